This is an optimization exercise on Yosys and OpenROAD, whose aim is small area, a short achievable clock period and few clock cycles, not a production implementation. RTL that was checked went through simulation tests only; none was proved equivalent to the original. Order is by start time. A run may have started before the one above it ended, and the first run may already hold edits. Some runs may be left out. An edit can pass the tests and still lose a function that they never use. For runs 2 to 4, 6 and 8 to 10, only the layout was checked, not whether the RTL still works. Power and IR drop assume default switching activity.

<file path="design/flow/design.v">
module mux
#(parameter width)
(
    input  [width-1:0] in1,
    input  [width-1:0] in2,
    input sel,
    output reg [width-1:0] mux_out
);
always @(*) begin
    case(sel)
    1'b0: mux_out = in1;
    1'b1: mux_out = in2;
    endcase
end
endmodule 
module Adder (
  input      [31:0]  IN_A,
  input      [31:0]  IN_B,
  output reg [31:0] ADD_out
);
always @(*) begin
    ADD_out = IN_A + IN_B; 
end
endmodule 
module shift 
(
    input  [31:0] IN,
    output reg [31:0] OUT
);
always @(*) begin
    OUT = IN <<2;
end
endmodule 
module shif_wid(
    input [25:0] IN,
    output reg [27:0] OUT
);
always @(*) begin
    OUT= {IN,2'b00};
end
endmodule 
module Sign_Ext (
    input      [15:0] sign_in,
    output reg [31:0] sign_out 
);
always @(*) begin
    if (sign_in[15]==1'b0)
      begin 
          sign_out = {16'h0000,sign_in};
      end
    else 
     begin 
        sign_out = {16'hFFFF,sign_in}; 
     end 
end
endmodule 
module PC_plus4(
    input        [31:0] PC_plus4_in,
    output reg   [31:0] PC_plus4_out 
);
always @(*) begin
    PC_plus4_out = PC_plus4_in +32'd4;  
end
endmodule 
module PC (
input        [31:0] PC_in,
input               clk,
input               rst,
output reg   [31:0] PC_out
);
always @(posedge clk , negedge rst) begin
     if (!rst)
      begin
       PC_out <= 32'b0;
      end 
     else
      begin 
          PC_out <= PC_in;
      end
end
endmodule
module reg_file(
    input [4:0] A1,
    input [4:0] A2,
    input [4:0] A3,
    input [31:0] WD3,
    input     clk,
    input     rst,
    input     WE3,
    output wire [31:0] RD1,
    output wire [31:0] RD2   
);
reg [31:0] REG  [31:0];
integer i;
always @(posedge clk , negedge rst) begin
    if (!rst) 
    begin 
        for(i=0; i<32; i=i+1)
        begin
            REG [i] <= { (32) {1'b0} };
        end
    end
    else if (WE3)
    begin
        REG[A3] <= WD3;
    end 
end
assign RD1 = REG[A1];
assign RD2 = REG[A2];
endmodule
module alu(
    input  [31:0] srcA,
    input  [31:0] srcB,
    input  [2:0]  alu_control,
    output reg       zero_flag,
    output reg [31:0] alu_out   
);
always @(*) 
begin
    case(alu_control)
    3'b000: alu_out = srcA & srcB;
    3'b001: alu_out = srcA | srcB;
    3'b010: alu_out = srcA + srcB;
    3'b100: alu_out = srcA - srcB;
    3'b101: alu_out = srcA * srcB;
    3'b110: 
      begin
        if (srcA < srcB) alu_out = 32'hFFFFFFFF;
        else  alu_out =32'b0;
      end
    default: alu_out = 32'b0;  
    endcase
end
always @(*) 
 begin
     if (alu_out == 32'b0 )
     begin
         zero_flag = 1'b1;
     end
     else 
     begin
         zero_flag = 1'b0;
     end  
 end
 endmodule
module DATA(
    input wire clkd,
    input wire rstd,
    input   [31:0] instrd,
    input   [31:0] ReadDatad,
    input   [2:0]  Alucontd,
    input          jumpd,
    input          PCsrcd,
    input          MemtoRegd,
    input          Alusrcd,
    input          RegDstd,
    input          RegWrited, 
    output         zerod,
    output  [31:0] PCd,
    output  [31:0] AluOutd,
    output  [31:0] WriteDatad
);
wire [31:0] mux_out1;
wire [31:0] PCplus4;
wire [31:0] PCbranch;
wire [31:0] PCjump;
wire [31:0] mux_out2;
wire [27:0] shif_out1;
wire [31:0] signlmm;
wire [31:0] shif_out2;
wire [4:0]  WriteReg;
wire [31:0] result;
wire [31:0] Alu1;
wire [31:0] Alu2;
assign PCjump = {PCplus4[31:28],shif_out1};
mux #(.width(32)) mux1 (
    .sel(PCsrcd),
    .in1(PCplus4),
    .in2(PCbranch),
    .mux_out(mux_out1)
);
mux #(.width(32)) mux2 (
    .sel(jumpd),
    .in1(mux_out1),
    .in2(PCjump),
    .mux_out(mux_out2)
);
PC PC_d (
  .PC_in(mux_out2),
  .clk(clkd),
  .rst(rstd),
  .PC_out(PCd)
);
PC_plus4 PC_plus4d (
   .PC_plus4_in(PCd),
   .PC_plus4_out(PCplus4) 
);
shif_wid shif_wid_d (
    .IN(instrd[25:0]),
    .OUT(shif_out1)
);
Sign_Ext  Sign_Ext_d (
    .sign_in(instrd[15:0]),
    .sign_out(signlmm) 
);
shift shiftd (
    .IN(signlmm),
    .OUT(shif_out2)
);
Adder Adderd (
    .IN_A(shif_out2),
    .IN_B(PCplus4),
    .ADD_out(PCbranch)
);
mux #(.width(5)) mux3 (
    .in1(instrd[20:16]),
    .in2(instrd[15:11]),
    .sel(RegDstd),
    .mux_out(WriteReg)
);
reg_file reg_file_d (
    .A1(instrd[25:21]),
    .A2(instrd[20:16]),
    .A3(WriteReg),
    .WD3(result),
    .clk(clkd),
    .rst(rstd),
    .WE3(RegWrited),
    .RD1(Alu1),
    .RD2(WriteDatad)   
);
mux #(.width(32)) mux4 (
    .in1(WriteDatad),
    .in2(signlmm),
    .sel(Alusrcd),
    .mux_out(Alu2)
);
alu alud (
    .srcA(Alu1),
    .srcB(Alu2),
    .alu_control(Alucontd),
    .zero_flag(zerod),
    .alu_out(AluOutd)
);
mux #(.width(32)) mux5 (
    .in1(AluOutd),
    .in2(ReadDatad),
    .sel(MemtoRegd),
    .mux_out(result)
);
endmodule
module control_unit(
    input  [5:0]  opcode,
    input  [5:0]  funct,
    output  reg jump,
    output  reg mem_to_reg,
    output  reg mem_wrt,
    output  reg branch,
    output  reg ALUsrc,
    output  reg reg_des,
    output  reg reg_wrt,
    output  reg  [2:0]  ALU_control   
);
reg  [1:0]  ALUout;
 always @(*) begin
     case(opcode)
      6'b10_0011: begin
          jump = 1'b0;
          ALUout = 2'b00;
          mem_wrt = 1'b0;
          reg_wrt = 1'b1;
          reg_des = 1'b0;
          ALUsrc = 1'b1;
          mem_to_reg = 1'b1;
          branch = 1'b0;
      end 
      6'b10_1011: begin
          jump = 1'b0;
          ALUout = 2'b00;
          mem_wrt = 1'b1;
          reg_wrt = 1'b0;
          reg_des = 1'b0;
          ALUsrc = 1'b1;
          mem_to_reg = 1'b1;
          branch = 1'b0;
      end
      6'b00_0000: begin
          jump = 1'b0;
          ALUout = 2'b10;
          mem_wrt = 1'b0;
          reg_wrt = 1'b1;
          reg_des = 1'b1;
          ALUsrc = 1'b0;
          mem_to_reg = 1'b0;
          branch = 1'b0; 
      end
      6'b00_1000: begin
          jump = 1'b0;
          ALUout = 2'b00;
          mem_wrt = 1'b0;
          reg_wrt = 1'b1;
          reg_des = 1'b0;
          ALUsrc = 1'b1;
          mem_to_reg = 1'b0;
          branch = 1'b0;
      end
      6'b00_0100: begin
          jump = 1'b0;
          ALUout = 2'b01;
          mem_wrt = 1'b0;
          reg_wrt = 1'b0;
          reg_des = 1'b0;
          ALUsrc = 1'b0;
          mem_to_reg = 1'b0;
          branch = 1'b1;
      end
      6'b00_0010: begin
          jump = 1'b1;
          ALUout = 2'b00;
          mem_wrt = 1'b0;
          reg_wrt = 1'b0;
          reg_des = 1'b0;
          ALUsrc = 1'b0;
          mem_to_reg = 1'b0;
          branch = 1'b0;
      end
      default: begin
         jump = 1'b0;
          ALUout = 2'b00;
          mem_wrt = 1'b0;
          reg_wrt = 1'b0;
          reg_des = 1'b0;
          ALUsrc = 1'b0;
          mem_to_reg = 1'b0;
          branch = 1'b0; 
      end 
     endcase
 end
always @(*) begin
    case(ALUout)
    2'b00: ALU_control = 3'b010;
    2'b01: ALU_control = 3'b100;
    2'b10: begin
        case (funct)
        6'b10_0000: ALU_control = 3'b010;
        6'b10_0010: ALU_control = 3'b100;
        6'b10_1010: ALU_control = 3'b110;
        6'b01_1100: ALU_control = 3'b101;
        default:    ALU_control = 3'b010;
        endcase
    end 
    default: ALU_control = 3'b010;  
    endcase
end
endmodule 
module mips_core(
    input         clk,
    input         rst_n,
    output [31:0] imem_addr,
    input  [31:0] imem_data,
    output [31:0] dmem_addr,
    output [31:0] dmem_wdata,
    output        dmem_we,
    input  [31:0] dmem_rdata
);
wire [31:0] PC_top;
wire [31:0] instr;
wire [31:0] ReadData_top;
wire [31:0] AluOut_top;
wire [31:0] WriteData_top;
wire        MemWrite_top;
wire        RegWrite_top;
wire        RegDst_top;
wire        AluSrc_top;
wire        MemtoReg_top;
wire        Branch_top;
wire        jump_top;
wire    [2:0]    Alucont_top;
wire        PCsrc_top;
wire        zero_top;
assign PCsrc_top = zero_top & Branch_top;
assign imem_addr = PC_top;
assign instr     = imem_data;
assign dmem_addr    = AluOut_top;
assign dmem_wdata   = WriteData_top;
assign dmem_we      = MemWrite_top;
assign ReadData_top = dmem_rdata;
DATA DATA_top (
    .clkd(clk),
    .rstd(rst_n),
    .instrd(instr),
    .ReadDatad(ReadData_top),
    .Alucontd(Alucont_top),
    .jumpd(jump_top),
    .PCsrcd(PCsrc_top),
    .MemtoRegd(MemtoReg_top),
    .Alusrcd(AluSrc_top),
    .RegDstd(RegDst_top),
    .RegWrited(RegWrite_top),
    .zerod(zero_top),
    .PCd(PC_top),
    .AluOutd(AluOut_top),
    .WriteDatad(WriteData_top)
);
control_unit control_unit_top (
    .opcode(instr[31:26]),
    .funct(instr[5:0]),
    .jump(jump_top),
    .mem_to_reg(MemtoReg_top),
    .mem_wrt(MemWrite_top),
    .branch(Branch_top),
    .ALUsrc(AluSrc_top),
    .reg_des(RegDst_top),
    .reg_wrt(RegWrite_top),
    .ALU_control(Alucont_top)
);
endmodule
</file>
<file path="design/flow/run.sh">
#!/bin/bash
# synth_recipe.tcl (not shown) runs the flow's synth.tcl, then flattens the netlist and writes it again
# the make line also repeats each setting of config.mk as NAME=value (left out here)
make -C /OpenROAD-flow-scripts/flow DESIGN_CONFIG=/design/flow/config.mk WORK_HOME=/design/flow/orfs CLKGATE_MAP_FILE= SYNTH_SCRIPT=/design/flow/synth_recipe.tcl finish
</file>
<file path="design/flow/config.mk">
export PLATFORM = sky130hd
export DESIGN_NAME = mips_core
export DESIGN_NICKNAME = mips_core
export VERILOG_FILES = /design/flow/design.v
export SDC_FILE = /design/flow/constraint.sdc
export NUM_CORES = 4
export LEC_CHECK = 0
export CAP_MARGIN = 20
export CORE_MARGIN = 2
export CORE_UTILIZATION = 35
export SETUP_SLACK_MARGIN = 0.3
export SLEW_MARGIN = 20
</file>
<file path="design/flow/constraint.sdc">
create_clock -name core_clock -period 19.0 [get_ports {clk}]
set_input_delay 3.8000 -clock core_clock [delete_from_list [all_inputs] [get_ports {clk}]]
set_output_delay 3.8000 -clock core_clock [all_outputs]
set_load 0.01 [all_outputs]
</file>
==> results of run 1 <==
[worst reg2reg max path: cells and delay by family, from the launching register on]
family | cells | cell delay [ns]
adder cells (fa/ha/maj) | 10 | 3.79
AO/OA/AOI/OAI | 9 | 2.26
flip-flops | 1 | 0.49
AND/OR/NAND/NOR | 8 | 2.94
multiplexers | 1 | 0.38
buffers and inverters | 12 | 2.05
XOR/XNOR | 1 | 0.16
[flip-flops by register name, summed over array words and instances, names as in the netlist]
register	flops
DATA_top.PC_d.PC_out	30
DATA_top.reg_file_d.REG	1024
[metal layers]
metal / GRT usage / share of wire / vias up
met5: 0.0127 / 0.0015 / -
met4: 0.254 / 0.085 / 52
met3: 0.175 / 0.16 / 1963
met2: 0.522 / 0.39 / 6915
met1: 0.491 / 0.37 / 38500
li1: - / - / 31500
[final cells by class]
class | count | area, um2
fillers | 21000 | 124000
multi-input cells | 6498 | 44200
flip-flops and latches | 1054 | 26400
repair buffers | 840 | 7370
well taps | 2821 | 3530
clock buffers | 157 | 3310
inverters | 637 | 2390
clock inverters | 57 | 883
diodes | 42 | 105
[per-stage QoR]
step	instance area [um2]	util
2_1_floorplan	75000	-
3_3_place_gp	83600	0.393
3_5_place_dp	83600	0.393
4_1_cts	87800	0.413
5_1_grt	88100	0.414
6_report	88100	0.415
[what timing repair did]
action,in CTS,in global routing
setup endpoints to repair,1,8
setup buffers,0,9
pin swaps,0,0
gates resized for setup,1,8
[final timing paths]
| path | startpoint | to | depth (start not counted) |
|---|---|---|---|
| worst max-delay path | imem_data[19] | dmem_addr[30] | 40 |
| worst min-delay path | DATA_top.reg_file_d.REG[16][26] | DATA_top.reg_file_d.REG[16][26] | 2 |
| worst max register to register | DATA_top.reg_file_d.REG[22][5] | DATA_top.PC_d.PC_out[30] | 41 |
| worst min register to register | DATA_top.reg_file_d.REG[16][26] | DATA_top.reg_file_d.REG[16][26] | 2 |
| max in group asynchronous | rst_n | DATA_top.PC_d.PC_out[10] | 5 |
| min in group asynchronous | rst_n | DATA_top.reg_file_d.REG[30][9] | 1 |
[cell families (layout without fill, tap and decap cells)]
kind of cell             count (synthesis)  in the layout  synth area share
AND/OR/NAND/NOR                       3247           3247             0.196
AO/OA/AOI/OAI                         2383           2383             0.201
buffers and inverters                 1350           1691            0.0721
flip-flops                            1054           1054             0.352
adder cells (fa/ha/maj)                662            662             0.152
XOR/XNOR                               144            144            0.0186
multiplexers                            60             60           0.00824
other                                    1             44         0.0000500
[cells in the final DEF, fill, tap and decap left out, types with 105 or more instances in the layout]
cell type / count
buf_4: 625
nor2_1: 532
nand3_1: 465
and3_1: 141
fa_1: 411
a21oi_1: 177
nand2_1: 1463
xnor2_1: 105
nand4_1: 227
dfrtp_1: 1054
ha_1: 251
a22oi_1: 568
clkdlybuf4s50_1: 149
inv_1: 619
o21ai_0: 1089
clkbuf_16: 118
[power breakdown]
| group | leakage [nW] | total [W] | switching [W] | internal, W |
|---|---|---|---|---|
| clock network | 2.05 | 0.00254 | 0.00106 | 0.00148 |
| registers | 14.6 | 0.00235 | 0.0000588 | 0.00229 |
| logic | 22.8 | 0.000925 | 0.000619 | 0.000306 |
==> metrics.csv, run 1 <==
metric,value,unit
initial_core_util,0.353,
leakage,39.5,nW
fin_crit,18.50,ns
row_count,169,
htreeDepth,3,
fmax,54.1,MHz
netlist_instances,8901,
num_vias,78900,
clk_pin_slew_worst_paths,0.06,ns
overflow,0,
grt_usage,0.387,
die_w,467,um
clock-sinks,1054,
crit_family,adder cells,
slew_headroom,0.137,
layout-drive-gt1-share,0.122,
wl,432,mm
pin_count,163,
synthTopCellsByCount,"1,497 x nand2_1, 1,095 x o21ai_0, 1,054 x dfrtp_1",
io_buffers,160,
powerDensity,66.0,nW/um2
drt_first_pass_iters,12,
antenna_found_initial,49,
synthDistinctLibCells,110,
dieArea,218000,um2
cts_buffers,116,
area_delta_synth_final,17.6,%
synthFlopType,dfrtp_1,
hpwl,306,mm
cp.required,15.20,ns
synth_edf_count,0,
final_cell_count_no_fill,12100,
core_area,213000,um2
ys_ff_latch,1054,
yosysMostFrequentCell,nand2_1,
wl_per_cell,35.7,um
r2r_slack,6.80,ns
grt_pass1_vias,74900,
yosys_warnings,12,
grt_pass1_wl,594,mm
clk-insertion-delay-late,0.84,ns
ys_seq_area_frac,0.352,
yosysTopAreaCellShare,0.352,
cpPeakStageDelay,0.78,ns
rsz0062_at_grt,true,
crit_type,input port to output port,
hold_violations,0,
syn_avg_cell_area,8.42,um2
hp-class,register to register,
crit_path_frequent_cell,fa_1,
cts_tree,done,
tightest_slew,1.29,ns
drt_iter0_markers,13800,
slowest_stage,a2111oi_1,
drv_slew,0,
cp.arrival,14.70,ns
synth-async-reset-ratio,1.00,
gp_congestion,1.12,
clockBufferDepth,3,
synth.area.top_cells,"dfrtp_1 35%, fa_1 11%, nand2_1 7.5%, o21ai_0 7.3%, a22oi_1 5.7%",
cts_root_buf,clkbuf_16,
vdd_drop_max,77.8,uV
drc,0,
p_total,0.00582,W
nNetsFinal,9875,
finalWorstSetupSlack,0.502,ns
status,timing/DRC/antenna clean,
postRouteAntennaNets,0,
period_share,0.974,
hold_buffers,0,
holdWs,0.506,ns
die_y,467,um
setup_viol,0,
crit_fanout,20,
yosys.area.top_type,dfrtp_1,
skew,0.0965,ns
vias_per_cell,6.52,
dp.cells,11800,
start_kind,input port,
end_kind,output port,
tns,0,ns
netlist_area,75000,um2
drv_cap,0,
path_buf_inv,14,
grt_max_degree,182,
pre_cts_ws,0.297,ns
Testbench counts, summed over its fixed seeds: cycles 101,209.
==> run 2, diff against run 1 <==
==> design/flow/design.v (replaced) <==
module reg_file(
    input         clk,
    input         rst_n,
    input  [31:0] sa,
    input  [31:0] sb,
    input         we,
    input  [4:0]  wa,
    input  [31:0] wd,
    output reg [31:0] da,
    output reg [31:0] db
);
reg [31:0] REG [0:31];
reg [31:0] valid;
integer i;
always @(posedge clk or negedge rst_n) begin
    if (!rst_n)
        valid <= 32'b0;
    else if (we)
        valid[wa] <= 1'b1;
end
always @(posedge clk) begin
    if (we)
        REG[wa] <= wd;
end
wire [31:0] ea = sa & valid;
wire [31:0] eb = sb & valid;
always @(*) begin
    da = 32'b0;
    db = 32'b0;
    for (i = 0; i < 32; i = i + 1) begin
        da = da | ({32{ea[i]}} & REG[i]);
        db = db | ({32{eb[i]}} & REG[i]);
    end
end
endmodule
module mul32lo (
  input  [31:0] a,
  input  [31:0] b,
  output [31:0] s,
  output [31:0] c
);
  wire neg0 = b[1];
  wire one0 = b[0] ^ 1'b0;
  wire two0 = (b[1] & ~b[0] & ~1'b0) | (~b[1] & b[0] & 1'b0);
  wire p0_0 = ((one0 & a[0]) | (two0 & 1'b0)) ^ neg0;
  wire p0_1 = ((one0 & a[1]) | (two0 & a[0])) ^ neg0;
  wire p0_2 = ((one0 & a[2]) | (two0 & a[1])) ^ neg0;
  wire p0_3 = ((one0 & a[3]) | (two0 & a[2])) ^ neg0;
  wire p0_4 = ((one0 & a[4]) | (two0 & a[3])) ^ neg0;
  wire p0_5 = ((one0 & a[5]) | (two0 & a[4])) ^ neg0;
  wire p0_6 = ((one0 & a[6]) | (two0 & a[5])) ^ neg0;
  wire p0_7 = ((one0 & a[7]) | (two0 & a[6])) ^ neg0;
  wire p0_8 = ((one0 & a[8]) | (two0 & a[7])) ^ neg0;
  wire p0_9 = ((one0 & a[9]) | (two0 & a[8])) ^ neg0;
  wire p0_10 = ((one0 & a[10]) | (two0 & a[9])) ^ neg0;
  wire p0_11 = ((one0 & a[11]) | (two0 & a[10])) ^ neg0;
  wire p0_12 = ((one0 & a[12]) | (two0 & a[11])) ^ neg0;
  wire p0_13 = ((one0 & a[13]) | (two0 & a[12])) ^ neg0;
  wire p0_14 = ((one0 & a[14]) | (two0 & a[13])) ^ neg0;
  wire p0_15 = ((one0 & a[15]) | (two0 & a[14])) ^ neg0;
  wire p0_16 = ((one0 & a[16]) | (two0 & a[15])) ^ neg0;
  wire p0_17 = ((one0 & a[17]) | (two0 & a[16])) ^ neg0;
  wire p0_18 = ((one0 & a[18]) | (two0 & a[17])) ^ neg0;
  wire p0_19 = ((one0 & a[19]) | (two0 & a[18])) ^ neg0;
  wire p0_20 = ((one0 & a[20]) | (two0 & a[19])) ^ neg0;
  wire p0_21 = ((one0 & a[21]) | (two0 & a[20])) ^ neg0;
  wire p0_22 = ((one0 & a[22]) | (two0 & a[21])) ^ neg0;
  wire p0_23 = ((one0 & a[23]) | (two0 & a[22])) ^ neg0;
  wire p0_24 = ((one0 & a[24]) | (two0 & a[23])) ^ neg0;
  wire p0_25 = ((one0 & a[25]) | (two0 & a[24])) ^ neg0;
  wire p0_26 = ((one0 & a[26]) | (two0 & a[25])) ^ neg0;
  wire p0_27 = ((one0 & a[27]) | (two0 & a[26])) ^ neg0;
  wire p0_28 = ((one0 & a[28]) | (two0 & a[27])) ^ neg0;
  wire p0_29 = ((one0 & a[29]) | (two0 & a[28])) ^ neg0;
  wire p0_30 = ((one0 & a[30]) | (two0 & a[29])) ^ neg0;
  wire p0_31 = ((one0 & a[31]) | (two0 & a[30])) ^ neg0;
  wire neg1 = b[3];
  wire one1 = b[2] ^ b[1];
  wire two1 = (b[3] & ~b[2] & ~b[1]) | (~b[3] & b[2] & b[1]);
  wire p1_0 = ((one1 & a[0]) | (two1 & 1'b0)) ^ neg1;
  wire p1_1 = ((one1 & a[1]) | (two1 & a[0])) ^ neg1;
  wire p1_2 = ((one1 & a[2]) | (two1 & a[1])) ^ neg1;
  wire p1_3 = ((one1 & a[3]) | (two1 & a[2])) ^ neg1;
  wire p1_4 = ((one1 & a[4]) | (two1 & a[3])) ^ neg1;
  wire p1_5 = ((one1 & a[5]) | (two1 & a[4])) ^ neg1;
  wire p1_6 = ((one1 & a[6]) | (two1 & a[5])) ^ neg1;
  wire p1_7 = ((one1 & a[7]) | (two1 & a[6])) ^ neg1;
  wire p1_8 = ((one1 & a[8]) | (two1 & a[7])) ^ neg1;
  wire p1_9 = ((one1 & a[9]) | (two1 & a[8])) ^ neg1;
  wire p1_10 = ((one1 & a[10]) | (two1 & a[9])) ^ neg1;
  wire p1_11 = ((one1 & a[11]) | (two1 & a[10])) ^ neg1;
  wire p1_12 = ((one1 & a[12]) | (two1 & a[11])) ^ neg1;
  wire p1_13 = ((one1 & a[13]) | (two1 & a[12])) ^ neg1;
  wire p1_14 = ((one1 & a[14]) | (two1 & a[13])) ^ neg1;
  wire p1_15 = ((one1 & a[15]) | (two1 & a[14])) ^ neg1;
  wire p1_16 = ((one1 & a[16]) | (two1 & a[15])) ^ neg1;
  wire p1_17 = ((one1 & a[17]) | (two1 & a[16])) ^ neg1;
  wire p1_18 = ((one1 & a[18]) | (two1 & a[17])) ^ neg1;
  wire p1_19 = ((one1 & a[19]) | (two1 & a[18])) ^ neg1;
  wire p1_20 = ((one1 & a[20]) | (two1 & a[19])) ^ neg1;
  wire p1_21 = ((one1 & a[21]) | (two1 & a[20])) ^ neg1;
  wire p1_22 = ((one1 & a[22]) | (two1 & a[21])) ^ neg1;
  wire p1_23 = ((one1 & a[23]) | (two1 & a[22])) ^ neg1;
  wire p1_24 = ((one1 & a[24]) | (two1 & a[23])) ^ neg1;
  wire p1_25 = ((one1 & a[25]) | (two1 & a[24])) ^ neg1;
  wire p1_26 = ((one1 & a[26]) | (two1 & a[25])) ^ neg1;
  wire p1_27 = ((one1 & a[27]) | (two1 & a[26])) ^ neg1;
  wire p1_28 = ((one1 & a[28]) | (two1 & a[27])) ^ neg1;
  wire p1_29 = ((one1 & a[29]) | (two1 & a[28])) ^ neg1;
  wire neg2 = b[5];
  wire one2 = b[4] ^ b[3];
  wire two2 = (b[5] & ~b[4] & ~b[3]) | (~b[5] & b[4] & b[3]);
  wire p2_0 = ((one2 & a[0]) | (two2 & 1'b0)) ^ neg2;
  wire p2_1 = ((one2 & a[1]) | (two2 & a[0])) ^ neg2;
  wire p2_2 = ((one2 & a[2]) | (two2 & a[1])) ^ neg2;
  wire p2_3 = ((one2 & a[3]) | (two2 & a[2])) ^ neg2;
  wire p2_4 = ((one2 & a[4]) | (two2 & a[3])) ^ neg2;
  wire p2_5 = ((one2 & a[5]) | (two2 & a[4])) ^ neg2;
  wire p2_6 = ((one2 & a[6]) | (two2 & a[5])) ^ neg2;
  wire p2_7 = ((one2 & a[7]) | (two2 & a[6])) ^ neg2;
  wire p2_8 = ((one2 & a[8]) | (two2 & a[7])) ^ neg2;
  wire p2_9 = ((one2 & a[9]) | (two2 & a[8])) ^ neg2;
  wire p2_10 = ((one2 & a[10]) | (two2 & a[9])) ^ neg2;
  wire p2_11 = ((one2 & a[11]) | (two2 & a[10])) ^ neg2;
  wire p2_12 = ((one2 & a[12]) | (two2 & a[11])) ^ neg2;
  wire p2_13 = ((one2 & a[13]) | (two2 & a[12])) ^ neg2;
  wire p2_14 = ((one2 & a[14]) | (two2 & a[13])) ^ neg2;
  wire p2_15 = ((one2 & a[15]) | (two2 & a[14])) ^ neg2;
  wire p2_16 = ((one2 & a[16]) | (two2 & a[15])) ^ neg2;
  wire p2_17 = ((one2 & a[17]) | (two2 & a[16])) ^ neg2;
  wire p2_18 = ((one2 & a[18]) | (two2 & a[17])) ^ neg2;
  wire p2_19 = ((one2 & a[19]) | (two2 & a[18])) ^ neg2;
  wire p2_20 = ((one2 & a[20]) | (two2 & a[19])) ^ neg2;
  wire p2_21 = ((one2 & a[21]) | (two2 & a[20])) ^ neg2;
  wire p2_22 = ((one2 & a[22]) | (two2 & a[21])) ^ neg2;
  wire p2_23 = ((one2 & a[23]) | (two2 & a[22])) ^ neg2;
  wire p2_24 = ((one2 & a[24]) | (two2 & a[23])) ^ neg2;
  wire p2_25 = ((one2 & a[25]) | (two2 & a[24])) ^ neg2;
  wire p2_26 = ((one2 & a[26]) | (two2 & a[25])) ^ neg2;
  wire p2_27 = ((one2 & a[27]) | (two2 & a[26])) ^ neg2;
  wire neg3 = b[7];
  wire one3 = b[6] ^ b[5];
  wire two3 = (b[7] & ~b[6] & ~b[5]) | (~b[7] & b[6] & b[5]);
  wire p3_0 = ((one3 & a[0]) | (two3 & 1'b0)) ^ neg3;
  wire p3_1 = ((one3 & a[1]) | (two3 & a[0])) ^ neg3;
  wire p3_2 = ((one3 & a[2]) | (two3 & a[1])) ^ neg3;
  wire p3_3 = ((one3 & a[3]) | (two3 & a[2])) ^ neg3;
  wire p3_4 = ((one3 & a[4]) | (two3 & a[3])) ^ neg3;
  wire p3_5 = ((one3 & a[5]) | (two3 & a[4])) ^ neg3;
  wire p3_6 = ((one3 & a[6]) | (two3 & a[5])) ^ neg3;
  wire p3_7 = ((one3 & a[7]) | (two3 & a[6])) ^ neg3;
  wire p3_8 = ((one3 & a[8]) | (two3 & a[7])) ^ neg3;
  wire p3_9 = ((one3 & a[9]) | (two3 & a[8])) ^ neg3;
  wire p3_10 = ((one3 & a[10]) | (two3 & a[9])) ^ neg3;
  wire p3_11 = ((one3 & a[11]) | (two3 & a[10])) ^ neg3;
  wire p3_12 = ((one3 & a[12]) | (two3 & a[11])) ^ neg3;
  wire p3_13 = ((one3 & a[13]) | (two3 & a[12])) ^ neg3;
  wire p3_14 = ((one3 & a[14]) | (two3 & a[13])) ^ neg3;
  wire p3_15 = ((one3 & a[15]) | (two3 & a[14])) ^ neg3;
  wire p3_16 = ((one3 & a[16]) | (two3 & a[15])) ^ neg3;
  wire p3_17 = ((one3 & a[17]) | (two3 & a[16])) ^ neg3;
  wire p3_18 = ((one3 & a[18]) | (two3 & a[17])) ^ neg3;
  wire p3_19 = ((one3 & a[19]) | (two3 & a[18])) ^ neg3;
  wire p3_20 = ((one3 & a[20]) | (two3 & a[19])) ^ neg3;
  wire p3_21 = ((one3 & a[21]) | (two3 & a[20])) ^ neg3;
  wire p3_22 = ((one3 & a[22]) | (two3 & a[21])) ^ neg3;
  wire p3_23 = ((one3 & a[23]) | (two3 & a[22])) ^ neg3;
  wire p3_24 = ((one3 & a[24]) | (two3 & a[23])) ^ neg3;
  wire p3_25 = ((one3 & a[25]) | (two3 & a[24])) ^ neg3;
  wire neg4 = b[9];
  wire one4 = b[8] ^ b[7];
  wire two4 = (b[9] & ~b[8] & ~b[7]) | (~b[9] & b[8] & b[7]);
  wire p4_0 = ((one4 & a[0]) | (two4 & 1'b0)) ^ neg4;
  wire p4_1 = ((one4 & a[1]) | (two4 & a[0])) ^ neg4;
  wire p4_2 = ((one4 & a[2]) | (two4 & a[1])) ^ neg4;
  wire p4_3 = ((one4 & a[3]) | (two4 & a[2])) ^ neg4;
  wire p4_4 = ((one4 & a[4]) | (two4 & a[3])) ^ neg4;
  wire p4_5 = ((one4 & a[5]) | (two4 & a[4])) ^ neg4;
  wire p4_6 = ((one4 & a[6]) | (two4 & a[5])) ^ neg4;
  wire p4_7 = ((one4 & a[7]) | (two4 & a[6])) ^ neg4;
  wire p4_8 = ((one4 & a[8]) | (two4 & a[7])) ^ neg4;
  wire p4_9 = ((one4 & a[9]) | (two4 & a[8])) ^ neg4;
  wire p4_10 = ((one4 & a[10]) | (two4 & a[9])) ^ neg4;
  wire p4_11 = ((one4 & a[11]) | (two4 & a[10])) ^ neg4;
  wire p4_12 = ((one4 & a[12]) | (two4 & a[11])) ^ neg4;
  wire p4_13 = ((one4 & a[13]) | (two4 & a[12])) ^ neg4;
  wire p4_14 = ((one4 & a[14]) | (two4 & a[13])) ^ neg4;
  wire p4_15 = ((one4 & a[15]) | (two4 & a[14])) ^ neg4;
  wire p4_16 = ((one4 & a[16]) | (two4 & a[15])) ^ neg4;
  wire p4_17 = ((one4 & a[17]) | (two4 & a[16])) ^ neg4;
  wire p4_18 = ((one4 & a[18]) | (two4 & a[17])) ^ neg4;
  wire p4_19 = ((one4 & a[19]) | (two4 & a[18])) ^ neg4;
  wire p4_20 = ((one4 & a[20]) | (two4 & a[19])) ^ neg4;
  wire p4_21 = ((one4 & a[21]) | (two4 & a[20])) ^ neg4;
  wire p4_22 = ((one4 & a[22]) | (two4 & a[21])) ^ neg4;
  wire p4_23 = ((one4 & a[23]) | (two4 & a[22])) ^ neg4;
  wire neg5 = b[11];
  wire one5 = b[10] ^ b[9];
  wire two5 = (b[11] & ~b[10] & ~b[9]) | (~b[11] & b[10] & b[9]);
  wire p5_0 = ((one5 & a[0]) | (two5 & 1'b0)) ^ neg5;
  wire p5_1 = ((one5 & a[1]) | (two5 & a[0])) ^ neg5;
  wire p5_2 = ((one5 & a[2]) | (two5 & a[1])) ^ neg5;
  wire p5_3 = ((one5 & a[3]) | (two5 & a[2])) ^ neg5;
  wire p5_4 = ((one5 & a[4]) | (two5 & a[3])) ^ neg5;
  wire p5_5 = ((one5 & a[5]) | (two5 & a[4])) ^ neg5;
  wire p5_6 = ((one5 & a[6]) | (two5 & a[5])) ^ neg5;
  wire p5_7 = ((one5 & a[7]) | (two5 & a[6])) ^ neg5;
  wire p5_8 = ((one5 & a[8]) | (two5 & a[7])) ^ neg5;
  wire p5_9 = ((one5 & a[9]) | (two5 & a[8])) ^ neg5;
  wire p5_10 = ((one5 & a[10]) | (two5 & a[9])) ^ neg5;
  wire p5_11 = ((one5 & a[11]) | (two5 & a[10])) ^ neg5;
  wire p5_12 = ((one5 & a[12]) | (two5 & a[11])) ^ neg5;
  wire p5_13 = ((one5 & a[13]) | (two5 & a[12])) ^ neg5;
  wire p5_14 = ((one5 & a[14]) | (two5 & a[13])) ^ neg5;
  wire p5_15 = ((one5 & a[15]) | (two5 & a[14])) ^ neg5;
  wire p5_16 = ((one5 & a[16]) | (two5 & a[15])) ^ neg5;
  wire p5_17 = ((one5 & a[17]) | (two5 & a[16])) ^ neg5;
  wire p5_18 = ((one5 & a[18]) | (two5 & a[17])) ^ neg5;
  wire p5_19 = ((one5 & a[19]) | (two5 & a[18])) ^ neg5;
  wire p5_20 = ((one5 & a[20]) | (two5 & a[19])) ^ neg5;
  wire p5_21 = ((one5 & a[21]) | (two5 & a[20])) ^ neg5;
  wire neg6 = b[13];
  wire one6 = b[12] ^ b[11];
  wire two6 = (b[13] & ~b[12] & ~b[11]) | (~b[13] & b[12] & b[11]);
  wire p6_0 = ((one6 & a[0]) | (two6 & 1'b0)) ^ neg6;
  wire p6_1 = ((one6 & a[1]) | (two6 & a[0])) ^ neg6;
  wire p6_2 = ((one6 & a[2]) | (two6 & a[1])) ^ neg6;
  wire p6_3 = ((one6 & a[3]) | (two6 & a[2])) ^ neg6;
  wire p6_4 = ((one6 & a[4]) | (two6 & a[3])) ^ neg6;
  wire p6_5 = ((one6 & a[5]) | (two6 & a[4])) ^ neg6;
  wire p6_6 = ((one6 & a[6]) | (two6 & a[5])) ^ neg6;
  wire p6_7 = ((one6 & a[7]) | (two6 & a[6])) ^ neg6;
  wire p6_8 = ((one6 & a[8]) | (two6 & a[7])) ^ neg6;
  wire p6_9 = ((one6 & a[9]) | (two6 & a[8])) ^ neg6;
  wire p6_10 = ((one6 & a[10]) | (two6 & a[9])) ^ neg6;
  wire p6_11 = ((one6 & a[11]) | (two6 & a[10])) ^ neg6;
  wire p6_12 = ((one6 & a[12]) | (two6 & a[11])) ^ neg6;
  wire p6_13 = ((one6 & a[13]) | (two6 & a[12])) ^ neg6;
  wire p6_14 = ((one6 & a[14]) | (two6 & a[13])) ^ neg6;
  wire p6_15 = ((one6 & a[15]) | (two6 & a[14])) ^ neg6;
  wire p6_16 = ((one6 & a[16]) | (two6 & a[15])) ^ neg6;
  wire p6_17 = ((one6 & a[17]) | (two6 & a[16])) ^ neg6;
  wire p6_18 = ((one6 & a[18]) | (two6 & a[17])) ^ neg6;
  wire p6_19 = ((one6 & a[19]) | (two6 & a[18])) ^ neg6;
  wire neg7 = b[15];
  wire one7 = b[14] ^ b[13];
  wire two7 = (b[15] & ~b[14] & ~b[13]) | (~b[15] & b[14] & b[13]);
  wire p7_0 = ((one7 & a[0]) | (two7 & 1'b0)) ^ neg7;
  wire p7_1 = ((one7 & a[1]) | (two7 & a[0])) ^ neg7;
  wire p7_2 = ((one7 & a[2]) | (two7 & a[1])) ^ neg7;
  wire p7_3 = ((one7 & a[3]) | (two7 & a[2])) ^ neg7;
  wire p7_4 = ((one7 & a[4]) | (two7 & a[3])) ^ neg7;
  wire p7_5 = ((one7 & a[5]) | (two7 & a[4])) ^ neg7;
  wire p7_6 = ((one7 & a[6]) | (two7 & a[5])) ^ neg7;
  wire p7_7 = ((one7 & a[7]) | (two7 & a[6])) ^ neg7;
  wire p7_8 = ((one7 & a[8]) | (two7 & a[7])) ^ neg7;
  wire p7_9 = ((one7 & a[9]) | (two7 & a[8])) ^ neg7;
  wire p7_10 = ((one7 & a[10]) | (two7 & a[9])) ^ neg7;
  wire p7_11 = ((one7 & a[11]) | (two7 & a[10])) ^ neg7;
  wire p7_12 = ((one7 & a[12]) | (two7 & a[11])) ^ neg7;
  wire p7_13 = ((one7 & a[13]) | (two7 & a[12])) ^ neg7;
  wire p7_14 = ((one7 & a[14]) | (two7 & a[13])) ^ neg7;
  wire p7_15 = ((one7 & a[15]) | (two7 & a[14])) ^ neg7;
  wire p7_16 = ((one7 & a[16]) | (two7 & a[15])) ^ neg7;
  wire p7_17 = ((one7 & a[17]) | (two7 & a[16])) ^ neg7;
  wire neg8 = b[17];
  wire one8 = b[16] ^ b[15];
  wire two8 = (b[17] & ~b[16] & ~b[15]) | (~b[17] & b[16] & b[15]);
  wire p8_0 = ((one8 & a[0]) | (two8 & 1'b0)) ^ neg8;
  wire p8_1 = ((one8 & a[1]) | (two8 & a[0])) ^ neg8;
  wire p8_2 = ((one8 & a[2]) | (two8 & a[1])) ^ neg8;
  wire p8_3 = ((one8 & a[3]) | (two8 & a[2])) ^ neg8;
  wire p8_4 = ((one8 & a[4]) | (two8 & a[3])) ^ neg8;
  wire p8_5 = ((one8 & a[5]) | (two8 & a[4])) ^ neg8;
  wire p8_6 = ((one8 & a[6]) | (two8 & a[5])) ^ neg8;
  wire p8_7 = ((one8 & a[7]) | (two8 & a[6])) ^ neg8;
  wire p8_8 = ((one8 & a[8]) | (two8 & a[7])) ^ neg8;
  wire p8_9 = ((one8 & a[9]) | (two8 & a[8])) ^ neg8;
  wire p8_10 = ((one8 & a[10]) | (two8 & a[9])) ^ neg8;
  wire p8_11 = ((one8 & a[11]) | (two8 & a[10])) ^ neg8;
  wire p8_12 = ((one8 & a[12]) | (two8 & a[11])) ^ neg8;
  wire p8_13 = ((one8 & a[13]) | (two8 & a[12])) ^ neg8;
  wire p8_14 = ((one8 & a[14]) | (two8 & a[13])) ^ neg8;
  wire p8_15 = ((one8 & a[15]) | (two8 & a[14])) ^ neg8;
  wire neg9 = b[19];
  wire one9 = b[18] ^ b[17];
  wire two9 = (b[19] & ~b[18] & ~b[17]) | (~b[19] & b[18] & b[17]);
  wire p9_0 = ((one9 & a[0]) | (two9 & 1'b0)) ^ neg9;
  wire p9_1 = ((one9 & a[1]) | (two9 & a[0])) ^ neg9;
  wire p9_2 = ((one9 & a[2]) | (two9 & a[1])) ^ neg9;
  wire p9_3 = ((one9 & a[3]) | (two9 & a[2])) ^ neg9;
  wire p9_4 = ((one9 & a[4]) | (two9 & a[3])) ^ neg9;
  wire p9_5 = ((one9 & a[5]) | (two9 & a[4])) ^ neg9;
  wire p9_6 = ((one9 & a[6]) | (two9 & a[5])) ^ neg9;
  wire p9_7 = ((one9 & a[7]) | (two9 & a[6])) ^ neg9;
  wire p9_8 = ((one9 & a[8]) | (two9 & a[7])) ^ neg9;
  wire p9_9 = ((one9 & a[9]) | (two9 & a[8])) ^ neg9;
  wire p9_10 = ((one9 & a[10]) | (two9 & a[9])) ^ neg9;
  wire p9_11 = ((one9 & a[11]) | (two9 & a[10])) ^ neg9;
  wire p9_12 = ((one9 & a[12]) | (two9 & a[11])) ^ neg9;
  wire p9_13 = ((one9 & a[13]) | (two9 & a[12])) ^ neg9;
  wire neg10 = b[21];
  wire one10 = b[20] ^ b[19];
  wire two10 = (b[21] & ~b[20] & ~b[19]) | (~b[21] & b[20] & b[19]);
  wire p10_0 = ((one10 & a[0]) | (two10 & 1'b0)) ^ neg10;
  wire p10_1 = ((one10 & a[1]) | (two10 & a[0])) ^ neg10;
  wire p10_2 = ((one10 & a[2]) | (two10 & a[1])) ^ neg10;
  wire p10_3 = ((one10 & a[3]) | (two10 & a[2])) ^ neg10;
  wire p10_4 = ((one10 & a[4]) | (two10 & a[3])) ^ neg10;
  wire p10_5 = ((one10 & a[5]) | (two10 & a[4])) ^ neg10;
  wire p10_6 = ((one10 & a[6]) | (two10 & a[5])) ^ neg10;
  wire p10_7 = ((one10 & a[7]) | (two10 & a[6])) ^ neg10;
  wire p10_8 = ((one10 & a[8]) | (two10 & a[7])) ^ neg10;
  wire p10_9 = ((one10 & a[9]) | (two10 & a[8])) ^ neg10;
  wire p10_10 = ((one10 & a[10]) | (two10 & a[9])) ^ neg10;
  wire p10_11 = ((one10 & a[11]) | (two10 & a[10])) ^ neg10;
  wire neg11 = b[23];
  wire one11 = b[22] ^ b[21];
  wire two11 = (b[23] & ~b[22] & ~b[21]) | (~b[23] & b[22] & b[21]);
  wire p11_0 = ((one11 & a[0]) | (two11 & 1'b0)) ^ neg11;
  wire p11_1 = ((one11 & a[1]) | (two11 & a[0])) ^ neg11;
  wire p11_2 = ((one11 & a[2]) | (two11 & a[1])) ^ neg11;
  wire p11_3 = ((one11 & a[3]) | (two11 & a[2])) ^ neg11;
  wire p11_4 = ((one11 & a[4]) | (two11 & a[3])) ^ neg11;
  wire p11_5 = ((one11 & a[5]) | (two11 & a[4])) ^ neg11;
  wire p11_6 = ((one11 & a[6]) | (two11 & a[5])) ^ neg11;
  wire p11_7 = ((one11 & a[7]) | (two11 & a[6])) ^ neg11;
  wire p11_8 = ((one11 & a[8]) | (two11 & a[7])) ^ neg11;
  wire p11_9 = ((one11 & a[9]) | (two11 & a[8])) ^ neg11;
  wire neg12 = b[25];
  wire one12 = b[24] ^ b[23];
  wire two12 = (b[25] & ~b[24] & ~b[23]) | (~b[25] & b[24] & b[23]);
  wire p12_0 = ((one12 & a[0]) | (two12 & 1'b0)) ^ neg12;
  wire p12_1 = ((one12 & a[1]) | (two12 & a[0])) ^ neg12;
  wire p12_2 = ((one12 & a[2]) | (two12 & a[1])) ^ neg12;
  wire p12_3 = ((one12 & a[3]) | (two12 & a[2])) ^ neg12;
  wire p12_4 = ((one12 & a[4]) | (two12 & a[3])) ^ neg12;
  wire p12_5 = ((one12 & a[5]) | (two12 & a[4])) ^ neg12;
  wire p12_6 = ((one12 & a[6]) | (two12 & a[5])) ^ neg12;
  wire p12_7 = ((one12 & a[7]) | (two12 & a[6])) ^ neg12;
  wire neg13 = b[27];
  wire one13 = b[26] ^ b[25];
  wire two13 = (b[27] & ~b[26] & ~b[25]) | (~b[27] & b[26] & b[25]);
  wire p13_0 = ((one13 & a[0]) | (two13 & 1'b0)) ^ neg13;
  wire p13_1 = ((one13 & a[1]) | (two13 & a[0])) ^ neg13;
  wire p13_2 = ((one13 & a[2]) | (two13 & a[1])) ^ neg13;
  wire p13_3 = ((one13 & a[3]) | (two13 & a[2])) ^ neg13;
  wire p13_4 = ((one13 & a[4]) | (two13 & a[3])) ^ neg13;
  wire p13_5 = ((one13 & a[5]) | (two13 & a[4])) ^ neg13;
  wire neg14 = b[29];
  wire one14 = b[28] ^ b[27];
  wire two14 = (b[29] & ~b[28] & ~b[27]) | (~b[29] & b[28] & b[27]);
  wire p14_0 = ((one14 & a[0]) | (two14 & 1'b0)) ^ neg14;
  wire p14_1 = ((one14 & a[1]) | (two14 & a[0])) ^ neg14;
  wire p14_2 = ((one14 & a[2]) | (two14 & a[1])) ^ neg14;
  wire p14_3 = ((one14 & a[3]) | (two14 & a[2])) ^ neg14;
  wire neg15 = b[31];
  wire one15 = b[30] ^ b[29];
  wire two15 = (b[31] & ~b[30] & ~b[29]) | (~b[31] & b[30] & b[29]);
  wire p15_0 = ((one15 & a[0]) | (two15 & 1'b0)) ^ neg15;
  wire p15_1 = ((one15 & a[1]) | (two15 & a[0])) ^ neg15;
  wire s0 = p0_24 ^ p1_22;
  wire c0 = p0_24 & p1_22;
  wire s1 = p0_25 ^ p1_23;
  wire c1 = p0_25 & p1_23;
  wire s2 = p0_26 ^ p1_24 ^ p2_22;
  wire c2 = (p0_26 & p1_24) | (p0_26 & p2_22) | (p1_24 & p2_22);
  wire s3 = p3_20 ^ p4_18;
  wire c3 = p3_20 & p4_18;
  wire s4 = p0_27 ^ p1_25 ^ p2_23;
  wire c4 = (p0_27 & p1_25) | (p0_27 & p2_23) | (p1_25 & p2_23);
  wire s5 = p3_21 ^ p4_19;
  wire c5 = p3_21 & p4_19;
  wire s6 = p0_28 ^ p1_26 ^ p2_24;
  wire c6 = (p0_28 & p1_26) | (p0_28 & p2_24) | (p1_26 & p2_24);
  wire s7 = p3_22 ^ p4_20 ^ p5_18;
  wire c7 = (p3_22 & p4_20) | (p3_22 & p5_18) | (p4_20 & p5_18);
  wire s8 = p6_16 ^ p7_14;
  wire c8 = p6_16 & p7_14;
  wire s9 = p0_29 ^ p1_27 ^ p2_25;
  wire c9 = (p0_29 & p1_27) | (p0_29 & p2_25) | (p1_27 & p2_25);
  wire s10 = p3_23 ^ p4_21 ^ p5_19;
  wire c10 = (p3_23 & p4_21) | (p3_23 & p5_19) | (p4_21 & p5_19);
  wire s11 = p6_17 ^ p7_15;
  wire c11 = p6_17 & p7_15;
  wire s12 = p0_30 ^ p1_28 ^ p2_26;
  wire c12 = (p0_30 & p1_28) | (p0_30 & p2_26) | (p1_28 & p2_26);
  wire s13 = p3_24 ^ p4_22 ^ p5_20;
  wire c13 = (p3_24 & p4_22) | (p3_24 & p5_20) | (p4_22 & p5_20);
  wire s14 = p6_18 ^ p7_16 ^ p8_14;
  wire c14 = (p6_18 & p7_16) | (p6_18 & p8_14) | (p7_16 & p8_14);
  wire s15 = p9_12 ^ p10_10;
  wire c15 = p9_12 & p10_10;
  wire s16 = p0_31 ^ p1_29 ^ p2_27;
  wire s17 = p3_25 ^ p4_23 ^ p5_21;
  wire s18 = p6_19 ^ p7_17 ^ p8_15;
  wire s19 = p9_13 ^ p10_11;
  wire s20 = p0_16 ^ p1_14;
  wire c20 = p0_16 & p1_14;
  wire s21 = p0_17 ^ p1_15;
  wire c21 = p0_17 & p1_15;
  wire s22 = p0_18 ^ p1_16 ^ p2_14;
  wire c22 = (p0_18 & p1_16) | (p0_18 & p2_14) | (p1_16 & p2_14);
  wire s23 = p3_12 ^ p4_10;
  wire c23 = p3_12 & p4_10;
  wire s24 = p0_19 ^ p1_17 ^ p2_15;
  wire c24 = (p0_19 & p1_17) | (p0_19 & p2_15) | (p1_17 & p2_15);
  wire s25 = p3_13 ^ p4_11;
  wire c25 = p3_13 & p4_11;
  wire s26 = p0_20 ^ p1_18 ^ p2_16;
  wire c26 = (p0_20 & p1_18) | (p0_20 & p2_16) | (p1_18 & p2_16);
  wire s27 = p3_14 ^ p4_12 ^ p5_10;
  wire c27 = (p3_14 & p4_12) | (p3_14 & p5_10) | (p4_12 & p5_10);
  wire s28 = p6_8 ^ p7_6;
  wire c28 = p6_8 & p7_6;
  wire s29 = p0_21 ^ p1_19 ^ p2_17;
  wire c29 = (p0_21 & p1_19) | (p0_21 & p2_17) | (p1_19 & p2_17);
  wire s30 = p3_15 ^ p4_13 ^ p5_11;
  wire c30 = (p3_15 & p4_13) | (p3_15 & p5_11) | (p4_13 & p5_11);
  wire s31 = p6_9 ^ p7_7;
  wire c31 = p6_9 & p7_7;
  wire s32 = p0_22 ^ p1_20 ^ p2_18;
  wire c32 = (p0_22 & p1_20) | (p0_22 & p2_18) | (p1_20 & p2_18);
  wire s33 = p3_16 ^ p4_14 ^ p5_12;
  wire c33 = (p3_16 & p4_14) | (p3_16 & p5_12) | (p4_14 & p5_12);
  wire s34 = p6_10 ^ p7_8 ^ p8_6;
  wire c34 = (p6_10 & p7_8) | (p6_10 & p8_6) | (p7_8 & p8_6);
  wire s35 = p9_4 ^ p10_2;
  wire c35 = p9_4 & p10_2;
  wire s36 = p0_23 ^ p1_21 ^ p2_19;
  wire c36 = (p0_23 & p1_21) | (p0_23 & p2_19) | (p1_21 & p2_19);
  wire s37 = p3_17 ^ p4_15 ^ p5_13;
  wire c37 = (p3_17 & p4_15) | (p3_17 & p5_13) | (p4_15 & p5_13);
  wire s38 = p6_11 ^ p7_9 ^ p8_7;
  wire c38 = (p6_11 & p7_9) | (p6_11 & p8_7) | (p7_9 & p8_7);
  wire s39 = p9_5 ^ p10_3;
  wire c39 = p9_5 & p10_3;
  wire s40 = p2_20 ^ p3_18 ^ p4_16;
  wire c40 = (p2_20 & p3_18) | (p2_20 & p4_16) | (p3_18 & p4_16);
  wire s41 = p5_14 ^ p6_12 ^ p7_10;
  wire c41 = (p5_14 & p6_12) | (p5_14 & p7_10) | (p6_12 & p7_10);
  wire s42 = p8_8 ^ p9_6 ^ p10_4;
  wire c42 = (p8_8 & p9_6) | (p8_8 & p10_4) | (p9_6 & p10_4);
  wire s43 = p11_2 ^ p12_0 ^ neg12;
  wire c43 = (p11_2 & p12_0) | (p11_2 & neg12) | (p12_0 & neg12);
  wire s44 = p2_21 ^ p3_19 ^ p4_17;
  wire c44 = (p2_21 & p3_19) | (p2_21 & p4_17) | (p3_19 & p4_17);
  wire s45 = p5_15 ^ p6_13 ^ p7_11;
  wire c45 = (p5_15 & p6_13) | (p5_15 & p7_11) | (p6_13 & p7_11);
  wire s46 = p8_9 ^ p9_7 ^ p10_5;
  wire c46 = (p8_9 & p9_7) | (p8_9 & p10_5) | (p9_7 & p10_5);
  wire s47 = p11_3 ^ p12_1 ^ c0;
  wire c47 = (p11_3 & p12_1) | (p11_3 & c0) | (p12_1 & c0);
  wire s48 = p5_16 ^ p6_14 ^ p7_12;
  wire c48 = (p5_16 & p6_14) | (p5_16 & p7_12) | (p6_14 & p7_12);
  wire s49 = p8_10 ^ p9_8 ^ p10_6;
  wire c49 = (p8_10 & p9_8) | (p8_10 & p10_6) | (p9_8 & p10_6);
  wire s50 = p11_4 ^ p12_2 ^ p13_0;
  wire c50 = (p11_4 & p12_2) | (p11_4 & p13_0) | (p12_2 & p13_0);
  wire s51 = neg13 ^ c1 ^ s2;
  wire c51 = (neg13 & c1) | (neg13 & s2) | (c1 & s2);
  wire s52 = p5_17 ^ p6_15 ^ p7_13;
  wire c52 = (p5_17 & p6_15) | (p5_17 & p7_13) | (p6_15 & p7_13);
  wire s53 = p8_11 ^ p9_9 ^ p10_7;
  wire c53 = (p8_11 & p9_9) | (p8_11 & p10_7) | (p9_9 & p10_7);
  wire s54 = p11_5 ^ p12_3 ^ p13_1;
  wire c54 = (p11_5 & p12_3) | (p11_5 & p13_1) | (p12_3 & p13_1);
  wire s55 = c2 ^ c3 ^ s4;
  wire c55 = (c2 & c3) | (c2 & s4) | (c3 & s4);
  wire s56 = p8_12 ^ p9_10 ^ p10_8;
  wire c56 = (p8_12 & p9_10) | (p8_12 & p10_8) | (p9_10 & p10_8);
  wire s57 = p11_6 ^ p12_4 ^ p13_2;
  wire c57 = (p11_6 & p12_4) | (p11_6 & p13_2) | (p12_4 & p13_2);
  wire s58 = p14_0 ^ neg14 ^ c4;
  wire c58 = (p14_0 & neg14) | (p14_0 & c4) | (neg14 & c4);
  wire s59 = c5 ^ s6 ^ s7;
  wire c59 = (c5 & s6) | (c5 & s7) | (s6 & s7);
  wire s60 = p8_13 ^ p9_11 ^ p10_9;
  wire c60 = (p8_13 & p9_11) | (p8_13 & p10_9) | (p9_11 & p10_9);
  wire s61 = p11_7 ^ p12_5 ^ p13_3;
  wire c61 = (p11_7 & p12_5) | (p11_7 & p13_3) | (p12_5 & p13_3);
  wire s62 = p14_1 ^ c6 ^ c7;
  wire c62 = (p14_1 & c6) | (p14_1 & c7) | (c6 & c7);
  wire s63 = c8 ^ s9 ^ s10;
  wire c63 = (c8 & s9) | (c8 & s10) | (s9 & s10);
  wire s64 = p11_8 ^ p12_6 ^ p13_4;
  wire c64 = (p11_8 & p12_6) | (p11_8 & p13_4) | (p12_6 & p13_4);
  wire s65 = p14_2 ^ p15_0 ^ neg15;
  wire c65 = (p14_2 & p15_0) | (p14_2 & neg15) | (p15_0 & neg15);
  wire s66 = c9 ^ c10 ^ c11;
  wire c66 = (c9 & c10) | (c9 & c11) | (c10 & c11);
  wire s67 = s12 ^ s13 ^ s14;
  wire c67 = (s12 & s13) | (s12 & s14) | (s13 & s14);
  wire s68 = p11_9 ^ p12_7 ^ p13_5;
  wire s69 = p14_3 ^ p15_1 ^ c12;
  wire s70 = c13 ^ c14 ^ c15;
  wire s71 = s16 ^ s17 ^ s18;
  wire s72 = p0_10 ^ p1_8;
  wire c72 = p0_10 & p1_8;
  wire s73 = p0_11 ^ p1_9;
  wire c73 = p0_11 & p1_9;
  wire s74 = p0_12 ^ p1_10 ^ p2_8;
  wire c74 = (p0_12 & p1_10) | (p0_12 & p2_8) | (p1_10 & p2_8);
  wire s75 = p3_6 ^ p4_4;
  wire c75 = p3_6 & p4_4;
  wire s76 = p0_13 ^ p1_11 ^ p2_9;
  wire c76 = (p0_13 & p1_11) | (p0_13 & p2_9) | (p1_11 & p2_9);
  wire s77 = p3_7 ^ p4_5;
  wire c77 = p3_7 & p4_5;
  wire s78 = p0_14 ^ p1_12 ^ p2_10;
  wire c78 = (p0_14 & p1_12) | (p0_14 & p2_10) | (p1_12 & p2_10);
  wire s79 = p3_8 ^ p4_6 ^ p5_4;
  wire c79 = (p3_8 & p4_6) | (p3_8 & p5_4) | (p4_6 & p5_4);
  wire s80 = p6_2 ^ p7_0;
  wire c80 = p6_2 & p7_0;
  wire s81 = p0_15 ^ p1_13 ^ p2_11;
  wire c81 = (p0_15 & p1_13) | (p0_15 & p2_11) | (p1_13 & p2_11);
  wire s82 = p3_9 ^ p4_7 ^ p5_5;
  wire c82 = (p3_9 & p4_7) | (p3_9 & p5_5) | (p4_7 & p5_5);
  wire s83 = p6_3 ^ p7_1;
  wire c83 = p6_3 & p7_1;
  wire s84 = p2_12 ^ p3_10 ^ p4_8;
  wire c84 = (p2_12 & p3_10) | (p2_12 & p4_8) | (p3_10 & p4_8);
  wire s85 = p5_6 ^ p6_4 ^ p7_2;
  wire c85 = (p5_6 & p6_4) | (p5_6 & p7_2) | (p6_4 & p7_2);
  wire s86 = p8_0 ^ neg8 ^ s20;
  wire c86 = (p8_0 & neg8) | (p8_0 & s20) | (neg8 & s20);
  wire s87 = p2_13 ^ p3_11 ^ p4_9;
  wire c87 = (p2_13 & p3_11) | (p2_13 & p4_9) | (p3_11 & p4_9);
  wire s88 = p5_7 ^ p6_5 ^ p7_3;
  wire c88 = (p5_7 & p6_5) | (p5_7 & p7_3) | (p6_5 & p7_3);
  wire s89 = p8_1 ^ c20 ^ s21;
  wire c89 = (p8_1 & c20) | (p8_1 & s21) | (c20 & s21);
  wire s90 = p5_8 ^ p6_6 ^ p7_4;
  wire c90 = (p5_8 & p6_6) | (p5_8 & p7_4) | (p6_6 & p7_4);
  wire s91 = p8_2 ^ p9_0 ^ neg9;
  wire c91 = (p8_2 & p9_0) | (p8_2 & neg9) | (p9_0 & neg9);
  wire s92 = c21 ^ s22 ^ s23;
  wire c92 = (c21 & s22) | (c21 & s23) | (s22 & s23);
  wire s93 = p5_9 ^ p6_7 ^ p7_5;
  wire c93 = (p5_9 & p6_7) | (p5_9 & p7_5) | (p6_7 & p7_5);
  wire s94 = p8_3 ^ p9_1 ^ c22;
  wire c94 = (p8_3 & p9_1) | (p8_3 & c22) | (p9_1 & c22);
  wire s95 = c23 ^ s24 ^ s25;
  wire c95 = (c23 & s24) | (c23 & s25) | (s24 & s25);
  wire s96 = p8_4 ^ p9_2 ^ p10_0;
  wire c96 = (p8_4 & p9_2) | (p8_4 & p10_0) | (p9_2 & p10_0);
  wire s97 = neg10 ^ c24 ^ c25;
  wire c97 = (neg10 & c24) | (neg10 & c25) | (c24 & c25);
  wire s98 = s26 ^ s27 ^ s28;
  wire c98 = (s26 & s27) | (s26 & s28) | (s27 & s28);
  wire s99 = p8_5 ^ p9_3 ^ p10_1;
  wire c99 = (p8_5 & p9_3) | (p8_5 & p10_1) | (p9_3 & p10_1);
  wire s100 = c26 ^ c27 ^ c28;
  wire c100 = (c26 & c27) | (c26 & c28) | (c27 & c28);
  wire s101 = s29 ^ s30 ^ s31;
  wire c101 = (s29 & s30) | (s29 & s31) | (s30 & s31);
  wire s102 = p11_0 ^ neg11 ^ c29;
  wire c102 = (p11_0 & neg11) | (p11_0 & c29) | (neg11 & c29);
  wire s103 = c30 ^ c31 ^ s32;
  wire c103 = (c30 & c31) | (c30 & s32) | (c31 & s32);
  wire s104 = s33 ^ s34 ^ s35;
  wire c104 = (s33 & s34) | (s33 & s35) | (s34 & s35);
  wire s105 = p11_1 ^ c32 ^ c33;
  wire c105 = (p11_1 & c32) | (p11_1 & c33) | (c32 & c33);
  wire s106 = c34 ^ c35 ^ s36;
  wire c106 = (c34 & c35) | (c34 & s36) | (c35 & s36);
  wire s107 = s37 ^ s38 ^ s39;
  wire c107 = (s37 & s38) | (s37 & s39) | (s38 & s39);
  wire s108 = s0 ^ c36 ^ c37;
  wire c108 = (s0 & c36) | (s0 & c37) | (c36 & c37);
  wire s109 = c38 ^ c39 ^ s40;
  wire c109 = (c38 & c39) | (c38 & s40) | (c39 & s40);
  wire s110 = s41 ^ s42 ^ s43;
  wire c110 = (s41 & s42) | (s41 & s43) | (s42 & s43);
  wire s111 = s1 ^ c40 ^ c41;
  wire c111 = (s1 & c40) | (s1 & c41) | (c40 & c41);
  wire s112 = c42 ^ c43 ^ s44;
  wire c112 = (c42 & c43) | (c42 & s44) | (c43 & s44);
  wire s113 = s45 ^ s46 ^ s47;
  wire c113 = (s45 & s46) | (s45 & s47) | (s46 & s47);
  wire s114 = s3 ^ c44 ^ c45;
  wire c114 = (s3 & c44) | (s3 & c45) | (c44 & c45);
  wire s115 = c46 ^ c47 ^ s48;
  wire c115 = (c46 & c47) | (c46 & s48) | (c47 & s48);
  wire s116 = s49 ^ s50 ^ s51;
  wire c116 = (s49 & s50) | (s49 & s51) | (s50 & s51);
  wire s117 = s5 ^ c48 ^ c49;
  wire c117 = (s5 & c48) | (s5 & c49) | (c48 & c49);
  wire s118 = c50 ^ c51 ^ s52;
  wire c118 = (c50 & c51) | (c50 & s52) | (c51 & s52);
  wire s119 = s53 ^ s54 ^ s55;
  wire c119 = (s53 & s54) | (s53 & s55) | (s54 & s55);
  wire s120 = s8 ^ c52 ^ c53;
  wire c120 = (s8 & c52) | (s8 & c53) | (c52 & c53);
  wire s121 = c54 ^ c55 ^ s56;
  wire c121 = (c54 & c55) | (c54 & s56) | (c55 & s56);
  wire s122 = s57 ^ s58 ^ s59;
  wire c122 = (s57 & s58) | (s57 & s59) | (s58 & s59);
  wire s123 = s11 ^ c56 ^ c57;
  wire c123 = (s11 & c56) | (s11 & c57) | (c56 & c57);
  wire s124 = c58 ^ c59 ^ s60;
  wire c124 = (c58 & c59) | (c58 & s60) | (c59 & s60);
  wire s125 = s61 ^ s62 ^ s63;
  wire c125 = (s61 & s62) | (s61 & s63) | (s62 & s63);
  wire s126 = s15 ^ c60 ^ c61;
  wire c126 = (s15 & c60) | (s15 & c61) | (c60 & c61);
  wire s127 = c62 ^ c63 ^ s64;
  wire c127 = (c62 & c63) | (c62 & s64) | (c63 & s64);
  wire s128 = s65 ^ s66 ^ s67;
  wire c128 = (s65 & s66) | (s65 & s67) | (s66 & s67);
  wire s129 = s19 ^ c64 ^ c65;
  wire s130 = c66 ^ c67 ^ s68;
  wire s131 = s69 ^ s70 ^ s71;
  wire s132 = p0_6 ^ p1_4;
  wire c132 = p0_6 & p1_4;
  wire s133 = p0_7 ^ p1_5;
  wire c133 = p0_7 & p1_5;
  wire s134 = p0_8 ^ p1_6 ^ p2_4;
  wire c134 = (p0_8 & p1_6) | (p0_8 & p2_4) | (p1_6 & p2_4);
  wire s135 = p3_2 ^ p4_0;
  wire c135 = p3_2 & p4_0;
  wire s136 = p0_9 ^ p1_7 ^ p2_5;
  wire c136 = (p0_9 & p1_7) | (p0_9 & p2_5) | (p1_7 & p2_5);
  wire s137 = p3_3 ^ p4_1;
  wire c137 = p3_3 & p4_1;
  wire s138 = p2_6 ^ p3_4 ^ p4_2;
  wire c138 = (p2_6 & p3_4) | (p2_6 & p4_2) | (p3_4 & p4_2);
  wire s139 = p5_0 ^ neg5 ^ s72;
  wire c139 = (p5_0 & neg5) | (p5_0 & s72) | (neg5 & s72);
  wire s140 = p2_7 ^ p3_5 ^ p4_3;
  wire c140 = (p2_7 & p3_5) | (p2_7 & p4_3) | (p3_5 & p4_3);
  wire s141 = p5_1 ^ c72 ^ s73;
  wire c141 = (p5_1 & c72) | (p5_1 & s73) | (c72 & s73);
  wire s142 = p5_2 ^ p6_0 ^ neg6;
  wire c142 = (p5_2 & p6_0) | (p5_2 & neg6) | (p6_0 & neg6);
  wire s143 = c73 ^ s74 ^ s75;
  wire c143 = (c73 & s74) | (c73 & s75) | (s74 & s75);
  wire s144 = p5_3 ^ p6_1 ^ c74;
  wire c144 = (p5_3 & p6_1) | (p5_3 & c74) | (p6_1 & c74);
  wire s145 = c75 ^ s76 ^ s77;
  wire c145 = (c75 & s76) | (c75 & s77) | (s76 & s77);
  wire s146 = neg7 ^ c76 ^ c77;
  wire c146 = (neg7 & c76) | (neg7 & c77) | (c76 & c77);
  wire s147 = s78 ^ s79 ^ s80;
  wire c147 = (s78 & s79) | (s78 & s80) | (s79 & s80);
  wire s148 = c78 ^ c79 ^ c80;
  wire c148 = (c78 & c79) | (c78 & c80) | (c79 & c80);
  wire s149 = s81 ^ s82 ^ s83;
  wire c149 = (s81 & s82) | (s81 & s83) | (s82 & s83);
  wire s150 = c81 ^ c82 ^ c83;
  wire c150 = (c81 & c82) | (c81 & c83) | (c82 & c83);
  wire s151 = s84 ^ s85 ^ s86;
  wire c151 = (s84 & s85) | (s84 & s86) | (s85 & s86);
  wire s152 = c84 ^ c85 ^ c86;
  wire c152 = (c84 & c85) | (c84 & c86) | (c85 & c86);
  wire s153 = s87 ^ s88 ^ s89;
  wire c153 = (s87 & s88) | (s87 & s89) | (s88 & s89);
  wire s154 = c87 ^ c88 ^ c89;
  wire c154 = (c87 & c88) | (c87 & c89) | (c88 & c89);
  wire s155 = s90 ^ s91 ^ s92;
  wire c155 = (s90 & s91) | (s90 & s92) | (s91 & s92);
  wire s156 = c90 ^ c91 ^ c92;
  wire c156 = (c90 & c91) | (c90 & c92) | (c91 & c92);
  wire s157 = s93 ^ s94 ^ s95;
  wire c157 = (s93 & s94) | (s93 & s95) | (s94 & s95);
  wire s158 = c93 ^ c94 ^ c95;
  wire c158 = (c93 & c94) | (c93 & c95) | (c94 & c95);
  wire s159 = s96 ^ s97 ^ s98;
  wire c159 = (s96 & s97) | (s96 & s98) | (s97 & s98);
  wire s160 = c96 ^ c97 ^ c98;
  wire c160 = (c96 & c97) | (c96 & c98) | (c97 & c98);
  wire s161 = s99 ^ s100 ^ s101;
  wire c161 = (s99 & s100) | (s99 & s101) | (s100 & s101);
  wire s162 = c99 ^ c100 ^ c101;
  wire c162 = (c99 & c100) | (c99 & c101) | (c100 & c101);
  wire s163 = s102 ^ s103 ^ s104;
  wire c163 = (s102 & s103) | (s102 & s104) | (s103 & s104);
  wire s164 = c102 ^ c103 ^ c104;
  wire c164 = (c102 & c103) | (c102 & c104) | (c103 & c104);
  wire s165 = s105 ^ s106 ^ s107;
  wire c165 = (s105 & s106) | (s105 & s107) | (s106 & s107);
  wire s166 = c105 ^ c106 ^ c107;
  wire c166 = (c105 & c106) | (c105 & c107) | (c106 & c107);
  wire s167 = s108 ^ s109 ^ s110;
  wire c167 = (s108 & s109) | (s108 & s110) | (s109 & s110);
  wire s168 = c108 ^ c109 ^ c110;
  wire c168 = (c108 & c109) | (c108 & c110) | (c109 & c110);
  wire s169 = s111 ^ s112 ^ s113;
  wire c169 = (s111 & s112) | (s111 & s113) | (s112 & s113);
  wire s170 = c111 ^ c112 ^ c113;
  wire c170 = (c111 & c112) | (c111 & c113) | (c112 & c113);
  wire s171 = s114 ^ s115 ^ s116;
  wire c171 = (s114 & s115) | (s114 & s116) | (s115 & s116);
  wire s172 = c114 ^ c115 ^ c116;
  wire c172 = (c114 & c115) | (c114 & c116) | (c115 & c116);
  wire s173 = s117 ^ s118 ^ s119;
  wire c173 = (s117 & s118) | (s117 & s119) | (s118 & s119);
  wire s174 = c117 ^ c118 ^ c119;
  wire c174 = (c117 & c118) | (c117 & c119) | (c118 & c119);
  wire s175 = s120 ^ s121 ^ s122;
  wire c175 = (s120 & s121) | (s120 & s122) | (s121 & s122);
  wire s176 = c120 ^ c121 ^ c122;
  wire c176 = (c120 & c121) | (c120 & c122) | (c121 & c122);
  wire s177 = s123 ^ s124 ^ s125;
  wire c177 = (s123 & s124) | (s123 & s125) | (s124 & s125);
  wire s178 = c123 ^ c124 ^ c125;
  wire c178 = (c123 & c124) | (c123 & c125) | (c124 & c125);
  wire s179 = s126 ^ s127 ^ s128;
  wire c179 = (s126 & s127) | (s126 & s128) | (s127 & s128);
  wire s180 = c126 ^ c127 ^ c128;
  wire s181 = s129 ^ s130 ^ s131;
  wire s182 = p0_4 ^ p1_2;
  wire c182 = p0_4 & p1_2;
  wire s183 = p0_5 ^ p1_3;
  wire c183 = p0_5 & p1_3;
  wire s184 = p2_2 ^ p3_0 ^ neg3;
  wire c184 = (p2_2 & p3_0) | (p2_2 & neg3) | (p3_0 & neg3);
  wire s185 = p2_3 ^ p3_1 ^ c132;
  wire c185 = (p2_3 & p3_1) | (p2_3 & c132) | (p3_1 & c132);
  wire s186 = neg4 ^ c133 ^ s134;
  wire c186 = (neg4 & c133) | (neg4 & s134) | (c133 & s134);
  wire s187 = c134 ^ c135 ^ s136;
  wire c187 = (c134 & c135) | (c134 & s136) | (c135 & s136);
  wire s188 = c136 ^ c137 ^ s138;
  wire c188 = (c136 & c137) | (c136 & s138) | (c137 & s138);
  wire s189 = c138 ^ c139 ^ s140;
  wire c189 = (c138 & c139) | (c138 & s140) | (c139 & s140);
  wire s190 = c140 ^ c141 ^ s142;
  wire c190 = (c140 & c141) | (c140 & s142) | (c141 & s142);
  wire s191 = c142 ^ c143 ^ s144;
  wire c191 = (c142 & c143) | (c142 & s144) | (c143 & s144);
  wire s192 = c144 ^ c145 ^ s146;
  wire c192 = (c144 & c145) | (c144 & s146) | (c145 & s146);
  wire s193 = c146 ^ c147 ^ s148;
  wire c193 = (c146 & c147) | (c146 & s148) | (c147 & s148);
  wire s194 = c148 ^ c149 ^ s150;
  wire c194 = (c148 & c149) | (c148 & s150) | (c149 & s150);
  wire s195 = c150 ^ c151 ^ s152;
  wire c195 = (c150 & c151) | (c150 & s152) | (c151 & s152);
  wire s196 = c152 ^ c153 ^ s154;
  wire c196 = (c152 & c153) | (c152 & s154) | (c153 & s154);
  wire s197 = c154 ^ c155 ^ s156;
  wire c197 = (c154 & c155) | (c154 & s156) | (c155 & s156);
  wire s198 = c156 ^ c157 ^ s158;
  wire c198 = (c156 & c157) | (c156 & s158) | (c157 & s158);
  wire s199 = c158 ^ c159 ^ s160;
  wire c199 = (c158 & c159) | (c158 & s160) | (c159 & s160);
  wire s200 = c160 ^ c161 ^ s162;
  wire c200 = (c160 & c161) | (c160 & s162) | (c161 & s162);
  wire s201 = c162 ^ c163 ^ s164;
  wire c201 = (c162 & c163) | (c162 & s164) | (c163 & s164);
  wire s202 = c164 ^ c165 ^ s166;
  wire c202 = (c164 & c165) | (c164 & s166) | (c165 & s166);
  wire s203 = c166 ^ c167 ^ s168;
  wire c203 = (c166 & c167) | (c166 & s168) | (c167 & s168);
  wire s204 = c168 ^ c169 ^ s170;
  wire c204 = (c168 & c169) | (c168 & s170) | (c169 & s170);
  wire s205 = c170 ^ c171 ^ s172;
  wire c205 = (c170 & c171) | (c170 & s172) | (c171 & s172);
  wire s206 = c172 ^ c173 ^ s174;
  wire c206 = (c172 & c173) | (c172 & s174) | (c173 & s174);
  wire s207 = c174 ^ c175 ^ s176;
  wire c207 = (c174 & c175) | (c174 & s176) | (c175 & s176);
  wire s208 = c176 ^ c177 ^ s178;
  wire c208 = (c176 & c177) | (c176 & s178) | (c177 & s178);
  wire s209 = c178 ^ c179 ^ s180;
  wire s210 = p0_2 ^ p1_0;
  wire c210 = p0_2 & p1_0;
  wire s211 = p0_3 ^ p1_1;
  wire c211 = p0_3 & p1_1;
  wire s212 = p2_0 ^ neg2 ^ s182;
  wire c212 = (p2_0 & neg2) | (p2_0 & s182) | (neg2 & s182);
  wire s213 = p2_1 ^ c182 ^ s183;
  wire c213 = (p2_1 & c182) | (p2_1 & s183) | (c182 & s183);
  wire s214 = s132 ^ c183 ^ s184;
  wire c214 = (s132 & c183) | (s132 & s184) | (c183 & s184);
  wire s215 = s133 ^ c184 ^ s185;
  wire c215 = (s133 & c184) | (s133 & s185) | (c184 & s185);
  wire s216 = s135 ^ c185 ^ s186;
  wire c216 = (s135 & c185) | (s135 & s186) | (c185 & s186);
  wire s217 = s137 ^ c186 ^ s187;
  wire c217 = (s137 & c186) | (s137 & s187) | (c186 & s187);
  wire s218 = s139 ^ c187 ^ s188;
  wire c218 = (s139 & c187) | (s139 & s188) | (c187 & s188);
  wire s219 = s141 ^ c188 ^ s189;
  wire c219 = (s141 & c188) | (s141 & s189) | (c188 & s189);
  wire s220 = s143 ^ c189 ^ s190;
  wire c220 = (s143 & c189) | (s143 & s190) | (c189 & s190);
  wire s221 = s145 ^ c190 ^ s191;
  wire c221 = (s145 & c190) | (s145 & s191) | (c190 & s191);
  wire s222 = s147 ^ c191 ^ s192;
  wire c222 = (s147 & c191) | (s147 & s192) | (c191 & s192);
  wire s223 = s149 ^ c192 ^ s193;
  wire c223 = (s149 & c192) | (s149 & s193) | (c192 & s193);
  wire s224 = s151 ^ c193 ^ s194;
  wire c224 = (s151 & c193) | (s151 & s194) | (c193 & s194);
  wire s225 = s153 ^ c194 ^ s195;
  wire c225 = (s153 & c194) | (s153 & s195) | (c194 & s195);
  wire s226 = s155 ^ c195 ^ s196;
  wire c226 = (s155 & c195) | (s155 & s196) | (c195 & s196);
  wire s227 = s157 ^ c196 ^ s197;
  wire c227 = (s157 & c196) | (s157 & s197) | (c196 & s197);
  wire s228 = s159 ^ c197 ^ s198;
  wire c228 = (s159 & c197) | (s159 & s198) | (c197 & s198);
  wire s229 = s161 ^ c198 ^ s199;
  wire c229 = (s161 & c198) | (s161 & s199) | (c198 & s199);
  wire s230 = s163 ^ c199 ^ s200;
  wire c230 = (s163 & c199) | (s163 & s200) | (c199 & s200);
  wire s231 = s165 ^ c200 ^ s201;
  wire c231 = (s165 & c200) | (s165 & s201) | (c200 & s201);
  wire s232 = s167 ^ c201 ^ s202;
  wire c232 = (s167 & c201) | (s167 & s202) | (c201 & s202);
  wire s233 = s169 ^ c202 ^ s203;
  wire c233 = (s169 & c202) | (s169 & s203) | (c202 & s203);
  wire s234 = s171 ^ c203 ^ s204;
  wire c234 = (s171 & c203) | (s171 & s204) | (c203 & s204);
  wire s235 = s173 ^ c204 ^ s205;
  wire c235 = (s173 & c204) | (s173 & s205) | (c204 & s205);
  wire s236 = s175 ^ c205 ^ s206;
  wire c236 = (s175 & c205) | (s175 & s206) | (c205 & s206);
  wire s237 = s177 ^ c206 ^ s207;
  wire c237 = (s177 & c206) | (s177 & s207) | (c206 & s207);
  wire s238 = s179 ^ c207 ^ s208;
  wire c238 = (s179 & c207) | (s179 & s208) | (c207 & s208);
  wire s239 = s181 ^ c208 ^ s209;
  assign s[0] = p0_0;
  assign c[0] = neg0;
  assign s[1] = p0_1;
  assign c[1] = 1'b0;
  assign s[2] = neg1;
  assign c[2] = s210;
  assign s[3] = c210;
  assign c[3] = s211;
  assign s[4] = c211;
  assign c[4] = s212;
  assign s[5] = c212;
  assign c[5] = s213;
  assign s[6] = c213;
  assign c[6] = s214;
  assign s[7] = c214;
  assign c[7] = s215;
  assign s[8] = c215;
  assign c[8] = s216;
  assign s[9] = c216;
  assign c[9] = s217;
  assign s[10] = c217;
  assign c[10] = s218;
  assign s[11] = c218;
  assign c[11] = s219;
  assign s[12] = c219;
  assign c[12] = s220;
  assign s[13] = c220;
  assign c[13] = s221;
  assign s[14] = c221;
  assign c[14] = s222;
  assign s[15] = c222;
  assign c[15] = s223;
  assign s[16] = c223;
  assign c[16] = s224;
  assign s[17] = c224;
  assign c[17] = s225;
  assign s[18] = c225;
  assign c[18] = s226;
  assign s[19] = c226;
  assign c[19] = s227;
  assign s[20] = c227;
  assign c[20] = s228;
  assign s[21] = c228;
  assign c[21] = s229;
  assign s[22] = c229;
  assign c[22] = s230;
  assign s[23] = c230;
  assign c[23] = s231;
  assign s[24] = c231;
  assign c[24] = s232;
  assign s[25] = c232;
  assign c[25] = s233;
  assign s[26] = c233;
  assign c[26] = s234;
  assign s[27] = c234;
  assign c[27] = s235;
  assign s[28] = c235;
  assign c[28] = s236;
  assign s[29] = c236;
  assign c[29] = s237;
  assign s[30] = c237;
  assign c[30] = s238;
  assign s[31] = c238;
  assign c[31] = s239;
endmodule
module mips_core(
    input         clk,
    input         rst_n,
    output [31:0] imem_addr,
    input  [31:0] imem_data,
    output [31:0] dmem_addr,
    output [31:0] dmem_wdata,
    output        dmem_we,
    input  [31:0] dmem_rdata
);
reg  [9:0]  pc;           
reg  [31:0] ir;           
reg         v2;           
reg  [9:0]  pc2n;         
reg  [31:0] sel_a;        
reg  [31:0] sel_b;        
reg  [31:0] x3;           
reg  [31:0] y3;           
reg  [4:0]  rd3;
reg         wr3, st3, ld3, mul3;
reg  [31:0] ws4, wc4;     
reg  [4:0]  rd4;
reg         wr4;
assign imem_addr  = {20'b0, pc, 2'b00};
assign dmem_addr  = x3;
assign dmem_wdata = y3;
assign dmem_we    = st3;
wire [31:0] w4 = ws4 + wc4;
wire [5:0] op = ir[31:26];
wire [5:0] fn = ir[5:0];
wire [4:0] rs = ir[25:21];
wire [4:0] rt = ir[20:16];
wire [4:0] rd = ir[15:11];
wire is_r    = (op == 6'h00);
wire is_lw   = (op == 6'h23);
wire is_sw   = (op == 6'h2B);
wire is_addi = (op == 6'h08);
wire is_beq  = (op == 6'h04);
wire use_rs  = is_r | is_lw | is_sw | is_addi | is_beq;
wire use_rt  = is_r | is_sw | is_beq;
wire f_sub   = (fn == 6'h22);
wire f_slt   = (fn == 6'h2A);
wire f_mul   = (fn == 6'h1C);
wire [31:0] rf_a, rf_b;
reg_file rf (
    .clk(clk), .rst_n(rst_n),
    .sa(sel_a), .sb(sel_b),
    .we(wr4), .wa(rd4), .wd(w4),
    .da(rf_a), .db(rf_b)
);
wire hit3a = wr3 & (rd3 == rs);
wire hit3b = wr3 & (rd3 == rt);
wire hit4a = wr4 & (rd4 == rs);
wire hit4b = wr4 & (rd4 == rt);
wire [31:0] a = hit3a ? x3 : hit4a ? w4 : rf_a;
wire [31:0] b = hit3b ? x3 : hit4b ? w4 : rf_b;
wire stall = v2 & (ld3 | mul3) & ((use_rs & hit3a) | (use_rt & hit3b));
wire [31:0] imm  = {{16{ir[15]}}, ir[15:0]};
wire        sub  = is_r & (f_sub | f_slt);
wire [31:0] bop  = is_r ? b : imm;
wire [33:0] sum  = {1'b0, a, 1'b1} + {1'b0, bop ^ {32{sub}}, sub};
wire        ltu  = ~sum[33];
wire [31:0] res  = (is_r & f_mul) ? a :
                   (is_r & f_slt) ? {32{ltu}} : sum[32:1];
wire       taken    = v2 & is_beq & (a == b);
wire       redirect = taken & ~stall & (ir[9:0] != 10'd0);
wire [9:0] btgt     = pc2n + ir[9:0];
wire [9:0] pc1 = pc + 10'd1;
wire       f_j = (imem_data[31:26] == 6'h02);
always @(posedge clk or negedge rst_n) begin
    if (!rst_n) begin
        pc <= 10'd0;
        v2 <= 1'b0;
    end else if (!stall) begin
        if (redirect) begin
            pc <= btgt;
            v2 <= 1'b0;
        end else begin
            pc <= f_j ? imem_data[9:0] : pc1;
            v2 <= 1'b1;
        end
    end
end
always @(posedge clk) begin
    if (!stall) begin
        ir    <= imem_data;
        pc2n  <= pc1;
        sel_a <= 32'd1 << imem_data[25:21];
        sel_b <= 32'd1 << imem_data[20:16];
    end
end
always @(posedge clk or negedge rst_n) begin
    if (!rst_n) begin
        wr3 <= 1'b0;
        st3 <= 1'b0;
    end else begin
        wr3 <= v2 & ~stall & (is_r | is_lw | is_addi);
        st3 <= v2 & ~stall & is_sw;
    end
end
always @(posedge clk) begin
    x3   <= res;
    y3   <= b;
    rd3  <= is_r ? rd : rt;
    ld3  <= is_lw;
    mul3 <= is_r & f_mul;
end
wire [31:0] ms, mc;
mul32lo mul (.a(x3), .b(y3), .s(ms), .c(mc));
always @(posedge clk or negedge rst_n) begin
    if (!rst_n)
        wr4 <= 1'b0;
    else
        wr4 <= wr3;
end
always @(posedge clk) begin
    ws4 <= ld3 ? dmem_rdata : mul3 ? ms : x3;
    wc4 <= (mul3 & ~ld3) ? mc : 32'b0;
    rd4 <= rd3;
end
endmodule
==> design/flow/flow/run.sh (new file) <==
#!/bin/bash
set -euo pipefail
MARGIN=$(cat flow/margin.txt)
bash standard.sh SETUP_SLACK_MARGIN="$MARGIN" finish > make_finish.log 2>&1
==> design/flow/flow/margin.txt (new file) <==
13.7
==> design/flow/standard.sh (new file) <==
#!/bin/bash
# synth_recipe.tcl (not shown) runs the flow's synth.tcl, then flattens the netlist and writes it again
# the make line also repeats each setting of config.mk as NAME=value (left out here)
make -C /OpenROAD-flow-scripts/flow DESIGN_CONFIG=/design/flow/config.mk WORK_HOME=/design/flow/orfs CLKGATE_MAP_FILE= SYNTH_SCRIPT=/design/flow/synth_recipe.tcl "${@:-finish}"
--- a/design/flow/config.mk
+++ b/design/flow/config.mk
@@ -8,5 +8,4 @@
 export CAP_MARGIN = 20
 export CORE_MARGIN = 2
-export CORE_UTILIZATION = 35
-export SETUP_SLACK_MARGIN = 0.3
+export CORE_UTILIZATION = 45
 export SLEW_MARGIN = 20
removed: design/flow/run.sh
==> run 2 against run 1 <==
Net effect:
- register-to-register slack gained 6.2 ns
- sequential cell count grew 261
- cell count shrank 25%
- core utilization grew 13 points
- total power grew 34%
- die area shrank 25%
- design area shrank 0.40%
- via count shrank 12%
- non-clock buffer count shrank 115
- worst setup slack gained 12 ns
- first-iteration DRC count grew 21%
- critical path type is now register to register
- largest power group is now registers
==> metrics.csv, run 2 <==
metric,value,unit
drv_slew,0,
yosys.area.top_type,edfxtp_1,
regToRegEndpoint,x3[23],
clockBufferDepth,3,
clock-sinks,1315,
dieArea,164000,um2
drt_first_pass_iters,14,
largest-register,rf.REG,
largest_reg_flops,1024,
hold_buffers,0,
combPwrFrac,0.199,
ys_ff_latch,1315,
holdWs,0.383,ns
cts_root_buf,clkbuf_16,
p_seq_frac,0.432,
wl,391,mm
reg2reg_from,sel_a[11],
regArea,38100,um2
io_buffers,140,
final_common_cell,edfxtp_1,
overflow,0,
n_fill_cell,13500,
start_kind,register,
synthTopCellsByCount,"1,130 x edfxtp_1, 696 x a22oi_1, 545 x nand2_1",
die_y,405,um
layout-drive-gt1-share,0.195,
setup_viol,0,
power_switching,0.00232,W
wl_met1,125,mm
drv_cap,0,
clk_pin_slew_worst_paths,0.06,ns
cp.arrival,6.71,ns
crit_type,register to register,
drt_iter0_markers,16700,
yosysTopAreaCellShare,0.469,
rsz0062_at_grt,true,
synth-async-reset-ratio,0.0350,
status,timing/DRC/antenna clean,
synthDistinctLibCells,93,
clk-insertion-delay-late,0.83,ns
hold_start,rd3[2],
fin_crit,6.00,ns
initial_core_util,0.452,
period_share,0.316,
hold_violations,0,
yosysMostFrequentCell,edfxtp_1,
antenna_found_initial,38,
core_area,160000,um2
wl_per_cell,43.1,um
vdd_drop_max,105,uV
synth.area.top_cells,"edfxtp_1 47%, a22oi_1 7.2%, fa_1 5.2%, dfxtp_1 3.8%, a221oi_1 3.2%",
crit_fanout,28,
switching_share,0.298,
postRouteAntennaNets,0,
min_to,rd4[2],
htreeDepth,4,
pwr-share-clk,0.370,
grt_pass1_wl,521,mm
area_delta_synth_final,21.5,%
nNetsFinal,7178,
cts_buffers,143,
route.met2.wl,153,mm
drc,0,
hp-class,register to register,
cp.required,19.71,ns
grt_max_degree,79,
die_w,405,um
yosys_warnings,2,
tns,0,ns
netlist_instances,6498,
skew,0.0560,ns
fmax,167,MHz
final_cell_mix,"1,130 x edfxtp_1, 679 x a22oi_1, 539 x nand2_1",
tightest_slew,1.30,ns
multiInputGateArea,33400,um2
pin_count,163,
grt_usage,0.462,
grt_pass1_vias,63200,
ff2ff_path_depth,26,
hold_depth,0,
met3WireLength,69.7,mm
vias_per_cell,7.66,
r2r_slack,13.00,ns
end_kind,register,
synth_edf_count,1130,
synthFlopType,edfxtp_1,
cts_tree,done,
num_vias,69400,
syn_avg_cell_area,11.1,um2
netlist_area,72300,um2
gp_congestion,1.00,
ys_seq_area_frac,0.524,
top_layer,met5,
slew_headroom,0.129,
powerDensity,88.8,nW/um2
row_count,147,
leakage,32.0,nW
hpwl,215,mm
intPower,0.00548,W
[run 2: cell count changes in the layout (fill, tap and decap cells not counted), moves of 317 or more]
cell      delta
dfrtp_1   -1028
edfxtp_1  +1130
inv_1      -411
nand2_1    -924
nand3_1    -317
o21ai_0    -807
[run 2: power by group through the flow]
stage / clock network, W / registers, W / logic [W]
finish: 0.00288 / 0.00336 / 0.00155
floorplan: 0 / 0.00340 / 0.000790
detailed placement: 0 / 0.00344 / 0.00125
global placement: 0 / 0.00344 / 0.00125
global route: 0.00296 / 0.00336 / 0.00162
CTS: 0.00285 / 0.00336 / 0.00145
[run 2: timing repair]
item | 4_1_cts | 5_1_grt
buffers inserted | 272 | 52
resized for setup | 800 | 174
gates cloned | 43 | 6
endpoints found under the setup margin | 134 | 61
pin swaps | 92 | 96
[run 2: kinds of logic after synthesis]
family	share of synthesized area
AO/OA/AOI/OAI	0.210
XOR/XNOR	0.0325
adder cells (fa/ha/maj)	0.0717
buffers and inverters	0.0455
flip-flops	0.524
multiplexers	0.00819
other	0.0000519
AND/OR/NAND/NOR	0.108
[run 2: worst max path at each step]
stage,start,end,slack [ns],cells after the start
2_1_floorplan,ws4[5],x3[22],13.69,24
3_3_place_gp,wc4[2],x3[4],12.31,25
3_5_place_dp,ws4[2],x3[5],12.19,25
4_1_cts,sel_b[11],x3[16],13.36,27
5_1_grt,rf.valid[25],x3[23],13.04,27
6_report,sel_a[11],x3[23],13.00,26
[run 2: cell type report]
cell class / count / share of cell area
Clock buffer: 169 / 0.0434
Multi-Input combinational cell: 4419 / 0.381
Clock inverter: 93 / 0.0104
Timing Repair Buffer: 725 / 0.0917
Inverter: 214 / 0.00921
Antenna cell: 34 / 0.000969
Sequential cell: 1315 / 0.434
Tap cell: 2086 / 0.0297
[run 2: per-layer routing]
metal  global-route usage  vias to the layer above
li1                     -                    25600
met2                0.634                     7875
met1                0.537                    33200
met5               0.0294                        -
met3                0.244                     2616
met4                0.361                       48
[run 2: stage by stage]
| step | instances | util | instance area [um2] | setup WS [ns] | power [W] |
|---|---|---|---|---|---|
| 3_3_place_gp | 8384 | 0.476 | 76200 | 12.31 | 0.00470 |
| 6_report | 9055 | 0.549 | 87800 | 13.00 | 0.00779 |
| 4_1_cts | 8961 | 0.541 | 86500 | 13.36 | 0.00766 |
| 2_1_floorplan | 6519 | - | 72600 | 13.69 | 0.00419 |
| 5_1_grt | 9033 | 0.548 | 87700 | 13.04 | 0.00794 |
| 3_5_place_dp | 8384 | 0.477 | 76300 | 12.19 | 0.00470 |
[run 2: critical path, cell delays in order, from the launching register on]
cell and delay, ns:
edfxtp_1 0.58, and2_2 0.30, buf_8 0.25, a221oi_1 0.35, nand4_1 0.19, nor3_2 0.24, nand4_1 0.41, o21ai_2 0.22
o21ai_0 0.16, ha_1 0.37, o21a_1 0.12, o21a_1 0.19, o211a_1 0.24, o21a_1 0.20, o21ai_2 0.17, o311ai_4 0.15
a21o_1 0.23, nand4_1 0.11, nand3_2 0.12, o211a_1 0.23, o21a_1 0.22, o31ai_4 0.18, buf_6 0.16, buf_12 0.13
buf_16 0.14, a21oi_1 0.05, nor2_1 0.13
==> run 3, diff against run 2 <==
--- a/design/flow/design.v
+++ b/design/flow/design.v
@@ -955,8 +955,10 @@
                    (is_r & f_slt) ? {32{ltu}} : sum[32:1];
 wire       taken    = v2 & is_beq & (a == b);
-wire       redirect = taken & ~stall & (ir[9:0] != 10'd0);
+wire       redirect = taken & ~stall & (rs != rt) & (ir[9:0] != 10'd0);
 wire [9:0] btgt     = pc2n + ir[9:0];
 wire [9:0] pc1 = pc + 10'd1;
 wire       f_j = (imem_data[31:26] == 6'h02);
+wire       f_b = (imem_data[31:26] == 6'h04) & (imem_data[25:21] == imem_data[20:16]);
+wire [9:0] f_btgt = pc1 + imem_data[9:0];
 always @(posedge clk or negedge rst_n) begin
     if (!rst_n) begin
@@ -968,5 +970,5 @@
             v2 <= 1'b0;
         end else begin
-            pc <= f_j ? imem_data[9:0] : pc1;
+            pc <= f_j ? imem_data[9:0] : f_b ? f_btgt : pc1;
             v2 <= 1'b1;
         end
--- a/design/flow/config.mk
+++ b/design/flow/config.mk
@@ -6,4 +6,5 @@
 export NUM_CORES = 4
 export LEC_CHECK = 0
+export ABC_CLOCK_PERIOD_IN_PS = 5000
 export CAP_MARGIN = 20
 export CORE_MARGIN = 2
==> run 3 against run 2 <==
Net effect:
- still clean
- synthesized cell count up 3.3%
- worst hold slack better by 0.0029 ns
- worst setup slack better by 0.087 ns
- first-iteration DRC count down 0.96%
- clock power up 4%
- clock-buffer cell count up 13
- core utilization up 0.79 points
- critical path type unchanged
==> metrics.csv, run 3 <==
metric,value,unit
pin_count,163,
hold_violations,0,
yosysTopAreaCellShare,0.466,
nNetsFinal,7452,
ys_seq_area_frac,0.520,
vdd_drop_max,108,uV
row_count,147,
ys_ff_latch,1315,
dieArea,165000,um2
grt_pass1_vias,64600,
vias_per_cell,7.56,
synthDistinctLibCells,92,
die_y,406,um
tightest_slew,1.29,ns
crit_family,compound AO/OA/AOI/OAI gates,
wl,416,mm
synth-async-reset-ratio,0.0350,
cts_tree,done,
slew_headroom,0.132,
synthFlopType,edfxtp_1,
hold_buffers,0,
clk_pin_slew_worst_paths,0.06,ns
drc,0,
cp.required,19.70,ns
core_area,161000,um2
pre_cts_ws,11.82,ns
yosysMostFrequentCell,edfxtp_1,
grt_usage,0.489,
final_area,89500,um2
fmax,169,MHz
cts_buffers,146,
postRouteAntennaNets,0,
syn_avg_cell_area,10.9,um2
drv_cap,0,
grt_max_degree,69,
htreeDepth,4,
leakage,33.1,nW
grt_pass1_wl,548,mm
crit_fanout,8,
crit_chain,and2_4 -> buf_12 -> buf_4 -> clkbuf_16 -> a221oi_1 -> nand4_1 -> nor4_4 -> a211oi_2 -> a21oi_2 -> inv_1 -> ha_4 -> a21o_1 -> a21o_1 -> a21oi_2 -> o22ai_2 -> a311o_1 -> nand2_2 -> nor3b_2 -> o31a_1 -> nand4_1 -> buf_6 -> a31o_4 -> a21oi_2 -> a21oi_1,
cts_root_buf,clkbuf_16,
clockBufferDepth,3,
crit_type,register to register,
cp.arrival,6.61,ns
powerDensity,91.3,nW/um2
initial_core_util,0.453,
place_area,77400,um2
final_cell_count_no_fill,9395,
power_switching,0.00250,W
final_common_cell,edfxtp_1,
combPwrFrac,0.222,
finalWorstSetupSlack,13.08,ns
fin_util,0.557,
final_cell_mix,"1,130 x edfxtp_1, 594 x a22oi_1, 578 x nand2_1",
period_share,0.311,
skew,0.0751,ns
setup_viol,0,
yosys_warnings,2,
yosys.area.top_type,edfxtp_1,
start_kind,register,
tns,0,ns
rsz0062_at_grt,true,
wl_per_cell,44.2,um
drv_slew,0,
area_delta_synth_final,22.8,%
cpPeakStageDelay,1.06,ns
crit_path_frequent_cell,a21oi_2,
largest_reg_flops,1024,
hp-class,register to register,
intPower,0.00567,W
path_buf_inv,5,
clk-insertion-delay-late,0.85,ns
io_buffers,140,
fin_crit,5.92,ns
hpwl,239,mm
overflow,0,
die_w,406,um
switching_share,0.306,
largest-register,rf.REG,
synth_edf_count,1130,
drt_first_pass_iters,17,
netlist_area,72900,um2
pwr-share-clk,0.367,
slowest_stage,nor4_4,
status,timing/DRC/antenna clean,
clock-sinks,1315,
p_seq_frac,0.412,
synth.area.top_cells,"edfxtp_1 47%, a22oi_1 6.2%, fa_1 5.2%, dfxtp_1 3.8%, a221oi_1 3.2%",
dp.cells,8688,
netlist_instances,6713,
layout-drive-gt1-share,0.205,
num_vias,71000,
synthTopCellsByCount,"1,130 x edfxtp_1, 600 x a22oi_1, 590 x nand2_1",
drt_iter0_markers,16500,
antenna_found_initial,49,
end_kind,register,
gp_congestion,1.01,
[run 3: cell types whose count changed in the layout (fill, tap and decap cells not counted), moves of 20 or more]
cell | before | now
a22oi_1 | 679 | 594
clkdlybuf4s50_1 | 64 | 44
buf_4 | 379 | 484
nor2_1 | 351 | 318
a21oi_2 | 20 | 46
a21oi_1 | 264 | 289
o22ai_1 | 33 | 8
nand3_1 | 148 | 352
nand2_1 | 539 | 578
buf_6 | 70 | 44
nand4_1 | 187 | 221
[run 3: routing by layer]
metal | vias to the layer above | wire length [um] | GRT usage
met4 | 52 | 43400 | 0.372
li1 | 26400 | - | -
met5 | - | 513 | 0.000595
met2 | 7857 | 160000 | 0.654
met1 | 34200 | 138000 | 0.598
met3 | 2518 | 74400 | 0.242
[run 3: cells by family (layout without fill, tap and decap cells)]
kind of cell | count (synthesis) | after routing | synth area share
AO/OA/AOI/OAI | 2012 | 2015 | 0.196
AND/OR/NAND/NOR | 1914 | 1915 | 0.126
buffers and inverters | 831 | 1295 | 0.0446
flip-flops | 1315 | 1315 | 0.520
multiplexers | 56 | 56 | 0.00778
XOR/XNOR | 280 | 282 | 0.0337
adder cells (fa/ha/maj) | 304 | 304 | 0.0717
other | 1 | 53 | 0.0000515
[run 3: worst reg2reg max path, cell delays in order, from the launching register on]
cell       delay [ns]
edfxtp_1         0.48
and2_4           0.28
buf_12           0.17
buf_4            0.17
clkbuf_16        0.17
a221oi_1         0.30
nand4_1          0.24
nor4_4           1.06
a211oi_2         0.12
a21oi_2          0.27
inv_1            0.11
ha_4             0.25
a21o_1           0.16
a21o_1           0.19
a21oi_2          0.18
o22ai_2          0.09
a311o_1          0.34
nand2_2          0.08
nor3b_2          0.05
o31a_1           0.32
nand4_1          0.14
buf_6            0.14
a31o_4           0.29
a21oi_2          0.05
a21oi_1          0.15
[run 3: per-stage QoR]
step                total power (W)  hold slack, ns
floorplan                   0.00427           0.374
global placement            0.00485           0.395
detailed placement          0.00487           0.393
CTS                         0.00802           0.396
global route                0.00832           0.401
finish                      0.00817           0.386
[run 3: area by class of cell]
cell class              instances  area [um2]
flip-flops and latches       1315       38100
diodes                         31        77.6
repair buffers                803        8560
inverters                     222         841
multi-input cells            4594       34200
clock buffers                 182        3890
well taps                    2160        2700
clock inverters                88        1050
fillers                     13700       71300
[run 3: repair_timing]
action | 4_1_cts | 5_1_grt
setup endpoints to repair | 144 | 55
gates cloned | 41 | 7
pin swaps | 117 | 87
gates resized for setup | 920 | 148
buffers inserted | 291 | 65
[run 3: path summary, 6_finish.rpt]
path                       startpoint           end  slack, ns  cells past startpoint
setup / recovery            sel_a[26]        x3[28]      13.08                     24
hold / removal                 rd3[0]        rd4[0]       0.39                      0
setup reg to reg            sel_a[26]        x3[28]      13.08                     24
hold reg to reg                rd3[0]        rd4[0]       0.39                      0
max in group asynchronous       rst_n  rf.valid[18]      15.04                      2
min in group asynchronous       rst_n  rf.valid[21]       2.81                      1
[run 3: power by group through the flow]
stage / sequential [W] / combinational [W] / clock (W)
after global placement: 0.00344 / 0.00141 / 0
after CTS: 0.00336 / 0.00169 / 0.00297
final: 0.00336 / 0.00181 / 0.00299
after floorplan: 0.00340 / 0.000872 / 0
after global routing: 0.00336 / 0.00187 / 0.00308
after detailed placement: 0.00344 / 0.00142 / 0
==> run 4, diff against run 3 <==
--- a/design/flow/design.v
+++ b/design/flow/design.v
@@ -2,15 +2,16 @@
     input         clk,
     input         rst_n,
-    input  [31:0] sa,
-    input  [31:0] sb,
+    input  [4:0]  ra,
+    input  [4:0]  rb,
     input         we,
     input  [4:0]  wa,
     input  [31:0] wd,
-    output reg [31:0] da,
-    output reg [31:0] db
+    output [31:0] qa,
+    output [31:0] qb,
+    output        va,
+    output        vb
 );
 reg [31:0] REG [0:31];
 reg [31:0] valid;
-integer i;
 always @(posedge clk or negedge rst_n) begin
     if (!rst_n)
@@ -23,14 +24,8 @@
         REG[wa] <= wd;
 end
-wire [31:0] ea = sa & valid;
-wire [31:0] eb = sb & valid;
-always @(*) begin
-    da = 32'b0;
-    db = 32'b0;
-    for (i = 0; i < 32; i = i + 1) begin
-        da = da | ({32{ea[i]}} & REG[i]);
-        db = db | ({32{eb[i]}} & REG[i]);
-    end
-end
+assign va = valid[ra];
+assign vb = valid[rb];
+assign qa = REG[ra];
+assign qb = REG[rb];
 endmodule
 module mul32lo (
@@ -903,11 +898,11 @@
 reg  [31:0] ir;           
 reg         v2;           
-reg  [9:0]  pc2n;         
-reg  [31:0] sel_a;        
-reg  [31:0] sel_b;        
+reg  [9:0]  pc2;          
 reg  [31:0] x3;           
 reg  [31:0] y3;           
+reg  [31:0] ma3, mb3;     
 reg  [4:0]  rd3;
 reg         wr3, st3, ld3, mul3;
+reg         slt3, lt3;    
 reg  [31:0] ws4, wc4;     
 reg  [4:0]  rd4;
@@ -934,9 +929,10 @@
 wire f_mul   = (fn == 6'h1C);
 wire [31:0] rf_a, rf_b;
+wire        rf_va, rf_vb;
 reg_file rf (
     .clk(clk), .rst_n(rst_n),
-    .sa(sel_a), .sb(sel_b),
+    .ra(rs), .rb(rt),
     .we(wr4), .wa(rd4), .wd(w4),
-    .da(rf_a), .db(rf_b)
+    .qa(rf_a), .qb(rf_b), .va(rf_va), .vb(rf_vb)
 );
 wire hit3a = wr3 & (rd3 == rs);
@@ -944,6 +940,13 @@
 wire hit4a = wr4 & (rd4 == rs);
 wire hit4b = wr4 & (rd4 == rt);
-wire [31:0] a = hit3a ? x3 : hit4a ? w4 : rf_a;
-wire [31:0] b = hit3b ? x3 : hit4b ? w4 : rf_b;
+wire [31:0] r3 = slt3 ? {32{lt3}} : x3;     
+wire        sa3 = hit3a;
+wire        sa4 = ~hit3a & hit4a;
+wire        saf = ~hit3a & ~hit4a & rf_va;
+wire        sb3 = hit3b;
+wire        sb4 = ~hit3b & hit4b;
+wire        sbf = ~hit3b & ~hit4b & rf_vb;
+wire [31:0] a = ({32{sa3}} & r3) | ({32{sa4}} & w4) | ({32{saf}} & rf_a);
+wire [31:0] b = ({32{sb3}} & r3) | ({32{sb4}} & w4) | ({32{sbf}} & rf_b);
 wire stall = v2 & (ld3 | mul3) & ((use_rs & hit3a) | (use_rt & hit3b));
 wire [31:0] imm  = {{16{ir[15]}}, ir[15:0]};
@@ -952,9 +955,9 @@
 wire [33:0] sum  = {1'b0, a, 1'b1} + {1'b0, bop ^ {32{sub}}, sub};
 wire        ltu  = ~sum[33];
-wire [31:0] res  = (is_r & f_mul) ? a :
-                   (is_r & f_slt) ? {32{ltu}} : sum[32:1];
+wire [31:0] res  = sum[32:1];
 wire       taken    = v2 & is_beq & (a == b);
 wire       redirect = taken & ~stall & (rs != rt) & (ir[9:0] != 10'd0);
-wire [9:0] btgt     = pc2n + ir[9:0];
+wire [10:0] btgt2   = {pc2, 1'b1} + {ir[9:0], 1'b1};    
+wire [9:0] btgt     = btgt2[10:1];
 wire [9:0] pc1 = pc + 10'd1;
 wire       f_j = (imem_data[31:26] == 6'h02);
@@ -965,5 +968,8 @@
         pc <= 10'd0;
         v2 <= 1'b0;
-    end else if (!stall) begin
+    end else if (stall) begin
+        pc <= pc2;
+        v2 <= 1'b0;
+    end else begin
         if (redirect) begin
             pc <= btgt;
@@ -976,10 +982,6 @@
 end
 always @(posedge clk) begin
-    if (!stall) begin
-        ir    <= imem_data;
-        pc2n  <= pc1;
-        sel_a <= 32'd1 << imem_data[25:21];
-        sel_b <= 32'd1 << imem_data[20:16];
-    end
+    ir    <= imem_data;
+    pc2   <= pc;
 end
 always @(posedge clk or negedge rst_n) begin
@@ -995,10 +997,14 @@
     x3   <= res;
     y3   <= b;
+    ma3  <= a;
+    mb3  <= b & {32{is_r & f_mul}};
     rd3  <= is_r ? rd : rt;
     ld3  <= is_lw;
     mul3 <= is_r & f_mul;
+    slt3 <= is_r & f_slt;
+    lt3  <= ltu;
 end
 wire [31:0] ms, mc;
-mul32lo mul (.a(x3), .b(y3), .s(ms), .c(mc));
+mul32lo mul (.a(ma3), .b(mb3), .s(ms), .c(mc));
 always @(posedge clk or negedge rst_n) begin
     if (!rst_n)
@@ -1008,5 +1014,5 @@
 end
 always @(posedge clk) begin
-    ws4 <= ld3 ? dmem_rdata : mul3 ? ms : x3;
+    ws4 <= ld3 ? dmem_rdata : mul3 ? ms : r3;
     wc4 <= (mul3 & ~ld3) ? mc : 32'b0;
     rd4 <= rd3;
==> design/flow/flow/margin.txt (replaced) <==
13.75
--- a/design/flow/config.mk
+++ b/design/flow/config.mk
@@ -6,5 +6,4 @@
 export NUM_CORES = 4
 export LEC_CHECK = 0
-export ABC_CLOCK_PERIOD_IN_PS = 5000
 export CAP_MARGIN = 20
 export CORE_MARGIN = 2
==> run 4 against run 3 <==
Net effect:
- combinational power decreased by 22%
- global-route usage decreased by 16 points
- first-iteration DRC count decreased by 51%
- non-clock buffer count decreased by 244
- synthesized area increased by 8.8%
- design area increased by 3.8%
- critical path depth decreased by 3
- register-to-register slack improved by 0.27 ns
- via count decreased by 16%
- die area increased by 8.7%
- worst setup slack improved by 0.27 ns
- critical endpoint is now lt3
- highest routed layer unchanged
==> metrics.csv, run 4 <==
metric,value,unit
netlist_instances,6536,
final_cell_mix,"1,024 x edfxtp_1, 715 x nand2_1, 535 x mux4_2",
antenna_found_initial,15,
htreeDepth,4,
tns,0,ns
grt_max_degree,84,
cp.required,19.72,ns
crit_fanout,35,
largest-register,rf.REG,
die_y,424,um
num_vias,59900,
slew_headroom,0.240,
cts_buffers,138,
row_count,154,
crit_type,register to register,
hp-class,register to register,
powerDensity,80.9,nW/um2
period_share,0.297,
final_common_cell,edfxtp_1,
synthDistinctLibCells,89,
synthFlopType,edfxtp_1,
drt_first_pass_iters,9,
wl,297,mm
initial_core_util,0.452,
cp.arrival,6.36,ns
synth_edf_count,1024,
p_total,0.00751,W
final_area,92900,um2
clockBufferDepth,3,
fin_crit,5.64,ns
yosys.area.top_type,edfxtp_1,
hpwl,174,mm
die_w,424,um
yosysTopAreaCellShare,0.388,
pin_count,163,
cts_tree,done,
layout-drive-gt1-share,0.242,
leakage,32.8,nW
clk-insertion-delay-late,0.80,ns
ys_seq_area_frac,0.465,
rsz0062_at_grt,true,
area_delta_synth_final,17.1,%
synth-async-reset-ratio,0.0349,
skew,0.0368,ns
overflow,0,
fmax,177,MHz
yosys_warnings,2,
cts_root_buf,clkbuf_16,
postRouteAntennaNets,0,
tightest_slew,1.14,ns
grt_pass1_wl,420,mm
gp_congestion,0.965,
crit_chain,buf_12 -> bufbuf_16 -> mux4_2 -> mux4_2 -> mux2i_1 -> o21ai_0 -> ha_1 -> o21ai_1 -> nand2b_1 -> a21oi_1 -> a21o_1 -> nor2_2 -> nand3_2 -> o21ai_2 -> o41ai_4 -> buf_4 -> o31ai_4 -> a221o_1 -> or4b_4 -> a31o_4 -> a21oi_1,
dieArea,180000,um2
status,timing/DRC/antenna clean,
netlist_area,79300,um2
nNetsFinal,7033,
syn_avg_cell_area,12.1,um2
largest_reg_flops,1024,
setup_viol,0,
path_buf_inv,3,
vdd_drop_max,76.6,uV
cpPeakStageDelay,0.51,ns
wl_per_cell,32.5,um
slowest_stage,or4b_4,
dp.cells,8599,
grt_usage,0.326,
end_kind,register,
ys_ff_latch,1317,
yosysMostFrequentCell,edfxtp_1,
clk_pin_slew_worst_paths,0.06,ns
clock-sinks,1317,
drv_slew,0,
drt_iter0_markers,8039,
grt_pass1_vias,57000,
synthTopCellsByCount,"1,024 x edfxtp_1, 735 x nand2_1, 531 x mux4_2",
drc,0,
drv_cap,0,
io_buffers,140,
crit_family,compound AO/OA/AOI/OAI gates,
place_area,83000,um2
final_cell_count_no_fill,9113,
start_kind,register,
hold_violations,0,
core_area,176000,um2
vias_per_cell,6.57,
synth.area.top_cells,"edfxtp_1 39%, mux4_2 15%, dfxtp_1 6.2%, fa_1 4.7%, nand2_1 3.5%",
## run 4: kinds of logic (layout without fill, tap and decap cells)
| family | after synthesis | after routing | synth area share |
|---|---|---|---|
| other cells | 1 | 25 | 0.0000473 |
| mux | 799 | 799 | 0.187 |
| fa+ha+maj | 408 | 408 | 0.0789 |
| compound gates | 1429 | 1430 | 0.114 |
| xor+xnor | 235 | 242 | 0.0260 |
| flops | 1317 | 1317 | 0.465 |
| simple gates | 1497 | 1501 | 0.0834 |
| buf+inv | 850 | 1051 | 0.0463 |
## run 4: per-stage QoR
step                      hold slack (ns)   util  setup slack, ns
after floorplan                     0.373      -            13.11
after CTS                           0.396  0.524            13.43
final                               0.411  0.529            13.36
after global placement              0.401  0.473            11.14
after global routing                0.412  0.529            13.23
after detailed placement            0.386  0.473            11.08
## run 4: timing repair
action | 4_1_cts | 5_1_grt
endpoints found under the setup margin | 146 | 37
hold buffers | 0 | 0
gates resized for setup | 711 | 116
setup buffers | 165 | 43
pin swaps | 119 | 64
gates cloned | 54 | 2
## run 4: path summary, 6_finish.rpt
check / slack [ns] / depth (start not counted) / startpoint / to
setup / recovery: 13.36 / 21 / ir[22] / lt3
hold / removal: 0.41 / 0 / rd3[0] / rd4[0]
setup reg to reg: 13.36 / 21 / ir[22] / lt3
hold reg to reg: 0.41 / 0 / rd3[0] / rd4[0]
max in group asynchronous: 15.48 / 1 / rst_n / pc[2]
min in group asynchronous: 3.03 / 1 / rst_n / rf.valid[6]
## run 4: metal layers
| layer | GRT usage | wire (um) | vias to the layer above |
|---|---|---|---|
| li1 | - | - | 24900 |
| met1 | 0.419 | 108000 | 30400 |
| met2 | 0.519 | 139000 | 3792 |
| met3 | 0.0640 | 30300 | 796 |
| met4 | 0.178 | 19200 | 10 |
| met5 | 0 | 70 | - |
## run 4: layout make-up
cell class / instances / area [um2]
flip-flops and latches: 1317 / 37100
multi-input cells: 4402 / 41100
clock buffers: 176 / 3770
well taps: 2340 / 2930
inverters: 246 / 957
fillers: 14500 / 82700
clock inverters: 70 / 627
repair buffers: 559 / 6440
diodes: 3 / 7.51
## run 4: power breakdown
part | internal (W) | total (W) | switching [W]
Sequential | 0.00330 | 0.00340 | 0.0000931
Clock | 0.00153 | 0.00270 | 0.00118
Combinational | 0.000565 | 0.00141 | 0.000846
==> run 5, diff against run 4 <==
==> design/flow/design.v (replaced) <==
module reg_file(
    input         clk,
    input         rst_n,
    input  [4:0]  ra,
    input  [4:0]  rb,
    input         we,
    input  [4:0]  wa,
    input  [31:0] wd,
    output [31:0] da,
    output [31:0] db
);
reg [31:0] REG [0:31];
reg [31:0] valid;
always @(posedge clk or negedge rst_n) begin
    if (!rst_n)
        valid <= 32'b0;
    else if (we)
        valid[wa] <= 1'b1;
end
always @(posedge clk) begin
    if (we)
        REG[wa] <= wd;
end
assign da = valid[ra] ? REG[ra] : 32'b0;
assign db = valid[rb] ? REG[rb] : 32'b0;
endmodule
module mul32lo (
  input  [31:0] a,
  input  [31:0] b,
  output [31:0] s,
  output [31:0] c
);
  wire pp0_0 = a[0] & b[0];
  wire pp0_1 = a[1] & b[0];
  wire pp1_0 = a[0] & b[1];
  wire pp0_2 = a[2] & b[0];
  wire pp1_1 = a[1] & b[1];
  wire pp2_0 = a[0] & b[2];
  wire pp0_3 = a[3] & b[0];
  wire pp1_2 = a[2] & b[1];
  wire pp2_1 = a[1] & b[2];
  wire pp3_0 = a[0] & b[3];
  wire pp0_4 = a[4] & b[0];
  wire pp1_3 = a[3] & b[1];
  wire pp2_2 = a[2] & b[2];
  wire pp3_1 = a[1] & b[3];
  wire pp4_0 = a[0] & b[4];
  wire pp0_5 = a[5] & b[0];
  wire pp1_4 = a[4] & b[1];
  wire pp2_3 = a[3] & b[2];
  wire pp3_2 = a[2] & b[3];
  wire pp4_1 = a[1] & b[4];
  wire pp5_0 = a[0] & b[5];
  wire pp0_6 = a[6] & b[0];
  wire pp1_5 = a[5] & b[1];
  wire pp2_4 = a[4] & b[2];
  wire pp3_3 = a[3] & b[3];
  wire pp4_2 = a[2] & b[4];
  wire pp5_1 = a[1] & b[5];
  wire pp6_0 = a[0] & b[6];
  wire pp0_7 = a[7] & b[0];
  wire pp1_6 = a[6] & b[1];
  wire pp2_5 = a[5] & b[2];
  wire pp3_4 = a[4] & b[3];
  wire pp4_3 = a[3] & b[4];
  wire pp5_2 = a[2] & b[5];
  wire pp6_1 = a[1] & b[6];
  wire pp7_0 = a[0] & b[7];
  wire pp0_8 = a[8] & b[0];
  wire pp1_7 = a[7] & b[1];
  wire pp2_6 = a[6] & b[2];
  wire pp3_5 = a[5] & b[3];
  wire pp4_4 = a[4] & b[4];
  wire pp5_3 = a[3] & b[5];
  wire pp6_2 = a[2] & b[6];
  wire pp7_1 = a[1] & b[7];
  wire pp8_0 = a[0] & b[8];
  wire pp0_9 = a[9] & b[0];
  wire pp1_8 = a[8] & b[1];
  wire pp2_7 = a[7] & b[2];
  wire pp3_6 = a[6] & b[3];
  wire pp4_5 = a[5] & b[4];
  wire pp5_4 = a[4] & b[5];
  wire pp6_3 = a[3] & b[6];
  wire pp7_2 = a[2] & b[7];
  wire pp8_1 = a[1] & b[8];
  wire pp9_0 = a[0] & b[9];
  wire pp0_10 = a[10] & b[0];
  wire pp1_9 = a[9] & b[1];
  wire pp2_8 = a[8] & b[2];
  wire pp3_7 = a[7] & b[3];
  wire pp4_6 = a[6] & b[4];
  wire pp5_5 = a[5] & b[5];
  wire pp6_4 = a[4] & b[6];
  wire pp7_3 = a[3] & b[7];
  wire pp8_2 = a[2] & b[8];
  wire pp9_1 = a[1] & b[9];
  wire pp10_0 = a[0] & b[10];
  wire pp0_11 = a[11] & b[0];
  wire pp1_10 = a[10] & b[1];
  wire pp2_9 = a[9] & b[2];
  wire pp3_8 = a[8] & b[3];
  wire pp4_7 = a[7] & b[4];
  wire pp5_6 = a[6] & b[5];
  wire pp6_5 = a[5] & b[6];
  wire pp7_4 = a[4] & b[7];
  wire pp8_3 = a[3] & b[8];
  wire pp9_2 = a[2] & b[9];
  wire pp10_1 = a[1] & b[10];
  wire pp11_0 = a[0] & b[11];
  wire pp0_12 = a[12] & b[0];
  wire pp1_11 = a[11] & b[1];
  wire pp2_10 = a[10] & b[2];
  wire pp3_9 = a[9] & b[3];
  wire pp4_8 = a[8] & b[4];
  wire pp5_7 = a[7] & b[5];
  wire pp6_6 = a[6] & b[6];
  wire pp7_5 = a[5] & b[7];
  wire pp8_4 = a[4] & b[8];
  wire pp9_3 = a[3] & b[9];
  wire pp10_2 = a[2] & b[10];
  wire pp11_1 = a[1] & b[11];
  wire pp12_0 = a[0] & b[12];
  wire pp0_13 = a[13] & b[0];
  wire pp1_12 = a[12] & b[1];
  wire pp2_11 = a[11] & b[2];
  wire pp3_10 = a[10] & b[3];
  wire pp4_9 = a[9] & b[4];
  wire pp5_8 = a[8] & b[5];
  wire pp6_7 = a[7] & b[6];
  wire pp7_6 = a[6] & b[7];
  wire pp8_5 = a[5] & b[8];
  wire pp9_4 = a[4] & b[9];
  wire pp10_3 = a[3] & b[10];
  wire pp11_2 = a[2] & b[11];
  wire pp12_1 = a[1] & b[12];
  wire pp13_0 = a[0] & b[13];
  wire pp0_14 = a[14] & b[0];
  wire pp1_13 = a[13] & b[1];
  wire pp2_12 = a[12] & b[2];
  wire pp3_11 = a[11] & b[3];
  wire pp4_10 = a[10] & b[4];
  wire pp5_9 = a[9] & b[5];
  wire pp6_8 = a[8] & b[6];
  wire pp7_7 = a[7] & b[7];
  wire pp8_6 = a[6] & b[8];
  wire pp9_5 = a[5] & b[9];
  wire pp10_4 = a[4] & b[10];
  wire pp11_3 = a[3] & b[11];
  wire pp12_2 = a[2] & b[12];
  wire pp13_1 = a[1] & b[13];
  wire pp14_0 = a[0] & b[14];
  wire pp0_15 = a[15] & b[0];
  wire pp1_14 = a[14] & b[1];
  wire pp2_13 = a[13] & b[2];
  wire pp3_12 = a[12] & b[3];
  wire pp4_11 = a[11] & b[4];
  wire pp5_10 = a[10] & b[5];
  wire pp6_9 = a[9] & b[6];
  wire pp7_8 = a[8] & b[7];
  wire pp8_7 = a[7] & b[8];
  wire pp9_6 = a[6] & b[9];
  wire pp10_5 = a[5] & b[10];
  wire pp11_4 = a[4] & b[11];
  wire pp12_3 = a[3] & b[12];
  wire pp13_2 = a[2] & b[13];
  wire pp14_1 = a[1] & b[14];
  wire pp15_0 = a[0] & b[15];
  wire pp0_16 = a[16] & b[0];
  wire pp1_15 = a[15] & b[1];
  wire pp2_14 = a[14] & b[2];
  wire pp3_13 = a[13] & b[3];
  wire pp4_12 = a[12] & b[4];
  wire pp5_11 = a[11] & b[5];
  wire pp6_10 = a[10] & b[6];
  wire pp7_9 = a[9] & b[7];
  wire pp8_8 = a[8] & b[8];
  wire pp9_7 = a[7] & b[9];
  wire pp10_6 = a[6] & b[10];
  wire pp11_5 = a[5] & b[11];
  wire pp12_4 = a[4] & b[12];
  wire pp13_3 = a[3] & b[13];
  wire pp14_2 = a[2] & b[14];
  wire pp15_1 = a[1] & b[15];
  wire pp16_0 = a[0] & b[16];
  wire pp0_17 = a[17] & b[0];
  wire pp1_16 = a[16] & b[1];
  wire pp2_15 = a[15] & b[2];
  wire pp3_14 = a[14] & b[3];
  wire pp4_13 = a[13] & b[4];
  wire pp5_12 = a[12] & b[5];
  wire pp6_11 = a[11] & b[6];
  wire pp7_10 = a[10] & b[7];
  wire pp8_9 = a[9] & b[8];
  wire pp9_8 = a[8] & b[9];
  wire pp10_7 = a[7] & b[10];
  wire pp11_6 = a[6] & b[11];
  wire pp12_5 = a[5] & b[12];
  wire pp13_4 = a[4] & b[13];
  wire pp14_3 = a[3] & b[14];
  wire pp15_2 = a[2] & b[15];
  wire pp16_1 = a[1] & b[16];
  wire pp17_0 = a[0] & b[17];
  wire pp0_18 = a[18] & b[0];
  wire pp1_17 = a[17] & b[1];
  wire pp2_16 = a[16] & b[2];
  wire pp3_15 = a[15] & b[3];
  wire pp4_14 = a[14] & b[4];
  wire pp5_13 = a[13] & b[5];
  wire pp6_12 = a[12] & b[6];
  wire pp7_11 = a[11] & b[7];
  wire pp8_10 = a[10] & b[8];
  wire pp9_9 = a[9] & b[9];
  wire pp10_8 = a[8] & b[10];
  wire pp11_7 = a[7] & b[11];
  wire pp12_6 = a[6] & b[12];
  wire pp13_5 = a[5] & b[13];
  wire pp14_4 = a[4] & b[14];
  wire pp15_3 = a[3] & b[15];
  wire pp16_2 = a[2] & b[16];
  wire pp17_1 = a[1] & b[17];
  wire pp18_0 = a[0] & b[18];
  wire pp0_19 = a[19] & b[0];
  wire pp1_18 = a[18] & b[1];
  wire pp2_17 = a[17] & b[2];
  wire pp3_16 = a[16] & b[3];
  wire pp4_15 = a[15] & b[4];
  wire pp5_14 = a[14] & b[5];
  wire pp6_13 = a[13] & b[6];
  wire pp7_12 = a[12] & b[7];
  wire pp8_11 = a[11] & b[8];
  wire pp9_10 = a[10] & b[9];
  wire pp10_9 = a[9] & b[10];
  wire pp11_8 = a[8] & b[11];
  wire pp12_7 = a[7] & b[12];
  wire pp13_6 = a[6] & b[13];
  wire pp14_5 = a[5] & b[14];
  wire pp15_4 = a[4] & b[15];
  wire pp16_3 = a[3] & b[16];
  wire pp17_2 = a[2] & b[17];
  wire pp18_1 = a[1] & b[18];
  wire pp19_0 = a[0] & b[19];
  wire pp0_20 = a[20] & b[0];
  wire pp1_19 = a[19] & b[1];
  wire pp2_18 = a[18] & b[2];
  wire pp3_17 = a[17] & b[3];
  wire pp4_16 = a[16] & b[4];
  wire pp5_15 = a[15] & b[5];
  wire pp6_14 = a[14] & b[6];
  wire pp7_13 = a[13] & b[7];
  wire pp8_12 = a[12] & b[8];
  wire pp9_11 = a[11] & b[9];
  wire pp10_10 = a[10] & b[10];
  wire pp11_9 = a[9] & b[11];
  wire pp12_8 = a[8] & b[12];
  wire pp13_7 = a[7] & b[13];
  wire pp14_6 = a[6] & b[14];
  wire pp15_5 = a[5] & b[15];
  wire pp16_4 = a[4] & b[16];
  wire pp17_3 = a[3] & b[17];
  wire pp18_2 = a[2] & b[18];
  wire pp19_1 = a[1] & b[19];
  wire pp20_0 = a[0] & b[20];
  wire pp0_21 = a[21] & b[0];
  wire pp1_20 = a[20] & b[1];
  wire pp2_19 = a[19] & b[2];
  wire pp3_18 = a[18] & b[3];
  wire pp4_17 = a[17] & b[4];
  wire pp5_16 = a[16] & b[5];
  wire pp6_15 = a[15] & b[6];
  wire pp7_14 = a[14] & b[7];
  wire pp8_13 = a[13] & b[8];
  wire pp9_12 = a[12] & b[9];
  wire pp10_11 = a[11] & b[10];
  wire pp11_10 = a[10] & b[11];
  wire pp12_9 = a[9] & b[12];
  wire pp13_8 = a[8] & b[13];
  wire pp14_7 = a[7] & b[14];
  wire pp15_6 = a[6] & b[15];
  wire pp16_5 = a[5] & b[16];
  wire pp17_4 = a[4] & b[17];
  wire pp18_3 = a[3] & b[18];
  wire pp19_2 = a[2] & b[19];
  wire pp20_1 = a[1] & b[20];
  wire pp21_0 = a[0] & b[21];
  wire pp0_22 = a[22] & b[0];
  wire pp1_21 = a[21] & b[1];
  wire pp2_20 = a[20] & b[2];
  wire pp3_19 = a[19] & b[3];
  wire pp4_18 = a[18] & b[4];
  wire pp5_17 = a[17] & b[5];
  wire pp6_16 = a[16] & b[6];
  wire pp7_15 = a[15] & b[7];
  wire pp8_14 = a[14] & b[8];
  wire pp9_13 = a[13] & b[9];
  wire pp10_12 = a[12] & b[10];
  wire pp11_11 = a[11] & b[11];
  wire pp12_10 = a[10] & b[12];
  wire pp13_9 = a[9] & b[13];
  wire pp14_8 = a[8] & b[14];
  wire pp15_7 = a[7] & b[15];
  wire pp16_6 = a[6] & b[16];
  wire pp17_5 = a[5] & b[17];
  wire pp18_4 = a[4] & b[18];
  wire pp19_3 = a[3] & b[19];
  wire pp20_2 = a[2] & b[20];
  wire pp21_1 = a[1] & b[21];
  wire pp22_0 = a[0] & b[22];
  wire pp0_23 = a[23] & b[0];
  wire pp1_22 = a[22] & b[1];
  wire pp2_21 = a[21] & b[2];
  wire pp3_20 = a[20] & b[3];
  wire pp4_19 = a[19] & b[4];
  wire pp5_18 = a[18] & b[5];
  wire pp6_17 = a[17] & b[6];
  wire pp7_16 = a[16] & b[7];
  wire pp8_15 = a[15] & b[8];
  wire pp9_14 = a[14] & b[9];
  wire pp10_13 = a[13] & b[10];
  wire pp11_12 = a[12] & b[11];
  wire pp12_11 = a[11] & b[12];
  wire pp13_10 = a[10] & b[13];
  wire pp14_9 = a[9] & b[14];
  wire pp15_8 = a[8] & b[15];
  wire pp16_7 = a[7] & b[16];
  wire pp17_6 = a[6] & b[17];
  wire pp18_5 = a[5] & b[18];
  wire pp19_4 = a[4] & b[19];
  wire pp20_3 = a[3] & b[20];
  wire pp21_2 = a[2] & b[21];
  wire pp22_1 = a[1] & b[22];
  wire pp23_0 = a[0] & b[23];
  wire pp0_24 = a[24] & b[0];
  wire pp1_23 = a[23] & b[1];
  wire pp2_22 = a[22] & b[2];
  wire pp3_21 = a[21] & b[3];
  wire pp4_20 = a[20] & b[4];
  wire pp5_19 = a[19] & b[5];
  wire pp6_18 = a[18] & b[6];
  wire pp7_17 = a[17] & b[7];
  wire pp8_16 = a[16] & b[8];
  wire pp9_15 = a[15] & b[9];
  wire pp10_14 = a[14] & b[10];
  wire pp11_13 = a[13] & b[11];
  wire pp12_12 = a[12] & b[12];
  wire pp13_11 = a[11] & b[13];
  wire pp14_10 = a[10] & b[14];
  wire pp15_9 = a[9] & b[15];
  wire pp16_8 = a[8] & b[16];
  wire pp17_7 = a[7] & b[17];
  wire pp18_6 = a[6] & b[18];
  wire pp19_5 = a[5] & b[19];
  wire pp20_4 = a[4] & b[20];
  wire pp21_3 = a[3] & b[21];
  wire pp22_2 = a[2] & b[22];
  wire pp23_1 = a[1] & b[23];
  wire pp24_0 = a[0] & b[24];
  wire pp0_25 = a[25] & b[0];
  wire pp1_24 = a[24] & b[1];
  wire pp2_23 = a[23] & b[2];
  wire pp3_22 = a[22] & b[3];
  wire pp4_21 = a[21] & b[4];
  wire pp5_20 = a[20] & b[5];
  wire pp6_19 = a[19] & b[6];
  wire pp7_18 = a[18] & b[7];
  wire pp8_17 = a[17] & b[8];
  wire pp9_16 = a[16] & b[9];
  wire pp10_15 = a[15] & b[10];
  wire pp11_14 = a[14] & b[11];
  wire pp12_13 = a[13] & b[12];
  wire pp13_12 = a[12] & b[13];
  wire pp14_11 = a[11] & b[14];
  wire pp15_10 = a[10] & b[15];
  wire pp16_9 = a[9] & b[16];
  wire pp17_8 = a[8] & b[17];
  wire pp18_7 = a[7] & b[18];
  wire pp19_6 = a[6] & b[19];
  wire pp20_5 = a[5] & b[20];
  wire pp21_4 = a[4] & b[21];
  wire pp22_3 = a[3] & b[22];
  wire pp23_2 = a[2] & b[23];
  wire pp24_1 = a[1] & b[24];
  wire pp25_0 = a[0] & b[25];
  wire pp0_26 = a[26] & b[0];
  wire pp1_25 = a[25] & b[1];
  wire pp2_24 = a[24] & b[2];
  wire pp3_23 = a[23] & b[3];
  wire pp4_22 = a[22] & b[4];
  wire pp5_21 = a[21] & b[5];
  wire pp6_20 = a[20] & b[6];
  wire pp7_19 = a[19] & b[7];
  wire pp8_18 = a[18] & b[8];
  wire pp9_17 = a[17] & b[9];
  wire pp10_16 = a[16] & b[10];
  wire pp11_15 = a[15] & b[11];
  wire pp12_14 = a[14] & b[12];
  wire pp13_13 = a[13] & b[13];
  wire pp14_12 = a[12] & b[14];
  wire pp15_11 = a[11] & b[15];
  wire pp16_10 = a[10] & b[16];
  wire pp17_9 = a[9] & b[17];
  wire pp18_8 = a[8] & b[18];
  wire pp19_7 = a[7] & b[19];
  wire pp20_6 = a[6] & b[20];
  wire pp21_5 = a[5] & b[21];
  wire pp22_4 = a[4] & b[22];
  wire pp23_3 = a[3] & b[23];
  wire pp24_2 = a[2] & b[24];
  wire pp25_1 = a[1] & b[25];
  wire pp26_0 = a[0] & b[26];
  wire pp0_27 = a[27] & b[0];
  wire pp1_26 = a[26] & b[1];
  wire pp2_25 = a[25] & b[2];
  wire pp3_24 = a[24] & b[3];
  wire pp4_23 = a[23] & b[4];
  wire pp5_22 = a[22] & b[5];
  wire pp6_21 = a[21] & b[6];
  wire pp7_20 = a[20] & b[7];
  wire pp8_19 = a[19] & b[8];
  wire pp9_18 = a[18] & b[9];
  wire pp10_17 = a[17] & b[10];
  wire pp11_16 = a[16] & b[11];
  wire pp12_15 = a[15] & b[12];
  wire pp13_14 = a[14] & b[13];
  wire pp14_13 = a[13] & b[14];
  wire pp15_12 = a[12] & b[15];
  wire pp16_11 = a[11] & b[16];
  wire pp17_10 = a[10] & b[17];
  wire pp18_9 = a[9] & b[18];
  wire pp19_8 = a[8] & b[19];
  wire pp20_7 = a[7] & b[20];
  wire pp21_6 = a[6] & b[21];
  wire pp22_5 = a[5] & b[22];
  wire pp23_4 = a[4] & b[23];
  wire pp24_3 = a[3] & b[24];
  wire pp25_2 = a[2] & b[25];
  wire pp26_1 = a[1] & b[26];
  wire pp27_0 = a[0] & b[27];
  wire pp0_28 = a[28] & b[0];
  wire pp1_27 = a[27] & b[1];
  wire pp2_26 = a[26] & b[2];
  wire pp3_25 = a[25] & b[3];
  wire pp4_24 = a[24] & b[4];
  wire pp5_23 = a[23] & b[5];
  wire pp6_22 = a[22] & b[6];
  wire pp7_21 = a[21] & b[7];
  wire pp8_20 = a[20] & b[8];
  wire pp9_19 = a[19] & b[9];
  wire pp10_18 = a[18] & b[10];
  wire pp11_17 = a[17] & b[11];
  wire pp12_16 = a[16] & b[12];
  wire pp13_15 = a[15] & b[13];
  wire pp14_14 = a[14] & b[14];
  wire pp15_13 = a[13] & b[15];
  wire pp16_12 = a[12] & b[16];
  wire pp17_11 = a[11] & b[17];
  wire pp18_10 = a[10] & b[18];
  wire pp19_9 = a[9] & b[19];
  wire pp20_8 = a[8] & b[20];
  wire pp21_7 = a[7] & b[21];
  wire pp22_6 = a[6] & b[22];
  wire pp23_5 = a[5] & b[23];
  wire pp24_4 = a[4] & b[24];
  wire pp25_3 = a[3] & b[25];
  wire pp26_2 = a[2] & b[26];
  wire pp27_1 = a[1] & b[27];
  wire pp28_0 = a[0] & b[28];
  wire pp0_29 = a[29] & b[0];
  wire pp1_28 = a[28] & b[1];
  wire pp2_27 = a[27] & b[2];
  wire pp3_26 = a[26] & b[3];
  wire pp4_25 = a[25] & b[4];
  wire pp5_24 = a[24] & b[5];
  wire pp6_23 = a[23] & b[6];
  wire pp7_22 = a[22] & b[7];
  wire pp8_21 = a[21] & b[8];
  wire pp9_20 = a[20] & b[9];
  wire pp10_19 = a[19] & b[10];
  wire pp11_18 = a[18] & b[11];
  wire pp12_17 = a[17] & b[12];
  wire pp13_16 = a[16] & b[13];
  wire pp14_15 = a[15] & b[14];
  wire pp15_14 = a[14] & b[15];
  wire pp16_13 = a[13] & b[16];
  wire pp17_12 = a[12] & b[17];
  wire pp18_11 = a[11] & b[18];
  wire pp19_10 = a[10] & b[19];
  wire pp20_9 = a[9] & b[20];
  wire pp21_8 = a[8] & b[21];
  wire pp22_7 = a[7] & b[22];
  wire pp23_6 = a[6] & b[23];
  wire pp24_5 = a[5] & b[24];
  wire pp25_4 = a[4] & b[25];
  wire pp26_3 = a[3] & b[26];
  wire pp27_2 = a[2] & b[27];
  wire pp28_1 = a[1] & b[28];
  wire pp29_0 = a[0] & b[29];
  wire pp0_30 = a[30] & b[0];
  wire pp1_29 = a[29] & b[1];
  wire pp2_28 = a[28] & b[2];
  wire pp3_27 = a[27] & b[3];
  wire pp4_26 = a[26] & b[4];
  wire pp5_25 = a[25] & b[5];
  wire pp6_24 = a[24] & b[6];
  wire pp7_23 = a[23] & b[7];
  wire pp8_22 = a[22] & b[8];
  wire pp9_21 = a[21] & b[9];
  wire pp10_20 = a[20] & b[10];
  wire pp11_19 = a[19] & b[11];
  wire pp12_18 = a[18] & b[12];
  wire pp13_17 = a[17] & b[13];
  wire pp14_16 = a[16] & b[14];
  wire pp15_15 = a[15] & b[15];
  wire pp16_14 = a[14] & b[16];
  wire pp17_13 = a[13] & b[17];
  wire pp18_12 = a[12] & b[18];
  wire pp19_11 = a[11] & b[19];
  wire pp20_10 = a[10] & b[20];
  wire pp21_9 = a[9] & b[21];
  wire pp22_8 = a[8] & b[22];
  wire pp23_7 = a[7] & b[23];
  wire pp24_6 = a[6] & b[24];
  wire pp25_5 = a[5] & b[25];
  wire pp26_4 = a[4] & b[26];
  wire pp27_3 = a[3] & b[27];
  wire pp28_2 = a[2] & b[28];
  wire pp29_1 = a[1] & b[29];
  wire pp30_0 = a[0] & b[30];
  wire pp0_31 = a[31] & b[0];
  wire pp1_30 = a[30] & b[1];
  wire pp2_29 = a[29] & b[2];
  wire pp3_28 = a[28] & b[3];
  wire pp4_27 = a[27] & b[4];
  wire pp5_26 = a[26] & b[5];
  wire pp6_25 = a[25] & b[6];
  wire pp7_24 = a[24] & b[7];
  wire pp8_23 = a[23] & b[8];
  wire pp9_22 = a[22] & b[9];
  wire pp10_21 = a[21] & b[10];
  wire pp11_20 = a[20] & b[11];
  wire pp12_19 = a[19] & b[12];
  wire pp13_18 = a[18] & b[13];
  wire pp14_17 = a[17] & b[14];
  wire pp15_16 = a[16] & b[15];
  wire pp16_15 = a[15] & b[16];
  wire pp17_14 = a[14] & b[17];
  wire pp18_13 = a[13] & b[18];
  wire pp19_12 = a[12] & b[19];
  wire pp20_11 = a[11] & b[20];
  wire pp21_10 = a[10] & b[21];
  wire pp22_9 = a[9] & b[22];
  wire pp23_8 = a[8] & b[23];
  wire pp24_7 = a[7] & b[24];
  wire pp25_6 = a[6] & b[25];
  wire pp26_5 = a[5] & b[26];
  wire pp27_4 = a[4] & b[27];
  wire pp28_3 = a[3] & b[28];
  wire pp29_2 = a[2] & b[29];
  wire pp30_1 = a[1] & b[30];
  wire pp31_0 = a[0] & b[31];
  wire s0 = pp0_28 ^ pp1_27;
  wire c0 = pp0_28 & pp1_27;
  wire s1 = pp0_29 ^ pp1_28 ^ pp2_27;
  wire c1 = (pp0_29 & pp1_28) | (pp0_29 & pp2_27) | (pp1_28 & pp2_27);
  wire s2 = pp3_26 ^ pp4_25;
  wire c2 = pp3_26 & pp4_25;
  wire s3 = pp0_30 ^ pp1_29 ^ pp2_28;
  wire c3 = (pp0_30 & pp1_29) | (pp0_30 & pp2_28) | (pp1_29 & pp2_28);
  wire s4 = pp3_27 ^ pp4_26 ^ pp5_25;
  wire c4 = (pp3_27 & pp4_26) | (pp3_27 & pp5_25) | (pp4_26 & pp5_25);
  wire s5 = pp6_24 ^ pp7_23;
  wire c5 = pp6_24 & pp7_23;
  wire s6 = pp0_31 ^ pp1_30 ^ pp2_29;
  wire s7 = pp3_28 ^ pp4_27 ^ pp5_26;
  wire s8 = pp6_25 ^ pp7_24 ^ pp8_23;
  wire s9 = pp9_22 ^ pp10_21;
  wire s10 = pp0_19 ^ pp1_18;
  wire c10 = pp0_19 & pp1_18;
  wire s11 = pp0_20 ^ pp1_19 ^ pp2_18;
  wire c11 = (pp0_20 & pp1_19) | (pp0_20 & pp2_18) | (pp1_19 & pp2_18);
  wire s12 = pp3_17 ^ pp4_16;
  wire c12 = pp3_17 & pp4_16;
  wire s13 = pp0_21 ^ pp1_20 ^ pp2_19;
  wire c13 = (pp0_21 & pp1_20) | (pp0_21 & pp2_19) | (pp1_20 & pp2_19);
  wire s14 = pp3_18 ^ pp4_17 ^ pp5_16;
  wire c14 = (pp3_18 & pp4_17) | (pp3_18 & pp5_16) | (pp4_17 & pp5_16);
  wire s15 = pp6_15 ^ pp7_14;
  wire c15 = pp6_15 & pp7_14;
  wire s16 = pp0_22 ^ pp1_21 ^ pp2_20;
  wire c16 = (pp0_22 & pp1_21) | (pp0_22 & pp2_20) | (pp1_21 & pp2_20);
  wire s17 = pp3_19 ^ pp4_18 ^ pp5_17;
  wire c17 = (pp3_19 & pp4_18) | (pp3_19 & pp5_17) | (pp4_18 & pp5_17);
  wire s18 = pp6_16 ^ pp7_15 ^ pp8_14;
  wire c18 = (pp6_16 & pp7_15) | (pp6_16 & pp8_14) | (pp7_15 & pp8_14);
  wire s19 = pp9_13 ^ pp10_12;
  wire c19 = pp9_13 & pp10_12;
  wire s20 = pp0_23 ^ pp1_22 ^ pp2_21;
  wire c20 = (pp0_23 & pp1_22) | (pp0_23 & pp2_21) | (pp1_22 & pp2_21);
  wire s21 = pp3_20 ^ pp4_19 ^ pp5_18;
  wire c21 = (pp3_20 & pp4_19) | (pp3_20 & pp5_18) | (pp4_19 & pp5_18);
  wire s22 = pp6_17 ^ pp7_16 ^ pp8_15;
  wire c22 = (pp6_17 & pp7_16) | (pp6_17 & pp8_15) | (pp7_16 & pp8_15);
  wire s23 = pp9_14 ^ pp10_13 ^ pp11_12;
  wire c23 = (pp9_14 & pp10_13) | (pp9_14 & pp11_12) | (pp10_13 & pp11_12);
  wire s24 = pp12_11 ^ pp13_10;
  wire c24 = pp12_11 & pp13_10;
  wire s25 = pp0_24 ^ pp1_23 ^ pp2_22;
  wire c25 = (pp0_24 & pp1_23) | (pp0_24 & pp2_22) | (pp1_23 & pp2_22);
  wire s26 = pp3_21 ^ pp4_20 ^ pp5_19;
  wire c26 = (pp3_21 & pp4_20) | (pp3_21 & pp5_19) | (pp4_20 & pp5_19);
  wire s27 = pp6_18 ^ pp7_17 ^ pp8_16;
  wire c27 = (pp6_18 & pp7_17) | (pp6_18 & pp8_16) | (pp7_17 & pp8_16);
  wire s28 = pp9_15 ^ pp10_14 ^ pp11_13;
  wire c28 = (pp9_15 & pp10_14) | (pp9_15 & pp11_13) | (pp10_14 & pp11_13);
  wire s29 = pp12_12 ^ pp13_11 ^ pp14_10;
  wire c29 = (pp12_12 & pp13_11) | (pp12_12 & pp14_10) | (pp13_11 & pp14_10);
  wire s30 = pp15_9 ^ pp16_8;
  wire c30 = pp15_9 & pp16_8;
  wire s31 = pp0_25 ^ pp1_24 ^ pp2_23;
  wire c31 = (pp0_25 & pp1_24) | (pp0_25 & pp2_23) | (pp1_24 & pp2_23);
  wire s32 = pp3_22 ^ pp4_21 ^ pp5_20;
  wire c32 = (pp3_22 & pp4_21) | (pp3_22 & pp5_20) | (pp4_21 & pp5_20);
  wire s33 = pp6_19 ^ pp7_18 ^ pp8_17;
  wire c33 = (pp6_19 & pp7_18) | (pp6_19 & pp8_17) | (pp7_18 & pp8_17);
  wire s34 = pp9_16 ^ pp10_15 ^ pp11_14;
  wire c34 = (pp9_16 & pp10_15) | (pp9_16 & pp11_14) | (pp10_15 & pp11_14);
  wire s35 = pp12_13 ^ pp13_12 ^ pp14_11;
  wire c35 = (pp12_13 & pp13_12) | (pp12_13 & pp14_11) | (pp13_12 & pp14_11);
  wire s36 = pp15_10 ^ pp16_9 ^ pp17_8;
  wire c36 = (pp15_10 & pp16_9) | (pp15_10 & pp17_8) | (pp16_9 & pp17_8);
  wire s37 = pp18_7 ^ pp19_6;
  wire c37 = pp18_7 & pp19_6;
  wire s38 = pp0_26 ^ pp1_25 ^ pp2_24;
  wire c38 = (pp0_26 & pp1_25) | (pp0_26 & pp2_24) | (pp1_25 & pp2_24);
  wire s39 = pp3_23 ^ pp4_22 ^ pp5_21;
  wire c39 = (pp3_23 & pp4_22) | (pp3_23 & pp5_21) | (pp4_22 & pp5_21);
  wire s40 = pp6_20 ^ pp7_19 ^ pp8_18;
  wire c40 = (pp6_20 & pp7_19) | (pp6_20 & pp8_18) | (pp7_19 & pp8_18);
  wire s41 = pp9_17 ^ pp10_16 ^ pp11_15;
  wire c41 = (pp9_17 & pp10_16) | (pp9_17 & pp11_15) | (pp10_16 & pp11_15);
  wire s42 = pp12_14 ^ pp13_13 ^ pp14_12;
  wire c42 = (pp12_14 & pp13_13) | (pp12_14 & pp14_12) | (pp13_13 & pp14_12);
  wire s43 = pp15_11 ^ pp16_10 ^ pp17_9;
  wire c43 = (pp15_11 & pp16_10) | (pp15_11 & pp17_9) | (pp16_10 & pp17_9);
  wire s44 = pp18_8 ^ pp19_7 ^ pp20_6;
  wire c44 = (pp18_8 & pp19_7) | (pp18_8 & pp20_6) | (pp19_7 & pp20_6);
  wire s45 = pp21_5 ^ pp22_4;
  wire c45 = pp21_5 & pp22_4;
  wire s46 = pp0_27 ^ pp1_26 ^ pp2_25;
  wire c46 = (pp0_27 & pp1_26) | (pp0_27 & pp2_25) | (pp1_26 & pp2_25);
  wire s47 = pp3_24 ^ pp4_23 ^ pp5_22;
  wire c47 = (pp3_24 & pp4_23) | (pp3_24 & pp5_22) | (pp4_23 & pp5_22);
  wire s48 = pp6_21 ^ pp7_20 ^ pp8_19;
  wire c48 = (pp6_21 & pp7_20) | (pp6_21 & pp8_19) | (pp7_20 & pp8_19);
  wire s49 = pp9_18 ^ pp10_17 ^ pp11_16;
  wire c49 = (pp9_18 & pp10_17) | (pp9_18 & pp11_16) | (pp10_17 & pp11_16);
  wire s50 = pp12_15 ^ pp13_14 ^ pp14_13;
  wire c50 = (pp12_15 & pp13_14) | (pp12_15 & pp14_13) | (pp13_14 & pp14_13);
  wire s51 = pp15_12 ^ pp16_11 ^ pp17_10;
  wire c51 = (pp15_12 & pp16_11) | (pp15_12 & pp17_10) | (pp16_11 & pp17_10);
  wire s52 = pp18_9 ^ pp19_8 ^ pp20_7;
  wire c52 = (pp18_9 & pp19_8) | (pp18_9 & pp20_7) | (pp19_8 & pp20_7);
  wire s53 = pp21_6 ^ pp22_5 ^ pp23_4;
  wire c53 = (pp21_6 & pp22_5) | (pp21_6 & pp23_4) | (pp22_5 & pp23_4);
  wire s54 = pp24_3 ^ pp25_2;
  wire c54 = pp24_3 & pp25_2;
  wire s55 = pp2_26 ^ pp3_25 ^ pp4_24;
  wire c55 = (pp2_26 & pp3_25) | (pp2_26 & pp4_24) | (pp3_25 & pp4_24);
  wire s56 = pp5_23 ^ pp6_22 ^ pp7_21;
  wire c56 = (pp5_23 & pp6_22) | (pp5_23 & pp7_21) | (pp6_22 & pp7_21);
  wire s57 = pp8_20 ^ pp9_19 ^ pp10_18;
  wire c57 = (pp8_20 & pp9_19) | (pp8_20 & pp10_18) | (pp9_19 & pp10_18);
  wire s58 = pp11_17 ^ pp12_16 ^ pp13_15;
  wire c58 = (pp11_17 & pp12_16) | (pp11_17 & pp13_15) | (pp12_16 & pp13_15);
  wire s59 = pp14_14 ^ pp15_13 ^ pp16_12;
  wire c59 = (pp14_14 & pp15_13) | (pp14_14 & pp16_12) | (pp15_13 & pp16_12);
  wire s60 = pp17_11 ^ pp18_10 ^ pp19_9;
  wire c60 = (pp17_11 & pp18_10) | (pp17_11 & pp19_9) | (pp18_10 & pp19_9);
  wire s61 = pp20_8 ^ pp21_7 ^ pp22_6;
  wire c61 = (pp20_8 & pp21_7) | (pp20_8 & pp22_6) | (pp21_7 & pp22_6);
  wire s62 = pp23_5 ^ pp24_4 ^ pp25_3;
  wire c62 = (pp23_5 & pp24_4) | (pp23_5 & pp25_3) | (pp24_4 & pp25_3);
  wire s63 = pp26_2 ^ pp27_1 ^ pp28_0;
  wire c63 = (pp26_2 & pp27_1) | (pp26_2 & pp28_0) | (pp27_1 & pp28_0);
  wire s64 = pp5_24 ^ pp6_23 ^ pp7_22;
  wire c64 = (pp5_24 & pp6_23) | (pp5_24 & pp7_22) | (pp6_23 & pp7_22);
  wire s65 = pp8_21 ^ pp9_20 ^ pp10_19;
  wire c65 = (pp8_21 & pp9_20) | (pp8_21 & pp10_19) | (pp9_20 & pp10_19);
  wire s66 = pp11_18 ^ pp12_17 ^ pp13_16;
  wire c66 = (pp11_18 & pp12_17) | (pp11_18 & pp13_16) | (pp12_17 & pp13_16);
  wire s67 = pp14_15 ^ pp15_14 ^ pp16_13;
  wire c67 = (pp14_15 & pp15_14) | (pp14_15 & pp16_13) | (pp15_14 & pp16_13);
  wire s68 = pp17_12 ^ pp18_11 ^ pp19_10;
  wire c68 = (pp17_12 & pp18_11) | (pp17_12 & pp19_10) | (pp18_11 & pp19_10);
  wire s69 = pp20_9 ^ pp21_8 ^ pp22_7;
  wire c69 = (pp20_9 & pp21_8) | (pp20_9 & pp22_7) | (pp21_8 & pp22_7);
  wire s70 = pp23_6 ^ pp24_5 ^ pp25_4;
  wire c70 = (pp23_6 & pp24_5) | (pp23_6 & pp25_4) | (pp24_5 & pp25_4);
  wire s71 = pp26_3 ^ pp27_2 ^ pp28_1;
  wire c71 = (pp26_3 & pp27_2) | (pp26_3 & pp28_1) | (pp27_2 & pp28_1);
  wire s72 = pp29_0 ^ c0 ^ s1;
  wire c72 = (pp29_0 & c0) | (pp29_0 & s1) | (c0 & s1);
  wire s73 = pp8_22 ^ pp9_21 ^ pp10_20;
  wire c73 = (pp8_22 & pp9_21) | (pp8_22 & pp10_20) | (pp9_21 & pp10_20);
  wire s74 = pp11_19 ^ pp12_18 ^ pp13_17;
  wire c74 = (pp11_19 & pp12_18) | (pp11_19 & pp13_17) | (pp12_18 & pp13_17);
  wire s75 = pp14_16 ^ pp15_15 ^ pp16_14;
  wire c75 = (pp14_16 & pp15_15) | (pp14_16 & pp16_14) | (pp15_15 & pp16_14);
  wire s76 = pp17_13 ^ pp18_12 ^ pp19_11;
  wire c76 = (pp17_13 & pp18_12) | (pp17_13 & pp19_11) | (pp18_12 & pp19_11);
  wire s77 = pp20_10 ^ pp21_9 ^ pp22_8;
  wire c77 = (pp20_10 & pp21_9) | (pp20_10 & pp22_8) | (pp21_9 & pp22_8);
  wire s78 = pp23_7 ^ pp24_6 ^ pp25_5;
  wire c78 = (pp23_7 & pp24_6) | (pp23_7 & pp25_5) | (pp24_6 & pp25_5);
  wire s79 = pp26_4 ^ pp27_3 ^ pp28_2;
  wire c79 = (pp26_4 & pp27_3) | (pp26_4 & pp28_2) | (pp27_3 & pp28_2);
  wire s80 = pp29_1 ^ pp30_0 ^ c1;
  wire c80 = (pp29_1 & pp30_0) | (pp29_1 & c1) | (pp30_0 & c1);
  wire s81 = c2 ^ s3 ^ s4;
  wire c81 = (c2 & s3) | (c2 & s4) | (s3 & s4);
  wire s82 = pp11_20 ^ pp12_19 ^ pp13_18;
  wire s83 = pp14_17 ^ pp15_16 ^ pp16_15;
  wire s84 = pp17_14 ^ pp18_13 ^ pp19_12;
  wire s85 = pp20_11 ^ pp21_10 ^ pp22_9;
  wire s86 = pp23_8 ^ pp24_7 ^ pp25_6;
  wire s87 = pp26_5 ^ pp27_4 ^ pp28_3;
  wire s88 = pp29_2 ^ pp30_1 ^ pp31_0;
  wire s89 = c3 ^ c4 ^ c5;
  wire s90 = s6 ^ s7 ^ s8;
  wire s91 = pp0_13 ^ pp1_12;
  wire c91 = pp0_13 & pp1_12;
  wire s92 = pp0_14 ^ pp1_13 ^ pp2_12;
  wire c92 = (pp0_14 & pp1_13) | (pp0_14 & pp2_12) | (pp1_13 & pp2_12);
  wire s93 = pp3_11 ^ pp4_10;
  wire c93 = pp3_11 & pp4_10;
  wire s94 = pp0_15 ^ pp1_14 ^ pp2_13;
  wire c94 = (pp0_15 & pp1_14) | (pp0_15 & pp2_13) | (pp1_14 & pp2_13);
  wire s95 = pp3_12 ^ pp4_11 ^ pp5_10;
  wire c95 = (pp3_12 & pp4_11) | (pp3_12 & pp5_10) | (pp4_11 & pp5_10);
  wire s96 = pp6_9 ^ pp7_8;
  wire c96 = pp6_9 & pp7_8;
  wire s97 = pp0_16 ^ pp1_15 ^ pp2_14;
  wire c97 = (pp0_16 & pp1_15) | (pp0_16 & pp2_14) | (pp1_15 & pp2_14);
  wire s98 = pp3_13 ^ pp4_12 ^ pp5_11;
  wire c98 = (pp3_13 & pp4_12) | (pp3_13 & pp5_11) | (pp4_12 & pp5_11);
  wire s99 = pp6_10 ^ pp7_9 ^ pp8_8;
  wire c99 = (pp6_10 & pp7_9) | (pp6_10 & pp8_8) | (pp7_9 & pp8_8);
  wire s100 = pp9_7 ^ pp10_6;
  wire c100 = pp9_7 & pp10_6;
  wire s101 = pp0_17 ^ pp1_16 ^ pp2_15;
  wire c101 = (pp0_17 & pp1_16) | (pp0_17 & pp2_15) | (pp1_16 & pp2_15);
  wire s102 = pp3_14 ^ pp4_13 ^ pp5_12;
  wire c102 = (pp3_14 & pp4_13) | (pp3_14 & pp5_12) | (pp4_13 & pp5_12);
  wire s103 = pp6_11 ^ pp7_10 ^ pp8_9;
  wire c103 = (pp6_11 & pp7_10) | (pp6_11 & pp8_9) | (pp7_10 & pp8_9);
  wire s104 = pp9_8 ^ pp10_7 ^ pp11_6;
  wire c104 = (pp9_8 & pp10_7) | (pp9_8 & pp11_6) | (pp10_7 & pp11_6);
  wire s105 = pp12_5 ^ pp13_4;
  wire c105 = pp12_5 & pp13_4;
  wire s106 = pp0_18 ^ pp1_17 ^ pp2_16;
  wire c106 = (pp0_18 & pp1_17) | (pp0_18 & pp2_16) | (pp1_17 & pp2_16);
  wire s107 = pp3_15 ^ pp4_14 ^ pp5_13;
  wire c107 = (pp3_15 & pp4_14) | (pp3_15 & pp5_13) | (pp4_14 & pp5_13);
  wire s108 = pp6_12 ^ pp7_11 ^ pp8_10;
  wire c108 = (pp6_12 & pp7_11) | (pp6_12 & pp8_10) | (pp7_11 & pp8_10);
  wire s109 = pp9_9 ^ pp10_8 ^ pp11_7;
  wire c109 = (pp9_9 & pp10_8) | (pp9_9 & pp11_7) | (pp10_8 & pp11_7);
  wire s110 = pp12_6 ^ pp13_5 ^ pp14_4;
  wire c110 = (pp12_6 & pp13_5) | (pp12_6 & pp14_4) | (pp13_5 & pp14_4);
  wire s111 = pp15_3 ^ pp16_2;
  wire c111 = pp15_3 & pp16_2;
  wire s112 = pp2_17 ^ pp3_16 ^ pp4_15;
  wire c112 = (pp2_17 & pp3_16) | (pp2_17 & pp4_15) | (pp3_16 & pp4_15);
  wire s113 = pp5_14 ^ pp6_13 ^ pp7_12;
  wire c113 = (pp5_14 & pp6_13) | (pp5_14 & pp7_12) | (pp6_13 & pp7_12);
  wire s114 = pp8_11 ^ pp9_10 ^ pp10_9;
  wire c114 = (pp8_11 & pp9_10) | (pp8_11 & pp10_9) | (pp9_10 & pp10_9);
  wire s115 = pp11_8 ^ pp12_7 ^ pp13_6;
  wire c115 = (pp11_8 & pp12_7) | (pp11_8 & pp13_6) | (pp12_7 & pp13_6);
  wire s116 = pp14_5 ^ pp15_4 ^ pp16_3;
  wire c116 = (pp14_5 & pp15_4) | (pp14_5 & pp16_3) | (pp15_4 & pp16_3);
  wire s117 = pp17_2 ^ pp18_1 ^ pp19_0;
  wire c117 = (pp17_2 & pp18_1) | (pp17_2 & pp19_0) | (pp18_1 & pp19_0);
  wire s118 = pp5_15 ^ pp6_14 ^ pp7_13;
  wire c118 = (pp5_15 & pp6_14) | (pp5_15 & pp7_13) | (pp6_14 & pp7_13);
  wire s119 = pp8_12 ^ pp9_11 ^ pp10_10;
  wire c119 = (pp8_12 & pp9_11) | (pp8_12 & pp10_10) | (pp9_11 & pp10_10);
  wire s120 = pp11_9 ^ pp12_8 ^ pp13_7;
  wire c120 = (pp11_9 & pp12_8) | (pp11_9 & pp13_7) | (pp12_8 & pp13_7);
  wire s121 = pp14_6 ^ pp15_5 ^ pp16_4;
  wire c121 = (pp14_6 & pp15_5) | (pp14_6 & pp16_4) | (pp15_5 & pp16_4);
  wire s122 = pp17_3 ^ pp18_2 ^ pp19_1;
  wire c122 = (pp17_3 & pp18_2) | (pp17_3 & pp19_1) | (pp18_2 & pp19_1);
  wire s123 = pp20_0 ^ c10 ^ s11;
  wire c123 = (pp20_0 & c10) | (pp20_0 & s11) | (c10 & s11);
  wire s124 = pp8_13 ^ pp9_12 ^ pp10_11;
  wire c124 = (pp8_13 & pp9_12) | (pp8_13 & pp10_11) | (pp9_12 & pp10_11);
  wire s125 = pp11_10 ^ pp12_9 ^ pp13_8;
  wire c125 = (pp11_10 & pp12_9) | (pp11_10 & pp13_8) | (pp12_9 & pp13_8);
  wire s126 = pp14_7 ^ pp15_6 ^ pp16_5;
  wire c126 = (pp14_7 & pp15_6) | (pp14_7 & pp16_5) | (pp15_6 & pp16_5);
  wire s127 = pp17_4 ^ pp18_3 ^ pp19_2;
  wire c127 = (pp17_4 & pp18_3) | (pp17_4 & pp19_2) | (pp18_3 & pp19_2);
  wire s128 = pp20_1 ^ pp21_0 ^ c11;
  wire c128 = (pp20_1 & pp21_0) | (pp20_1 & c11) | (pp21_0 & c11);
  wire s129 = c12 ^ s13 ^ s14;
  wire c129 = (c12 & s13) | (c12 & s14) | (s13 & s14);
  wire s130 = pp11_11 ^ pp12_10 ^ pp13_9;
  wire c130 = (pp11_11 & pp12_10) | (pp11_11 & pp13_9) | (pp12_10 & pp13_9);
  wire s131 = pp14_8 ^ pp15_7 ^ pp16_6;
  wire c131 = (pp14_8 & pp15_7) | (pp14_8 & pp16_6) | (pp15_7 & pp16_6);
  wire s132 = pp17_5 ^ pp18_4 ^ pp19_3;
  wire c132 = (pp17_5 & pp18_4) | (pp17_5 & pp19_3) | (pp18_4 & pp19_3);
  wire s133 = pp20_2 ^ pp21_1 ^ pp22_0;
  wire c133 = (pp20_2 & pp21_1) | (pp20_2 & pp22_0) | (pp21_1 & pp22_0);
  wire s134 = c13 ^ c14 ^ c15;
  wire c134 = (c13 & c14) | (c13 & c15) | (c14 & c15);
  wire s135 = s16 ^ s17 ^ s18;
  wire c135 = (s16 & s17) | (s16 & s18) | (s17 & s18);
  wire s136 = pp14_9 ^ pp15_8 ^ pp16_7;
  wire c136 = (pp14_9 & pp15_8) | (pp14_9 & pp16_7) | (pp15_8 & pp16_7);
  wire s137 = pp17_6 ^ pp18_5 ^ pp19_4;
  wire c137 = (pp17_6 & pp18_5) | (pp17_6 & pp19_4) | (pp18_5 & pp19_4);
  wire s138 = pp20_3 ^ pp21_2 ^ pp22_1;
  wire c138 = (pp20_3 & pp21_2) | (pp20_3 & pp22_1) | (pp21_2 & pp22_1);
  wire s139 = pp23_0 ^ c16 ^ c17;
  wire c139 = (pp23_0 & c16) | (pp23_0 & c17) | (c16 & c17);
  wire s140 = c18 ^ c19 ^ s20;
  wire c140 = (c18 & c19) | (c18 & s20) | (c19 & s20);
  wire s141 = s21 ^ s22 ^ s23;
  wire c141 = (s21 & s22) | (s21 & s23) | (s22 & s23);
  wire s142 = pp17_7 ^ pp18_6 ^ pp19_5;
  wire c142 = (pp17_7 & pp18_6) | (pp17_7 & pp19_5) | (pp18_6 & pp19_5);
  wire s143 = pp20_4 ^ pp21_3 ^ pp22_2;
  wire c143 = (pp20_4 & pp21_3) | (pp20_4 & pp22_2) | (pp21_3 & pp22_2);
  wire s144 = pp23_1 ^ pp24_0 ^ c20;
  wire c144 = (pp23_1 & pp24_0) | (pp23_1 & c20) | (pp24_0 & c20);
  wire s145 = c21 ^ c22 ^ c23;
  wire c145 = (c21 & c22) | (c21 & c23) | (c22 & c23);
  wire s146 = c24 ^ s25 ^ s26;
  wire c146 = (c24 & s25) | (c24 & s26) | (s25 & s26);
  wire s147 = s27 ^ s28 ^ s29;
  wire c147 = (s27 & s28) | (s27 & s29) | (s28 & s29);
  wire s148 = pp20_5 ^ pp21_4 ^ pp22_3;
  wire c148 = (pp20_5 & pp21_4) | (pp20_5 & pp22_3) | (pp21_4 & pp22_3);
  wire s149 = pp23_2 ^ pp24_1 ^ pp25_0;
  wire c149 = (pp23_2 & pp24_1) | (pp23_2 & pp25_0) | (pp24_1 & pp25_0);
  wire s150 = c25 ^ c26 ^ c27;
  wire c150 = (c25 & c26) | (c25 & c27) | (c26 & c27);
  wire s151 = c28 ^ c29 ^ c30;
  wire c151 = (c28 & c29) | (c28 & c30) | (c29 & c30);
  wire s152 = s31 ^ s32 ^ s33;
  wire c152 = (s31 & s32) | (s31 & s33) | (s32 & s33);
  wire s153 = s34 ^ s35 ^ s36;
  wire c153 = (s34 & s35) | (s34 & s36) | (s35 & s36);
  wire s154 = pp23_3 ^ pp24_2 ^ pp25_1;
  wire c154 = (pp23_3 & pp24_2) | (pp23_3 & pp25_1) | (pp24_2 & pp25_1);
  wire s155 = pp26_0 ^ c31 ^ c32;
  wire c155 = (pp26_0 & c31) | (pp26_0 & c32) | (c31 & c32);
  wire s156 = c33 ^ c34 ^ c35;
  wire c156 = (c33 & c34) | (c33 & c35) | (c34 & c35);
  wire s157 = c36 ^ c37 ^ s38;
  wire c157 = (c36 & c37) | (c36 & s38) | (c37 & s38);
  wire s158 = s39 ^ s40 ^ s41;
  wire c158 = (s39 & s40) | (s39 & s41) | (s40 & s41);
  wire s159 = s42 ^ s43 ^ s44;
  wire c159 = (s42 & s43) | (s42 & s44) | (s43 & s44);
  wire s160 = pp26_1 ^ pp27_0 ^ c38;
  wire c160 = (pp26_1 & pp27_0) | (pp26_1 & c38) | (pp27_0 & c38);
  wire s161 = c39 ^ c40 ^ c41;
  wire c161 = (c39 & c40) | (c39 & c41) | (c40 & c41);
  wire s162 = c42 ^ c43 ^ c44;
  wire c162 = (c42 & c43) | (c42 & c44) | (c43 & c44);
  wire s163 = c45 ^ s46 ^ s47;
  wire c163 = (c45 & s46) | (c45 & s47) | (s46 & s47);
  wire s164 = s48 ^ s49 ^ s50;
  wire c164 = (s48 & s49) | (s48 & s50) | (s49 & s50);
  wire s165 = s51 ^ s52 ^ s53;
  wire c165 = (s51 & s52) | (s51 & s53) | (s52 & s53);
  wire s166 = s0 ^ c46 ^ c47;
  wire c166 = (s0 & c46) | (s0 & c47) | (c46 & c47);
  wire s167 = c48 ^ c49 ^ c50;
  wire c167 = (c48 & c49) | (c48 & c50) | (c49 & c50);
  wire s168 = c51 ^ c52 ^ c53;
  wire c168 = (c51 & c52) | (c51 & c53) | (c52 & c53);
  wire s169 = c54 ^ s55 ^ s56;
  wire c169 = (c54 & s55) | (c54 & s56) | (s55 & s56);
  wire s170 = s57 ^ s58 ^ s59;
  wire c170 = (s57 & s58) | (s57 & s59) | (s58 & s59);
  wire s171 = s60 ^ s61 ^ s62;
  wire c171 = (s60 & s61) | (s60 & s62) | (s61 & s62);
  wire s172 = s2 ^ c55 ^ c56;
  wire c172 = (s2 & c55) | (s2 & c56) | (c55 & c56);
  wire s173 = c57 ^ c58 ^ c59;
  wire c173 = (c57 & c58) | (c57 & c59) | (c58 & c59);
  wire s174 = c60 ^ c61 ^ c62;
  wire c174 = (c60 & c61) | (c60 & c62) | (c61 & c62);
  wire s175 = c63 ^ s64 ^ s65;
  wire c175 = (c63 & s64) | (c63 & s65) | (s64 & s65);
  wire s176 = s66 ^ s67 ^ s68;
  wire c176 = (s66 & s67) | (s66 & s68) | (s67 & s68);
  wire s177 = s69 ^ s70 ^ s71;
  wire c177 = (s69 & s70) | (s69 & s71) | (s70 & s71);
  wire s178 = s5 ^ c64 ^ c65;
  wire c178 = (s5 & c64) | (s5 & c65) | (c64 & c65);
  wire s179 = c66 ^ c67 ^ c68;
  wire c179 = (c66 & c67) | (c66 & c68) | (c67 & c68);
  wire s180 = c69 ^ c70 ^ c71;
  wire c180 = (c69 & c70) | (c69 & c71) | (c70 & c71);
  wire s181 = c72 ^ s73 ^ s74;
  wire c181 = (c72 & s73) | (c72 & s74) | (s73 & s74);
  wire s182 = s75 ^ s76 ^ s77;
  wire c182 = (s75 & s76) | (s75 & s77) | (s76 & s77);
  wire s183 = s78 ^ s79 ^ s80;
  wire c183 = (s78 & s79) | (s78 & s80) | (s79 & s80);
  wire s184 = s9 ^ c73 ^ c74;
  wire s185 = c75 ^ c76 ^ c77;
  wire s186 = c78 ^ c79 ^ c80;
  wire s187 = c81 ^ s82 ^ s83;
  wire s188 = s84 ^ s85 ^ s86;
  wire s189 = s87 ^ s88 ^ s89;
  wire s190 = pp0_9 ^ pp1_8;
  wire c190 = pp0_9 & pp1_8;
  wire s191 = pp0_10 ^ pp1_9 ^ pp2_8;
  wire c191 = (pp0_10 & pp1_9) | (pp0_10 & pp2_8) | (pp1_9 & pp2_8);
  wire s192 = pp3_7 ^ pp4_6;
  wire c192 = pp3_7 & pp4_6;
  wire s193 = pp0_11 ^ pp1_10 ^ pp2_9;
  wire c193 = (pp0_11 & pp1_10) | (pp0_11 & pp2_9) | (pp1_10 & pp2_9);
  wire s194 = pp3_8 ^ pp4_7 ^ pp5_6;
  wire c194 = (pp3_8 & pp4_7) | (pp3_8 & pp5_6) | (pp4_7 & pp5_6);
  wire s195 = pp6_5 ^ pp7_4;
  wire c195 = pp6_5 & pp7_4;
  wire s196 = pp0_12 ^ pp1_11 ^ pp2_10;
  wire c196 = (pp0_12 & pp1_11) | (pp0_12 & pp2_10) | (pp1_11 & pp2_10);
  wire s197 = pp3_9 ^ pp4_8 ^ pp5_7;
  wire c197 = (pp3_9 & pp4_8) | (pp3_9 & pp5_7) | (pp4_8 & pp5_7);
  wire s198 = pp6_6 ^ pp7_5 ^ pp8_4;
  wire c198 = (pp6_6 & pp7_5) | (pp6_6 & pp8_4) | (pp7_5 & pp8_4);
  wire s199 = pp9_3 ^ pp10_2;
  wire c199 = pp9_3 & pp10_2;
  wire s200 = pp2_11 ^ pp3_10 ^ pp4_9;
  wire c200 = (pp2_11 & pp3_10) | (pp2_11 & pp4_9) | (pp3_10 & pp4_9);
  wire s201 = pp5_8 ^ pp6_7 ^ pp7_6;
  wire c201 = (pp5_8 & pp6_7) | (pp5_8 & pp7_6) | (pp6_7 & pp7_6);
  wire s202 = pp8_5 ^ pp9_4 ^ pp10_3;
  wire c202 = (pp8_5 & pp9_4) | (pp8_5 & pp10_3) | (pp9_4 & pp10_3);
  wire s203 = pp11_2 ^ pp12_1 ^ pp13_0;
  wire c203 = (pp11_2 & pp12_1) | (pp11_2 & pp13_0) | (pp12_1 & pp13_0);
  wire s204 = pp5_9 ^ pp6_8 ^ pp7_7;
  wire c204 = (pp5_9 & pp6_8) | (pp5_9 & pp7_7) | (pp6_8 & pp7_7);
  wire s205 = pp8_6 ^ pp9_5 ^ pp10_4;
  wire c205 = (pp8_6 & pp9_5) | (pp8_6 & pp10_4) | (pp9_5 & pp10_4);
  wire s206 = pp11_3 ^ pp12_2 ^ pp13_1;
  wire c206 = (pp11_3 & pp12_2) | (pp11_3 & pp13_1) | (pp12_2 & pp13_1);
  wire s207 = pp14_0 ^ c91 ^ s92;
  wire c207 = (pp14_0 & c91) | (pp14_0 & s92) | (c91 & s92);
  wire s208 = pp8_7 ^ pp9_6 ^ pp10_5;
  wire c208 = (pp8_7 & pp9_6) | (pp8_7 & pp10_5) | (pp9_6 & pp10_5);
  wire s209 = pp11_4 ^ pp12_3 ^ pp13_2;
  wire c209 = (pp11_4 & pp12_3) | (pp11_4 & pp13_2) | (pp12_3 & pp13_2);
  wire s210 = pp14_1 ^ pp15_0 ^ c92;
  wire c210 = (pp14_1 & pp15_0) | (pp14_1 & c92) | (pp15_0 & c92);
  wire s211 = c93 ^ s94 ^ s95;
  wire c211 = (c93 & s94) | (c93 & s95) | (s94 & s95);
  wire s212 = pp11_5 ^ pp12_4 ^ pp13_3;
  wire c212 = (pp11_5 & pp12_4) | (pp11_5 & pp13_3) | (pp12_4 & pp13_3);
  wire s213 = pp14_2 ^ pp15_1 ^ pp16_0;
  wire c213 = (pp14_2 & pp15_1) | (pp14_2 & pp16_0) | (pp15_1 & pp16_0);
  wire s214 = c94 ^ c95 ^ c96;
  wire c214 = (c94 & c95) | (c94 & c96) | (c95 & c96);
  wire s215 = s97 ^ s98 ^ s99;
  wire c215 = (s97 & s98) | (s97 & s99) | (s98 & s99);
  wire s216 = pp14_3 ^ pp15_2 ^ pp16_1;
  wire c216 = (pp14_3 & pp15_2) | (pp14_3 & pp16_1) | (pp15_2 & pp16_1);
  wire s217 = pp17_0 ^ c97 ^ c98;
  wire c217 = (pp17_0 & c97) | (pp17_0 & c98) | (c97 & c98);
  wire s218 = c99 ^ c100 ^ s101;
  wire c218 = (c99 & c100) | (c99 & s101) | (c100 & s101);
  wire s219 = s102 ^ s103 ^ s104;
  wire c219 = (s102 & s103) | (s102 & s104) | (s103 & s104);
  wire s220 = pp17_1 ^ pp18_0 ^ c101;
  wire c220 = (pp17_1 & pp18_0) | (pp17_1 & c101) | (pp18_0 & c101);
  wire s221 = c102 ^ c103 ^ c104;
  wire c221 = (c102 & c103) | (c102 & c104) | (c103 & c104);
  wire s222 = c105 ^ s106 ^ s107;
  wire c222 = (c105 & s106) | (c105 & s107) | (s106 & s107);
  wire s223 = s108 ^ s109 ^ s110;
  wire c223 = (s108 & s109) | (s108 & s110) | (s109 & s110);
  wire s224 = s10 ^ c106 ^ c107;
  wire c224 = (s10 & c106) | (s10 & c107) | (c106 & c107);
  wire s225 = c108 ^ c109 ^ c110;
  wire c225 = (c108 & c109) | (c108 & c110) | (c109 & c110);
  wire s226 = c111 ^ s112 ^ s113;
  wire c226 = (c111 & s112) | (c111 & s113) | (s112 & s113);
  wire s227 = s114 ^ s115 ^ s116;
  wire c227 = (s114 & s115) | (s114 & s116) | (s115 & s116);
  wire s228 = s12 ^ c112 ^ c113;
  wire c228 = (s12 & c112) | (s12 & c113) | (c112 & c113);
  wire s229 = c114 ^ c115 ^ c116;
  wire c229 = (c114 & c115) | (c114 & c116) | (c115 & c116);
  wire s230 = c117 ^ s118 ^ s119;
  wire c230 = (c117 & s118) | (c117 & s119) | (s118 & s119);
  wire s231 = s120 ^ s121 ^ s122;
  wire c231 = (s120 & s121) | (s120 & s122) | (s121 & s122);
  wire s232 = s15 ^ c118 ^ c119;
  wire c232 = (s15 & c118) | (s15 & c119) | (c118 & c119);
  wire s233 = c120 ^ c121 ^ c122;
  wire c233 = (c120 & c121) | (c120 & c122) | (c121 & c122);
  wire s234 = c123 ^ s124 ^ s125;
  wire c234 = (c123 & s124) | (c123 & s125) | (s124 & s125);
  wire s235 = s126 ^ s127 ^ s128;
  wire c235 = (s126 & s127) | (s126 & s128) | (s127 & s128);
  wire s236 = s19 ^ c124 ^ c125;
  wire c236 = (s19 & c124) | (s19 & c125) | (c124 & c125);
  wire s237 = c126 ^ c127 ^ c128;
  wire c237 = (c126 & c127) | (c126 & c128) | (c127 & c128);
  wire s238 = c129 ^ s130 ^ s131;
  wire c238 = (c129 & s130) | (c129 & s131) | (s130 & s131);
  wire s239 = s132 ^ s133 ^ s134;
  wire c239 = (s132 & s133) | (s132 & s134) | (s133 & s134);
  wire s240 = s24 ^ c130 ^ c131;
  wire c240 = (s24 & c130) | (s24 & c131) | (c130 & c131);
  wire s241 = c132 ^ c133 ^ c134;
  wire c241 = (c132 & c133) | (c132 & c134) | (c133 & c134);
  wire s242 = c135 ^ s136 ^ s137;
  wire c242 = (c135 & s136) | (c135 & s137) | (s136 & s137);
  wire s243 = s138 ^ s139 ^ s140;
  wire c243 = (s138 & s139) | (s138 & s140) | (s139 & s140);
  wire s244 = s30 ^ c136 ^ c137;
  wire c244 = (s30 & c136) | (s30 & c137) | (c136 & c137);
  wire s245 = c138 ^ c139 ^ c140;
  wire c245 = (c138 & c139) | (c138 & c140) | (c139 & c140);
  wire s246 = c141 ^ s142 ^ s143;
  wire c246 = (c141 & s142) | (c141 & s143) | (s142 & s143);
  wire s247 = s144 ^ s145 ^ s146;
  wire c247 = (s144 & s145) | (s144 & s146) | (s145 & s146);
  wire s248 = s37 ^ c142 ^ c143;
  wire c248 = (s37 & c142) | (s37 & c143) | (c142 & c143);
  wire s249 = c144 ^ c145 ^ c146;
  wire c249 = (c144 & c145) | (c144 & c146) | (c145 & c146);
  wire s250 = c147 ^ s148 ^ s149;
  wire c250 = (c147 & s148) | (c147 & s149) | (s148 & s149);
  wire s251 = s150 ^ s151 ^ s152;
  wire c251 = (s150 & s151) | (s150 & s152) | (s151 & s152);
  wire s252 = s45 ^ c148 ^ c149;
  wire c252 = (s45 & c148) | (s45 & c149) | (c148 & c149);
  wire s253 = c150 ^ c151 ^ c152;
  wire c253 = (c150 & c151) | (c150 & c152) | (c151 & c152);
  wire s254 = c153 ^ s154 ^ s155;
  wire c254 = (c153 & s154) | (c153 & s155) | (s154 & s155);
  wire s255 = s156 ^ s157 ^ s158;
  wire c255 = (s156 & s157) | (s156 & s158) | (s157 & s158);
  wire s256 = s54 ^ c154 ^ c155;
  wire c256 = (s54 & c154) | (s54 & c155) | (c154 & c155);
  wire s257 = c156 ^ c157 ^ c158;
  wire c257 = (c156 & c157) | (c156 & c158) | (c157 & c158);
  wire s258 = c159 ^ s160 ^ s161;
  wire c258 = (c159 & s160) | (c159 & s161) | (s160 & s161);
  wire s259 = s162 ^ s163 ^ s164;
  wire c259 = (s162 & s163) | (s162 & s164) | (s163 & s164);
  wire s260 = s63 ^ c160 ^ c161;
  wire c260 = (s63 & c160) | (s63 & c161) | (c160 & c161);
  wire s261 = c162 ^ c163 ^ c164;
  wire c261 = (c162 & c163) | (c162 & c164) | (c163 & c164);
  wire s262 = c165 ^ s166 ^ s167;
  wire c262 = (c165 & s166) | (c165 & s167) | (s166 & s167);
  wire s263 = s168 ^ s169 ^ s170;
  wire c263 = (s168 & s169) | (s168 & s170) | (s169 & s170);
  wire s264 = s72 ^ c166 ^ c167;
  wire c264 = (s72 & c166) | (s72 & c167) | (c166 & c167);
  wire s265 = c168 ^ c169 ^ c170;
  wire c265 = (c168 & c169) | (c168 & c170) | (c169 & c170);
  wire s266 = c171 ^ s172 ^ s173;
  wire c266 = (c171 & s172) | (c171 & s173) | (s172 & s173);
  wire s267 = s174 ^ s175 ^ s176;
  wire c267 = (s174 & s175) | (s174 & s176) | (s175 & s176);
  wire s268 = s81 ^ c172 ^ c173;
  wire c268 = (s81 & c172) | (s81 & c173) | (c172 & c173);
  wire s269 = c174 ^ c175 ^ c176;
  wire c269 = (c174 & c175) | (c174 & c176) | (c175 & c176);
  wire s270 = c177 ^ s178 ^ s179;
  wire c270 = (c177 & s178) | (c177 & s179) | (s178 & s179);
  wire s271 = s180 ^ s181 ^ s182;
  wire c271 = (s180 & s181) | (s180 & s182) | (s181 & s182);
  wire s272 = s90 ^ c178 ^ c179;
  wire s273 = c180 ^ c181 ^ c182;
  wire s274 = c183 ^ s184 ^ s185;
  wire s275 = s186 ^ s187 ^ s188;
  wire s276 = pp0_6 ^ pp1_5;
  wire c276 = pp0_6 & pp1_5;
  wire s277 = pp0_7 ^ pp1_6 ^ pp2_5;
  wire c277 = (pp0_7 & pp1_6) | (pp0_7 & pp2_5) | (pp1_6 & pp2_5);
  wire s278 = pp3_4 ^ pp4_3;
  wire c278 = pp3_4 & pp4_3;
  wire s279 = pp0_8 ^ pp1_7 ^ pp2_6;
  wire c279 = (pp0_8 & pp1_7) | (pp0_8 & pp2_6) | (pp1_7 & pp2_6);
  wire s280 = pp3_5 ^ pp4_4 ^ pp5_3;
  wire c280 = (pp3_5 & pp4_4) | (pp3_5 & pp5_3) | (pp4_4 & pp5_3);
  wire s281 = pp6_2 ^ pp7_1;
  wire c281 = pp6_2 & pp7_1;
  wire s282 = pp2_7 ^ pp3_6 ^ pp4_5;
  wire c282 = (pp2_7 & pp3_6) | (pp2_7 & pp4_5) | (pp3_6 & pp4_5);
  wire s283 = pp5_4 ^ pp6_3 ^ pp7_2;
  wire c283 = (pp5_4 & pp6_3) | (pp5_4 & pp7_2) | (pp6_3 & pp7_2);
  wire s284 = pp8_1 ^ pp9_0 ^ s190;
  wire c284 = (pp8_1 & pp9_0) | (pp8_1 & s190) | (pp9_0 & s190);
  wire s285 = pp5_5 ^ pp6_4 ^ pp7_3;
  wire c285 = (pp5_5 & pp6_4) | (pp5_5 & pp7_3) | (pp6_4 & pp7_3);
  wire s286 = pp8_2 ^ pp9_1 ^ pp10_0;
  wire c286 = (pp8_2 & pp9_1) | (pp8_2 & pp10_0) | (pp9_1 & pp10_0);
  wire s287 = c190 ^ s191 ^ s192;
  wire c287 = (c190 & s191) | (c190 & s192) | (s191 & s192);
  wire s288 = pp8_3 ^ pp9_2 ^ pp10_1;
  wire c288 = (pp8_3 & pp9_2) | (pp8_3 & pp10_1) | (pp9_2 & pp10_1);
  wire s289 = pp11_0 ^ c191 ^ c192;
  wire c289 = (pp11_0 & c191) | (pp11_0 & c192) | (c191 & c192);
  wire s290 = s193 ^ s194 ^ s195;
  wire c290 = (s193 & s194) | (s193 & s195) | (s194 & s195);
  wire s291 = pp11_1 ^ pp12_0 ^ c193;
  wire c291 = (pp11_1 & pp12_0) | (pp11_1 & c193) | (pp12_0 & c193);
  wire s292 = c194 ^ c195 ^ s196;
  wire c292 = (c194 & c195) | (c194 & s196) | (c195 & s196);
  wire s293 = s197 ^ s198 ^ s199;
  wire c293 = (s197 & s198) | (s197 & s199) | (s198 & s199);
  wire s294 = s91 ^ c196 ^ c197;
  wire c294 = (s91 & c196) | (s91 & c197) | (c196 & c197);
  wire s295 = c198 ^ c199 ^ s200;
  wire c295 = (c198 & c199) | (c198 & s200) | (c199 & s200);
  wire s296 = s201 ^ s202 ^ s203;
  wire c296 = (s201 & s202) | (s201 & s203) | (s202 & s203);
  wire s297 = s93 ^ c200 ^ c201;
  wire c297 = (s93 & c200) | (s93 & c201) | (c200 & c201);
  wire s298 = c202 ^ c203 ^ s204;
  wire c298 = (c202 & c203) | (c202 & s204) | (c203 & s204);
  wire s299 = s205 ^ s206 ^ s207;
  wire c299 = (s205 & s206) | (s205 & s207) | (s206 & s207);
  wire s300 = s96 ^ c204 ^ c205;
  wire c300 = (s96 & c204) | (s96 & c205) | (c204 & c205);
  wire s301 = c206 ^ c207 ^ s208;
  wire c301 = (c206 & c207) | (c206 & s208) | (c207 & s208);
  wire s302 = s209 ^ s210 ^ s211;
  wire c302 = (s209 & s210) | (s209 & s211) | (s210 & s211);
  wire s303 = s100 ^ c208 ^ c209;
  wire c303 = (s100 & c208) | (s100 & c209) | (c208 & c209);
  wire s304 = c210 ^ c211 ^ s212;
  wire c304 = (c210 & c211) | (c210 & s212) | (c211 & s212);
  wire s305 = s213 ^ s214 ^ s215;
  wire c305 = (s213 & s214) | (s213 & s215) | (s214 & s215);
  wire s306 = s105 ^ c212 ^ c213;
  wire c306 = (s105 & c212) | (s105 & c213) | (c212 & c213);
  wire s307 = c214 ^ c215 ^ s216;
  wire c307 = (c214 & c215) | (c214 & s216) | (c215 & s216);
  wire s308 = s217 ^ s218 ^ s219;
  wire c308 = (s217 & s218) | (s217 & s219) | (s218 & s219);
  wire s309 = s111 ^ c216 ^ c217;
  wire c309 = (s111 & c216) | (s111 & c217) | (c216 & c217);
  wire s310 = c218 ^ c219 ^ s220;
  wire c310 = (c218 & c219) | (c218 & s220) | (c219 & s220);
  wire s311 = s221 ^ s222 ^ s223;
  wire c311 = (s221 & s222) | (s221 & s223) | (s222 & s223);
  wire s312 = s117 ^ c220 ^ c221;
  wire c312 = (s117 & c220) | (s117 & c221) | (c220 & c221);
  wire s313 = c222 ^ c223 ^ s224;
  wire c313 = (c222 & c223) | (c222 & s224) | (c223 & s224);
  wire s314 = s225 ^ s226 ^ s227;
  wire c314 = (s225 & s226) | (s225 & s227) | (s226 & s227);
  wire s315 = s123 ^ c224 ^ c225;
  wire c315 = (s123 & c224) | (s123 & c225) | (c224 & c225);
  wire s316 = c226 ^ c227 ^ s228;
  wire c316 = (c226 & c227) | (c226 & s228) | (c227 & s228);
  wire s317 = s229 ^ s230 ^ s231;
  wire c317 = (s229 & s230) | (s229 & s231) | (s230 & s231);
  wire s318 = s129 ^ c228 ^ c229;
  wire c318 = (s129 & c228) | (s129 & c229) | (c228 & c229);
  wire s319 = c230 ^ c231 ^ s232;
  wire c319 = (c230 & c231) | (c230 & s232) | (c231 & s232);
  wire s320 = s233 ^ s234 ^ s235;
  wire c320 = (s233 & s234) | (s233 & s235) | (s234 & s235);
  wire s321 = s135 ^ c232 ^ c233;
  wire c321 = (s135 & c232) | (s135 & c233) | (c232 & c233);
  wire s322 = c234 ^ c235 ^ s236;
  wire c322 = (c234 & c235) | (c234 & s236) | (c235 & s236);
  wire s323 = s237 ^ s238 ^ s239;
  wire c323 = (s237 & s238) | (s237 & s239) | (s238 & s239);
  wire s324 = s141 ^ c236 ^ c237;
  wire c324 = (s141 & c236) | (s141 & c237) | (c236 & c237);
  wire s325 = c238 ^ c239 ^ s240;
  wire c325 = (c238 & c239) | (c238 & s240) | (c239 & s240);
  wire s326 = s241 ^ s242 ^ s243;
  wire c326 = (s241 & s242) | (s241 & s243) | (s242 & s243);
  wire s327 = s147 ^ c240 ^ c241;
  wire c327 = (s147 & c240) | (s147 & c241) | (c240 & c241);
  wire s328 = c242 ^ c243 ^ s244;
  wire c328 = (c242 & c243) | (c242 & s244) | (c243 & s244);
  wire s329 = s245 ^ s246 ^ s247;
  wire c329 = (s245 & s246) | (s245 & s247) | (s246 & s247);
  wire s330 = s153 ^ c244 ^ c245;
  wire c330 = (s153 & c244) | (s153 & c245) | (c244 & c245);
  wire s331 = c246 ^ c247 ^ s248;
  wire c331 = (c246 & c247) | (c246 & s248) | (c247 & s248);
  wire s332 = s249 ^ s250 ^ s251;
  wire c332 = (s249 & s250) | (s249 & s251) | (s250 & s251);
  wire s333 = s159 ^ c248 ^ c249;
  wire c333 = (s159 & c248) | (s159 & c249) | (c248 & c249);
  wire s334 = c250 ^ c251 ^ s252;
  wire c334 = (c250 & c251) | (c250 & s252) | (c251 & s252);
  wire s335 = s253 ^ s254 ^ s255;
  wire c335 = (s253 & s254) | (s253 & s255) | (s254 & s255);
  wire s336 = s165 ^ c252 ^ c253;
  wire c336 = (s165 & c252) | (s165 & c253) | (c252 & c253);
  wire s337 = c254 ^ c255 ^ s256;
  wire c337 = (c254 & c255) | (c254 & s256) | (c255 & s256);
  wire s338 = s257 ^ s258 ^ s259;
  wire c338 = (s257 & s258) | (s257 & s259) | (s258 & s259);
  wire s339 = s171 ^ c256 ^ c257;
  wire c339 = (s171 & c256) | (s171 & c257) | (c256 & c257);
  wire s340 = c258 ^ c259 ^ s260;
  wire c340 = (c258 & c259) | (c258 & s260) | (c259 & s260);
  wire s341 = s261 ^ s262 ^ s263;
  wire c341 = (s261 & s262) | (s261 & s263) | (s262 & s263);
  wire s342 = s177 ^ c260 ^ c261;
  wire c342 = (s177 & c260) | (s177 & c261) | (c260 & c261);
  wire s343 = c262 ^ c263 ^ s264;
  wire c343 = (c262 & c263) | (c262 & s264) | (c263 & s264);
  wire s344 = s265 ^ s266 ^ s267;
  wire c344 = (s265 & s266) | (s265 & s267) | (s266 & s267);
  wire s345 = s183 ^ c264 ^ c265;
  wire c345 = (s183 & c264) | (s183 & c265) | (c264 & c265);
  wire s346 = c266 ^ c267 ^ s268;
  wire c346 = (c266 & c267) | (c266 & s268) | (c267 & s268);
  wire s347 = s269 ^ s270 ^ s271;
  wire c347 = (s269 & s270) | (s269 & s271) | (s270 & s271);
  wire s348 = s189 ^ c268 ^ c269;
  wire s349 = c270 ^ c271 ^ s272;
  wire s350 = s273 ^ s274 ^ s275;
  wire s351 = pp0_4 ^ pp1_3;
  wire c351 = pp0_4 & pp1_3;
  wire s352 = pp0_5 ^ pp1_4 ^ pp2_3;
  wire c352 = (pp0_5 & pp1_4) | (pp0_5 & pp2_3) | (pp1_4 & pp2_3);
  wire s353 = pp3_2 ^ pp4_1;
  wire c353 = pp3_2 & pp4_1;
  wire s354 = pp2_4 ^ pp3_3 ^ pp4_2;
  wire c354 = (pp2_4 & pp3_3) | (pp2_4 & pp4_2) | (pp3_3 & pp4_2);
  wire s355 = pp5_1 ^ pp6_0 ^ s276;
  wire c355 = (pp5_1 & pp6_0) | (pp5_1 & s276) | (pp6_0 & s276);
  wire s356 = pp5_2 ^ pp6_1 ^ pp7_0;
  wire c356 = (pp5_2 & pp6_1) | (pp5_2 & pp7_0) | (pp6_1 & pp7_0);
  wire s357 = c276 ^ s277 ^ s278;
  wire c357 = (c276 & s277) | (c276 & s278) | (s277 & s278);
  wire s358 = pp8_0 ^ c277 ^ c278;
  wire c358 = (pp8_0 & c277) | (pp8_0 & c278) | (c277 & c278);
  wire s359 = s279 ^ s280 ^ s281;
  wire c359 = (s279 & s280) | (s279 & s281) | (s280 & s281);
  wire s360 = c279 ^ c280 ^ c281;
  wire c360 = (c279 & c280) | (c279 & c281) | (c280 & c281);
  wire s361 = s282 ^ s283 ^ s284;
  wire c361 = (s282 & s283) | (s282 & s284) | (s283 & s284);
  wire s362 = c282 ^ c283 ^ c284;
  wire c362 = (c282 & c283) | (c282 & c284) | (c283 & c284);
  wire s363 = s285 ^ s286 ^ s287;
  wire c363 = (s285 & s286) | (s285 & s287) | (s286 & s287);
  wire s364 = c285 ^ c286 ^ c287;
  wire c364 = (c285 & c286) | (c285 & c287) | (c286 & c287);
  wire s365 = s288 ^ s289 ^ s290;
  wire c365 = (s288 & s289) | (s288 & s290) | (s289 & s290);
  wire s366 = c288 ^ c289 ^ c290;
  wire c366 = (c288 & c289) | (c288 & c290) | (c289 & c290);
  wire s367 = s291 ^ s292 ^ s293;
  wire c367 = (s291 & s292) | (s291 & s293) | (s292 & s293);
  wire s368 = c291 ^ c292 ^ c293;
  wire c368 = (c291 & c292) | (c291 & c293) | (c292 & c293);
  wire s369 = s294 ^ s295 ^ s296;
  wire c369 = (s294 & s295) | (s294 & s296) | (s295 & s296);
  wire s370 = c294 ^ c295 ^ c296;
  wire c370 = (c294 & c295) | (c294 & c296) | (c295 & c296);
  wire s371 = s297 ^ s298 ^ s299;
  wire c371 = (s297 & s298) | (s297 & s299) | (s298 & s299);
  wire s372 = c297 ^ c298 ^ c299;
  wire c372 = (c297 & c298) | (c297 & c299) | (c298 & c299);
  wire s373 = s300 ^ s301 ^ s302;
  wire c373 = (s300 & s301) | (s300 & s302) | (s301 & s302);
  wire s374 = c300 ^ c301 ^ c302;
  wire c374 = (c300 & c301) | (c300 & c302) | (c301 & c302);
  wire s375 = s303 ^ s304 ^ s305;
  wire c375 = (s303 & s304) | (s303 & s305) | (s304 & s305);
  wire s376 = c303 ^ c304 ^ c305;
  wire c376 = (c303 & c304) | (c303 & c305) | (c304 & c305);
  wire s377 = s306 ^ s307 ^ s308;
  wire c377 = (s306 & s307) | (s306 & s308) | (s307 & s308);
  wire s378 = c306 ^ c307 ^ c308;
  wire c378 = (c306 & c307) | (c306 & c308) | (c307 & c308);
  wire s379 = s309 ^ s310 ^ s311;
  wire c379 = (s309 & s310) | (s309 & s311) | (s310 & s311);
  wire s380 = c309 ^ c310 ^ c311;
  wire c380 = (c309 & c310) | (c309 & c311) | (c310 & c311);
  wire s381 = s312 ^ s313 ^ s314;
  wire c381 = (s312 & s313) | (s312 & s314) | (s313 & s314);
  wire s382 = c312 ^ c313 ^ c314;
  wire c382 = (c312 & c313) | (c312 & c314) | (c313 & c314);
  wire s383 = s315 ^ s316 ^ s317;
  wire c383 = (s315 & s316) | (s315 & s317) | (s316 & s317);
  wire s384 = c315 ^ c316 ^ c317;
  wire c384 = (c315 & c316) | (c315 & c317) | (c316 & c317);
  wire s385 = s318 ^ s319 ^ s320;
  wire c385 = (s318 & s319) | (s318 & s320) | (s319 & s320);
  wire s386 = c318 ^ c319 ^ c320;
  wire c386 = (c318 & c319) | (c318 & c320) | (c319 & c320);
  wire s387 = s321 ^ s322 ^ s323;
  wire c387 = (s321 & s322) | (s321 & s323) | (s322 & s323);
  wire s388 = c321 ^ c322 ^ c323;
  wire c388 = (c321 & c322) | (c321 & c323) | (c322 & c323);
  wire s389 = s324 ^ s325 ^ s326;
  wire c389 = (s324 & s325) | (s324 & s326) | (s325 & s326);
  wire s390 = c324 ^ c325 ^ c326;
  wire c390 = (c324 & c325) | (c324 & c326) | (c325 & c326);
  wire s391 = s327 ^ s328 ^ s329;
  wire c391 = (s327 & s328) | (s327 & s329) | (s328 & s329);
  wire s392 = c327 ^ c328 ^ c329;
  wire c392 = (c327 & c328) | (c327 & c329) | (c328 & c329);
  wire s393 = s330 ^ s331 ^ s332;
  wire c393 = (s330 & s331) | (s330 & s332) | (s331 & s332);
  wire s394 = c330 ^ c331 ^ c332;
  wire c394 = (c330 & c331) | (c330 & c332) | (c331 & c332);
  wire s395 = s333 ^ s334 ^ s335;
  wire c395 = (s333 & s334) | (s333 & s335) | (s334 & s335);
  wire s396 = c333 ^ c334 ^ c335;
  wire c396 = (c333 & c334) | (c333 & c335) | (c334 & c335);
  wire s397 = s336 ^ s337 ^ s338;
  wire c397 = (s336 & s337) | (s336 & s338) | (s337 & s338);
  wire s398 = c336 ^ c337 ^ c338;
  wire c398 = (c336 & c337) | (c336 & c338) | (c337 & c338);
  wire s399 = s339 ^ s340 ^ s341;
  wire c399 = (s339 & s340) | (s339 & s341) | (s340 & s341);
  wire s400 = c339 ^ c340 ^ c341;
  wire c400 = (c339 & c340) | (c339 & c341) | (c340 & c341);
  wire s401 = s342 ^ s343 ^ s344;
  wire c401 = (s342 & s343) | (s342 & s344) | (s343 & s344);
  wire s402 = c342 ^ c343 ^ c344;
  wire c402 = (c342 & c343) | (c342 & c344) | (c343 & c344);
  wire s403 = s345 ^ s346 ^ s347;
  wire c403 = (s345 & s346) | (s345 & s347) | (s346 & s347);
  wire s404 = c345 ^ c346 ^ c347;
  wire s405 = s348 ^ s349 ^ s350;
  wire s406 = pp0_3 ^ pp1_2;
  wire c406 = pp0_3 & pp1_2;
  wire s407 = pp2_2 ^ pp3_1 ^ pp4_0;
  wire c407 = (pp2_2 & pp3_1) | (pp2_2 & pp4_0) | (pp3_1 & pp4_0);
  wire s408 = pp5_0 ^ c351 ^ s352;
  wire c408 = (pp5_0 & c351) | (pp5_0 & s352) | (c351 & s352);
  wire s409 = c352 ^ c353 ^ s354;
  wire c409 = (c352 & c353) | (c352 & s354) | (c353 & s354);
  wire s410 = c354 ^ c355 ^ s356;
  wire c410 = (c354 & c355) | (c354 & s356) | (c355 & s356);
  wire s411 = c356 ^ c357 ^ s358;
  wire c411 = (c356 & c357) | (c356 & s358) | (c357 & s358);
  wire s412 = c358 ^ c359 ^ s360;
  wire c412 = (c358 & c359) | (c358 & s360) | (c359 & s360);
  wire s413 = c360 ^ c361 ^ s362;
  wire c413 = (c360 & c361) | (c360 & s362) | (c361 & s362);
  wire s414 = c362 ^ c363 ^ s364;
  wire c414 = (c362 & c363) | (c362 & s364) | (c363 & s364);
  wire s415 = c364 ^ c365 ^ s366;
  wire c415 = (c364 & c365) | (c364 & s366) | (c365 & s366);
  wire s416 = c366 ^ c367 ^ s368;
  wire c416 = (c366 & c367) | (c366 & s368) | (c367 & s368);
  wire s417 = c368 ^ c369 ^ s370;
  wire c417 = (c368 & c369) | (c368 & s370) | (c369 & s370);
  wire s418 = c370 ^ c371 ^ s372;
  wire c418 = (c370 & c371) | (c370 & s372) | (c371 & s372);
  wire s419 = c372 ^ c373 ^ s374;
  wire c419 = (c372 & c373) | (c372 & s374) | (c373 & s374);
  wire s420 = c374 ^ c375 ^ s376;
  wire c420 = (c374 & c375) | (c374 & s376) | (c375 & s376);
  wire s421 = c376 ^ c377 ^ s378;
  wire c421 = (c376 & c377) | (c376 & s378) | (c377 & s378);
  wire s422 = c378 ^ c379 ^ s380;
  wire c422 = (c378 & c379) | (c378 & s380) | (c379 & s380);
  wire s423 = c380 ^ c381 ^ s382;
  wire c423 = (c380 & c381) | (c380 & s382) | (c381 & s382);
  wire s424 = c382 ^ c383 ^ s384;
  wire c424 = (c382 & c383) | (c382 & s384) | (c383 & s384);
  wire s425 = c384 ^ c385 ^ s386;
  wire c425 = (c384 & c385) | (c384 & s386) | (c385 & s386);
  wire s426 = c386 ^ c387 ^ s388;
  wire c426 = (c386 & c387) | (c386 & s388) | (c387 & s388);
  wire s427 = c388 ^ c389 ^ s390;
  wire c427 = (c388 & c389) | (c388 & s390) | (c389 & s390);
  wire s428 = c390 ^ c391 ^ s392;
  wire c428 = (c390 & c391) | (c390 & s392) | (c391 & s392);
  wire s429 = c392 ^ c393 ^ s394;
  wire c429 = (c392 & c393) | (c392 & s394) | (c393 & s394);
  wire s430 = c394 ^ c395 ^ s396;
  wire c430 = (c394 & c395) | (c394 & s396) | (c395 & s396);
  wire s431 = c396 ^ c397 ^ s398;
  wire c431 = (c396 & c397) | (c396 & s398) | (c397 & s398);
  wire s432 = c398 ^ c399 ^ s400;
  wire c432 = (c398 & c399) | (c398 & s400) | (c399 & s400);
  wire s433 = c400 ^ c401 ^ s402;
  wire c433 = (c400 & c401) | (c400 & s402) | (c401 & s402);
  wire s434 = c402 ^ c403 ^ s404;
  wire s435 = pp0_2 ^ pp1_1;
  wire c435 = pp0_2 & pp1_1;
  wire s436 = pp2_1 ^ pp3_0 ^ s406;
  wire c436 = (pp2_1 & pp3_0) | (pp2_1 & s406) | (pp3_0 & s406);
  wire s437 = s351 ^ c406 ^ s407;
  wire c437 = (s351 & c406) | (s351 & s407) | (c406 & s407);
  wire s438 = s353 ^ c407 ^ s408;
  wire c438 = (s353 & c407) | (s353 & s408) | (c407 & s408);
  wire s439 = s355 ^ c408 ^ s409;
  wire c439 = (s355 & c408) | (s355 & s409) | (c408 & s409);
  wire s440 = s357 ^ c409 ^ s410;
  wire c440 = (s357 & c409) | (s357 & s410) | (c409 & s410);
  wire s441 = s359 ^ c410 ^ s411;
  wire c441 = (s359 & c410) | (s359 & s411) | (c410 & s411);
  wire s442 = s361 ^ c411 ^ s412;
  wire c442 = (s361 & c411) | (s361 & s412) | (c411 & s412);
  wire s443 = s363 ^ c412 ^ s413;
  wire c443 = (s363 & c412) | (s363 & s413) | (c412 & s413);
  wire s444 = s365 ^ c413 ^ s414;
  wire c444 = (s365 & c413) | (s365 & s414) | (c413 & s414);
  wire s445 = s367 ^ c414 ^ s415;
  wire c445 = (s367 & c414) | (s367 & s415) | (c414 & s415);
  wire s446 = s369 ^ c415 ^ s416;
  wire c446 = (s369 & c415) | (s369 & s416) | (c415 & s416);
  wire s447 = s371 ^ c416 ^ s417;
  wire c447 = (s371 & c416) | (s371 & s417) | (c416 & s417);
  wire s448 = s373 ^ c417 ^ s418;
  wire c448 = (s373 & c417) | (s373 & s418) | (c417 & s418);
  wire s449 = s375 ^ c418 ^ s419;
  wire c449 = (s375 & c418) | (s375 & s419) | (c418 & s419);
  wire s450 = s377 ^ c419 ^ s420;
  wire c450 = (s377 & c419) | (s377 & s420) | (c419 & s420);
  wire s451 = s379 ^ c420 ^ s421;
  wire c451 = (s379 & c420) | (s379 & s421) | (c420 & s421);
  wire s452 = s381 ^ c421 ^ s422;
  wire c452 = (s381 & c421) | (s381 & s422) | (c421 & s422);
  wire s453 = s383 ^ c422 ^ s423;
  wire c453 = (s383 & c422) | (s383 & s423) | (c422 & s423);
  wire s454 = s385 ^ c423 ^ s424;
  wire c454 = (s385 & c423) | (s385 & s424) | (c423 & s424);
  wire s455 = s387 ^ c424 ^ s425;
  wire c455 = (s387 & c424) | (s387 & s425) | (c424 & s425);
  wire s456 = s389 ^ c425 ^ s426;
  wire c456 = (s389 & c425) | (s389 & s426) | (c425 & s426);
  wire s457 = s391 ^ c426 ^ s427;
  wire c457 = (s391 & c426) | (s391 & s427) | (c426 & s427);
  wire s458 = s393 ^ c427 ^ s428;
  wire c458 = (s393 & c427) | (s393 & s428) | (c427 & s428);
  wire s459 = s395 ^ c428 ^ s429;
  wire c459 = (s395 & c428) | (s395 & s429) | (c428 & s429);
  wire s460 = s397 ^ c429 ^ s430;
  wire c460 = (s397 & c429) | (s397 & s430) | (c429 & s430);
  wire s461 = s399 ^ c430 ^ s431;
  wire c461 = (s399 & c430) | (s399 & s431) | (c430 & s431);
  wire s462 = s401 ^ c431 ^ s432;
  wire c462 = (s401 & c431) | (s401 & s432) | (c431 & s432);
  wire s463 = s403 ^ c432 ^ s433;
  wire c463 = (s403 & c432) | (s403 & s433) | (c432 & s433);
  wire s464 = s405 ^ c433 ^ s434;
  assign s[0] = pp0_0;
  assign c[0] = 1'b0;
  assign s[1] = pp0_1;
  assign c[1] = pp1_0;
  assign s[2] = pp2_0;
  assign c[2] = s435;
  assign s[3] = c435;
  assign c[3] = s436;
  assign s[4] = c436;
  assign c[4] = s437;
  assign s[5] = c437;
  assign c[5] = s438;
  assign s[6] = c438;
  assign c[6] = s439;
  assign s[7] = c439;
  assign c[7] = s440;
  assign s[8] = c440;
  assign c[8] = s441;
  assign s[9] = c441;
  assign c[9] = s442;
  assign s[10] = c442;
  assign c[10] = s443;
  assign s[11] = c443;
  assign c[11] = s444;
  assign s[12] = c444;
  assign c[12] = s445;
  assign s[13] = c445;
  assign c[13] = s446;
  assign s[14] = c446;
  assign c[14] = s447;
  assign s[15] = c447;
  assign c[15] = s448;
  assign s[16] = c448;
  assign c[16] = s449;
  assign s[17] = c449;
  assign c[17] = s450;
  assign s[18] = c450;
  assign c[18] = s451;
  assign s[19] = c451;
  assign c[19] = s452;
  assign s[20] = c452;
  assign c[20] = s453;
  assign s[21] = c453;
  assign c[21] = s454;
  assign s[22] = c454;
  assign c[22] = s455;
  assign s[23] = c455;
  assign c[23] = s456;
  assign s[24] = c456;
  assign c[24] = s457;
  assign s[25] = c457;
  assign c[25] = s458;
  assign s[26] = c458;
  assign c[26] = s459;
  assign s[27] = c459;
  assign c[27] = s460;
  assign s[28] = c460;
  assign c[28] = s461;
  assign s[29] = c461;
  assign c[29] = s462;
  assign s[30] = c462;
  assign c[30] = s463;
  assign s[31] = c463;
  assign c[31] = s464;
endmodule
module mips_core(
    input         clk,
    input         rst_n,
    output [31:0] imem_addr,
    input  [31:0] imem_data,
    output [31:0] dmem_addr,
    output [31:0] dmem_wdata,
    output        dmem_we,
    input  [31:0] dmem_rdata
);
reg  [9:0]  pc;           
reg  [31:0] ir;           
reg         v2;           
reg  [9:0]  pc2n;         
reg  [31:0] x3;           
reg  [31:0] y3;           
reg  [4:0]  rd3;
reg         wr3, st3, ld3, mul3;
reg  [31:0] ws4, wc4;     
reg  [4:0]  rd4;
reg         wr4;
assign imem_addr  = {20'b0, pc, 2'b00};
assign dmem_addr  = x3;
assign dmem_wdata = y3;
assign dmem_we    = st3;
wire [31:0] w4 = ws4 + wc4;
wire [5:0] op = ir[31:26];
wire [5:0] fn = ir[5:0];
wire [4:0] rs = ir[25:21];
wire [4:0] rt = ir[20:16];
wire [4:0] rd = ir[15:11];
wire is_r    = (op == 6'h00);
wire is_lw   = (op == 6'h23);
wire is_sw   = (op == 6'h2B);
wire is_addi = (op == 6'h08);
wire is_beq  = (op == 6'h04);
wire use_rs  = is_r | is_lw | is_sw | is_addi | is_beq;
wire use_rt  = is_r | is_sw | is_beq;
wire f_sub   = (fn == 6'h22);
wire f_slt   = (fn == 6'h2A);
wire f_mul   = (fn == 6'h1C);
wire [31:0] rf_a, rf_b;
reg_file rf (
    .clk(clk), .rst_n(rst_n),
    .ra(rs), .rb(rt),
    .we(wr4), .wa(rd4), .wd(w4),
    .da(rf_a), .db(rf_b)
);
wire hit3a = wr3 & (rd3 == rs);
wire hit3b = wr3 & (rd3 == rt);
wire hit4a = wr4 & (rd4 == rs);
wire hit4b = wr4 & (rd4 == rt);
wire [31:0] a = hit3a ? x3 : hit4a ? w4 : rf_a;
wire [31:0] b = hit3b ? x3 : hit4b ? w4 : rf_b;
wire stall = v2 & (ld3 | mul3) & ((use_rs & hit3a) | (use_rt & hit3b));
wire [31:0] imm  = {{16{ir[15]}}, ir[15:0]};
wire        sub  = is_r & (f_sub | f_slt);
wire [31:0] bop  = is_r ? b : imm;
wire [33:0] sum  = {1'b0, a, 1'b1} + {1'b0, bop ^ {32{sub}}, sub};
wire        ltu  = ~sum[33];
wire [31:0] res  = (is_r & f_mul) ? a :
                   (is_r & f_slt) ? {32{ltu}} : sum[32:1];
wire       taken    = v2 & is_beq & (a == b);
wire       redirect = taken & ~stall & (ir[9:0] != 10'd0);
wire [9:0] btgt     = pc2n + ir[9:0];
wire [9:0] pc1 = pc + 10'd1;
wire       f_j = (imem_data[31:26] == 6'h02);
always @(posedge clk or negedge rst_n) begin
    if (!rst_n) begin
        pc <= 10'd0;
        v2 <= 1'b0;
    end else if (!stall) begin
        if (redirect) begin
            pc <= btgt;
            v2 <= 1'b0;
        end else begin
            pc <= f_j ? imem_data[9:0] : pc1;
            v2 <= 1'b1;
        end
    end
end
always @(posedge clk) begin
    if (!stall) begin
        ir   <= imem_data;
        pc2n <= pc1;
    end
end
always @(posedge clk or negedge rst_n) begin
    if (!rst_n) begin
        wr3 <= 1'b0;
        st3 <= 1'b0;
    end else begin
        wr3 <= v2 & ~stall & (is_r | is_lw | is_addi);
        st3 <= v2 & ~stall & is_sw;
    end
end
always @(posedge clk) begin
    x3   <= res;
    y3   <= b;
    rd3  <= is_r ? rd : rt;
    ld3  <= is_lw;
    mul3 <= is_r & f_mul;
end
wire [31:0] ms, mc;
mul32lo mul (.a(x3), .b(y3), .s(ms), .c(mc));
always @(posedge clk or negedge rst_n) begin
    if (!rst_n)
        wr4 <= 1'b0;
    else
        wr4 <= wr3;
end
always @(posedge clk) begin
    ws4 <= ld3 ? dmem_rdata : mul3 ? ms : x3;
    wc4 <= (mul3 & ~ld3) ? mc : 32'b0;
    rd4 <= rd3;
end
endmodule
==> design/flow/flow/margin.txt (replaced) <==
13.7
==> run 5 against run 4 <==
Net effect:
- clock-buffer cell count increased by 5
- critical path type unchanged
- worst hold slack lost 0.020 ns
- sequential share of layout area shrank 0.72 points
- wire length increased by 4.4%
- critical path depth grew 5
- combinational power increased by 120%
- non-clock buffer count rose by 170
- synthesized area is 3.4% lower
- worst setup slack better by 0.31 ns
- global-route usage up 2.6 points
- critical endpoint is now x3[15]
- register-to-register slack better by 0.31 ns
- die area shrank 3.4%
==> metrics.csv, run 5 <==
metric,value,unit
status,timing/DRC/antenna clean,
yosys.area.top_type,edfxtp_1,
crit_path_frequent_cell,a21o_1,
cts_root_buf,clkbuf_16,
num_vias,56400,
drt_iter0_markers,7569,
rsz0062_at_grt,true,
postRouteAntennaNets,0,
layout-drive-gt1-share,0.244,
wl_per_cell,35.6,um
crit_family,compound AO/OA/AOI/OAI gates,
tns,0,ns
pin_count,163,
grt_pass1_vias,55800,
crit_type,register to register,
cp.arrival,6.04,ns
largest-register,rf.REG,
hp-class,register to register,
grt_max_degree,67,
yosys_warnings,2,
cpPeakStageDelay,0.51,ns
start_kind,register,
gp_congestion,0.933,
synthTopCellsByCount,"1,066 x edfxtp_1, 461 x mux2i_1, 448 x inv_1",
tightest_slew,1.10,ns
area_delta_synth_final,21.2,%
overflow,0,
setup_viol,0,
synth_edf_count,1066,
skew,0.0749,ns
vdd_drop_max,98.0,uV
dieArea,174000,um2
core_area,169000,um2
die_y,417,um
n_fill_cell,13900,
synth.area.top_cells,"edfxtp_1 42%, fa_1 11%, mux4_2 10%, mux2i_1 6.0%, dfxtp_1 3.9%",
drt_first_pass_iters,6,
synthDistinctLibCells,88,
drc,0,
netlist_area,76600,um2
hold_buffers,0,
clockBufferDepth,3,
path_buf_inv,6,
ys_ff_latch,1261,
netlist_instances,5867,
initial_core_util,0.452,
synthFlopType,edfxtp_1,
wl,310,mm
hold_violations,0,
clock-sinks,1261,
final_common_cell,edfxtp_1,
ys_seq_area_frac,0.472,
cts_tree,done,
clk_pin_slew_worst_paths,0.06,ns
clk-insertion-delay-late,0.83,ns
final_cell_mix,"1,066 x edfxtp_1, 454 x mux2i_1, 446 x inv_1",
cts_buffers,141,
syn_avg_cell_area,13.1,um2
fin_crit,5.33,ns
row_count,151,
powerDensity,98.4,nW/um2
period_share,0.281,
yosysMostFrequentCell,edfxtp_1,
htreeDepth,4,
drv_cap,0,
p_total,0.00913,W
hpwl,175,mm
synth-async-reset-ratio,0.0365,
nNetsFinal,6947,
grt_usage,0.351,
antenna_found_initial,26,
end_kind,register,
grt_pass1_wl,427,mm
leakage,35.9,nW
largest_reg_flops,1024,
cp.required,19.71,ns
drv_slew,0,
crit_fanout,14,
slowest_stage,mux4_2,
yosysTopAreaCellShare,0.418,
slew_headroom,0.249,
die_w,417,um
fmax,187,MHz
io_buffers,140,
vias_per_cell,6.47,
run 5: cell types whose count changed in the layout (fill, tap and decap cells not counted), moves of 104 or more:
cell and delta:
mux2i_1 +217, o21ai_0 -264, a21oi_1 -156, fa_1 +223
maj3_1 -105, and2_1 +356, nand2_1 -309, inv_1 +213
nor2_1 -176, mux4_2 -180, buf_4 +104
run 5: timing repair:
item,CTS,global route
setup endpoints to repair,123,43
pin swaps,33,90
buffers inserted,218,113
gates resized for setup,721,213
gates cloned,48,10
run 5: kinds of logic (layout without fill, tap and decap cells):
kind of cell	Yosys count	in the layout	share of synthesized area
AOI/OAI and AO/OA	851	851	0.0750
and+or+nand+nor	1347	1347	0.0885
xor gates and xnor gates	212	214	0.0242
other	1	31	0.0000490
adders and majority gates	513	513	0.124
muxes	837	837	0.168
DFF	1261	1261	0.472
buffers and inverters	845	1439	0.0487
run 5: report_power, final:
part,switching [W],internal [W],leakage (nW)
logic,0.00182,0.00121,22.2
clock network,0.00120,0.00157,2.24
registers,0.0000850,0.00324,11.5
run 5: layout make-up:
class | count | area (um2) | area share
Multi-Input combinational cell | 3784 | 38700 | 0.417
Sequential cell | 1261 | 36400 | 0.392
Timing Repair Buffer | 729 | 8600 | 0.0927
Clock buffer | 181 | 3730 | 0.0402
Tap cell | 2218 | 2780 | 0.0299
Inverter | 451 | 1700 | 0.0183
Clock inverter | 78 | 918 | 0.00989
Antenna cell | 9 | 22.5 | 0.000243
run 5: final timing paths:
kind | cells after the start | startpoint | slack, ns | end
max | 26 | register | 13.67 | x3[15]
min | 0 | rd3[4] | 0.39 | rd4[4]
max reg2reg | 26 | register | 13.67 | x3[15]
min reg2reg | 0 | rd3[4] | 0.39 | rd4[4]
max in group asynchronous | 1 | rst_n | 15.47 | pc[6]
min in group asynchronous | 1 | rst_n | 3.01 | rf.valid[2]
run 5: per-layer routing:
metal	share of wire	wire length (um)	vias to the layer above	global-route usage
met3	0.12	36900	1011	0.102
met1	0.35	108000	29000	0.431
li1	-	-	22400	-
met2	0.45	141000	3946	0.544
met4	0.076	23600	10	0.226
met5	0.00020	62	-	0
run 5: through the flow:
stage	util	worst slack, ns	instance area [um2]	hold WS, ns	instances
floorplan	-	13.71	76800	0.373	5888
global placement	0.478	10.86	81000	0.392	8052
detailed placement	0.479	10.78	81000	0.389	8054
CTS	0.537	13.67	90800	0.390	8579
global route	0.548	13.52	92800	0.402	8702
finish	0.548	13.67	92800	0.391	8711
run 5: worst register-to-register path, stage by stage (launching register included):
cell	delay (ns)
dfxtp_4	0.42
buf_16	0.19
buf_16	0.20
buf_16	0.21
mux4_2	0.52
o211ai_1	0.19
o211ai_1	0.13
nor2_2	0.25
o21ai_0	0.25
o22ai_2	0.22
xnor2_1	0.14
a21oi_1	0.09
ha_1	0.24
a21o_1	0.20
a21o_1	0.18
a21o_1	0.20
a21o_1	0.21
a21oi_4	0.16
o32ai_4	0.13
o41ai_4	0.21
buf_4	0.18
o41ai_4	0.07
buf_6	0.17
clkbuf_16	0.17
nand2_1	0.07
nor2_1	0.04
nor3b_1	0.19
Testbench counts for the RTL of run 5, summed over its fixed seeds: cycles 104,643.
==> run 6, diff against run 5 <==
==> design/flow/design.v (replaced) <==
module reg_file(
    input         clk,
    input         rst_n,
    input  [4:0]  ra,
    input  [4:0]  rb,
    input         we,
    input  [4:0]  wa,
    input  [31:0] wd,
    output [31:0] qa,
    output [31:0] qb,
    output        va,
    output        vb
);
reg [31:0] REG [0:31];
reg [31:0] valid;
always @(posedge clk or negedge rst_n) begin
    if (!rst_n)
        valid <= 32'b0;
    else if (we)
        valid[wa] <= 1'b1;
end
always @(posedge clk) begin
    if (we)
        REG[wa] <= wd;
end
assign va = valid[ra];
assign vb = valid[rb];
assign qa = REG[ra];
assign qb = REG[rb];
endmodule
module mul32lo (
  input  [31:0] a,
  input  [31:0] b,
  output [31:0] s,
  output [31:0] c
);
  wire neg0 = b[1];
  wire one0 = b[0] ^ 1'b0;
  wire two0 = (b[1] & ~b[0] & ~1'b0) | (~b[1] & b[0] & 1'b0);
  wire p0_0 = ((one0 & a[0]) | (two0 & 1'b0)) ^ neg0;
  wire p0_1 = ((one0 & a[1]) | (two0 & a[0])) ^ neg0;
  wire p0_2 = ((one0 & a[2]) | (two0 & a[1])) ^ neg0;
  wire p0_3 = ((one0 & a[3]) | (two0 & a[2])) ^ neg0;
  wire p0_4 = ((one0 & a[4]) | (two0 & a[3])) ^ neg0;
  wire p0_5 = ((one0 & a[5]) | (two0 & a[4])) ^ neg0;
  wire p0_6 = ((one0 & a[6]) | (two0 & a[5])) ^ neg0;
  wire p0_7 = ((one0 & a[7]) | (two0 & a[6])) ^ neg0;
  wire p0_8 = ((one0 & a[8]) | (two0 & a[7])) ^ neg0;
  wire p0_9 = ((one0 & a[9]) | (two0 & a[8])) ^ neg0;
  wire p0_10 = ((one0 & a[10]) | (two0 & a[9])) ^ neg0;
  wire p0_11 = ((one0 & a[11]) | (two0 & a[10])) ^ neg0;
  wire p0_12 = ((one0 & a[12]) | (two0 & a[11])) ^ neg0;
  wire p0_13 = ((one0 & a[13]) | (two0 & a[12])) ^ neg0;
  wire p0_14 = ((one0 & a[14]) | (two0 & a[13])) ^ neg0;
  wire p0_15 = ((one0 & a[15]) | (two0 & a[14])) ^ neg0;
  wire p0_16 = ((one0 & a[16]) | (two0 & a[15])) ^ neg0;
  wire p0_17 = ((one0 & a[17]) | (two0 & a[16])) ^ neg0;
  wire p0_18 = ((one0 & a[18]) | (two0 & a[17])) ^ neg0;
  wire p0_19 = ((one0 & a[19]) | (two0 & a[18])) ^ neg0;
  wire p0_20 = ((one0 & a[20]) | (two0 & a[19])) ^ neg0;
  wire p0_21 = ((one0 & a[21]) | (two0 & a[20])) ^ neg0;
  wire p0_22 = ((one0 & a[22]) | (two0 & a[21])) ^ neg0;
  wire p0_23 = ((one0 & a[23]) | (two0 & a[22])) ^ neg0;
  wire p0_24 = ((one0 & a[24]) | (two0 & a[23])) ^ neg0;
  wire p0_25 = ((one0 & a[25]) | (two0 & a[24])) ^ neg0;
  wire p0_26 = ((one0 & a[26]) | (two0 & a[25])) ^ neg0;
  wire p0_27 = ((one0 & a[27]) | (two0 & a[26])) ^ neg0;
  wire p0_28 = ((one0 & a[28]) | (two0 & a[27])) ^ neg0;
  wire p0_29 = ((one0 & a[29]) | (two0 & a[28])) ^ neg0;
  wire p0_30 = ((one0 & a[30]) | (two0 & a[29])) ^ neg0;
  wire p0_31 = ((one0 & a[31]) | (two0 & a[30])) ^ neg0;
  wire neg1 = b[3];
  wire one1 = b[2] ^ b[1];
  wire two1 = (b[3] & ~b[2] & ~b[1]) | (~b[3] & b[2] & b[1]);
  wire p1_0 = ((one1 & a[0]) | (two1 & 1'b0)) ^ neg1;
  wire p1_1 = ((one1 & a[1]) | (two1 & a[0])) ^ neg1;
  wire p1_2 = ((one1 & a[2]) | (two1 & a[1])) ^ neg1;
  wire p1_3 = ((one1 & a[3]) | (two1 & a[2])) ^ neg1;
  wire p1_4 = ((one1 & a[4]) | (two1 & a[3])) ^ neg1;
  wire p1_5 = ((one1 & a[5]) | (two1 & a[4])) ^ neg1;
  wire p1_6 = ((one1 & a[6]) | (two1 & a[5])) ^ neg1;
  wire p1_7 = ((one1 & a[7]) | (two1 & a[6])) ^ neg1;
  wire p1_8 = ((one1 & a[8]) | (two1 & a[7])) ^ neg1;
  wire p1_9 = ((one1 & a[9]) | (two1 & a[8])) ^ neg1;
  wire p1_10 = ((one1 & a[10]) | (two1 & a[9])) ^ neg1;
  wire p1_11 = ((one1 & a[11]) | (two1 & a[10])) ^ neg1;
  wire p1_12 = ((one1 & a[12]) | (two1 & a[11])) ^ neg1;
  wire p1_13 = ((one1 & a[13]) | (two1 & a[12])) ^ neg1;
  wire p1_14 = ((one1 & a[14]) | (two1 & a[13])) ^ neg1;
  wire p1_15 = ((one1 & a[15]) | (two1 & a[14])) ^ neg1;
  wire p1_16 = ((one1 & a[16]) | (two1 & a[15])) ^ neg1;
  wire p1_17 = ((one1 & a[17]) | (two1 & a[16])) ^ neg1;
  wire p1_18 = ((one1 & a[18]) | (two1 & a[17])) ^ neg1;
  wire p1_19 = ((one1 & a[19]) | (two1 & a[18])) ^ neg1;
  wire p1_20 = ((one1 & a[20]) | (two1 & a[19])) ^ neg1;
  wire p1_21 = ((one1 & a[21]) | (two1 & a[20])) ^ neg1;
  wire p1_22 = ((one1 & a[22]) | (two1 & a[21])) ^ neg1;
  wire p1_23 = ((one1 & a[23]) | (two1 & a[22])) ^ neg1;
  wire p1_24 = ((one1 & a[24]) | (two1 & a[23])) ^ neg1;
  wire p1_25 = ((one1 & a[25]) | (two1 & a[24])) ^ neg1;
  wire p1_26 = ((one1 & a[26]) | (two1 & a[25])) ^ neg1;
  wire p1_27 = ((one1 & a[27]) | (two1 & a[26])) ^ neg1;
  wire p1_28 = ((one1 & a[28]) | (two1 & a[27])) ^ neg1;
  wire p1_29 = ((one1 & a[29]) | (two1 & a[28])) ^ neg1;
  wire neg2 = b[5];
  wire one2 = b[4] ^ b[3];
  wire two2 = (b[5] & ~b[4] & ~b[3]) | (~b[5] & b[4] & b[3]);
  wire p2_0 = ((one2 & a[0]) | (two2 & 1'b0)) ^ neg2;
  wire p2_1 = ((one2 & a[1]) | (two2 & a[0])) ^ neg2;
  wire p2_2 = ((one2 & a[2]) | (two2 & a[1])) ^ neg2;
  wire p2_3 = ((one2 & a[3]) | (two2 & a[2])) ^ neg2;
  wire p2_4 = ((one2 & a[4]) | (two2 & a[3])) ^ neg2;
  wire p2_5 = ((one2 & a[5]) | (two2 & a[4])) ^ neg2;
  wire p2_6 = ((one2 & a[6]) | (two2 & a[5])) ^ neg2;
  wire p2_7 = ((one2 & a[7]) | (two2 & a[6])) ^ neg2;
  wire p2_8 = ((one2 & a[8]) | (two2 & a[7])) ^ neg2;
  wire p2_9 = ((one2 & a[9]) | (two2 & a[8])) ^ neg2;
  wire p2_10 = ((one2 & a[10]) | (two2 & a[9])) ^ neg2;
  wire p2_11 = ((one2 & a[11]) | (two2 & a[10])) ^ neg2;
  wire p2_12 = ((one2 & a[12]) | (two2 & a[11])) ^ neg2;
  wire p2_13 = ((one2 & a[13]) | (two2 & a[12])) ^ neg2;
  wire p2_14 = ((one2 & a[14]) | (two2 & a[13])) ^ neg2;
  wire p2_15 = ((one2 & a[15]) | (two2 & a[14])) ^ neg2;
  wire p2_16 = ((one2 & a[16]) | (two2 & a[15])) ^ neg2;
  wire p2_17 = ((one2 & a[17]) | (two2 & a[16])) ^ neg2;
  wire p2_18 = ((one2 & a[18]) | (two2 & a[17])) ^ neg2;
  wire p2_19 = ((one2 & a[19]) | (two2 & a[18])) ^ neg2;
  wire p2_20 = ((one2 & a[20]) | (two2 & a[19])) ^ neg2;
  wire p2_21 = ((one2 & a[21]) | (two2 & a[20])) ^ neg2;
  wire p2_22 = ((one2 & a[22]) | (two2 & a[21])) ^ neg2;
  wire p2_23 = ((one2 & a[23]) | (two2 & a[22])) ^ neg2;
  wire p2_24 = ((one2 & a[24]) | (two2 & a[23])) ^ neg2;
  wire p2_25 = ((one2 & a[25]) | (two2 & a[24])) ^ neg2;
  wire p2_26 = ((one2 & a[26]) | (two2 & a[25])) ^ neg2;
  wire p2_27 = ((one2 & a[27]) | (two2 & a[26])) ^ neg2;
  wire neg3 = b[7];
  wire one3 = b[6] ^ b[5];
  wire two3 = (b[7] & ~b[6] & ~b[5]) | (~b[7] & b[6] & b[5]);
  wire p3_0 = ((one3 & a[0]) | (two3 & 1'b0)) ^ neg3;
  wire p3_1 = ((one3 & a[1]) | (two3 & a[0])) ^ neg3;
  wire p3_2 = ((one3 & a[2]) | (two3 & a[1])) ^ neg3;
  wire p3_3 = ((one3 & a[3]) | (two3 & a[2])) ^ neg3;
  wire p3_4 = ((one3 & a[4]) | (two3 & a[3])) ^ neg3;
  wire p3_5 = ((one3 & a[5]) | (two3 & a[4])) ^ neg3;
  wire p3_6 = ((one3 & a[6]) | (two3 & a[5])) ^ neg3;
  wire p3_7 = ((one3 & a[7]) | (two3 & a[6])) ^ neg3;
  wire p3_8 = ((one3 & a[8]) | (two3 & a[7])) ^ neg3;
  wire p3_9 = ((one3 & a[9]) | (two3 & a[8])) ^ neg3;
  wire p3_10 = ((one3 & a[10]) | (two3 & a[9])) ^ neg3;
  wire p3_11 = ((one3 & a[11]) | (two3 & a[10])) ^ neg3;
  wire p3_12 = ((one3 & a[12]) | (two3 & a[11])) ^ neg3;
  wire p3_13 = ((one3 & a[13]) | (two3 & a[12])) ^ neg3;
  wire p3_14 = ((one3 & a[14]) | (two3 & a[13])) ^ neg3;
  wire p3_15 = ((one3 & a[15]) | (two3 & a[14])) ^ neg3;
  wire p3_16 = ((one3 & a[16]) | (two3 & a[15])) ^ neg3;
  wire p3_17 = ((one3 & a[17]) | (two3 & a[16])) ^ neg3;
  wire p3_18 = ((one3 & a[18]) | (two3 & a[17])) ^ neg3;
  wire p3_19 = ((one3 & a[19]) | (two3 & a[18])) ^ neg3;
  wire p3_20 = ((one3 & a[20]) | (two3 & a[19])) ^ neg3;
  wire p3_21 = ((one3 & a[21]) | (two3 & a[20])) ^ neg3;
  wire p3_22 = ((one3 & a[22]) | (two3 & a[21])) ^ neg3;
  wire p3_23 = ((one3 & a[23]) | (two3 & a[22])) ^ neg3;
  wire p3_24 = ((one3 & a[24]) | (two3 & a[23])) ^ neg3;
  wire p3_25 = ((one3 & a[25]) | (two3 & a[24])) ^ neg3;
  wire neg4 = b[9];
  wire one4 = b[8] ^ b[7];
  wire two4 = (b[9] & ~b[8] & ~b[7]) | (~b[9] & b[8] & b[7]);
  wire p4_0 = ((one4 & a[0]) | (two4 & 1'b0)) ^ neg4;
  wire p4_1 = ((one4 & a[1]) | (two4 & a[0])) ^ neg4;
  wire p4_2 = ((one4 & a[2]) | (two4 & a[1])) ^ neg4;
  wire p4_3 = ((one4 & a[3]) | (two4 & a[2])) ^ neg4;
  wire p4_4 = ((one4 & a[4]) | (two4 & a[3])) ^ neg4;
  wire p4_5 = ((one4 & a[5]) | (two4 & a[4])) ^ neg4;
  wire p4_6 = ((one4 & a[6]) | (two4 & a[5])) ^ neg4;
  wire p4_7 = ((one4 & a[7]) | (two4 & a[6])) ^ neg4;
  wire p4_8 = ((one4 & a[8]) | (two4 & a[7])) ^ neg4;
  wire p4_9 = ((one4 & a[9]) | (two4 & a[8])) ^ neg4;
  wire p4_10 = ((one4 & a[10]) | (two4 & a[9])) ^ neg4;
  wire p4_11 = ((one4 & a[11]) | (two4 & a[10])) ^ neg4;
  wire p4_12 = ((one4 & a[12]) | (two4 & a[11])) ^ neg4;
  wire p4_13 = ((one4 & a[13]) | (two4 & a[12])) ^ neg4;
  wire p4_14 = ((one4 & a[14]) | (two4 & a[13])) ^ neg4;
  wire p4_15 = ((one4 & a[15]) | (two4 & a[14])) ^ neg4;
  wire p4_16 = ((one4 & a[16]) | (two4 & a[15])) ^ neg4;
  wire p4_17 = ((one4 & a[17]) | (two4 & a[16])) ^ neg4;
  wire p4_18 = ((one4 & a[18]) | (two4 & a[17])) ^ neg4;
  wire p4_19 = ((one4 & a[19]) | (two4 & a[18])) ^ neg4;
  wire p4_20 = ((one4 & a[20]) | (two4 & a[19])) ^ neg4;
  wire p4_21 = ((one4 & a[21]) | (two4 & a[20])) ^ neg4;
  wire p4_22 = ((one4 & a[22]) | (two4 & a[21])) ^ neg4;
  wire p4_23 = ((one4 & a[23]) | (two4 & a[22])) ^ neg4;
  wire neg5 = b[11];
  wire one5 = b[10] ^ b[9];
  wire two5 = (b[11] & ~b[10] & ~b[9]) | (~b[11] & b[10] & b[9]);
  wire p5_0 = ((one5 & a[0]) | (two5 & 1'b0)) ^ neg5;
  wire p5_1 = ((one5 & a[1]) | (two5 & a[0])) ^ neg5;
  wire p5_2 = ((one5 & a[2]) | (two5 & a[1])) ^ neg5;
  wire p5_3 = ((one5 & a[3]) | (two5 & a[2])) ^ neg5;
  wire p5_4 = ((one5 & a[4]) | (two5 & a[3])) ^ neg5;
  wire p5_5 = ((one5 & a[5]) | (two5 & a[4])) ^ neg5;
  wire p5_6 = ((one5 & a[6]) | (two5 & a[5])) ^ neg5;
  wire p5_7 = ((one5 & a[7]) | (two5 & a[6])) ^ neg5;
  wire p5_8 = ((one5 & a[8]) | (two5 & a[7])) ^ neg5;
  wire p5_9 = ((one5 & a[9]) | (two5 & a[8])) ^ neg5;
  wire p5_10 = ((one5 & a[10]) | (two5 & a[9])) ^ neg5;
  wire p5_11 = ((one5 & a[11]) | (two5 & a[10])) ^ neg5;
  wire p5_12 = ((one5 & a[12]) | (two5 & a[11])) ^ neg5;
  wire p5_13 = ((one5 & a[13]) | (two5 & a[12])) ^ neg5;
  wire p5_14 = ((one5 & a[14]) | (two5 & a[13])) ^ neg5;
  wire p5_15 = ((one5 & a[15]) | (two5 & a[14])) ^ neg5;
  wire p5_16 = ((one5 & a[16]) | (two5 & a[15])) ^ neg5;
  wire p5_17 = ((one5 & a[17]) | (two5 & a[16])) ^ neg5;
  wire p5_18 = ((one5 & a[18]) | (two5 & a[17])) ^ neg5;
  wire p5_19 = ((one5 & a[19]) | (two5 & a[18])) ^ neg5;
  wire p5_20 = ((one5 & a[20]) | (two5 & a[19])) ^ neg5;
  wire p5_21 = ((one5 & a[21]) | (two5 & a[20])) ^ neg5;
  wire neg6 = b[13];
  wire one6 = b[12] ^ b[11];
  wire two6 = (b[13] & ~b[12] & ~b[11]) | (~b[13] & b[12] & b[11]);
  wire p6_0 = ((one6 & a[0]) | (two6 & 1'b0)) ^ neg6;
  wire p6_1 = ((one6 & a[1]) | (two6 & a[0])) ^ neg6;
  wire p6_2 = ((one6 & a[2]) | (two6 & a[1])) ^ neg6;
  wire p6_3 = ((one6 & a[3]) | (two6 & a[2])) ^ neg6;
  wire p6_4 = ((one6 & a[4]) | (two6 & a[3])) ^ neg6;
  wire p6_5 = ((one6 & a[5]) | (two6 & a[4])) ^ neg6;
  wire p6_6 = ((one6 & a[6]) | (two6 & a[5])) ^ neg6;
  wire p6_7 = ((one6 & a[7]) | (two6 & a[6])) ^ neg6;
  wire p6_8 = ((one6 & a[8]) | (two6 & a[7])) ^ neg6;
  wire p6_9 = ((one6 & a[9]) | (two6 & a[8])) ^ neg6;
  wire p6_10 = ((one6 & a[10]) | (two6 & a[9])) ^ neg6;
  wire p6_11 = ((one6 & a[11]) | (two6 & a[10])) ^ neg6;
  wire p6_12 = ((one6 & a[12]) | (two6 & a[11])) ^ neg6;
  wire p6_13 = ((one6 & a[13]) | (two6 & a[12])) ^ neg6;
  wire p6_14 = ((one6 & a[14]) | (two6 & a[13])) ^ neg6;
  wire p6_15 = ((one6 & a[15]) | (two6 & a[14])) ^ neg6;
  wire p6_16 = ((one6 & a[16]) | (two6 & a[15])) ^ neg6;
  wire p6_17 = ((one6 & a[17]) | (two6 & a[16])) ^ neg6;
  wire p6_18 = ((one6 & a[18]) | (two6 & a[17])) ^ neg6;
  wire p6_19 = ((one6 & a[19]) | (two6 & a[18])) ^ neg6;
  wire neg7 = b[15];
  wire one7 = b[14] ^ b[13];
  wire two7 = (b[15] & ~b[14] & ~b[13]) | (~b[15] & b[14] & b[13]);
  wire p7_0 = ((one7 & a[0]) | (two7 & 1'b0)) ^ neg7;
  wire p7_1 = ((one7 & a[1]) | (two7 & a[0])) ^ neg7;
  wire p7_2 = ((one7 & a[2]) | (two7 & a[1])) ^ neg7;
  wire p7_3 = ((one7 & a[3]) | (two7 & a[2])) ^ neg7;
  wire p7_4 = ((one7 & a[4]) | (two7 & a[3])) ^ neg7;
  wire p7_5 = ((one7 & a[5]) | (two7 & a[4])) ^ neg7;
  wire p7_6 = ((one7 & a[6]) | (two7 & a[5])) ^ neg7;
  wire p7_7 = ((one7 & a[7]) | (two7 & a[6])) ^ neg7;
  wire p7_8 = ((one7 & a[8]) | (two7 & a[7])) ^ neg7;
  wire p7_9 = ((one7 & a[9]) | (two7 & a[8])) ^ neg7;
  wire p7_10 = ((one7 & a[10]) | (two7 & a[9])) ^ neg7;
  wire p7_11 = ((one7 & a[11]) | (two7 & a[10])) ^ neg7;
  wire p7_12 = ((one7 & a[12]) | (two7 & a[11])) ^ neg7;
  wire p7_13 = ((one7 & a[13]) | (two7 & a[12])) ^ neg7;
  wire p7_14 = ((one7 & a[14]) | (two7 & a[13])) ^ neg7;
  wire p7_15 = ((one7 & a[15]) | (two7 & a[14])) ^ neg7;
  wire p7_16 = ((one7 & a[16]) | (two7 & a[15])) ^ neg7;
  wire p7_17 = ((one7 & a[17]) | (two7 & a[16])) ^ neg7;
  wire neg8 = b[17];
  wire one8 = b[16] ^ b[15];
  wire two8 = (b[17] & ~b[16] & ~b[15]) | (~b[17] & b[16] & b[15]);
  wire p8_0 = ((one8 & a[0]) | (two8 & 1'b0)) ^ neg8;
  wire p8_1 = ((one8 & a[1]) | (two8 & a[0])) ^ neg8;
  wire p8_2 = ((one8 & a[2]) | (two8 & a[1])) ^ neg8;
  wire p8_3 = ((one8 & a[3]) | (two8 & a[2])) ^ neg8;
  wire p8_4 = ((one8 & a[4]) | (two8 & a[3])) ^ neg8;
  wire p8_5 = ((one8 & a[5]) | (two8 & a[4])) ^ neg8;
  wire p8_6 = ((one8 & a[6]) | (two8 & a[5])) ^ neg8;
  wire p8_7 = ((one8 & a[7]) | (two8 & a[6])) ^ neg8;
  wire p8_8 = ((one8 & a[8]) | (two8 & a[7])) ^ neg8;
  wire p8_9 = ((one8 & a[9]) | (two8 & a[8])) ^ neg8;
  wire p8_10 = ((one8 & a[10]) | (two8 & a[9])) ^ neg8;
  wire p8_11 = ((one8 & a[11]) | (two8 & a[10])) ^ neg8;
  wire p8_12 = ((one8 & a[12]) | (two8 & a[11])) ^ neg8;
  wire p8_13 = ((one8 & a[13]) | (two8 & a[12])) ^ neg8;
  wire p8_14 = ((one8 & a[14]) | (two8 & a[13])) ^ neg8;
  wire p8_15 = ((one8 & a[15]) | (two8 & a[14])) ^ neg8;
  wire neg9 = b[19];
  wire one9 = b[18] ^ b[17];
  wire two9 = (b[19] & ~b[18] & ~b[17]) | (~b[19] & b[18] & b[17]);
  wire p9_0 = ((one9 & a[0]) | (two9 & 1'b0)) ^ neg9;
  wire p9_1 = ((one9 & a[1]) | (two9 & a[0])) ^ neg9;
  wire p9_2 = ((one9 & a[2]) | (two9 & a[1])) ^ neg9;
  wire p9_3 = ((one9 & a[3]) | (two9 & a[2])) ^ neg9;
  wire p9_4 = ((one9 & a[4]) | (two9 & a[3])) ^ neg9;
  wire p9_5 = ((one9 & a[5]) | (two9 & a[4])) ^ neg9;
  wire p9_6 = ((one9 & a[6]) | (two9 & a[5])) ^ neg9;
  wire p9_7 = ((one9 & a[7]) | (two9 & a[6])) ^ neg9;
  wire p9_8 = ((one9 & a[8]) | (two9 & a[7])) ^ neg9;
  wire p9_9 = ((one9 & a[9]) | (two9 & a[8])) ^ neg9;
  wire p9_10 = ((one9 & a[10]) | (two9 & a[9])) ^ neg9;
  wire p9_11 = ((one9 & a[11]) | (two9 & a[10])) ^ neg9;
  wire p9_12 = ((one9 & a[12]) | (two9 & a[11])) ^ neg9;
  wire p9_13 = ((one9 & a[13]) | (two9 & a[12])) ^ neg9;
  wire neg10 = b[21];
  wire one10 = b[20] ^ b[19];
  wire two10 = (b[21] & ~b[20] & ~b[19]) | (~b[21] & b[20] & b[19]);
  wire p10_0 = ((one10 & a[0]) | (two10 & 1'b0)) ^ neg10;
  wire p10_1 = ((one10 & a[1]) | (two10 & a[0])) ^ neg10;
  wire p10_2 = ((one10 & a[2]) | (two10 & a[1])) ^ neg10;
  wire p10_3 = ((one10 & a[3]) | (two10 & a[2])) ^ neg10;
  wire p10_4 = ((one10 & a[4]) | (two10 & a[3])) ^ neg10;
  wire p10_5 = ((one10 & a[5]) | (two10 & a[4])) ^ neg10;
  wire p10_6 = ((one10 & a[6]) | (two10 & a[5])) ^ neg10;
  wire p10_7 = ((one10 & a[7]) | (two10 & a[6])) ^ neg10;
  wire p10_8 = ((one10 & a[8]) | (two10 & a[7])) ^ neg10;
  wire p10_9 = ((one10 & a[9]) | (two10 & a[8])) ^ neg10;
  wire p10_10 = ((one10 & a[10]) | (two10 & a[9])) ^ neg10;
  wire p10_11 = ((one10 & a[11]) | (two10 & a[10])) ^ neg10;
  wire neg11 = b[23];
  wire one11 = b[22] ^ b[21];
  wire two11 = (b[23] & ~b[22] & ~b[21]) | (~b[23] & b[22] & b[21]);
  wire p11_0 = ((one11 & a[0]) | (two11 & 1'b0)) ^ neg11;
  wire p11_1 = ((one11 & a[1]) | (two11 & a[0])) ^ neg11;
  wire p11_2 = ((one11 & a[2]) | (two11 & a[1])) ^ neg11;
  wire p11_3 = ((one11 & a[3]) | (two11 & a[2])) ^ neg11;
  wire p11_4 = ((one11 & a[4]) | (two11 & a[3])) ^ neg11;
  wire p11_5 = ((one11 & a[5]) | (two11 & a[4])) ^ neg11;
  wire p11_6 = ((one11 & a[6]) | (two11 & a[5])) ^ neg11;
  wire p11_7 = ((one11 & a[7]) | (two11 & a[6])) ^ neg11;
  wire p11_8 = ((one11 & a[8]) | (two11 & a[7])) ^ neg11;
  wire p11_9 = ((one11 & a[9]) | (two11 & a[8])) ^ neg11;
  wire neg12 = b[25];
  wire one12 = b[24] ^ b[23];
  wire two12 = (b[25] & ~b[24] & ~b[23]) | (~b[25] & b[24] & b[23]);
  wire p12_0 = ((one12 & a[0]) | (two12 & 1'b0)) ^ neg12;
  wire p12_1 = ((one12 & a[1]) | (two12 & a[0])) ^ neg12;
  wire p12_2 = ((one12 & a[2]) | (two12 & a[1])) ^ neg12;
  wire p12_3 = ((one12 & a[3]) | (two12 & a[2])) ^ neg12;
  wire p12_4 = ((one12 & a[4]) | (two12 & a[3])) ^ neg12;
  wire p12_5 = ((one12 & a[5]) | (two12 & a[4])) ^ neg12;
  wire p12_6 = ((one12 & a[6]) | (two12 & a[5])) ^ neg12;
  wire p12_7 = ((one12 & a[7]) | (two12 & a[6])) ^ neg12;
  wire neg13 = b[27];
  wire one13 = b[26] ^ b[25];
  wire two13 = (b[27] & ~b[26] & ~b[25]) | (~b[27] & b[26] & b[25]);
  wire p13_0 = ((one13 & a[0]) | (two13 & 1'b0)) ^ neg13;
  wire p13_1 = ((one13 & a[1]) | (two13 & a[0])) ^ neg13;
  wire p13_2 = ((one13 & a[2]) | (two13 & a[1])) ^ neg13;
  wire p13_3 = ((one13 & a[3]) | (two13 & a[2])) ^ neg13;
  wire p13_4 = ((one13 & a[4]) | (two13 & a[3])) ^ neg13;
  wire p13_5 = ((one13 & a[5]) | (two13 & a[4])) ^ neg13;
  wire neg14 = b[29];
  wire one14 = b[28] ^ b[27];
  wire two14 = (b[29] & ~b[28] & ~b[27]) | (~b[29] & b[28] & b[27]);
  wire p14_0 = ((one14 & a[0]) | (two14 & 1'b0)) ^ neg14;
  wire p14_1 = ((one14 & a[1]) | (two14 & a[0])) ^ neg14;
  wire p14_2 = ((one14 & a[2]) | (two14 & a[1])) ^ neg14;
  wire p14_3 = ((one14 & a[3]) | (two14 & a[2])) ^ neg14;
  wire neg15 = b[31];
  wire one15 = b[30] ^ b[29];
  wire two15 = (b[31] & ~b[30] & ~b[29]) | (~b[31] & b[30] & b[29]);
  wire p15_0 = ((one15 & a[0]) | (two15 & 1'b0)) ^ neg15;
  wire p15_1 = ((one15 & a[1]) | (two15 & a[0])) ^ neg15;
  wire s0 = p0_24 ^ p1_22;
  wire c0 = p0_24 & p1_22;
  wire s1 = p0_25 ^ p1_23;
  wire c1 = p0_25 & p1_23;
  wire s2 = p0_26 ^ p1_24 ^ p2_22;
  wire c2 = (p0_26 & p1_24) | (p0_26 & p2_22) | (p1_24 & p2_22);
  wire s3 = p3_20 ^ p4_18;
  wire c3 = p3_20 & p4_18;
  wire s4 = p0_27 ^ p1_25 ^ p2_23;
  wire c4 = (p0_27 & p1_25) | (p0_27 & p2_23) | (p1_25 & p2_23);
  wire s5 = p3_21 ^ p4_19;
  wire c5 = p3_21 & p4_19;
  wire s6 = p0_28 ^ p1_26 ^ p2_24;
  wire c6 = (p0_28 & p1_26) | (p0_28 & p2_24) | (p1_26 & p2_24);
  wire s7 = p3_22 ^ p4_20 ^ p5_18;
  wire c7 = (p3_22 & p4_20) | (p3_22 & p5_18) | (p4_20 & p5_18);
  wire s8 = p6_16 ^ p7_14;
  wire c8 = p6_16 & p7_14;
  wire s9 = p0_29 ^ p1_27 ^ p2_25;
  wire c9 = (p0_29 & p1_27) | (p0_29 & p2_25) | (p1_27 & p2_25);
  wire s10 = p3_23 ^ p4_21 ^ p5_19;
  wire c10 = (p3_23 & p4_21) | (p3_23 & p5_19) | (p4_21 & p5_19);
  wire s11 = p6_17 ^ p7_15;
  wire c11 = p6_17 & p7_15;
  wire s12 = p0_30 ^ p1_28 ^ p2_26;
  wire c12 = (p0_30 & p1_28) | (p0_30 & p2_26) | (p1_28 & p2_26);
  wire s13 = p3_24 ^ p4_22 ^ p5_20;
  wire c13 = (p3_24 & p4_22) | (p3_24 & p5_20) | (p4_22 & p5_20);
  wire s14 = p6_18 ^ p7_16 ^ p8_14;
  wire c14 = (p6_18 & p7_16) | (p6_18 & p8_14) | (p7_16 & p8_14);
  wire s15 = p9_12 ^ p10_10;
  wire c15 = p9_12 & p10_10;
  wire s16 = p0_31 ^ p1_29 ^ p2_27;
  wire s17 = p3_25 ^ p4_23 ^ p5_21;
  wire s18 = p6_19 ^ p7_17 ^ p8_15;
  wire s19 = p9_13 ^ p10_11;
  wire s20 = p0_16 ^ p1_14;
  wire c20 = p0_16 & p1_14;
  wire s21 = p0_17 ^ p1_15;
  wire c21 = p0_17 & p1_15;
  wire s22 = p0_18 ^ p1_16 ^ p2_14;
  wire c22 = (p0_18 & p1_16) | (p0_18 & p2_14) | (p1_16 & p2_14);
  wire s23 = p3_12 ^ p4_10;
  wire c23 = p3_12 & p4_10;
  wire s24 = p0_19 ^ p1_17 ^ p2_15;
  wire c24 = (p0_19 & p1_17) | (p0_19 & p2_15) | (p1_17 & p2_15);
  wire s25 = p3_13 ^ p4_11;
  wire c25 = p3_13 & p4_11;
  wire s26 = p0_20 ^ p1_18 ^ p2_16;
  wire c26 = (p0_20 & p1_18) | (p0_20 & p2_16) | (p1_18 & p2_16);
  wire s27 = p3_14 ^ p4_12 ^ p5_10;
  wire c27 = (p3_14 & p4_12) | (p3_14 & p5_10) | (p4_12 & p5_10);
  wire s28 = p6_8 ^ p7_6;
  wire c28 = p6_8 & p7_6;
  wire s29 = p0_21 ^ p1_19 ^ p2_17;
  wire c29 = (p0_21 & p1_19) | (p0_21 & p2_17) | (p1_19 & p2_17);
  wire s30 = p3_15 ^ p4_13 ^ p5_11;
  wire c30 = (p3_15 & p4_13) | (p3_15 & p5_11) | (p4_13 & p5_11);
  wire s31 = p6_9 ^ p7_7;
  wire c31 = p6_9 & p7_7;
  wire s32 = p0_22 ^ p1_20 ^ p2_18;
  wire c32 = (p0_22 & p1_20) | (p0_22 & p2_18) | (p1_20 & p2_18);
  wire s33 = p3_16 ^ p4_14 ^ p5_12;
  wire c33 = (p3_16 & p4_14) | (p3_16 & p5_12) | (p4_14 & p5_12);
  wire s34 = p6_10 ^ p7_8 ^ p8_6;
  wire c34 = (p6_10 & p7_8) | (p6_10 & p8_6) | (p7_8 & p8_6);
  wire s35 = p9_4 ^ p10_2;
  wire c35 = p9_4 & p10_2;
  wire s36 = p0_23 ^ p1_21 ^ p2_19;
  wire c36 = (p0_23 & p1_21) | (p0_23 & p2_19) | (p1_21 & p2_19);
  wire s37 = p3_17 ^ p4_15 ^ p5_13;
  wire c37 = (p3_17 & p4_15) | (p3_17 & p5_13) | (p4_15 & p5_13);
  wire s38 = p6_11 ^ p7_9 ^ p8_7;
  wire c38 = (p6_11 & p7_9) | (p6_11 & p8_7) | (p7_9 & p8_7);
  wire s39 = p9_5 ^ p10_3;
  wire c39 = p9_5 & p10_3;
  wire s40 = p2_20 ^ p3_18 ^ p4_16;
  wire c40 = (p2_20 & p3_18) | (p2_20 & p4_16) | (p3_18 & p4_16);
  wire s41 = p5_14 ^ p6_12 ^ p7_10;
  wire c41 = (p5_14 & p6_12) | (p5_14 & p7_10) | (p6_12 & p7_10);
  wire s42 = p8_8 ^ p9_6 ^ p10_4;
  wire c42 = (p8_8 & p9_6) | (p8_8 & p10_4) | (p9_6 & p10_4);
  wire s43 = p11_2 ^ p12_0 ^ neg12;
  wire c43 = (p11_2 & p12_0) | (p11_2 & neg12) | (p12_0 & neg12);
  wire s44 = p2_21 ^ p3_19 ^ p4_17;
  wire c44 = (p2_21 & p3_19) | (p2_21 & p4_17) | (p3_19 & p4_17);
  wire s45 = p5_15 ^ p6_13 ^ p7_11;
  wire c45 = (p5_15 & p6_13) | (p5_15 & p7_11) | (p6_13 & p7_11);
  wire s46 = p8_9 ^ p9_7 ^ p10_5;
  wire c46 = (p8_9 & p9_7) | (p8_9 & p10_5) | (p9_7 & p10_5);
  wire s47 = p11_3 ^ p12_1 ^ c0;
  wire c47 = (p11_3 & p12_1) | (p11_3 & c0) | (p12_1 & c0);
  wire s48 = p5_16 ^ p6_14 ^ p7_12;
  wire c48 = (p5_16 & p6_14) | (p5_16 & p7_12) | (p6_14 & p7_12);
  wire s49 = p8_10 ^ p9_8 ^ p10_6;
  wire c49 = (p8_10 & p9_8) | (p8_10 & p10_6) | (p9_8 & p10_6);
  wire s50 = p11_4 ^ p12_2 ^ p13_0;
  wire c50 = (p11_4 & p12_2) | (p11_4 & p13_0) | (p12_2 & p13_0);
  wire s51 = neg13 ^ c1 ^ s2;
  wire c51 = (neg13 & c1) | (neg13 & s2) | (c1 & s2);
  wire s52 = p5_17 ^ p6_15 ^ p7_13;
  wire c52 = (p5_17 & p6_15) | (p5_17 & p7_13) | (p6_15 & p7_13);
  wire s53 = p8_11 ^ p9_9 ^ p10_7;
  wire c53 = (p8_11 & p9_9) | (p8_11 & p10_7) | (p9_9 & p10_7);
  wire s54 = p11_5 ^ p12_3 ^ p13_1;
  wire c54 = (p11_5 & p12_3) | (p11_5 & p13_1) | (p12_3 & p13_1);
  wire s55 = c2 ^ c3 ^ s4;
  wire c55 = (c2 & c3) | (c2 & s4) | (c3 & s4);
  wire s56 = p8_12 ^ p9_10 ^ p10_8;
  wire c56 = (p8_12 & p9_10) | (p8_12 & p10_8) | (p9_10 & p10_8);
  wire s57 = p11_6 ^ p12_4 ^ p13_2;
  wire c57 = (p11_6 & p12_4) | (p11_6 & p13_2) | (p12_4 & p13_2);
  wire s58 = p14_0 ^ neg14 ^ c4;
  wire c58 = (p14_0 & neg14) | (p14_0 & c4) | (neg14 & c4);
  wire s59 = c5 ^ s6 ^ s7;
  wire c59 = (c5 & s6) | (c5 & s7) | (s6 & s7);
  wire s60 = p8_13 ^ p9_11 ^ p10_9;
  wire c60 = (p8_13 & p9_11) | (p8_13 & p10_9) | (p9_11 & p10_9);
  wire s61 = p11_7 ^ p12_5 ^ p13_3;
  wire c61 = (p11_7 & p12_5) | (p11_7 & p13_3) | (p12_5 & p13_3);
  wire s62 = p14_1 ^ c6 ^ c7;
  wire c62 = (p14_1 & c6) | (p14_1 & c7) | (c6 & c7);
  wire s63 = c8 ^ s9 ^ s10;
  wire c63 = (c8 & s9) | (c8 & s10) | (s9 & s10);
  wire s64 = p11_8 ^ p12_6 ^ p13_4;
  wire c64 = (p11_8 & p12_6) | (p11_8 & p13_4) | (p12_6 & p13_4);
  wire s65 = p14_2 ^ p15_0 ^ neg15;
  wire c65 = (p14_2 & p15_0) | (p14_2 & neg15) | (p15_0 & neg15);
  wire s66 = c9 ^ c10 ^ c11;
  wire c66 = (c9 & c10) | (c9 & c11) | (c10 & c11);
  wire s67 = s12 ^ s13 ^ s14;
  wire c67 = (s12 & s13) | (s12 & s14) | (s13 & s14);
  wire s68 = p11_9 ^ p12_7 ^ p13_5;
  wire s69 = p14_3 ^ p15_1 ^ c12;
  wire s70 = c13 ^ c14 ^ c15;
  wire s71 = s16 ^ s17 ^ s18;
  wire s72 = p0_10 ^ p1_8;
  wire c72 = p0_10 & p1_8;
  wire s73 = p0_11 ^ p1_9;
  wire c73 = p0_11 & p1_9;
  wire s74 = p0_12 ^ p1_10 ^ p2_8;
  wire c74 = (p0_12 & p1_10) | (p0_12 & p2_8) | (p1_10 & p2_8);
  wire s75 = p3_6 ^ p4_4;
  wire c75 = p3_6 & p4_4;
  wire s76 = p0_13 ^ p1_11 ^ p2_9;
  wire c76 = (p0_13 & p1_11) | (p0_13 & p2_9) | (p1_11 & p2_9);
  wire s77 = p3_7 ^ p4_5;
  wire c77 = p3_7 & p4_5;
  wire s78 = p0_14 ^ p1_12 ^ p2_10;
  wire c78 = (p0_14 & p1_12) | (p0_14 & p2_10) | (p1_12 & p2_10);
  wire s79 = p3_8 ^ p4_6 ^ p5_4;
  wire c79 = (p3_8 & p4_6) | (p3_8 & p5_4) | (p4_6 & p5_4);
  wire s80 = p6_2 ^ p7_0;
  wire c80 = p6_2 & p7_0;
  wire s81 = p0_15 ^ p1_13 ^ p2_11;
  wire c81 = (p0_15 & p1_13) | (p0_15 & p2_11) | (p1_13 & p2_11);
  wire s82 = p3_9 ^ p4_7 ^ p5_5;
  wire c82 = (p3_9 & p4_7) | (p3_9 & p5_5) | (p4_7 & p5_5);
  wire s83 = p6_3 ^ p7_1;
  wire c83 = p6_3 & p7_1;
  wire s84 = p2_12 ^ p3_10 ^ p4_8;
  wire c84 = (p2_12 & p3_10) | (p2_12 & p4_8) | (p3_10 & p4_8);
  wire s85 = p5_6 ^ p6_4 ^ p7_2;
  wire c85 = (p5_6 & p6_4) | (p5_6 & p7_2) | (p6_4 & p7_2);
  wire s86 = p8_0 ^ neg8 ^ s20;
  wire c86 = (p8_0 & neg8) | (p8_0 & s20) | (neg8 & s20);
  wire s87 = p2_13 ^ p3_11 ^ p4_9;
  wire c87 = (p2_13 & p3_11) | (p2_13 & p4_9) | (p3_11 & p4_9);
  wire s88 = p5_7 ^ p6_5 ^ p7_3;
  wire c88 = (p5_7 & p6_5) | (p5_7 & p7_3) | (p6_5 & p7_3);
  wire s89 = p8_1 ^ c20 ^ s21;
  wire c89 = (p8_1 & c20) | (p8_1 & s21) | (c20 & s21);
  wire s90 = p5_8 ^ p6_6 ^ p7_4;
  wire c90 = (p5_8 & p6_6) | (p5_8 & p7_4) | (p6_6 & p7_4);
  wire s91 = p8_2 ^ p9_0 ^ neg9;
  wire c91 = (p8_2 & p9_0) | (p8_2 & neg9) | (p9_0 & neg9);
  wire s92 = c21 ^ s22 ^ s23;
  wire c92 = (c21 & s22) | (c21 & s23) | (s22 & s23);
  wire s93 = p5_9 ^ p6_7 ^ p7_5;
  wire c93 = (p5_9 & p6_7) | (p5_9 & p7_5) | (p6_7 & p7_5);
  wire s94 = p8_3 ^ p9_1 ^ c22;
  wire c94 = (p8_3 & p9_1) | (p8_3 & c22) | (p9_1 & c22);
  wire s95 = c23 ^ s24 ^ s25;
  wire c95 = (c23 & s24) | (c23 & s25) | (s24 & s25);
  wire s96 = p8_4 ^ p9_2 ^ p10_0;
  wire c96 = (p8_4 & p9_2) | (p8_4 & p10_0) | (p9_2 & p10_0);
  wire s97 = neg10 ^ c24 ^ c25;
  wire c97 = (neg10 & c24) | (neg10 & c25) | (c24 & c25);
  wire s98 = s26 ^ s27 ^ s28;
  wire c98 = (s26 & s27) | (s26 & s28) | (s27 & s28);
  wire s99 = p8_5 ^ p9_3 ^ p10_1;
  wire c99 = (p8_5 & p9_3) | (p8_5 & p10_1) | (p9_3 & p10_1);
  wire s100 = c26 ^ c27 ^ c28;
  wire c100 = (c26 & c27) | (c26 & c28) | (c27 & c28);
  wire s101 = s29 ^ s30 ^ s31;
  wire c101 = (s29 & s30) | (s29 & s31) | (s30 & s31);
  wire s102 = p11_0 ^ neg11 ^ c29;
  wire c102 = (p11_0 & neg11) | (p11_0 & c29) | (neg11 & c29);
  wire s103 = c30 ^ c31 ^ s32;
  wire c103 = (c30 & c31) | (c30 & s32) | (c31 & s32);
  wire s104 = s33 ^ s34 ^ s35;
  wire c104 = (s33 & s34) | (s33 & s35) | (s34 & s35);
  wire s105 = p11_1 ^ c32 ^ c33;
  wire c105 = (p11_1 & c32) | (p11_1 & c33) | (c32 & c33);
  wire s106 = c34 ^ c35 ^ s36;
  wire c106 = (c34 & c35) | (c34 & s36) | (c35 & s36);
  wire s107 = s37 ^ s38 ^ s39;
  wire c107 = (s37 & s38) | (s37 & s39) | (s38 & s39);
  wire s108 = s0 ^ c36 ^ c37;
  wire c108 = (s0 & c36) | (s0 & c37) | (c36 & c37);
  wire s109 = c38 ^ c39 ^ s40;
  wire c109 = (c38 & c39) | (c38 & s40) | (c39 & s40);
  wire s110 = s41 ^ s42 ^ s43;
  wire c110 = (s41 & s42) | (s41 & s43) | (s42 & s43);
  wire s111 = s1 ^ c40 ^ c41;
  wire c111 = (s1 & c40) | (s1 & c41) | (c40 & c41);
  wire s112 = c42 ^ c43 ^ s44;
  wire c112 = (c42 & c43) | (c42 & s44) | (c43 & s44);
  wire s113 = s45 ^ s46 ^ s47;
  wire c113 = (s45 & s46) | (s45 & s47) | (s46 & s47);
  wire s114 = s3 ^ c44 ^ c45;
  wire c114 = (s3 & c44) | (s3 & c45) | (c44 & c45);
  wire s115 = c46 ^ c47 ^ s48;
  wire c115 = (c46 & c47) | (c46 & s48) | (c47 & s48);
  wire s116 = s49 ^ s50 ^ s51;
  wire c116 = (s49 & s50) | (s49 & s51) | (s50 & s51);
  wire s117 = s5 ^ c48 ^ c49;
  wire c117 = (s5 & c48) | (s5 & c49) | (c48 & c49);
  wire s118 = c50 ^ c51 ^ s52;
  wire c118 = (c50 & c51) | (c50 & s52) | (c51 & s52);
  wire s119 = s53 ^ s54 ^ s55;
  wire c119 = (s53 & s54) | (s53 & s55) | (s54 & s55);
  wire s120 = s8 ^ c52 ^ c53;
  wire c120 = (s8 & c52) | (s8 & c53) | (c52 & c53);
  wire s121 = c54 ^ c55 ^ s56;
  wire c121 = (c54 & c55) | (c54 & s56) | (c55 & s56);
  wire s122 = s57 ^ s58 ^ s59;
  wire c122 = (s57 & s58) | (s57 & s59) | (s58 & s59);
  wire s123 = s11 ^ c56 ^ c57;
  wire c123 = (s11 & c56) | (s11 & c57) | (c56 & c57);
  wire s124 = c58 ^ c59 ^ s60;
  wire c124 = (c58 & c59) | (c58 & s60) | (c59 & s60);
  wire s125 = s61 ^ s62 ^ s63;
  wire c125 = (s61 & s62) | (s61 & s63) | (s62 & s63);
  wire s126 = s15 ^ c60 ^ c61;
  wire c126 = (s15 & c60) | (s15 & c61) | (c60 & c61);
  wire s127 = c62 ^ c63 ^ s64;
  wire c127 = (c62 & c63) | (c62 & s64) | (c63 & s64);
  wire s128 = s65 ^ s66 ^ s67;
  wire c128 = (s65 & s66) | (s65 & s67) | (s66 & s67);
  wire s129 = s19 ^ c64 ^ c65;
  wire s130 = c66 ^ c67 ^ s68;
  wire s131 = s69 ^ s70 ^ s71;
  wire s132 = p0_6 ^ p1_4;
  wire c132 = p0_6 & p1_4;
  wire s133 = p0_7 ^ p1_5;
  wire c133 = p0_7 & p1_5;
  wire s134 = p0_8 ^ p1_6 ^ p2_4;
  wire c134 = (p0_8 & p1_6) | (p0_8 & p2_4) | (p1_6 & p2_4);
  wire s135 = p3_2 ^ p4_0;
  wire c135 = p3_2 & p4_0;
  wire s136 = p0_9 ^ p1_7 ^ p2_5;
  wire c136 = (p0_9 & p1_7) | (p0_9 & p2_5) | (p1_7 & p2_5);
  wire s137 = p3_3 ^ p4_1;
  wire c137 = p3_3 & p4_1;
  wire s138 = p2_6 ^ p3_4 ^ p4_2;
  wire c138 = (p2_6 & p3_4) | (p2_6 & p4_2) | (p3_4 & p4_2);
  wire s139 = p5_0 ^ neg5 ^ s72;
  wire c139 = (p5_0 & neg5) | (p5_0 & s72) | (neg5 & s72);
  wire s140 = p2_7 ^ p3_5 ^ p4_3;
  wire c140 = (p2_7 & p3_5) | (p2_7 & p4_3) | (p3_5 & p4_3);
  wire s141 = p5_1 ^ c72 ^ s73;
  wire c141 = (p5_1 & c72) | (p5_1 & s73) | (c72 & s73);
  wire s142 = p5_2 ^ p6_0 ^ neg6;
  wire c142 = (p5_2 & p6_0) | (p5_2 & neg6) | (p6_0 & neg6);
  wire s143 = c73 ^ s74 ^ s75;
  wire c143 = (c73 & s74) | (c73 & s75) | (s74 & s75);
  wire s144 = p5_3 ^ p6_1 ^ c74;
  wire c144 = (p5_3 & p6_1) | (p5_3 & c74) | (p6_1 & c74);
  wire s145 = c75 ^ s76 ^ s77;
  wire c145 = (c75 & s76) | (c75 & s77) | (s76 & s77);
  wire s146 = neg7 ^ c76 ^ c77;
  wire c146 = (neg7 & c76) | (neg7 & c77) | (c76 & c77);
  wire s147 = s78 ^ s79 ^ s80;
  wire c147 = (s78 & s79) | (s78 & s80) | (s79 & s80);
  wire s148 = c78 ^ c79 ^ c80;
  wire c148 = (c78 & c79) | (c78 & c80) | (c79 & c80);
  wire s149 = s81 ^ s82 ^ s83;
  wire c149 = (s81 & s82) | (s81 & s83) | (s82 & s83);
  wire s150 = c81 ^ c82 ^ c83;
  wire c150 = (c81 & c82) | (c81 & c83) | (c82 & c83);
  wire s151 = s84 ^ s85 ^ s86;
  wire c151 = (s84 & s85) | (s84 & s86) | (s85 & s86);
  wire s152 = c84 ^ c85 ^ c86;
  wire c152 = (c84 & c85) | (c84 & c86) | (c85 & c86);
  wire s153 = s87 ^ s88 ^ s89;
  wire c153 = (s87 & s88) | (s87 & s89) | (s88 & s89);
  wire s154 = c87 ^ c88 ^ c89;
  wire c154 = (c87 & c88) | (c87 & c89) | (c88 & c89);
  wire s155 = s90 ^ s91 ^ s92;
  wire c155 = (s90 & s91) | (s90 & s92) | (s91 & s92);
  wire s156 = c90 ^ c91 ^ c92;
  wire c156 = (c90 & c91) | (c90 & c92) | (c91 & c92);
  wire s157 = s93 ^ s94 ^ s95;
  wire c157 = (s93 & s94) | (s93 & s95) | (s94 & s95);
  wire s158 = c93 ^ c94 ^ c95;
  wire c158 = (c93 & c94) | (c93 & c95) | (c94 & c95);
  wire s159 = s96 ^ s97 ^ s98;
  wire c159 = (s96 & s97) | (s96 & s98) | (s97 & s98);
  wire s160 = c96 ^ c97 ^ c98;
  wire c160 = (c96 & c97) | (c96 & c98) | (c97 & c98);
  wire s161 = s99 ^ s100 ^ s101;
  wire c161 = (s99 & s100) | (s99 & s101) | (s100 & s101);
  wire s162 = c99 ^ c100 ^ c101;
  wire c162 = (c99 & c100) | (c99 & c101) | (c100 & c101);
  wire s163 = s102 ^ s103 ^ s104;
  wire c163 = (s102 & s103) | (s102 & s104) | (s103 & s104);
  wire s164 = c102 ^ c103 ^ c104;
  wire c164 = (c102 & c103) | (c102 & c104) | (c103 & c104);
  wire s165 = s105 ^ s106 ^ s107;
  wire c165 = (s105 & s106) | (s105 & s107) | (s106 & s107);
  wire s166 = c105 ^ c106 ^ c107;
  wire c166 = (c105 & c106) | (c105 & c107) | (c106 & c107);
  wire s167 = s108 ^ s109 ^ s110;
  wire c167 = (s108 & s109) | (s108 & s110) | (s109 & s110);
  wire s168 = c108 ^ c109 ^ c110;
  wire c168 = (c108 & c109) | (c108 & c110) | (c109 & c110);
  wire s169 = s111 ^ s112 ^ s113;
  wire c169 = (s111 & s112) | (s111 & s113) | (s112 & s113);
  wire s170 = c111 ^ c112 ^ c113;
  wire c170 = (c111 & c112) | (c111 & c113) | (c112 & c113);
  wire s171 = s114 ^ s115 ^ s116;
  wire c171 = (s114 & s115) | (s114 & s116) | (s115 & s116);
  wire s172 = c114 ^ c115 ^ c116;
  wire c172 = (c114 & c115) | (c114 & c116) | (c115 & c116);
  wire s173 = s117 ^ s118 ^ s119;
  wire c173 = (s117 & s118) | (s117 & s119) | (s118 & s119);
  wire s174 = c117 ^ c118 ^ c119;
  wire c174 = (c117 & c118) | (c117 & c119) | (c118 & c119);
  wire s175 = s120 ^ s121 ^ s122;
  wire c175 = (s120 & s121) | (s120 & s122) | (s121 & s122);
  wire s176 = c120 ^ c121 ^ c122;
  wire c176 = (c120 & c121) | (c120 & c122) | (c121 & c122);
  wire s177 = s123 ^ s124 ^ s125;
  wire c177 = (s123 & s124) | (s123 & s125) | (s124 & s125);
  wire s178 = c123 ^ c124 ^ c125;
  wire c178 = (c123 & c124) | (c123 & c125) | (c124 & c125);
  wire s179 = s126 ^ s127 ^ s128;
  wire c179 = (s126 & s127) | (s126 & s128) | (s127 & s128);
  wire s180 = c126 ^ c127 ^ c128;
  wire s181 = s129 ^ s130 ^ s131;
  wire s182 = p0_4 ^ p1_2;
  wire c182 = p0_4 & p1_2;
  wire s183 = p0_5 ^ p1_3;
  wire c183 = p0_5 & p1_3;
  wire s184 = p2_2 ^ p3_0 ^ neg3;
  wire c184 = (p2_2 & p3_0) | (p2_2 & neg3) | (p3_0 & neg3);
  wire s185 = p2_3 ^ p3_1 ^ c132;
  wire c185 = (p2_3 & p3_1) | (p2_3 & c132) | (p3_1 & c132);
  wire s186 = neg4 ^ c133 ^ s134;
  wire c186 = (neg4 & c133) | (neg4 & s134) | (c133 & s134);
  wire s187 = c134 ^ c135 ^ s136;
  wire c187 = (c134 & c135) | (c134 & s136) | (c135 & s136);
  wire s188 = c136 ^ c137 ^ s138;
  wire c188 = (c136 & c137) | (c136 & s138) | (c137 & s138);
  wire s189 = c138 ^ c139 ^ s140;
  wire c189 = (c138 & c139) | (c138 & s140) | (c139 & s140);
  wire s190 = c140 ^ c141 ^ s142;
  wire c190 = (c140 & c141) | (c140 & s142) | (c141 & s142);
  wire s191 = c142 ^ c143 ^ s144;
  wire c191 = (c142 & c143) | (c142 & s144) | (c143 & s144);
  wire s192 = c144 ^ c145 ^ s146;
  wire c192 = (c144 & c145) | (c144 & s146) | (c145 & s146);
  wire s193 = c146 ^ c147 ^ s148;
  wire c193 = (c146 & c147) | (c146 & s148) | (c147 & s148);
  wire s194 = c148 ^ c149 ^ s150;
  wire c194 = (c148 & c149) | (c148 & s150) | (c149 & s150);
  wire s195 = c150 ^ c151 ^ s152;
  wire c195 = (c150 & c151) | (c150 & s152) | (c151 & s152);
  wire s196 = c152 ^ c153 ^ s154;
  wire c196 = (c152 & c153) | (c152 & s154) | (c153 & s154);
  wire s197 = c154 ^ c155 ^ s156;
  wire c197 = (c154 & c155) | (c154 & s156) | (c155 & s156);
  wire s198 = c156 ^ c157 ^ s158;
  wire c198 = (c156 & c157) | (c156 & s158) | (c157 & s158);
  wire s199 = c158 ^ c159 ^ s160;
  wire c199 = (c158 & c159) | (c158 & s160) | (c159 & s160);
  wire s200 = c160 ^ c161 ^ s162;
  wire c200 = (c160 & c161) | (c160 & s162) | (c161 & s162);
  wire s201 = c162 ^ c163 ^ s164;
  wire c201 = (c162 & c163) | (c162 & s164) | (c163 & s164);
  wire s202 = c164 ^ c165 ^ s166;
  wire c202 = (c164 & c165) | (c164 & s166) | (c165 & s166);
  wire s203 = c166 ^ c167 ^ s168;
  wire c203 = (c166 & c167) | (c166 & s168) | (c167 & s168);
  wire s204 = c168 ^ c169 ^ s170;
  wire c204 = (c168 & c169) | (c168 & s170) | (c169 & s170);
  wire s205 = c170 ^ c171 ^ s172;
  wire c205 = (c170 & c171) | (c170 & s172) | (c171 & s172);
  wire s206 = c172 ^ c173 ^ s174;
  wire c206 = (c172 & c173) | (c172 & s174) | (c173 & s174);
  wire s207 = c174 ^ c175 ^ s176;
  wire c207 = (c174 & c175) | (c174 & s176) | (c175 & s176);
  wire s208 = c176 ^ c177 ^ s178;
  wire c208 = (c176 & c177) | (c176 & s178) | (c177 & s178);
  wire s209 = c178 ^ c179 ^ s180;
  wire s210 = p0_2 ^ p1_0;
  wire c210 = p0_2 & p1_0;
  wire s211 = p0_3 ^ p1_1;
  wire c211 = p0_3 & p1_1;
  wire s212 = p2_0 ^ neg2 ^ s182;
  wire c212 = (p2_0 & neg2) | (p2_0 & s182) | (neg2 & s182);
  wire s213 = p2_1 ^ c182 ^ s183;
  wire c213 = (p2_1 & c182) | (p2_1 & s183) | (c182 & s183);
  wire s214 = s132 ^ c183 ^ s184;
  wire c214 = (s132 & c183) | (s132 & s184) | (c183 & s184);
  wire s215 = s133 ^ c184 ^ s185;
  wire c215 = (s133 & c184) | (s133 & s185) | (c184 & s185);
  wire s216 = s135 ^ c185 ^ s186;
  wire c216 = (s135 & c185) | (s135 & s186) | (c185 & s186);
  wire s217 = s137 ^ c186 ^ s187;
  wire c217 = (s137 & c186) | (s137 & s187) | (c186 & s187);
  wire s218 = s139 ^ c187 ^ s188;
  wire c218 = (s139 & c187) | (s139 & s188) | (c187 & s188);
  wire s219 = s141 ^ c188 ^ s189;
  wire c219 = (s141 & c188) | (s141 & s189) | (c188 & s189);
  wire s220 = s143 ^ c189 ^ s190;
  wire c220 = (s143 & c189) | (s143 & s190) | (c189 & s190);
  wire s221 = s145 ^ c190 ^ s191;
  wire c221 = (s145 & c190) | (s145 & s191) | (c190 & s191);
  wire s222 = s147 ^ c191 ^ s192;
  wire c222 = (s147 & c191) | (s147 & s192) | (c191 & s192);
  wire s223 = s149 ^ c192 ^ s193;
  wire c223 = (s149 & c192) | (s149 & s193) | (c192 & s193);
  wire s224 = s151 ^ c193 ^ s194;
  wire c224 = (s151 & c193) | (s151 & s194) | (c193 & s194);
  wire s225 = s153 ^ c194 ^ s195;
  wire c225 = (s153 & c194) | (s153 & s195) | (c194 & s195);
  wire s226 = s155 ^ c195 ^ s196;
  wire c226 = (s155 & c195) | (s155 & s196) | (c195 & s196);
  wire s227 = s157 ^ c196 ^ s197;
  wire c227 = (s157 & c196) | (s157 & s197) | (c196 & s197);
  wire s228 = s159 ^ c197 ^ s198;
  wire c228 = (s159 & c197) | (s159 & s198) | (c197 & s198);
  wire s229 = s161 ^ c198 ^ s199;
  wire c229 = (s161 & c198) | (s161 & s199) | (c198 & s199);
  wire s230 = s163 ^ c199 ^ s200;
  wire c230 = (s163 & c199) | (s163 & s200) | (c199 & s200);
  wire s231 = s165 ^ c200 ^ s201;
  wire c231 = (s165 & c200) | (s165 & s201) | (c200 & s201);
  wire s232 = s167 ^ c201 ^ s202;
  wire c232 = (s167 & c201) | (s167 & s202) | (c201 & s202);
  wire s233 = s169 ^ c202 ^ s203;
  wire c233 = (s169 & c202) | (s169 & s203) | (c202 & s203);
  wire s234 = s171 ^ c203 ^ s204;
  wire c234 = (s171 & c203) | (s171 & s204) | (c203 & s204);
  wire s235 = s173 ^ c204 ^ s205;
  wire c235 = (s173 & c204) | (s173 & s205) | (c204 & s205);
  wire s236 = s175 ^ c205 ^ s206;
  wire c236 = (s175 & c205) | (s175 & s206) | (c205 & s206);
  wire s237 = s177 ^ c206 ^ s207;
  wire c237 = (s177 & c206) | (s177 & s207) | (c206 & s207);
  wire s238 = s179 ^ c207 ^ s208;
  wire c238 = (s179 & c207) | (s179 & s208) | (c207 & s208);
  wire s239 = s181 ^ c208 ^ s209;
  assign s[0] = p0_0;
  assign c[0] = neg0;
  assign s[1] = p0_1;
  assign c[1] = 1'b0;
  assign s[2] = neg1;
  assign c[2] = s210;
  assign s[3] = c210;
  assign c[3] = s211;
  assign s[4] = c211;
  assign c[4] = s212;
  assign s[5] = c212;
  assign c[5] = s213;
  assign s[6] = c213;
  assign c[6] = s214;
  assign s[7] = c214;
  assign c[7] = s215;
  assign s[8] = c215;
  assign c[8] = s216;
  assign s[9] = c216;
  assign c[9] = s217;
  assign s[10] = c217;
  assign c[10] = s218;
  assign s[11] = c218;
  assign c[11] = s219;
  assign s[12] = c219;
  assign c[12] = s220;
  assign s[13] = c220;
  assign c[13] = s221;
  assign s[14] = c221;
  assign c[14] = s222;
  assign s[15] = c222;
  assign c[15] = s223;
  assign s[16] = c223;
  assign c[16] = s224;
  assign s[17] = c224;
  assign c[17] = s225;
  assign s[18] = c225;
  assign c[18] = s226;
  assign s[19] = c226;
  assign c[19] = s227;
  assign s[20] = c227;
  assign c[20] = s228;
  assign s[21] = c228;
  assign c[21] = s229;
  assign s[22] = c229;
  assign c[22] = s230;
  assign s[23] = c230;
  assign c[23] = s231;
  assign s[24] = c231;
  assign c[24] = s232;
  assign s[25] = c232;
  assign c[25] = s233;
  assign s[26] = c233;
  assign c[26] = s234;
  assign s[27] = c234;
  assign c[27] = s235;
  assign s[28] = c235;
  assign c[28] = s236;
  assign s[29] = c236;
  assign c[29] = s237;
  assign s[30] = c237;
  assign c[30] = s238;
  assign s[31] = c238;
  assign c[31] = s239;
endmodule
module mips_core(
    input         clk,
    input         rst_n,
    output [31:0] imem_addr,
    input  [31:0] imem_data,
    output [31:0] dmem_addr,
    output [31:0] dmem_wdata,
    output        dmem_we,
    input  [31:0] dmem_rdata
);
reg  [9:0]  pc;           
reg  [31:0] ir;           
reg  [31:0] qa2, qb2;     
reg         va2, vb2;     
reg         v2;           
reg  [9:0]  pc2;          
reg  [31:0] x3;           
reg  [31:0] y3;           
reg  [31:0] ma3, mb3;     
reg  [4:0]  rd3;
reg         wr3, st3, ld3, mul3;
reg         slt3, lt3;    
reg  [31:0] ws4, wc4;     
reg  [4:0]  rd4;
reg         wr4;
reg  [31:0] w5;           
reg  [4:0]  rd5;
reg         wr5;
assign imem_addr  = {20'b0, pc, 2'b00};
assign dmem_addr  = x3;
assign dmem_wdata = y3;
assign dmem_we    = st3;
wire [31:0] w4 = ws4 + wc4;
wire [5:0] op = ir[31:26];
wire [5:0] fn = ir[5:0];
wire [4:0] rs = ir[25:21];
wire [4:0] rt = ir[20:16];
wire [4:0] rd = ir[15:11];
wire is_r    = (op == 6'h00);
wire is_lw   = (op == 6'h23);
wire is_sw   = (op == 6'h2B);
wire is_addi = (op == 6'h08);
wire is_beq  = (op == 6'h04);
wire use_rs  = is_r | is_lw | is_sw | is_addi | is_beq;
wire use_rt  = is_r | is_sw | is_beq;
wire f_sub   = (fn == 6'h22);
wire f_slt   = (fn == 6'h2A);
wire f_mul   = (fn == 6'h1C);
wire [31:0] rf_a, rf_b;
wire        rf_va, rf_vb;
reg_file rf (
    .clk(clk), .rst_n(rst_n),
    .ra(imem_data[25:21]), .rb(imem_data[20:16]),
    .we(wr4), .wa(rd4), .wd(w4),
    .qa(rf_a), .qb(rf_b), .va(rf_va), .vb(rf_vb)
);
wire hit3a = wr3 & (rd3 == rs);
wire hit3b = wr3 & (rd3 == rt);
wire hit4a = wr4 & (rd4 == rs);
wire hit4b = wr4 & (rd4 == rt);
wire hit5a = wr5 & (rd5 == rs);
wire hit5b = wr5 & (rd5 == rt);
wire [31:0] r3 = slt3 ? {32{lt3}} : x3;     
wire        sa3 = hit3a;
wire        sa4 = ~hit3a & hit4a;
wire        sa5 = ~hit3a & ~hit4a & hit5a;
wire        saf = ~hit3a & ~hit4a & ~hit5a & va2;
wire        sb3 = hit3b;
wire        sb4 = ~hit3b & hit4b;
wire        sb5 = ~hit3b & ~hit4b & hit5b;
wire        sbf = ~hit3b & ~hit4b & ~hit5b & vb2;
wire [31:0] a = ({32{sa3}} & r3) | ({32{sa4}} & w4) | ({32{sa5}} & w5) | ({32{saf}} & qa2);
wire [31:0] b = ({32{sb3}} & r3) | ({32{sb4}} & w4) | ({32{sb5}} & w5) | ({32{sbf}} & qb2);
wire stall = v2 & (ld3 | mul3) & ((use_rs & hit3a) | (use_rt & hit3b));
wire [31:0] imm  = {{16{ir[15]}}, ir[15:0]};
wire        sub  = is_r & (f_sub | f_slt);
wire [31:0] bop  = is_r ? b : imm;
wire [33:0] sum  = {1'b0, a, 1'b1} + {1'b0, bop ^ {32{sub}}, sub};
wire        ltu  = ~sum[33];
wire [31:0] res  = sum[32:1];
wire       taken    = v2 & is_beq & (a == b);
wire       redirect = taken & ~stall & (rs != rt) & (ir[9:0] != 10'd0);
wire [10:0] btgt2   = {pc2, 1'b1} + {ir[9:0], 1'b1};    
wire [9:0] btgt     = btgt2[10:1];
wire [9:0] pc1 = pc + 10'd1;
wire       f_j = (imem_data[31:26] == 6'h02);
wire       f_b = (imem_data[31:26] == 6'h04) & (imem_data[25:21] == imem_data[20:16]);
wire [9:0] f_btgt = pc1 + imem_data[9:0];
always @(posedge clk or negedge rst_n) begin
    if (!rst_n) begin
        pc <= 10'd0;
        v2 <= 1'b0;
    end else if (stall) begin
        pc <= pc2;
        v2 <= 1'b0;
    end else begin
        if (redirect) begin
            pc <= btgt;
            v2 <= 1'b0;
        end else begin
            pc <= f_j ? imem_data[9:0] : f_b ? f_btgt : pc1;
            v2 <= 1'b1;
        end
    end
end
always @(posedge clk) begin
    ir    <= imem_data;
    qa2   <= rf_a;
    qb2   <= rf_b;
    va2   <= rf_va;
    vb2   <= rf_vb;
    pc2   <= pc;
end
always @(posedge clk or negedge rst_n) begin
    if (!rst_n) begin
        wr3 <= 1'b0;
        st3 <= 1'b0;
    end else begin
        wr3 <= v2 & ~stall & (is_r | is_lw | is_addi);
        st3 <= v2 & ~stall & is_sw;
    end
end
always @(posedge clk) begin
    x3   <= res;
    y3   <= b;
    ma3  <= a;
    mb3  <= b & {32{is_r & f_mul}};
    rd3  <= is_r ? rd : rt;
    ld3  <= is_lw;
    mul3 <= is_r & f_mul;
    slt3 <= is_r & f_slt;
    lt3  <= ltu;
end
wire [31:0] ms, mc;
mul32lo mul (.a(ma3), .b(mb3), .s(ms), .c(mc));
always @(posedge clk or negedge rst_n) begin
    if (!rst_n) begin
        wr4 <= 1'b0;
        wr5 <= 1'b0;
    end else begin
        wr4 <= wr3;
        wr5 <= wr4;
    end
end
always @(posedge clk) begin
    w5  <= w4;
    rd5 <= rd4;
end
always @(posedge clk) begin
    ws4 <= ld3 ? dmem_rdata : mul3 ? ms : r3;
    wc4 <= (mul3 & ~ld3) ? mc : 32'b0;
    rd4 <= rd3;
end
endmodule
==> design/flow/flow/margin.txt (replaced) <==
13.8
==> run 6 against run 5 <==
Net effect:
- still clean
- register-to-register slack gained 0.19 ns
- critical path depth shrank 22
- via count grew 4.8%
- first-iteration DRC count grew 6.1%
- wire length shrank 6.8%
- clock power grew 6%
- maximum frequency grew 2.5%
- clock-buffer cell count grew 2
- core utilization shrank 2.7 points
- sequential share of layout area grew 2.3 points
- cell count grew 3.3%
- sequential power grew 9.6%
- largest power group unchanged
==> metrics.csv, run 6 <==
metric,value,unit
status,timing/DRC/antenna clean,
yosysMostFrequentCell,edfxtp_1,
wl_per_cell,32.1,um
largest_reg_flops,1024,
vias_per_cell,6.56,
nNetsFinal,6875,
synth_top_family_by_area,multiplexers,
start_kind,input port,
synth_compound_area_frac,0.101,
initial_core_util,0.452,
largest-register,rf.REG,
synth.area.top_cells,"edfxtp_1 38%, mux4_2 18%, dfxtp_1 8.6%, fa_1 4.6%, nand2_1 2.9%",
vdd_drop_max,77.4,uV
hp-class,register to register,
synthMuxAreaShare,0.200,
overflow,0,
clockBufferDepth,3,
row_count,156,
fin_util,0.522,
holdWs,0.394,ns
slowest_stage,buf_4,
fin_crit,5.20,ns
pre_cts_ws,10.39,ns
p_total,0.00784,W
ys_seq_area_frac,0.477,
crit_family,buffers and inverters,
cts_root_buf,clkbuf_16,
pin_count,163,
crit_chain,buf_6 -> buf_4 -> mux4_2 -> mux2_2,
drc,0,
final_cell_mix,"1,024 x edfxtp_1, 660 x mux4_2, 623 x nand2_1",
fmax,192,MHz
ys_ff_latch,1421,
synth_xor_area_frac,0.0303,
crit_fanout,37,
cp.required,19.70,ns
final_common_cell,edfxtp_1,
syn_avg_cell_area,12.7,um2
synthDistinctLibCells,98,
wl,289,mm
synth-async-reset-ratio,0.0331,
synth_fa_ha_area_frac,0.0757,
synth-simple-area-share,0.0755,
end_kind,register,
tns,0,ns
drt_iter0_markers,8031,
yosysTopAreaCellShare,0.377,
path_buf_inv,2,
netlist_instances,6451,
crit_type,input port to register,
hpwl,174,mm
drv_slew,0,
yosys.area.top_type,edfxtp_1,
clock-sinks,1421,
cts_buffers,144,
io_buffers,140,
area_delta_synth_final,15.4,%
finalWorstSetupSlack,13.80,ns
die_y,430,um
setup_viol,0,
tightest_slew,1.14,ns
postRouteAntennaNets,0,
antenna_found_initial,9,
yosys_warnings,2,
core_area,181000,um2
grt_usage,0.306,
rsz0062_at_grt,true,
powerDensity,83.2,nW/um2
drv_cap,0,
grt_pass1_wl,408,mm
gp_congestion,1.01,
cp.arrival,5.90,ns
slew_headroom,0.239,
htreeDepth,4,
cts_tree,done,
leakage,32.6,nW
dieArea,185000,um2
synthTopCellsByCount,"1,024 x edfxtp_1, 660 x mux4_2, 629 x nand2_1",
cpPeakStageDelay,0.76,ns
synthFlopType,edfxtp_1,
num_vias,59100,
r2r_slack,13.86,ns
grt_max_degree,101,
layout-drive-gt1-share,0.256,
drt_first_pass_iters,7,
netlist_area,81600,um2
clk-insertion-delay-late,0.84,ns
die_w,430,um
synth_edf_count,1024,
skew,0.0398,ns
period_share,0.274,
clk_pin_slew_worst_paths,0.07,ns
hold_violations,0,
grt_pass1_vias,56100,
[run 6: cell count changes after synthesis, moves of 200 or more]
cell,before,now
fa_1,408,188
mux4_2,355,660
o21ai_0,141,397
and2_1,434,65
mux2i_1,461,54
clkbuf_1,185,421
dfxtp_1,149,350
nand2_1,414,629
inv_1,448,248
[run 6: path summary, 6_finish.rpt]
kind	from	end	cells past startpoint
min	rd3[3]	rd4[3]	0
max	imem_data[24]	qa2[0]	4
max reg2reg	ws4[0]	lt3	25
max in group asynchronous	rst_n	pc[7]	1
min reg2reg	rd3[3]	rd4[3]	0
min in group asynchronous	rst_n	rf.valid[23]	1
[run 6: timing repair]
item	4_1_cts	5_1_grt
endpoints found under the setup margin	194	62
pin swaps	47	67
gates cloned	35	8
gates resized for setup	545	146
hold buffers	0	0
setup buffers	80	49
[run 6: power by group]
part	total [W]	internal [W]	switching, W	leakage (nW)
clock network	0.00294	0.00166	0.00128	2.35
registers	0.00364	0.00352	0.000121	12.7
logic	0.00126	0.000529	0.000730	17.5
[run 6: routing by layer]
metal | part of all wire | GRT usage | vias up | wire [um]
met5 | 0.000080 | 0 | - | 23
met4 | 0.060 | 0.151 | 4 | 17200
met3 | 0.11 | 0.0685 | 719 | 31300
met2 | 0.45 | 0.467 | 3612 | 130000
met1 | 0.38 | 0.415 | 30200 | 110000
li1 | - | - | 24500 | -
[run 6: logic make-up (layout without fill, tap and decap cells)]
group	count (synthesis)	count (layout)
AOI/OAI and AO/OA	1322	1322
and+or+nand+nor	1387	1389
other	1	24
muxes	793	793
buffers and inverters	844	996
DFF	1421	1421
xor gates and xnor gates	282	283
adders and majority gates	401	401
[run 6: metrics by stage]
| stage | cell area, um2 | std cells |
|---|---|---|
| final | 94200 | 8999 |
| after CTS | 93100 | 8940 |
| after floorplan | 83000 | 6472 |
| after global placement | 85600 | 8558 |
| after global routing | 94200 | 8997 |
| after detailed placement | 85600 | 8558 |
[run 6: worst register-to-register path, delay by kind of cell (launching register included)]
kind / cells / cell delay [ns]
XOR/XNOR: 2 / 0.27
AO/OA/AOI/OAI: 16 / 3.32
AND/OR/NAND/NOR: 2 / 0.18
adder cells (fa/ha/maj): 3 / 0.60
flip-flops: 1 / 0.34
buffers and inverters: 2 / 0.35
[run 6: cell type report]
type | count | area (um2)
repair inverters | 2 | 10.0
fillers | 15000 | 86300
clock buffers | 183 | 3950
repair buffers | 478 | 5320
well taps | 2370 | 2970
flip-flops and latches | 1421 | 39100
multi-input cells | 4210 | 41000
inverters | 249 | 942
diodes | 2 | 5.00
clock inverters | 84 | 906
==> run 7, diff against run 6 <==
--- a/design/flow/design.v
+++ b/design/flow/design.v
@@ -2,11 +2,11 @@
     input         clk,
     input         rst_n,
-    input  [4:0]  ra,
-    input  [4:0]  rb,
+    input  [31:0] sa,
+    input  [31:0] sb,
     input         we,
     input  [4:0]  wa,
     input  [31:0] wd,
-    output [31:0] qa,
-    output [31:0] qb,
+    output reg [31:0] qa,
+    output reg [31:0] qb,
     output        va,
     output        vb
@@ -14,4 +14,5 @@
 reg [31:0] REG [0:31];
 reg [31:0] valid;
+integer i;
 always @(posedge clk or negedge rst_n) begin
     if (!rst_n)
@@ -24,8 +25,14 @@
         REG[wa] <= wd;
 end
-assign va = valid[ra];
-assign vb = valid[rb];
-assign qa = REG[ra];
-assign qb = REG[rb];
+assign va = |(sa & valid);
+assign vb = |(sb & valid);
+always @(*) begin
+    qa = 32'b0;
+    qb = 32'b0;
+    for (i = 0; i < 32; i = i + 1) begin
+        qa = qa | ({32{sa[i]}} & REG[i]);
+        qb = qb | ({32{sb[i]}} & REG[i]);
+    end
+end
 endmodule
 module mul32lo (
@@ -897,8 +904,8 @@
 reg  [9:0]  pc;           
 reg  [31:0] ir;           
-reg  [31:0] qa2, qb2;     
-reg         va2, vb2;     
 reg         v2;           
 reg  [9:0]  pc2;          
+reg  [31:0] sel_a;        
+reg  [31:0] sel_b;        
 reg  [31:0] x3;           
 reg  [31:0] y3;           
@@ -910,7 +917,4 @@
 reg  [4:0]  rd4;
 reg         wr4;
-reg  [31:0] w5;           
-reg  [4:0]  rd5;
-reg         wr5;
 assign imem_addr  = {20'b0, pc, 2'b00};
 assign dmem_addr  = x3;
@@ -937,5 +941,5 @@
 reg_file rf (
     .clk(clk), .rst_n(rst_n),
-    .ra(imem_data[25:21]), .rb(imem_data[20:16]),
+    .sa(sel_a), .sb(sel_b),
     .we(wr4), .wa(rd4), .wd(w4),
     .qa(rf_a), .qb(rf_b), .va(rf_va), .vb(rf_vb)
@@ -945,17 +949,13 @@
 wire hit4a = wr4 & (rd4 == rs);
 wire hit4b = wr4 & (rd4 == rt);
-wire hit5a = wr5 & (rd5 == rs);
-wire hit5b = wr5 & (rd5 == rt);
 wire [31:0] r3 = slt3 ? {32{lt3}} : x3;     
 wire        sa3 = hit3a;
 wire        sa4 = ~hit3a & hit4a;
-wire        sa5 = ~hit3a & ~hit4a & hit5a;
-wire        saf = ~hit3a & ~hit4a & ~hit5a & va2;
+wire        saf = ~hit3a & ~hit4a & rf_va;
 wire        sb3 = hit3b;
 wire        sb4 = ~hit3b & hit4b;
-wire        sb5 = ~hit3b & ~hit4b & hit5b;
-wire        sbf = ~hit3b & ~hit4b & ~hit5b & vb2;
-wire [31:0] a = ({32{sa3}} & r3) | ({32{sa4}} & w4) | ({32{sa5}} & w5) | ({32{saf}} & qa2);
-wire [31:0] b = ({32{sb3}} & r3) | ({32{sb4}} & w4) | ({32{sb5}} & w5) | ({32{sbf}} & qb2);
+wire        sbf = ~hit3b & ~hit4b & rf_vb;
+wire [31:0] a = ({32{sa3}} & r3) | ({32{sa4}} & w4) | ({32{saf}} & rf_a);
+wire [31:0] b = ({32{sb3}} & r3) | ({32{sb4}} & w4) | ({32{sbf}} & rf_b);
 wire stall = v2 & (ld3 | mul3) & ((use_rs & hit3a) | (use_rt & hit3b));
 wire [31:0] imm  = {{16{ir[15]}}, ir[15:0]};
@@ -992,9 +992,7 @@
 always @(posedge clk) begin
     ir    <= imem_data;
-    qa2   <= rf_a;
-    qb2   <= rf_b;
-    va2   <= rf_va;
-    vb2   <= rf_vb;
     pc2   <= pc;
+    sel_a <= 32'd1 << imem_data[25:21];
+    sel_b <= 32'd1 << imem_data[20:16];
 end
 always @(posedge clk or negedge rst_n) begin
@@ -1021,15 +1019,8 @@
 mul32lo mul (.a(ma3), .b(mb3), .s(ms), .c(mc));
 always @(posedge clk or negedge rst_n) begin
-    if (!rst_n) begin
+    if (!rst_n)
         wr4 <= 1'b0;
-        wr5 <= 1'b0;
-    end else begin
+    else
         wr4 <= wr3;
-        wr5 <= wr4;
-    end
-end
-always @(posedge clk) begin
-    w5  <= w4;
-    rd5 <= rd4;
 end
 always @(posedge clk) begin
==> design/flow/flow/margin.txt (replaced) <==
13.75
==> run 7 against run 6 <==
Net effect:
- still clean
- sequential power down 4%
- worst hold slack worse by 0.0023 ns
- worst setup slack worse by 0.17 ns
- global-route usage up 11 points
- clock power up 4%
- critical endpoint is now pc[7]
- largest cell class is now sequential cells
- largest power group unchanged
- highest routed layer unchanged
==> metrics.csv, run 7 <==
metric,value,unit
overflow,0,
clk_pin_slew_worst_paths,0.06,ns
core_area,165000,um2
grt_usage,0.413,
die_w,411,um
switching_share,0.275,
fin_crit,5.38,ns
cts_tree,done,
leakage,29.8,nW
initial_core_util,0.452,
final_cell_mix,"1,024 x edfxtp_1, 970 x a22oi_1, 606 x nand2_1",
grt_max_degree,96,
synth.area.top_cells,"edfxtp_1 41%, a22oi_1 9.8%, dfxtp_1 8.4%, fa_1 5.1%, nand2_1 3.1%",
start_kind,register,
synthTopCellsByCount,"1,024 x edfxtp_1, 974 x a22oi_1, 615 x nand2_1",
netlist_instances,6944,
powerDensity,87.8,nW/um2
slowest_stage,nor4_4,
dieArea,169000,um2
crit_type,register to register,
largest-register,rf.REG,
cp.required,19.74,ns
htreeDepth,4,
drv_slew,0,
postRouteAntennaNets,0,
drt_first_pass_iters,11,
ys_ff_latch,1381,
p_seq_frac,0.461,
synth-async-reset-ratio,0.0333,
vias_per_cell,7.26,
netlist_area,74500,um2
status,timing/DRC/antenna clean,
pre_cts_ws,12.37,ns
synthFlopType,edfxtp_1,
final_area,86200,um2
finalWorstSetupSlack,13.62,ns
n_fill_cell,14300,
grt_pass1_wl,490,mm
yosys_warnings,2,
layout-drive-gt1-share,0.145,
drv_cap,0,
cts_root_buf,clkbuf_16,
crit_chain,buf_4 -> buf_4 -> a22oi_1 -> nand4_1 -> nor4_4 -> nor4_1 -> a221o_1 -> xnor2_1 -> or4b_1 -> nor4_2 -> nand4_1 -> nor4_4 -> nand2_4 -> or3_1 -> nand3_1,
combPwrFrac,0.133,
syn_avg_cell_area,10.7,um2
hp-class,register to register,
drt_iter0_markers,13300,
yosysTopAreaCellShare,0.413,
wl,362,mm
clock-sinks,1381,
setup_viol,0,
end_kind,register,
synth_edf_count,1024,
tns,0,ns
io_buffers,140,
yosysMostFrequentCell,edfxtp_1,
power_switching,0.00208,W
tightest_slew,1.20,ns
final_common_cell,edfxtp_1,
place_area,78600,um2
yosys.area.top_type,edfxtp_1,
clockBufferDepth,3,
vdd_drop_max,105,uV
rsz0062_at_grt,true,
largest_reg_flops,1024,
ys_seq_area_frac,0.512,
path_buf_inv,2,
hpwl,215,mm
skew,0.0803,ns
cpPeakStageDelay,0.72,ns
cp.arrival,6.12,ns
intPower,0.00549,W
slew_headroom,0.200,
area_delta_synth_final,15.8,%
crit_family,simple AND/OR/NAND/NOR gates,
nNetsFinal,7328,
clk-insertion-delay-late,0.85,ns
die_y,411,um
gp_congestion,0.984,
period_share,0.283,
pin_count,163,
grt_pass1_vias,61900,
num_vias,67400,
drc,0,
wl_per_cell,38.9,um
row_count,149,
cts_buffers,151,
fmax,186,MHz
synthDistinctLibCells,88,
pwr-share-clk,0.406,
antenna_found_initial,18,
hold_violations,0,
crit_fanout,19,
==> run 7: cell count changes in the layout (fill, tap and decap cells not counted), moves of 75 or more <==
cell      previous run  this run
a22oi_1             88       970
nand4_1             27       208
a221oi_1            40       115
mux4_2             660         0
mux2_2              78         3
a22o_1              10        88
dfxtp_1            277       168
==> run 7: cells by family (layout without fill, tap and decap cells) <==
family	after synthesis	after routing	synth area share
mux	57	57	0.00773
compound gates	2319	2319	0.216
simple gates	1641	1642	0.104
other cells	1	35	0.0000504
fa+ha+maj	400	400	0.0829
flops	1381	1381	0.512
xor+xnor	270	271	0.0318
buf+inv	875	992	0.0455
==> run 7: what timing repair did <==
action                                  in CTS  in global routing
buffers inserted                            43                 51
gates cloned                                 6                  3
resized for setup                          517                216
endpoints found under the hold margin        0                  0
hold buffers                                 0                  0
pin swaps                                   38                 53
endpoints found under the setup margin     123                 49
==> run 7: worst reg2reg max path, stage by stage (launching register included) <==
cell and delay, ns:
dfxtp_2 0.31, buf_4 0.29, buf_4 0.40, a22oi_1 0.25, nand4_1 0.18, nor4_4 0.72
nor4_1 0.17, a221o_1 0.41, xnor2_1 0.17, or4b_1 0.56, nor4_2 0.40, nand4_1 0.37
nor4_4 0.35, nand2_4 0.22, or3_1 0.40, nand3_1 0.10
==> run 7: path summary, 6_finish.rpt <==
| check | to | slack, ns | from | depth (start not counted) |
|---|---|---|---|---|
| setup / recovery | pc[7] | 13.62 | sel_a[27] | 15 |
| hold / removal | rd4[3] | 0.39 | rd3[3] | 0 |
| setup reg to reg | pc[7] | 13.62 | sel_a[27] | 15 |
| hold reg to reg | rd4[3] | 0.39 | rd3[3] | 0 |
| max in group asynchronous | pc[0] | 15.27 | rst_n | 2 |
| min in group asynchronous | rf.valid[23] | 3.13 | rst_n | 2 |
==> run 7: final cells by class <==
cell class	count	area (um2)	share of cell area
well taps	2189	2740	0.0318
inverters	257	968	0.0112
flip-flops and latches	1381	38500	0.446
diodes	13	32.5	0.000377
clock inverters	86	1070	0.0125
clock buffers	192	4050	0.0469
repair buffers	457	4250	0.0492
multi-input cells	4711	34700	0.402
==> run 7: routing by layer <==
metal / part of all wire / global-route usage
met1: 0.33 / 0.488
met2: 0.41 / 0.602
met3: 0.16 / 0.188
met4: 0.093 / 0.277
met5: 0.0016 / 0.0119
==> run 7: metrics by stage <==
stage                     total power (W)   util  hold WS [ns]  instances
after detailed placement          0.00440  0.477         0.385       8891
after floorplan                   0.00400      -         0.366       6965
after CTS                         0.00745  0.516         0.388       9218
after global placement            0.00440  0.477         0.382       8890
after global routing              0.00772  0.524         0.390       9275
final                             0.00757  0.524         0.392       9286
==> run 7: power by group through the flow <==
stage	Sequential, W	Combinational, W	Clock (W)
after floorplan	0.00350	0.000507	0
after global placement	0.00355	0.000851	0
after detailed placement	0.00355	0.000856	0
after CTS	0.00348	0.000917	0.00306
after global routing	0.00348	0.00106	0.00318
final	0.00349	0.00101	0.00307
Testbench counts for the RTL of run 7, summed over its fixed seeds: cycles 103,356.
==> run 8, diff against run 7 <==
--- a/design/flow/design.v
+++ b/design/flow/design.v
@@ -904,8 +904,8 @@
 reg  [9:0]  pc;           
 reg  [31:0] ir;           
+reg  [31:0] qa2, qb2;     
+reg         va2, vb2;     
 reg         v2;           
 reg  [9:0]  pc2;          
-reg  [31:0] sel_a;        
-reg  [31:0] sel_b;        
 reg  [31:0] x3;           
 reg  [31:0] y3;           
@@ -917,4 +917,7 @@
 reg  [4:0]  rd4;
 reg         wr4;
+reg  [31:0] w5;           
+reg  [4:0]  rd5;
+reg         wr5;
 assign imem_addr  = {20'b0, pc, 2'b00};
 assign dmem_addr  = x3;
@@ -941,5 +944,5 @@
 reg_file rf (
     .clk(clk), .rst_n(rst_n),
-    .sa(sel_a), .sb(sel_b),
+    .sa(32'd1 << imem_data[25:21]), .sb(32'd1 << imem_data[20:16]),
     .we(wr4), .wa(rd4), .wd(w4),
     .qa(rf_a), .qb(rf_b), .va(rf_va), .vb(rf_vb)
@@ -949,13 +952,17 @@
 wire hit4a = wr4 & (rd4 == rs);
 wire hit4b = wr4 & (rd4 == rt);
+wire hit5a = wr5 & (rd5 == rs);
+wire hit5b = wr5 & (rd5 == rt);
 wire [31:0] r3 = slt3 ? {32{lt3}} : x3;     
 wire        sa3 = hit3a;
 wire        sa4 = ~hit3a & hit4a;
-wire        saf = ~hit3a & ~hit4a & rf_va;
+wire        sa5 = ~hit3a & ~hit4a & hit5a;
+wire        saf = ~hit3a & ~hit4a & ~hit5a & va2;
 wire        sb3 = hit3b;
 wire        sb4 = ~hit3b & hit4b;
-wire        sbf = ~hit3b & ~hit4b & rf_vb;
-wire [31:0] a = ({32{sa3}} & r3) | ({32{sa4}} & w4) | ({32{saf}} & rf_a);
-wire [31:0] b = ({32{sb3}} & r3) | ({32{sb4}} & w4) | ({32{sbf}} & rf_b);
+wire        sb5 = ~hit3b & ~hit4b & hit5b;
+wire        sbf = ~hit3b & ~hit4b & ~hit5b & vb2;
+wire [31:0] a = ({32{sa3}} & r3) | ({32{sa4}} & w4) | ({32{sa5}} & w5) | ({32{saf}} & qa2);
+wire [31:0] b = ({32{sb3}} & r3) | ({32{sb4}} & w4) | ({32{sb5}} & w5) | ({32{sbf}} & qb2);
 wire stall = v2 & (ld3 | mul3) & ((use_rs & hit3a) | (use_rt & hit3b));
 wire [31:0] imm  = {{16{ir[15]}}, ir[15:0]};
@@ -992,7 +999,9 @@
 always @(posedge clk) begin
     ir    <= imem_data;
+    qa2   <= rf_a;
+    qb2   <= rf_b;
+    va2   <= rf_va;
+    vb2   <= rf_vb;
     pc2   <= pc;
-    sel_a <= 32'd1 << imem_data[25:21];
-    sel_b <= 32'd1 << imem_data[20:16];
 end
 always @(posedge clk or negedge rst_n) begin
@@ -1019,8 +1028,15 @@
 mul32lo mul (.a(ma3), .b(mb3), .s(ms), .c(mc));
 always @(posedge clk or negedge rst_n) begin
-    if (!rst_n)
+    if (!rst_n) begin
         wr4 <= 1'b0;
-    else
+        wr5 <= 1'b0;
+    end else begin
         wr4 <= wr3;
+        wr5 <= wr4;
+    end
+end
+always @(posedge clk) begin
+    w5  <= w4;
+    rd5 <= rd4;
 end
 always @(posedge clk) begin
==> design/flow/flow/margin.txt (replaced) <==
13.8
==> run 8 against run 7 <==
Net effect:
- via count increased by 4.1%
- core utilization rose by 1.2 points
- maximum frequency rose by 1.5%
- total power rose by 2.6%
- sequential power is 4% higher
==> metrics.csv, run 8 <==
metric,value,unit
status,timing/DRC/antenna clean,
grt_pass1_wl,503,mm
netlist_area,76900,um2
netlist_instances,7225,
skew,0.0719,ns
area_delta_synth_final,18.2,%
tns,0,ns
cts_root_buf,clkbuf_16,
leakage,31.6,nW
period_share,0.279,
htreeDepth,4,
largest-register,rf.REG,
final_cell_mix,"1,024 x edfxtp_1, 666 x a22oi_1, 649 x nand2_1",
setup_viol,0,
grt_pass1_vias,64300,
holdWs,0.384,ns
clk_pin_slew_worst_paths,0.06,ns
r2r_slack,13.71,ns
synthTopCellsByCount,"1,024 x edfxtp_1, 770 x a22oi_1, 660 x nand2_1",
hp-class,register to register,
die_w,417,um
antenna_found_initial,20,
slew_headroom,0.218,
synth_edf_count,1024,
n_fill_cell,14400,
fmax,189,MHz
fin_crit,5.30,ns
synth.area.top_cells,"edfxtp_1 40%, dfxtp_1 9.1%, a22oi_1 7.5%, fa_1 4.9%, nand2_1 3.2%",
yosysTopAreaCellShare,0.400,
hold_violations,0,
initial_core_util,0.454,
wl_per_cell,38.4,um
yosysMostFrequentCell,edfxtp_1,
drc,0,
drt_first_pass_iters,10,
crit_type,input port to register,
dieArea,174000,um2
largest_reg_flops,1024,
fin_util,0.536,
final_common_cell,edfxtp_1,
start_kind,input port,
vias_per_cell,7.28,
ys_ff_latch,1421,
grt_usage,0.411,
grt_max_degree,84,
ys_seq_area_frac,0.506,
hpwl,208,mm
powerDensity,85.4,nW/um2
pin_count,163,
cts_tree,done,
drv_slew,0,
io_buffers,140,
clk-insertion-delay-late,0.87,ns
end_kind,register,
tightest_slew,1.17,ns
synth-async-reset-ratio,0.0331,
syn_avg_cell_area,10.6,um2
die_y,417,um
yosys.area.top_type,edfxtp_1,
rsz0062_at_grt,true,
yosys_warnings,2,
vdd_drop_max,108,uV
row_count,151,
core_area,169000,um2
cp.arrival,6.01,ns
synthFlopType,edfxtp_1,
gp_congestion,0.974,
crit_fanout,2,
drv_cap,0,
postRouteAntennaNets,0,
num_vias,70200,
clockBufferDepth,3,
nNetsFinal,7648,
drt_iter0_markers,13500,
wl,370,mm
layout-drive-gt1-share,0.172,
synthDistinctLibCells,90,
overflow,0,
cp.required,19.71,ns
clock-sinks,1421,
cts_buffers,150,
run 8: cells by family after synthesis:
kind of cell | Yosys count | synth area share
other | 1 | 0.0000488
xor gates and xnor gates | 275 | 0.0313
DFF | 1421 | 0.506
buffers and inverters | 885 | 0.0450
adders and majority gates | 400 | 0.0803
AOI/OAI and AO/OA | 2391 | 0.219
and+or+nand+nor | 1795 | 0.110
muxes | 57 | 0.00760
run 8: power breakdown:
part | total [W] | switching [W] | internal (W)
clock network | 0.00313 | 0.00134 | 0.00179
registers | 0.00362 | 0.000147 | 0.00348
logic | 0.00101 | 0.000613 | 0.000394
run 8: worst paths after layout:
path | from | endpoint | depth (start not counted)
worst max-delay path | imem_data[0] | pc[8] | 16
worst min-delay path | rd3[0] | rd4[0] | 0
worst min register to register | rd3[0] | rd4[0] | 0
min in group asynchronous | rst_n | rf.valid[7] | 2
max in group asynchronous | rst_n | pc[5] | 2
worst max register to register | mb3[5] | wc4[31] | 21
run 8: final cells by class:
cell class | instances | area (um2) | share of cell area
clock inverters | 81 | 1110 | 0.0122
clock buffers | 198 | 4100 | 0.0451
multi-input cells | 4943 | 37700 | 0.414
diodes | 17 | 42.5 | 0.000468
repair buffers | 524 | 5220 | 0.0574
well taps | 2218 | 2780 | 0.0305
flip-flops and latches | 1421 | 39100 | 0.430
inverters | 239 | 903 | 0.00994
run 8: per-stage QoR:
| step | setup slack (ns) | instances | instance area (um2) | total power [W] |
|---|---|---|---|---|
| 2_1_floorplan | 13.10 | 7246 | 79600 | 0.00412 |
| 5_1_grt | 13.58 | 9624 | 90900 | 0.00794 |
| 4_1_cts | 13.54 | 9571 | 89800 | 0.00767 |
| 3_5_place_dp | 11.90 | 9170 | 82500 | 0.00450 |
| 6_report | 13.70 | 9641 | 90900 | 0.00776 |
| 3_3_place_gp | 11.91 | 9170 | 82500 | 0.00448 |
run 8: worst max-delay path: stages:
cell,delay [ns]
buf_8,0.10
ha_4,0.16
fa_2,0.35
a21oi_2,0.15
nor2_1,0.06
nor2_1,0.15
o21bai_1,0.10
a21oi_2,0.15
nor2b_1,0.06
o21ai_1,0.13
nand2b_1,0.09
xnor2_1,0.19
nand2_1,0.08
o21ai_2,0.07
a2111oi_2,0.08
a211o_1,0.28
run 8: timing repair:
item | CTS | global route
pin swaps | 55 | 72
cloned | 11 | 4
hold buffers | 0 | 0
buffers inserted | 111 | 47
endpoints found under the setup margin | 192 | 110
gates resized for setup | 543 | 226
run 8: metal layers:
metal | track usage | up-vias | wire length (um)
li1 | - | 27600 | -
met1 | 0.504 | 34100 | 128000
met2 | 0.590 | 6589 | 152000
met3 | 0.165 | 1948 | 55800
met4 | 0.282 | 22 | 33800
met5 | 0.00611 | - | 209
==> run 9, diff against run 8 <==
--- a/design/flow/design.v
+++ b/design/flow/design.v
@@ -2,11 +2,11 @@
     input         clk,
     input         rst_n,
-    input  [31:0] sa,
-    input  [31:0] sb,
+    input  [4:0]  ra,
+    input  [4:0]  rb,
     input         we,
     input  [4:0]  wa,
     input  [31:0] wd,
-    output reg [31:0] qa,
-    output reg [31:0] qb,
+    output [31:0] qa,
+    output [31:0] qb,
     output        va,
     output        vb
@@ -14,5 +14,4 @@
 reg [31:0] REG [0:31];
 reg [31:0] valid;
-integer i;
 always @(posedge clk or negedge rst_n) begin
     if (!rst_n)
@@ -25,14 +24,8 @@
         REG[wa] <= wd;
 end
-assign va = |(sa & valid);
-assign vb = |(sb & valid);
-always @(*) begin
-    qa = 32'b0;
-    qb = 32'b0;
-    for (i = 0; i < 32; i = i + 1) begin
-        qa = qa | ({32{sa[i]}} & REG[i]);
-        qb = qb | ({32{sb[i]}} & REG[i]);
-    end
-end
+assign va = valid[ra];
+assign vb = valid[rb];
+assign qa = REG[ra];
+assign qb = REG[rb];
 endmodule
 module mul32lo (
@@ -944,5 +937,5 @@
 reg_file rf (
     .clk(clk), .rst_n(rst_n),
-    .sa(32'd1 << imem_data[25:21]), .sb(32'd1 << imem_data[20:16]),
+    .ra(imem_data[25:21]), .rb(imem_data[20:16]),
     .we(wr4), .wa(rd4), .wd(w4),
     .qa(rf_a), .qb(rf_b), .va(rf_va), .vb(rf_vb)
--- a/design/flow/config.mk
+++ b/design/flow/config.mk
@@ -9,3 +9,5 @@
 export CORE_MARGIN = 2
 export CORE_UTILIZATION = 45
+export CTS_CLUSTER_DIAMETER = 120
+export CTS_CLUSTER_SIZE = 24
 export SLEW_MARGIN = 20
==> run 9 against run 8 <==
Net effect:
- register-to-register slack improved by 0.13 ns
- sequential cell count did not move
- clock power fell by 44%
- total power fell by 14%
- clock skew fell by 0.019 ns
- sequential share of layout area fell by 0.54 points
- die area rose by 6.1%
- clock-buffer cell count fell by 83
- critical endpoint is now qa2[0]
- largest cell class is now multi-input combinational cells
- highest routed layer unchanged
- design area rose by 1.3%
- maximum frequency rose by 0.89%
==> metrics.csv, run 9 <==
metric,value,unit
leakage,31.6,nW
hold_violations,0,
hpwl,174,mm
wl_per_cell,32.3,um
ys_seq_area_frac,0.477,
overflow,0,
wl,287,mm
pin_count,163,
hold_buffers,0,
finalWorstSetupSlack,13.75,ns
powerDensity,72.5,nW/um2
cpPeakStageDelay,0.75,ns
skew,0.0528,ns
clk-insertion-delay-late,0.73,ns
vdd_drop_max,63.7,uV
netlist_area,81600,um2
fin_crit,5.25,ns
io_buffers,140,
clock-sinks,1421,
synthDistinctLibCells,98,
syn_avg_cell_area,12.7,um2
crit_fanout,37,
layout-drive-gt1-share,0.241,
row_count,156,
crit_chain,buf_6 -> buf_4 -> mux4_2 -> mux2_2,
cp.required,19.62,ns
status,timing/DRC/antenna clean,
postRouteAntennaNets,0,
grt_usage,0.304,
crit_family,buffers and inverters,
antenna_found_initial,21,
slew_headroom,0.240,
synth-async-reset-ratio,0.0331,
setup_viol,0,
dieArea,185000,um2
path_buf_inv,2,
yosysMostFrequentCell,edfxtp_1,
drv_slew,0,
n_fill_cell,15200,
clk_pin_slew_worst_paths,0.10,ns
yosys.area.top_type,edfxtp_1,
drc,0,
cp.arrival,5.87,ns
pre_cts_ws,10.39,ns
die_w,430,um
fmax,190,MHz
cts_tree,done,
clockBufferDepth,3,
grt_pass1_vias,55100,
crit_type,input port to register,
htreeDepth,3,
tns,0,ns
gp_congestion,1.01,
drv_cap,0,
cts_buffers,71,
hp-class,register to register,
yosysTopAreaCellShare,0.377,
largest-register,rf.REG,
synthTopCellsByCount,"1,024 x edfxtp_1, 660 x mux4_2, 629 x nand2_1",
core_area,181000,um2
yosys_warnings,2,
tightest_slew,1.14,ns
holdWs,0.385,ns
drt_first_pass_iters,8,
drt_iter0_markers,8081,
rsz0062_at_grt,true,
cts_root_buf,clkbuf_16,
vias_per_cell,6.61,
synth.area.top_cells,"edfxtp_1 38%, mux4_2 18%, dfxtp_1 8.6%, fa_1 4.6%, nand2_1 2.9%",
grt_max_degree,101,
final_cell_mix,"1,024 x edfxtp_1, 660 x mux4_2, 622 x nand2_1",
nNetsFinal,6823,
die_y,430,um
ys_ff_latch,1421,
period_share,0.276,
initial_core_util,0.452,
final_common_cell,edfxtp_1,
netlist_instances,6451,
start_kind,input port,
slowest_stage,buf_4,
largest_reg_flops,1024,
end_kind,register,
synthFlopType,edfxtp_1,
synth_edf_count,1024,
num_vias,58700,
grt_pass1_wl,405,mm
area_delta_synth_final,12.7,%
## run 9: cell types whose count changed in the layout (fill, tap and decap cells not counted), sizes merged, moves of 36 or more
cell,previous run,this run
a221oi,239,45
or3,42,6
nand4,182,27
nor2,432,383
clkbuf,212,138
clkinv,47,10
buf,431,346
mux4,0,660
a22oi,771,92
a22o,210,10
nand3,135,59
mux2,11,79
## run 9: final timing paths
kind	start	endpoint	slack (ns)	depth (start not counted)
worst min register to register	rd3[3]	rd4[3]	0.39	0
min in group asynchronous	rst_n	rf.valid[21]	3.09	1
worst max-delay path	imem_data[24]	qa2[0]	13.75	4
worst max register to register	ir[19]	x3[24]	13.84	26
max in group asynchronous	rst_n	pc[2]	15.42	1
worst min-delay path	rd3[3]	rd4[3]	0.39	0
## run 9: logic make-up after synthesis
family / share of synthesized area
buffers and inverters: 0.0408
AND/OR/NAND/NOR: 0.0755
AO/OA/AOI/OAI: 0.101
other: 0.0000459
multiplexers: 0.200
flip-flops: 0.477
adder cells (fa/ha/maj): 0.0757
XOR/XNOR: 0.0303
## run 9: per-layer routing
layer	track usage	routed length (um)	part of all wire
met1	0.419	111000	0.39
met2	0.462	129000	0.45
met3	0.0600	30300	0.11
met4	0.148	17500	0.061
met5	0	48	0.00017
## run 9: cell type report
type	instances	area (um2)	share of cell area
multi-input combinational	4211	41100	0.447
sequential	1421	39100	0.425
timing repair buffer	498	5740	0.0624
tap	2370	2970	0.0322
clock buffer	115	1940	0.0211
timing repair inverter	2	10.0	0.000109
clock inverter	11	181	0.00197
antenna	10	25.0	0.000272
inverter	249	942	0.0102
## run 9: power breakdown
group	internal (W)	switching (W)	total, W
combinational	0.000538	0.000732	0.00127
sequential	0.00352	0.000121	0.00364
clock	0.000727	0.00104	0.00176
total	0.00478	0.00189	0.00667
## run 9: timing repair
action	in CTS	in global routing
setup buffers	91	51
pin swaps	51	85
cloned	39	10
setup endpoints to repair	194	61
gates resized for setup	442	191
## run 9: metrics by stage
stage           util  total power, W  instance area, um2  std cells
3_3_place_gp   0.474         0.00479               85600       8558
5_1_grt        0.510         0.00688               92000       8877
4_1_cts        0.502         0.00660               90700       8814
3_5_place_dp   0.474         0.00481               85600       8558
6_report       0.510         0.00667               92000       8887
2_1_floorplan      -         0.00441               83000       6472
==> run 10, diff against run 9 <==
--- a/design/flow/config.mk
+++ b/design/flow/config.mk
@@ -9,5 +9,4 @@
 export CORE_MARGIN = 2
 export CORE_UTILIZATION = 45
-export CTS_CLUSTER_DIAMETER = 120
-export CTS_CLUSTER_SIZE = 24
 export SLEW_MARGIN = 20
+export TNS_END_PERCENT = 20
==> run 10 against run 9 <==
Net effect:
- register-to-register slack about the same
- sequential power about the same
- non-clock buffer count decreased by 25
- synthesized cell count unchanged
- sequential share of layout area decreased by 0.97 points
- maximum frequency decreased by 1.1%
- total power increased by 19%
- synthesized area unchanged
- highest routed layer unchanged
- clock-buffer cell count increased by 88
- worst setup slack got worse by 0.059 ns
- still clean on timing, DRC and antenna
==> metrics.csv, run 10 <==
metric,value,unit
ff2ff_path_depth,19,
crit_type,input port to register,
end_kind,register,
hold_depth,0,
grt_max_degree,104,
hold_start,rd3[4],
synthFlopType,edfxtp_1,
cts_buffers,147,
synth_edf_count,1024,
synthDistinctLibCells,98,
p_total,0.00796,W
io_buffers,140,
wl_per_cell,31.9,um
overflow,0,
fin_crit,5.31,ns
clk-insertion-delay-late,0.82,ns
wl,287,mm
leakage,32.7,nW
grt_pass1_vias,56900,
netlist_instances,6451,
cp.required,19.69,ns
cts_tree,done,
status,timing/DRC/antenna clean,
grt_pass1_wl,406,mm
synth.area.top_cells,"edfxtp_1 38%, mux4_2 18%, dfxtp_1 8.6%, fa_1 4.6%, nand2_1 2.9%",
die_y,430,um
r2r_slack,13.85,ns
final_cell_mix,"1,024 x edfxtp_1, 660 x mux4_2, 623 x nand2_1",
synth-async-reset-ratio,0.0331,
tightest_slew,1.16,ns
yosysMostFrequentCell,edfxtp_1,
crit_fanout,103,
drt_iter0_markers,8040,
largest-register,rf.REG,
start_kind,input port,
slew_headroom,0.224,
tns,0,ns
crit_chain,buf_16 -> buf_16 -> mux4_2 -> mux4_2 -> mux2_2,
drt_first_pass_iters,7,
yosysTopAreaCellShare,0.377,
layout-drive-gt1-share,0.250,
hp-class,register to register,
grt_usage,0.304,
drc,0,
slowest_stage,mux4_2,
hold_violations,0,
gp_congestion,0.999,
fmax,188,MHz
clock-sinks,1421,
synthTopCellsByCount,"1,024 x edfxtp_1, 660 x mux4_2, 629 x nand2_1",
antenna_found_initial,24,
skew,0.0357,ns
dieArea,185000,um2
die_w,430,um
area_delta_synth_final,15.3,%
final_common_cell,edfxtp_1,
vdd_drop_max,76.1,uV
yosys.area.top_type,edfxtp_1,
core_area,181000,um2
htreeDepth,4,
period_share,0.280,
regToRegEndpoint,x3[30],
postRouteAntennaNets,0,
largest_reg_flops,1024,
setup_viol,0,
yosys_warnings,2,
ys_ff_latch,1421,
ys_seq_area_frac,0.477,
clk_pin_slew_worst_paths,0.06,ns
rsz0062_at_grt,true,
syn_avg_cell_area,12.7,um2
clockBufferDepth,3,
netlist_area,81600,um2
powerDensity,84.5,nW/um2
hpwl,176,mm
min_to,rd4[4],
cts_root_buf,clkbuf_16,
pin_count,163,
cp.arrival,6.00,ns
reg2reg_from,rd4[0],
nNetsFinal,6875,
row_count,156,
num_vias,58800,
cpPeakStageDelay,0.52,ns
drv_cap,0,
vias_per_cell,6.53,
drv_slew,0,
initial_core_util,0.452,
==> run 10: final cells by class <==
type | count | area [um2]
Clock buffer | 203 | 4150
Timing Repair inverter | 2 | 10.0
Fill cell | 15000 | 86400
Timing Repair Buffer | 473 | 5040
Inverter | 249 | 942
Antenna cell | 9 | 22.5
Tap cell | 2370 | 2970
Clock inverter | 72 | 897
Sequential cell | 1421 | 39000
Multi-Input combinational cell | 4212 | 41000
==> run 10: cell families (layout without fill, tap and decap cells) <==
kind of cell | Yosys count | in the layout | share of synthesized area
xor gates and xnor gates | 282 | 283 | 0.0303
other | 1 | 31 | 0.0000459
adders and majority gates | 401 | 401 | 0.0757
AOI/OAI and AO/OA | 1322 | 1322 | 0.101
DFF | 1421 | 1421 | 0.477
buffers and inverters | 844 | 999 | 0.0408
muxes | 793 | 793 | 0.200
and+or+nand+nor | 1387 | 1391 | 0.0755
==> run 10: timing repair <==
action | in CTS | in global routing
buffers inserted | 61 | 72
resized for setup | 420 | 153
cloned | 28 | 4
hold buffers | 0 | 0
setup endpoints to repair | 190 | 131
pin swaps | 53 | 80
==> run 10: routing by layer <==
metal / vias up / GRT usage / part of all wire
met1: 30000 / 0.404 / 0.38
met2: 3530 / 0.463 / 0.45
li1: 24500 / - / -
met5: - / 0 / 0.0011
met3: 745 / 0.0698 / 0.11
met4: 18 / 0.171 / 0.064
==> run 10: critical path, delay by kind of cell <==
family | cells | cell delay, ns
buffers and inverters | 2 | 0.75
multiplexers | 3 | 1.18
==> run 10: worst max-delay path by stage <==
stage / start / to / slack [ns] / depth (start not counted)
finish: imem_data[22] / qa2[2] / 13.69 / 5
global route: rd4[0] / x3[30] / 13.67 / 21
CTS: x3[23] / dmem_addr[23] / 13.71 / 1
detailed placement: imem_data[21] / qa2[20] / 11.28 / 6
global placement: imem_data[21] / qa2[25] / 11.32 / 6
floorplan: imem_data[0] / pc[8] / 13.17 / 13
==> run 10: metrics by stage <==
stage          hold WS (ns)   util  std cells  instance area, um2  setup slack [ns]
4_1_cts               0.384  0.514       8925               92800             13.71
3_3_place_gp          0.392  0.474       8561               85600             11.32
3_5_place_dp          0.390  0.474       8561               85600             11.28
6_report              0.385  0.521       9011               94100             13.69
2_1_floorplan         0.369      -       6472               82400             13.17
5_1_grt               0.391  0.521       9007               94100             13.67
==> run 10: power breakdown <==
group / leakage, nW / switching, W / total, W / internal [W]
combinational: 17.5 / 0.000747 / 0.00129 / 0.000544
sequential: 12.7 / 0.000124 / 0.00365 / 0.00352
clock: 2.43 / 0.00130 / 0.00302 / 0.00172
==> run 11, diff against run 10 <==
==> design/flow/design.v: back to that of run 7 <==
==> design/flow/flow/margin.txt (replaced) <==
13.75
--- a/design/flow/config.mk
+++ b/design/flow/config.mk
@@ -9,4 +9,5 @@
 export CORE_MARGIN = 2
 export CORE_UTILIZATION = 45
+export CTS_CLUSTER_DIAMETER = 110
+export CTS_CLUSTER_SIZE = 22
 export SLEW_MARGIN = 20
-export TNS_END_PERCENT = 20
==> run 11 against run 10 <==
Net effect:
- clock-buffer cell count fell by 88
- register-to-register slack got worse by 0.32 ns
- non-clock buffer count fell by 1
- design area fell by 11%
- critical path type is now register to register
- largest cell class is now sequential cells
==> metrics.csv, run 11 <==
metric,value,unit
dieArea,169000,um2
yosysMostFrequentCell,edfxtp_1,
largest-register,rf.REG,
ys_seq_area_frac,0.512,
leakage,28.6,nW
netlist_area,74500,um2
grt_pass1_wl,485,mm
die_w,411,um
synth_edf_count,1024,
yosys_warnings,2,
synthDistinctLibCells,88,
clockBufferDepth,3,
cp.arrival,6.13,ns
cts_buffers,75,
clk_pin_slew_worst_paths,0.10,ns
ys_ff_latch,1381,
final_area,83600,um2
largest_reg_flops,1024,
status,timing/DRC/antenna clean,
cp.required,19.67,ns
initial_core_util,0.452,
area_delta_synth_final,12.3,%
place_area,78600,um2
drt_first_pass_iters,14,
row_count,149,
final_cell_mix,"1,024 x edfxtp_1, 968 x a22oi_1, 606 x nand2_1",
hpwl,215,mm
syn_avg_cell_area,10.7,um2
clk-insertion-delay-late,0.78,ns
start_kind,register,
yosysTopAreaCellShare,0.413,
grt_pass1_vias,61000,
vias_per_cell,7.30,
pwr-share-clk,0.291,
clock-sinks,1381,
synthTopCellsByCount,"1,024 x edfxtp_1, 974 x a22oi_1, 615 x nand2_1",
core_area,165000,um2
antenna_found_initial,19,
yosys.area.top_type,edfxtp_1,
final_common_cell,edfxtp_1,
cts_tree,done,
layout-drive-gt1-share,0.126,
pin_count,163,
crit_fanout,27,
hp-class,register to register,
tns,0,ns
p_seq_frac,0.548,
synthFlopType,edfxtp_1,
intPower,0.00452,W
drv_cap,0,
powerDensity,76.0,nW/um2
combPwrFrac,0.161,
drv_slew,0,
io_buffers,140,
wl,359,mm
end_kind,register,
rsz0062_at_grt,true,
fin_util,0.508,
num_vias,66900,
vdd_drop_max,86.7,uV
switching_share,0.289,
period_share,0.288,
netlist_instances,6944,
crit_type,register to register,
synth.area.top_cells,"edfxtp_1 41%, a22oi_1 9.8%, dfxtp_1 8.4%, fa_1 5.1%, nand2_1 3.1%",
postRouteAntennaNets,0,
die_y,411,um
hold_buffers,0,
gp_congestion,0.984,
overflow,0,
drc,0,
wl_per_cell,39.3,um
fmax,183,MHz
fin_crit,5.47,ns
tightest_slew,1.38,ns
drt_iter0_markers,13300,
hold_violations,0,
grt_max_degree,96,
synth-async-reset-ratio,0.0333,
slew_headroom,0.0720,
grt_usage,0.409,
setup_viol,0,
cts_root_buf,clkbuf_16,
htreeDepth,3,
nNetsFinal,7267,
skew,0.0917,ns
power_switching,0.00184,W
run 11: path summary, 6_finish.rpt:
kind / from / end / slack [ns] / depth (start not counted)
min in group asynchronous: rst_n / rf.valid[23] / 3.19 / 2
min: rd3[4] / rd4[4] / 0.38 / 0
min reg2reg: rd3[4] / rd4[4] / 0.38 / 0
max reg2reg: sel_a[10] / pc[7] / 13.53 / 12
max: sel_a[10] / pc[7] / 13.53 / 12
max in group asynchronous: rst_n / pc[8] / 15.21 / 2
run 11: per-stage QoR:
stage                     total power (W)  hold slack, ns  std cells  setup slack [ns]
after detailed placement          0.00440           0.385       8891             12.37
after global routing              0.00648           0.388       9142             13.60
after floorplan                   0.00400           0.366       6965             13.18
after CTS                         0.00623           0.394       9069             13.48
final                             0.00635           0.383       9156             13.53
after global placement            0.00440           0.382       8890             12.34
run 11: cells by family (layout without fill, tap and decap cells):
family,Yosys count,after routing,synth area share
other cells,1,39,0.0000504
mux,57,57,0.00773
fa+ha+maj,400,400,0.0829
flops,1381,1381,0.512
xor+xnor,270,271,0.0318
compound gates,2319,2319,0.216
simple gates,1641,1642,0.104
buf+inv,875,858,0.0455
run 11: timing repair:
item / 4_1_cts / 5_1_grt
buffers inserted: 45 / 64
hold endpoints to repair: 0 / 0
setup endpoints to repair: 124 / 36
gates resized for setup: 459 / 241
pin swaps: 43 / 67
cloned: 4 / 5
run 11: critical path, stage by stage, from the launching register on:
cell      delay, ns
dfxtp_2        0.45
buf_4          0.44
a221oi_1       0.41
nand3_1        0.15
o41ai_2        1.16
o311ai_1       0.53
xor2_1         0.30
nor4_2         0.47
nand4_1        0.36
nor4_4         0.35
nand2_4        0.21
or3_1          0.40
nand3_1        0.10
run 11: metal layers:
metal / global-route usage / vias to the layer above / wire length, um
met5: 0.00254 / - / 497
met4: 0.271 / 24 / 33100
met3: 0.177 / 1866 / 57300
met2: 0.597 / 6407 / 149000
met1: 0.488 / 32400 / 120000
li1: - / 26200 / -
run 11: layout make-up:
cell class              instances  area [um2]
diodes                         17        42.5
clock buffers                 115        2030
clock inverters                14         264
fillers                     14500       81000
inverters                     257         968
multi-input cells            4711       34700
flip-flops and latches       1381       38500
well taps                    2189        2740
repair buffers                472        4420
run 11: power groups by stage:
stage	combinational, W	sequential [W]	clock, W
2_1_floorplan	0.000507	0.00350	0
3_3_place_gp	0.000851	0.00355	0
3_5_place_dp	0.000856	0.00355	0
4_1_cts	0.000925	0.00347	0.00184
5_1_grt	0.00107	0.00348	0.00193
6_report	0.00102	0.00348	0.00185
Testbench counts for the RTL of run 11, summed over its fixed seeds: cycles 103,356.
==> run 12, diff against run 11 <==
==> design/flow/flow/run.sh (replaced) <==
#!/bin/bash
set -euo pipefail
MARGIN=$(cat flow/margin.txt)
CTS=$(cat flow/cts_args.txt)
bash standard.sh SETUP_SLACK_MARGIN="$MARGIN" "CTS_ARGS=$CTS" finish > make_finish.log 2>&1
==> design/flow/flow/cts_args.txt (new file) <==
-sink_clustering_enable -repair_clock_nets -sink_clustering_size 22 -sink_clustering_max_diameter 110 -dont_use_dummy_load
--- a/design/flow/config.mk
+++ b/design/flow/config.mk
@@ -9,5 +9,3 @@
 export CORE_MARGIN = 2
 export CORE_UTILIZATION = 45
-export CTS_CLUSTER_DIAMETER = 110
-export CTS_CLUSTER_SIZE = 22
 export SLEW_MARGIN = 20
==> run 12 against run 11 <==
Net effect:
- still clean on timing, DRC and antenna
- total power fell by 2.3%
- global-route usage shrank 0.070 points
- wire length down 0.40%
- non-clock buffer count shrank 9
- via count shrank 0.31%
- clock skew increased by 0.048 ns
- clock power is 8% lower
- critical endpoint unchanged
- highest routed layer unchanged
==> metrics.csv, run 12 <==
metric,value,unit
setup_viol,0,
vias_per_cell,7.33,
final_common_cell,edfxtp_1,
netlist_area,74500,um2
synth_edf_count,1024,
pwr-share-clk,0.274,
die_w,411,um
period_share,0.287,
crit_fanout,28,
cp.arrival,6.07,ns
antenna_found_initial,24,
layout-drive-gt1-share,0.122,
pre_cts_ws,12.37,ns
syn_avg_cell_area,10.7,um2
crit_type,register to register,
drc,0,
hold_violations,0,
crit_chain,buf_4 -> a22oi_1 -> nand4_1 -> nor4_1 -> o221ai_1 -> xor2_1 -> nor4_1 -> nand4_1 -> nor4_4 -> nand2_4 -> or3_1 -> nand3_1,
cp.required,19.63,ns
drt_iter0_markers,13400,
end_kind,register,
nNetsFinal,7258,
htreeDepth,3,
final_cell_mix,"1,024 x edfxtp_1, 971 x a22oi_1, 605 x nand2_1",
row_count,149,
tns,0,ns
die_y,411,um
netlist_instances,6944,
yosysTopAreaCellShare,0.413,
powerDensity,74.7,nW/um2
postRouteAntennaNets,0,
clockBufferDepth,3,
gp_congestion,0.984,
clock-sinks,1381,
wl_per_cell,39.3,um
hold_buffers,0,
fin_util,0.505,
cts_tree,done,
area_delta_synth_final,11.6,%
grt_max_degree,96,
core_area,165000,um2
skew,0.140,ns
synth-async-reset-ratio,0.0333,
pin_count,163,
wl,358,mm
holdWs,0.384,ns
synthFlopType,edfxtp_1,
grt_pass1_wl,484,mm
finalWorstSetupSlack,13.55,ns
yosys.area.top_type,edfxtp_1,
hp-class,register to register,
cts_buffers,75,
slowest_stage,nor4_1,
slew_headroom,0.0963,
initial_core_util,0.452,
clk_pin_slew_worst_paths,0.10,ns
dieArea,169000,um2
synthTopCellsByCount,"1,024 x edfxtp_1, 974 x a22oi_1, 615 x nand2_1",
ys_seq_area_frac,0.512,
synth.area.top_cells,"edfxtp_1 41%, a22oi_1 9.8%, dfxtp_1 8.4%, fa_1 5.1%, nand2_1 3.1%",
cts_root_buf,clkbuf_16,
leakage,28.3,nW
io_buffers,140,
intPower,0.00445,W
drv_slew,0,
num_vias,66700,
synthDistinctLibCells,88,
grt_pass1_vias,60900,
combPwrFrac,0.165,
overflow,0,
ys_ff_latch,1381,
largest_reg_flops,1024,
grt_usage,0.408,
vdd_drop_max,80.0,uV
fmax,184,MHz
cpPeakStageDelay,1.13,ns
switching_share,0.283,
p_seq_frac,0.561,
fin_crit,5.45,ns
yosysMostFrequentCell,edfxtp_1,
yosys_warnings,2,
tightest_slew,1.34,ns
clk-insertion-delay-late,0.78,ns
drv_cap,0,
power_switching,0.00175,W
hpwl,215,mm
largest-register,rf.REG,
drt_first_pass_iters,13,
start_kind,register,
rsz0062_at_grt,true,
status,timing/DRC/antenna clean,
run 12: routing by layer:
layer / part of all wire / global-route usage
met1: 0.33 / 0.487
met2: 0.42 / 0.597
met3: 0.16 / 0.176
met4: 0.088 / 0.270
met5: 0.00067 / 0.00339
run 12: per-stage QoR:
stage | power (W) | instances | instance area [um2]
detailed placement | 0.00440 | 8891 | 78600
global placement | 0.00440 | 8890 | 78600
finish | 0.00620 | 9100 | 83100
global route | 0.00632 | 9079 | 83000
CTS | 0.00609 | 9016 | 81700
floorplan | 0.00400 | 6965 | 74700
run 12: repair_timing:
action / CTS / global route
gates resized for setup: 420 / 204
setup endpoints to repair: 122 / 38
gates cloned: 4 / 3
pin swaps: 46 / 61
setup buffers: 46 / 55
run 12: worst paths after layout:
check	start	endpoint	slack, ns	depth (start not counted)
hold / removal	rd3[4]	rd4[4]	0.38	0
max in group asynchronous	rst_n	pc[7]	15.15	2
setup reg to reg	sel_a[26]	pc[7]	13.55	12
hold reg to reg	rd3[4]	rd4[4]	0.38	0
setup / recovery	sel_a[26]	pc[7]	13.55	12
min in group asynchronous	rst_n	rf.valid[23]	3.23	2
run 12: layout make-up:
type | instances | area [um2]
Inverter | 257 | 968
Clock buffer | 75 | 1880
Timing Repair Buffer | 463 | 4290
Sequential cell | 1381 | 38400
Multi-Input combinational cell | 4711 | 34700
Antenna cell | 24 | 60.1
Tap cell | 2189 | 2740
Fill cell | 14600 | 81500
run 12: cell families after synthesis:
group	after synthesis	synth area share
AOI/OAI and AO/OA	2319	0.216
xor gates and xnor gates	270	0.0318
adders and majority gates	400	0.0829
buffers and inverters	875	0.0455
DFF	1381	0.512
muxes	57	0.00773
other	1	0.0000504
and+or+nand+nor	1641	0.104
run 12: critical path: cells and delay by family (launching register included):
family                    cells  cell delay (ns)
AOI/OAI and AO/OA             2             0.92
xor gates and xnor gates      1             0.27
buffers and inverters         1             0.40
DFF                           1             0.44
and+or+nand+nor               8             3.23
run 12: power groups by stage:
stage / clock network (W) / registers [W] / logic [W]
3_5_place_dp: 0 / 0.00355 / 0.000856
3_3_place_gp: 0 / 0.00355 / 0.000851
2_1_floorplan: 0 / 0.00350 / 0.000507
6_report: 0.00170 / 0.00348 / 0.00102
4_1_cts: 0.00169 / 0.00347 / 0.000930
5_1_grt: 0.00177 / 0.00348 / 0.00107
==> run 13, diff against run 12 <==
--- a/design/flow/design.v
+++ b/design/flow/design.v
@@ -910,5 +910,4 @@
 reg  [31:0] x3;           
 reg  [31:0] y3;           
-reg  [31:0] ma3, mb3;     
 reg  [4:0]  rd3;
 reg         wr3, st3, ld3, mul3;
@@ -961,5 +960,5 @@
 wire [31:0] imm  = {{16{ir[15]}}, ir[15:0]};
 wire        sub  = is_r & (f_sub | f_slt);
-wire [31:0] bop  = is_r ? b : imm;
+wire [31:0] bop  = ({32{is_r & ~f_mul}} & b) | ({32{~is_r}} & imm);
 wire [33:0] sum  = {1'b0, a, 1'b1} + {1'b0, bop ^ {32{sub}}, sub};
 wire        ltu  = ~sum[33];
@@ -1008,6 +1007,4 @@
     x3   <= res;
     y3   <= b;
-    ma3  <= a;
-    mb3  <= b & {32{is_r & f_mul}};
     rd3  <= is_r ? rd : rt;
     ld3  <= is_lw;
@@ -1017,5 +1014,5 @@
 end
 wire [31:0] ms, mc;
-mul32lo mul (.a(ma3), .b(mb3), .s(ms), .c(mc));
+mul32lo mul (.a(x3), .b(y3), .s(ms), .c(mc));
 always @(posedge clk or negedge rst_n) begin
     if (!rst_n)
==> design/flow/flow/run.sh (replaced) <==
#!/bin/bash
set -euo pipefail
MARGIN=$(cat flow/margin.txt)
bash standard.sh SETUP_SLACK_MARGIN="$MARGIN" finish > make_finish.log 2>&1
--- a/design/flow/config.mk
+++ b/design/flow/config.mk
@@ -9,3 +9,5 @@
 export CORE_MARGIN = 2
 export CORE_UTILIZATION = 45
+export CTS_CLUSTER_DIAMETER = 110
+export CTS_CLUSTER_SIZE = 22
 export SLEW_MARGIN = 20
removed: design/flow/flow/cts_args.txt
==> run 13 against run 12 <==
Net effect:
- combinational power rose by 65%
- sequential power down 5%
- sequential share of layout area down 1.3 points
- clock power is 2% higher
- non-clock buffer count grew 199
- maximum frequency down 0.96%
- critical path type unchanged
==> metrics.csv, run 13 <==
metric,value,unit
synth.area.top_cells,"edfxtp_1 44%, a22oi_1 11%, dfxtp_1 7.0%, fa_1 5.4%, nand2_1 3.0%",
grt_max_degree,66,
clk-insertion-delay-late,0.75,ns
nNetsFinal,6928,
synth-async-reset-ratio,0.0349,
core_area,156000,um2
crit_path_frequent_cell,nand4_1,
drv_cap,0,
overflow,0,
synthFlopType,edfxtp_1,
leakage,29.5,nW
ys_ff_latch,1317,
postRouteAntennaNets,0,
hpwl,199,mm
fin_crit,5.50,ns
regToRegEndpoint,x3[30],
largest-register,rf.REG,
rsz0062_at_grt,true,
pin_count,163,
fmax,182,MHz
hold_depth,0,
slew_headroom,0.118,
tns,0,ns
antenna_found_initial,16,
area_delta_synth_final,17.8,%
gp_congestion,0.978,
yosys.area.top_type,edfxtp_1,
hold_start,rd3[4],
clock-sinks,1317,
crit_chain,buf_6 -> a22oi_1 -> nand4_1 -> nor4_4 -> buf_4 -> or3_4 -> o22ai_1 -> ha_2 -> a21o_1 -> a21oi_1 -> o311a_1 -> nor4_2 -> o21ai_2 -> nand4_1 -> a311oi_2 -> o21ai_1 -> a31oi_1 -> nor2b_1 -> o21a_1 -> o41a_1 -> xor2_1,
end_kind,register,
cts_buffers,72,
cpPeakStageDelay,0.68,ns
clk_pin_slew_worst_paths,0.11,ns
skew,0.0475,ns
synthDistinctLibCells,108,
hold_buffers,0,
synth_edf_count,1024,
wl,364,mm
synthTopCellsByCount,"1,047 x a22oi_1, 1,024 x edfxtp_1, 564 x nand2_1",
drt_iter0_markers,13700,
met2_usage,0.625,
grt_pass1_wl,487,mm
clockBufferDepth,3,
syn_avg_cell_area,11.1,um2
final_cell_count_no_fill,8670,
drt_first_pass_iters,11,
period_share,0.290,
hold_violations,0,
finalWorstSetupSlack,13.50,ns
initial_core_util,0.452,
htreeDepth,3,
place_area,74400,um2
busiest_layer,met2,
hp-class,register to register,
min_to,rd4[4],
vdd_drop_max,56.2,uV
dp.cells,8247,
cts_tree,done,
ys_seq_area_frac,0.524,
grt_pass1_vias,60200,
final_area,82800,um2
layout-drive-gt1-share,0.170,
reg2reg_from,sel_a[19],
yosys_warnings,2,
met1_usage,0.504,
grt_usage,0.441,
row_count,145,
io_buffers,140,
drv_slew,0,
die_y,399,um
yosysTopAreaCellShare,0.437,
cp.arrival,6.11,ns
cp.required,19.61,ns
wl_per_cell,42.0,um
largest_reg_flops,1024,
netlist_area,70300,um2
tightest_slew,1.31,ns
slowest_stage,dfxtp_4,
final_common_cell,a22oi_1,
final_cell_mix,"1,033 x a22oi_1, 1,024 x edfxtp_1, 553 x nand2_1",
powerDensity,81.3,nW/um2
netlist_instances,6342,
num_vias,65200,
dieArea,159000,um2
cts_root_buf,clkbuf_16,
yosysMostFrequentCell,a22oi_1,
grtUsageMet3,0.224,
r2r_slack,13.50,ns
crit_fanout,17,
ff2ff_path_depth,21,
pre_cts_ws,11.82,ns
drc,0,
vias_per_cell,7.52,
start_kind,register,
status,timing/DRC/antenna clean,
setup_viol,0,
crit_type,register to register,
die_w,399,um
[run 13: critical path: cells and delay by family, from the launching register on]
| family | cells | cell delay (ns) |
|---|---|---|
| AOI/OAI and AO/OA | 11 | 2.50 |
| DFF | 1 | 0.68 |
| xor gates and xnor gates | 1 | 0.15 |
| and+or+nand+nor | 6 | 1.02 |
| adders and majority gates | 1 | 0.39 |
| buffers and inverters | 2 | 0.57 |
[run 13: power breakdown]
part           internal [W]  switching, W  total [W]
Clock              0.000735       0.00100    0.00174
Combinational      0.000632       0.00105    0.00168
Sequential          0.00324     0.0000792    0.00332
[run 13: per-layer routing]
metal | routed length [um] | vias to the layer above
met3 | 62900 | 2265
li1 | - | 24700
met1 | 115000 | 31200
met2 | 147000 | 7047
met4 | 39300 | 18
met5 | 432 | -
[run 13: cells by family after synthesis]
group	Yosys count	share of synthesized area
fa+ha+maj	303	0.0740
flops	1317	0.524
xor+xnor	278	0.0346
compound gates	2165	0.219
other cells	1	0.0000533
mux	43	0.00623
simple gates	1448	0.0977
buf+inv	787	0.0442
[run 13: through the flow]
stage | hold WS (ns) | total power [W] | utilization
after floorplan | 0.373 | 0.00418 | -
after global placement | 0.378 | 0.00470 | 0.478
after detailed placement | 0.387 | 0.00470 | 0.478
after CTS | 0.392 | 0.00658 | 0.520
after global routing | 0.404 | 0.00689 | 0.532
final | 0.392 | 0.00673 | 0.532
[run 13: final cells by class]
cell class                 count  area [um2]
sequential                  1317       37300
clock inverter                11         158
inverter                     245         923
tap                         2058        2570
timing repair buffer         662        7640
multi-input combinational   4260       32300
clock buffer                  97        1940
timing repair inverter         1        5.00
antenna                       19        47.5
fill                       13300       72800
[run 13: what timing repair did]
| item | in CTS | in global routing |
|---|---|---|
| buffers inserted | 173 | 73 |
| pin swaps | 68 | 99 |
| gates cloned | 38 | 10 |
| setup endpoints to repair | 115 | 52 |
| gates resized for setup | 704 | 260 |
[run 13: worst max-delay path by stage]
stage / startpoint / endpoint / slack [ns]
floorplan: imem_data[1] / pc[9] / 13.23
global placement: imem_data[31] / pc[9] / 11.78
detailed placement: imem_data[31] / pc[9] / 11.82
CTS: y3[3] / wc4[31] / 13.61
global route: sel_b[29] / x3[30] / 13.37
finish: sel_a[19] / x3[30] / 13.50
Testbench counts for the RTL of run 13, summed over its fixed seeds: cycles 103,356.
==> run 14, diff against run 13 <==
--- a/design/flow/config.mk
+++ b/design/flow/config.mk
@@ -8,5 +8,5 @@
 export CAP_MARGIN = 20
 export CORE_MARGIN = 2
-export CORE_UTILIZATION = 45
+export CORE_UTILIZATION = 40
 export CTS_CLUSTER_DIAMETER = 110
 export CTS_CLUSTER_SIZE = 22
==> run 14 against run 13 <==
Net effect:
- sequential share of layout area rose by 0.19 points
- first-iteration DRC count increased by 1.1%
- sequential cell count stayed put
- still clean on timing, DRC and antenna
- register-to-register slack improved by 0.14 ns
- clock-buffer cell count fell by 3
- clock power shrank 3%
- non-clock buffer count is 44 lower
- worst hold slack improved by 0.013 ns
- critical path depth is the same
- total power shrank 1.4%
- sequential power about the same
==> metrics.csv, run 14 <==
metric,value,unit
row_count,153,
num_vias,64200,
cts_tree,done,
n_fill_cell,15500,
crit_chain,buf_12 -> a22oi_1 -> nand4_1 -> nor4_4 -> buf_4 -> or3_4 -> o22ai_1 -> ha_2 -> a21o_1 -> a21oi_1 -> o311a_1 -> nor4_2 -> o21ai_2 -> nand4_1 -> a311oi_2 -> o21ai_1 -> a31oi_1 -> nor2b_1 -> o21a_1 -> o41a_1 -> xor2_1,
core_area,174000,um2
ys_seq_area_frac,0.524,
status,timing/DRC/antenna clean,
final_common_cell,a22oi_1,
period_share,0.282,
wl_met1,117,mm
grt_pass1_vias,59300,
clk_pin_slew_worst_paths,0.09,ns
end_kind,register,
wl_per_cell,39.5,um
initial_core_util,0.404,
dieArea,179000,um2
r2r_slack,13.63,ns
grt_max_degree,58,
synth-async-reset-ratio,0.0349,
clock-sinks,1317,
synthDistinctLibCells,108,
crit_path_frequent_cell,nand4_1,
area_delta_synth_final,17.2,%
die_w,423,um
largest-register,rf.REG,
reg2reg_from,sel_a[15],
nNetsFinal,6886,
postRouteAntennaNets,0,
setup_viol,0,
grt_usage,0.373,
route.met2.wl,146,mm
dp.cells,8496,
leakage,29.0,nW
clk-insertion-delay-late,0.76,ns
top_layer,met5,
pin_count,163,
drv_cap,0,
drt_first_pass_iters,14,
wl,351,mm
ys_ff_latch,1317,
slew_headroom,0.0900,
netlist_instances,6342,
start_kind,register,
cts_root_buf,clkbuf_16,
synthTopCellsByCount,"1,047 x a22oi_1, 1,024 x edfxtp_1, 564 x nand2_1",
cp.required,19.60,ns
overflow,0,
syn_avg_cell_area,11.1,um2
drt_iter0_markers,13900,
synth_edf_count,1024,
synthFlopType,edfxtp_1,
crit_type,register to register,
die_y,423,um
hold_buffers,0,
grt_pass1_wl,472,mm
hold_violations,0,
yosys_warnings,2,
vias_per_cell,7.22,
fin_crit,5.37,ns
yosysMostFrequentCell,a22oi_1,
final_cell_mix,"1,035 x a22oi_1, 1,024 x edfxtp_1, 556 x nand2_1",
met3WireLength,55.9,mm
yosysTopAreaCellShare,0.437,
powerDensity,80.5,nW/um2
synth.area.top_cells,"edfxtp_1 44%, a22oi_1 11%, dfxtp_1 7.0%, fa_1 5.4%, nand2_1 3.0%",
vdd_drop_max,75.6,uV
final_cell_count_no_fill,8886,
netlist_area,70300,um2
cts_buffers,70,
largest_reg_flops,1024,
gp_congestion,0.962,
crit_fanout,24,
crit_path_end,x3[30],
hp-class,register to register,
clockBufferDepth,3,
skew,0.0709,ns
io_buffers,140,
drv_slew,0,
tns,0,ns
layout-drive-gt1-share,0.166,
slowest_stage,dfxtp_4,
yosys.area.top_type,edfxtp_1,
rsz0062_at_grt,true,
antenna_found_initial,16,
tightest_slew,1.35,ns
cp.arrival,5.97,ns
drc,0,
hpwl,194,mm
crit_start,sel_a[15],
cpPeakStageDelay,0.56,ns
fmax,186,MHz
regToRegEndpoint,x3[30],
htreeDepth,3,
ff2ff_path_depth,21,
## run 14: cell counts after synthesis
No cell type changed its count.
## run 14: critical path, delay by kind of cell (launching register included)
kind | cells | cell delay [ns]
AOI/OAI and AO/OA | 11 | 2.55
xor gates and xnor gates | 1 | 0.15
adders and majority gates | 1 | 0.38
buffers and inverters | 2 | 0.48
DFF | 1 | 0.56
and+or+nand+nor | 6 | 1.06
## run 14: how the worst min path moves through the flow
stage	to	cells after the start	start
after global routing	rd4[3]	0	rd3[3]
after global placement	rd4[2]	0	rd3[2]
after floorplan	rd4[0]	0	rd3[0]
final	rd4[3]	0	rd3[3]
after CTS	rd4[4]	0	rd3[4]
after detailed placement	rd4[2]	0	rd3[2]
## run 14: layout make-up
| cell class | instances | area [um2] | area share |
|---|---|---|---|
| multi-input combinational | 4264 | 32500 | 0.394 |
| antenna | 13 | 32.5 | 0.000395 |
| timing repair buffer | 618 | 6850 | 0.0831 |
| inverter | 245 | 923 | 0.0112 |
| sequential | 1317 | 37200 | 0.452 |
| tap | 2325 | 2910 | 0.0353 |
| clock buffer | 94 | 1840 | 0.0223 |
| timing repair inverter | 1 | 5.00 | 0.0000607 |
| clock inverter | 9 | 161 | 0.00196 |
## run 14: logic make-up after synthesis
kind of cell | after synthesis | share of synthesized area
buf+inv | 787 | 0.0442
fa+ha+maj | 303 | 0.0740
other cells | 1 | 0.0000533
mux | 43 | 0.00623
xor+xnor | 278 | 0.0346
simple gates | 1448 | 0.0977
flops | 1317 | 0.524
compound gates | 2165 | 0.219
## run 14: where the power goes
group / total, W / switching, W / internal [W]
clock network: 0.00168 / 0.000984 / 0.000698
registers: 0.00332 / 0.0000800 / 0.00324
logic: 0.00164 / 0.00103 / 0.000606
## run 14: timing repair
item | CTS | global route
gates resized for setup | 734 | 248
endpoints found under the setup margin | 119 | 41
pin swaps | 70 | 82
gates cloned | 29 | 18
buffers inserted | 140 | 85
## run 14: stage by stage
step           power [W]  worst slack (ns)  hold slack, ns   util  instance area [um2]
2_1_floorplan    0.00418             13.23           0.373      -                70500
3_3_place_gp     0.00470             12.25           0.378  0.429                74700
3_5_place_dp     0.00470             12.32           0.385  0.429                74700
4_1_cts          0.00648             13.68           0.395  0.461                80300
5_1_grt          0.00681             13.52           0.417  0.473                82400
6_report         0.00663             13.63           0.405  0.473                82400
## run 14: metal layers
layer  global-route usage  vias up
li1                     -    24600
met1                0.452    31100
met2                0.550     6469
met3                0.156     2004
met4                0.229       36
met5              0.00565        -
==> run 15, diff against run 14 <==
--- a/design/flow/design.v
+++ b/design/flow/design.v
@@ -910,4 +910,5 @@
 reg  [31:0] x3;           
 reg  [31:0] y3;           
+reg  [31:0] ma3, mb3;     
 reg  [4:0]  rd3;
 reg         wr3, st3, ld3, mul3;
@@ -960,5 +961,5 @@
 wire [31:0] imm  = {{16{ir[15]}}, ir[15:0]};
 wire        sub  = is_r & (f_sub | f_slt);
-wire [31:0] bop  = ({32{is_r & ~f_mul}} & b) | ({32{~is_r}} & imm);
+wire [31:0] bop  = is_r ? b : imm;
 wire [33:0] sum  = {1'b0, a, 1'b1} + {1'b0, bop ^ {32{sub}}, sub};
 wire        ltu  = ~sum[33];
@@ -1007,4 +1008,6 @@
     x3   <= res;
     y3   <= b;
+    ma3  <= a;
+    mb3  <= b & {32{is_r & f_mul}};
     rd3  <= is_r ? rd : rt;
     ld3  <= is_lw;
@@ -1014,5 +1017,5 @@
 end
 wire [31:0] ms, mc;
-mul32lo mul (.a(x3), .b(y3), .s(ms), .c(mc));
+mul32lo mul (.a(ma3), .b(mb3), .s(ms), .c(mc));
 always @(posedge clk or negedge rst_n) begin
     if (!rst_n)
==> design/flow/flow/margin.txt (replaced) <==
13.85
--- a/design/flow/config.mk
+++ b/design/flow/config.mk
@@ -8,5 +8,5 @@
 export CAP_MARGIN = 20
 export CORE_MARGIN = 2
-export CORE_UTILIZATION = 40
+export CORE_UTILIZATION = 45
 export CTS_CLUSTER_DIAMETER = 110
 export CTS_CLUSTER_SIZE = 22
==> run 15 against run 14 <==
Net effect:
- die area shrank 5.8%
- still clean
- global-route usage grew 4.1 points
- first-iteration DRC count shrank 0.43%
- clock skew grew 0.0090 ns
- synthesized area grew 5.9%
- maximum frequency grew 1.5%
- worst hold slack lost 0.0024 ns
- register-to-register slack gained 0.08 ns
- combinational power shrank 38%
==> metrics.csv, run 15 <==
metric,value,unit
status,timing/DRC/antenna clean,
syn_avg_cell_area,10.7,um2
synth_xor_area_frac,0.0318,
regArea,38500,um2
drv_cap,0,
hpwl,215,mm
period_share,0.278,
netlist_area,74500,um2
drt_first_pass_iters,12,
vdd_drop_max,97.0,uV
multiInputGateArea,34700,um2
crit_type,register to register,
largest-register,rf.REG,
synthDistinctLibCells,88,
grt_usage,0.415,
synthFlopType,edfxtp_1,
cpPeakStageDelay,1.03,ns
netlist_instances,6944,
slew_headroom,0.136,
num_vias,67000,
drc,0,
synth_fa_ha_area_frac,0.0829,
synth_compound_area_frac,0.216,
cts_tree,done,
powerDensity,75.7,nW/um2
row_count,149,
grt_max_degree,109,
yosys.area.top_type,edfxtp_1,
io_buffers,140,
path_buf_inv,1,
final_cell_count_no_fill,9178,
gp_congestion,1.00,
clockBufferDepth,3,
drv_slew,0,
wl,364,mm
tns,0,ns
rsz0062_at_grt,true,
n_fill_cell,14500,
crit_chain,buf_6 -> a22oi_1 -> nand4_1 -> nor4_1 -> o221ai_1 -> xnor2_1 -> o21ai_0 -> ha_1 -> a21o_1 -> a41o_4 -> a21oi_4 -> o21ai_1 -> a21o_1 -> a21oi_2 -> nor2_1 -> a211oi_1,
antenna_found_initial,29,
ys_ff_latch,1381,
core_area,165000,um2
dieArea,169000,um2
yosysTopAreaCellShare,0.413,
hold_violations,0,
die_w,411,um
fin_crit,5.29,ns
initial_core_util,0.452,
die_y,411,um
final_common_cell,edfxtp_1,
synth-async-reset-ratio,0.0333,
area_delta_synth_final,13.1,%
synth_top_family_by_area,compound AO/OA/AOI/OAI gates,
start_kind,register,
cts_buffers,76,
crit_family,compound AO/OA/AOI/OAI gates,
nNetsFinal,7281,
cts_root_buf,clkbuf_16,
synthMuxAreaShare,0.00773,
synth_edf_count,1024,
vias_per_cell,7.30,
end_kind,register,
final_cell_mix,"1,024 x edfxtp_1, 971 x a22oi_1, 606 x nand2_1",
yosys_warnings,2,
holdWs,0.403,ns
ys_seq_area_frac,0.512,
crit_fanout,21,
leakage,28.8,nW
synth.area.top_cells,"edfxtp_1 41%, a22oi_1 9.8%, dfxtp_1 8.4%, fa_1 5.1%, nand2_1 3.1%",
layout-drive-gt1-share,0.134,
slowest_stage,nor4_1,
fmax,189,MHz
pin_count,163,
clock-sinks,1381,
cp.arrival,5.97,ns
clk-insertion-delay-late,0.79,ns
drt_iter0_markers,13800,
tightest_slew,1.28,ns
cp.required,19.68,ns
largest_reg_flops,1024,
grt_pass1_wl,490,mm
setup_viol,0,
fin_util,0.511,
clk_pin_slew_worst_paths,0.10,ns
overflow,0,
skew,0.0799,ns
htreeDepth,3,
hp-class,register to register,
grt_pass1_vias,61000,
yosysMostFrequentCell,edfxtp_1,
wl_per_cell,39.7,um
synthTopCellsByCount,"1,024 x edfxtp_1, 974 x a22oi_1, 615 x nand2_1",
postRouteAntennaNets,0,
synth-simple-area-share,0.104,
dp.cells,8893,
crit_path_frequent_cell,a21o_1,
-- run 15: cell types whose count changed in the layout (fill, tap and decap cells not counted), moves of 37 or more --
| cell | before | now |
|---|---|---|
| a31oi_1 | 5 | 42 |
| nor2_1 | 270 | 346 |
| a22oi_1 | 1035 | 971 |
| o21ai_0 | 241 | 359 |
| nand2_1 | 556 | 606 |
| o211ai_1 | 11 | 63 |
| dfxtp_1 | 107 | 165 |
| maj3_1 | 0 | 97 |
| buf_4 | 310 | 244 |
-- run 15: final cells by class --
| cell class | instances | area share |
|---|---|---|
| antenna | 21 | 0.000624 |
| clock buffer | 118 | 0.0247 |
| clock inverter | 16 | 0.00305 |
| inverter | 257 | 0.0115 |
| multi-input combinational | 4711 | 0.412 |
| sequential | 1381 | 0.457 |
| tap | 2189 | 0.0325 |
| timing repair buffer | 485 | 0.0579 |
-- run 15: per-layer routing --
metal  up-vias  track usage  wire length, um
li1      26300            -                -
met5         -       0.0116              678
met3      2036        0.197            60300
met4        42        0.287            35200
met1     32100        0.485           119000
met2      6598        0.598           149000
-- run 15: path summary, 6_finish.rpt --
path / from / cells past startpoint / endpoint / slack [ns]
min reg2reg: rd3[0] / 0 / rd4[0] / 0.40
max in group asynchronous: rst_n / 2 / pc[1] / 15.17
max reg2reg: sel_b[19] / 16 / lt3 / 13.71
max: sel_b[19] / 16 / lt3 / 13.71
min: rd3[0] / 0 / rd4[0] / 0.40
min in group asynchronous: rst_n / 2 / rf.valid[5] / 3.19
-- run 15: logic make-up after synthesis --
logic type                 Yosys count
other                                1
AOI/OAI and AO/OA                 2319
adders and majority gates          400
DFF                               1381
and+or+nand+nor                   1641
xor gates and xnor gates           270
muxes                               57
buffers and inverters              875
-- run 15: worst reg2reg max path, delay by kind of cell (launching register included) --
family / cells / cell delay [ns]
compound gates: 10 / 2.41
xor+xnor: 1 / 0.26
fa+ha+maj: 1 / 0.36
buf+inv: 1 / 0.36
flops: 1 / 0.57
simple gates: 3 / 1.22
-- run 15: power breakdown --
group | switching [W] | internal (W)
Combinational | 0.000658 | 0.000364
Clock | 0.00108 | 0.000786
Sequential | 0.000103 | 0.00338
-- run 15: timing repair --
item                                    4_1_cts  5_1_grt
resized for setup                           699      173
endpoints found under the setup margin      130       47
buffers inserted                             49       62
cloned                                       11        7
hold buffers                                  0        0
pin swaps                                    52       64
-- run 15: through the flow --
| stage | setup WS (ns) | power (W) | area, um2 |
|---|---|---|---|
| 2_1_floorplan | 13.18 | 0.00400 | 74700 |
| 3_3_place_gp | 12.20 | 0.00441 | 78600 |
| 3_5_place_dp | 12.38 | 0.00441 | 78600 |
| 4_1_cts | 13.70 | 0.00626 | 82800 |
| 5_1_grt | 13.63 | 0.00651 | 84200 |
| 6_report | 13.71 | 0.00637 | 84200 |
Testbench counts for the RTL of run 15, summed over its fixed seeds: cycles 103,356.
==> run 16, diff against run 15 <==
--- a/design/flow/design.v
+++ b/design/flow/design.v
@@ -910,5 +910,4 @@
 reg  [31:0] x3;           
 reg  [31:0] y3;           
-reg  [31:0] ma3, mb3;     
 reg  [4:0]  rd3;
 reg         wr3, st3, ld3, mul3;
@@ -961,5 +960,5 @@
 wire [31:0] imm  = {{16{ir[15]}}, ir[15:0]};
 wire        sub  = is_r & (f_sub | f_slt);
-wire [31:0] bop  = is_r ? b : imm;
+wire [31:0] bop  = ({32{is_r & ~f_mul}} & b) | ({32{~is_r}} & imm);
 wire [33:0] sum  = {1'b0, a, 1'b1} + {1'b0, bop ^ {32{sub}}, sub};
 wire        ltu  = ~sum[33];
@@ -1008,6 +1007,4 @@
     x3   <= res;
     y3   <= b;
-    ma3  <= a;
-    mb3  <= b & {32{is_r & f_mul}};
     rd3  <= is_r ? rd : rt;
     ld3  <= is_lw;
@@ -1017,5 +1014,5 @@
 end
 wire [31:0] ms, mc;
-mul32lo mul (.a(ma3), .b(mb3), .s(ms), .c(mc));
+mul32lo mul (.a(x3), .b(y3), .s(ms), .c(mc));
 always @(posedge clk or negedge rst_n) begin
     if (!rst_n)
--- a/design/flow/config.mk
+++ b/design/flow/config.mk
@@ -8,5 +8,5 @@
 export CAP_MARGIN = 20
 export CORE_MARGIN = 2
-export CORE_UTILIZATION = 45
+export CORE_UTILIZATION = 40
 export CTS_CLUSTER_DIAMETER = 110
 export CTS_CLUSTER_SIZE = 22
==> run 16 against run 15 <==
Net effect:
- synthesized area decreased by 5.6%
- maximum frequency decreased by 1.7%
- worst hold slack got worse by 0.016 ns
- critical path type unchanged
- clock-buffer cell count decreased by 21
- global-route usage decreased by 3.5 points
- total power increased by 6.1%
- still clean on timing, DRC and antenna
- largest cell class unchanged
==> metrics.csv, run 16 <==
metric,value,unit
postRouteAntennaNets,0,
yosys.area.top_type,edfxtp_1,
cts_buffers,70,
p_total,0.00676,W
end_kind,register,
synth-async-reset-ratio,0.0349,
hpwl,198,mm
drt_iter0_markers,13700,
nNetsFinal,6950,
die_y,423,um
htreeDepth,3,
dieArea,179000,um2
drc,0,
yosysMostFrequentCell,a22oi_1,
vias_per_cell,7.26,
wl,357,mm
crit_type,register to register,
layout-drive-gt1-share,0.183,
grt_pass1_vias,60000,
ys_ff_latch,1317,
reg2reg_from,sel_b[9],
drv_slew,0,
pin_count,163,
ys_seq_area_frac,0.524,
num_vias,65000,
ff2ff_path_depth,25,
yosys_warnings,2,
hold_violations,0,
synth_edf_count,1024,
io_buffers,140,
largest_reg_flops,1024,
antenna_found_initial,21,
row_count,153,
synth.area.top_cells,"edfxtp_1 44%, a22oi_1 11%, dfxtp_1 7.0%, fa_1 5.4%, nand2_1 3.0%",
start_kind,register,
tns,0,ns
yosysTopAreaCellShare,0.437,
skew,0.0679,ns
status,timing/DRC/antenna clean,
cts_tree,done,
n_fill_cell,15500,
grt_max_degree,67,
clk-insertion-delay-late,0.76,ns
netlist_area,70300,um2
hold_buffers,0,
cp.required,19.60,ns
cts_root_buf,clkbuf_16,
rsz0062_at_grt,true,
hp-class,register to register,
grt_usage,0.380,
clk_pin_slew_worst_paths,0.10,ns
tightest_slew,1.31,ns
fin_util,0.481,
powerDensity,80.7,nW/um2
netlist_instances,6342,
largest-register,rf.REG,
finalWorstSetupSlack,13.63,ns
regToRegEndpoint,x3[30],
crit_start,sel_b[9],
r2r_slack,13.63,ns
grt_pass1_wl,480,mm
vdd_drop_max,62.2,uV
wl_per_cell,39.9,um
fmax,186,MHz
syn_avg_cell_area,11.1,um2
synthFlopType,edfxtp_1,
cp.arrival,5.97,ns
leakage,29.7,nW
drt_first_pass_iters,14,
setup_viol,0,
initial_core_util,0.404,
core_area,174000,um2
clockBufferDepth,3,
fin_crit,5.37,ns
final_cell_mix,"1,024 x edfxtp_1, 1,017 x a22oi_1, 558 x nand2_1",
crit_path_end,x3[30],
drv_cap,0,
period_share,0.283,
gp_congestion,0.995,
die_w,423,um
synthDistinctLibCells,108,
final_common_cell,edfxtp_1,
synthTopCellsByCount,"1,047 x a22oi_1, 1,024 x edfxtp_1, 564 x nand2_1",
area_delta_synth_final,19.1,%
pre_cts_ws,12.33,ns
clock-sinks,1317,
overflow,0,
slew_headroom,0.114,
crit_fanout,10,
run 16: area by class of cell:
cell class | count | area [um2] | share of cell area
flip-flops and latches | 1317 | 37300 | 0.445
multi-input cells | 4263 | 32700 | 0.391
repair buffers | 683 | 7810 | 0.0933
well taps | 2325 | 2910 | 0.0347
clock buffers | 97 | 1920 | 0.0229
inverters | 245 | 925 | 0.0110
clock inverters | 8 | 123 | 0.00146
diodes | 19 | 47.5 | 0.000568
repair inverters | 1 | 5.00 | 0.0000598
run 16: routing by layer:
layer / part of all wire / global-route usage
met4: 0.094 / 0.247
met1: 0.33 / 0.453
met2: 0.41 / 0.557
met5: 0.0012 / 0.00108
met3: 0.16 / 0.166
run 16: what timing repair did:
| item | 4_1_cts | 5_1_grt |
|---|---|---|
| endpoints found under the setup margin | 132 | 54 |
| resized for setup | 943 | 249 |
| cloned | 36 | 12 |
| pin swaps | 100 | 114 |
| setup buffers | 196 | 102 |
run 16: cell families (layout without fill, tap and decap cells):
| kind of cell | count (synthesis) | after routing | share of synthesized area |
|---|---|---|---|
| AO/OA/AOI/OAI | 2165 | 2166 | 0.219 |
| multiplexers | 43 | 43 | 0.00623 |
| XOR/XNOR | 278 | 279 | 0.0346 |
| other | 1 | 41 | 0.0000533 |
| buffers and inverters | 787 | 1034 | 0.0442 |
| AND/OR/NAND/NOR | 1448 | 1450 | 0.0977 |
| flip-flops | 1317 | 1317 | 0.524 |
| adder cells (fa/ha/maj) | 303 | 303 | 0.0740 |
run 16: metrics by stage:
stage | cells | hold WS (ns) | cell area [um2]
2_1_floorplan | 6363 | 0.373 | 70600
3_3_place_gp | 8487 | 0.380 | 74700
3_5_place_dp | 8487 | 0.381 | 74700
4_1_cts | 8824 | 0.378 | 81400
5_1_grt | 8944 | 0.394 | 83700
6_report | 8958 | 0.387 | 83700
run 16: where the power goes:
group / total, W / switching [W] / internal (W)
sequential: 0.00331 / 0.0000797 / 0.00323
clock: 0.00170 / 0.000976 / 0.000719
combinational: 0.00175 / 0.00106 / 0.000685
run 16: worst min path at each step:
stage,startpoint,endpoint,slack (ns),depth (start not counted)
after floorplan,rd3[0],rd4[0],0.37,0
after global placement,rd3[3],rd4[3],0.38,0
after detailed placement,rd3[2],rd4[2],0.38,0
after CTS,rd3[2],rd4[2],0.38,0
after global routing,rd3[2],rd4[2],0.39,0
final,rd3[4],rd4[4],0.39,0
run 16: critical path, cell delays in order (launching register included):
cell	delay, ns
dfxtp_4	0.37
buf_4	0.13
a22oi_1	0.16
nand4_1	0.25
nor4_4	0.48
nor3_4	0.09
buf_12	0.17
a222oi_1	0.34
buf_4	0.19
nor2_1	0.04
xor2_1	0.15
o21ai_1	0.16
ha_2	0.30
o21ai_1	0.12
nand2b_1	0.09
a21oi_2	0.18
nor4_2	0.07
o21ai_2	0.21
nand4_1	0.21
a311oi_2	0.35
o21ai_1	0.11
a31oi_1	0.27
nor2b_1	0.09
o21a_1	0.19
o41a_1	0.35
xor2_1	0.16
Testbench counts for the RTL of run 16, summed over its fixed seeds: cycles 103,356.

==> port drivers added, routing unchanged <==
No port has a modelled driver above. Below, the same layouts with a new extraction and two added sets of constraints. Step 1, drivers: a clkbuf_16 drives clk and a buf_2 each remaining input, both assumed. Step 2 adds t to the input delays and takes it off the output delays; t is the mean of the earliest and latest rising clock arrival at the registers after step 1. Input paths then give back, and output paths get back, about the clock's delay inside the block. Slacks: ideal / step 1 / step 2; pairs: ideal / step 1.
run | t (ns) | slack for setup (ns) | worst setup path at the end | latest minus earliest clock arrival (ns) | pins driven straight from the clock port
run 1 | 0.891 | 0.502 / 0.439 / 0.439 | input to output | 0.097 / 0.096 | 1
run 2 | 0.888 | 12.998 / 12.998 / 12.998 | register to register | 0.057 / 0.056 | 1
run 3 | 0.899 | 13.085 / 13.085 / 12.792 | input to register | 0.075 / 0.075 | 1
run 4 | 0.869 | 13.359 / 13.359 / 12.701 | input to register | 0.043 / 0.043 | 1
run 5 | 0.873 | 13.666 / 13.627 / 13.076 | input to register | 0.075 / 0.075 | 1
run 6 | 0.899 | 13.796 / 13.688 / 12.789 | input to register | 0.042 / 0.042 | 1
run 7 | 0.895 | 13.624 / 13.624 / 12.950 | input to register | 0.081 / 0.081 | 1
run 8 | 0.914 | 13.701 / 13.708 / 12.832 | input to register | 0.072 / 0.072 | 1
run 9 | 0.796 | 13.748 / 13.591 / 12.795 | input to register | 0.061 / 0.061 | 1
run 10 | 0.894 | 13.689 / 13.637 / 12.743 | input to register | 0.038 / 0.038 | 1
run 11 | 0.821 | 13.535 / 13.535 / 12.898 | input to register | 0.092 / 0.092 | 1
run 12 | 0.789 | 13.551 / 13.551 / 12.875 | input to register | 0.143 / 0.143 | 1
run 13 | 0.806 | 13.498 / 13.498 / 12.836 | input to register | 0.049 / 0.048 | 1
run 14 | 0.805 | 13.635 / 13.586 / 12.935 | input to register | 0.071 / 0.070 | 1
run 15 | 0.838 | 13.715 / 13.715 / 12.985 | input to register | 0.081 / 0.082 | 1
run 16 | 0.815 | 13.626 / 13.626 / 12.920 | input to register | 0.068 / 0.068 | 1
After both steps setup and hold are still met in every run listed. The setup slack of run 6, which loses most, moves by -0.108 ns with the drivers and by -1.007 ns with both steps.
